Background: an optimization exercise with open tools, aiming at small area, a short achievable clock period and few clock cycles. Do not read the settings as production practice. At most, simulation tests tie the RTL to the original design; equivalence was not proved. Order is by start time. A run may have started before the one above it ended, and the first run may already hold edits. The series may have gaps, and a smaller design here may also do less where the tests do not look. The RTL of runs 2 to 11, 13, 14, 20, 27 and 28 was laid out without a check of its function.

==> flow/design.v <==
localparam logic [3:0] FMOVA = 4'b0000;
localparam logic [3:0] FINC  = 4'b0001;
localparam logic [3:0] FADD  = 4'b0010;
localparam logic [3:0] FMUL  = 4'b0011;
localparam logic [3:0] FSRA  = 4'b0100;
localparam logic [3:0] FSUB  = 4'b0101;
localparam logic [3:0] FDEC  = 4'b0110;
localparam logic [3:0] FSLA  = 4'b0111;
localparam logic [3:0] FAND  = 4'b1000;
localparam logic [3:0] FOR   = 4'b1001;
localparam logic [3:0] FXOR  = 4'b1010;
localparam logic [3:0] FNOT  = 4'b1011;
localparam logic [3:0] FMOVB = 4'b1100;
localparam logic [3:0] FSHR  = 4'b1101;
localparam logic [3:0] FSHL  = 4'b1110;
localparam logic [3:0] FUSR  = 4'b1111;
localparam logic [6:0] MOVA = 7'b0000000;
localparam logic [6:0] INC  = 7'b0000001;
localparam logic [6:0] ADD  = 7'b0000010;
localparam logic [6:0] MUL  = 7'b0000011;
localparam logic [6:0] SRA  = 7'b0000100;
localparam logic [6:0] SUB  = 7'b0000101;
localparam logic [6:0] DEC  = 7'b0000110;
localparam logic [6:0] SLA  = 7'b0000111;
localparam logic [6:0] AND  = 7'b0001000;
localparam logic [6:0] OR   = 7'b0001001;
localparam logic [6:0] XOR  = 7'b0001010;
localparam logic [6:0] NOT  = 7'b0001011;
localparam logic [6:0] MOVB = 7'b0001100;
localparam logic [6:0] SHR  = 7'b0001101;
localparam logic [6:0] SHL  = 7'b0001110;
localparam logic [6:0] USR  = 7'b0001111;
localparam logic [6:0] LDI  = 7'b1001100;
localparam logic [6:0] ADI  = 7'b1000010;
localparam logic [6:0] LD   = 7'b0010000;
localparam logic [6:0] ST   = 7'b0100000;
localparam logic [6:0] BRZ  = 7'b1100000;
localparam logic [6:0] BRN  = 7'b1100001;
localparam logic [6:0] JMP  = 7'b1110000;
localparam logic [6:0] IOR  = 7'b0010001;
localparam logic [6:0] IOW  = 7'b0100001;
localparam logic [6:0] HAL  = 7'b1111111;
localparam logic [5:0] RST = 6'b000000;
localparam logic [5:0] INF = 6'b000001;
localparam logic [5:0] EX0 = 6'b000010;
localparam logic [5:0] HLT = 6'b000100;
module cu
  (
   input logic 	       clk,
   input logic 	       rst_n,
   input logic [15:0]  ins_in,
   input logic [1:0]   nz_in,
   output logic        il_out,
   output logic [1:0]  ps_out,
   output logic        rw_out,
   output logic [11:0] rs_out,
   output logic [3:0]  mx_out,
   output logic [3:0] fs_out, 
   output logic        wen_out,
   output logic        iom_out   
   );
localparam logic [3:0] FMOVA = 4'b0000;
localparam logic [3:0] FINC  = 4'b0001;
localparam logic [3:0] FADD  = 4'b0010;
localparam logic [3:0] FMUL  = 4'b0011;
localparam logic [3:0] FSRA  = 4'b0100;
localparam logic [3:0] FSUB  = 4'b0101;
localparam logic [3:0] FDEC  = 4'b0110;
localparam logic [3:0] FSLA  = 4'b0111;
localparam logic [3:0] FAND  = 4'b1000;
localparam logic [3:0] FOR   = 4'b1001;
localparam logic [3:0] FXOR  = 4'b1010;
localparam logic [3:0] FNOT  = 4'b1011;
localparam logic [3:0] FMOVB = 4'b1100;
localparam logic [3:0] FSHR  = 4'b1101;
localparam logic [3:0] FSHL  = 4'b1110;
localparam logic [3:0] FUSR  = 4'b1111;
localparam logic [6:0] MOVA = 7'b0000000;
localparam logic [6:0] INC  = 7'b0000001;
localparam logic [6:0] ADD  = 7'b0000010;
localparam logic [6:0] MUL  = 7'b0000011;
localparam logic [6:0] SRA  = 7'b0000100;
localparam logic [6:0] SUB  = 7'b0000101;
localparam logic [6:0] DEC  = 7'b0000110;
localparam logic [6:0] SLA  = 7'b0000111;
localparam logic [6:0] AND  = 7'b0001000;
localparam logic [6:0] OR   = 7'b0001001;
localparam logic [6:0] XOR  = 7'b0001010;
localparam logic [6:0] NOT  = 7'b0001011;
localparam logic [6:0] MOVB = 7'b0001100;
localparam logic [6:0] SHR  = 7'b0001101;
localparam logic [6:0] SHL  = 7'b0001110;
localparam logic [6:0] USR  = 7'b0001111;
localparam logic [6:0] LDI  = 7'b1001100;
localparam logic [6:0] ADI  = 7'b1000010;
localparam logic [6:0] LD   = 7'b0010000;
localparam logic [6:0] ST   = 7'b0100000;
localparam logic [6:0] BRZ  = 7'b1100000;
localparam logic [6:0] BRN  = 7'b1100001;
localparam logic [6:0] JMP  = 7'b1110000;
localparam logic [6:0] IOR  = 7'b0010001;
localparam logic [6:0] IOW  = 7'b0100001;
localparam logic [6:0] HAL  = 7'b1111111;
localparam logic [5:0] RST = 6'b000000;
localparam logic [5:0] INF = 6'b000001;
localparam logic [5:0] EX0 = 6'b000010;
localparam logic [5:0] HLT = 6'b000100;
   logic [5:0]         st_r;		 
   logic [5:0]         ns;   	
   logic [6:0]         opcode;		 
   always_ff @(posedge clk or negedge rst_n)  
    begin : st_regs
    if(rst_n == '0)
     st_r <= RST;
    else 
     st_r <= ns;			 
    end : st_regs 
   always_comb
   begin : idecoder
   case(st_r)
    RST: 	     begin : rst_state	 
     ns = INF;
     ps_out  = '0;
     il_out  = '0;
     rw_out  = '0;
     wen_out = '1;
     rs_out  = '0;                       
     mx_out  = '0;  
     fs_out  = FMOVA; 			 
     iom_out = '0;   end   : rst_state
    INF:	     begin : fetch_state
     ns = EX0;
     ps_out  = '0;
     il_out  = '1;
     rw_out  = '0;
     mx_out  =  1;			 
     rs_out  = '0; 			 
     fs_out  = FMOVA;			 
     wen_out = '1;   
     iom_out = '0;   end   : fetch_state
    EX0: 	     begin : EX0_state
     rs_out  = {'0, ins_in[8:6], '0, ins_in[5:3], '0, ins_in[2:0]};
     if(opcode == MOVA) begin
      ns = INF;
      ps_out  =  1;
      il_out  = '0;
      rw_out  = '1;
      mx_out  = 4'b0100;		 
      fs_out  = FMOVA;
      wen_out = '1;     
      iom_out = '0;     end
     else if(opcode == INC) begin 
      ns = INF;
      ps_out  =  1;
      il_out  = '0;
      rw_out  = '1;
      mx_out  = 4'b0100;		 
      fs_out  =  FINC;
      wen_out = '1;     
      iom_out = '0;         end
     else if(opcode == ADD) begin 
      ns = INF;
      ps_out  =  1;
      il_out  = '0;
      rw_out  = '1;
      mx_out  = 4'b0100;		 
      fs_out  = FADD;	
      wen_out = '1;     
      iom_out = '0;         end  
     else if(opcode == MUL) begin 
      ns = INF;
      ps_out  =  1;
      il_out  = '0;
      rw_out  = '1;
      mx_out  = 4'b0100;		 
      fs_out  = FMUL;
      wen_out = '1;     
      iom_out = '0;         end 
     else if(opcode == SRA) begin 
      ns = INF;
      ps_out  =  1;
      il_out  = '0;
      rw_out  = '1;
      mx_out  = 4'b1100;		 
      fs_out  = FSRA;
      wen_out = '1;     
      iom_out = '0;         end
     else if(opcode == SUB) begin 
      ns = INF;
      ps_out  =  1;
      il_out  = '0;
      rw_out  = '1;
      mx_out  = 4'b0100;		 
      fs_out  = FSUB;
      wen_out = '1;     
      iom_out = '0;         end  
     else if(opcode == DEC) begin 
      ns = INF;
      ps_out  =  1;
      il_out  = '0;
      rw_out  = '1;
      mx_out  = 4'b0100;		 
      fs_out  = FDEC;
      wen_out = '1;     
      iom_out = '0;         end    
     else if(opcode == SLA) begin 
      ns = INF;
      ps_out  =  1;
      il_out  = '0;
      rw_out  = '1;
      mx_out  = 4'b1100;		 
      fs_out  = FSLA;
      wen_out = '1;     
      iom_out = '0;         end 
     else if(opcode == AND) begin 
      ns = INF;
      ps_out  =  1;
      il_out  = '0;
      rw_out  = '1;
      mx_out  = 4'b0100;		 
      fs_out  = FAND;
      wen_out = '1;     
      iom_out = '0;         end    
     else if(opcode == OR) begin 
      ns = INF;
      ps_out  =  1;
      il_out  = '0;
      rw_out  = '1;
      mx_out  = 4'b0100;		 
      fs_out  = FOR;
      wen_out = '1;     
      iom_out = '0;         end   
     else if(opcode == XOR) begin 
      ns = INF;
      ps_out  =  1;
      il_out  = '0;
      rw_out  = '1;
      mx_out  = 4'b0100;		 
      fs_out  = FXOR;
      wen_out = '1;     
      iom_out = '0;         end  
     else if(opcode == NOT) begin 
      ns = INF;
      ps_out  =  1;
      il_out  = '0;
      rw_out  = '1;
      mx_out  = 4'b0100;		 
      fs_out  = FNOT;
      wen_out = '1;     
      iom_out = '0;         end    
     else if(opcode == MOVB) begin 
      ns = INF;
      ps_out  =  1;
      il_out  = '0;
      rw_out  = '1;
      mx_out  = 4'b0100;		 
      fs_out  = FMOVB;
      wen_out = '1;     
      iom_out = '0;         end   
     else if(opcode == SHR) begin 
      ns = INF;
      ps_out  =  1;
      il_out  = '0;
      rw_out  = '1;
      mx_out  = 4'b0100;		 
      fs_out  = FSHR;
      wen_out = '1;     
      iom_out = '0;         end      
     else if(opcode == SHL) begin 
      ns = INF;
      ps_out  =  1;
      il_out  = '0;
      rw_out  = '1;
      mx_out  = 4'b0100;		 
      fs_out  = FSHL;
      wen_out = '1;     
      iom_out = '0;         end  
     else if(opcode == USR) begin 	 
       ns = INF;
       ps_out =  1;
       il_out = '0;
       rw_out =  1;
       mx_out = 4'b0100; 		 
       fs_out = FUSR;
       wen_out =  1;
       iom_out = '0;
     end   
     else if(opcode == LD) begin 
      ns = INF;
      ps_out  =  1;
      il_out  = '0;
      rw_out  = '1;
      mx_out  = 4'b0010;		 
      fs_out  = FMOVA;			 
      wen_out = '1;     
      iom_out = '0;         end  
     else if(opcode == ST) begin 
      ns = INF;
      ps_out  =  1;
      il_out  = '0;
      rw_out  = '0;
      mx_out  = 4'b0000;		 
      fs_out  = FMOVA;			 
      wen_out = '0;     
      iom_out = '0;         end 
     else if(opcode == LDI) begin 
      ns = INF;
      ps_out  =  1;
      il_out  = '0;
      rw_out  = '1;
      mx_out  = 4'b1100;		 
      fs_out  = FMOVB;
      wen_out = '1;     
      iom_out = '0;         end 
     else if(opcode == ADI) begin 
      ns = INF;
      ps_out  =  1;
      il_out  = '0;
      rw_out  = '1;
      mx_out  = 4'b1100;		 
      fs_out  = FADD;
      wen_out = '1;     
      iom_out = '0;         end    
     else if(opcode == BRZ) begin   
      if(nz_in == 2'b01 || nz_in == 2'b11)    begin   
       ns = INF;
       ps_out  = 2'b10;
       il_out  = '0;
       rw_out  = '0;
       mx_out  = 4'b0000;		 
       fs_out  = FMOVA;
       wen_out = '1;     
       iom_out = '0;         end 
      else 		     begin	 
       ns = INF;
       ps_out  = 2'b01;
       il_out  = '0;
       rw_out  = '0;
       mx_out  = 4'b0000;		 
       fs_out  = FMOVA;
       wen_out = '1;     
       iom_out = '0;         end  end
     else if(opcode == BRN) begin      
      if(nz_in == 2'b10 || nz_in == 2'b11)    begin 
       ns = INF;
       ps_out  = 2'b10;
       il_out  = '0;
       rw_out  = '0;
       mx_out  = 4'b0000;		 
       fs_out  = FMOVA;
       wen_out = '1;     
       iom_out = '0;         end 
     else 		     begin
       ns = INF;
       ps_out  = 2'b01;
       il_out  = '0;
       rw_out  = '0;
       mx_out  = 4'b0000;		 
       fs_out  = FMOVA;
       wen_out = '1;     
       iom_out = '0;         end  end
     else if(opcode == JMP) begin 
      ns = INF;
      ps_out  = '1;
      il_out  = '0;
      rw_out  = '0;
      mx_out  = 4'b0000;		 
      fs_out  = FMOVA;
      wen_out = '1;     
      iom_out = '0;         end
     else if(opcode == IOR) begin 
      ns = INF;
      ps_out  = 2'b01;
      il_out  = '0;
      rw_out  = '1;
      mx_out  = 4'b0000;		 
      fs_out  = FMOVA;			 
      wen_out = '1;     
      iom_out = '1;         end
     else if(opcode == IOW) begin 
      ns = INF;
      ps_out  =  1;
      il_out  = '0;
      rw_out  = '0;
      mx_out  = 4'b0000;		 
      fs_out  = FMOVA;		 	 
      wen_out = '0;     
      iom_out = '1;         end
     else if(opcode == HAL) begin 
      ns = HLT;
      ps_out  = '0;
      il_out  = '0;
      rw_out  = '0;
      mx_out  = 4'b0000;		 
      fs_out  = FMOVA;			 
      wen_out = '1;     
      iom_out = '0;         end
     else begin 			 
      ns = HLT;
      ps_out  = '0;
      il_out  = '0;
      rw_out  = '0;
      mx_out  = 4'b0000;		 
      fs_out  = FMOVA;			 
      wen_out = '1;     
      iom_out = '0;         end
    end : EX0_state
    default: begin : dft_case		 
    ns = HLT;
    ps_out  = '0;
    il_out  = '0;
    rw_out  = '0;
    rs_out  = '0;
    mx_out  = 4'b0000;			 
    fs_out  = FMOVA;			 
    wen_out = '1;     
    iom_out = '0;         
    end : dft_case
    endcase;
   end : idecoder 
   assign opcode = ins_in[15:9];    
endmodule
module fu
  (
   input logic [15:0]  a_in,		 
   input logic [15:0]  b_in, 
   input logic [3:0] fs_in, 
   output logic [15:0] f_out,		 
   output logic [1:0]  nz_out
   );
localparam logic [3:0] FMOVA = 4'b0000;
localparam logic [3:0] FINC  = 4'b0001;
localparam logic [3:0] FADD  = 4'b0010;
localparam logic [3:0] FMUL  = 4'b0011;
localparam logic [3:0] FSRA  = 4'b0100;
localparam logic [3:0] FSUB  = 4'b0101;
localparam logic [3:0] FDEC  = 4'b0110;
localparam logic [3:0] FSLA  = 4'b0111;
localparam logic [3:0] FAND  = 4'b1000;
localparam logic [3:0] FOR   = 4'b1001;
localparam logic [3:0] FXOR  = 4'b1010;
localparam logic [3:0] FNOT  = 4'b1011;
localparam logic [3:0] FMOVB = 4'b1100;
localparam logic [3:0] FSHR  = 4'b1101;
localparam logic [3:0] FSHL  = 4'b1110;
localparam logic [3:0] FUSR  = 4'b1111;
localparam logic [6:0] MOVA = 7'b0000000;
localparam logic [6:0] INC  = 7'b0000001;
localparam logic [6:0] ADD  = 7'b0000010;
localparam logic [6:0] MUL  = 7'b0000011;
localparam logic [6:0] SRA  = 7'b0000100;
localparam logic [6:0] SUB  = 7'b0000101;
localparam logic [6:0] DEC  = 7'b0000110;
localparam logic [6:0] SLA  = 7'b0000111;
localparam logic [6:0] AND  = 7'b0001000;
localparam logic [6:0] OR   = 7'b0001001;
localparam logic [6:0] XOR  = 7'b0001010;
localparam logic [6:0] NOT  = 7'b0001011;
localparam logic [6:0] MOVB = 7'b0001100;
localparam logic [6:0] SHR  = 7'b0001101;
localparam logic [6:0] SHL  = 7'b0001110;
localparam logic [6:0] USR  = 7'b0001111;
localparam logic [6:0] LDI  = 7'b1001100;
localparam logic [6:0] ADI  = 7'b1000010;
localparam logic [6:0] LD   = 7'b0010000;
localparam logic [6:0] ST   = 7'b0100000;
localparam logic [6:0] BRZ  = 7'b1100000;
localparam logic [6:0] BRN  = 7'b1100001;
localparam logic [6:0] JMP  = 7'b1110000;
localparam logic [6:0] IOR  = 7'b0010001;
localparam logic [6:0] IOW  = 7'b0100001;
localparam logic [6:0] HAL  = 7'b1111111;
localparam logic [5:0] RST = 6'b000000;
localparam logic [5:0] INF = 6'b000001;
localparam logic [5:0] EX0 = 6'b000010;
localparam logic [5:0] HLT = 6'b000100;
  logic [15:0] alu;    
  logic [15:0] mul;    
  logic [15:0] usr;    
  logic signed [31:0] mab;    
  logic [15:0] DR;      
  always_comb
    begin: ALU_LGC     	 
     case(fs_in)   
      FMOVA   :          
        alu = a_in; 
      FINC    :          
        alu = a_in + 1;
      FADD    :		 
	alu = a_in + b_in;	
      FSRA    :          
        alu = $signed(a_in)>>>(b_in[2:0]+1);
      FSUB    :		 
        alu = a_in - b_in;
      FDEC    :		 
	alu = a_in - 1;
      FSLA    :          
	alu = $signed(a_in)<<<(b_in[2:0]+1);
      FAND    :		 
	alu = a_in & b_in;
      FOR     :		 
	alu = a_in | b_in;
      FXOR    :		 
	alu = a_in ^ b_in;
      FNOT    :		 
	alu = ~a_in;
      FMOVB   :		 
	alu = b_in;
      FSHR    :		 
	alu = b_in >> 1;
      FSHL    :		 
	alu = b_in << 1;
      default :          
        alu = '0;
      endcase
    end: ALU_LGC
  always_comb 		
   begin : MUL_LGC	 
   mab = $signed(a_in) * $signed(b_in);
    if(fs_in == FMUL)
      begin : sgn_mul
      if(mab > $signed(16'h7fff))	   
       mul = 16'h7FFF;
      else if(mab < $signed(16'h8000))     
       mul = $signed(16'h8000); 
      else
       mul = $unsigned(mab);
      end   : sgn_mul
    else
      mul = '0;
   end   : MUL_LGC
  always_comb                                     
   begin : USR_LGC	
   DR = '0;			
   if(fs_in == FUSR) begin
    if($signed(a_in) >= 0)			 
     DR = a_in;
    else					 
     DR = {1'b1, a_in[14:0]};
   usr = DR;
   end
   else 
    usr = '0;
   end   : USR_LGC 
  always_comb				          
   begin : fout
   f_out = alu | mul | usr;
   if(f_out == '0)      
    nz_out[0] = 1;
   else
    nz_out[0] = 0;
   if(f_out[15] == 1)   
    nz_out[1] = 1;
   else
    nz_out[1] = 0;     
   end   : fout
endmodule
module ir
  (
   input logic 	       clk,
   input logic 	       rst_n,
   input logic 	       il_in,
   input logic [15:0]  ins_in,
   output logic [15:0] ins_out
   );
localparam logic [3:0] FMOVA = 4'b0000;
localparam logic [3:0] FINC  = 4'b0001;
localparam logic [3:0] FADD  = 4'b0010;
localparam logic [3:0] FMUL  = 4'b0011;
localparam logic [3:0] FSRA  = 4'b0100;
localparam logic [3:0] FSUB  = 4'b0101;
localparam logic [3:0] FDEC  = 4'b0110;
localparam logic [3:0] FSLA  = 4'b0111;
localparam logic [3:0] FAND  = 4'b1000;
localparam logic [3:0] FOR   = 4'b1001;
localparam logic [3:0] FXOR  = 4'b1010;
localparam logic [3:0] FNOT  = 4'b1011;
localparam logic [3:0] FMOVB = 4'b1100;
localparam logic [3:0] FSHR  = 4'b1101;
localparam logic [3:0] FSHL  = 4'b1110;
localparam logic [3:0] FUSR  = 4'b1111;
localparam logic [6:0] MOVA = 7'b0000000;
localparam logic [6:0] INC  = 7'b0000001;
localparam logic [6:0] ADD  = 7'b0000010;
localparam logic [6:0] MUL  = 7'b0000011;
localparam logic [6:0] SRA  = 7'b0000100;
localparam logic [6:0] SUB  = 7'b0000101;
localparam logic [6:0] DEC  = 7'b0000110;
localparam logic [6:0] SLA  = 7'b0000111;
localparam logic [6:0] AND  = 7'b0001000;
localparam logic [6:0] OR   = 7'b0001001;
localparam logic [6:0] XOR  = 7'b0001010;
localparam logic [6:0] NOT  = 7'b0001011;
localparam logic [6:0] MOVB = 7'b0001100;
localparam logic [6:0] SHR  = 7'b0001101;
localparam logic [6:0] SHL  = 7'b0001110;
localparam logic [6:0] USR  = 7'b0001111;
localparam logic [6:0] LDI  = 7'b1001100;
localparam logic [6:0] ADI  = 7'b1000010;
localparam logic [6:0] LD   = 7'b0010000;
localparam logic [6:0] ST   = 7'b0100000;
localparam logic [6:0] BRZ  = 7'b1100000;
localparam logic [6:0] BRN  = 7'b1100001;
localparam logic [6:0] JMP  = 7'b1110000;
localparam logic [6:0] IOR  = 7'b0010001;
localparam logic [6:0] IOW  = 7'b0100001;
localparam logic [6:0] HAL  = 7'b1111111;
localparam logic [5:0] RST = 6'b000000;
localparam logic [5:0] INF = 6'b000001;
localparam logic [5:0] EX0 = 6'b000010;
localparam logic [5:0] HLT = 6'b000100;
logic [15:0] ir_r;   
  always_ff @(posedge clk or negedge rst_n)   
   begin : ir_regs
   if(rst_n == '0)
    ir_r <= 0;                                
   else if(il_in == '1)
    ir_r <= ins_in;
   end   : ir_regs
  assign ins_out = ir_r;                      
endmodule
module pc
  (
   input logic 	       clk,
   input logic 	       rst_n,
   input logic [1:0]   ps_in,
   input logic [15:0]  ins_in,
   input logic [15:0]  ra_in, 
   output logic [15:0] pc_out      
   );
localparam logic [3:0] FMOVA = 4'b0000;
localparam logic [3:0] FINC  = 4'b0001;
localparam logic [3:0] FADD  = 4'b0010;
localparam logic [3:0] FMUL  = 4'b0011;
localparam logic [3:0] FSRA  = 4'b0100;
localparam logic [3:0] FSUB  = 4'b0101;
localparam logic [3:0] FDEC  = 4'b0110;
localparam logic [3:0] FSLA  = 4'b0111;
localparam logic [3:0] FAND  = 4'b1000;
localparam logic [3:0] FOR   = 4'b1001;
localparam logic [3:0] FXOR  = 4'b1010;
localparam logic [3:0] FNOT  = 4'b1011;
localparam logic [3:0] FMOVB = 4'b1100;
localparam logic [3:0] FSHR  = 4'b1101;
localparam logic [3:0] FSHL  = 4'b1110;
localparam logic [3:0] FUSR  = 4'b1111;
localparam logic [6:0] MOVA = 7'b0000000;
localparam logic [6:0] INC  = 7'b0000001;
localparam logic [6:0] ADD  = 7'b0000010;
localparam logic [6:0] MUL  = 7'b0000011;
localparam logic [6:0] SRA  = 7'b0000100;
localparam logic [6:0] SUB  = 7'b0000101;
localparam logic [6:0] DEC  = 7'b0000110;
localparam logic [6:0] SLA  = 7'b0000111;
localparam logic [6:0] AND  = 7'b0001000;
localparam logic [6:0] OR   = 7'b0001001;
localparam logic [6:0] XOR  = 7'b0001010;
localparam logic [6:0] NOT  = 7'b0001011;
localparam logic [6:0] MOVB = 7'b0001100;
localparam logic [6:0] SHR  = 7'b0001101;
localparam logic [6:0] SHL  = 7'b0001110;
localparam logic [6:0] USR  = 7'b0001111;
localparam logic [6:0] LDI  = 7'b1001100;
localparam logic [6:0] ADI  = 7'b1000010;
localparam logic [6:0] LD   = 7'b0010000;
localparam logic [6:0] ST   = 7'b0100000;
localparam logic [6:0] BRZ  = 7'b1100000;
localparam logic [6:0] BRN  = 7'b1100001;
localparam logic [6:0] JMP  = 7'b1110000;
localparam logic [6:0] IOR  = 7'b0010001;
localparam logic [6:0] IOW  = 7'b0100001;
localparam logic [6:0] HAL  = 7'b1111111;
localparam logic [5:0] RST = 6'b000000;
localparam logic [5:0] INF = 6'b000001;
localparam logic [5:0] EX0 = 6'b000010;
localparam logic [5:0] HLT = 6'b000100;
logic [15:0] pc_r;	 
logic signed [5:0]  ba;         
  always_ff @(posedge clk or negedge rst_n)
   begin : pc_regs
   if(rst_n == '0)
    pc_r <= '0;
   else
    begin : n_reset     
    if(ps_in == '0)
     pc_r <= pc_r;
    else if(ps_in == 2'b01)
     pc_r <= pc_r + 1;
    else if(ps_in == 2'b10)
     pc_r <= $unsigned($signed(pc_r) + ba);
    else 
     pc_r <= ra_in;
    end   : n_reset 
   end   : pc_regs 
assign ba     = {{ins_in[8:6]}, {ins_in[2:0]}};
assign pc_out = pc_r;
endmodule
module rb
  (
   input logic 	       clk,
   input logic 	       rst_n,
   input logic [15:0]  d_in,
   input logic 	       rw_in,
   input logic [11:0]   rs_in,
   output logic [15:0] a_out,
   output logic [15:0] b_out
   );
localparam logic [3:0] FMOVA = 4'b0000;
localparam logic [3:0] FINC  = 4'b0001;
localparam logic [3:0] FADD  = 4'b0010;
localparam logic [3:0] FMUL  = 4'b0011;
localparam logic [3:0] FSRA  = 4'b0100;
localparam logic [3:0] FSUB  = 4'b0101;
localparam logic [3:0] FDEC  = 4'b0110;
localparam logic [3:0] FSLA  = 4'b0111;
localparam logic [3:0] FAND  = 4'b1000;
localparam logic [3:0] FOR   = 4'b1001;
localparam logic [3:0] FXOR  = 4'b1010;
localparam logic [3:0] FNOT  = 4'b1011;
localparam logic [3:0] FMOVB = 4'b1100;
localparam logic [3:0] FSHR  = 4'b1101;
localparam logic [3:0] FSHL  = 4'b1110;
localparam logic [3:0] FUSR  = 4'b1111;
localparam logic [6:0] MOVA = 7'b0000000;
localparam logic [6:0] INC  = 7'b0000001;
localparam logic [6:0] ADD  = 7'b0000010;
localparam logic [6:0] MUL  = 7'b0000011;
localparam logic [6:0] SRA  = 7'b0000100;
localparam logic [6:0] SUB  = 7'b0000101;
localparam logic [6:0] DEC  = 7'b0000110;
localparam logic [6:0] SLA  = 7'b0000111;
localparam logic [6:0] AND  = 7'b0001000;
localparam logic [6:0] OR   = 7'b0001001;
localparam logic [6:0] XOR  = 7'b0001010;
localparam logic [6:0] NOT  = 7'b0001011;
localparam logic [6:0] MOVB = 7'b0001100;
localparam logic [6:0] SHR  = 7'b0001101;
localparam logic [6:0] SHL  = 7'b0001110;
localparam logic [6:0] USR  = 7'b0001111;
localparam logic [6:0] LDI  = 7'b1001100;
localparam logic [6:0] ADI  = 7'b1000010;
localparam logic [6:0] LD   = 7'b0010000;
localparam logic [6:0] ST   = 7'b0100000;
localparam logic [6:0] BRZ  = 7'b1100000;
localparam logic [6:0] BRN  = 7'b1100001;
localparam logic [6:0] JMP  = 7'b1110000;
localparam logic [6:0] IOR  = 7'b0010001;
localparam logic [6:0] IOW  = 7'b0100001;
localparam logic [6:0] HAL  = 7'b1111111;
localparam logic [5:0] RST = 6'b000000;
localparam logic [5:0] INF = 6'b000001;
localparam logic [5:0] EX0 = 6'b000010;
localparam logic [5:0] HLT = 6'b000100;
logic [7:0][15:0] rb_r; 	 
logic [7:0][15:0] hb_r;          
  always_ff @(posedge clk or negedge rst_n)
   begin : reg_bnk
   if(rst_n == 0)
    begin : rst_state
    rb_r <= '0;
    hb_r <= '0;
    end   : rst_state
   else
    begin : reg_asgn			 
    for(int i = 0; i < 8; i++)
     begin : iteration_rb 		 
     if(rs_in[11:8] == i && rw_in == 1)
      rb_r[i] <= d_in;
     end   : iteration_rb
    for(int i = 8; i < 16; i++)
     begin : iteration_hb		 
     if(rs_in[11:8] == i && rw_in == 1)
      hb_r[i-8] <= d_in;
     end : iteration_hb   
    end : reg_asgn		
   end : reg_bnk
  always_comb
   begin : op_asgn 			 
     a_out = '0;
     b_out = '0;
   for(int i = 0; i < 8; i++)
    begin : a_op			 
    if(rs_in[7:4] == i)
     a_out = rb_r[i];
    else if(rs_in[7:4] == i+8)
     a_out = hb_r[i];
    end : a_op
   for(int i = 0; i < 8; i++)
    begin : b_op			 
    if(rs_in[3:0] == i)
     b_out = rb_r[i];
    else if(rs_in[3:0] == i+8)
     b_out = hb_r[i];
    else;				 
    end : b_op
   end : op_asgn
endmodule
module muxb
  (input logic sel_in,
   input logic [15:0] d0_in,
   input logic [15:0] d1_in,
   output logic [15:0] m_out);
localparam logic [3:0] FMOVA = 4'b0000;
localparam logic [3:0] FINC  = 4'b0001;
localparam logic [3:0] FADD  = 4'b0010;
localparam logic [3:0] FMUL  = 4'b0011;
localparam logic [3:0] FSRA  = 4'b0100;
localparam logic [3:0] FSUB  = 4'b0101;
localparam logic [3:0] FDEC  = 4'b0110;
localparam logic [3:0] FSLA  = 4'b0111;
localparam logic [3:0] FAND  = 4'b1000;
localparam logic [3:0] FOR   = 4'b1001;
localparam logic [3:0] FXOR  = 4'b1010;
localparam logic [3:0] FNOT  = 4'b1011;
localparam logic [3:0] FMOVB = 4'b1100;
localparam logic [3:0] FSHR  = 4'b1101;
localparam logic [3:0] FSHL  = 4'b1110;
localparam logic [3:0] FUSR  = 4'b1111;
localparam logic [6:0] MOVA = 7'b0000000;
localparam logic [6:0] INC  = 7'b0000001;
localparam logic [6:0] ADD  = 7'b0000010;
localparam logic [6:0] MUL  = 7'b0000011;
localparam logic [6:0] SRA  = 7'b0000100;
localparam logic [6:0] SUB  = 7'b0000101;
localparam logic [6:0] DEC  = 7'b0000110;
localparam logic [6:0] SLA  = 7'b0000111;
localparam logic [6:0] AND  = 7'b0001000;
localparam logic [6:0] OR   = 7'b0001001;
localparam logic [6:0] XOR  = 7'b0001010;
localparam logic [6:0] NOT  = 7'b0001011;
localparam logic [6:0] MOVB = 7'b0001100;
localparam logic [6:0] SHR  = 7'b0001101;
localparam logic [6:0] SHL  = 7'b0001110;
localparam logic [6:0] USR  = 7'b0001111;
localparam logic [6:0] LDI  = 7'b1001100;
localparam logic [6:0] ADI  = 7'b1000010;
localparam logic [6:0] LD   = 7'b0010000;
localparam logic [6:0] ST   = 7'b0100000;
localparam logic [6:0] BRZ  = 7'b1100000;
localparam logic [6:0] BRN  = 7'b1100001;
localparam logic [6:0] JMP  = 7'b1110000;
localparam logic [6:0] IOR  = 7'b0010001;
localparam logic [6:0] IOW  = 7'b0100001;
localparam logic [6:0] HAL  = 7'b1111111;
localparam logic [5:0] RST = 6'b000000;
localparam logic [5:0] INF = 6'b000001;
localparam logic [5:0] EX0 = 6'b000010;
localparam logic [5:0] HLT = 6'b000100;
   always_comb
   begin : muxb_logic
   if(sel_in)
   m_out = 16'h0000 | d1_in[2:0];
   else
   m_out = d0_in;   
   end   : muxb_logic
endmodule
module muxd
  #(parameter N = 3)
  (input logic [$clog2(N)-1:0] sel_in,
   input logic [N-1:0][15:0]  d_in,
   output logic [15:0] m_out);
localparam logic [3:0] FMOVA = 4'b0000;
localparam logic [3:0] FINC  = 4'b0001;
localparam logic [3:0] FADD  = 4'b0010;
localparam logic [3:0] FMUL  = 4'b0011;
localparam logic [3:0] FSRA  = 4'b0100;
localparam logic [3:0] FSUB  = 4'b0101;
localparam logic [3:0] FDEC  = 4'b0110;
localparam logic [3:0] FSLA  = 4'b0111;
localparam logic [3:0] FAND  = 4'b1000;
localparam logic [3:0] FOR   = 4'b1001;
localparam logic [3:0] FXOR  = 4'b1010;
localparam logic [3:0] FNOT  = 4'b1011;
localparam logic [3:0] FMOVB = 4'b1100;
localparam logic [3:0] FSHR  = 4'b1101;
localparam logic [3:0] FSHL  = 4'b1110;
localparam logic [3:0] FUSR  = 4'b1111;
localparam logic [6:0] MOVA = 7'b0000000;
localparam logic [6:0] INC  = 7'b0000001;
localparam logic [6:0] ADD  = 7'b0000010;
localparam logic [6:0] MUL  = 7'b0000011;
localparam logic [6:0] SRA  = 7'b0000100;
localparam logic [6:0] SUB  = 7'b0000101;
localparam logic [6:0] DEC  = 7'b0000110;
localparam logic [6:0] SLA  = 7'b0000111;
localparam logic [6:0] AND  = 7'b0001000;
localparam logic [6:0] OR   = 7'b0001001;
localparam logic [6:0] XOR  = 7'b0001010;
localparam logic [6:0] NOT  = 7'b0001011;
localparam logic [6:0] MOVB = 7'b0001100;
localparam logic [6:0] SHR  = 7'b0001101;
localparam logic [6:0] SHL  = 7'b0001110;
localparam logic [6:0] USR  = 7'b0001111;
localparam logic [6:0] LDI  = 7'b1001100;
localparam logic [6:0] ADI  = 7'b1000010;
localparam logic [6:0] LD   = 7'b0010000;
localparam logic [6:0] ST   = 7'b0100000;
localparam logic [6:0] BRZ  = 7'b1100000;
localparam logic [6:0] BRN  = 7'b1100001;
localparam logic [6:0] JMP  = 7'b1110000;
localparam logic [6:0] IOR  = 7'b0010001;
localparam logic [6:0] IOW  = 7'b0100001;
localparam logic [6:0] HAL  = 7'b1111111;
localparam logic [5:0] RST = 6'b000000;
localparam logic [5:0] INF = 6'b000001;
localparam logic [5:0] EX0 = 6'b000010;
localparam logic [5:0] HLT = 6'b000100;
   always_comb
   begin  : muxd_logic
     m_out = '0;
     for(int i = 0; i < N; i++)
     begin : for_loop
     if(sel_in == i)
       m_out = d_in[i];
     end   : for_loop
   end    : muxd_logic
endmodule
module muxm
  (input logic sel_in,
   input logic [15:0] d0_in,
   input logic [15:0] d1_in,
   output logic [15:0] m_out);
localparam logic [3:0] FMOVA = 4'b0000;
localparam logic [3:0] FINC  = 4'b0001;
localparam logic [3:0] FADD  = 4'b0010;
localparam logic [3:0] FMUL  = 4'b0011;
localparam logic [3:0] FSRA  = 4'b0100;
localparam logic [3:0] FSUB  = 4'b0101;
localparam logic [3:0] FDEC  = 4'b0110;
localparam logic [3:0] FSLA  = 4'b0111;
localparam logic [3:0] FAND  = 4'b1000;
localparam logic [3:0] FOR   = 4'b1001;
localparam logic [3:0] FXOR  = 4'b1010;
localparam logic [3:0] FNOT  = 4'b1011;
localparam logic [3:0] FMOVB = 4'b1100;
localparam logic [3:0] FSHR  = 4'b1101;
localparam logic [3:0] FSHL  = 4'b1110;
localparam logic [3:0] FUSR  = 4'b1111;
localparam logic [6:0] MOVA = 7'b0000000;
localparam logic [6:0] INC  = 7'b0000001;
localparam logic [6:0] ADD  = 7'b0000010;
localparam logic [6:0] MUL  = 7'b0000011;
localparam logic [6:0] SRA  = 7'b0000100;
localparam logic [6:0] SUB  = 7'b0000101;
localparam logic [6:0] DEC  = 7'b0000110;
localparam logic [6:0] SLA  = 7'b0000111;
localparam logic [6:0] AND  = 7'b0001000;
localparam logic [6:0] OR   = 7'b0001001;
localparam logic [6:0] XOR  = 7'b0001010;
localparam logic [6:0] NOT  = 7'b0001011;
localparam logic [6:0] MOVB = 7'b0001100;
localparam logic [6:0] SHR  = 7'b0001101;
localparam logic [6:0] SHL  = 7'b0001110;
localparam logic [6:0] USR  = 7'b0001111;
localparam logic [6:0] LDI  = 7'b1001100;
localparam logic [6:0] ADI  = 7'b1000010;
localparam logic [6:0] LD   = 7'b0010000;
localparam logic [6:0] ST   = 7'b0100000;
localparam logic [6:0] BRZ  = 7'b1100000;
localparam logic [6:0] BRN  = 7'b1100001;
localparam logic [6:0] JMP  = 7'b1110000;
localparam logic [6:0] IOR  = 7'b0010001;
localparam logic [6:0] IOW  = 7'b0100001;
localparam logic [6:0] HAL  = 7'b1111111;
localparam logic [5:0] RST = 6'b000000;
localparam logic [5:0] INF = 6'b000001;
localparam logic [5:0] EX0 = 6'b000010;
localparam logic [5:0] HLT = 6'b000100;
   always_comb
   begin : muxm_logic
   if(sel_in)
   m_out = d1_in;
   else
   m_out = d0_in;
   end   : muxm_logic
endmodule
module mycpu
  (
   input logic 	       clk,
   input logic 	       rst_n,
   output logic [15:0] a_out, 
   input logic [15:0]  d_in,
   output logic [15:0] d_out,
   input logic [15:0]  io_in,
   output logic        wen_out,
   output logic        iom_out
   );
localparam logic [3:0] FMOVA = 4'b0000;
localparam logic [3:0] FINC  = 4'b0001;
localparam logic [3:0] FADD  = 4'b0010;
localparam logic [3:0] FMUL  = 4'b0011;
localparam logic [3:0] FSRA  = 4'b0100;
localparam logic [3:0] FSUB  = 4'b0101;
localparam logic [3:0] FDEC  = 4'b0110;
localparam logic [3:0] FSLA  = 4'b0111;
localparam logic [3:0] FAND  = 4'b1000;
localparam logic [3:0] FOR   = 4'b1001;
localparam logic [3:0] FXOR  = 4'b1010;
localparam logic [3:0] FNOT  = 4'b1011;
localparam logic [3:0] FMOVB = 4'b1100;
localparam logic [3:0] FSHR  = 4'b1101;
localparam logic [3:0] FSHL  = 4'b1110;
localparam logic [3:0] FUSR  = 4'b1111;
localparam logic [6:0] MOVA = 7'b0000000;
localparam logic [6:0] INC  = 7'b0000001;
localparam logic [6:0] ADD  = 7'b0000010;
localparam logic [6:0] MUL  = 7'b0000011;
localparam logic [6:0] SRA  = 7'b0000100;
localparam logic [6:0] SUB  = 7'b0000101;
localparam logic [6:0] DEC  = 7'b0000110;
localparam logic [6:0] SLA  = 7'b0000111;
localparam logic [6:0] AND  = 7'b0001000;
localparam logic [6:0] OR   = 7'b0001001;
localparam logic [6:0] XOR  = 7'b0001010;
localparam logic [6:0] NOT  = 7'b0001011;
localparam logic [6:0] MOVB = 7'b0001100;
localparam logic [6:0] SHR  = 7'b0001101;
localparam logic [6:0] SHL  = 7'b0001110;
localparam logic [6:0] USR  = 7'b0001111;
localparam logic [6:0] LDI  = 7'b1001100;
localparam logic [6:0] ADI  = 7'b1000010;
localparam logic [6:0] LD   = 7'b0010000;
localparam logic [6:0] ST   = 7'b0100000;
localparam logic [6:0] BRZ  = 7'b1100000;
localparam logic [6:0] BRN  = 7'b1100001;
localparam logic [6:0] JMP  = 7'b1110000;
localparam logic [6:0] IOR  = 7'b0010001;
localparam logic [6:0] IOW  = 7'b0100001;
localparam logic [6:0] HAL  = 7'b1111111;
localparam logic [5:0] RST = 6'b000000;
localparam logic [5:0] INF = 6'b000001;
localparam logic [5:0] EX0 = 6'b000010;
localparam logic [5:0] HLT = 6'b000100;
logic [1:0] ps;
logic il;
logic [3:0] mx;
logic [2:0][15:0] md;
logic rw;
logic [11:0] rs;
logic [3:0] fs;
logic [15:0] pca;
logic [15:0] ins;
logic [15:0] abus;
logic [15:0] bdat;
logic [15:0] bbus;
logic [15:0] dbus;
logic [15:0] fbus;
logic [1:0] nz;
pc   PC(.clk(clk), .rst_n(rst_n), .ps_in(ps), .ins_in(ins), .ra_in(abus), .pc_out(pca));
ir   IR(.clk(clk), .rst_n(rst_n), .il_in(il), .ins_in(d_in), .ins_out(ins));
cu CU(.clk(clk), .rst_n(rst_n), .ins_in(ins), .nz_in(nz), .il_out(il), .ps_out(ps), .rw_out(rw), .rs_out(rs), .mx_out(mx), .fs_out(fs), .wen_out(wen_out), .iom_out(iom_out));
fu   FU(.a_in(abus), .b_in(bbus), .fs_in(fs), .f_out(fbus), .nz_out(nz));
muxb MUXB(.sel_in(mx[3]), .d0_in(bdat), .d1_in(ins), .m_out(bbus));
rb   RB(.clk(clk), .rst_n(rst_n), .d_in(dbus), .rw_in(rw), .rs_in(rs), .a_out(abus), .b_out(bdat));
muxd MUXD(.sel_in(mx[2:1]), .d_in(md), .m_out(dbus));  
muxm MUXM(.sel_in(mx[0]), .d0_in(abus), .d1_in(pca), .m_out(a_out));
assign d_out = bbus;
assign md[0] = io_in;
assign md[1] = d_in;
assign md[2] = fbus;
endmodule 
==> flow/run.sh <==
#!/bin/bash
# synth_recipe.tcl (not shown) runs the flow's synth.tcl, then flattens the netlist and writes it again
# the make line also repeats each setting of config.mk as NAME=value (left out here)
make -C /OpenROAD-flow-scripts/flow DESIGN_CONFIG=/design/flow/config.mk WORK_HOME=/design/flow/orfs CLKGATE_MAP_FILE= SYNTH_SCRIPT=/design/flow/synth_recipe.tcl finish
==> flow/config.mk <==
export PLATFORM = sky130hd
export DESIGN_NAME = mycpu
export DESIGN_NICKNAME = mycpu
export VERILOG_FILES = /design/flow/design.v
export SDC_FILE = /design/flow/constraint.sdc
export NUM_CORES = 4
export LEC_CHECK = 0
export CAP_MARGIN = 20
export CORE_MARGIN = 2
export CORE_UTILIZATION = 40
export SLEW_MARGIN = 20
==> flow/constraint.sdc <==
create_clock -name core_clock -period 12.0 [get_ports {clk}]
set_input_delay 2.4000 -clock core_clock [delete_from_list [all_inputs] [get_ports {clk}]]
set_output_delay 2.4000 -clock core_clock [all_outputs]
set_load 0.01 [all_outputs]
==> metrics.md, run 1 <==
| Metric | Value |
|---|---|
| Crit-path leading delay family | `adder cells` |
| Clock buffer depth | `2` |
| Syn nets | `between 3000 and 4000` |
| Status | `finished clean` |
| 1st-iter DRT viols | `3040` |
| Relative slew slack | `between 10% and 20%` |
| TritonRoute pass-1 iters | `6` |
| Post-synth EDFFs | `0` |
| Synth top area share | `about a fifth` |
| I/O pins | `68` |
| Max_cap viols | `0` |
| Count leader, synth | `nand2_1` |
| Final min period | `11.52 ns` |
| Unrepaired setup endpoints after global routing | `no` |
| Largest net degree at the start of global routing | `84` |
| FF-to-FF End | `PC.pc_r[8]` |
| CTS tree | `yes` |
| Worst slew pin tran | `1.22 ns` |
| TritonCTS Sinks | `163` |
| Syn. warnings | `8` |
| Post-route design area | `28100 sq um` |
| CP Launch Point | `CU.st_r[1]` |
| Die area | `65700 sq um` |
| Top cells by count, synth | `399 x nand2_1, 376 x inv_1, 264 x fa_1` |
| DR DRC count | `0` |
| Area Growth Syn to Fin | `10.4%` |
| Final wirelength | `109000 um` |
| Clock Tree Root | `clkbuf_16` |
| Avg WL per Cell | `26.8 um` |
| CTS H-Tree Depth | `4` |
| Resize count post-CTS | `0` |
| Post-synth top flop | `dfrtp_1` |
| Most common cell on crit path | `fa_1` |
| Vias in the first global route | `24436` |
| Post-CTS Setup Bufs | `0` |
| CP Launch Type | `register` |
| R2R Setup Slk | `0.48 ns` |
| First-pass GRT wire length | `163000 um` |
| Distinct cells, synth | `112` |
| Hold_buf cts | `0` |
| Share of post-route cells with drive strength above 1 | `about a tenth` |
| WS Path Type | `reg2reg` |
| Yosys top cell by area | `fa_1` |
| Gpl congestion | `1.03` |
| FP Rows | `92` |
| Final setup vio count | `0` |
| Max-slew violations | `0` |
| Crit share post-route | `96.0%` |
| Fillers | `6365` |
| Clock latency at the later pin of the worst-skew pair | `0.47 ns` |
| Seq cells post-synth | `163` |
| Mean area per synthesized cell | `8.09 sq um` |
| Sequential fraction of the synthesis area | `16.0%` |
| Hold Crit Class | `reg2reg` |
| Core area | `roughly 63000 sq um` |
| Via/cell ratio | `about 6.1` |
| Clk_skew | `0.0120 ns` |
| Clk pin slew, worst setup/hold paths | `0.08 ns` |
| Initial antenna violation count | `3` |
| Post-placement cell area | `27500 sq um` |
| Total grt overflow | `0` |
| Critical Path AT | `11.88 ns` |
| Worst path depth | `35` |
| R2r startpoint | `CU.st_r[1]` |
| Initial Utilization | `40.4%` |
| Crit path buf inv count | `7` |
| TritonCTS buffer count | `17` |
| Die X | `256 um` |
| Critical path required time | `approximately 12 ns` |
| Number of routed nets with antenna violations | `0` |
| Final hold violation count | `0` |
| Cells after synthesis | `3146` |
| Number of I/O port buffers | `67` |
| Final net count | `3646` |
| Max Freq | `0.0868 GHz` |
| Crit path largest cell delay | `0.73 ns` |
| Crit. End Element | `register` |
| R2R depth | `35` |
| Die extent in y | `256 um` |
| Synthesized area | `25500 sq um` |
| TNS Setup | `0 ns` |
| Gr usage total | `33.2%` |
| CP max FO | `38` |
| Crit path to | `PC.pc_r[8]` |
| Via total after detailed routing | `24965` |
| Crit-path slowest cell | `or3b_4` |
| Area contributors post-synth | `fa_1 21%, dfrtp_1 16%, ha_1 7.3%` |
| Synth async-reset ratio | `100%` |
| DP HPWL | `roughly 85000 um` |
[state kept, by name (all words and copies together) (netlist names)]
signal,flops
RB.rb_r,128
IR.ir_r,16
PC.pc_r,16
CU.st_r,3
[metrics by stage]
stage,worst slack (ns),util (%),instances,hold slack [ns]
4_1_cts,0.376,44.6,4058,0.496
3_3_place_gp,0.393,43.6,4026,0.466
5_1_grt,0.00502,44.6,4059,0.535
2_1_floorplan,2.34,-,3146,0.450
6_report,0.481,44.6,4060,0.492
3_5_place_dp,0.435,43.6,4026,0.480
[placed cells by master, fill, tap and decap left out, drive strengths merged, types with 54 or more instances in the layout]
cell,count
a21oi,116
buf,169
clkdlybuf4s50,66
dfrtp,163
fa,264
ha,148
inv,397
nand2,401
nand3,54
nor2,265
nor3,70
o21ai,285
xnor2,58
[cell families after synthesis]
logic type | Yosys count | share of synthesized area, %
DFF | 163 | 16.0
muxes | 56 | 2.49
adders and majority gates | 413 | 28.1
buffers and inverters | 590 | 9.68
and+or+nand+nor | 1027 | 19.0
AOI/OAI and AO/OA | 820 | 21.9
xor gates and xnor gates | 77 | 2.85
[how the worst min path moves through the flow]
| stage | start | end | slack (ns) | cells after the start |
|---|---|---|---|---|
| after floorplan | RB.rb_r[90] | RB.rb_r[90] | 0.45 | 2 |
| after global placement | RB.rb_r[90] | RB.rb_r[90] | 0.47 | 2 |
| after detailed placement | RB.rb_r[90] | RB.rb_r[90] | 0.48 | 2 |
| after CTS | RB.rb_r[90] | RB.rb_r[90] | 0.50 | 2 |
| after global routing | RB.rb_r[91] | RB.rb_r[91] | 0.54 | 2 |
| final | RB.rb_r[90] | RB.rb_r[90] | 0.49 | 2 |
[area by class of cell]
cell class | count | area (sq um) | share of cell area (%)
flip-flops and latches | 163 | 4080 | 14.5
inverters | 390 | 1470 | 5.23
clock inverters | 14 | 153 | 0.543
repair buffers | 235 | 1940 | 6.91
clock buffers | 18 | 439 | 1.56
multi-input cells | 2393 | 19000 | 67.5
well taps | 846 | 1060 | 3.77
diodes | 1 | 2.50 | 0.00891
[routing by layer]
layer	global-route usage (%)	vias to the layer above	wire length [um]	part of all wire [%]
met1	44.5	12091	44300	41
li1	-	10931	-	-
met2	50.6	1544	47000	43
met3	7.73	395	11100	10
met4	15.5	4	6280	5.8
met5	0	-	19	0.017
[worst register-to-register path, delay by kind of cell, from the launching register on]
kind,cells,cell delay (ns)
muxes,1,0.10
AOI/OAI and AO/OA,8,2.40
adders and majority gates,7,3.54
buffers and inverters,7,1.27
DFF,1,0.61
and+or+nand+nor,12,3.50
Testbench counts, summed over its fixed seeds: cycles 354,144.
Power of run 1 is not shown: default switching activity piles up to over one toggle a cycle in this logic, so the estimate is an artifact.
==> inputs of run 2 (changes only) <==
==> flow/design.v (replaced) <==
module mycpu
  (
   input  logic        clk,
   input  logic        rst_n,
   output logic [15:0] a_out,
   input  logic [15:0] d_in,
   output logic [15:0] d_out,
   input  logic [15:0] io_in,
   output logic        wen_out,
   output logic        iom_out
   );
   logic [15:0] pc;                  
   logic        started;             
   logic        halted;
   logic        d_valid;
   logic [15:0] d_ir;
   logic        e_valid;
   logic [15:0] e_ir;
   logic        e_bus;               
   logic        e_wr;                
   logic        e_io;                
   logic [15:0] oa, ob;              
   logic [16:0] ms;                  
   logic        mp;                  
   logic [2:0]  mk;                  
   logic [7:0][15:0] rf;
   function automatic logic writes_reg(input logic [6:0] op);
      writes_reg = (op[6:4] == 3'b000) || op == 7'b1001100 || op == 7'b1000010 ||
                   op == 7'b0010000 || op == 7'b0010001;
   endfunction
   function automatic logic legal(input logic [6:0] op);
      legal = writes_reg(op) || op == 7'b0100000 || op == 7'b0100001 ||
              op == 7'b1100000 || op == 7'b1100001 || op == 7'b1110000;
   endfunction
   wire [6:0] d_op = d_ir[15:9];
   wire [2:0] d_sa = d_ir[5:3];
   wire [2:0] d_sb = d_ir[2:0];
   wire d_imm = d_op == 7'b0000100 || d_op == 7'b0000111 ||
                d_op == 7'b1001100 || d_op == 7'b1000010;
   wire d_bus = d_op == 7'b0010000 || d_op == 7'b0100000 ||
                d_op == 7'b0010001 || d_op == 7'b0100001;
   wire d_wr  = d_op == 7'b0100000 || d_op == 7'b0100001;
   wire d_io  = d_op == 7'b0010001 || d_op == 7'b0100001;
   wire [6:0] e_op = e_ir[15:9];
   wire [2:0] e_dr = e_ir[8:6];
   wire e_mul   = e_op == 7'b0000011;
   wire e_ld    = e_op == 7'b0010000;
   wire e_ior   = e_op == 7'b0010001;
   wire e_brz   = e_op == 7'b1100000;
   wire e_brn   = e_op == 7'b1100001;
   wire e_jmp   = e_op == 7'b1110000;
   wire e_legal = legal(e_op);
   wire e_wreg  = writes_reg(e_op);
   wire mul_busy = e_valid && e_mul && mk != 3'd4;
   wire e_taken  = e_valid && ((e_brz && oa == 16'h0) || (e_brn && oa[15]) || e_jmp);
   wire e_halt   = e_valid && !e_legal;
   logic [15:0] alu;
   logic [15:0] bsel;
   logic        cin;
   logic [15:0] sum;
   logic [4:0]  sh;
   always_comb begin
      case (e_op)
        7'b0000001: begin bsel = 16'h0000; cin = 1'b1; end
        7'b0000101: begin bsel = ~ob;      cin = 1'b1; end
        7'b0000110: begin bsel = 16'hffff; cin = 1'b0; end
        default:    begin bsel = ob;       cin = 1'b0; end
      endcase
      sum = oa + bsel + {15'b0, cin};
      sh  = {2'b0, ob[2:0]} + 5'd1;
      case (e_op)
        7'b0000001, 7'b0000010, 7'b0000101, 7'b0000110, 7'b1000010:
          alu = sum;
        7'b0000100: alu = $unsigned($signed(oa) >>> sh);
        7'b0000111: alu = oa << sh;
        7'b0001000: alu = oa & ob;
        7'b0001001: alu = oa | ob;
        7'b0001010: alu = oa ^ ob;
        7'b0001011: alu = ~oa;
        7'b0001100, 7'b1001100: alu = ob;
        7'b0001101: alu = {1'b0, ob[15:1]};
        7'b0001110: alu = {ob[14:0], 1'b0};
        7'b0000011: alu = (ms[15:0] == {16{ob[15]}}) ? ob : (ms[16] ? 16'h8000 : 16'h7fff);
        default:    alu = oa;       
      endcase
   end
   function automatic logic [16:0] brow(input logic [2:0] b, input logic [15:0] a);
      logic [16:0] m;
      case (b)
        3'b001, 3'b010: m = {a[15], a};
        3'b101, 3'b110: m = ~{a[15], a};
        3'b011:         m = {a, 1'b0};
        3'b100:         m = ~{a, 1'b0};
        3'b111:         m = 17'h1ffff;
        default:        m = 17'h0;
      endcase
      brow = m;
   endfunction
   wire [2:0]  bd0 = {ob[1:0], mp && mk != 3'd0};
   wire [2:0]  bd1 = ob[3:1];
   wire [16:0] r0  = brow(bd0, oa);
   wire [16:0] r1  = brow(bd1, oa);
   wire [16:0] sin = (mk == 3'd0) ? 17'h0 : ms;
   wire [20:0] mt  = {{4{sin[16]}}, sin} + {{4{r0[16]}}, r0} + {{2{r1[16]}}, r1, 2'b00}
                     + {20'b0, bd0[2]} + {18'b0, bd1[2], 2'b00};
   wire [15:0] wdata = e_ld ? d_in : e_ior ? io_in : alu;
   wire        we    = e_valid && e_wreg && !mul_busy;
   wire fwd_ok = e_valid && e_wreg && !e_ld && !e_ior && !mul_busy;
   wire [15:0] rd_a = rf[d_sa];
   wire [15:0] rd_b = rf[d_sb];
   wire [15:0] op_a = (fwd_ok && e_dr == d_sa) ? alu : rd_a;
   wire [15:0] op_b = d_imm ? {13'b0, d_sb} : (fwd_ok && e_dr == d_sb) ? alu : rd_b;
   wire e_stop = e_taken || e_halt || halted;
   wire adv    = d_valid && !mul_busy && !(e_valid && e_bus) && !e_stop;
   wire fetch  = !mul_busy && !(e_valid && e_bus) && !e_stop && (adv || !d_valid);
   wire [15:0] target = e_jmp ? oa : pc + {{10{e_ir[8]}}, e_ir[8:6], e_ir[2:0]} - 16'd2;
   assign a_out   = e_bus ? oa : pc;
   assign d_out   = ob;
   assign wen_out = !(e_bus && e_wr);
   assign iom_out = e_bus && e_io;
   always_ff @(posedge clk or negedge rst_n)
     if (!rst_n) begin
        pc      <= 16'h0;
        started <= 1'b0;
        halted  <= 1'b0;
        d_valid <= 1'b0;
        e_valid <= 1'b0;
        e_bus   <= 1'b0;
        e_wr    <= 1'b0;
        e_io    <= 1'b0;
        mk      <= 3'd0;
     end else begin
        started <= 1'b1;
        if (e_halt) halted <= 1'b1;
        if (e_taken) pc <= target;
        else if (fetch) pc <= pc + 16'd1;
        if (e_stop) d_valid <= 1'b0;
        else if (fetch) d_valid <= 1'b1;
        else if (adv) d_valid <= 1'b0;
        if (!mul_busy) e_valid <= adv;
        e_bus <= adv && d_bus;
        e_wr  <= adv && d_wr;
        e_io  <= adv && d_io;
        if (mul_busy) mk <= mk + 3'd1;
        else mk <= 3'd0;
     end
   always_ff @(posedge clk) begin
      if (fetch) d_ir <= d_in;
      if (!mul_busy) begin
         e_ir <= d_ir;
         oa   <= op_a;
         ob   <= op_b;
      end else begin
         ob <= {mt[3:0], ob[15:4]};
         ms <= mt[20:4];
         mp <= ob[3];
      end
      for (int i = 0; i < 8; i++)
        if (!started) rf[i] <= 16'h0;
        else if (we && e_dr == i) rf[i] <= wdata;
   end
endmodule
==> metrics.md, run 2 <==
| Metric | Value |
|---|---|
| Status | `finished clean` |
| Mean area per synthesized cell | `8.58 sq um (+6.0%)` |
| Total grt overflow | `0 (unchanged)` |
| Die area | `50900 sq um (-22%)` |
| Post-synth EDFFs | `63 (+63)` |
| Relative slew slack | `25.6% (+7.7 points)` |
| Clock Tree Root | `clkbuf_16` |
| Worst slew pin tran | `1.11 ns (-0.109 ns)` |
| Core area | `48700 sq um (-23%)` |
| Gpl congestion | `0.974 (-5.6%)` |
| Clk pin slew, worst setup/hold paths | `0.06 ns (-0.02 ns)` |
| Avg WL per Cell | `23.9 um (-11%)` |
| First-pass GRT wire length | `107000 um (-35%)` |
| Syn. warnings | `1 (-7)` |
| WS Path Type | `reg2reg` |
| Max_cap viols | `0 (unchanged)` |
| Max Freq | `0.150 GHz (+73%)` |
| I/O pins | `68 (unchanged)` |
| N_diodes | `0 (-1)` |
| Initial Utilization | `40.3% (-0.088 points)` |
| CP Launch Type | `register` |
| Top cells by count, synth | `194 x a21oi_1, 190 x nand2_1, 184 x o21ai_0` |
| Count leader, synth | `a21oi_1` |
| Hold_buf cts | `0 (unchanged)` |
| Most frequent cells in the layout | `194 x a21oi_1, 189 x nand2_1, 183 x o21ai_0, 165 x nor2_1, 141 x dfxtp_1` |
| 1st-iter DRT viols | `1957 (-36%)` |
| DP HPWL | `49900 um (-41%)` |
| Unrepaired setup endpoints after global routing | `no` |
| Largest register FFs | `128 (unchanged)` |
| Vias in the first global route | `17414 (-29%)` |
| TNS Setup | `0 ns (unchanged)` |
| Largest reg by FF count | `rf` |
| Gr usage total | `27.1% (-6.1 points)` |
| Post-CTS Setup Bufs | `0 (unchanged)` |
| Biggest registers after layout | `rf: 128 flops, ms: 17 flops` |
| Clock latency at the later pin of the worst-skew pair | `0.60 ns (+0.13 ns)` |
| Critical path required time | `12.29 ns (-0.08 ns)` |
| FP Rows | `81 (-12%)` |
| Initial antenna violation count | `1 (-2)` |
| Syn nets | `2465 (-31%)` |
| Most common cell after layout, fill and taps aside | `a21oi_1` |
| Number of routed nets with antenna violations | `0 (unchanged)` |
| TritonCTS Sinks | `233 (+43%)` |
| Synth async-reset ratio | `11.2% (-89 points)` |
| Cells after synthesis | `2292 (-27%)` |
| Die X | `226 um (-12%)` |
| Core Util, Final | `44.5% (-0.14 points)` |
| Number of I/O port buffers | `67 (unchanged)` |
| Critical Path AT | `6.96 ns (-4.92 ns)` |
| Area Growth Syn to Fin | `10.3%` |
| Final wirelength | `69900 um (-36%)` |
| Crit. End Element | `register` |
| Via/cell ratio | `6.27 (+2.0%)` |
| Final setup vio count | `0 (unchanged)` |
| Synth top area share | `14.7% (-6.1 points)` |
| R2R Setup Slk | `5.33 ns (+4.85 ns)` |
| Distinct cells, synth | `93 (-17%)` |
| Crit share post-route | `55.5% (-40 points)` |
| Share of post-route cells with drive strength above 1 | `11.0% (+1.5 points)` |
| Seq cells post-synth | `233 (+43%)` |
| Final hold violation count | `0 (unchanged)` |
| Post-synth top flop | `dfxtp_1` |
| Clk_skew | `0.0436 ns (+0.0316 ns)` |
| DR DRC count | `0 (unchanged)` |
| CTS H-Tree Depth | `1 (-3)` |
| Resize count post-CTS | `0 (unchanged)` |
| CP max FO | `33 (-13%)` |
| Final min period | `6.67 ns (-4.85 ns)` |
| Met2 Use GR | `43.7% (-6.9 points)` |
| Synthesized area | `19700 sq um (-23%)` |
| Grt met3 use | `4.74% (-3.0 points)` |
| Via total after detailed routing | `18348 (-27%)` |
| Clock buffer depth | `3 (+1)` |
| TritonRoute pass-1 iters | `5 (-1)` |
| TritonCTS buffer count | `28 (+11)` |
| Die extent in y | `226 um (-12%)` |
| Largest net degree at the start of global routing | `73 (-13%)` |
| Most used routing layer | `met2` |
| Yosys top cell by area | `dfxtp_1` |
| Hold Crit Class | `reg2reg` |
| Max-slew violations | `0 (unchanged)` |
| CTS tree | `yes` |
| Area contributors post-synth | `dfxtp_1 15%, mux4_2 11%, edfxtp_1 9.6%` |
| Final net count | `2412 (-34%)` |
| Sequential fraction of the synthesis area | `27.6% (+12 points)` |
| GR Layer Usage met1 | `36.1% (-8.5 points)` |
[run 2: changes by cell type in the layout (fill, tap and decap cells not counted), sizes merged, moves of 32 or more]
cell	delta
a21oi	+78
buf	-119
dfrtp	-137
dfxtp	+144
edfxtp	+63
fa	-241
ha	-32
inv	-292
mux4	+89
nand2	-211
nand3	+75
nor2	-99
o21ai	-87
[run 2: kinds of logic (layout without fill, tap and decap cells)]
family | Yosys count | after routing | synth area share [%]
buf+inv | 307 | 276 | 6.34
compound gates | 704 | 704 | 23.0
xor+xnor | 62 | 62 | 2.76
other cells | 1 | 1 | 0.0191
mux | 154 | 154 | 13.8
simple gates | 692 | 692 | 16.7
fa+ha+maj | 139 | 139 | 9.72
flops | 233 | 233 | 27.6
[run 2: layout make-up]
class	count	area, sq um
Sequential cell	233	5430
Inverter	107	402
Tap cell	664	831
Clock buffer	42	793
Timing Repair Buffer	117	1070
Multi-Input combinational cell	1752	13000
Fill cell	4786	27100
Clock inverter	10	135
[run 2: final timing paths]
check | end | cells after the start | startpoint
worst max-delay path | ms[16] | 21 | mk[0]
worst min-delay path | e_ir[6] | 0 | d_ir[6]
worst max register to register | ms[16] | 21 | mk[0]
worst min register to register | e_ir[6] | 0 | d_ir[6]
max in group asynchronous | started | 2 | rst_n
min in group asynchronous | pc[11] | 2 | rst_n
[run 2: critical path: stages (launching register included)]
cell and delay, ns:
dfrtp_1 0.37, inv_1 0.05, ha_1 0.20, nand2b_1 0.45
and2_1 0.89, nand2_1 0.57, o22ai_1 0.26, nor2_1 0.08
nor2_1 0.10, a221oi_1 0.08, fa_1 0.55, fa_1 0.42
ha_1 0.24, fa_1 0.48, a211oi_1 0.26, o21a_1 0.27
a211oi_1 0.12, nor2_1 0.18, a21oi_1 0.11, a41o_1 0.27
o41ai_1 0.32, xor2_1 0.11
[run 2: metal layers]
metal / share of wire (%) / routed length (um) / vias up
met5: 0 / 0 / -
li1: - / - / 8410
met3: 7.8 / 5460 / 182
met1: 42 / 29500 / 8949
met4: 4.5 / 3120 / 0
met2: 46 / 31800 / 807
[run 2: through the flow]
step / setup WS (ns) / area (sq um) / std cells / hold WS, ns
finish: 5.33 / 21700 / 2925 / 0.426
global route: 4.80 / 21700 / 2925 / 0.427
CTS: 5.40 / 21700 / 2924 / 0.423
detailed placement: 5.42 / 20700 / 2872 / 0.407
global placement: 5.62 / 20700 / 2872 / 0.402
floorplan: 6.62 / 19700 / 2292 / 0.400
Power of run 2 is not shown: the default activity estimate is doubtful for this run.
==> inputs of run 3 (changes only) <==
==> flow/design.v (replaced) <==
module mycpu
  (
   input  logic        clk,
   input  logic        rst_n,
   output logic [15:0] a_out,
   input  logic [15:0] d_in,
   output logic [15:0] d_out,
   input  logic [15:0] io_in,
   output logic        wen_out,
   output logic        iom_out
   );
   function automatic logic [15:0] add16(input logic [15:0] a, input logic [15:0] b,
                                         input logic ci);
      logic [15:0] g, p, gg, pp, gn, pn;
      g = a & b;
      p = a ^ b;
      gg = g; pp = p;
      for (int d = 1; d < 16; d = d * 2) begin
         gn = gg; pn = pp;
         for (int i = d; i < 16; i++) begin
            gn[i] = gg[i] | (pp[i] & gg[i-d]);
            pn[i] = pp[i] & pp[i-d];
         end
         gg = gn; pp = pn;
      end
      add16[0] = p[0] ^ ci;
      for (int i = 1; i < 16; i++)
        add16[i] = p[i] ^ (gg[i-1] | (pp[i-1] & ci));
   endfunction
   function automatic logic [19:0] add20(input logic [19:0] a, input logic [19:0] b,
                                         input logic ci);
      logic [19:0] g, p, gg, pp, gn, pn;
      g = a & b;
      p = a ^ b;
      gg = g; pp = p;
      for (int d = 1; d < 20; d = d * 2) begin
         gn = gg; pn = pp;
         for (int i = d; i < 20; i++) begin
            gn[i] = gg[i] | (pp[i] & gg[i-d]);
            pn[i] = pp[i] & pp[i-d];
         end
         gg = gn; pp = pn;
      end
      add20[0] = p[0] ^ ci;
      for (int i = 1; i < 20; i++)
        add20[i] = p[i] ^ (gg[i-1] | (pp[i-1] & ci));
   endfunction
   function automatic logic [16:0] brow(input logic [2:0] b, input logic [15:0] a);
      logic one, two, neg;
      one = b[1] ^ b[0];
      two = (b[2] & ~b[1] & ~b[0]) | (~b[2] & b[1] & b[0]);
      neg = b[2];
      brow = ({17{one}} & {a[15], a} | {17{two}} & {a, 1'b0}) ^ {17{neg}};
   endfunction
   logic [15:0] pc;                  
   logic        started;             
   logic        halted;
   logic        d_valid;
   logic [15:0] d_ir;
   logic        e_valid;
   logic        e_bus;               
   logic        e_wr;                
   logic        e_io;                
   logic        e_add, e_log, e_shr, e_shl, e_mul, e_cin, e_binv, e_fill;
   logic [3:0]  e_lt;                
   logic        e_we, e_ld, e_ior, e_brz, e_brn, e_jmp, e_hal;
   logic [2:0]  e_dr;
   logic [6:0]  e_off;               
   logic [15:0] oa, ob;              
   logic [15:0] ms;                  
   logic        mp;                  
   logic [2:0]  mk;                  
   logic [7:0][15:0] rf;
   wire [6:0] op = d_ir[15:9];
   wire [2:0] f_dr = d_ir[8:6];
   wire [2:0] f_sa = d_ir[5:3];
   wire [2:0] f_sb = d_ir[2:0];
   wire o_mova = op == 7'b0000000, o_inc = op == 7'b0000001, o_add = op == 7'b0000010,
        o_mul  = op == 7'b0000011, o_sra = op == 7'b0000100, o_sub = op == 7'b0000101,
        o_dec  = op == 7'b0000110, o_sla = op == 7'b0000111, o_and = op == 7'b0001000,
        o_or   = op == 7'b0001001, o_xor = op == 7'b0001010, o_not = op == 7'b0001011,
        o_movb = op == 7'b0001100, o_shr = op == 7'b0001101, o_shl = op == 7'b0001110,
        o_usr  = op == 7'b0001111, o_ldi = op == 7'b1001100, o_adi = op == 7'b1000010,
        o_ld   = op == 7'b0010000, o_st  = op == 7'b0100000, o_ior = op == 7'b0010001,
        o_iow  = op == 7'b0100001, o_brz = op == 7'b1100000, o_brn = op == 7'b1100001,
        o_jmp  = op == 7'b1110000;
   wire c_add = o_inc | o_add | o_sub | o_dec | o_adi;
   wire c_log = o_mova | o_usr | o_and | o_or | o_xor | o_not | o_movb | o_ldi;
   wire c_shr = o_sra | o_shr;
   wire c_shl = o_sla | o_shl;
   wire c_we  = c_add | c_log | c_shr | c_shl | o_mul | o_ld | o_ior;
   wire c_bus = o_ld | o_st | o_ior | o_iow;
   wire c_hal = !(c_we | o_st | o_iow | o_brz | o_brn | o_jmp);
   wire       swap  = o_movb | o_shr | o_shl;
   wire [2:0] ra    = swap ? f_sb : f_sa;
   wire b_reg  = o_add | o_sub | o_and | o_or | o_xor | o_mul | o_st | o_iow;
   wire b_imm  = o_adi | o_sra | o_sla;
   wire b_ones = o_dec;
   wire [3:0] lt = o_and ? 4'b1000 : o_or ? 4'b1110 : o_xor ? 4'b0110 :
                   o_not ? 4'b0011 : 4'b1100;
   wire mul_busy = e_valid && e_mul && mk != 3'd4;
   wire e_taken  = e_valid && ((e_brz && oa == 16'h0) || (e_brn && oa[15]) || e_jmp);
   wire e_halt   = e_valid && e_hal;
   wire [15:0] sum = add16(oa, ob ^ {16{e_binv}}, e_cin);
   wire [15:0] lgc = ({16{e_lt[3]}} & oa & ob) | ({16{e_lt[2]}} & oa & ~ob) |
                     ({16{e_lt[1]}} & ~oa & ob) | ({16{e_lt[0]}} & ~oa & ~ob);
   wire [15:0] shr1 = {e_fill & oa[15], oa[15:1]};
   wire [15:0] shr2 = ob[0] ? {e_fill & oa[15], shr1[15:1]} : shr1;
   wire [15:0] shr3 = ob[1] ? {{2{e_fill & oa[15]}}, shr2[15:2]} : shr2;
   wire [15:0] shr  = ob[2] ? {{4{e_fill & oa[15]}}, shr3[15:4]} : shr3;
   wire [15:0] shl1 = {oa[14:0], 1'b0};
   wire [15:0] shl2 = ob[0] ? {shl1[14:0], 1'b0} : shl1;
   wire [15:0] shl3 = ob[1] ? {shl2[13:0], 2'b0} : shl2;
   wire [15:0] shl  = ob[2] ? {shl3[11:0], 4'b0} : shl3;
   wire [15:0] mres = (ms == {16{ob[15]}}) ? ob : (ms[15] ? 16'h8000 : 16'h7fff);
   wire [15:0] alu  = ({16{e_add}} & sum) | ({16{e_log}} & lgc) | ({16{e_shr}} & shr) |
                      ({16{e_shl}} & shl) | ({16{e_mul}} & mres);
   wire [2:0]  bd0 = {ob[1:0], mp && mk != 3'd0};
   wire [2:0]  bd1 = ob[3:1];
   wire [16:0] r0  = brow(bd0, oa);
   wire [16:0] r1  = brow(bd1, oa);
   wire [15:0] sin = (mk == 3'd0) ? 16'h0 : ms;
   wire [19:0] x0  = {{4{sin[15]}}, sin};
   wire [19:0] x1  = {{3{r0[16]}}, r0};
   wire [19:0] x2  = {{1{r1[16]}}, r1, {2{bd1[2]}}};
   wire [19:0] cs_s = x0 ^ x1 ^ x2;
   wire [19:0] cs_c = (x0 & x1) | (x0 & x2) | (x1 & x2);
   wire [19:0] mt  = add20(cs_s, {cs_c[18:0], bd1[2]}, bd0[2]);
   wire [15:0] wdata = alu | ({16{e_ld}} & d_in) | ({16{e_ior}} & io_in);
   wire        we    = e_valid && e_we && !mul_busy;
   logic [15:0] rd_a, rd_b;
   always_comb begin
      rd_a = 16'h0;
      rd_b = 16'h0;
      for (int i = 0; i < 8; i++) begin
         rd_a = rd_a | ({16{ra == i}} & rf[i]);
         rd_b = rd_b | ({16{f_sb == i}} & rf[i]);
      end
   end
   wire fwd   = e_valid && e_we && !mul_busy;
   wire [15:0] op_a = o_ldi ? {13'b0, f_sb} : (fwd && e_dr == ra) ? alu : rd_a;
   wire [15:0] op_b = b_reg ? ((fwd && e_dr == f_sb) ? alu : rd_b) :
                      b_imm ? {13'b0, f_sb} : {16{b_ones}};
   wire e_stop = e_taken || e_halt || halted;
   wire adv    = d_valid && !mul_busy && !(e_valid && e_bus) && !e_stop;
   wire fetch  = !mul_busy && !(e_valid && e_bus) && !e_stop && (adv || !d_valid);
   wire [15:0] target = e_jmp ? oa : pc + {{9{e_off[6]}}, e_off};
   assign a_out   = e_bus ? oa : pc;
   assign d_out   = ob;
   assign wen_out = !(e_bus && e_wr);
   assign iom_out = e_bus && e_io;
   always_ff @(posedge clk or negedge rst_n)
     if (!rst_n) begin
        pc      <= 16'h0;
        started <= 1'b0;
        halted  <= 1'b0;
        d_valid <= 1'b0;
        e_valid <= 1'b0;
        e_bus   <= 1'b0;
        e_wr    <= 1'b0;
        e_io    <= 1'b0;
        mk      <= 3'd0;
     end else begin
        started <= 1'b1;
        if (e_halt) halted <= 1'b1;
        if (e_taken) pc <= target;
        else if (fetch) pc <= pc + 16'd1;
        if (e_stop) d_valid <= 1'b0;
        else if (fetch) d_valid <= 1'b1;
        else if (adv) d_valid <= 1'b0;
        if (!mul_busy) e_valid <= adv;
        e_bus <= adv && c_bus;
        e_wr  <= adv && (o_st || o_iow);
        e_io  <= adv && (o_ior || o_iow);
        if (mul_busy) mk <= mk + 3'd1;
        else mk <= 3'd0;
     end
   always_ff @(posedge clk) begin
      if (fetch) d_ir <= d_in;
      if (!mul_busy) begin
         e_add  <= c_add;
         e_log  <= c_log;
         e_shr  <= c_shr;
         e_shl  <= c_shl;
         e_mul  <= o_mul;
         e_cin  <= o_inc | o_sub;
         e_binv <= o_sub;
         e_fill <= o_sra;
         e_lt   <= lt;
         e_we   <= c_we;
         e_ld   <= o_ld;
         e_ior  <= o_ior;
         e_brz  <= o_brz;
         e_brn  <= o_brn;
         e_jmp  <= o_jmp;
         e_hal  <= c_hal;
         e_dr   <= f_dr;
         e_off  <= {f_dr[2], f_dr, f_sb} - 7'd2;
         oa     <= op_a;
         ob     <= op_b;
      end else begin
         ob <= {mt[3:0], ob[15:4]};
         ms <= mt[19:4];
         mp <= ob[3];
      end
      for (int i = 0; i < 8; i++)
        if (!started) rf[i] <= 16'h0;
        else if (we && e_dr == i) rf[i] <= wdata;
   end
endmodule
==> flow/flow/run.sh (new file) <==
#!/bin/bash
# Standard layout, with repair_timing aiming for extra setup slack.
set -euo pipefail
bash standard.sh SETUP_SLACK_MARGIN=8 finish > standard.log 2>&1
==> flow/standard.sh (new file) <==
#!/bin/bash
# synth_recipe.tcl (not shown) runs the flow's synth.tcl, then flattens the netlist and writes it again
# the make line also repeats each setting of config.mk as NAME=value (left out here)
make -C /OpenROAD-flow-scripts/flow DESIGN_CONFIG=/design/flow/config.mk WORK_HOME=/design/flow/orfs CLKGATE_MAP_FILE= SYNTH_SCRIPT=/design/flow/synth_recipe.tcl "${@:-finish}"
removed: flow/run.sh
==> metrics.md, run 3 <==
| Metric | Value |
|---|---|
| Status | `finished clean` |
| Clock buffer depth | `3 (unchanged)` |
| Critical Path AT | `1.88 ns (-5.08 ns)` |
| Gr usage total | `26.9% (-0.24 points)` |
| Initial antenna violation count | `0 (-1)` |
| Share of post-route cells with drive strength above 1 | `16.7% (+5.7 points)` |
| Clk_skew | `0.0173 ns (-0.0263 ns)` |
| CTS H-Tree Depth | `1 (unchanged)` |
| Most common cell after layout, fill and taps aside | `nor2_1` |
| CTS tree | `yes` |
| Gpl congestion | `0.927 (-4.9%)` |
| Clock Tree Root | `clkbuf_16` |
| Vias in the first global route | `15944 (-8.4%)` |
| Syn. warnings | `1 (unchanged)` |
| Post-synth top flop | `dfxtp_1` |
| Crit path largest cell delay | `0.50 ns (-0.39 ns)` |
| Number of routed nets with antenna violations | `0 (unchanged)` |
| Crit. End Element | `output pin` |
| TritonRoute pass-1 iters | `6 (+1)` |
| Synth top area share | `16.2% (+1.5 points)` |
| CP Launch Type | `register` |
| Total grt overflow | `0 (unchanged)` |
| Top cells by count, synth | `225 x nor2_1, 144 x dfxtp_1, 142 x a21oi_1, 142 x clkbuf_1, 127 x nand2_1` |
| DP HPWL | `42000 um (-16%)` |
| Via total after detailed routing | `16708 (-8.9%)` |
| PnR worst setup slack | `7.72 ns (+2.39 ns)` |
| Hold_buf cts | `0 (unchanged)` |
| Max-slew violations | `0 (unchanged)` |
| Final net count | `2130 (-12%)` |
| Crit path buf inv count | `4 (+3)` |
| Critical path cell sequence | `buf_12, buf_6, buf_6, mux2_4, buf_6` |
| 1st-iter DRT viols | `1918 (-2.0%)` |
| Worst slew pin tran | `1.09 ns (-0.0250 ns)` |
| Synthesized area | `17800 sq um (-9.5%)` |
| Cells after synthesis | `2002 (-13%)` |
| Crit-path slowest cell | `dfrtp_4` |
| FP Rows | `77 (-4.9%)` |
| Distinct cells, synth | `86 (-7.5%)` |
| WS Path Type | `reg2out` |
| Post-synth EDFFs | `78 (+24%)` |
| Area contributors post-synth | `dfxtp_1 16%, edfxtp_1 13%, mux4_2 5.3%` |
| DR DRC count | `0 (unchanged)` |
| Crit share post-route | `35.7% (-20 points)` |
| CP max FO | `4 (-88%)` |
| Number of I/O port buffers | `67 (unchanged)` |
| Most common cell on crit path | `buf_6` |
| Syn nets | `2111 (-14%)` |
| Largest reg by FF count | `rf` |
| Mean area per synthesized cell | `8.89 sq um (+3.7%)` |
| Clk pin slew, worst setup/hold paths | `0.06 ns (about the same)` |
| Core area | `44000 sq um (-9.7%)` |
| Count leader, synth | `nor2_1` |
| Post-place setup slack | `6.97 ns (+1.55 ns)` |
| Largest net degree at the start of global routing | `57 (-22%)` |
| Clock latency at the later pin of the worst-skew pair | `0.59 ns (about the same)` |
| Max Freq | `0.234 GHz (+56%)` |
| TNS Setup | `0 ns (unchanged)` |
| Hold slack final | `0.503 ns (+0.0776 ns)` |
| Die extent in y | `215 um (-4.8%)` |
| Avg WL per Cell | `24.5 um (+2.7%)` |
| Final setup vio count | `0 (unchanged)` |
| Most frequent cells in the layout | `218 x nor2_1, 137 x a21oi_1, 128 x dfxtp_1, 124 x nand2_1` |
| Yosys top cell by area | `dfxtp_1` |
| TritonCTS Sinks | `248 (+6.4%)` |
| Largest register FFs | `128 (unchanged)` |
| Hold Crit Class | `reg2reg` |
| Seq cells post-synth | `248 (+6.4%)` |
| TritonCTS buffer count | `29 (+3.6%)` |
| Die X | `215 um (-4.8%)` |
| Final wirelength | `64700 um (-7.5%)` |
| First-pass GRT wire length | `97600 um (-8.6%)` |
| Relative slew slack | `27.5% (+1.9 points)` |
| Final hold violation count | `0 (unchanged)` |
| Max_cap viols | `0 (unchanged)` |
| Via/cell ratio | `6.34 (+1.0%)` |
| Synth async-reset ratio | `10.5% (-0.67 points)` |
| Sequential fraction of the synthesis area | `33.0% (+5.4 points)` |
| Unrepaired setup endpoints after global routing | `yes` |
| Final min period | `4.28 ns (-2.39 ns)` |
| N_diodes | `0 (unchanged)` |
| Die area | `46200 sq um (-9.3%)` |
| Critical path required time | `9.60 ns (-2.69 ns)` |
| Initial Utilization | `40.4% (+0.10 points)` |
| Crit-path leading delay family | `flip-flops` |
| Area Growth Syn to Fin | `17.2%` |
| I/O pins | `68 (unchanged)` |
[run 3: cell count changes after synthesis, moves of 52 or more]
cell	before	now
nand2_1	190	127
inv_1	102	35
nor2_1	165	225
nand3_1	127	36
a211oi_1	57	116
o21ai_0	184	119
ha_1	116	54
a21oi_1	194	142
[run 3: worst paths after layout]
| kind | startpoint | to | slack, ns | cells past startpoint |
|---|---|---|---|---|
| max reg2reg | mk[0] | ms[14] | 8.13 | 19 |
| max in group asynchronous | rst_n | e_bus | 9.48 | 2 |
| min reg2reg | halted | halted | 0.50 | 2 |
| min in group asynchronous | rst_n | pc[4] | 2.20 | 2 |
| max | e_bus | a_out[15] | 7.72 | 5 |
| min | halted | halted | 0.50 | 2 |
[run 3: kinds of logic after synthesis]
family / count (synthesis) / synth area share (%)
compound gates: 622 / 23.4
xor+xnor: 100 / 4.92
fa+ha+maj: 88 / 6.89
buf+inv: 213 / 4.76
flops: 248 / 33.0
mux: 144 / 11.4
other cells: 1 / 0.0211
simple gates: 586 / 15.6
[run 3: timing repair]
action	in CTS	in global routing
gates cloned	1	3
pin swaps	7	23
resized for setup	144	54
setup endpoints to repair	134	106
setup buffers	32	20
[run 3: through the flow]
stage	instances	area [sq um]	utilization, %
after floorplan	2002	17900	-
after global placement	2526	18900	43.0
after detailed placement	2526	18900	43.0
after CTS	2613	20400	46.4
after global routing	2636	20900	47.4
final	2636	20900	47.4
[run 3: layout make-up]
class | count | area (sq um)
clock inverters | 15 | 170
well taps | 592 | 741
multi-input cells | 1542 | 11500
repair buffers | 161 | 1590
clock buffers | 39 | 805
inverters | 39 | 155
flip-flops and latches | 248 | 5940
fillers | 4183 | 23200
[run 3: worst min-delay path, cell delays in order, from the launching register on]
cell and delay, ns:
dfrtp_1 0.33, a21oi_1 0.07, inv_1 0.07
[run 3: per-layer routing]
metal	global-route usage [%]	vias up	routed length [um]	part of all wire, %
met5	0	-	0	0
met4	9.98	0	2520	3.9
met3	4.18	164	5220	8.1
met2	44.4	805	30100	47
met1	35.6	8171	26800	41
li1	-	7568	-	-
Power of run 3 is not shown: the default activity estimate is doubtful for this run.
==> inputs of run 4 (changes only) <==
==> flow/run.sh (new file) <==
#!/bin/bash
# synth_recipe.tcl (not shown) runs the flow's synth.tcl, then flattens the netlist and writes it again
# the make line also repeats each setting of config.mk as NAME=value (left out here)
make -C /OpenROAD-flow-scripts/flow DESIGN_CONFIG=/design/flow/config.mk WORK_HOME=/design/flow/orfs CLKGATE_MAP_FILE= SYNTH_SCRIPT=/design/flow/synth_recipe.tcl finish
removed: flow/flow/run.sh
removed: flow/standard.sh
==> metrics.md, run 4 <==
| Metric | Value |
|---|---|
| Mean area per synthesized cell | `8.89 sq um (unchanged)` |
| Largest reg by FF count | `rf` |
| Sequential fraction of the synthesis area | `33.0% (unchanged)` |
| Vias in the first global route | `15624 (-2.0%)` |
| Final hold violation count | `0 (unchanged)` |
| I/O pins | `68 (unchanged)` |
| Critical Path AT | `5.59 ns (+3.71 ns)` |
| Largest register FFs | `128 (unchanged)` |
| Yosys top cell by area | `dfxtp_1` |
| Crit path buf inv count | `1 (-3)` |
| R2r startpoint | `mk[0]` |
| Gr usage total | `26.0% (-0.86 points)` |
| Seq cells post-synth | `248 (unchanged)` |
| Cells after synthesis | `2002 (unchanged)` |
| R2R Setup Slk | `6.75 ns (-1.38 ns)` |
| Final setup vio count | `0 (unchanged)` |
| Die extent in y | `215 um (unchanged)` |
| DR DRC count | `0 (unchanged)` |
| Crit-path slowest cell | `o21ai_1` |
| Max Freq | `0.191 GHz (-18%)` |
| Clock Tree Root | `clkbuf_16` |
| Relative slew slack | `24.9% (-2.7 points)` |
| Die X | `215 um (unchanged)` |
| 1st-iter DRT viols | `1721 (-10%)` |
| Crit-path leading delay family | `compound AO/OA/AOI/OAI gates` |
| Hold slack final | `0.460 ns (-0.0431 ns)` |
| Number of I/O port buffers | `67 (unchanged)` |
| Top cells by count, synth | `225 x nor2_1, 144 x dfxtp_1, 142 x a21oi_1, 142 x clkbuf_1, 127 x nand2_1` |
| Syn. warnings | `1 (unchanged)` |
| Core area | `44000 sq um (unchanged)` |
| Crit share post-route | `43.7% (+8.1 points)` |
| Crit path largest cell delay | `0.84 ns (+0.34 ns)` |
| Final min period | `5.25 ns (+0.968 ns)` |
| TritonRoute pass-1 iters | `6 (unchanged)` |
| Crit. End Element | `register` |
| N_diodes | `0 (unchanged)` |
| Initial Utilization | `40.4% (unchanged)` |
| Worst path depth | `16 (+11)` |
| Share of post-route cells with drive strength above 1 | `11.2% (-5.5 points)` |
| Area contributors post-synth | `dfxtp_1 16%, edfxtp_1 13%, mux4_2 5.3%` |
| First-pass GRT wire length | `94600 um (-3.1%)` |
| Largest net degree at the start of global routing | `74 (+30%)` |
| Gpl congestion | `0.956 (+3.2%)` |
| Via total after detailed routing | `16310 (-2.4%)` |
| CP Launch Type | `register` |
| Final wirelength | `61600 um (-4.8%)` |
| TNS Setup | `0 ns (unchanged)` |
| Hold_buf cts | `0 (unchanged)` |
| TritonCTS Sinks | `248 (unchanged)` |
| FF-to-FF End | `ms[11]` |
| Clk_skew | `0.0184 ns (+0.00107 ns)` |
| Die area | `46200 sq um (unchanged)` |
| Initial antenna violation count | `0 (unchanged)` |
| Hold Crit Class | `reg2reg` |
| R2R depth | `16 (-3)` |
| WS Path Type | `reg2reg` |
| Distinct cells, synth | `86 (unchanged)` |
| Post-CTS Setup Bufs | `0 (-100%)` |
| Critical path required time | `12.34 ns (+2.74 ns)` |
| Hold Path Depth | `1 (-1)` |
| Via/cell ratio | `6.29 (-0.72%)` |
| Synth async-reset ratio | `10.5% (unchanged)` |
| Count leader, synth | `nor2_1` |
| CTS H-Tree Depth | `1 (unchanged)` |
| TritonCTS buffer count | `29 (unchanged)` |
| Synthesized area | `17800 sq um (unchanged)` |
| Clk pin slew, worst setup/hold paths | `0.06 ns (about the same)` |
| Max_cap viols | `0 (unchanged)` |
| Crit path to | `ms[11]` |
| Post-synth top flop | `dfxtp_1` |
| CP max FO | `19 (+15)` |
| Resize count post-CTS | `0 (-100%)` |
| Clock buffer depth | `3 (unchanged)` |
| FP Rows | `77 (unchanged)` |
| Critical path cell sequence | `inv_1, ha_1, nand2b_1, nand3_1, o21ai_1, a22oi_1, xnor2_1, fa_1, ha_1, o21a_1, a21oi_1, a211oi_1, or2_2, a41o_1, a21oi_1, xnor2_1` |
| Number of routed nets with antenna violations | `0 (unchanged)` |
| Area Growth Syn to Fin | `11.7%` |
| Most frequent cells in the layout | `219 x nor2_1, 142 x a21oi_1, 140 x dfxtp_1, 127 x nand2_1, 119 x o21ai_0` |
| Clock latency at the later pin of the worst-skew pair | `0.60 ns (about the same)` |
| DP HPWL | `41900 um (-0.12%)` |
| Total grt overflow | `0 (unchanged)` |
| Status | `finished clean` |
| Syn nets | `2111 (unchanged)` |
| Worst slew pin tran | `1.12 ns (+0.0315 ns)` |
| Final net count | `2086 (-2.1%)` |
| Unrepaired setup endpoints after global routing | `no` |
| Synth top area share | `16.2% (unchanged)` |
| Max-slew violations | `0 (unchanged)` |
| CP Launch Point | `mk[0]` |
| Post-synth EDFFs | `78 (unchanged)` |
| CTS tree | `yes` |
| Most common cell after layout, fill and taps aside | `nor2_1` |
| Avg WL per Cell | `23.8 um (-3.1%)` |
[run 4: cell counts after synthesis]
No cell type changed its count.
[run 4: layout make-up]
class / instances / area, sq um
clock buffer: 40 / 797
clock inverter: 14 / 135
fill: 4365 / 24100
inverter: 39 / 146
multi-input combinational: 1541 / 11100
sequential: 248 / 5880
tap: 592 / 741
timing repair buffer: 118 / 1040
[run 4: per-stage QoR]
step | setup slack [ns] | utilization, % | instances | area [sq um]
3_3_place_gp | 6.88 | 43.0 | 2531 | 18900
4_1_cts | 6.78 | 45.1 | 2587 | 19900
5_1_grt | 6.34 | 45.2 | 2592 | 19900
2_1_floorplan | 7.09 | - | 2002 | 17800
3_5_place_dp | 6.80 | 43.0 | 2533 | 18900
6_report | 6.75 | 45.2 | 2592 | 19900
[run 4: how the worst min path moves through the flow]
stage,start,endpoint,slack (ns)
floorplan,d_ir[0],e_off[0],0.42
global placement,mk[0],mk[0],0.45
detailed placement,mk[0],mk[0],0.45
CTS,mk[0],mk[0],0.47
global route,mk[0],mk[0],0.49
finish,mk[0],mk[0],0.46
[run 4: worst register-to-register path: stages, from the launching register on]
cell and delay (ns):
dfrtp_1 0.37, inv_1 0.05, ha_1 0.20, nand2b_1 0.47
nand3_1 0.19, o21ai_1 0.84, a22oi_1 0.24, xnor2_1 0.24
fa_1 0.44, ha_1 0.33, o21a_1 0.19, a21oi_1 0.33
a211oi_1 0.20, or2_2 0.37, a41o_1 0.27, a21oi_1 0.18
xnor2_1 0.08
[run 4: cell families (layout without fill, tap and decap cells)]
kind of cell / after synthesis / count (layout) / share of synthesized area, %
flip-flops: 248 / 248 / 33.0
AO/OA/AOI/OAI: 622 / 622 / 23.4
multiplexers: 144 / 144 / 11.4
AND/OR/NAND/NOR: 586 / 586 / 15.6
XOR/XNOR: 100 / 100 / 4.92
buffers and inverters: 213 / 211 / 4.76
adder cells (fa/ha/maj): 88 / 88 / 6.89
other: 1 / 1 / 0.0211
[run 4: per-layer routing]
| layer | global-route usage (%) | vias up | routed length (um) |
|---|---|---|---|
| li1 | - | 7477 | - |
| met1 | 34.1 | 7912 | 25500 |
| met2 | 42.2 | 748 | 28300 |
| met3 | 4.46 | 173 | 4990 |
| met4 | 11.5 | 0 | 2900 |
| met5 | 0 | - | 0 |
Power of run 4 is not shown: the default activity estimate is doubtful for this run.
==> inputs of run 5 (changes only) <==
--- a/flow/design.v
+++ b/flow/design.v
@@ -54,4 +54,5 @@
    endfunction
    logic [15:0] pc;                  
+   logic [15:0] ar;                  
    logic        started;             
    logic        halted;
@@ -116,10 +117,9 @@
    wire [15:0] alu  = ({16{e_add}} & sum) | ({16{e_log}} & lgc) | ({16{e_shr}} & shr) |
                       ({16{e_shl}} & shl) | ({16{e_mul}} & mres);
-   wire [2:0]  bd0 = {ob[1:0], mp && mk != 3'd0};
+   wire [2:0]  bd0 = {ob[1:0], mp};
    wire [2:0]  bd1 = ob[3:1];
    wire [16:0] r0  = brow(bd0, oa);
    wire [16:0] r1  = brow(bd1, oa);
-   wire [15:0] sin = (mk == 3'd0) ? 16'h0 : ms;
-   wire [19:0] x0  = {{4{sin[15]}}, sin};
+   wire [19:0] x0  = {{4{ms[15]}}, ms};
    wire [19:0] x1  = {{3{r0[16]}}, r0};
    wire [19:0] x2  = {{1{r1[16]}}, r1, {2{bd1[2]}}};
@@ -145,6 +145,7 @@
    wire adv    = d_valid && !mul_busy && !(e_valid && e_bus) && !e_stop;
    wire fetch  = !mul_busy && !(e_valid && e_bus) && !e_stop && (adv || !d_valid);
-   wire [15:0] target = e_jmp ? oa : pc + {{9{e_off[6]}}, e_off};
-   assign a_out   = e_bus ? oa : pc;
+   wire [15:0] target  = e_jmp ? oa : pc + {{9{e_off[6]}}, e_off};
+   wire [15:0] pc_next = e_taken ? target : fetch ? pc + 16'd1 : pc;
+   assign a_out   = ar;
    assign d_out   = ob;
    assign wen_out = !(e_bus && e_wr);
@@ -153,4 +154,5 @@
      if (!rst_n) begin
         pc      <= 16'h0;
+        ar      <= 16'h0;
         started <= 1'b0;
         halted  <= 1'b0;
@@ -164,6 +166,6 @@
         started <= 1'b1;
         if (e_halt) halted <= 1'b1;
-        if (e_taken) pc <= target;
-        else if (fetch) pc <= pc + 16'd1;
+        pc <= pc_next;
+        ar <= (adv && c_bus) ? op_a : pc_next;
         if (e_stop) d_valid <= 1'b0;
         else if (fetch) d_valid <= 1'b1;
@@ -199,4 +201,6 @@
          oa     <= op_a;
          ob     <= op_b;
+         ms     <= 16'h0;
+         mp     <= 1'b0;
       end else begin
          ob <= {mt[3:0], ob[15:4]};
==> flow/flow/run.sh (new file) <==
#!/bin/bash
# Standard layout, with repair_timing aiming for extra setup slack.
set -euo pipefail
bash standard.sh SETUP_SLACK_MARGIN=8 finish > standard.log 2>&1
==> flow/standard.sh (new file) <==
#!/bin/bash
# synth_recipe.tcl (not shown) runs the flow's synth.tcl, then flattens the netlist and writes it again
# the make line also repeats each setting of config.mk as NAME=value (left out here)
make -C /OpenROAD-flow-scripts/flow DESIGN_CONFIG=/design/flow/config.mk WORK_HOME=/design/flow/orfs CLKGATE_MAP_FILE= SYNTH_SCRIPT=/design/flow/synth_recipe.tcl "${@:-finish}"
removed: flow/run.sh
==> metrics.md, run 5 <==
| Metric | Value |
|---|---|
| TritonCTS Sinks | `264 (+6.5%)` |
| Vias in the first global route | `15905 (+1.8%)` |
| Final net count | `2194 (+5.2%)` |
| Final min period | `3.97 ns (-1.28 ns)` |
| Critical Path AT | `4.39 ns (-1.20 ns)` |
| Die area | `48800 sq um (+5.6%)` |
| Die X | `221 um (+2.8%)` |
| Most common cell after layout, fill and taps aside | `nor2_1` |
| Gr usage total | `26.1% (+0.047 points)` |
| Hold Crit Class | `reg2reg` |
| Clock latency at the later pin of the worst-skew pair | `0.57 ns (-0.03 ns)` |
| CTS H-Tree Depth | `2 (+1)` |
| Relative slew slack | `34.4% (+9.5 points)` |
| Critical path required time | `12.43 ns (+0.09 ns)` |
| I/O pins | `68 (unchanged)` |
| DP HPWL | `43300 um (+3.1%)` |
| Synth top area share | `17.1% (+0.93 points)` |
| Hold Path Depth | `2 (+1)` |
| Area contributors post-synth | `dfxtp_1 17%, edfxtp_1 9.7%, mux4_2 5.6%` |
| Status | `finished clean` |
| 1st-iter DRT viols | `2025 (+18%)` |
| Final setup vio count | `0 (unchanged)` |
| R2R depth | `18 (+2)` |
| Yosys top cell by area | `dfxtp_1` |
| Clk_skew | `0.0255 ns (+0.00706 ns)` |
| N_diodes | `0 (unchanged)` |
| Syn. warnings | `1 (unchanged)` |
| Crit-path slowest cell | `dfxtp_4` |
| Unrepaired setup endpoints after global routing | `yes` |
| Largest net degree at the start of global routing | `60 (-19%)` |
| Cells after synthesis | `2093 (+4.5%)` |
| CTS tree | `yes` |
| Max-slew violations | `0 (unchanged)` |
| Clock buffer depth | `3 (unchanged)` |
| Max Freq | `0.252 GHz (+32%)` |
| DR DRC count | `0 (unchanged)` |
| Crit path largest cell delay | `0.39 ns (-0.45 ns)` |
| Inst Count DP | `2607 (+2.9%)` |
| First-pass GRT wire length | `99800 um (+5.5%)` |
| Post-place setup slack | `7.56 ns (+0.764 ns)` |
| Sequential fraction of the synthesis area | `32.4% (-0.56 points)` |
| Max_cap viols | `0 (unchanged)` |
| Top cells by count, synth | `216 x nor2_1, 161 x dfxtp_1, 147 x clkbuf_1` |
| TritonRoute pass-1 iters | `7 (+1)` |
| CP max FO | `7 (-12)` |
| Largest reg by FF count | `rf` |
| Most frequent cells in the layout | `210 x nor2_1, 144 x dfxtp_1, 140 x nand2_1, 135 x a21oi_1, 114 x o21ai_0` |
| Clock Tree Root | `clkbuf_16` |
| Count leader, synth | `nor2_1` |
| Worst slew pin tran | `0.984 ns (-0.135 ns)` |
| Crit. End Element | `register` |
| Core Util, Final | `46.8% (+1.7 points)` |
| Post-synth EDFFs | `61 (-22%)` |
| Gpl congestion | `0.925 (-3.2%)` |
| Synthesized area | `18800 sq um (+5.7%)` |
| Largest register FFs | `128 (unchanged)` |
| Distinct cells, synth | `86 (unchanged)` |
| Mean area per synthesized cell | `8.99 sq um (+1.1%)` |
| TNS Setup | `0 ns (unchanged)` |
| Share of post-route cells with drive strength above 1 | `14.7% (+3.5 points)` |
| Final hold violation count | `0 (unchanged)` |
| Core area | `46500 sq um (+5.5%)` |
| Synth async-reset ratio | `15.9% (+5.4 points)` |
| Syn nets | `2202 (+4.3%)` |
| Critical path cell sequence | `buf_12, clkinvlp_4, buf_8, clkbuf_2, buf_4, o311a_1, o22a_1, fa_1, ha_1, and4_4, and3_1, a22o_1, o41ai_4, buf_4, nor2b_2, a21oi_2, xor2_1, nor2_1` |
| Area Growth Syn to Fin | `15.6%` |
| WS Path Type | `reg2reg` |
| Fin cells | `2714 (+4.7%)` |
| Total grt overflow | `0 (unchanged)` |
| Number of routed nets with antenna violations | `0 (unchanged)` |
| Avg WL per Cell | `24.4 um (+2.6%)` |
| CP Launch Type | `register` |
| PnR worst setup slack | `8.03 ns (+1.28 ns)` |
| Most common cell on crit path | `buf_4` |
| Final wirelength | `66200 um (+7.5%)` |
| Clk pin slew, worst setup/hold paths | `0.06 ns (about the same)` |
| Initial antenna violation count | `0 (unchanged)` |
| Initial Utilization | `40.5% (+0.078 points)` |
| Seq cells post-synth | `264 (+6.5%)` |
| Die extent in y | `221 um (+2.8%)` |
| Post-synth top flop | `dfxtp_1` |
| FP Rows | `79 (+2.6%)` |
| Via total after detailed routing | `17213 (+5.5%)` |
| Number of I/O port buffers | `67 (unchanged)` |
| Crit share post-route | `33.1% (-11 points)` |
| TritonCTS buffer count | `34 (+17%)` |
| Via/cell ratio | `6.34 (+0.79%)` |
| Hold_buf cts | `0 (unchanged)` |
[run 5: cell count changes after synthesis, moves of 15 or more]
cell,delta
dfxtp_1,+17
edfxtp_1,-17
nor2b_1,+32
maj3_1,+15
a22o_1,+16
and2_1,-17
xnor2_1,-18
dfrtp_1,+16
[run 5: area by class of cell]
type	count	area, sq um
fill	4460	24700
multi-input combinational	1581	11900
tap	607	759
sequential	264	6150
clock inverter	15	203
timing repair buffer	154	1610
clock buffer	43	915
inverter	50	195
[run 5: metrics by stage]
step / instance area [sq um] / hold slack [ns]
after floorplan: 19000 / 0.426
after global placement: 19800 / 0.446
after detailed placement: 19800 / 0.454
after CTS: 21300 / 0.469
after global routing: 21800 / 0.499
final: 21800 / 0.478
[run 5: final timing paths]
check                      slack (ns)  startpoint     end
max in group asynchronous        9.77       rst_n   ar[4]
min in group asynchronous        1.84       rst_n  ar[14]
max reg2reg                      8.03          mp  ms[11]
min reg2reg                      0.48      halted  halted
min                              0.48      halted  halted
max                              8.03          mp  ms[11]
[run 5: repair_timing]
action / in CTS / in global routing
resized for setup: 36 / 43
buffers inserted: 14 / 29
endpoints found under the setup margin: 108 / 88
cloned: 4 / 2
pin swaps: 0 / 16
endpoints found under the hold margin: 0 / 0
[run 5: critical path, delay by kind of cell (launching register included)]
family / cells / cell delay (ns)
compound gates: 5 / 1.21
xor+xnor: 1 / 0.17
fa+ha+maj: 2 / 0.75
buf+inv: 6 / 0.83
flops: 1 / 0.39
simple gates: 4 / 0.49
[run 5: cell families after synthesis]
| logic type | synth area share, % |
|---|---|
| other | 0.0199 |
| buffers and inverters | 5.32 |
| xor gates and xnor gates | 3.77 |
| adders and majority gates | 7.31 |
| muxes | 10.9 |
| AOI/OAI and AO/OA | 25.8 |
| and+or+nand+nor | 14.4 |
| DFF | 32.4 |
[run 5: per-layer routing]
layer	GRT usage, %	wire length (um)	part of all wire [%]
met5	0	0	0
met1	34.7	27300	41
met3	4.40	5460	8.3
met2	41.2	30300	46
met4	12.4	3100	4.7
Power of run 5 is not shown: the default activity estimate is doubtful for this run.
==> inputs of run 6 (changes only) <==
==> flow/flow/run.sh (replaced) <==
#!/bin/bash
# Standard layout, with repair_timing aiming for extra setup slack.
set -euo pipefail
bash standard.sh SETUP_SLACK_MARGIN=9 finish > standard.log 2>&1
==> metrics.md, run 6 <==
| Metric | Value |
|---|---|
| Status | `finished clean` |
| Synth Area in XOR/XNOR | `3.77% (unchanged)` |
| CP Launch Type | `register` |
| TritonRoute pass-1 iters | `6 (-1)` |
| Hold slack final | `0.471 ns (-0.00693 ns)` |
| Largest net degree at the start of global routing | `56 (-6.7%)` |
| Main combinational cell family by area after synthesis | `compound AO/OA/AOI/OAI gates` |
| Crit path largest cell delay | `0.52 ns (+0.13 ns)` |
| Post-synthesis mux area share | `10.9% (unchanged)` |
| Avg WL per Cell | `25.7 um (+5.2%)` |
| Distinct cells, synth | `86 (unchanged)` |
| Gpl congestion | `0.917 (-0.82%)` |
| CTS tree | `yes` |
| Vias in the first global route | `17571 (+10%)` |
| Die X | `221 um (unchanged)` |
| Crit share post-route | `32.4% (-0.65 points)` |
| Yosys top cell by area | `dfxtp_1` |
| Critical path required time | `12.48 ns (+0.05 ns)` |
| Initial Utilization | `40.5% (unchanged)` |
| Fillers | `4133 (-7.3%)` |
| DR DRC count | `0 (unchanged)` |
| Max-slew violations | `0 (unchanged)` |
| Clock buffer depth | `3 (unchanged)` |
| Final min period | `3.89 ns (-0.0775 ns)` |
| Count leader, synth | `nor2_1` |
| Largest reg by FF count | `rf` |
| Post-synth top flop | `dfxtp_1` |
| WS Path Type | `reg2reg` |
| Via total after detailed routing | `18542 (+7.7%)` |
| Number of routed nets with antenna violations | `0 (unchanged)` |
| Worst slew pin tran | `1.10 ns (+0.113 ns)` |
| Seq cells post-synth | `264 (unchanged)` |
| Max Freq | `0.257 GHz (+2.0%)` |
| Post-route design area | `24500 sq um (+13%)` |
| Hold Crit Class | `reg2reg` |
| Top cells by count, synth | `216 x nor2_1, 161 x dfxtp_1, 147 x clkbuf_1` |
| Inst Count DP | `2608 (+0.038%)` |
| Max_cap viols | `0 (unchanged)` |
| TNS Setup | `0 ns (unchanged)` |
| Crit. End Element | `register` |
| Complex-gate fraction of the synthesized area | `25.8% (unchanged)` |
| Synth async-reset ratio | `15.9% (unchanged)` |
| Synth top area share | `17.1% (unchanged)` |
| Number of I/O port buffers | `67 (unchanged)` |
| Cells after synthesis | `2093 (unchanged)` |
| Die extent in y | `221 um (unchanged)` |
| Syn nets | `2202 (unchanged)` |
| Mean area per synthesized cell | `8.99 sq um (unchanged)` |
| DP HPWL | `42900 um (-0.90%)` |
| Most frequent cells in the layout | `204 x nor2_1, 159 x buf_4, 143 x dfxtp_1, 136 x nand2_1, 105 x o21ai_0` |
| Fin cells | `2867 (+5.6%)` |
| Synthesized area | `18800 sq um (unchanged)` |
| Hold_buf cts | `0 (unchanged)` |
| N_diodes | `0 (unchanged)` |
| Syn. warnings | `1 (unchanged)` |
| Most common cell after layout, fill and taps aside | `nor2_1` |
| Unrepaired setup endpoints after global routing | `yes` |
| Simple-Gate Fraction of Synth Area | `14.4% (unchanged)` |
| First-pass GRT wire length | `107000 um (+7.2%)` |
| FP Rows | `79 (unchanged)` |
| Crit-path slowest cell | `fa_1` |
| Post-placement cell area | `19900 sq um (+0.40%)` |
| Most common cell on crit path | `buf_6` |
| I/O pins | `68 (unchanged)` |
| Adder-cell share of the synthesized area | `7.31% (unchanged)` |
| Final wirelength | `73600 um (+11%)` |
| Largest register FFs | `128 (unchanged)` |
| Clock latency at the later pin of the worst-skew pair | `0.62 ns (+0.05 ns)` |
| Post-synth EDFFs | `61 (unchanged)` |
| Core area | `46500 sq um (unchanged)` |
| Clock Tree Root | `clkbuf_16` |
| Critical path cell sequence | `buf_12, buf_6, and2_4, buf_6, a221oi_2, o22ai_2, fa_1, inv_2, ha_4, and3_4, a221o_1, a22o_4, o41ai_4, buf_4, nor2b_2, a21oi_2, xor2_1, nor2_1` |
| CTS H-Tree Depth | `1 (-1)` |
| Relative slew slack | `26.9% (-7.5 points)` |
| Final hold violation count | `0 (unchanged)` |
| Share of post-route cells with drive strength above 1 | `29.6% (+15 points)` |
| Initial antenna violation count | `0 (unchanged)` |
| TritonCTS Sinks | `264 (unchanged)` |
| Clk_skew | `0.0312 ns (+0.00578 ns)` |
| Gr usage total | `27.9% (+1.8 points)` |
| TritonCTS buffer count | `31 (-8.8%)` |
| 1st-iter DRT viols | `2159 (+6.6%)` |
| Critical Path AT | `4.37 ns (-0.02 ns)` |
| Area Growth Syn to Fin | `30.3%` |
| Die area | `48800 sq um (unchanged)` |
| CP max FO | `8 (+1)` |
| Via/cell ratio | `6.47 (+2.0%)` |
| Clk pin slew, worst setup/hold paths | `0.07 ns (about the same)` |
| Final net count | `2345 (+6.9%)` |
| Total grt overflow | `0 (unchanged)` |
| Area contributors post-synth | `dfxtp_1 17%, edfxtp_1 9.7%, mux4_2 5.6%` |
| Sequential fraction of the synthesis area | `32.4% (unchanged)` |
| Final setup vio count | `0 (unchanged)` |
[run 6: cell counts after synthesis]
No cell type changed its count.
[run 6: area by class of cell]
type / instances / area [sq um] / area share [%]
timing repair buffer: 301 / 3250 / 13.3
tap: 607 / 759 / 3.10
clock buffer: 46 / 902 / 3.68
multi-input combinational: 1588 / 13100 / 53.4
inverter: 50 / 216 / 0.883
clock inverter: 11 / 129 / 0.525
sequential: 264 / 6170 / 25.2
[run 6: per-layer routing]
metal / vias to the layer above / share of wire, % / GRT usage (%)
li1: 8157 / - / -
met1: 8953 / 39 / 36.1
met2: 1122 / 45 / 43.8
met3: 310 / 9.4 / 4.73
met4: 0 / 7.0 / 16.3
met5: - / 0 / 0
[run 6: cells by family after synthesis]
group / Yosys count
other: 1
AOI/OAI and AO/OA: 678
muxes: 139
and+or+nand+nor: 579
adders and majority gates: 103
xor gates and xnor gates: 81
DFF: 264
buffers and inverters: 248
[run 6: timing repair]
item	4_1_cts	5_1_grt
setup endpoints to repair	236	221
cloned	14	8
buffers inserted	140	40
resized for setup	416	105
pin swaps	70	56
[run 6: per-stage QoR]
stage | worst slack (ns) | util, %
floorplan | 8.11 | -
global placement | 6.83 | 42.9
detailed placement | 6.72 | 42.9
CTS | 8.22 | 50.8
global route | 8.02 | 52.8
finish | 8.11 | 52.8
[run 6: worst paths after layout]
check | startpoint | endpoint | slack (ns) | cells after the start
setup / recovery | mp | ms[11] | 8.11 | 18
hold / removal | mk[0] | mk[0] | 0.47 | 1
setup reg to reg | mp | ms[11] | 8.11 | 18
hold reg to reg | mk[0] | mk[0] | 0.47 | 1
max in group asynchronous | rst_n | pc[0] | 9.82 | 1
min in group asynchronous | rst_n | pc[7] | 1.77 | 1
[run 6: critical path: cells and delay by family (launching register included)]
| family | cells | cell delay (ns) |
|---|---|---|
| xor+xnor | 1 | 0.17 |
| fa+ha+maj | 2 | 0.73 |
| simple gates | 4 | 0.44 |
| buf+inv | 5 | 0.59 |
| flops | 1 | 0.36 |
| compound gates | 6 | 1.45 |
Power of run 6 is not shown: the default activity estimate is doubtful for this run.
==> inputs of run 7 (changes only) <==
==> flow/design.v (replaced) <==
module mycpu
  (
   input  logic        clk,
   input  logic        rst_n,
   output logic [15:0] a_out,
   input  logic [15:0] d_in,
   output logic [15:0] d_out,
   input  logic [15:0] io_in,
   output logic        wen_out,
   output logic        iom_out
   );
   function automatic logic [15:0] add16(input logic [15:0] a, input logic [15:0] b,
                                         input logic ci);
      logic [15:0] g, p, gg, pp, gn, pn;
      g = a & b;
      p = a ^ b;
      gg = g; pp = p;
      for (int d = 1; d < 16; d = d * 2) begin
         gn = gg; pn = pp;
         for (int i = d; i < 16; i++) begin
            gn[i] = gg[i] | (pp[i] & gg[i-d]);
            pn[i] = pp[i] & pp[i-d];
         end
         gg = gn; pp = pn;
      end
      add16[0] = p[0] ^ ci;
      for (int i = 1; i < 16; i++)
        add16[i] = p[i] ^ (gg[i-1] | (pp[i-1] & ci));
   endfunction
   function automatic logic [19:0] add20(input logic [19:0] a, input logic [19:0] b,
                                         input logic ci);
      logic [19:0] g, p, gg, pp, gn, pn;
      g = a & b;
      p = a ^ b;
      gg = g; pp = p;
      for (int d = 1; d < 20; d = d * 2) begin
         gn = gg; pn = pp;
         for (int i = d; i < 20; i++) begin
            gn[i] = gg[i] | (pp[i] & gg[i-d]);
            pn[i] = pp[i] & pp[i-d];
         end
         gg = gn; pp = pn;
      end
      add20[0] = p[0] ^ ci;
      for (int i = 1; i < 20; i++)
        add20[i] = p[i] ^ (gg[i-1] | (pp[i-1] & ci));
   endfunction
   function automatic logic [2:0] benc(input logic [2:0] b);
      benc[2] = b[1] ^ b[0];
      benc[1] = (b[2] & ~b[1] & ~b[0]) | (~b[2] & b[1] & b[0]);
      benc[0] = b[2];
   endfunction
   function automatic logic [16:0] brow(input logic [2:0] c, input logic [15:0] a);
      brow = ({17{c[2]}} & {a[15], a} | {17{c[1]}} & {a, 1'b0}) ^ {17{c[0]}};
   endfunction
   logic [15:0] pc;                  
   logic [15:0] ar;                  
   logic        started;             
   logic        halted;
   logic        d_valid;
   logic [15:0] d_ir;
   logic [2:0]  d_ra;                
   logic        d_ldi, d_breg, d_bimm, d_bones;
   logic        e_valid;
   logic        e_bus;               
   logic        e_wr;                
   logic        e_io;                
   logic        e_add, e_log, e_shr, e_shl, e_mul, e_cin, e_binv, e_fill;
   logic [3:0]  e_lt;                
   logic        e_we, e_ld, e_ior, e_brz, e_brn, e_jmp, e_hal;
   logic [2:0]  e_dr;
   logic [2:0]  e_sh;                
   logic [6:0]  e_off;               
   logic [15:0] oa, ob;              
   logic [15:0] dout;                
   logic [15:0] ms;                  
   logic [5:0]  bc;                  
   logic [2:0]  mk;                  
   logic [7:0][15:0] rf;
   wire [6:0] op = d_ir[15:9];
   wire [2:0] f_dr = d_ir[8:6];
   wire [2:0] f_sb = d_ir[2:0];
   wire o_inc = op == 7'b0000001, o_add = op == 7'b0000010,
        o_mul  = op == 7'b0000011, o_sra = op == 7'b0000100, o_sub = op == 7'b0000101,
        o_dec  = op == 7'b0000110, o_sla = op == 7'b0000111, o_and = op == 7'b0001000,
        o_or   = op == 7'b0001001, o_xor = op == 7'b0001010, o_not = op == 7'b0001011,
        o_shr  = op == 7'b0001101, o_shl = op == 7'b0001110,
        o_ldi  = op == 7'b1001100, o_adi = op == 7'b1000010,
        o_ld   = op == 7'b0010000, o_st  = op == 7'b0100000, o_ior = op == 7'b0010001,
        o_iow  = op == 7'b0100001, o_brz = op == 7'b1100000, o_brn = op == 7'b1100001,
        o_jmp  = op == 7'b1110000;
   wire c_log = (op[6:4] == 3'b000 && (op[3] || op[2:0] == 3'b000) &&
                 !o_shr && !o_shl) || o_ldi;
   wire c_add = o_inc | o_add | o_sub | o_dec | o_adi;
   wire c_shr = o_sra | o_shr;
   wire c_shl = o_sla | o_shl;
   wire c_we  = c_add | c_log | c_shr | c_shl | o_mul | o_ld | o_ior;
   wire c_bus = o_ld | o_st | o_ior | o_iow;
   wire c_hal = !(c_we | o_st | o_iow | o_brz | o_brn | o_jmp);
   wire [3:0] lt = o_and ? 4'b1000 : o_or ? 4'b1110 : o_xor ? 4'b0110 :
                   o_not ? 4'b0011 : 4'b1100;
   wire [6:0] n_op   = d_in[15:9];
   wire       n_swap = n_op == 7'b0001100 || n_op == 7'b0001101 || n_op == 7'b0001110;
   wire       n_breg = n_op == 7'b0000010 || n_op == 7'b0000101 || n_op == 7'b0001000 ||
                       n_op == 7'b0001001 || n_op == 7'b0001010 || n_op == 7'b0000011 ||
                       n_op == 7'b0100000 || n_op == 7'b0100001;
   wire       n_bimm = n_op == 7'b1000010 || n_op == 7'b0000100 || n_op == 7'b0000111;
   wire mul_busy = e_valid && e_mul && mk != 3'd4;
   wire e_taken  = e_valid && ((e_brz && oa == 16'h0) || (e_brn && oa[15]) || e_jmp);
   wire e_halt   = e_valid && e_hal;
   wire e_inb    = e_valid && (e_ld || e_ior);    
   wire [15:0] sum = add16(oa, ob ^ {16{e_binv}}, e_cin);
   wire [15:0] lgc = ({16{e_lt[3]}} & oa & ob) | ({16{e_lt[2]}} & oa & ~ob) |
                     ({16{e_lt[1]}} & ~oa & ob) | ({16{e_lt[0]}} & ~oa & ~ob);
   wire        fill = e_fill & oa[15];
   wire [15:0] shr1 = {fill, oa[15:1]};
   wire [15:0] shr2 = e_sh[0] ? {fill, shr1[15:1]} : shr1;
   wire [15:0] shr3 = e_sh[1] ? {{2{fill}}, shr2[15:2]} : shr2;
   wire [15:0] shr  = e_sh[2] ? {{4{fill}}, shr3[15:4]} : shr3;
   wire [15:0] shl1 = {oa[14:0], 1'b0};
   wire [15:0] shl2 = e_sh[0] ? {shl1[14:0], 1'b0} : shl1;
   wire [15:0] shl3 = e_sh[1] ? {shl2[13:0], 2'b0} : shl2;
   wire [15:0] shl  = e_sh[2] ? {shl3[11:0], 4'b0} : shl3;
   wire [15:0] mres = (ms == {16{ob[15]}}) ? ob : (ms[15] ? 16'h8000 : 16'h7fff);
   wire [15:0] alu  = ({16{e_add}} & sum) | ({16{e_log}} & lgc) | ({16{e_shr}} & shr) |
                      ({16{e_shl}} & shl) | ({16{e_mul}} & mres);
   wire [16:0] r0  = brow(bc[2:0], oa);
   wire [16:0] r1  = brow(bc[5:3], oa);
   wire [19:0] x0  = {{4{ms[15]}}, ms};
   wire [19:0] x1  = {{3{r0[16]}}, r0};
   wire [19:0] x2  = {{1{r1[16]}}, r1, {2{bc[3]}}};
   wire [19:0] cs_s = x0 ^ x1 ^ x2;
   wire [19:0] cs_c = (x0 & x1) | (x0 & x2) | (x1 & x2);
   wire [19:0] mt  = add20(cs_s, {cs_c[18:0], bc[3]}, bc[0]);
   wire we = e_valid && e_we && !mul_busy && !e_inb;
   wire [15:0] rd_a = rf[d_ra];
   wire [15:0] rd_b = rf[f_sb];
   wire fwd   = e_valid && e_we && !mul_busy && !e_inb;
   wire fwd_a = fwd && e_dr == d_ra;
   wire fwd_b = fwd && e_dr == f_sb;
   wire [15:0] op_a = d_ldi ? {13'b0, f_sb} : fwd_a ? alu : rd_a;
   wire [15:0] op_b = d_breg ? (fwd_b ? alu : rd_b) :
                      d_bimm ? {13'b0, f_sb} : {16{d_bones}};
   wire mul_wait = o_mul && fwd_b;
   wire e_stop = e_taken || e_halt || halted;
   wire adv    = d_valid && !mul_busy && !(e_valid && e_bus) && !e_stop && !mul_wait;
   wire fetch  = !mul_busy && !(e_valid && e_bus) && !e_stop && (adv || !d_valid);
   wire [15:0] target  = e_jmp ? oa : pc + {{9{e_off[6]}}, e_off};
   wire [15:0] pc_next = e_taken ? target : fetch ? pc + 16'd1 : pc;
   assign a_out   = ar;
   assign d_out   = dout;
   assign wen_out = !(e_bus && e_wr);
   assign iom_out = e_bus && e_io;
   always_ff @(posedge clk or negedge rst_n)
     if (!rst_n) begin
        pc      <= 16'h0;
        ar      <= 16'h0;
        started <= 1'b0;
        halted  <= 1'b0;
        d_valid <= 1'b0;
        e_valid <= 1'b0;
        e_bus   <= 1'b0;
        e_wr    <= 1'b0;
        e_io    <= 1'b0;
        mk      <= 3'd0;
     end else begin
        started <= 1'b1;
        if (e_halt) halted <= 1'b1;
        pc <= pc_next;
        ar <= (adv && c_bus) ? op_a : pc_next;
        if (e_stop) d_valid <= 1'b0;
        else if (fetch) d_valid <= 1'b1;
        else if (adv) d_valid <= 1'b0;
        if (!mul_busy) e_valid <= adv || e_inb;
        e_bus <= adv && c_bus;
        e_wr  <= adv && (o_st || o_iow);
        e_io  <= adv && (o_ior || o_iow);
        if (mul_busy) mk <= mk + 3'd1;
        else mk <= 3'd0;
     end
   always_ff @(posedge clk) begin
      if (fetch) begin
         d_ir    <= d_in;
         d_ra    <= n_swap ? d_in[2:0] : d_in[5:3];
         d_ldi   <= n_op == 7'b1001100;
         d_breg  <= n_breg;
         d_bimm  <= n_bimm;
         d_bones <= n_op == 7'b0000110;
      end
      dout <= op_b;
      if (e_inb) begin
         e_add  <= 1'b0;
         e_log  <= 1'b1;
         e_shr  <= 1'b0;
         e_shl  <= 1'b0;
         e_mul  <= 1'b0;
         e_lt   <= 4'b1100;
         e_ld   <= 1'b0;
         e_ior  <= 1'b0;
         e_brz  <= 1'b0;
         e_brn  <= 1'b0;
         e_jmp  <= 1'b0;
         e_hal  <= 1'b0;
         oa     <= e_ior ? io_in : d_in;
      end else if (!mul_busy) begin
         e_add  <= c_add;
         e_log  <= c_log;
         e_shr  <= c_shr;
         e_shl  <= c_shl;
         e_mul  <= o_mul;
         e_cin  <= o_inc | o_sub;
         e_binv <= o_sub;
         e_fill <= o_sra;
         e_lt   <= lt;
         e_we   <= c_we;
         e_ld   <= o_ld;
         e_ior  <= o_ior;
         e_brz  <= o_brz;
         e_brn  <= o_brn;
         e_jmp  <= o_jmp;
         e_hal  <= c_hal;
         e_dr   <= f_dr;
         e_sh   <= (o_sra || o_sla) ? f_sb : 3'd0;
         e_off  <= {f_dr[2], f_dr, f_sb} - 7'd2;
         oa     <= op_a;
         ob     <= op_b;
         ms     <= 16'h0;
         bc     <= {benc(rd_b[3:1]), benc({rd_b[1:0], 1'b0})};
      end else begin
         ob <= {mt[3:0], ob[15:4]};
         ms <= mt[19:4];
         bc <= {benc(ob[7:5]), benc(ob[5:3])};
      end
      for (int i = 0; i < 8; i++)
        if (!started) rf[i] <= 16'h0;
        else if (we && e_dr == i) rf[i] <= alu;
   end
endmodule
==> flow/flow/run.sh (replaced) <==
#!/bin/bash
# Standard layout, with repair_timing aiming for extra setup slack.
set -euo pipefail
bash standard.sh SETUP_SLACK_MARGIN=8 finish > standard.log 2>&1
==> metrics.md, run 7 <==
| Metric | Value |
|---|---|
| Sequential fraction of the synthesis area | `35.9% (+3.4 points)` |
| Distinct cells, synth | `91 (+5.8%)` |
| Critical Path AT | `1.54 ns (-2.83 ns)` |
| Initial Utilization | `40.6% (+0.069 points)` |
| Status | `finished clean` |
| Via/cell ratio | `6.28 (-2.8%)` |
| FF-to-FF End | `oa[12]` |
| CTS H-Tree Depth | `2 (+1)` |
| Core area | `47800 sq um (+3.0%)` |
| CTS tree | `yes` |
| Initial antenna violation count | `2 (+2)` |
| Fillers | `4542 (+9.9%)` |
| DR DRC count | `0 (unchanged)` |
| R2R Setup Slk | `8.12 ns (about the same)` |
| Top cells by count, synth | `202 x nor2_1, 159 x dfxtp_1, 144 x a211oi_1` |
| Syn. warnings | `1 (unchanged)` |
| WS Path Type | `reg2out` |
| Clk_skew | `0.0318 ns (+0.000585 ns)` |
| Clock latency at the later pin of the worst-skew pair | `0.58 ns (-0.04 ns)` |
| Critical path required time | `9.60 ns (-2.88 ns)` |
| Clock Tree Root | `clkbuf_16` |
| Yosys top cell by area | `dfxtp_1` |
| Worst slew pin tran | `0.961 ns (-0.136 ns)` |
| Die extent in y | `224 um (+1.5%)` |
| Hold path endpoint | `e_hal` |
| Max Freq | `0.254 GHz (-1.3%)` |
| Clk pin slew, worst setup/hold paths | `0.06 ns (about the same)` |
| Relative slew slack | `35.8% (+9.0 points)` |
| Avg WL per Cell | `24.5 um (-4.5%)` |
| Largest register FFs | `128 (unchanged)` |
| Max_cap viols | `0 (unchanged)` |
| TritonRoute pass-1 iters | `5 (-1)` |
| R2r startpoint | `oa[11]` |
| Mean area per synthesized cell | `9.73 sq um (+8.2%)` |
| Share of post-route cells with drive strength above 1 | `14.8% (-15 points)` |
| Gpl congestion | `0.932 (+1.6%)` |
| First-pass GRT wire length | `98800 um (-7.7%)` |
| Vias in the first global route | `15935 (-9.3%)` |
| TritonCTS Sinks | `292 (+11%)` |
| Final hold violation count | `0 (unchanged)` |
| 1st-iter DRT viols | `1643 (-24%)` |
| Crit share post-route | `32.8% (+0.43 points)` |
| Crit path buf inv count | `1 (-4)` |
| Seq cells post-synth | `292 (+11%)` |
| Number of I/O port buffers | `67 (unchanged)` |
| TNS Setup | `0 ns (unchanged)` |
| Crit. End Element | `output pin` |
| Max-slew violations | `0 (unchanged)` |
| Via total after detailed routing | `16613 (-10%)` |
| Cells after synthesis | `1996 (-4.6%)` |
| TritonCTS buffer count | `35 (+13%)` |
| HP Start | `e_hal` |
| Final wirelength | `64800 um (-12%)` |
| Most common cell after layout, fill and taps aside | `nor2_1` |
| Largest net degree at the start of global routing | `78 (+39%)` |
| Die area | `50300 sq um (+3.1%)` |
| Area Growth Syn to Fin | `13.6%` |
| Final min period | `3.94 ns (+0.0512 ns)` |
| Hold Path Depth | `2 (+1)` |
| Count leader, synth | `nor2_1` |
| Die X | `224 um (+1.5%)` |
| Syn nets | `2110 (-4.2%)` |
| Synth top area share | `16.4% (-0.73 points)` |
| Clock buffer depth | `3 (unchanged)` |
| Largest reg by FF count | `rf` |
| Number of routed nets with antenna violations | `0 (unchanged)` |
| I/O pins | `68 (unchanged)` |
| Hold_buf cts | `0 (unchanged)` |
| Final setup vio count | `0 (unchanged)` |
| CP max FO | `1 (-7)` |
| Synthesized area | `19400 sq um (+3.2%)` |
| Final net count | `2115 (-9.8%)` |
| DP HPWL | `43800 um (+2.2%)` |
| Crit path largest cell delay | `0.57 ns (+0.05 ns)` |
| Post-synth EDFFs | `91 (+49%)` |
| Unrepaired setup endpoints after global routing | `yes` |
| Synth async-reset ratio | `14.4% (-1.5 points)` |
| FP Rows | `80 (+1.3%)` |
| Area contributors post-synth | `dfxtp_1 16%, edfxtp_1 14%, mux4_2 11%` |
| Crit-path leading delay family | `buffers and inverters` |
| Gr usage total | `25.6% (-2.2 points)` |
| Most frequent cells in the layout | `199 x nor2_1, 159 x dfxtp_1, 144 x a211oi_1, 138 x nand2_1, 105 x a21oi_1` |
| Critical path cell sequence | `clkdlybuf4s50_1` |
| Post-synth top flop | `dfxtp_1` |
| Hold Crit Class | `reg2reg` |
| Crit-path slowest cell | `clkdlybuf4s50_1` |
| R2R depth | `7 (-11)` |
| Total grt overflow | `0 (unchanged)` |
| CP Launch Type | `register` |
-- run 7: cell types whose count changed in the layout (fill, tap and decap cells not counted), sizes merged, moves of 20 or more --
cell	previous run	this run
buf	257	74
xnor2	31	70
maj3	28	0
a221oi	51	9
a21oi	139	108
a31oi	31	11
edfxtp	61	91
mux4	47	98
clkdlybuf4s50	20	63
a22o	25	4
a211oi	108	146
-- run 7: per-layer routing --
metal	vias to the layer above	routed length, um	GRT usage, %
met5	-	0	0
met2	659	29700	40.2
met3	131	4190	4.19
met1	8295	28500	35.5
met4	0	2390	9.78
li1	7528	-	-
-- run 7: logic make-up after synthesis --
kind of cell,count (synthesis),synth area share (%)
AND/OR/NAND/NOR,584,14.3
AO/OA/AOI/OAI,549,19.6
flip-flops,292,35.9
buffers and inverters,220,4.56
multiplexers,160,14.7
XOR/XNOR,110,4.96
adder cells (fa/ha/maj),80,5.97
other,1,0.0193
-- run 7: worst min-delay path, cell delays in order (launching register included) --
cell and delay (ns):
dfxtp_1 0.33, nand2_1 0.05, o21ai_0 0.05
-- run 7: timing repair --
item                                    in CTS  in global routing
setup buffers                                7                 28
endpoints found under the setup margin      16                 14
pin swaps                                    0                  1
gates resized for setup                      3                  4
-- run 7: final cells by class --
class	instances	area (sq um)	area share, %
sequential	292	6970	31.6
inverter	47	176	0.800
multi-input combinational	1484	11700	52.9
antenna	1	2.50	0.0113
timing repair buffer	141	1260	5.73
tap	615	769	3.49
clock inverter	15	196	0.891
clock buffer	49	1010	4.58
-- run 7: worst max-delay path by stage --
stage,end,start,slack [ns],cells past startpoint
floorplan,ms[9],bc[3],8.10,13
global placement,d_ra[0],d_in[11],7.94,4
detailed placement,oa[12],e_binv,7.90,10
CTS,ms[9],oa[4],8.01,12
global route,ms[10],oa[9],7.97,13
finish,d_out[8],dout[8],8.06,1
-- run 7: metrics by stage --
stage                     instance area (sq um)  hold WS, ns  std cells  setup WS, ns  utilization (%)
after floorplan                           19400        0.421       1996          8.10                -
after global routing                      22100        0.488       2643          7.97             46.1
final                                     22100        0.465       2644          8.06             46.1
after global placement                    20500        0.445       2543          7.94             42.9
after CTS                                 21800        0.469       2615          8.01             45.6
after detailed placement                  20500        0.455       2544          7.90             42.9
Power of run 7 is not shown: the default activity estimate is doubtful for this run.
==> inputs of run 8 (changes only) <==
--- a/flow/design.v
+++ b/flow/design.v
@@ -74,5 +74,4 @@
    logic [15:0] oa, ob;              
    logic [15:0] dout;                
-   logic [15:0] ms;                  
    logic [5:0]  bc;                  
    logic [2:0]  mk;                  
@@ -122,4 +121,5 @@
    wire [15:0] shl3 = e_sh[1] ? {shl2[13:0], 2'b0} : shl2;
    wire [15:0] shl  = e_sh[2] ? {shl3[11:0], 4'b0} : shl3;
+   wire [15:0] ms   = dout;
    wire [15:0] mres = (ms == {16{ob[15]}}) ? ob : (ms[15] ? 16'h8000 : 16'h7fff);
    wire [15:0] alu  = ({16{e_add}} & sum) | ({16{e_log}} & lgc) | ({16{e_shr}} & shr) |
@@ -134,4 +134,5 @@
    wire [19:0] mt  = add20(cs_s, {cs_c[18:0], bc[3]}, bc[0]);
    wire we = e_valid && e_we && !mul_busy && !e_inb;
+   wire [15:0] wd0 = alu & {16{started}};
    wire [15:0] rd_a = rf[d_ra];
    wire [15:0] rd_b = rf[f_sb];
@@ -188,5 +189,6 @@
          d_bones <= n_op == 7'b0000110;
       end
-      dout <= op_b;
+      if (mul_busy) dout <= mt[19:4];
+      else dout <= op_b & {16{!o_mul}};
       if (e_inb) begin
          e_add  <= 1'b0;
@@ -225,14 +227,11 @@
          oa     <= op_a;
          ob     <= op_b;
-         ms     <= 16'h0;
          bc     <= {benc(rd_b[3:1]), benc({rd_b[1:0], 1'b0})};
       end else begin
          ob <= {mt[3:0], ob[15:4]};
-         ms <= mt[19:4];
          bc <= {benc(ob[7:5]), benc(ob[5:3])};
       end
       for (int i = 0; i < 8; i++)
-        if (!started) rf[i] <= 16'h0;
-        else if (we && e_dr == i) rf[i] <= alu;
+        if (!started || (we && e_dr == i)) rf[i] <= wd0;
    end
 endmodule
==> flow/flow/run.sh (replaced) <==
#!/bin/bash
# Standard layout, with repair_timing aiming for extra setup slack.
set -euo pipefail
bash standard.sh SETUP_SLACK_MARGIN=9 finish > standard.log 2>&1
==> metrics.md, run 8 <==
| Metric | Value |
|---|---|
| Via total after detailed routing | `15744 (-5.2%)` |
| Syn nets | `1810 (-14%)` |
| Share of post-route cells with drive strength above 1 | `33.9% (+19 points)` |
| Post-synth top flop | `edfxtp_1` |
| Clk pin slew, worst setup/hold paths | `0.06 ns (about the same)` |
| Relative slew slack | `14.4% (-21 points)` |
| Most used routing layer | `met2` |
| TNS Setup | `0 ns (unchanged)` |
| Avg WL per Cell | `25.9 um (+5.6%)` |
| GR Layer Usage met1 | `34.5% (-1.0 points)` |
| Crit-path slowest cell | `edfxtp_1` |
| Core Util, Final | `52.0% (+5.9 points)` |
| TritonCTS Sinks | `276 (-5.5%)` |
| Clk_skew | `0.0275 ns (-0.00437 ns)` |
| Cells after synthesis | `1696 (-15%)` |
| Max_cap viols | `0 (unchanged)` |
| Largest register FFs | `128 (unchanged)` |
| Count leader, synth | `edfxtp_1` |
| Mean area per synthesized cell | `11.0 sq um (+13%)` |
| Worst slew pin tran | `1.28 ns (+0.322 ns)` |
| Number of I/O port buffers | `67 (unchanged)` |
| Hold Crit Class | `reg2reg` |
| Die area | `48500 sq um (-3.6%)` |
| Crit. End Element | `register` |
| Seq cells post-synth | `276 (-5.5%)` |
| CTS tree | `yes` |
| Crit path largest cell delay | `0.59 ns (+0.02 ns)` |
| Most common cell after layout, fill and taps aside | `edfxtp_1` |
| Area Growth Syn to Fin | `29.0%` |
| Syn. warnings | `1 (unchanged)` |
| Final net count | `2004 (-5.2%)` |
| I/O pins | `68 (unchanged)` |
| Inst Count DP | `2266 (-11%)` |
| Clock Tree Root | `clkbuf_16` |
| Crit share post-route | `30.8% (-2.1 points)` |
| PnR worst setup slack | `8.31 ns (+0.248 ns)` |
| Final min period | `3.69 ns (-0.248 ns)` |
| Final setup vio count | `0 (unchanged)` |
| Core area | `46400 sq um (-3.1%)` |
| Most frequent cells in the layout | `203 x edfxtp_1, 162 x buf_4, 106 x nand2_1, 97 x nor2_1, 91 x mux4_2` |
| Max-slew violations | `0 (unchanged)` |
| Grt met3 use | `4.71% (+0.52 points)` |
| Crit path buf inv count | `1 (unchanged)` |
| Initial Utilization | `40.3% (-0.25 points)` |
| N_diodes | `0 (-1)` |
| Crit-path leading delay family | `compound AO/OA/AOI/OAI gates` |
| Sequential fraction of the synthesis area | `41.5% (+5.7 points)` |
| DP HPWL | `41200 um (-6.0%)` |
| Synth async-reset ratio | `15.2% (+0.83 points)` |
| WS Path Type | `reg2reg` |
| Status | `finished clean` |
| Post-synth EDFFs | `203 (+120%)` |
| Die X | `220 um (-1.8%)` |
| FP Rows | `79 (-1.3%)` |
| TritonCTS buffer count | `34 (-2.9%)` |
| Fin cells | `2523 (-4.6%)` |
| Clock latency at the later pin of the worst-skew pair | `0.56 ns (-0.02 ns)` |
| CP max FO | `4 (+3)` |
| Max Freq | `0.271 GHz (+6.7%)` |
| Number of routed nets with antenna violations | `0 (unchanged)` |
| Synth top area share | `32.6% (+16 points)` |
| CTS H-Tree Depth | `2 (unchanged)` |
| Total grt overflow | `0 (unchanged)` |
| Via/cell ratio | `6.24 (-0.69%)` |
| Final hold violation count | `0 (unchanged)` |
| DR DRC count | `0 (unchanged)` |
| Initial antenna violation count | `0 (-2)` |
| Vias in the first global route | `15051 (-5.5%)` |
| Met2 Use GR | `40.3% (+0.076 points)` |
| Unrepaired setup endpoints after global routing | `yes` |
| Top cells by count, synth | `203 x edfxtp_1, 112 x nand2_1, 102 x nor2_1` |
| Largest reg by FF count | `rf` |
| Critical path cell sequence | `a22oi_2, xnor2_2, fa_1, ha_4, and3_4, a221o_1, a311oi_4, buf_4, o211ai_1, a31oi_1, nor2b_1, nor3_1, o22ai_1` |
| Final wirelength | `65300 um (+0.76%)` |
| Critical path required time | `12.42 ns (+2.82 ns)` |
| Largest net degree at the start of global routing | `52 (-33%)` |
| Yosys top cell by area | `edfxtp_1` |
| Die extent in y | `220 um (-1.8%)` |
| CP Launch Type | `register` |
| Distinct cells, synth | `89 (-2.2%)` |
| Synthesized area | `18700 sq um (-3.7%)` |
| Hold_buf cts | `0 (unchanged)` |
| Clock buffer depth | `3 (unchanged)` |
| Gr usage total | `26.0% (+0.41 points)` |
| TritonRoute pass-1 iters | `6 (+1)` |
| Post-place setup slack | `7.74 ns (-0.161 ns)` |
| 1st-iter DRT viols | `1644 (+0.061%)` |
| Area contributors post-synth | `edfxtp_1 33%, mux4_2 11%, dfrtp_1 5.6%` |
| Critical Path AT | `4.11 ns (+2.57 ns)` |
| Gpl congestion | `0.910 (-2.4%)` |
| First-pass GRT wire length | `94300 um (-4.6%)` |
[run 8: cell count changes in the layout (fill, tap and decap cells not counted), moves of 31 or more]
cell / before / now
dfxtp_1: 159 / 16
a211oi_1: 144 / 26
edfxtp_1: 91 / 203
nor2_1: 199 / 97
buf_4: 69 / 162
o21ai_0: 104 / 44
buf_6: 1 / 60
a21oi_1: 105 / 49
clkdlybuf4s50_1: 63 / 19
nand2_1: 138 / 106
inv_1: 45 / 76
[run 8: per-stage QoR]
step / hold slack, ns / cell area [sq um]
2_1_floorplan: 0.417 / 19000
3_3_place_gp: 0.444 / 20000
3_5_place_dp: 0.445 / 20000
4_1_cts: 0.457 / 23100
5_1_grt: 0.468 / 24100
6_report: 0.456 / 24100
[run 8: cells by family (layout without fill, tap and decap cells)]
family                   after synthesis  count (layout)  synth area share, %
adder cells (fa/ha/maj)               80              80                 6.20
buffers and inverters                213             433                 4.66
AO/OA/AOI/OAI                        413             413                 15.5
multiplexers                         171             171                 15.5
AND/OR/NAND/NOR                      433             433                 11.5
flip-flops                           276             276                 41.5
other                                  1               1               0.0201
XOR/XNOR                             109             109                 5.11
[run 8: worst register-to-register path, delay by kind of cell, from the launching register on]
kind                     cells  cell delay, ns
AO/OA/AOI/OAI                6            1.49
XOR/XNOR                     1            0.15
adder cells (fa/ha/maj)      2            0.72
AND/OR/NAND/NOR              3            0.43
buffers and inverters        1            0.18
flip-flops                   1            0.59
[run 8: cell type report]
| type | instances | area (sq um) |
|---|---|---|
| fill | 3899 | 22200 |
| multi-input combinational | 1207 | 11500 |
| sequential | 276 | 7800 |
| timing repair buffer | 289 | 2650 |
| clock buffer | 45 | 923 |
| tap | 607 | 759 |
| inverter | 82 | 335 |
| clock inverter | 17 | 151 |
[run 8: worst paths after layout]
kind / from / endpoint / slack (ns) / depth (start not counted)
worst max register to register: oa[2] / dout[9] / 8.31 / 13
worst min-delay path: e_brz / e_brz / 0.46 / 2
min in group asynchronous: rst_n / ar[8] / 1.94 / 2
worst min register to register: e_brz / e_brz / 0.46 / 2
worst max-delay path: oa[2] / dout[9] / 8.31 / 13
max in group asynchronous: rst_n / e_valid / 9.57 / 2
[run 8: repair_timing]
item | in CTS | in global routing
gates cloned | 0 | 3
pin swaps | 94 | 81
setup buffers | 148 | 43
endpoints found under the setup margin | 292 | 201
resized for setup | 410 | 134
[run 8: per-layer routing]
layer  vias up  wire length (um)
li1       6856                 -
met1      7842             25600
met2       835             30000
met3       211              5720
met4         0              3930
met5         -                 0
Power of run 8 is not shown: the default activity estimate is doubtful for this run.
==> inputs of run 9 (changes only) <==
==> flow/flow/run.sh (replaced) <==
#!/bin/bash
# Standard layout, with repair_timing aiming for extra setup slack.
set -euo pipefail
bash standard.sh SETUP_SLACK_MARGIN=8.5 finish > standard.log 2>&1
==> metrics.md, run 9 <==
| Metric | Value |
|---|---|
| Simple-Gate Fraction of Synth Area | `11.5% (unchanged)` |
| Hold Crit Class | `reg2reg` |
| Most common cell after layout, fill and taps aside | `edfxtp_1` |
| FP Rows | `79 (unchanged)` |
| Clock latency at the later pin of the worst-skew pair | `0.55 ns (about the same)` |
| First-pass GRT wire length | `94000 um (-0.26%)` |
| Metal2 WL | `28600 um (-4.7%)` |
| Die area | `48500 sq um (unchanged)` |
| Crit-path slowest cell | `fa_1` |
| TritonCTS buffer count | `35 (+2.9%)` |
| Clk_skew | `0.0218 ns (-0.00567 ns)` |
| Crit-path leading delay family | `compound AO/OA/AOI/OAI gates` |
| Post-route design area | `22000 sq um (-8.8%)` |
| Max-slew violations | `0 (unchanged)` |
| Initial Utilization | `40.3% (unchanged)` |
| Initial antenna violation count | `1 (+1)` |
| Gr usage total | `26.3% (+0.31 points)` |
| Post-synth top flop | `edfxtp_1` |
| CTS H-Tree Depth | `2 (unchanged)` |
| Clk pin slew, worst setup/hold paths | `0.06 ns (about the same)` |
| Final setup vio count | `0 (unchanged)` |
| Worst slew pin tran | `1.09 ns (-0.194 ns)` |
| Core Util, Final | `47.4% (-4.6 points)` |
| Max_cap viols | `0 (unchanged)` |
| Via total after detailed routing | `14970 (-4.9%)` |
| Complex-gate fraction of the synthesized area | `15.5% (unchanged)` |
| Met3 routed WL | `5280 um (-7.7%)` |
| Distinct cells, synth | `89 (unchanged)` |
| Gpl congestion | `0.965 (+6.1%)` |
| Unrepaired setup endpoints after global routing | `yes` |
| WS Path Type | `reg2reg` |
| Crit path buf inv count | `2 (+1)` |
| Hold Path Depth | `1 (-1)` |
| Total grt overflow | `0 (unchanged)` |
| Largest register FFs | `128 (unchanged)` |
| N_diodes | `0 (unchanged)` |
| 1st-iter DRT viols | `1539 (-6.4%)` |
| Adder-cell share of the synthesized area | `6.20% (unchanged)` |
| R2R depth | `14 (+1)` |
| Hold_buf cts | `0 (unchanged)` |
| Relative slew slack | `27.4% (+13 points)` |
| DR DRC count | `0 (unchanged)` |
| Yosys top cell by area | `edfxtp_1` |
| Area Growth Syn to Fin | `17.6%` |
| Synth async-reset ratio | `15.2% (unchanged)` |
| Crit path largest cell delay | `0.48 ns (-0.11 ns)` |
| Critical path cell sequence | `buf_6, buf_6, a22oi_2, xnor2_2, fa_1, ha_4, and3_4, a221o_1, a311oi_4, o2111a_2, o21ai_4, a41oi_4, o21ai_0, a211o_1` |
| Post-synthesis mux area share | `15.5% (unchanged)` |
| Clock buffer depth | `3 (unchanged)` |
| Largest reg by FF count | `rf` |
| Most frequent cells in the layout | `203 x edfxtp_1, 109 x nand2_1, 102 x nor2_1, 95 x buf_4, 91 x mux4_2` |
| Avg WL per Cell | `26.5 um (+2.3%)` |
| Number of I/O port buffers | `67 (unchanged)` |
| Synthesized area | `18700 sq um (unchanged)` |
| Syn. warnings | `1 (unchanged)` |
| Max layer used | `met4` |
| Via/cell ratio | `6.21 (-0.42%)` |
| Mean area per synthesized cell | `11.0 sq um (unchanged)` |
| TritonCTS Sinks | `276 (unchanged)` |
| Critical Path AT | `4.14 ns (+0.03 ns)` |
| Post-placement cell area | `19900 sq um (-0.28%)` |
| Share of post-route cells with drive strength above 1 | `23.8% (-10 points)` |
| DP HPWL | `43400 um (+5.5%)` |
| Max Freq | `0.270 GHz (-0.35%)` |
| Core area | `46400 sq um (unchanged)` |
| Count leader, synth | `edfxtp_1` |
| I/O pins | `68 (unchanged)` |
| Status | `finished clean` |
| Number of routed nets with antenna violations | `0 (unchanged)` |
| Inst Count DP | `2275 (+0.40%)` |
| TNS Setup | `0 ns (unchanged)` |
| Top cells by count, synth | `203 x edfxtp_1, 112 x nand2_1, 102 x nor2_1` |
| Largest net degree at the start of global routing | `52 (unchanged)` |
| Vias in the first global route | `14463 (-3.9%)` |
| FF-to-FF End | `dout[15]` |
| Cells after synthesis | `1696 (unchanged)` |
| Die extent in y | `220 um (unchanged)` |
| Syn nets | `1810 (unchanged)` |
| Final min period | `3.71 ns (+0.0129 ns)` |
| Most common cell on crit path | `buf_6` |
| Critical path required time | `12.44 ns (+0.02 ns)` |
| Sequential fraction of the synthesis area | `41.5% (unchanged)` |
| Seq cells post-synth | `276 (unchanged)` |
| Final net count | `1890 (-5.7%)` |
| Synth top area share | `32.6% (unchanged)` |
| Post-synth EDFFs | `203 (unchanged)` |
| Crit share post-route | `30.9% (+0.11 points)` |
| Final wirelength | `63700 um (-2.4%)` |
| CP max FO | `4 (unchanged)` |
| Synth Area in XOR/XNOR | `5.11% (unchanged)` |
| Area contributors post-synth | `edfxtp_1 33%, mux4_2 11%, dfrtp_1 5.6%` |
| Crit. End Element | `register` |
| Final hold violation count | `0 (unchanged)` |
| R2R Setup Slk | `8.29 ns (about the same)` |
| CP Launch Type | `register` |
| CTS tree | `yes` |
| Hold path endpoint | `mk[0]` |
| R2r startpoint | `oa[1]` |
| HP Start | `mk[0]` |
| TritonRoute pass-1 iters | `6 (unchanged)` |
| Fin cells | `2409 (-4.5%)` |
| WL met1 | `26300 um (+2.5%)` |
| Clock Tree Root | `clkbuf_16` |
| Main combinational cell family by area after synthesis | `multiplexers` |
| Die X | `220 um (unchanged)` |
[run 9: cell counts after synthesis]
Identical to the previous run, type by type.
[run 9: routing by layer]
layer	up-vias	track usage (%)
li1	6614	-
met1	7471	36.2
met2	717	40.1
met3	168	4.89
met4	0	12.9
met5	-	0
[run 9: metrics by stage]
stage / setup slack (ns) / hold WS (ns)
2_1_floorplan: 8.48 / 0.417
3_3_place_gp: 7.14 / 0.445
3_5_place_dp: 7.53 / 0.452
4_1_cts: 8.30 / 0.460
5_1_grt: 8.18 / 0.484
6_report: 8.29 / 0.458
[run 9: kinds of logic after synthesis]
logic type                 count (synthesis)
AOI/OAI and AO/OA                        413
buffers and inverters                    213
muxes                                    171
adders and majority gates                 80
xor gates and xnor gates                 109
other                                      1
DFF                                      276
and+or+nand+nor                          433
[run 9: repair_timing]
item                                   in CTS  in global routing
setup buffers                              58                 13
pin swaps                                  19                 23
endpoints found under the hold margin       0                  0
gates resized for setup                   204                 54
setup endpoints to repair                 172                 97
[run 9: worst reg2reg max path, stage by stage, from the launching register on]
cell and delay, ns:
edfxtp_1 0.41, buf_6 0.16, buf_6 0.12, a22oi_2 0.20
xnor2_2 0.15, fa_1 0.48, ha_4 0.25, and3_4 0.16
a221o_1 0.34, a311oi_4 0.30, o2111a_2 0.32, o21ai_4 0.09
a41oi_4 0.22, o21ai_0 0.12, a211o_1 0.27
[run 9: worst max-delay path by stage]
stage,start,endpoint,slack (ns),depth (start not counted)
floorplan,bc[3],dout[15],8.48,14
global placement,e_binv,ar[13],7.14,10
detailed placement,e_binv,ob[10],7.53,10
CTS,oa[1],dout[15],8.30,14
global route,bc[1],dout[15],8.18,14
finish,oa[1],dout[15],8.29,14
[run 9: layout make-up]
type	instances	area, sq um
clock buffer	40	916
clock inverter	23	248
fill	4199	24400
inverter	82	312
multi-input combinational	1207	10600
sequential	276	7810
tap	607	759
timing repair buffer	174	1390
Power of run 9 is not shown: the default activity estimate is doubtful for this run.
==> inputs of run 10 (changes only) <==
--- a/flow/design.v
+++ b/flow/design.v
@@ -151,6 +151,6 @@
    assign a_out   = ar;
    assign d_out   = dout;
-   assign wen_out = !(e_bus && e_wr);
-   assign iom_out = e_bus && e_io;
+   assign wen_out = !e_wr;
+   assign iom_out = e_io;
    always_ff @(posedge clk or negedge rst_n)
      if (!rst_n) begin
@@ -176,5 +176,5 @@
         e_bus <= adv && c_bus;
         e_wr  <= adv && (o_st || o_iow);
-        e_io  <= adv && (o_ior || o_iow);
+        e_io  <= adv && (o_ior || o_iow);    
         if (mul_busy) mk <= mk + 3'd1;
         else mk <= 3'd0;
==> flow/flow/run.sh (replaced) <==
#!/bin/bash
# Standard layout; port buffers are buf_2 cells and repair_timing aims for extra setup slack.
set -euo pipefail
bash standard.sh "BUFFER_PORTS_ARGS=-buffer_cell sky130_fd_sc_hd__buf_2" SETUP_SLACK_MARGIN=8.5 finish > standard.log 2>&1
==> metrics.md, run 10 <==
| Metric | Value |
|---|---|
| Fillers | `4138 (-1.5%)` |
| Hold Crit Class | `reg2reg` |
| Most frequent cells in the layout | `203 x edfxtp_1, 119 x nand2_1, 109 x nor2_1, 102 x buf_4, 92 x mux4_2` |
| 1st-iter DRT viols | `1534 (-0.32%)` |
| Share of post-route cells with drive strength above 1 | `26.2% (+2.4 points)` |
| Distinct cells, synth | `94 (+5.6%)` |
| Total grt overflow | `0 (unchanged)` |
| PnR worst setup slack | `8.39 ns (+0.0968 ns)` |
| Clock latency at the later pin of the worst-skew pair | `0.55 ns (about the same)` |
| Post-place setup slack | `7.79 ns (+0.259 ns)` |
| Relative slew slack | `27.8% (+0.35 points)` |
| Die X | `219 um (-0.57%)` |
| FP Rows | `78 (-1.3%)` |
| Hold path endpoint | `e_brz` |
| TritonRoute pass-1 iters | `6 (unchanged)` |
| Post-synth top flop | `edfxtp_1` |
| Seq cells post-synth | `276 (unchanged)` |
| Worst path depth | `15 (+1)` |
| Sequential fraction of the synthesis area | `42.0% (+0.49 points)` |
| HP Start | `e_brz` |
| Gpl congestion | `0.916 (-5.1%)` |
| Clk_skew | `0.0272 ns (+0.00543 ns)` |
| Avg WL per Cell | `25.2 um (-4.9%)` |
| R2R Setup Slk | `8.39 ns (+0.10 ns)` |
| Count leader, synth | `edfxtp_1` |
| R2r startpoint | `bc[2]` |
| Number of I/O port buffers | `67 (unchanged)` |
| Largest net degree at the start of global routing | `50 (-3.8%)` |
| WS Path Type | `reg2reg` |
| Crit-path slowest cell | `edfxtp_1` |
| Critical Path AT | `3.99 ns (-0.15 ns)` |
| Worst slew pin tran | `1.08 ns (-0.0125 ns)` |
| Vias in the first global route | `14411 (-0.36%)` |
| Largest reg by FF count | `rf` |
| Most common cell after layout, fill and taps aside | `edfxtp_1` |
| Via/cell ratio | `6.16 (-0.92%)` |
| Synth async-reset ratio | `15.2% (unchanged)` |
| Hold Path Depth | `2 (+1)` |
| CTS H-Tree Depth | `2 (unchanged)` |
| Max Freq | `0.277 GHz (+2.7%)` |
| Core area | `45500 sq um (-1.9%)` |
| Syn nets | `1797 (-0.72%)` |
| Core Util, Final | `47.8% (+0.38 points)` |
| Status | `finished clean` |
| TritonCTS Sinks | `276 (unchanged)` |
| Clock Tree Root | `clkbuf_16` |
| Final hold violation count | `0 (unchanged)` |
| Post-synth EDFFs | `203 (unchanged)` |
| Mean area per synthesized cell | `11.0 sq um (-0.40%)` |
| Crit-path leading delay family | `compound AO/OA/AOI/OAI gates` |
| Final setup vio count | `0 (unchanged)` |
| Final net count | `1891 (+0.053%)` |
| Crit. End Element | `register` |
| Gr usage total | `25.2% (-1.1 points)` |
| Crit path buf inv count | `2 (unchanged)` |
| Max-slew violations | `0 (unchanged)` |
| Critical path cell sequence | `buf_6, a22oi_2, xor2_1, fa_1, inv_2, ha_4, and3_1, o2bb2ai_2, o31a_1, nand2_2, a31oi_4, a41o_1, o41ai_2, xnor2_1, o22ai_1` |
| CP Launch Type | `register` |
| Post-route design area | `21800 sq um (-1.1%)` |
| TritonCTS buffer count | `34 (-2.9%)` |
| Via total after detailed routing | `14789 (-1.2%)` |
| Final wirelength | `60500 um (-5.2%)` |
| Post-placement cell area | `19300 sq um (-2.8%)` |
| Synthesized area | `18500 sq um (-1.2%)` |
| Final min period | `3.61 ns (-0.0968 ns)` |
| R2R depth | `15 (+1)` |
| Initial Utilization | `40.6% (+0.30 points)` |
| Yosys top cell by area | `edfxtp_1` |
| Crit path largest cell delay | `0.47 ns (about the same)` |
| Synth top area share | `33.0% (+0.38 points)` |
| Die area | `47900 sq um (-1.1%)` |
| Clock buffer depth | `3 (unchanged)` |
| Crit share post-route | `30.1% (-0.81 points)` |
| Largest register FFs | `128 (unchanged)` |
| Area Growth Syn to Fin | `17.7% (about the same)` |
| Initial antenna violation count | `1 (unchanged)` |
| Max_cap viols | `0 (unchanged)` |
| First-pass GRT wire length | `90400 um (-3.9%)` |
| FF-to-FF End | `dout[15]` |
| Clk pin slew, worst setup/hold paths | `0.06 ns (about the same)` |
| Die extent in y | `219 um (-0.57%)` |
| Area contributors post-synth | `edfxtp_1 33%, mux4_2 11%, dfrtp_1 5.7%` |
| Top cells by count, synth | `203 x edfxtp_1, 122 x nand2_1, 111 x nor2_1` |
| CP max FO | `6 (+2)` |
| TNS Setup | `0 ns (unchanged)` |
| Unrepaired setup endpoints after global routing | `yes` |
| Syn. warnings | `1 (unchanged)` |
| Number of routed nets with antenna violations | `0 (unchanged)` |
| DR DRC count | `0 (unchanged)` |
| Critical path required time | `12.38 ns (-0.06 ns)` |
| DP HPWL | `39900 um (-8.1%)` |
| I/O pins | `68 (unchanged)` |
| Cells after synthesis | `1683 (-0.77%)` |
| CTS tree | `yes` |
==> run 10: worst max path at each step <==
stage	startpoint	endpoint	slack (ns)
after global routing	bc[4]	dout[7]	8.29
after CTS	oa[0]	ar[15]	8.36
final	bc[2]	dout[15]	8.39
after detailed placement	e_binv	ar[15]	7.79
after floorplan	bc[5]	dout[7]	8.43
after global placement	e_binv	ar[15]	7.85
==> run 10: worst reg2reg max path, stage by stage (launching register included) <==
cell and delay (ns):
edfxtp_1 0.47, buf_6 0.18, a22oi_2 0.21, xor2_1 0.20, fa_1 0.46, inv_2 0.08
ha_4 0.21, and3_1 0.19, o2bb2ai_2 0.18, o31a_1 0.30, nand2_2 0.11, a31oi_4 0.10
a41o_1 0.25, o41ai_2 0.25, xnor2_1 0.17, o22ai_1 0.09
==> run 10: timing repair <==
action	4_1_cts	5_1_grt
endpoints found under the setup margin	186	107
gates resized for setup	64	77
hold buffers	0	0
cloned	1	1
buffers inserted	64	16
pin swaps	40	53
==> run 10: stage by stage <==
step / hold WS (ns) / instances
global placement: 0.445 / 2259
finish: 0.463 / 2402
CTS: 0.467 / 2384
floorplan: 0.417 / 1683
detailed placement: 0.459 / 2259
global route: 0.480 / 2401
==> run 10: logic make-up after synthesis <==
group / after synthesis / share of synthesized area (%)
compound gates: 405 / 14.6
fa+ha+maj: 80 / 6.27
mux: 168 / 15.6
simple gates: 422 / 11.1
flops: 276 / 42.0
xor+xnor: 122 / 5.78
buf+inv: 209 / 4.62
other cells: 1 / 0.0203
==> run 10: layout make-up <==
cell class	count	area, sq um	share of cell area, %
multi-input cells	1198	10500	48.2
repair inverters	1	5.00	0.0230
clock buffers	50	972	4.47
well taps	600	751	3.45
flip-flops and latches	276	7790	35.8
clock inverters	10	125	0.575
diodes	1	2.50	0.0115
repair buffers	184	1300	5.99
inverters	82	323	1.48
==> run 10: metal layers <==
metal | wire length, um | track usage, % | share of wire (%) | vias to the layer above
met3 | 5110 | 4.21 | 8.4 | 153
li1 | - | - | - | 6515
met1 | 24500 | 34.2 | 40 | 7376
met5 | 0 | 0 | 0 | -
met2 | 28100 | 40.0 | 47 | 745
met4 | 2740 | 10.7 | 4.5 | 0
Power of run 10 is not shown: the default activity estimate is doubtful for this run.
==> inputs of run 11 (changes only) <==
--- a/flow/config.mk
+++ b/flow/config.mk
@@ -8,4 +8,4 @@
 export CAP_MARGIN = 20
 export CORE_MARGIN = 2
-export CORE_UTILIZATION = 40
+export CORE_UTILIZATION = 60
 export SLEW_MARGIN = 20
==> metrics.md, run 11 <==
| Metric | Value |
|---|---|
| Status | `finished clean` |
| Avg WL per Cell | `26.7 um (+6.3%)` |
| Complex-gate fraction of the synthesized area | `14.6% (unchanged)` |
| Unrepaired setup endpoints after global routing | `yes` |
| Synth async-reset ratio | `15.2% (unchanged)` |
| Syn nets | `1797 (unchanged)` |
| Max Freq | `0.278 GHz (+0.18%)` |
| Largest net degree at the start of global routing | `51 (+2.0%)` |
| Inst Count DP | `2053 (-9.1%)` |
| Number of I/O port buffers | `67 (unchanged)` |
| Fin cells | `2190 (-8.8%)` |
| Total grt overflow | `0 (unchanged)` |
| Number of routed nets with antenna violations | `0 (unchanged)` |
| Register area | `7800 sq um (+0.18%)` |
| CTS H-Tree Depth | `1 (-1)` |
| 1st-iter DRT viols | `1678 (+9.4%)` |
| R2R Setup Slk | `8.40 ns (about the same)` |
| Final net count | `1885 (-0.32%)` |
| Area contributors post-synth | `edfxtp_1 33%, mux4_2 11%, dfrtp_1 5.7%` |
| Top cells by count, synth | `203 x edfxtp_1, 122 x nand2_1, 111 x nor2_1` |
| Hold_buf cts | `0 (unchanged)` |
| Initial Utilization | `60.7% (+20 points)` |
| Gpl congestion | `0.965 (+5.4%)` |
| Initial antenna violation count | `1 (unchanged)` |
| Fillers | `2195 (-47%)` |
| Die area | `32200 sq um (-33%)` |
| Critical path required time | `12.50 ns (+0.12 ns)` |
| Crit share post-route | `30.0% (-0.053 points)` |
| Yosys top cell by area | `edfxtp_1` |
| Gr usage total | `35.5% (+10 points)` |
| Post-synthesis mux area share | `15.6% (unchanged)` |
| TNS Setup | `0 ns (unchanged)` |
| Worst slew pin tran | `1.00 ns (-0.0715 ns)` |
| Final hold violation count | `0 (unchanged)` |
| Synthesized area | `18500 sq um (unchanged)` |
| FP Rows | `64 (-18%)` |
| Area Growth Syn to Fin | `16.1%` |
| Post-synth top flop | `edfxtp_1` |
| Synth Area in XOR/XNOR | `5.78% (unchanged)` |
| TritonCTS Sinks | `276 (unchanged)` |
| Sequential fraction of the synthesis area | `42.0% (unchanged)` |
| CP max FO | `4 (-2)` |
| Multi-input logic area | `10500 sq um (+0.20%)` |
| N_diodes | `0 (-1)` |
| Syn. warnings | `1 (unchanged)` |
| TritonRoute pass-1 iters | `5 (-1)` |
| DP HPWL | `39400 um (-1.2%)` |
| Largest register FFs | `128 (unchanged)` |
| First-pass GRT wire length | `87600 um (-3.1%)` |
| Count leader, synth | `edfxtp_1` |
| Die X | `180 um (-18%)` |
| Cells after synthesis | `1683 (unchanged)` |
| Max_cap viols | `0 (unchanged)` |
| Seq cells post-synth | `276 (unchanged)` |
| Largest reg by FF count | `rf` |
| CP Launch Type | `register` |
| Hold Crit Class | `reg2reg` |
| Max-slew violations | `0 (unchanged)` |
| Via total after detailed routing | `14933 (+0.97%)` |
| TritonCTS buffer count | `30 (-12%)` |
| Share of post-route cells with drive strength above 1 | `26.2% (+0.046 points)` |
| Relative slew slack | `33.0% (+5.2 points)` |
| Via/cell ratio | `6.82 (+11%)` |
| WS Path Type | `reg2reg` |
| I/O pins | `68 (unchanged)` |
| Most common cell after layout, fill and taps aside | `edfxtp_1` |
| Clk pin slew, worst setup/hold paths | `0.06 ns (about the same)` |
| Post-synth EDFFs | `203 (unchanged)` |
| Core area | `30400 sq um (-33%)` |
| Final wirelength | `58600 um (-3.1%)` |
| Main combinational cell family by area after synthesis | `multiplexers` |
| Final setup vio count | `0 (unchanged)` |
| Most frequent cells in the layout | `203 x edfxtp_1, 121 x nand2_1, 110 x nor2_1, 104 x buf_4, 92 x mux4_2` |
| Crit. End Element | `register` |
| Final min period | `3.60 ns (-0.00630 ns)` |
| Adder-cell share of the synthesized area | `6.27% (unchanged)` |
| Die extent in y | `180 um (-18%)` |
| Synth top area share | `33.0% (unchanged)` |
| Simple-Gate Fraction of Synth Area | `11.1% (unchanged)` |
| Clock buffer depth | `3 (unchanged)` |
| DR DRC count | `0 (unchanged)` |
| Vias in the first global route | `14160 (-1.7%)` |
| CTS tree | `yes` |
| Clk_skew | `0.0335 ns (+0.00627 ns)` |
| Critical Path AT | `4.10 ns (+0.11 ns)` |
| Mean area per synthesized cell | `11.0 sq um (unchanged)` |
| Clock Tree Root | `clkbuf_16` |
| Distinct cells, synth | `94 (unchanged)` |
| Clock latency at the later pin of the worst-skew pair | `0.59 ns (+0.04 ns)` |
==> run 11: per-stage QoR <==
step / utilization (%) / worst slack (ns) / cell area, sq um / hold slack, ns
finish: 70.5 / 8.40 / 21500 / 0.469
global route: 70.5 / 8.25 / 21500 / 0.487
CTS: 68.5 / 8.42 / 20800 / 0.469
detailed placement: 62.7 / 7.67 / 19100 / 0.461
global placement: 62.7 / 7.73 / 19100 / 0.454
floorplan: - / 8.43 / 18500 / 0.417
==> run 11: cell families (layout without fill, tap and decap cells) <==
kind of cell	after synthesis	in the layout
and+or+nand+nor	422	422
AOI/OAI and AO/OA	405	405
DFF	276	276
buffers and inverters	209	320
muxes	168	168
xor gates and xnor gates	122	122
adders and majority gates	80	80
other	1	1
==> run 11: timing repair <==
item                       in CTS  in global routing
pin swaps                      25                 32
resized for setup              60                 79
setup endpoints to repair     135                 82
setup buffers                  58                 24
==> run 11: worst max-delay path, stage by stage (launching register included) <==
cell       delay [ns]
edfxtp_1         0.50
buf_6            0.18
a22oi_2          0.22
xnor2_2          0.12
fa_1             0.48
ha_1             0.33
and3_4           0.19
o2bb2ai_4        0.12
o31a_1           0.34
a21o_1           0.20
a21o_1           0.24
a2111oi_2        0.31
a41o_1           0.13
a21oi_1          0.04
o21ai_1          0.11
==> run 11: worst paths after layout <==
check | start | depth (start not counted) | endpoint
worst max register to register | bc[2] | 14 | dout[7]
worst min-delay path | mk[0] | 1 | mk[0]
worst min register to register | mk[0] | 1 | mk[0]
worst max-delay path | bc[2] | 14 | dout[7]
min in group asynchronous | rst_n | 1 | ar[7]
max in group asynchronous | rst_n | 1 | e_wr
==> run 11: final cells by class <==
cell class	instances	share of cell area (%)
multi-input cells	1198	48.9
flip-flops and latches	276	36.4
repair buffers	183	6.07
clock buffers	36	3.85
well taps	396	2.31
inverters	82	1.49
clock inverters	19	0.991
==> run 11: layer usage <==
metal / track usage, % / vias to the layer above / share of wire [%]
met2: 55.7 / 813 / 47
met5: 0 / - / 0.015
li1: - / 6505 / -
met4: 14.5 / 2 / 5.1
met1: 50.0 / 7435 / 39
met3: 5.25 / 178 / 9.1
Power of run 11 is not shown: the default activity estimate is doubtful for this run.
==> inputs of run 12 (changes only) <==
--- a/flow/design.v
+++ b/flow/design.v
@@ -62,4 +62,5 @@
    logic [2:0]  d_ra;                
    logic        d_ldi, d_breg, d_bimm, d_bones;
+   logic        d_brc;               
    logic        e_valid;
    logic        e_bus;               
@@ -68,8 +69,7 @@
    logic        e_add, e_log, e_shr, e_shl, e_mul, e_cin, e_binv, e_fill;
    logic [3:0]  e_lt;                
-   logic        e_we, e_ld, e_ior, e_brz, e_brn, e_jmp, e_hal;
+   logic        e_we, e_ld, e_ior, e_br, e_cond, e_hal;
    logic [2:0]  e_dr;
    logic [2:0]  e_sh;                
-   logic [6:0]  e_off;               
    logic [15:0] oa, ob;              
    logic [15:0] dout;                
@@ -106,5 +106,5 @@
    wire       n_bimm = n_op == 7'b1000010 || n_op == 7'b0000100 || n_op == 7'b0000111;
    wire mul_busy = e_valid && e_mul && mk != 3'd4;
-   wire e_taken  = e_valid && ((e_brz && oa == 16'h0) || (e_brn && oa[15]) || e_jmp);
+   wire e_taken  = e_valid && e_br && e_cond;
    wire e_halt   = e_valid && e_hal;
    wire e_inb    = e_valid && (e_ld || e_ior);    
@@ -140,13 +140,15 @@
    wire fwd_a = fwd && e_dr == d_ra;
    wire fwd_b = fwd && e_dr == f_sb;
-   wire [15:0] op_a = d_ldi ? {13'b0, f_sb} : fwd_a ? alu : rd_a;
+   wire [6:0]  offm = {f_dr[2], f_dr, f_sb} - 7'd1;
+   wire [15:0] op_a = d_ldi ? {13'b0, f_sb} : d_brc ? pc : fwd_a ? alu : rd_a;
    wire [15:0] op_b = d_breg ? (fwd_b ? alu : rd_b) :
-                      d_bimm ? {13'b0, f_sb} : {16{d_bones}};
-   wire mul_wait = o_mul && fwd_b;
+                      d_bimm ? {13'b0, f_sb} : d_brc ? {{9{offm[6]}}, offm} : {16{d_bones}};
+   wire ra_zero = rd_a == 16'h0;
+   wire ra_neg  = fwd_a ? alu[15] : rd_a[15];
+   wire mul_wait = (o_mul && fwd_b) || (o_brz && fwd_a);
    wire e_stop = e_taken || e_halt || halted;
    wire adv    = d_valid && !mul_busy && !(e_valid && e_bus) && !e_stop && !mul_wait;
    wire fetch  = !mul_busy && !(e_valid && e_bus) && !e_stop && (adv || !d_valid);
-   wire [15:0] target  = e_jmp ? oa : pc + {{9{e_off[6]}}, e_off};
-   wire [15:0] pc_next = e_taken ? target : fetch ? pc + 16'd1 : pc;
+   wire [15:0] pc_next = e_taken ? sum : fetch ? pc + 16'd1 : pc;
    assign a_out   = ar;
    assign d_out   = dout;
@@ -188,4 +190,5 @@
          d_bimm  <= n_bimm;
          d_bones <= n_op == 7'b0000110;
+         d_brc   <= n_op == 7'b1100000 || n_op == 7'b1100001;
       end
       if (mul_busy) dout <= mt[19:4];
@@ -200,11 +203,9 @@
          e_ld   <= 1'b0;
          e_ior  <= 1'b0;
-         e_brz  <= 1'b0;
-         e_brn  <= 1'b0;
-         e_jmp  <= 1'b0;
+         e_br   <= 1'b0;
          e_hal  <= 1'b0;
          oa     <= e_ior ? io_in : d_in;
       end else if (!mul_busy) begin
-         e_add  <= c_add;
+         e_add  <= c_add || o_brz || o_brn || o_jmp;
          e_log  <= c_log;
          e_shr  <= c_shr;
@@ -218,11 +219,9 @@
          e_ld   <= o_ld;
          e_ior  <= o_ior;
-         e_brz  <= o_brz;
-         e_brn  <= o_brn;
-         e_jmp  <= o_jmp;
+         e_br   <= o_brz || o_brn || o_jmp;
+         e_cond <= o_jmp || (o_brz && ra_zero) || (o_brn && ra_neg);
          e_hal  <= c_hal;
          e_dr   <= f_dr;
          e_sh   <= (o_sra || o_sla) ? f_sb : 3'd0;
-         e_off  <= {f_dr[2], f_dr, f_sb} - 7'd2;
          oa     <= op_a;
          ob     <= op_b;
--- a/flow/config.mk
+++ b/flow/config.mk
@@ -8,4 +8,4 @@
 export CAP_MARGIN = 20
 export CORE_MARGIN = 2
-export CORE_UTILIZATION = 60
+export CORE_UTILIZATION = 40
 export SLEW_MARGIN = 20
==> metrics.md, run 12 <==
| Metric | Value |
|---|---|
| Inst Count DP | `2166 (+5.5%)` |
| Largest register FFs | `128 (unchanged)` |
| Critical path required time | `12.45 ns (-0.05 ns)` |
| Area contributors post-synth | `edfxtp_1 33%, mux4_2 12%, dfrtp_1 5.9%` |
| Die area | `46400 sq um (+44%)` |
| Max Freq | `0.270 GHz (-2.6%)` |
| Critical path cell sequence | `buf_6, a22oi_2, xor2_2, fa_1, inv_2, ha_4, and4_1, and4_1, a22o_1, o21ai_4, inv_2, a211o_1, xor2_2, a22o_1` |
| Clock buffer depth | `3 (unchanged)` |
| Post-place setup slack | `7.73 ns (+0.0516 ns)` |
| Syn. warnings | `1 (unchanged)` |
| DR DRC count | `0 (unchanged)` |
| Mean area per synthesized cell | `11.1 sq um (+1.5%)` |
| Status | `finished clean` |
| Area Growth Syn to Fin | `17.2%` |
| First-pass GRT wire length | `89200 um (+1.8%)` |
| Avg WL per Cell | `26.6 um (-0.64%)` |
| Fillers | `4087 (+86%)` |
| Post-synth top flop | `edfxtp_1` |
| Die X | `215 um (+20%)` |
| Top cells by count, synth | `198 x edfxtp_1, 125 x nand2_1, 100 x nor2_1` |
| Gr usage total | `25.7% (-9.8 points)` |
| Number of routed nets with antenna violations | `0 (unchanged)` |
| Clock Tree Root | `clkbuf_16` |
| Crit path largest cell delay | `0.56 ns (+0.06 ns)` |
| TritonCTS buffer count | `30 (unchanged)` |
| Final min period | `3.70 ns (+0.0956 ns)` |
| Crit share post-route | `30.8% (+0.80 points)` |
| CTS H-Tree Depth | `1 (unchanged)` |
| Cells after synthesis | `1603 (-4.8%)` |
| Final setup vio count | `0 (unchanged)` |
| Clk_skew | `0.0503 ns (+0.0168 ns)` |
| Syn nets | `1701 (-5.3%)` |
| Synth top area share | `33.3% (+0.29 points)` |
| CTS tree | `yes` |
| PnR worst setup slack | `8.30 ns (-0.0956 ns)` |
| I/O pins | `68 (unchanged)` |
| Total grt overflow | `0 (unchanged)` |
| Crit. End Element | `register` |
| Worst slew pin tran | `1.19 ns (+0.190 ns)` |
| Initial antenna violation count | `1 (unchanged)` |
| TritonCTS Sinks | `269 (-2.5%)` |
| Clock latency at the later pin of the worst-skew pair | `0.61 ns (+0.02 ns)` |
| Clk pin slew, worst setup/hold paths | `0.07 ns (about the same)` |
| TritonRoute pass-1 iters | `5 (unchanged)` |
| Final wirelength | `61100 um (+4.3%)` |
| Vias in the first global route | `13683 (-3.4%)` |
| Crit path buf inv count | `3 (+2)` |
| CP max FO | `4 (unchanged)` |
| Hold_buf cts | `0 (unchanged)` |
| Yosys top cell by area | `edfxtp_1` |
| Largest net degree at the start of global routing | `54 (+5.9%)` |
| Core area | `44100 sq um (+45%)` |
| Initial Utilization | `40.5% (-20 points)` |
| Max_cap viols | `0 (unchanged)` |
| Relative slew slack | `20.3% (-13 points)` |
| Critical Path AT | `4.14 ns (+0.04 ns)` |
| Post-placement cell area | `18700 sq um (-2.0%)` |
| Crit-path leading delay family | `compound AO/OA/AOI/OAI gates` |
| CP Launch Type | `register` |
| Final hold violation count | `0 (unchanged)` |
| Max-slew violations | `0 (unchanged)` |
| Distinct cells, synth | `86 (-8.5%)` |
| Unrepaired setup endpoints after global routing | `yes` |
| Post-synth EDFFs | `198 (-2.5%)` |
| Count leader, synth | `edfxtp_1` |
| Via/cell ratio | `6.19 (-9.3%)` |
| TNS Setup | `0 ns (unchanged)` |
| Sequential fraction of the synthesis area | `42.4% (+0.37 points)` |
| Final net count | `1780 (-5.6%)` |
| Via total after detailed routing | `14222 (-4.8%)` |
| 1st-iter DRT viols | `1681 (+0.18%)` |
| Most frequent cells in the layout | `198 x edfxtp_1, 125 x nand2_1, 98 x nor2_1, 92 x mux4_2, 92 x buf_4` |
| WS Path Type | `reg2reg` |
| Most common cell after layout, fill and taps aside | `edfxtp_1` |
| Hold Crit Class | `reg2reg` |
| FP Rows | `77 (+20%)` |
| DP HPWL | `41800 um (+6.0%)` |
| Gpl congestion | `0.958 (-0.79%)` |
| Synthesized area | `17900 sq um (-3.3%)` |
| Synth async-reset ratio | `15.6% (+0.40 points)` |
| Share of post-route cells with drive strength above 1 | `27.0% (+0.77 points)` |
| Seq cells post-synth | `269 (-2.5%)` |
| Largest reg by FF count | `rf` |
| Number of I/O port buffers | `67 (unchanged)` |
| Die extent in y | `215 um (+20%)` |
| Post-route design area | `20900 sq um (-2.4%)` |
| Crit-path slowest cell | `fa_1` |
| Fin cells | `2299 (+5.0%)` |
==> run 12: cell count changes in the layout (fill, tap and decap cells not counted), moves of 14 or more <==
cell	previous run	this run
a21oi_1	88	60
a211oi_1	34	16
xor2_1	60	45
o21ai_1	40	8
mux2i_1	51	65
ha_1	48	33
==> run 12: final timing paths <==
check / from / to / slack, ns / depth (start not counted)
setup / recovery: oa[9] / dout[10] / 8.30 / 14
hold / removal: mk[0] / mk[0] / 0.46 / 1
setup reg to reg: oa[9] / dout[10] / 8.30 / 14
hold reg to reg: mk[0] / mk[0] / 0.46 / 1
max in group asynchronous: rst_n / e_bus / 9.75 / 1
min in group asynchronous: rst_n / ar[6] / 1.81 / 1
==> run 12: logic make-up after synthesis <==
group	Yosys count	synth area share [%]
simple gates	423	11.6
compound gates	360	14.0
flops	269	42.4
buf+inv	195	4.45
mux	186	17.1
xor+xnor	105	5.15
fa+ha+maj	64	5.32
other cells	1	0.0210
==> run 12: final cells by class <==
type	instances	area, sq um	share of cell area [%]
multi-input cells	1139	10100	48.4
well taps	592	741	3.54
clock inverters	16	133	0.633
flip-flops and latches	269	7610	36.3
clock buffers	40	828	3.95
inverters	77	295	1.41
repair buffers	165	1190	5.70
diodes	1	2.50	0.0119
==> run 12: what timing repair did <==
item,CTS,global route
buffers inserted,60,16
gates resized for setup,54,90
pin swaps,10,35
endpoints found under the setup margin,226,125
==> run 12: metal layers <==
layer | wire [um] | global-route usage [%]
met5 | 0 | 0
met4 | 2760 | 9.31
met3 | 5530 | 4.59
met2 | 27800 | 40.2
met1 | 25000 | 36.0
==> run 12: through the flow <==
stage          hold slack (ns)  util, %
2_1_floorplan            0.426        -
3_3_place_gp             0.446     42.4
3_5_place_dp             0.452     42.4
4_1_cts                  0.466     46.2
5_1_grt                  0.506     47.5
6_report                 0.463     47.5
Testbench counts for the RTL of run 12, summed over its fixed seeds: cycles 273,451.
Power of run 12 is not shown: the default activity estimate is doubtful for this run.
==> inputs of run 13 (changes only) <==
--- a/flow/design.v
+++ b/flow/design.v
@@ -74,4 +74,6 @@
    logic [15:0] oa, ob;              
    logic [15:0] dout;                
+   logic [15:0] ms;                  
+   logic        mfirst;              
    logic [5:0]  bc;                  
    logic [2:0]  mk;                  
@@ -121,5 +123,4 @@
    wire [15:0] shl3 = e_sh[1] ? {shl2[13:0], 2'b0} : shl2;
    wire [15:0] shl  = e_sh[2] ? {shl3[11:0], 4'b0} : shl3;
-   wire [15:0] ms   = dout;
    wire [15:0] mres = (ms == {16{ob[15]}}) ? ob : (ms[15] ? 16'h8000 : 16'h7fff);
    wire [15:0] alu  = ({16{e_add}} & sum) | ({16{e_log}} & lgc) | ({16{e_shr}} & shr) |
@@ -127,5 +128,6 @@
    wire [16:0] r0  = brow(bc[2:0], oa);
    wire [16:0] r1  = brow(bc[5:3], oa);
-   wire [19:0] x0  = {{4{ms[15]}}, ms};
+   wire [15:0] msv = ms & {16{!mfirst}};
+   wire [19:0] x0  = {{4{msv[15]}}, msv};
    wire [19:0] x1  = {{3{r0[16]}}, r0};
    wire [19:0] x2  = {{1{r1[16]}}, r1, {2{bc[3]}}};
@@ -192,6 +194,7 @@
          d_brc   <= n_op == 7'b1100000 || n_op == 7'b1100001;
       end
-      if (mul_busy) dout <= mt[19:4];
-      else dout <= op_b & {16{!o_mul}};
+      dout <= op_b;
+      ms   <= mt[19:4];
+      mfirst <= !mul_busy;
       if (e_inb) begin
          e_add  <= 1'b0;
@@ -206,4 +209,5 @@
          e_hal  <= 1'b0;
          oa     <= e_ior ? io_in : d_in;
+         bc     <= {benc(rd_b[3:1]), benc({rd_b[1:0], 1'b0})};
       end else if (!mul_busy) begin
          e_add  <= c_add || o_brz || o_brn || o_jmp;
==> metrics.md, run 13 <==
| Metric | Value |
|---|---|
| Yosys top cell by area | `edfxtp_1` |
| Most frequent cells in the layout | `192 x edfxtp_1, 129 x nand2_1, 89 x mux4_2, 80 x nor2_1, 73 x a21oi_1` |
| Clock latency at the later pin of the worst-skew pair | `0.62 ns (about the same)` |
| First-pass GRT wire length | `90600 um (+1.5%)` |
| Crit-path slowest cell | `dfrtp_1` |
| Post-synth top flop | `edfxtp_1` |
| Hold Crit Class | `reg2reg` |
| Multi-input logic area | `10200 sq um (+0.54%)` |
| Grt met3 use | `4.57% (-0.025 points)` |
| Most used routing layer | `met2` |
| Crit share post-route | `30.0% (-0.78 points)` |
| Worst slew pin tran | `1.04 ns (-0.154 ns)` |
| N_diodes | `0 (-1)` |
| Area contributors post-synth | `edfxtp_1 32%, mux4_2 11%, dfrtp_1 5.8%` |
| Register area | `7900 sq um (+3.7%)` |
| Critical path required time | `9.60 ns (-2.85 ns)` |
| TritonCTS Sinks | `286 (+6.3%)` |
| Syn nets | `1734 (+1.9%)` |
| 1st-iter DRT viols | `1654 (-1.6%)` |
| Number of I/O port buffers | `67 (unchanged)` |
| Distinct cells, synth | `91 (+5.8%)` |
| CTS H-Tree Depth | `1 (unchanged)` |
| Largest net degree at the start of global routing | `43 (-20%)` |
| Largest reg by FF count | `rf` |
| I/O pins | `68 (unchanged)` |
| Synth async-reset ratio | `14.7% (-0.93 points)` |
| Vias in the first global route | `13916 (+1.7%)` |
| Crit path largest cell delay | `0.43 ns (-0.13 ns)` |
| Avg WL per Cell | `26.4 um (-0.57%)` |
| Gr usage total | `25.7% (-0.056 points)` |
| Unrepaired setup endpoints after global routing | `yes` |
| Critical Path AT | `1.21 ns (-2.93 ns)` |
| Gpl congestion | `1.00 (+4.6%)` |
| Seq cells post-synth | `286 (+6.3%)` |
| Cells after synthesis | `1636 (+2.1%)` |
| Max_cap viols | `0 (unchanged)` |
| Clk pin slew, worst setup/hold paths | `0.07 ns (about the same)` |
| Synthesized area | `18200 sq um (+1.8%)` |
| Status | `finished clean` |
| CP max FO | `1 (-3)` |
| TritonRoute pass-1 iters | `9 (+4)` |
| Post-synth EDFFs | `192 (-3.0%)` |
| Final hold violation count | `0 (unchanged)` |
| Clock buffer depth | `3 (unchanged)` |
| Number of routed nets with antenna violations | `0 (unchanged)` |
| Initial Utilization | `40.3% (-0.22 points)` |
| Clk_skew | `0.0369 ns (-0.0134 ns)` |
| Crit path buf inv count | `1 (-2)` |
| Critical path cell sequence | `buf_6` |
| Total grt overflow | `0 (unchanged)` |
| Via total after detailed routing | `14444 (+1.6%)` |
| Final min period | `3.61 ns (-0.0933 ns)` |
| Share of post-route cells with drive strength above 1 | `25.6% (-1.4 points)` |
| Hold_buf cts | `0 (unchanged)` |
| Max Freq | `0.277 GHz (+2.6%)` |
| Mean area per synthesized cell | `11.1 sq um (-0.21%)` |
| Crit-path leading delay family | `flip-flops` |
| DP HPWL | `43200 um (+3.3%)` |
| Most common cell after layout, fill and taps aside | `edfxtp_1` |
| Final wirelength | `61000 um (-0.18%)` |
| Count leader, synth | `edfxtp_1` |
| Max-slew violations | `0 (unchanged)` |
| TNS Setup | `0 ns (unchanged)` |
| GR Layer Usage met1 | `35.0% (-1.1 points)` |
| Die X | `217 um (+0.90%)` |
| Syn. warnings | `1 (unchanged)` |
| Die extent in y | `217 um (+0.90%)` |
| DR DRC count | `0 (unchanged)` |
| Final net count | `1781 (+0.056%)` |
| Synth top area share | `31.7% (-1.6 points)` |
| TritonCTS buffer count | `31 (+3.3%)` |
| Initial antenna violation count | `0 (-1)` |
| Sequential fraction of the synthesis area | `43.2% (+0.77 points)` |
| Top cells by count, synth | `192 x edfxtp_1, 130 x nand2_1, 101 x clkbuf_1` |
| Final setup vio count | `0 (unchanged)` |
| Met2 Use GR | `40.3% (+0.15 points)` |
| FP Rows | `78 (+1.3%)` |
| Via/cell ratio | `6.26 (+1.2%)` |
| Relative slew slack | `30.7% (+10 points)` |
| CTS tree | `yes` |
| Crit. End Element | `output pin` |
| Die area | `47200 sq um (+1.8%)` |
| Area Growth Syn to Fin | `16.3%` |
| Fillers | `4138 (+1.2%)` |
| CP Launch Type | `register` |
| Core area | `45200 sq um (+2.4%)` |
| Largest register FFs | `128 (unchanged)` |
| WS Path Type | `reg2out` |
| Clock Tree Root | `clkbuf_16` |
## run 13: cell count changes in the layout (fill, tap and decap cells not counted), moves of 14 or more
cell	before	now
buf_4	92	68
dfxtp_1	15	38
inv_1	68	32
nand3_1	28	46
nor2_1	98	80
o22ai_1	20	6
## run 13: layout make-up
type | instances | area share, %
multi-input cells | 1180 | 48.1
flip-flops and latches | 286 | 37.3
repair buffers | 145 | 4.99
clock buffers | 46 | 4.67
well taps | 600 | 3.55
inverters | 39 | 0.709
clock inverters | 12 | 0.650
## run 13: path summary, 6_finish.rpt
kind                                 end  cells after the start  startpoint  slack (ns)
worst min register to register    halted                      1      halted        0.46
min in group asynchronous         ar[10]                      1       rst_n        1.79
worst min-delay path              halted                      1      halted        0.46
worst max-delay path            a_out[9]                      1       ar[9]        8.39
worst max register to register    ob[13]                     11      e_binv        8.51
max in group asynchronous        started                      1       rst_n        9.72
## run 13: per-layer routing
layer	vias to the layer above	share of wire, %
li1	6323	-
met1	7191	40
met2	766	46
met3	164	8.7
met4	0	5.0
met5	-	0
## run 13: logic make-up after synthesis
| kind of cell | after synthesis | synth area share, % |
|---|---|---|
| buffers and inverters | 170 | 3.75 |
| muxes | 177 | 16.1 |
| DFF | 286 | 43.2 |
| and+or+nand+nor | 449 | 12.4 |
| other | 1 | 0.0206 |
| xor gates and xnor gates | 104 | 5.00 |
| adders and majority gates | 64 | 5.22 |
| AOI/OAI and AO/OA | 385 | 14.4 |
## run 13: through the flow
step	worst slack (ns)	hold WS (ns)	instances	instance area, sq um	util [%]
3_5_place_dp	7.05	0.447	2195	19000	41.9
2_1_floorplan	8.50	0.426	1636	18200	-
3_3_place_gp	7.12	0.445	2194	18900	41.9
6_report	8.39	0.461	2308	21200	46.9
5_1_grt	8.39	0.494	2308	21200	46.9
4_1_cts	8.41	0.461	2282	20600	45.6
## run 13: repair_timing
| item | CTS | global route |
|---|---|---|
| setup endpoints to repair | 210 | 164 |
| resized for setup | 65 | 80 |
| buffers inserted | 29 | 26 |
| pin swaps | 9 | 30 |
Power of run 13 is not shown: the default activity estimate is doubtful for this run.
==> inputs of run 14 (changes only) <==
--- a/flow/design.v
+++ b/flow/design.v
@@ -74,8 +74,7 @@
    logic [15:0] oa, ob;              
    logic [15:0] dout;                
-   logic [15:0] ms;                  
-   logic        mfirst;              
    logic [5:0]  bc;                  
    logic [2:0]  mk;                  
+   logic        mshort;              
    logic [7:0][15:0] rf;
    wire [6:0] op = d_ir[15:9];
@@ -107,5 +106,5 @@
                        n_op == 7'b0100000 || n_op == 7'b0100001;
    wire       n_bimm = n_op == 7'b1000010 || n_op == 7'b0000100 || n_op == 7'b0000111;
-   wire mul_busy = e_valid && e_mul && mk != 3'd4;
+   wire mul_busy = e_valid && e_mul && !(mshort ? mk == 3'd1 : mk == 3'd4);
    wire e_taken  = e_valid && e_br && e_cond;
    wire e_halt   = e_valid && e_hal;
@@ -123,11 +122,13 @@
    wire [15:0] shl3 = e_sh[1] ? {shl2[13:0], 2'b0} : shl2;
    wire [15:0] shl  = e_sh[2] ? {shl3[11:0], 4'b0} : shl3;
-   wire [15:0] mres = (ms == {16{ob[15]}}) ? ob : (ms[15] ? 16'h8000 : 16'h7fff);
+   wire [15:0] ms   = dout;
+   wire        mok  = mshort ? (ms[15:11] == {5{ms[11]}}) : (ms == {16{ob[15]}});
+   wire [15:0] mval = mshort ? {ms[11:0], ob[15:12]} : ob;
+   wire [15:0] mres = mok ? mval : (ms[15] ? 16'h8000 : 16'h7fff);
    wire [15:0] alu  = ({16{e_add}} & sum) | ({16{e_log}} & lgc) | ({16{e_shr}} & shr) |
                       ({16{e_shl}} & shl) | ({16{e_mul}} & mres);
    wire [16:0] r0  = brow(bc[2:0], oa);
    wire [16:0] r1  = brow(bc[5:3], oa);
-   wire [15:0] msv = ms & {16{!mfirst}};
-   wire [19:0] x0  = {{4{msv[15]}}, msv};
+   wire [19:0] x0  = {{4{ms[15]}}, ms};
    wire [19:0] x1  = {{3{r0[16]}}, r0};
    wire [19:0] x2  = {{1{r1[16]}}, r1, {2{bc[3]}}};
@@ -194,7 +195,6 @@
          d_brc   <= n_op == 7'b1100000 || n_op == 7'b1100001;
       end
-      dout <= op_b;
-      ms   <= mt[19:4];
-      mfirst <= !mul_busy;
+      if (mul_busy) dout <= mt[19:4];
+      else dout <= op_b & {16{!o_mul}};
       if (e_inb) begin
          e_add  <= 1'b0;
@@ -209,5 +209,4 @@
          e_hal  <= 1'b0;
          oa     <= e_ior ? io_in : d_in;
-         bc     <= {benc(rd_b[3:1]), benc({rd_b[1:0], 1'b0})};
       end else if (!mul_busy) begin
          e_add  <= c_add || o_brz || o_brn || o_jmp;
@@ -231,4 +230,5 @@
          ob     <= op_b;
          bc     <= {benc(rd_b[3:1]), benc({rd_b[1:0], 1'b0})};
+         mshort <= rd_b[15:3] == {13{rd_b[3]}};
       end else begin
          ob <= {mt[3:0], ob[15:4]};
==> metrics.md, run 14 <==
| Metric | Value |
|---|---|
| Via/cell ratio | `6.37 (+1.8%)` |
| Synth top area share | `32.6% (+0.93 points)` |
| Unrepaired setup endpoints after global routing | `yes` |
| Most frequent cells in the layout | `199 x edfxtp_1, 116 x nand2_1, 104 x mux4_2, 103 x buf_4, 101 x nor2_1` |
| Largest reg by FF count | `rf` |
| Largest net degree at the start of global routing | `44 (+2.3%)` |
| Synthesized area | `18300 sq um (+0.68%)` |
| Mean area per synthesized cell | `11.0 sq um (-1.3%)` |
| Post-synth EDFFs | `199 (+3.6%)` |
| CP Launch Point | `e_wr` |
| Worst slew pin tran | `1.01 ns (-0.0289 ns)` |
| Clock Tree Root | `clkbuf_16` |
| Max Freq | `0.275 GHz (-0.77%)` |
| Initial antenna violation count | `0 (unchanged)` |
| Share of post-route cells with drive strength above 1 | `27.5% (+1.9 points)` |
| Relative slew slack | `30.7% (about the same)` |
| Clk_skew | `0.0221 ns (-0.0149 ns)` |
| Gr usage total | `27.2% (+1.5 points)` |
| Synth async-reset ratio | `15.6% (+0.87 points)` |
| Syn. warnings | `1 (unchanged)` |
| 1st-iter DRT viols | `2016 (+22%)` |
| Avg WL per Cell | `27.6 um (+4.5%)` |
| Final setup vio count | `0 (unchanged)` |
| Most common cell after layout, fill and taps aside | `edfxtp_1` |
| Crit-path leading delay family | `flip-flops` |
| CTS H-Tree Depth | `1 (unchanged)` |
| Final hold violation count | `0 (unchanged)` |
| Fillers | `4122 (-0.39%)` |
| Hold Crit Class | `reg2reg` |
| Crit share post-route | `30.3% (+0.23 points)` |
| Sequential fraction of the synthesis area | `41.5% (-1.7 points)` |
| Number of I/O port buffers | `67 (unchanged)` |
| Gpl congestion | `1.02 (+1.6%)` |
| Seq cells post-synth | `270 (-5.6%)` |
| Critical path required time | `9.60 ns (about the same)` |
| First-pass GRT wire length | `95400 um (+5.4%)` |
| Status | `finished clean` |
| Die extent in y | `218 um (+0.33%)` |
| Max_cap viols | `0 (unchanged)` |
| WS Path Type | `reg2out` |
| Count leader, synth | `edfxtp_1` |
| Post-synth top flop | `edfxtp_1` |
| Final net count | `1858 (+4.3%)` |
| Die area | `47500 sq um (+0.67%)` |
| Crit path largest cell delay | `0.45 ns (+0.02 ns)` |
| Area Growth Syn to Fin | `18.8%` |
| Vias in the first global route | `14255 (+2.4%)` |
| Total grt overflow | `0 (unchanged)` |
| TritonRoute pass-1 iters | `8 (-1)` |
| Max-slew violations | `0 (unchanged)` |
| Core area | `45300 sq um (+0.22%)` |
| CP max FO | `1 (unchanged)` |
| Area contributors post-synth | `edfxtp_1 33%, mux4_2 13%, dfrtp_1 5.7%` |
| Largest register FFs | `128 (unchanged)` |
| Crit path buf inv count | `2 (+1)` |
| Number of routed nets with antenna violations | `0 (unchanged)` |
| HP Start | `e_hal` |
| TritonCTS Sinks | `270 (-5.6%)` |
| N_diodes | `0 (unchanged)` |
| Initial Utilization | `40.5% (+0.19 points)` |
| R2r startpoint | `bc[1]` |
| FP Rows | `78 (unchanged)` |
| Critical path cell sequence | `inv_1, buf_2` |
| Yosys top cell by area | `edfxtp_1` |
| DR DRC count | `0 (unchanged)` |
| Clock latency at the later pin of the worst-skew pair | `0.58 ns (-0.04 ns)` |
| Clk pin slew, worst setup/hold paths | `0.06 ns (about the same)` |
| Syn nets | `1766 (+1.8%)` |
| Crit. End Element | `output pin` |
| Final wirelength | `65800 um (+7.9%)` |
| TNS Setup | `0 ns (unchanged)` |
| Die X | `218 um (+0.33%)` |
| Cells after synthesis | `1669 (+2.0%)` |
| Final min period | `3.63 ns (+0.0278 ns)` |
| CTS tree | `yes` |
| DP HPWL | `45200 um (+4.7%)` |
| Critical Path AT | `1.23 ns (+0.02 ns)` |
| Distinct cells, synth | `79 (-13%)` |
| Top cells by count, synth | `199 x edfxtp_1, 118 x nand2_1, 104 x clkbuf_1, 104 x mux4_2, 102 x nor2_1` |
| Crit-path slowest cell | `dfrtp_1` |
| Via total after detailed routing | `15191 (+5.2%)` |
| TritonCTS buffer count | `29 (-6.5%)` |
| CP Launch Type | `register` |
| Clock buffer depth | `3 (unchanged)` |
| I/O pins | `68 (unchanged)` |
[run 14: what timing repair did]
| action | CTS | global route |
|---|---|---|
| resized for setup | 89 | 88 |
| pin swaps | 11 | 32 |
| endpoints found under the setup margin | 287 | 139 |
| buffers inserted | 84 | 13 |
| hold buffers | 0 | 0 |
| cloned | 0 | 1 |
[run 14: per-stage QoR]
stage	hold slack, ns	util [%]	worst slack [ns]	area [sq um]	instances
floorplan	0.420	-	8.46	18300	1669
global placement	0.461	42.3	7.21	19100	2230
detailed placement	0.456	42.4	7.10	19200	2232
CTS	0.471	46.8	8.38	21200	2370
global route	0.489	48.1	8.31	21800	2384
finish	0.474	48.1	8.37	21800	2384
[run 14: tightest hold or removal path, stage by stage, from the launching register on]
cell and delay, ns:
dfxtp_1 0.33, nand2_1 0.05, o41ai_1 0.06
[run 14: cell type report]
class | instances | area, sq um | area share (%)
repair buffers | 189 | 1510 | 6.96
multi-input cells | 1205 | 10700 | 49.0
clock buffers | 46 | 851 | 3.91
inverters | 66 | 258 | 1.18
flip-flops and latches | 270 | 7660 | 35.2
well taps | 600 | 751 | 3.45
clock inverters | 8 | 70.1 | 0.322
[run 14: cells by family after synthesis]
group,after synthesis,synth area share [%]
buf+inv,195,4.12
xor+xnor,106,5.07
flops,270,41.5
mux,177,16.9
compound gates,409,15.2
simple gates,448,12.0
other cells,1,0.0205
fa+ha+maj,63,5.12
[run 14: layer usage]
layer  vias to the layer above  part of all wire (%)  global-route usage [%]
met5                         -                     0                       0
met3                       162                    11                    5.02
met2                       867                    45                    42.1
met1                      7571                    41                    38.6
li1                       6591                     -                       -
met4                         0                   3.9                    8.73
[run 14: final timing paths]
kind	to	slack, ns	cells past startpoint
max in group asynchronous	started	9.74	1
min	e_hal	0.47	2
min in group asynchronous	ar[3]	1.83	1
max reg2reg	dout[12]	8.44	15
min reg2reg	e_hal	0.47	2
max	wen_out	8.37	2
Power of run 14 is not shown: the default activity estimate is doubtful for this run.
==> inputs of run 15 (changes only) <==
--- a/flow/design.v
+++ b/flow/design.v
@@ -74,4 +74,6 @@
    logic [15:0] oa, ob;              
    logic [15:0] dout;                
+   logic [15:0] ms;                  
+   logic        mfirst;              
    logic [5:0]  bc;                  
    logic [2:0]  mk;                  
@@ -122,5 +124,4 @@
    wire [15:0] shl3 = e_sh[1] ? {shl2[13:0], 2'b0} : shl2;
    wire [15:0] shl  = e_sh[2] ? {shl3[11:0], 4'b0} : shl3;
-   wire [15:0] ms   = dout;
    wire        mok  = mshort ? (ms[15:11] == {5{ms[11]}}) : (ms == {16{ob[15]}});
    wire [15:0] mval = mshort ? {ms[11:0], ob[15:12]} : ob;
@@ -130,5 +131,6 @@
    wire [16:0] r0  = brow(bc[2:0], oa);
    wire [16:0] r1  = brow(bc[5:3], oa);
-   wire [19:0] x0  = {{4{ms[15]}}, ms};
+   wire [15:0] msv = ms & {16{!mfirst}};
+   wire [19:0] x0  = {{4{msv[15]}}, msv};
    wire [19:0] x1  = {{3{r0[16]}}, r0};
    wire [19:0] x2  = {{1{r1[16]}}, r1, {2{bc[3]}}};
@@ -195,6 +197,7 @@
          d_brc   <= n_op == 7'b1100000 || n_op == 7'b1100001;
       end
-      if (mul_busy) dout <= mt[19:4];
-      else dout <= op_b & {16{!o_mul}};
+      dout <= op_b;
+      ms   <= mt[19:4];
+      mfirst <= !mul_busy;
       if (e_inb) begin
          e_add  <= 1'b0;
@@ -209,4 +212,5 @@
          e_hal  <= 1'b0;
          oa     <= e_ior ? io_in : d_in;
+         bc     <= {benc(rd_b[3:1]), benc({rd_b[1:0], 1'b0})};
       end else if (!mul_busy) begin
          e_add  <= c_add || o_brz || o_brn || o_jmp;
==> metrics.md, run 15 <==
| Metric | Value |
|---|---|
| Synth async-reset ratio | `14.6% (-0.92 points)` |
| Largest net degree at the start of global routing | `43 (-2.3%)` |
| Clock Tree Root | `clkbuf_16` |
| Crit path largest cell delay | `0.52 ns (+0.07 ns)` |
| Crit share post-route | `29.6% (-0.72 points)` |
| Number of routed nets with antenna violations | `0 (unchanged)` |
| Critical path cell sequence | `buf_6, a22oi_2, xnor2_2, fa_2, ha_2, a21o_1, a21o_1, a21o_1, a221oi_4, o31ai_4, or3_4, a31oi_4, xnor2_1` |
| Clock buffer depth | `3 (unchanged)` |
| Hold path endpoint | `mk[0]` |
| CTS tree | `yes` |
| Seq cells post-synth | `287 (+6.3%)` |
| DP HPWL | `40500 um (-10%)` |
| R2R Setup Slk | `8.45 ns (about the same)` |
| Crit-path slowest cell | `edfxtp_1` |
| Hold Path Depth | `1 (-1)` |
| Mean area per synthesized cell | `11.2 sq um (+2.2%)` |
| Final wirelength | `58800 um (-11%)` |
| CTS H-Tree Depth | `2 (+1)` |
| Final hold violation count | `0 (unchanged)` |
| Clk_skew | `0.0376 ns (+0.0155 ns)` |
| Critical Path AT | `4.01 ns (+2.78 ns)` |
| Max Freq | `0.282 GHz (+2.4%)` |
| Worst slew pin tran | `0.983 ns (-0.0277 ns)` |
| Via total after detailed routing | `14143 (-6.9%)` |
| Share of post-route cells with drive strength above 1 | `26.3% (-1.1 points)` |
| Sequential fraction of the synthesis area | `43.8% (+2.3 points)` |
| Die extent in y | `216 um (-0.86%)` |
| Final min period | `3.55 ns (-0.0867 ns)` |
| Gr usage total | `24.8% (-2.3 points)` |
| Syn. warnings | `1 (unchanged)` |
| CP Launch Type | `register` |
| Total grt overflow | `0 (unchanged)` |
| Cells after synthesis | `1604 (-3.9%)` |
| TritonCTS buffer count | `34 (+17%)` |
| Syn nets | `1701 (-3.7%)` |
| FF-to-FF End | `ms[15]` |
| Synthesized area | `18000 sq um (-1.7%)` |
| Post-synth top flop | `edfxtp_1` |
| Area Growth Syn to Fin | `17.7%` |
| WS Path Type | `reg2reg` |
| Max-slew violations | `0 (unchanged)` |
| Via/cell ratio | `6.16 (-3.3%)` |
| Largest register FFs | `128 (unchanged)` |
| Hold Crit Class | `reg2reg` |
| Vias in the first global route | `13633 (-4.4%)` |
| Area contributors post-synth | `edfxtp_1 32%, mux4_2 11%, dfrtp_1 5.8%` |
| Crit path buf inv count | `1 (-1)` |
| Die area | `46700 sq um (-1.7%)` |
| Status | `finished clean` |
| Die X | `216 um (-0.86%)` |
| Most common cell on crit path | `a21o_1` |
| Final setup vio count | `0 (unchanged)` |
| Clk pin slew, worst setup/hold paths | `0.06 ns (about the same)` |
| Critical path required time | `12.46 ns (+2.86 ns)` |
| Largest reg by FF count | `rf` |
| Post-synth EDFFs | `193 (-3.0%)` |
| Yosys top cell by area | `edfxtp_1` |
| Count leader, synth | `edfxtp_1` |
| Max_cap viols | `0 (unchanged)` |
| Initial antenna violation count | `0 (unchanged)` |
| Most frequent cells in the layout | `193 x edfxtp_1, 130 x nand2_1, 88 x mux4_2, 83 x nor2_1, 81 x buf_4` |
| R2r startpoint | `oa[7]` |
| Synth top area share | `32.2% (-0.42 points)` |
| N_diodes | `0 (unchanged)` |
| I/O pins | `68 (unchanged)` |
| Crit. End Element | `register` |
| R2R depth | `13 (-2)` |
| Most common cell after layout, fill and taps aside | `edfxtp_1` |
| DR DRC count | `0 (unchanged)` |
| FP Rows | `77 (-1.3%)` |
| Avg WL per Cell | `25.6 um (-7.3%)` |
| Clock latency at the later pin of the worst-skew pair | `0.57 ns (about the same)` |
| Distinct cells, synth | `82 (+3.8%)` |
| TNS Setup | `0 ns (unchanged)` |
| Relative slew slack | `34.5% (+3.8 points)` |
| CP Launch Point | `oa[7]` |
| 1st-iter DRT viols | `1795 (-11%)` |
| Gpl congestion | `0.950 (-6.6%)` |
| CP max FO | `3 (+2)` |
| Crit-path leading delay family | `compound AO/OA/AOI/OAI gates` |
| Core area | `44300 sq um (-2.1%)` |
| TritonRoute pass-1 iters | `6 (-2)` |
| TritonCTS Sinks | `287 (+6.3%)` |
| Final net count | `1775 (-4.5%)` |
| First-pass GRT wire length | `87700 um (-8.1%)` |
| Initial Utilization | `40.6% (+0.16 points)` |
| Unrepaired setup endpoints after global routing | `yes` |
| Number of I/O port buffers | `67 (unchanged)` |
| Top cells by count, synth | `193 x edfxtp_1, 134 x nand2_1, 92 x clkbuf_1` |
| HP Start | `mk[0]` |
## run 15: how the worst max path moves through the flow
stage,slack [ns],endpoint,depth (start not counted)
after floorplan,8.47,ms[15],15
after global placement,7.49,oa[13],11
after detailed placement,7.30,oa[15],11
after CTS,8.41,oa[1],9
after global routing,8.34,ms[15],13
final,8.45,ms[15],13
## run 15: logic make-up (layout without fill, tap and decap cells)
family / count (synthesis) / count (layout) / synth area share, %
simple gates: 438 / 438 / 12.0
buf+inv: 162 / 262 / 3.61
xor+xnor: 112 / 112 / 5.45
fa+ha+maj: 63 / 63 / 5.21
other cells: 1 / 1 / 0.0208
compound gates: 353 / 353 / 13.2
mux: 188 / 188 / 16.7
flops: 287 / 287 / 43.8
## run 15: repair_timing
action,in CTS,in global routing
resized for setup,73,80
hold buffers,0,0
gates cloned,0,1
pin swaps,31,46
setup endpoints to repair,226,117
buffers inserted,37,32
## run 15: stage by stage
step | std cells | hold slack [ns] | util (%) | area, sq um | setup WS, ns
floorplan | 1604 | 0.426 | - | 18000 | 8.47
global placement | 2164 | 0.474 | 42.3 | 18800 | 7.49
detailed placement | 2164 | 0.486 | 42.3 | 18800 | 7.30
CTS | 2263 | 0.497 | 46.2 | 20500 | 8.41
global route | 2296 | 0.526 | 47.8 | 21200 | 8.34
finish | 2296 | 0.499 | 47.8 | 21200 | 8.45
## run 15: layout make-up
cell class | count | area [sq um]
Clock buffer | 37 | 862
Clock inverter | 25 | 234
Multi-Input combinational cell | 1155 | 10200
Inverter | 41 | 166
Fill cell | 4015 | 23100
Tap cell | 592 | 741
Timing Repair Buffer | 159 | 1070
Sequential cell | 287 | 7910
## run 15: metal layers
metal  GRT usage [%]  share of wire [%]  vias up  wire [um]
met2            40.1                 48      616      28000
met1            34.3                 42     7158      24400
li1                -                  -     6234          -
met3            3.02                6.9      135       4030
met5               0                  0        -          0
met4            9.77                4.0        0       2360
Testbench counts for the RTL of run 15, summed over its fixed seeds: cycles 261,871.
Power of run 15 is not shown: the default activity estimate is doubtful for this run.
==> inputs of run 16 (changes only) <==
--- a/flow/config.mk
+++ b/flow/config.mk
@@ -8,4 +8,6 @@
 export CAP_MARGIN = 20
 export CORE_MARGIN = 2
-export CORE_UTILIZATION = 40
+export CORE_UTILIZATION = 60
+export CTS_CLUSTER_DIAMETER = 60
+export CTS_CLUSTER_SIZE = 30
 export SLEW_MARGIN = 20
==> metrics.md, run 16 <==
| Metric | Value |
|---|---|
| Status | `finished clean` |
| Worst slew pin tran | `0.984 ns (+0.000800 ns)` |
| Post-synth top flop | `edfxtp_1` |
| CP max FO | `4 (+1)` |
| DR DRC count | `0 (unchanged)` |
| First-pass GRT wire length | `81700 um (-6.9%)` |
| DP HPWL | `38100 um (-5.8%)` |
| WS Path Type | `reg2reg` |
| Initial Utilization | `60.9% (+20 points)` |
| Total grt overflow | `0 (unchanged)` |
| Die extent in y | `177 um (-18%)` |
| Top cells by count, synth | `193 x edfxtp_1, 134 x nand2_1, 92 x clkbuf_1` |
| I/O pins | `68 (unchanged)` |
| Hold_buf cts | `0 (unchanged)` |
| Clk_skew | `0.0365 ns (-0.00110 ns)` |
| Unrepaired setup endpoints after global routing | `yes` |
| Largest register FFs | `128 (unchanged)` |
| Clock buffer depth | `3 (unchanged)` |
| Via total after detailed routing | `14043 (-0.71%)` |
| Crit share post-route | `29.8% (+0.25 points)` |
| Number of routed nets with antenna violations | `0 (unchanged)` |
| Synth top area share | `32.2% (unchanged)` |
| Syn. warnings | `1 (unchanged)` |
| Mean area per synthesized cell | `11.2 sq um (unchanged)` |
| Hold Crit Class | `reg2reg` |
| Sequential fraction of the synthesis area | `43.8% (unchanged)` |
| TritonCTS Sinks | `287 (unchanged)` |
| Final min period | `3.58 ns (+0.0300 ns)` |
| Die X | `177 um (-18%)` |
| N_diodes | `0 (unchanged)` |
| TNS Setup | `0 ns (unchanged)` |
| Distinct cells, synth | `82 (unchanged)` |
| Clock Tree Root | `clkbuf_16` |
| Largest reg by FF count | `rf` |
| Fillers | `2153 (-46%)` |
| Synthesized area | `18000 sq um (unchanged)` |
| Final setup vio count | `0 (unchanged)` |
| Most common cell after layout, fill and taps aside | `edfxtp_1` |
| TritonCTS buffer count | `25 (-26%)` |
| Crit. End Element | `register` |
| Initial antenna violation count | `1 (+1)` |
| Cells after synthesis | `1604 (unchanged)` |
| FP Rows | `63 (-18%)` |
| Max-slew violations | `0 (unchanged)` |
| CTS tree | `yes` |
| CP Launch Type | `register` |
| Clk pin slew, worst setup/hold paths | `0.07 ns (about the same)` |
| CTS H-Tree Depth | `1 (-1)` |
| Count leader, synth | `edfxtp_1` |
| Gpl congestion | `0.964 (+1.4%)` |
| TritonRoute pass-1 iters | `6 (unchanged)` |
| Max_cap viols | `0 (unchanged)` |
| Post-synth EDFFs | `193 (unchanged)` |
| Core area | `29600 sq um (-33%)` |
| Area Growth Syn to Fin | `14.7%` |
| Final wirelength | `55000 um (-6.3%)` |
| Gr usage total | `35.0% (+10 points)` |
| Yosys top cell by area | `edfxtp_1` |
| Max Freq | `0.280 GHz (-0.84%)` |
| Die area | `31400 sq um (-33%)` |
| Final net count | `1764 (-0.62%)` |
| Critical path required time | `12.48 ns (+0.02 ns)` |
| Final hold violation count | `0 (unchanged)` |
| 1st-iter DRT viols | `1514 (-16%)` |
| Number of I/O port buffers | `67 (unchanged)` |
| Share of post-route cells with drive strength above 1 | `25.7% (-0.67 points)` |
| Critical Path AT | `4.06 ns (+0.05 ns)` |
| Largest net degree at the start of global routing | `43 (unchanged)` |
| Seq cells post-synth | `287 (unchanged)` |
| Avg WL per Cell | `26.5 um (+3.6%)` |
| Most frequent cells in the layout | `193 x edfxtp_1, 132 x nand2_1, 88 x mux4_2, 83 x nor2_1` |
| Synth async-reset ratio | `14.6% (unchanged)` |
| Relative slew slack | `34.4% (-0.053 points)` |
| Vias in the first global route | `13465 (-1.2%)` |
| Syn nets | `1701 (unchanged)` |
| Clock latency at the later pin of the worst-skew pair | `0.58 ns (about the same)` |
| Area contributors post-synth | `edfxtp_1 32%, mux4_2 11%, dfrtp_1 5.8%` |
| Via/cell ratio | `6.76 (+9.8%)` |
==> run 16: through the flow <==
stage          setup slack (ns)  hold WS, ns  instances  instance area [sq um]  utilization [%]
2_1_floorplan              8.47        0.426       1604                  18000                -
3_3_place_gp               7.58        0.469       1963                  18600             62.8
3_5_place_dp               7.40        0.491       1964                  18600             62.8
4_1_cts                    8.46        0.504       2049                  20100             67.9
5_1_grt                    8.33        0.507       2076                  20700             69.9
6_report                   8.42        0.497       2076                  20700             69.9
==> run 16: final cells by class <==
cell class	count	area (sq um)	share of cell area, %
Inverter	41	164	0.793
Clock inverter	20	287	1.39
Sequential cell	287	7920	38.3
Tap cell	390	488	2.36
Clock buffer	26	651	3.15
Multi-Input combinational cell	1155	10100	48.8
Timing Repair Buffer	157	1080	5.22
==> run 16: logic make-up after synthesis <==
kind of cell	Yosys count	share of synthesized area, %
XOR/XNOR	112	5.45
flip-flops	287	43.8
adder cells (fa/ha/maj)	63	5.21
buffers and inverters	162	3.61
other	1	0.0208
AND/OR/NAND/NOR	438	12.0
multiplexers	188	16.7
AO/OA/AOI/OAI	353	13.2
==> run 16: final timing paths <==
| path | from | endpoint | slack (ns) | cells after the start |
|---|---|---|---|---|
| max | oa[6] | ms[15] | 8.42 | 13 |
| min | e_hal | e_hal | 0.50 | 2 |
| max reg2reg | oa[6] | ms[15] | 8.42 | 13 |
| min reg2reg | e_hal | e_hal | 0.50 | 2 |
| max in group asynchronous | rst_n | ar[13] | 9.76 | 1 |
| min in group asynchronous | rst_n | pc[1] | 1.81 | 1 |
==> run 16: critical path, cell delays in order, from the launching register on <==
cell and delay, ns:
edfxtp_1 0.55, buf_6 0.19, a22oi_2 0.17, xnor2_1 0.16
fa_1 0.48, ha_4 0.25, a21o_1 0.17, a21o_1 0.19
a21o_1 0.20, a221oi_4 0.35, o31ai_2 0.10, or3_1 0.34
a31oi_1 0.21, xnor2_1 0.14
==> run 16: what timing repair did <==
item	in CTS	in global routing
pin swaps	15	32
buffers inserted	39	27
gates cloned	0	0
setup endpoints to repair	203	125
gates resized for setup	54	77
==> run 16: metal layers <==
layer  vias up  wire length [um]  track usage, %
li1       6209                 -               -
met1      6964             21800            47.5
met2       718             26300            57.2
met3       150              4210            4.38
met4         2              2700            15.1
met5         -                11               0
Power of run 16 is not shown: the default activity estimate is doubtful for this run.
==> inputs of run 17 (changes only) <==
--- a/flow/config.mk
+++ b/flow/config.mk
@@ -8,6 +8,6 @@
 export CAP_MARGIN = 20
 export CORE_MARGIN = 2
-export CORE_UTILIZATION = 60
-export CTS_CLUSTER_DIAMETER = 60
-export CTS_CLUSTER_SIZE = 30
+export CORE_UTILIZATION = 40
+export CTS_CLUSTER_DIAMETER = 100
+export CTS_CLUSTER_SIZE = 25
 export SLEW_MARGIN = 20
==> metrics.md, run 17 <==
| Metric | Value |
|---|---|
| Sequential fraction of the synthesis area | `43.8% (unchanged)` |
| PnR worst setup slack | `8.46 ns (+0.0318 ns)` |
| R2R Setup Slk | `8.46 ns (+0.03 ns)` |
| GR Layer Usage met1 | `33.6% (-14 points)` |
| Crit-path slowest cell | `a2111o_1` |
| Count leader, synth | `edfxtp_1` |
| Share of post-route cells with drive strength above 1 | `24.2% (-1.4 points)` |
| Largest register FFs | `128 (unchanged)` |
| Largest net degree at the start of global routing | `43 (unchanged)` |
| Worst path depth | `12 (-1)` |
| Total grt overflow | `0 (unchanged)` |
| CP max FO | `5 (+1)` |
| Most used routing layer | `met2` |
| Grt met3 use | `2.84% (-1.5 points)` |
| Crit. End Element | `register` |
| I/O pins | `68 (unchanged)` |
| Seq cells post-synth | `287 (unchanged)` |
| Max_cap viols | `0 (unchanged)` |
| TritonRoute pass-1 iters | `6 (unchanged)` |
| Die area | `46700 sq um (+49%)` |
| Die X | `216 um (+22%)` |
| CTS H-Tree Depth | `1 (unchanged)` |
| Vias in the first global route | `13469 (+0.030%)` |
| Number of I/O port buffers | `67 (unchanged)` |
| Gr usage total | `24.3% (-11 points)` |
| DR DRC count | `0 (unchanged)` |
| Critical path cell sequence | `buf_6, xor2_2, ha_1, a21oi_1, a2111o_1, nand3b_1, a21oi_1, xnor2_1, a2111o_1, buf_4, o211ai_1, a31oi_1` |
| Top cells by count, synth | `193 x edfxtp_1, 134 x nand2_1, 92 x clkbuf_1` |
| CP Launch Point | `e_binv` |
| Clk pin slew, worst setup/hold paths | `0.10 ns (+0.03 ns)` |
| Final min period | `3.54 ns (-0.0318 ns)` |
| Final hold violation count | `0 (unchanged)` |
| Clock latency at the later pin of the worst-skew pair | `0.54 ns (-0.04 ns)` |
| Crit-path leading delay family | `compound AO/OA/AOI/OAI gates` |
| Synth async-reset ratio | `14.6% (unchanged)` |
| R2R depth | `12 (-1)` |
| Via/cell ratio | `6.15 (-9.0%)` |
| CP Launch Type | `register` |
| Area Growth Syn to Fin | `13.4%` |
| Final net count | `1749 (-0.85%)` |
| DP HPWL | `40500 um (+6.1%)` |
| Clk_skew | `0.0313 ns (-0.00520 ns)` |
| CTS tree | `yes` |
| Initial antenna violation count | `1 (unchanged)` |
| Mean area per synthesized cell | `11.2 sq um (unchanged)` |
| Max Freq | `0.282 GHz (+0.90%)` |
| Distinct cells, synth | `82 (unchanged)` |
| Avg WL per Cell | `25.6 um (-3.3%)` |
| Clock Tree Root | `clkbuf_16` |
| Hold Crit Class | `reg2reg` |
| Core area | `44300 sq um (+50%)` |
| Crit path to | `ob[8]` |
| Clock buffer depth | `3 (unchanged)` |
| Hold Path Depth | `1 (-1)` |
| Die extent in y | `216 um (+22%)` |
| Relative slew slack | `34.7% (+0.26 points)` |
| Post-synth top flop | `edfxtp_1` |
| Final wirelength | `57800 um (+5.1%)` |
| Syn. warnings | `1 (unchanged)` |
| Via total after detailed routing | `13874 (-1.2%)` |
| Status | `finished clean` |
| Area contributors post-synth | `edfxtp_1 32%, mux4_2 11%, dfrtp_1 5.8%` |
| Gpl congestion | `0.950 (-1.4%)` |
| Initial Utilization | `40.6% (-20 points)` |
| Yosys top cell by area | `edfxtp_1` |
| Most frequent cells in the layout | `193 x edfxtp_1, 132 x nand2_1, 88 x mux4_2, 83 x nor2_1, 78 x mux2i_1` |
| Crit path largest cell delay | `0.54 ns (about the same)` |
| Core Util, Final | `46.1% (-24 points)` |
| Unrepaired setup endpoints after global routing | `yes` |
| Most common cell after layout, fill and taps aside | `edfxtp_1` |
| TritonCTS buffer count | `16 (-36%)` |
| R2r startpoint | `e_binv` |
| Synth top area share | `32.2% (unchanged)` |
| TritonCTS Sinks | `287 (unchanged)` |
| Multi-input logic area | `10100 sq um (about the same)` |
| Largest reg by FF count | `rf` |
| 1st-iter DRT viols | `1562 (+3.2%)` |
| Crit path buf inv count | `2 (+1)` |
| Worst slew pin tran | `0.980 ns (-0.00390 ns)` |
| Critical path required time | `12.29 ns (-0.19 ns)` |
| Final setup vio count | `0 (unchanged)` |
| Crit share post-route | `29.5% (-0.27 points)` |
| FP Rows | `77 (+22%)` |
| Number of routed nets with antenna violations | `0 (unchanged)` |
| Synthesized area | `18000 sq um (unchanged)` |
| Critical Path AT | `3.83 ns (-0.23 ns)` |
| Cells after synthesis | `1604 (unchanged)` |
| Met2 Use GR | `39.7% (-17 points)` |
| Post-place setup slack | `7.30 ns (-0.0954 ns)` |
| Syn nets | `1701 (unchanged)` |
| WS Path Type | `reg2reg` |
| TNS Setup | `0 ns (unchanged)` |
| FF-to-FF End | `ob[8]` |
| Max-slew violations | `0 (unchanged)` |
| First-pass GRT wire length | `86700 um (+6.1%)` |
| Register area | `7910 sq um (about the same)` |
| Post-synth EDFFs | `193 (unchanged)` |
| Fillers | `4112 (+91%)` |
run 17: cell count changes in the layout (fill, tap and decap cells not counted), moves of 5 or more:
cell,delta
o21ai_1,+6
inv_12,-5
inv_6,-5
o21ai_2,-6
clkbuf_1,+5
clkbuf_16,-10
run 17: metal layers:
metal | vias to the layer above | part of all wire [%]
li1 | 6156 | -
met1 | 6934 | 41
met2 | 647 | 47
met3 | 137 | 7.3
met4 | 0 | 4.2
met5 | - | 0
run 17: timing repair:
| action | in CTS | in global routing |
|---|---|---|
| endpoints found under the setup margin | 224 | 140 |
| hold buffers | 0 | 0 |
| pin swaps | 32 | 32 |
| resized for setup | 75 | 56 |
| setup buffers | 37 | 25 |
| hold endpoints to repair | 0 | 0 |
run 17: final cells by class:
class | instances | area share, %
Sequential cell | 287 | 38.8
Inverter | 41 | 0.815
Multi-Input combinational cell | 1155 | 49.4
Antenna cell | 1 | 0.0123
Tap cell | 592 | 3.63
Clock buffer | 22 | 2.12
Timing Repair Buffer | 151 | 4.94
Clock inverter | 6 | 0.313
run 17: per-stage QoR:
step | cell area [sq um] | hold slack (ns) | std cells
finish | 20400 | 0.505 | 2255
CTS | 19900 | 0.506 | 2229
global placement | 18800 | 0.474 | 2164
floorplan | 18000 | 0.426 | 1604
global route | 20400 | 0.531 | 2254
detailed placement | 18800 | 0.486 | 2164
run 17: worst min-delay path by stage:
stage | endpoint | start
6_report | mk[0] | mk[0]
5_1_grt | e_dr[2] | d_ir[8]
4_1_cts | mk[0] | mk[0]
3_5_place_dp | mk[0] | mk[0]
3_3_place_gp | e_hal | e_hal
2_1_floorplan | e_dr[2] | d_ir[8]
run 17: worst register-to-register path: stages (launching register included):
cell and delay (ns):
edfxtp_1 0.46, buf_6 0.18, xor2_2 0.19, ha_1 0.36
a21oi_1 0.11, a2111o_1 0.44, nand3b_1 0.12, a21oi_1 0.10
xnor2_1 0.22, a2111o_1 0.54, buf_4 0.19, o211ai_1 0.28
a31oi_1 0.13
run 17: kinds of logic (layout without fill, tap and decap cells):
kind of cell | after synthesis | after routing | synth area share [%]
AOI/OAI and AO/OA | 353 | 353 | 13.2
adders and majority gates | 63 | 63 | 5.21
and+or+nand+nor | 438 | 438 | 12.0
buffers and inverters | 162 | 220 | 3.61
xor gates and xnor gates | 112 | 112 | 5.45
muxes | 188 | 188 | 16.7
DFF | 287 | 287 | 43.8
other | 1 | 2 | 0.0208
Power of run 17 is not shown: the default activity estimate is doubtful for this run.
==> inputs of run 18 (changes only) <==
--- a/flow/config.mk
+++ b/flow/config.mk
@@ -11,3 +11,4 @@
 export CTS_CLUSTER_DIAMETER = 100
 export CTS_CLUSTER_SIZE = 25
+export GPL_TIMING_DRIVEN = 1
 export SLEW_MARGIN = 20
==> metrics.md, run 18 <==
| Metric | Value |
|---|---|
| Number of routed nets with antenna violations | `0 (unchanged)` |
| Final setup vio count | `0 (unchanged)` |
| Top cells by count, synth | `193 x edfxtp_1, 134 x nand2_1, 92 x clkbuf_1` |
| Status | `finished clean` |
| Clk_skew | `0.0313 ns (unchanged)` |
| Max Freq | `0.282 GHz (unchanged)` |
| Avg WL per Cell | `25.6 um (unchanged)` |
| Crit. End Element | `register` |
| Post-synth EDFFs | `193 (unchanged)` |
| CTS H-Tree Depth | `1 (unchanged)` |
| Total grt overflow | `0 (unchanged)` |
| R2R Setup Slk | `8.46 ns (about the same)` |
| Hold Crit Class | `reg2reg` |
| Crit path largest cell delay | `0.54 ns (about the same)` |
| TritonCTS Sinks | `287 (unchanged)` |
| Clock buffer depth | `3 (unchanged)` |
| CP max FO | `5 (unchanged)` |
| Met3 routed WL | `4240 um (unchanged)` |
| TNS Setup | `0 ns (unchanged)` |
| Final wirelength | `57800 um (unchanged)` |
| Final net count | `1749 (unchanged)` |
| Clock Tree Root | `clkbuf_16` |
| Max-slew violations | `0 (unchanged)` |
| Vias in the first global route | `13469 (unchanged)` |
| Synth top area share | `32.2% (unchanged)` |
| I/O pins | `68 (unchanged)` |
| WS Path Type | `reg2reg` |
| 1st-iter DRT viols | `1562 (unchanged)` |
| TritonCTS buffer count | `16 (unchanged)` |
| DR DRC count | `0 (unchanged)` |
| Most common cell after layout, fill and taps aside | `edfxtp_1` |
| Worst slew pin tran | `0.980 ns (unchanged)` |
| Largest register FFs | `128 (unchanged)` |
| Share of post-route cells with drive strength above 1 | `24.2% (unchanged)` |
| Unrepaired setup endpoints after global routing | `yes` |
| Largest reg by FF count | `rf` |
| Clock latency at the later pin of the worst-skew pair | `0.54 ns (about the same)` |
| Most frequent cells in the layout | `193 x edfxtp_1, 132 x nand2_1, 88 x mux4_2, 83 x nor2_1, 78 x mux2i_1` |
| FP Rows | `77 (unchanged)` |
| WL met1 | `23700 um (unchanged)` |
| Mean area per synthesized cell | `11.2 sq um (unchanged)` |
| Final hold violation count | `0 (unchanged)` |
| Critical path cell sequence | `buf_6, xor2_2, ha_1, a21oi_1, a2111o_1, nand3b_1, a21oi_1, xnor2_1, a2111o_1, buf_4, o211ai_1, a31oi_1` |
| Die extent in y | `216 um (unchanged)` |
| Distinct cells, synth | `82 (unchanged)` |
| Area Growth Syn to Fin | `13.4% (unchanged)` |
| Count leader, synth | `edfxtp_1` |
| Crit-path slowest cell | `a2111o_1` |
| Area contributors post-synth | `edfxtp_1 32%, mux4_2 11%, dfrtp_1 5.8%` |
| Post-synth top flop | `edfxtp_1` |
| Cells after synthesis | `1604 (unchanged)` |
| Via total after detailed routing | `13874 (unchanged)` |
| Critical Path AT | `3.83 ns (about the same)` |
| Sequential fraction of the synthesis area | `43.8% (unchanged)` |
| Relative slew slack | `34.7% (unchanged)` |
| Crit share post-route | `29.5% (unchanged)` |
| Yosys top cell by area | `edfxtp_1` |
| Number of I/O port buffers | `67 (unchanged)` |
| Seq cells post-synth | `287 (unchanged)` |
| Final min period | `3.54 ns (unchanged)` |
| Syn nets | `1701 (unchanged)` |
| Metal2 WL | `27400 um (unchanged)` |
| Syn. warnings | `1 (unchanged)` |
| Synth async-reset ratio | `14.6% (unchanged)` |
| Max_cap viols | `0 (unchanged)` |
| Via/cell ratio | `6.15 (unchanged)` |
| DP HPWL | `40500 um (unchanged)` |
| Die X | `216 um (unchanged)` |
| TritonRoute pass-1 iters | `6 (unchanged)` |
| Synthesized area | `18000 sq um (unchanged)` |
| Die area | `46700 sq um (unchanged)` |
| Core area | `44300 sq um (unchanged)` |
| Max layer used | `met4` |
| Largest net degree at the start of global routing | `43 (unchanged)` |
| Gpl congestion | `0.950 (unchanged)` |
| CP Launch Type | `register` |
| Initial Utilization | `40.6% (unchanged)` |
| Fillers | `4112 (unchanged)` |
| Critical path required time | `12.29 ns (about the same)` |
| Gr usage total | `24.3% (unchanged)` |
| Hold_buf cts | `0 (unchanged)` |
| Clk pin slew, worst setup/hold paths | `0.10 ns (about the same)` |
| First-pass GRT wire length | `86700 um (unchanged)` |
| CTS tree | `yes` |
| Initial antenna violation count | `1 (unchanged)` |
## run 18: layer usage
metal	track usage [%]	vias up
li1	-	6156
met1	33.6	6934
met2	39.7	647
met3	2.84	137
met4	8.47	0
met5	0	-
## run 18: worst paths after layout
kind,startpoint,to,depth (start not counted)
max reg2reg,e_binv,ob[8],12
max,e_binv,ob[8],12
max in group asynchronous,rst_n,ar[11],1
min in group asynchronous,rst_n,ar[3],1
min reg2reg,mk[0],mk[0],1
min,mk[0],mk[0],1
## run 18: layout make-up
cell class / count / area [sq um] / share of cell area [%]
multi-input combinational: 1155 / 10100 / 49.4
antenna: 1 / 2.50 / 0.0123
inverter: 41 / 166 / 0.815
clock inverter: 6 / 63.8 / 0.313
clock buffer: 22 / 433 / 2.12
tap: 592 / 741 / 3.63
sequential: 287 / 7910 / 38.8
timing repair buffer: 151 / 1010 / 4.94
## run 18: critical path, delay by kind of cell, from the launching register on
family	cells	cell delay, ns
AOI/OAI and AO/OA	6	1.59
xor gates and xnor gates	2	0.41
adders and majority gates	1	0.36
buffers and inverters	2	0.37
DFF	1	0.46
and+or+nand+nor	1	0.12
## run 18: cells by family (layout without fill, tap and decap cells)
kind of cell | after synthesis | after routing | synth area share [%]
other cells | 1 | 2 | 0.0208
simple gates | 438 | 438 | 12.0
flops | 287 | 287 | 43.8
fa+ha+maj | 63 | 63 | 5.21
xor+xnor | 112 | 112 | 5.45
buf+inv | 162 | 220 | 3.61
mux | 188 | 188 | 16.7
compound gates | 353 | 353 | 13.2
## run 18: what timing repair did
item,CTS,global route
hold endpoints to repair,0,0
setup buffers,37,25
pin swaps,32,32
resized for setup,75,56
endpoints found under the setup margin,224,140
gates cloned,0,0
## run 18: metrics by stage
| stage | worst slack (ns) | util (%) | hold WS (ns) | std cells | instance area (sq um) |
|---|---|---|---|---|---|
| finish | 8.46 | 46.1 | 0.505 | 2255 | 20400 |
| global route | 8.35 | 46.1 | 0.531 | 2254 | 20400 |
| CTS | 8.39 | 44.9 | 0.506 | 2229 | 19900 |
| detailed placement | 7.30 | 42.3 | 0.486 | 2164 | 18800 |
| global placement | 7.49 | 42.3 | 0.474 | 2164 | 18800 |
| floorplan | 8.47 | - | 0.426 | 1604 | 18000 |
Power of run 18 is not shown: the default activity estimate is doubtful for this run.
==> inputs of run 19 (changes only) <==
--- a/flow/config.mk
+++ b/flow/config.mk
@@ -8,7 +8,7 @@
 export CAP_MARGIN = 20
 export CORE_MARGIN = 2
-export CORE_UTILIZATION = 40
+export CORE_UTILIZATION = 50
 export CTS_CLUSTER_DIAMETER = 100
 export CTS_CLUSTER_SIZE = 25
-export GPL_TIMING_DRIVEN = 1
+export PLACE_DENSITY = 0.75
 export SLEW_MARGIN = 20
==> metrics.md, run 19 <==
| Metric | Value |
|---|---|
| Core area | `35500 sq um (-20%)` |
| Core Util, Final | `57.4% (+11 points)` |
| Post-synth EDFFs | `193 (unchanged)` |
| Hold Crit Class | `reg2reg` |
| Relative slew slack | `20.6% (-14 points)` |
| Number of I/O port buffers | `67 (unchanged)` |
| CTS tree | `yes` |
| Status | `finished clean` |
| Top cells by count, synth | `193 x edfxtp_1, 134 x nand2_1, 92 x clkbuf_1` |
| Hold slack final | `0.505 ns (+0.000648 ns)` |
| Worst slew pin tran | `1.19 ns (+0.209 ns)` |
| Cells after synthesis | `1604 (unchanged)` |
| Clk_skew | `0.0265 ns (-0.00471 ns)` |
| I/O pins | `68 (unchanged)` |
| Final hold violation count | `0 (unchanged)` |
| Max_cap viols | `0 (unchanged)` |
| Gpl congestion | `1.01 (+6.6%)` |
| Via total after detailed routing | `14200 (+2.3%)` |
| Mean area per synthesized cell | `11.2 sq um (unchanged)` |
| Initial Utilization | `50.7% (+10 points)` |
| Crit share post-route | `30.0% (+0.45 points)` |
| Most frequent cells in the layout | `193 x edfxtp_1, 131 x nand2_1, 88 x mux4_2, 82 x nor2_1, 79 x buf_4` |
| Count leader, synth | `edfxtp_1` |
| Crit. End Element | `register` |
| TritonCTS buffer count | `16 (unchanged)` |
| Syn nets | `1701 (unchanged)` |
| Gr usage total | `29.1% (+4.7 points)` |
| Avg WL per Cell | `26.3 um (+2.4%)` |
| CP max FO | `4 (-1)` |
| Max Freq | `0.278 GHz (-1.5%)` |
| Final net count | `1752 (+0.17%)` |
| Vias in the first global route | `13739 (+2.0%)` |
| Largest register FFs | `128 (unchanged)` |
| Critical Path AT | `4.00 ns (+0.17 ns)` |
| TNS Setup | `0 ns (unchanged)` |
| Syn. warnings | `1 (unchanged)` |
| Clock buffer depth | `3 (unchanged)` |
| Clock Tree Root | `clkbuf_16` |
| DR DRC count | `0 (unchanged)` |
| Area Growth Syn to Fin | `13.1%` |
| TritonCTS Sinks | `287 (unchanged)` |
| PnR worst setup slack | `8.40 ns (-0.0537 ns)` |
| Final setup vio count | `0 (unchanged)` |
| Post-synth top flop | `edfxtp_1` |
| Clock latency at the later pin of the worst-skew pair | `0.53 ns (about the same)` |
| Initial antenna violation count | `1 (unchanged)` |
| Distinct cells, synth | `82 (unchanged)` |
| CTS H-Tree Depth | `1 (unchanged)` |
| FP Rows | `69 (-10%)` |
| Die X | `194 um (-10%)` |
| Number of routed nets with antenna violations | `0 (unchanged)` |
| Total grt overflow | `0 (unchanged)` |
| Final wirelength | `55900 um (-3.4%)` |
| Sequential fraction of the synthesis area | `43.8% (unchanged)` |
| Seq cells post-synth | `287 (unchanged)` |
| Via/cell ratio | `6.68 (+8.5%)` |
| Area contributors post-synth | `edfxtp_1 32%, mux4_2 11%, dfrtp_1 5.8%` |
| 1st-iter DRT viols | `1771 (+13%)` |
| DP HPWL | `38800 um (-4.1%)` |
| Die extent in y | `194 um (-10%)` |
| CP Launch Type | `register` |
| Unrepaired setup endpoints after global routing | `yes` |
| Fillers | `2875 (-30%)` |
| WS Path Type | `reg2reg` |
| Synth async-reset ratio | `14.6% (unchanged)` |
| TritonRoute pass-1 iters | `6 (unchanged)` |
| Synthesized area | `18000 sq um (unchanged)` |
| First-pass GRT wire length | `83700 um (-3.5%)` |
| Share of post-route cells with drive strength above 1 | `25.2% (+0.92 points)` |
| Max-slew violations | `0 (unchanged)` |
| Critical path required time | `12.40 ns (+0.11 ns)` |
| Hold_buf cts | `0 (unchanged)` |
| Post-place setup slack | `7.30 ns (-0.00573 ns)` |
| Largest net degree at the start of global routing | `43 (unchanged)` |
| Clk pin slew, worst setup/hold paths | `0.10 ns (about the same)` |
| Largest reg by FF count | `rf` |
| Yosys top cell by area | `edfxtp_1` |
| Die area | `37500 sq um (-20%)` |
| Most common cell after layout, fill and taps aside | `edfxtp_1` |
| Final min period | `3.60 ns (+0.0537 ns)` |
| Synth top area share | `32.2% (unchanged)` |
==> run 19: path summary, 6_finish.rpt <==
check / startpoint / cells past startpoint / end / slack, ns
setup / recovery: oa[3] / 13 / ms[15] / 8.40
hold / removal: halted / 1 / halted / 0.51
setup reg to reg: oa[3] / 13 / ms[15] / 8.40
hold reg to reg: halted / 1 / halted / 0.51
max in group asynchronous: rst_n / 1 / mk[0] / 9.71
min in group asynchronous: rst_n / 1 / ar[7] / 1.87
==> run 19: area by class of cell <==
| cell class | count | area, sq um | area share, % |
|---|---|---|---|
| Clock inverter | 3 | 41.3 | 0.203 |
| Multi-Input combinational cell | 1155 | 10200 | 49.9 |
| Sequential cell | 287 | 7910 | 38.8 |
| Clock buffer | 25 | 475 | 2.34 |
| Tap cell | 461 | 577 | 2.83 |
| Antenna cell | 1 | 2.50 | 0.0123 |
| Inverter | 41 | 166 | 0.817 |
| Timing Repair Buffer | 154 | 1030 | 5.06 |
==> run 19: repair_timing <==
action / in CTS / in global routing
resized for setup: 44 / 108
pin swaps: 11 / 68
cloned: 0 / 0
buffers inserted: 37 / 26
setup endpoints to repair: 184 / 138
==> run 19: per-stage QoR <==
stage | std cells | instance area, sq um
after detailed placement | 2035 | 18600
final | 2127 | 20400
after CTS | 2100 | 19600
after global placement | 2035 | 18600
after floorplan | 1604 | 18000
after global routing | 2126 | 20400
==> run 19: per-layer routing <==
layer,up-vias,share of wire [%],track usage [%]
met1,7044,38,38.4
met4,0,5.2,11.9
met5,-,0,0
li1,6153,-,-
met2,831,48,47.8
met3,172,9.5,4.82
==> run 19: cell families after synthesis <==
kind of cell / share of synthesized area, %
flip-flops: 43.8
buffers and inverters: 3.61
multiplexers: 16.7
AO/OA/AOI/OAI: 13.2
other: 0.0208
AND/OR/NAND/NOR: 12.0
XOR/XNOR: 5.45
adder cells (fa/ha/maj): 5.21
==> run 19: critical path, stage by stage (launching register included) <==
cell and delay (ns):
edfxtp_1 0.53, buf_6 0.18, a22oi_2 0.18, xnor2_2 0.10, fa_1 0.54, ha_4 0.31, and3_4 0.20, nand4_1 0.20
a211oi_4 0.41, a221oi_4 0.13, o31ai_4 0.31, or3_4 0.19, a31oi_4 0.08, xnor2_1 0.13
Power of run 19 is not shown: the default activity estimate is doubtful for this run.
==> inputs of run 20 (changes only) <==
--- a/flow/design.v
+++ b/flow/design.v
@@ -63,4 +63,5 @@
    logic        d_ldi, d_breg, d_bimm, d_bones;
    logic        d_brc;               
+   logic        d_mulop;             
    logic        e_valid;
    logic        e_bus;               
@@ -139,4 +140,5 @@
    wire [19:0] mt  = add20(cs_s, {cs_c[18:0], bc[3]}, bc[0]);
    wire we = e_valid && e_we && !mul_busy && !e_inb;
+   wire ld_e = !mul_busy && !e_inb;      
    wire [15:0] wd0 = alu & {16{started}};
    wire [15:0] rd_a = rf[d_ra];
@@ -196,46 +198,31 @@
          d_bones <= n_op == 7'b0000110;
          d_brc   <= n_op == 7'b1100000 || n_op == 7'b1100001;
-      end
-      dout <= op_b;
+         d_mulop <= n_op == 7'b0000011;
+      end
+      dout <= mul_busy ? oa : d_mulop ? op_a : op_b;
       ms   <= mt[19:4];
       mfirst <= !mul_busy;
-      if (e_inb) begin
-         e_add  <= 1'b0;
-         e_log  <= 1'b1;
-         e_shr  <= 1'b0;
-         e_shl  <= 1'b0;
-         e_mul  <= 1'b0;
-         e_lt   <= 4'b1100;
-         e_ld   <= 1'b0;
-         e_ior  <= 1'b0;
-         e_br   <= 1'b0;
-         e_hal  <= 1'b0;
-         oa     <= e_ior ? io_in : d_in;
-         bc     <= {benc(rd_b[3:1]), benc({rd_b[1:0], 1'b0})};
-      end else if (!mul_busy) begin
-         e_add  <= c_add || o_brz || o_brn || o_jmp;
-         e_log  <= c_log;
-         e_shr  <= c_shr;
-         e_shl  <= c_shl;
-         e_mul  <= o_mul;
-         e_cin  <= o_inc | o_sub;
-         e_binv <= o_sub;
-         e_fill <= o_sra;
-         e_lt   <= lt;
-         e_we   <= c_we;
-         e_ld   <= o_ld;
-         e_ior  <= o_ior;
-         e_br   <= o_brz || o_brn || o_jmp;
-         e_cond <= o_jmp || (o_brz && ra_zero) || (o_brn && ra_neg);
-         e_hal  <= c_hal;
-         e_dr   <= f_dr;
-         e_sh   <= (o_sra || o_sla) ? f_sb : 3'd0;
-         oa     <= op_a;
-         ob     <= op_b;
-         bc     <= {benc(rd_b[3:1]), benc({rd_b[1:0], 1'b0})};
+      e_cin  <= o_inc | o_sub;
+      e_binv <= o_sub;
+      e_fill <= o_sra;
+      e_sh   <= (o_sra || o_sla) ? f_sb : 3'd0;
+      e_lt   <= e_inb ? 4'b1100 : lt;
+      e_add  <= ld_e && (c_add || o_brz || o_brn || o_jmp);
+      e_log  <= e_inb || (ld_e && c_log);
+      e_shr  <= ld_e && c_shr;
+      e_shl  <= ld_e && c_shl;
+      e_br   <= ld_e && (o_brz || o_brn || o_jmp);
+      e_cond <= o_jmp || (o_brz && ra_zero) || (o_brn && ra_neg);
+      e_hal  <= ld_e && c_hal;
+      e_ld   <= ld_e && o_ld;
+      e_ior  <= ld_e && o_ior;
+      bc     <= mul_busy ? {benc(ob[7:5]), benc(ob[5:3])} : {benc(rd_b[3:1]), benc({rd_b[1:0], 1'b0})};
+      ob     <= mul_busy ? {mt[3:0], ob[15:4]} : op_b;
+      oa     <= e_inb ? (e_ior ? io_in : d_in) : mul_busy ? dout : op_a;
+      if (!mul_busy) begin
+         e_mul  <= ld_e && o_mul;
+         e_we   <= e_inb || c_we;
+         if (!e_inb) e_dr <= f_dr;
          mshort <= rd_b[15:3] == {13{rd_b[3]}};
-      end else begin
-         ob <= {mt[3:0], ob[15:4]};
-         bc <= {benc(ob[7:5]), benc(ob[5:3])};
       end
       for (int i = 0; i < 8; i++)
--- a/flow/config.mk
+++ b/flow/config.mk
@@ -8,7 +8,6 @@
 export CAP_MARGIN = 20
 export CORE_MARGIN = 2
-export CORE_UTILIZATION = 50
+export CORE_UTILIZATION = 40
 export CTS_CLUSTER_DIAMETER = 100
 export CTS_CLUSTER_SIZE = 25
-export PLACE_DENSITY = 0.75
 export SLEW_MARGIN = 20
==> metrics.md, run 20 <==
| Metric | Value |
|---|---|
| Max-slew violations | `0 (unchanged)` |
| CP Launch Type | `register` |
| Hold Crit Class | `reg2reg` |
| Crit path to | `dout[13]` |
| Final min period | `3.56 ns (-0.0371 ns)` |
| Most common cell after layout, fill and taps aside | `edfxtp_1` |
| R2R Setup Slk | `8.44 ns (+0.04 ns)` |
| Syn. warnings | `1 (unchanged)` |
| Crit. End Element | `register` |
| CTS tree | `yes` |
| Seq cells post-synth | `288 (+0.35%)` |
| Count leader, synth | `edfxtp_1` |
| Relative slew slack | `15.5% (-5.1 points)` |
| Hold_buf cts | `0 (unchanged)` |
| Cells after synthesis | `1691 (+5.4%)` |
| Initial Utilization | `40.5% (-10 points)` |
| Die area | `47700 sq um (+27%)` |
| Worst slew pin tran | `1.26 ns (+0.0723 ns)` |
| I/O pins | `68 (unchanged)` |
| Largest register FFs | `128 (unchanged)` |
| GR Layer Usage met1 | `35.7% (-2.7 points)` |
| Clk_skew | `0.0581 ns (+0.0315 ns)` |
| Largest reg by FF count | `rf` |
| CP max FO | `4 (unchanged)` |
| Status | `finished clean` |
| Final hold violation count | `0 (unchanged)` |
| FP Rows | `78 (+13%)` |
| Hold Path Depth | `1 (unchanged)` |
| Clk pin slew, worst setup/hold paths | `0.11 ns (about the same)` |
| Max_cap viols | `0 (unchanged)` |
| Syn nets | `1788 (+5.1%)` |
| Most frequent cells in the layout | `156 x edfxtp_1, 130 x nand2_1, 119 x nor2_1, 102 x mux4_2, 83 x a21oi_1` |
| CP Launch Point | `ob[0]` |
| Number of routed nets with antenna violations | `0 (unchanged)` |
| Grt met3 use | `3.60% (-1.2 points)` |
| Top cells by count, synth | `156 x edfxtp_1, 131 x nand2_1, 120 x nor2_1` |
| Synth top area share | `25.5% (-6.7 points)` |
| Final setup vio count | `0 (unchanged)` |
| Crit share post-route | `29.7% (-0.31 points)` |
| Total grt overflow | `0 (unchanged)` |
| Sequential fraction of the synthesis area | `41.0% (-2.8 points)` |
| R2R depth | `12 (-1)` |
| Final wirelength | `62100 um (+11%)` |
| TNS Setup | `0 ns (unchanged)` |
| Critical Path AT | `4.02 ns (+0.02 ns)` |
| Number of I/O port buffers | `67 (unchanged)` |
| Via/cell ratio | `6.31 (-5.6%)` |
| Synth async-reset ratio | `14.6% (-0.051 points)` |
| Post-synth EDFFs | `156 (-19%)` |
| Clock buffer depth | `3 (unchanged)` |
| TritonCTS buffer count | `17 (+1)` |
| Gr usage total | `25.6% (-3.5 points)` |
| Initial antenna violation count | `1 (unchanged)` |
| Most used routing layer | `met2` |
| Die X | `218 um (+13%)` |
| FF-to-FF End | `dout[13]` |
| Mean area per synthesized cell | `10.9 sq um (-3.2%)` |
| Yosys top cell by area | `edfxtp_1` |
| Met2 Use GR | `39.2% (-8.6 points)` |
| Area Growth Syn to Fin | `12.6%` |
| R2r startpoint | `ob[0]` |
| First-pass GRT wire length | `90700 um (+8.5%)` |
| Vias in the first global route | `13938 (+1.4%)` |
| TritonCTS Sinks | `288 (+0.35%)` |
| WS Path Type | `reg2reg` |
| CTS H-Tree Depth | `1 (unchanged)` |
| DR DRC count | `0 (unchanged)` |
| Gpl congestion | `0.985 (-2.7%)` |
| Share of post-route cells with drive strength above 1 | `24.2% (-0.98 points)` |
| Synthesized area | `18400 sq um (+2.1%)` |
| Max Freq | `0.281 GHz (+1.0%)` |
| Die extent in y | `218 um (+13%)` |
| Area contributors post-synth | `edfxtp_1 25%, mux4_2 12%, dfxtp_1 9.8%` |
| Clock Tree Root | `clkbuf_16` |
| Largest net degree at the start of global routing | `63 (+47%)` |
| Clock latency at the later pin of the worst-skew pair | `0.56 ns (+0.03 ns)` |
| Core area | `45400 sq um (+28%)` |
| Via total after detailed routing | `14609 (+2.9%)` |
| Distinct cells, synth | `84 (+2.4%)` |
| Critical path required time | `12.46 ns (+0.06 ns)` |
| Post-synth top flop | `edfxtp_1` |
| Avg WL per Cell | `26.8 um (+2.0%)` |
| DP HPWL | `43900 um (+13%)` |
| 1st-iter DRT viols | `1605 (-9.4%)` |
| Fillers | `4209 (+46%)` |
| Final net count | `1802 (+2.9%)` |
| TritonRoute pass-1 iters | `5 (-1)` |
| Unrepaired setup endpoints after global routing | `yes` |
==> run 20: timing repair <==
| action | in CTS | in global routing |
|---|---|---|
| pin swaps | 18 | 26 |
| endpoints found under the setup margin | 294 | 134 |
| gates cloned | 1 | 1 |
| setup buffers | 19 | 13 |
| gates resized for setup | 83 | 75 |
==> run 20: cells by family after synthesis <==
family,Yosys count,share of synthesized area [%]
xor+xnor,97,4.62
fa+ha+maj,63,5.11
compound gates,404,15.0
flops,288,41.0
buf+inv,166,3.95
mux,192,17.6
simple gates,480,12.7
other cells,1,0.0204
==> run 20: area by class of cell <==
type / count / area (sq um) / share of cell area, %
multi-input cells: 1238 / 10700 / 51.6
flip-flops and latches: 288 / 7620 / 36.8
repair buffers: 126 / 932 / 4.51
well taps: 600 / 751 / 3.63
clock buffers: 23 / 448 / 2.17
clock inverters: 7 / 133 / 0.641
inverters: 34 / 130 / 0.629
diodes: 1 / 2.50 / 0.0121
==> run 20: metrics by stage <==
step	hold slack [ns]	setup WS (ns)	utilization, %	cell area (sq um)	std cells
floorplan	0.416	8.52	-	18400	1691
global route	0.484	8.36	45.6	20700	2316
global placement	0.440	7.28	42.1	19100	2251
CTS	0.475	8.42	44.4	20200	2301
detailed placement	0.447	7.13	42.2	19100	2251
finish	0.465	8.44	45.6	20700	2317
==> run 20: worst min-delay path by stage <==
stage,from,end,slack [ns]
6_report,e_hal,halted,0.47
5_1_grt,e_hal,halted,0.48
4_1_cts,e_hal,halted,0.47
3_3_place_gp,e_hal,halted,0.44
3_5_place_dp,halted,halted,0.45
2_1_floorplan,halted,halted,0.42
==> run 20: worst max-delay path: stages (launching register included) <==
cell	delay (ns)
dfxtp_4	0.41
xor2_2	0.19
ha_1	0.28
a21o_1	0.18
a21o_1	0.18
a2111o_1	0.40
a2111o_1	0.46
a31oi_2	0.21
xnor2_2	0.14
buf_4	0.16
a2111oi_4	0.39
o21ai_2	0.18
o221a_2	0.31
==> run 20: layer usage <==
| layer | share of wire (%) | vias up | routed length, um |
|---|---|---|---|
| li1 | - | 6431 | - |
| met1 | 41 | 7291 | 25600 |
| met2 | 45 | 752 | 28100 |
| met3 | 8.4 | 135 | 5190 |
| met4 | 5.1 | 0 | 3190 |
| met5 | 0 | - | 0 |
Power of run 20 is not shown: the default activity estimate is doubtful for this run.
==> inputs of run 21 (changes only) <==
--- a/flow/design.v
+++ b/flow/design.v
@@ -63,5 +63,4 @@
    logic        d_ldi, d_breg, d_bimm, d_bones;
    logic        d_brc;               
-   logic        d_mulop;             
    logic        e_valid;
    logic        e_bus;               
@@ -198,7 +197,6 @@
          d_bones <= n_op == 7'b0000110;
          d_brc   <= n_op == 7'b1100000 || n_op == 7'b1100001;
-         d_mulop <= n_op == 7'b0000011;
-      end
-      dout <= mul_busy ? oa : d_mulop ? op_a : op_b;
+      end
+      dout <= op_b;
       ms   <= mt[19:4];
       mfirst <= !mul_busy;
@@ -219,5 +217,6 @@
       bc     <= mul_busy ? {benc(ob[7:5]), benc(ob[5:3])} : {benc(rd_b[3:1]), benc({rd_b[1:0], 1'b0})};
       ob     <= mul_busy ? {mt[3:0], ob[15:4]} : op_b;
-      oa     <= e_inb ? (e_ior ? io_in : d_in) : mul_busy ? dout : op_a;
+      if (e_inb) oa <= e_ior ? io_in : d_in;
+      else if (!mul_busy) oa <= op_a;
       if (!mul_busy) begin
          e_mul  <= ld_e && o_mul;
==> flow/flow/run.sh (replaced) <==
#!/bin/bash
# Standard layout; port buffers are buf_2 cells and repair_timing aims for extra setup slack.
set -euo pipefail
bash standard.sh "BUFFER_PORTS_ARGS=-buffer_cell sky130_fd_sc_hd__buf_2" SETUP_SLACK_MARGIN=8.8 finish > standard.log 2>&1
==> metrics.md, run 21 <==
| Metric | Value |
|---|---|
| Largest net degree at the start of global routing | `43 (-32%)` |
| Vias in the first global route | `13641 (-2.1%)` |
| Count leader, synth | `edfxtp_1` |
| Relative slew slack | `31.2% (+16 points)` |
| Crit share post-route | `29.5% (-0.20 points)` |
| R2R depth | `12 (unchanged)` |
| Die area | `47300 sq um (-0.81%)` |
| Final hold violation count | `0 (unchanged)` |
| FP Rows | `78 (unchanged)` |
| Area Growth Syn to Fin | `18.3%` |
| Clock buffer depth | `3 (unchanged)` |
| Distinct cells, synth | `93 (+11%)` |
| Sequential fraction of the synthesis area | `42.1% (+1.1 points)` |
| Area contributors post-synth | `edfxtp_1 28%, mux4_2 11%, dfxtp_1 8.1%` |
| Core area | `45200 sq um (-0.43%)` |
| Crit-path leading delay family | `flip-flops` |
| Top cells by count, synth | `171 x edfxtp_1, 110 x nand2_1, 92 x mux4_2` |
| Seq cells post-synth | `287 (-0.35%)` |
| I/O pins | `68 (unchanged)` |
| Crit path largest cell delay | `0.44 ns (-0.02 ns)` |
| Most common cell after layout, fill and taps aside | `edfxtp_1` |
| First-pass GRT wire length | `89000 um (-1.9%)` |
| Die X | `217 um (-0.41%)` |
| Crit. End Element | `output pin` |
| Max-slew violations | `0 (unchanged)` |
| Critical path cell sequence | `buf_2` |
| Syn nets | `1697 (-5.1%)` |
| Max Freq | `0.283 GHz (+0.69%)` |
| Post-synth EDFFs | `171 (+9.6%)` |
| CP Launch Type | `register` |
| Number of I/O port buffers | `67 (unchanged)` |
| Clock Tree Root | `clkbuf_16` |
| Largest reg by FF count | `rf` |
| Hold Path Depth | `1 (unchanged)` |
| Clk pin slew, worst setup/hold paths | `0.10 ns (about the same)` |
| Clk_skew | `0.0413 ns (-0.0168 ns)` |
| Synth async-reset ratio | `14.6% (+0.051 points)` |
| Synthesized area | `18200 sq um (-0.82%)` |
| Share of post-route cells with drive strength above 1 | `31.6% (+7.4 points)` |
| CP max FO | `1 (-3)` |
| Status | `finished clean` |
| Largest register FFs | `128 (unchanged)` |
| Final net count | `1800 (-0.11%)` |
| WS Path Type | `reg2out` |
| Initial antenna violation count | `1 (unchanged)` |
| Gpl congestion | `0.919 (-6.7%)` |
| Via total after detailed routing | `14306 (-2.1%)` |
| 1st-iter DRT viols | `1649 (+2.7%)` |
| Final setup vio count | `0 (unchanged)` |
| Final wirelength | `60900 um (-1.8%)` |
| Post-synth top flop | `edfxtp_1` |
| Initial Utilization | `40.3% (-0.16 points)` |
| TNS Setup | `0 ns (unchanged)` |
| Cells after synthesis | `1600 (-5.4%)` |
| TritonCTS buffer count | `17 (unchanged)` |
| Via/cell ratio | `6.18 (-2.0%)` |
| Worst slew pin tran | `1.03 ns (-0.231 ns)` |
| DR DRC count | `0 (unchanged)` |
| Crit path buf inv count | `1 (unchanged)` |
| Critical Path AT | `1.14 ns (-2.88 ns)` |
| Total grt overflow | `0 (unchanged)` |
| Mean area per synthesized cell | `11.4 sq um (+4.8%)` |
| Avg WL per Cell | `26.3 um (-1.8%)` |
| Hold Crit Class | `reg2reg` |
| DP HPWL | `42400 um (-3.5%)` |
| Clock latency at the later pin of the worst-skew pair | `0.55 ns (about the same)` |
| CTS tree | `yes` |
| Number of routed nets with antenna violations | `0 (unchanged)` |
| TritonRoute pass-1 iters | `6 (+1)` |
| CTS H-Tree Depth | `1 (unchanged)` |
| Die extent in y | `217 um (-0.41%)` |
| Max_cap viols | `0 (unchanged)` |
| Final min period | `3.54 ns (-0.0244 ns)` |
| Synth top area share | `28.2% (+2.7 points)` |
| Crit-path slowest cell | `dfrtp_1` |
| Yosys top cell by area | `edfxtp_1` |
| Most frequent cells in the layout | `171 x edfxtp_1, 116 x buf_4, 109 x nand2_1, 92 x mux4_2, 82 x mux2i_1` |
| Gr usage total | `25.2% (-0.41 points)` |
| Worst path depth | `1 (-11)` |
| Syn. warnings | `1 (unchanged)` |
| Critical path required time | `9.60 ns (-2.86 ns)` |
| TritonCTS Sinks | `287 (-0.35%)` |
| Unrepaired setup endpoints after global routing | `yes` |
run 21: changes by cell type after synthesis, sizes merged, moves of 15 or more:
| cell | delta |
|---|---|
| clkbuf | -21 |
| edfxtp | +15 |
| nand2 | -21 |
| dfxtp | -16 |
| mux2i | +21 |
| nor2 | -38 |
| a21oi | -16 |
run 21: layout make-up:
type	instances	area (sq um)
repair buffers	204	1550
clock buffers	25	477
inverters	35	134
fillers	4071	23600
diodes	2	5.00
clock inverters	5	72.6
flip-flops and latches	287	7720
multi-input cells	1158	10800
well taps	600	751
run 21: through the flow:
| step | hold slack (ns) | instance area, sq um | worst slack (ns) | utilization (%) | std cells |
|---|---|---|---|---|---|
| after floorplan | 0.445 | 18300 | 8.54 | - | 1600 |
| after global placement | 0.466 | 19100 | 7.80 | 42.2 | 2174 |
| after detailed placement | 0.472 | 19100 | 7.68 | 42.2 | 2174 |
| after CTS | 0.495 | 20800 | 8.44 | 46.0 | 2276 |
| after global routing | 0.543 | 21600 | 8.43 | 47.7 | 2314 |
| final | 0.512 | 21600 | 8.46 | 47.7 | 2316 |
run 21: worst paths after layout:
check / slack (ns) / startpoint / to
max in group asynchronous: 9.39 / rst_n / ar[15]
max: 8.46 / ar[15] / a_out[15]
max reg2reg: 8.67 / oa[10] / ms[15]
min in group asynchronous: 2.00 / rst_n / ar[11]
min reg2reg: 0.51 / halted / halted
min: 0.51 / halted / halted
run 21: what timing repair did:
| action | in CTS | in global routing |
|---|---|---|
| gates resized for setup | 139 | 90 |
| endpoints found under the setup margin | 313 | 181 |
| buffers inserted | 72 | 38 |
| hold buffers | 0 | 0 |
| pin swaps | 29 | 58 |
run 21: kinds of logic after synthesis:
group           Yosys count  share of synthesized area, %
other cells               1                        0.0206
mux                     211                          18.2
compound gates          352                          13.6
flops                   287                          42.1
fa+ha+maj                63                          5.15
buf+inv                 155                          3.60
xor+xnor                114                          5.52
simple gates            417                          11.8
run 21: routing by layer:
layer	vias to the layer above	GRT usage [%]	share of wire, %
met5	-	0	0
met4	0	7.56	3.7
met3	115	3.92	8.0
met2	688	40.5	46
met1	7208	35.2	42
li1	6295	-	-
Testbench counts for the RTL of run 21, summed over its fixed seeds: cycles 261,871.
Power of run 21 is not shown: the default activity estimate is doubtful for this run.
==> inputs of run 22 (changes only) <==
==> flow/flow/run.sh (replaced) <==
#!/bin/bash
# Standard layout; port buffers are buf_2 cells and repair_timing aims for extra setup slack.
set -euo pipefail
bash standard.sh "BUFFER_PORTS_ARGS=-buffer_cell sky130_fd_sc_hd__buf_2" SETUP_SLACK_MARGIN=8.5 finish > standard.log 2>&1
==> metrics.md, run 22 <==
| Metric | Value |
|---|---|
| Status | `finished clean` |
| Count leader, synth | `edfxtp_1` |
| WS Path Type | `reg2out` |
| Post-synth EDFFs | `171 (unchanged)` |
| Final hold violation count | `0 (unchanged)` |
| Hold path endpoint | `halted` |
| Mean area per synthesized cell | `11.4 sq um (unchanged)` |
| Area Growth Syn to Fin | `10.9%` |
| Synth top area share | `28.2% (unchanged)` |
| TritonCTS Sinks | `287 (unchanged)` |
| R2r startpoint | `oa[9]` |
| Share of post-route cells with drive strength above 1 | `22.8% (-8.7 points)` |
| Core area | `45200 sq um (unchanged)` |
| Post-route design area | `20200 sq um (-6.3%)` |
| Number of I/O port buffers | `67 (unchanged)` |
| Largest net degree at the start of global routing | `43 (unchanged)` |
| Fin cells | `2251 (-2.8%)` |
| Number of routed nets with antenna violations | `0 (unchanged)` |
| 1st-iter DRT viols | `1578 (-4.3%)` |
| Critical path required time | `9.60 ns (about the same)` |
| Synth async-reset ratio | `14.6% (unchanged)` |
| Crit. End Element | `output pin` |
| Initial Utilization | `40.3% (unchanged)` |
| Area contributors post-synth | `edfxtp_1 28%, mux4_2 11%, dfxtp_1 8.1%` |
| Seq cells post-synth | `287 (unchanged)` |
| Crit-path leading delay family | `flip-flops` |
| Die area | `47300 sq um (unchanged)` |
| Final min period | `3.53 ns (-0.00265 ns)` |
| Hold_buf cts | `0 (unchanged)` |
| Post-synthesis mux area share | `18.2% (unchanged)` |
| Most common cell after layout, fill and taps aside | `edfxtp_1` |
| Crit-path slowest cell | `dfrtp_1` |
| Clk pin slew, worst setup/hold paths | `0.11 ns (about the same)` |
| Vias in the first global route | `13391 (-1.8%)` |
| Clock Tree Root | `clkbuf_16` |
| CP Launch Type | `register` |
| Post-synth top flop | `edfxtp_1` |
| Worst slew pin tran | `1.08 ns (+0.0534 ns)` |
| Critical path cell sequence | `buf_2` |
| TritonRoute pass-1 iters | `6 (unchanged)` |
| Hold Path Depth | `1 (unchanged)` |
| First-pass GRT wire length | `86700 um (-2.6%)` |
| Register area | `7700 sq um (-0.36%)` |
| TritonCTS buffer count | `17 (unchanged)` |
| Via/cell ratio | `6.21 (+0.48%)` |
| Hold Crit Class | `reg2reg` |
| DR DRC count | `0 (unchanged)` |
| Gr usage total | `24.5% (-0.73 points)` |
| CP max FO | `1 (unchanged)` |
| Most frequent cells in the layout | `171 x edfxtp_1, 110 x nand2_1, 92 x mux4_2, 83 x mux2i_1, 81 x nor2_1` |
| Clock latency at the later pin of the worst-skew pair | `0.55 ns (about the same)` |
| Final net count | `1737 (-3.5%)` |
| Sequential fraction of the synthesis area | `42.1% (unchanged)` |
| Post-placement cell area | `19100 sq um (+0.18%)` |
| Final setup vio count | `0 (unchanged)` |
| Yosys top cell by area | `edfxtp_1` |
| Avg WL per Cell | `26.1 um (-0.96%)` |
| Syn. warnings | `1 (unchanged)` |
| Max Freq | `0.283 GHz (about the same)` |
| Simple-Gate Fraction of Synth Area | `11.8% (unchanged)` |
| N_diodes | `0 (-2)` |
| HP Start | `halted` |
| Largest register FFs | `128 (unchanged)` |
| Crit share post-route | `29.5% (about the same)` |
| Clk_skew | `0.0336 ns (-0.00770 ns)` |
| Clock buffer depth | `3 (unchanged)` |
| Critical Path AT | `1.13 ns (about the same)` |
| Relative slew slack | `27.6% (-3.6 points)` |
| Unrepaired setup endpoints after global routing | `yes` |
| R2R Setup Slk | `8.47 ns (-0.20 ns)` |
| Crit path buf inv count | `1 (unchanged)` |
| Synthesized area | `18200 sq um (unchanged)` |
| Syn nets | `1697 (unchanged)` |
| Main combinational cell family by area after synthesis | `multiplexers` |
| Adder-cell share of the synthesized area | `5.15% (unchanged)` |
| Multi-input logic area | `10100 sq um (-6.7%)` |
| Gpl congestion | `0.923 (+0.45%)` |
| Crit path largest cell delay | `0.43 ns (about the same)` |
| Max_cap viols | `0 (unchanged)` |
| Complex-gate fraction of the synthesized area | `13.6% (unchanged)` |
| FF-to-FF End | `ob[2]` |
| Cells after synthesis | `1600 (unchanged)` |
| DP HPWL | `42200 um (-0.42%)` |
| Final wirelength | `58700 um (-3.7%)` |
| Via total after detailed routing | `13971 (-2.3%)` |
| Inst Count DP | `2175 (+0.046%)` |
| Largest reg by FF count | `rf` |
| I/O pins | `68 (unchanged)` |
| FP Rows | `78 (unchanged)` |
| Top cells by count, synth | `171 x edfxtp_1, 110 x nand2_1, 92 x mux4_2` |
| CTS H-Tree Depth | `1 (unchanged)` |
| Synth Area in XOR/XNOR | `5.52% (unchanged)` |
| CTS tree | `yes` |
| Fillers | `4218 (+3.6%)` |
| Total grt overflow | `0 (unchanged)` |
| Die extent in y | `217 um (unchanged)` |
| TNS Setup | `0 ns (unchanged)` |
| Initial antenna violation count | `0 (-1)` |
| Die X | `217 um (unchanged)` |
| Distinct cells, synth | `93 (unchanged)` |
| R2R depth | `11 (-1)` |
| Max-slew violations | `0 (unchanged)` |
## run 22: cell counts after synthesis
Identical to the previous run, type by type.
## run 22: cells by family after synthesis
kind of cell / Yosys count
AO/OA/AOI/OAI: 352
XOR/XNOR: 114
adder cells (fa/ha/maj): 63
buffers and inverters: 155
flip-flops: 287
multiplexers: 211
other: 1
AND/OR/NAND/NOR: 417
## run 22: per-stage QoR
stage               hold WS, ns  setup slack, ns  utilization (%)
global placement          0.477             7.85             42.2
detailed placement        0.485             7.68             42.2
CTS                       0.509             8.42             44.1
global route              0.529             8.45             44.7
floorplan                 0.445             8.51                -
finish                    0.497             8.47             44.7
## run 22: per-layer routing
layer	track usage, %	part of all wire (%)
met3	3.70	8.1
met1	34.2	42
met5	0	0
met4	8.20	3.8
met2	38.9	46
## run 22: final cells by class
type / instances / area share, %
multi-input combinational: 1158 / 50.1
sequential: 287 / 38.1
timing repair buffer: 141 / 4.80
tap: 600 / 3.71
clock buffer: 25 / 2.25
inverter: 35 / 0.650
clock inverter: 5 / 0.427
## run 22: worst max-delay path by stage
| stage | startpoint | to | slack [ns] | cells past startpoint |
|---|---|---|---|---|
| 2_1_floorplan | d_in[10] | d_ra[0] | 8.51 | 3 |
| 3_3_place_gp | e_binv | dout[14] | 7.85 | 10 |
| 3_5_place_dp | e_binv | dout[14] | 7.68 | 10 |
| 4_1_cts | e_binv | dout[14] | 8.42 | 10 |
| 5_1_grt | e_binv | dout[14] | 8.45 | 12 |
| 6_report | ar[12] | a_out[12] | 8.47 | 1 |
## run 22: repair_timing
| item | 4_1_cts | 5_1_grt |
|---|---|---|
| setup buffers | 29 | 17 |
| endpoints found under the setup margin | 265 | 102 |
| pin swaps | 1 | 5 |
| gates resized for setup | 20 | 32 |
Power of run 22 is not shown: the default activity estimate is doubtful for this run.
==> inputs of run 23 (changes only) <==
==> flow/flow/run.sh (replaced) <==
#!/bin/bash
# Standard layout; port buffers are buf_2 cells and repair_timing aims for extra setup slack.
set -euo pipefail
bash standard.sh "BUFFER_PORTS_ARGS=-buffer_cell sky130_fd_sc_hd__buf_2" SETUP_SLACK_MARGIN=8.3 finish > standard.log 2>&1
==> metrics.md, run 23 <==
| Metric | Value |
|---|---|
| Die extent in y | `217 um (unchanged)` |
| CTS H-Tree Depth | `1 (unchanged)` |
| Number of I/O port buffers | `67 (unchanged)` |
| CP max FO | `16 (+15)` |
| Final hold violation count | `0 (unchanged)` |
| Total grt overflow | `0 (unchanged)` |
| Seq cells post-synth | `287 (unchanged)` |
| CP Launch Type | `register` |
| Crit path largest cell delay | `0.63 ns (+0.20 ns)` |
| Die area | `47300 sq um (unchanged)` |
| Post-synth top flop | `edfxtp_1` |
| Most frequent cells in the layout | `171 x edfxtp_1, 110 x nand2_1, 92 x mux4_2, 83 x mux2i_1, 82 x nor2_1` |
| R2r startpoint | `e_binv` |
| Status | `finished clean` |
| Hold slack final | `0.500 ns (+0.00360 ns)` |
| TritonRoute pass-1 iters | `6 (unchanged)` |
| Final setup vio count | `0 (unchanged)` |
| Hold Path Depth | `1 (unchanged)` |
| Crit-path slowest cell | `a21oi_1` |
| Worst slew pin tran | `1.17 ns (+0.0892 ns)` |
| Largest net degree at the start of global routing | `43 (unchanged)` |
| Worst path depth | `10 (+9)` |
| Mean area per synthesized cell | `11.4 sq um (unchanged)` |
| Vias in the first global route | `13106 (-2.1%)` |
| Hold Crit Class | `reg2reg` |
| N_diodes | `0 (unchanged)` |
| Syn nets | `1697 (unchanged)` |
| Relative slew slack | `21.0% (-6.6 points)` |
| Crit share post-route | `30.4% (+0.96 points)` |
| I/O pins | `68 (unchanged)` |
| CTS tree | `yes` |
| Sequential fraction of the synthesis area | `42.1% (unchanged)` |
| Clk_skew | `0.0393 ns (+0.00568 ns)` |
| Area contributors post-synth | `edfxtp_1 28%, mux4_2 11%, dfxtp_1 8.1%` |
| Core area | `45200 sq um (unchanged)` |
| Area Growth Syn to Fin | `9.22%` |
| Largest register FFs | `128 (unchanged)` |
| Crit-path leading delay family | `compound AO/OA/AOI/OAI gates` |
| Gr usage total | `24.0% (-0.43 points)` |
| DR DRC count | `0 (unchanged)` |
| Final net count | `1726 (-0.63%)` |
| Avg WL per Cell | `25.8 um (-1.1%)` |
| Clock Tree Root | `clkbuf_16` |
| TritonCTS Sinks | `287 (unchanged)` |
| TritonCTS buffer count | `17 (unchanged)` |
| TNS Setup | `0 ns (unchanged)` |
| Synth top area share | `28.2% (unchanged)` |
| Distinct cells, synth | `93 (unchanged)` |
| FF-to-FF End | `oa[0]` |
| Clock latency at the later pin of the worst-skew pair | `0.55 ns (about the same)` |
| Most common cell after layout, fill and taps aside | `edfxtp_1` |
| Final wirelength | `57700 um (-1.6%)` |
| Unrepaired setup endpoints after global routing | `yes` |
| Most common cell on crit path | `a21oi_1` |
| Top cells by count, synth | `171 x edfxtp_1, 110 x nand2_1, 92 x mux4_2` |
| Die X | `217 um (unchanged)` |
| Max Freq | `0.274 GHz (-3.2%)` |
| Hold_buf cts | `0 (unchanged)` |
| FP Rows | `78 (unchanged)` |
| Clock buffer depth | `3 (unchanged)` |
| Clk pin slew, worst setup/hold paths | `0.10 ns (about the same)` |
| 1st-iter DRT viols | `1376 (-13%)` |
| Crit. End Element | `register` |
| Critical Path AT | `3.90 ns (+2.77 ns)` |
| Synthesized area | `18200 sq um (unchanged)` |
| Post-synth EDFFs | `171 (unchanged)` |
| Gpl congestion | `0.873 (-5.4%)` |
| Max-slew violations | `0 (unchanged)` |
| Share of post-route cells with drive strength above 1 | `20.5% (-2.3 points)` |
| Synth async-reset ratio | `14.6% (unchanged)` |
| CP Launch Point | `e_binv` |
| WS Path Type | `reg2reg` |
| Crit path buf inv count | `1 (unchanged)` |
| Max_cap viols | `0 (unchanged)` |
| R2R depth | `10 (-1)` |
| Number of routed nets with antenna violations | `0 (unchanged)` |
| HP Start | `halted` |
| Largest reg by FF count | `rf` |
| Count leader, synth | `edfxtp_1` |
| Yosys top cell by area | `edfxtp_1` |
| Critical path cell sequence | `xor2_1, inv_1, fa_1, nor2b_1, a21oi_1, o21ai_0, a21oi_1, a211oi_1, o22ai_1, a21oi_1` |
| Initial Utilization | `40.3% (unchanged)` |
| Critical path required time | `12.25 ns (+2.65 ns)` |
| Final min period | `3.65 ns (+0.115 ns)` |
| Cells after synthesis | `1600 (unchanged)` |
| Syn. warnings | `1 (unchanged)` |
| DP HPWL | `42300 um (+0.25%)` |
| R2R Setup Slk | `8.35 ns (-0.12 ns)` |
| Hold path endpoint | `halted` |
| Initial antenna violation count | `1 (+1)` |
| Via/cell ratio | `6.17 (-0.63%)` |
| Via total after detailed routing | `13815 (-1.1%)` |
| First-pass GRT wire length | `84700 um (-2.3%)` |
[run 23: cell count changes in the layout (fill, tap and decap cells not counted), sizes merged]
cell	delta
inv	-2
buf	-11
clkinv	+2
[run 23: routing by layer]
metal | vias to the layer above | GRT usage, % | share of wire (%) | wire (um)
met5 | - | 0 | 0.031 | 18
met4 | 2 | 7.88 | 3.9 | 2250
met3 | 116 | 3.44 | 7.6 | 4370
met2 | 635 | 38.3 | 46 | 26500
met1 | 6910 | 33.8 | 43 | 24600
li1 | 6152 | - | - | -
[run 23: timing repair]
item	4_1_cts	5_1_grt
endpoints found under the hold margin	0	0
gates resized for setup	7	9
endpoints found under the setup margin	112	38
buffers inserted	4	30
pin swaps	1	1
[run 23: cell type report]
cell class | count | area, sq um
tap | 600 | 751
inverter | 35 | 131
clock buffer | 25 | 455
multi-input combinational | 1158 | 9970
timing repair buffer | 130 | 832
clock inverter | 5 | 91.3
sequential | 287 | 7680
fill | 4287 | 25300
[run 23: kinds of logic (layout without fill, tap and decap cells)]
group                      Yosys count  in the layout  share of synthesized area, %
adders and majority gates           63             63                          5.15
buffers and inverters              155            195                          3.60
xor gates and xnor gates           114            114                          5.52
and+or+nand+nor                    417            417                          11.8
muxes                              211            211                          18.2
DFF                                287            287                          42.1
AOI/OAI and AO/OA                  352            352                          13.6
other                                1              1                        0.0206
[run 23: per-stage QoR]
stage	setup slack (ns)	std cells	instance area, sq um	util (%)
final	8.35	2240	19900	44.1
after global routing	8.28	2240	19900	44.1
after CTS	8.31	2210	19600	43.5
after detailed placement	7.82	2176	19000	42.1
after global placement	7.61	2173	19000	42.1
after floorplan	8.35	1600	18200	-
[run 23: worst max path at each step]
| stage | end | slack (ns) |
|---|---|---|
| 6_report | oa[0] | 8.35 |
| 3_3_place_gp | dout[14] | 7.61 |
| 3_5_place_dp | rf[92] | 7.82 |
| 2_1_floorplan | ms[15] | 8.35 |
| 5_1_grt | ms[15] | 8.28 |
| 4_1_cts | ms[15] | 8.31 |
Power of run 23 is not shown: the default activity estimate is doubtful for this run.
==> inputs of run 24 (changes only) <==
==> flow/flow/run.sh (replaced) <==
#!/bin/bash
# Standard layout; port buffers are buf_2 cells and repair_timing aims for extra setup slack.
set -euo pipefail
bash standard.sh "BUFFER_PORTS_ARGS=-buffer_cell sky130_fd_sc_hd__buf_2" SETUP_SLACK_MARGIN=8.5 finish > standard.log 2>&1
--- a/flow/config.mk
+++ b/flow/config.mk
@@ -9,5 +9,5 @@
 export CORE_MARGIN = 2
 export CORE_UTILIZATION = 40
-export CTS_CLUSTER_DIAMETER = 100
-export CTS_CLUSTER_SIZE = 25
+export CTS_CLUSTER_DIAMETER = 90
+export CTS_CLUSTER_SIZE = 30
 export SLEW_MARGIN = 20
==> metrics.md, run 24 <==
| Metric | Value |
|---|---|
| N_diodes | `0 (unchanged)` |
| Initial Utilization | `40.3% (unchanged)` |
| Fin cells | `2253 (+0.58%)` |
| Vias in the first global route | `13369 (+2.0%)` |
| TritonRoute pass-1 iters | `6 (unchanged)` |
| Final min period | `3.56 ns (-0.0879 ns)` |
| Crit. End Element | `output pin` |
| Number of I/O port buffers | `67 (unchanged)` |
| Most frequent cells in the layout | `171 x edfxtp_1, 110 x nand2_1, 92 x mux4_2, 83 x mux2i_1, 81 x nor2_1` |
| First-pass GRT wire length | `86700 um (+2.4%)` |
| Max Freq | `0.281 GHz (+2.5%)` |
| Yosys top cell by area | `edfxtp_1` |
| CP max FO | `1 (-15)` |
| Worst slew pin tran | `1.03 ns (-0.148 ns)` |
| Largest net degree at the start of global routing | `43 (unchanged)` |
| Die extent in y | `217 um (unchanged)` |
| Crit share post-route | `29.7% (-0.73 points)` |
| TritonCTS Sinks | `287 (unchanged)` |
| Mean area per synthesized cell | `11.4 sq um (unchanged)` |
| Crit path buf inv count | `1 (unchanged)` |
| Share of post-route cells with drive strength above 1 | `23.6% (+3.0 points)` |
| DP HPWL | `42200 um (-0.25%)` |
| Inst Count DP | `2175 (-0.046%)` |
| Clock buffer depth | `3 (unchanged)` |
| Initial antenna violation count | `0 (-1)` |
| Hold Crit Class | `reg2reg` |
| Post-synth EDFFs | `171 (unchanged)` |
| Syn nets | `1697 (unchanged)` |
| Post-place setup slack | `7.68 ns (-0.133 ns)` |
| Relative slew slack | `31.7% (+11 points)` |
| WS Path Type | `reg2out` |
| Total grt overflow | `0 (unchanged)` |
| Critical Path AT | `1.16 ns (-2.74 ns)` |
| CTS tree | `yes` |
| Synthesized area | `18200 sq um (unchanged)` |
| Status | `finished clean` |
| CP Launch Type | `register` |
| HP Start | `halted` |
| Die X | `217 um (unchanged)` |
| Final net count | `1738 (+0.70%)` |
| 1st-iter DRT viols | `1450 (+5.4%)` |
| Via/cell ratio | `6.19 (+0.44%)` |
| Syn. warnings | `1 (unchanged)` |
| Final wirelength | `58900 um (+2.0%)` |
| Top cells by count, synth | `171 x edfxtp_1, 110 x nand2_1, 92 x mux4_2` |
| Clk_skew | `0.0694 ns (+0.0301 ns)` |
| FP Rows | `78 (unchanged)` |
| Via total after detailed routing | `13957 (+1.0%)` |
| TNS Setup | `0 ns (unchanged)` |
| Final setup vio count | `0 (unchanged)` |
| Gr usage total | `24.5% (+0.43 points)` |
| Unrepaired setup endpoints after global routing | `yes` |
| Critical path cell sequence | `buf_6` |
| Core area | `45200 sq um (unchanged)` |
| Critical path required time | `9.60 ns (-2.65 ns)` |
| CTS H-Tree Depth | `1 (unchanged)` |
| Avg WL per Cell | `26.1 um (+1.4%)` |
| CP Launch Point | `ar[6]` |
| Seq cells post-synth | `287 (unchanged)` |
| Fillers | `4190 (-2.3%)` |
| Sequential fraction of the synthesis area | `42.1% (unchanged)` |
| Largest reg by FF count | `rf` |
| Crit-path leading delay family | `flip-flops` |
| Clock latency at the later pin of the worst-skew pair | `0.59 ns (+0.04 ns)` |
| Post-synth top flop | `edfxtp_1` |
| Die area | `47300 sq um (unchanged)` |
| Most common cell after layout, fill and taps aside | `edfxtp_1` |
| Gpl congestion | `0.923 (+5.7%)` |
| PnR worst setup slack | `8.44 ns (+0.0879 ns)` |
| Cells after synthesis | `1600 (unchanged)` |
| I/O pins | `68 (unchanged)` |
| R2r startpoint | `oa[5]` |
| DR DRC count | `0 (unchanged)` |
| Clk pin slew, worst setup/hold paths | `0.11 ns (about the same)` |
| Count leader, synth | `edfxtp_1` |
| Largest register FFs | `128 (unchanged)` |
| Crit-path slowest cell | `dfrtp_1` |
| Number of routed nets with antenna violations | `0 (unchanged)` |
| TritonCTS buffer count | `18 (+1)` |
| Max-slew violations | `0 (unchanged)` |
| Crit path largest cell delay | `0.43 ns (-0.20 ns)` |
| Distinct cells, synth | `93 (unchanged)` |
| Hold slack final | `0.497 ns (-0.00299 ns)` |
| Synth async-reset ratio | `14.6% (unchanged)` |
| Area contributors post-synth | `edfxtp_1 28%, mux4_2 11%, dfxtp_1 8.1%` |
| Area Growth Syn to Fin | `11.7%` |
| Max_cap viols | `0 (unchanged)` |
| Synth top area share | `28.2% (unchanged)` |
| Clock Tree Root | `clkbuf_16` |
| Hold_buf cts | `0 (unchanged)` |
| Final hold violation count | `0 (unchanged)` |
==> run 24: worst reg2reg max path: cells and delay by family, from the launching register on <==
family                   cells  cell delay (ns)
XOR/XNOR                     2             0.28
adder cells (fa/ha/maj)      2             0.81
AO/OA/AOI/OAI                6             1.63
flip-flops                   1             0.43
buffers and inverters        1             0.17
==> run 24: kinds of logic after synthesis <==
kind of cell             count (synthesis)  synth area share [%]
AO/OA/AOI/OAI                          352                  13.6
adder cells (fa/ha/maj)                 63                  5.15
other                                    1                0.0206
buffers and inverters                  155                  3.60
multiplexers                           211                  18.2
flip-flops                             287                  42.1
AND/OR/NAND/NOR                        417                  11.8
XOR/XNOR                               114                  5.52
==> run 24: layout make-up <==
| type | instances | area [sq um] | share of cell area [%] |
|---|---|---|---|
| repair buffers | 141 | 961 | 4.72 |
| clock inverters | 11 | 166 | 0.818 |
| inverters | 35 | 131 | 0.645 |
| multi-input cells | 1158 | 10200 | 49.9 |
| well taps | 600 | 751 | 3.69 |
| flip-flops and latches | 287 | 7700 | 37.8 |
| clock buffers | 21 | 493 | 2.42 |
==> run 24: final timing paths <==
kind	to	slack, ns	cells past startpoint
worst min-delay path	halted	0.50	1
worst min register to register	halted	0.50	1
max in group asynchronous	ar[12]	9.42	1
min in group asynchronous	ar[7]	1.97	1
worst max register to register	ms[15]	8.54	11
worst max-delay path	a_out[6]	8.44	1
==> run 24: through the flow <==
stage / area (sq um) / util (%)
5_1_grt: 20400 / 45.0
3_3_place_gp: 19100 / 42.2
3_5_place_dp: 19100 / 42.2
4_1_cts: 20100 / 44.4
6_report: 20400 / 45.0
2_1_floorplan: 18200 / -
==> run 24: repair_timing <==
action,in CTS,in global routing
pin swaps,2,5
gates resized for setup,26,33
endpoints found under the setup margin,269,122
buffers inserted,30,16
==> run 24: routing by layer <==
layer	vias to the layer above	track usage, %	share of wire [%]	wire length (um)
li1	6171	-	-	-
met1	7027	33.9	42	24600
met2	642	38.8	46	27000
met5	-	0	0	0
met4	0	8.65	4.1	2440
met3	117	4.03	8.3	4860
Power of run 24 is not shown: the default activity estimate is doubtful for this run.
==> inputs of run 25 (changes only) <==
--- a/flow/design.v
+++ b/flow/design.v
@@ -73,5 +73,4 @@
    logic [2:0]  e_sh;                
    logic [15:0] oa, ob;              
-   logic [15:0] dout;                
    logic [15:0] ms;                  
    logic        mfirst;              
@@ -158,5 +157,5 @@
    wire [15:0] pc_next = e_taken ? sum : fetch ? pc + 16'd1 : pc;
    assign a_out   = ar;
-   assign d_out   = dout;
+   assign d_out   = ob;
    assign wen_out = !e_wr;
    assign iom_out = e_io;
@@ -198,5 +197,4 @@
          d_brc   <= n_op == 7'b1100000 || n_op == 7'b1100001;
       end
-      dout <= op_b;
       ms   <= mt[19:4];
       mfirst <= !mul_busy;
--- a/flow/config.mk
+++ b/flow/config.mk
@@ -9,5 +9,5 @@
 export CORE_MARGIN = 2
 export CORE_UTILIZATION = 40
-export CTS_CLUSTER_DIAMETER = 90
-export CTS_CLUSTER_SIZE = 30
+export CTS_CLUSTER_DIAMETER = 100
+export CTS_CLUSTER_SIZE = 25
 export SLEW_MARGIN = 20
==> metrics.md, run 25 <==
| Metric | Value |
|---|---|
| Adder-cell share of the synthesized area | `5.33% (+0.19 points)` |
| Distinct cells, synth | `84 (-9.7%)` |
| TritonCTS Sinks | `271 (-5.6%)` |
| Largest reg by FF count | `rf` |
| Number of I/O port buffers | `67 (unchanged)` |
| Gpl congestion | `0.926 (+0.23%)` |
| Post-synth top flop | `edfxtp_1` |
| Area Growth Syn to Fin | `12.9%` |
| Max Freq | `0.280 GHz (-0.33%)` |
| Synth top area share | `29.2% (+1.0 points)` |
| Gr usage total | `26.0% (+1.6 points)` |
| Seq cells post-synth | `271 (-5.6%)` |
| Avg WL per Cell | `26.8 um (+2.7%)` |
| Mean area per synthesized cell | `11.3 sq um (-0.88%)` |
| FP Rows | `76 (-2.6%)` |
| Die X | `214 um (-1.7%)` |
| Top cells by count, synth | `171 x edfxtp_1, 104 x mux4_2, 102 x nor2_1` |
| Crit. End Element | `register` |
| Final wirelength | `59200 um (+0.46%)` |
| Unrepaired setup endpoints after global routing | `yes` |
| CTS H-Tree Depth | `1 (unchanged)` |
| Die extent in y | `214 um (-1.7%)` |
| Final setup vio count | `0 (unchanged)` |
| Clock Tree Root | `clkbuf_16` |
| 1st-iter DRT viols | `1773 (+22%)` |
| CTS tree | `yes` |
| Hold slack final | `0.500 ns (+0.00261 ns)` |
| Sequential fraction of the synthesis area | `41.8% (-0.30 points)` |
| Via total after detailed routing | `13884 (-0.52%)` |
| Main combinational cell family by area after synthesis | `multiplexers` |
| Post-synth EDFFs | `171 (unchanged)` |
| Largest net degree at the start of global routing | `43 (unchanged)` |
| Initial Utilization | `40.7% (+0.32 points)` |
| Crit-path slowest cell | `edfxtp_1` |
| Initial antenna violation count | `0 (unchanged)` |
| Crit path largest cell delay | `0.52 ns (+0.09 ns)` |
| Most common cell after layout, fill and taps aside | `edfxtp_1` |
| Status | `finished clean` |
| Max-slew violations | `0 (unchanged)` |
| Syn nets | `1655 (-2.5%)` |
| Synth Area in XOR/XNOR | `5.53% (+0.0073 points)` |
| Hold Crit Class | `reg2reg` |
| DP HPWL | `41200 um (-2.4%)` |
| Fin cells | `2204 (-2.2%)` |
| Critical path required time | `12.42 ns (+2.82 ns)` |
| Final min period | `3.57 ns (+0.0117 ns)` |
| Post-placement cell area | `18500 sq um (-3.2%)` |
| TNS Setup | `0 ns (unchanged)` |
| CP Launch Type | `register` |
| Die area | `45700 sq um (-3.4%)` |
| Core area | `43300 sq um (-4.2%)` |
| Worst slew pin tran | `1.05 ns (+0.0266 ns)` |
| Simple-Gate Fraction of Synth Area | `11.9% (+0.14 points)` |
| Crit share post-route | `29.8% (+0.098 points)` |
| Via/cell ratio | `6.30 (+1.7%)` |
| Final net count | `1705 (-1.9%)` |
| Most frequent cells in the layout | `171 x edfxtp_1, 104 x mux4_2, 98 x nor2_1, 91 x nand2_1, 88 x a21oi_1` |
| Critical Path AT | `4.00 ns (+2.84 ns)` |
| WS Path Type | `reg2reg` |
| Total grt overflow | `0 (unchanged)` |
| Share of post-route cells with drive strength above 1 | `23.9% (+0.26 points)` |
| Count leader, synth | `edfxtp_1` |
| Yosys top cell by area | `edfxtp_1` |
| Synthesized area | `17600 sq um (-3.5%)` |
| Number of routed nets with antenna violations | `0 (unchanged)` |
| Final hold violation count | `0 (unchanged)` |
| Fillers | `3973 (-5.2%)` |
| Clk pin slew, worst setup/hold paths | `0.10 ns (about the same)` |
| Syn. warnings | `1 (unchanged)` |
| TritonRoute pass-1 iters | `5 (-1)` |
| Post-synthesis mux area share | `17.9% (-0.30 points)` |
| I/O pins | `68 (unchanged)` |
| Clk_skew | `0.0361 ns (-0.0333 ns)` |
| Synth async-reset ratio | `15.5% (+0.86 points)` |
| Inst Count DP | `2116 (-2.7%)` |
| Cells after synthesis | `1558 (-2.6%)` |
| Max_cap viols | `0 (unchanged)` |
| First-pass GRT wire length | `87000 um (+0.42%)` |
| Relative slew slack | `29.9% (-1.8 points)` |
| Complex-gate fraction of the synthesized area | `13.9% (+0.31 points)` |
| Critical path cell sequence | `a22oi_2, xor2_1, fa_1, inv_2, ha_4, and3_4, a221oi_4, buf_4, a2111oi_4, o21a_2, o211ai_1, a31oi_2, buf_4, xor2_1` |
| CP max FO | `4 (+3)` |
| Area contributors post-synth | `edfxtp_1 29%, mux4_2 13%, dfxtp_1 6.6%` |
| Register area | `7420 sq um (-3.5%)` |
| DR DRC count | `0 (unchanged)` |
| TritonCTS buffer count | `16 (-2)` |
| Clock latency at the later pin of the worst-skew pair | `0.55 ns (-0.04 ns)` |
| Multi-input logic area | `9970 sq um (-1.8%)` |
| Post-route design area | `19900 sq um (-2.4%)` |
| Largest register FFs | `128 (unchanged)` |
| Clock buffer depth | `3 (unchanged)` |
| Vias in the first global route | `13371 (+0.015%)` |
run 25: cell types whose count changed in the layout (fill, tap and decap cells not counted), sizes merged, moves of 10 or more:
cell	previous run	this run
mux4	93	104
mux2	35	25
nand2	110	91
mux2i	83	53
a21oi	79	95
nor2	83	103
a31o	11	1
dfxtp	74	58
run 25: per-stage QoR:
stage / utilization [%] / setup WS, ns
floorplan: - / 8.50
global placement: 42.6 / 7.82
detailed placement: 42.7 / 7.71
CTS: 45.5 / 8.42
global route: 45.9 / 8.25
finish: 45.9 / 8.43
run 25: path summary, 6_finish.rpt:
check	start	to	slack, ns	depth (start not counted)
max reg2reg	oa[2]	ms[14]	8.43	14
max	oa[2]	ms[14]	8.43	14
max in group asynchronous	rst_n	mk[0]	9.63	2
min in group asynchronous	rst_n	e_wr	1.94	2
min	halted	halted	0.50	1
min reg2reg	halted	halted	0.50	1
run 25: what timing repair did:
action                                  in CTS  in global routing
endpoints found under the setup margin     253                 96
pin swaps                                   20                 17
buffers inserted                            49                  9
gates resized for setup                     75                 32
gates cloned                                 1                  0
hold buffers                                 0                  0
run 25: area by class of cell:
cell class | count | area share, %
clock buffer | 23 | 2.26
timing repair buffer | 150 | 5.34
clock inverter | 5 | 0.365
antenna | 1 | 0.0126
multi-input combinational | 1130 | 50.2
sequential | 271 | 37.4
inverter | 39 | 0.743
tap | 585 | 3.69
run 25: logic make-up after synthesis:
logic type,Yosys count
AND/OR/NAND/NOR,415
XOR/XNOR,111
adder cells (fa/ha/maj),63
flip-flops,271
buffers and inverters,158
multiplexers,182
AO/OA/AOI/OAI,357
other,1
run 25: critical path: cells and delay by family (launching register included):
family / cells / cell delay (ns)
AO/OA/AOI/OAI: 6 / 1.35
adder cells (fa/ha/maj): 2 / 0.65
flip-flops: 1 / 0.52
buffers and inverters: 3 / 0.44
XOR/XNOR: 2 / 0.34
AND/OR/NAND/NOR: 1 / 0.17
run 25: layer usage:
metal	vias to the layer above	part of all wire (%)	GRT usage (%)
met5	-	0	0
met4	0	4.0	9.75
met3	124	9.5	3.90
met2	747	44	39.4
met1	6978	42	37.9
li1	6035	-	-
Testbench counts for the RTL of run 25, summed over its fixed seeds: cycles 261,871.
Power of run 25 is not shown: the default activity estimate is doubtful for this run.
==> inputs of run 26 (changes only) <==
==> flow/flow/run.sh (replaced) <==
#!/bin/bash
# Standard layout; port buffers are buf_2 cells and repair_timing aims for extra setup slack.
set -euo pipefail
bash standard.sh "BUFFER_PORTS_ARGS=-buffer_cell sky130_fd_sc_hd__buf_2" SETUP_SLACK_MARGIN=8.65 finish > standard.log 2>&1
==> metrics.md, run 26 <==
| Metric | Value |
|---|---|
| Status | `finished clean` |
| Number of I/O port buffers | `67 (unchanged)` |
| Hold Path Depth | `1 (unchanged)` |
| FP Rows | `76 (unchanged)` |
| Largest register FFs | `128 (unchanged)` |
| Synthesized area | `17600 sq um (unchanged)` |
| WS Path Type | `reg2out` |
| Clk pin slew, worst setup/hold paths | `0.12 ns (+0.02 ns)` |
| Avg WL per Cell | `26.3 um (-2.0%)` |
| Clock buffer depth | `3 (unchanged)` |
| Syn. warnings | `1 (unchanged)` |
| Worst slew pin tran | `0.960 ns (-0.0920 ns)` |
| TritonCTS Sinks | `271 (unchanged)` |
| Via/cell ratio | `6.28 (-0.39%)` |
| Final setup vio count | `0 (unchanged)` |
| TritonCTS buffer count | `16 (unchanged)` |
| Post-route design area | `20300 sq um (+2.2%)` |
| Sequential fraction of the synthesis area | `41.8% (unchanged)` |
| Number of routed nets with antenna violations | `0 (unchanged)` |
| Post-placement cell area | `18500 sq um (about the same)` |
| Critical Path AT | `1.13 ns (-2.87 ns)` |
| Seq cells post-synth | `271 (unchanged)` |
| TNS Setup | `0 ns (unchanged)` |
| Crit path buf inv count | `1 (-2)` |
| Vias in the first global route | `13119 (-1.9%)` |
| Critical path required time | `9.60 ns (-2.82 ns)` |
| Max-slew violations | `0 (unchanged)` |
| Die extent in y | `214 um (unchanged)` |
| Die area | `45700 sq um (unchanged)` |
| Area contributors post-synth | `edfxtp_1 29%, mux4_2 13%, dfxtp_1 6.6%` |
| Clk_skew | `0.0571 ns (+0.0210 ns)` |
| Mean area per synthesized cell | `11.3 sq um (unchanged)` |
| Crit path largest cell delay | `0.42 ns (-0.10 ns)` |
| Post-synth top flop | `edfxtp_1` |
| Area Growth Syn to Fin | `15.4%` |
| Final min period | `3.53 ns (-0.0453 ns)` |
| Fin cells | `2229 (+1.1%)` |
| R2R Setup Slk | `8.48 ns (+0.05 ns)` |
| Crit share post-route | `29.4% (-0.38 points)` |
| FF-to-FF End | `ms[15]` |
| CP Launch Point | `ar[12]` |
| Crit-path leading delay family | `flip-flops` |
| Count leader, synth | `edfxtp_1` |
| Relative slew slack | `36.0% (+6.1 points)` |
| Core Util, Final | `46.9% (+1.0 points)` |
| 1st-iter DRT viols | `1716 (-3.2%)` |
| CP max FO | `1 (-3)` |
| Most common cell after layout, fill and taps aside | `edfxtp_1` |
| Core area | `43300 sq um (unchanged)` |
| Hold Crit Class | `reg2reg` |
| Crit. End Element | `output pin` |
| Unrepaired setup endpoints after global routing | `yes` |
| Initial antenna violation count | `1 (+1)` |
| Distinct cells, synth | `84 (unchanged)` |
| First-pass GRT wire length | `85500 um (-1.8%)` |
| Final hold violation count | `0 (unchanged)` |
| Syn nets | `1655 (unchanged)` |
| Largest net degree at the start of global routing | `43 (unchanged)` |
| Critical path cell sequence | `buf_2` |
| Most frequent cells in the layout | `171 x edfxtp_1, 104 x mux4_2, 98 x nor2_1, 95 x buf_4, 91 x nand2_1` |
| R2R depth | `13 (-1)` |
| Die X | `214 um (unchanged)` |
| Crit path to | `a_out[12]` |
| Yosys top cell by area | `edfxtp_1` |
| Final wirelength | `58600 um (-0.88%)` |
| Largest reg by FF count | `rf` |
| DR DRC count | `0 (unchanged)` |
| Cells after synthesis | `1558 (unchanged)` |
| Share of post-route cells with drive strength above 1 | `26.0% (+2.2 points)` |
| Max_cap viols | `0 (unchanged)` |
| Synth top area share | `29.2% (unchanged)` |
| Synth async-reset ratio | `15.5% (unchanged)` |
| Crit-path slowest cell | `dfrtp_1` |
| R2r startpoint | `oa[9]` |
| CP Launch Type | `register` |
| Top cells by count, synth | `171 x edfxtp_1, 104 x mux4_2, 102 x nor2_1` |
| Gr usage total | `25.4% (-0.63 points)` |
| DP HPWL | `40500 um (-1.6%)` |
| Final net count | `1730 (+1.5%)` |
| CTS H-Tree Depth | `1 (unchanged)` |
| Via total after detailed routing | `13987 (+0.74%)` |
| CTS tree | `yes` |
| Inst Count DP | `2115 (-0.047%)` |
| Clock latency at the later pin of the worst-skew pair | `0.56 ns (about the same)` |
| Total grt overflow | `0 (unchanged)` |
| Max Freq | `0.283 GHz (+1.3%)` |
| Initial Utilization | `40.7% (unchanged)` |
| Worst path depth | `1 (-13)` |
| Gpl congestion | `0.927 (+0.12%)` |
| Post-synth EDFFs | `171 (unchanged)` |
| Hold_buf cts | `0 (unchanged)` |
| Clock Tree Root | `clkbuf_16` |
| TritonRoute pass-1 iters | `6 (+1)` |
| I/O pins | `68 (unchanged)` |
==> run 26: cell counts after synthesis <==
No cell type changed its count.
==> run 26: cells by family (layout without fill, tap and decap cells) <==
| family | count (synthesis) | in the layout | synth area share [%] |
|---|---|---|---|
| AND/OR/NAND/NOR | 415 | 416 | 11.9 |
| AO/OA/AOI/OAI | 357 | 357 | 13.9 |
| flip-flops | 271 | 271 | 41.8 |
| multiplexers | 182 | 182 | 17.9 |
| buffers and inverters | 158 | 242 | 3.55 |
| XOR/XNOR | 111 | 111 | 5.53 |
| adder cells (fa/ha/maj) | 63 | 63 | 5.33 |
| other | 1 | 2 | 0.0213 |
==> run 26: worst min path at each step <==
stage	startpoint	endpoint	slack (ns)
detailed placement	halted	halted	0.48
CTS	halted	halted	0.50
finish	halted	halted	0.50
global route	mk[0]	mk[0]	0.53
global placement	halted	halted	0.47
floorplan	halted	halted	0.44
==> run 26: stage by stage <==
stage	setup slack, ns	hold slack, ns
floorplan	8.55	0.443
global placement	7.89	0.471
detailed placement	7.85	0.480
CTS	8.47	0.502
global route	8.31	0.527
finish	8.47	0.504
==> run 26: layout make-up <==
| class | count | area (sq um) |
|---|---|---|
| Fill cell | 3936 | 23000 |
| Multi-Input combinational cell | 1130 | 10100 |
| Sequential cell | 271 | 7430 |
| Timing Repair Buffer | 175 | 1380 |
| Tap cell | 585 | 732 |
| Clock buffer | 22 | 423 |
| Inverter | 39 | 148 |
| Clock inverter | 6 | 91.3 |
| Antenna cell | 1 | 2.50 |
==> run 26: layer usage <==
| metal | global-route usage, % | routed length (um) | vias up |
|---|---|---|---|
| met3 | 4.22 | 4980 | 118 |
| li1 | - | - | 6089 |
| met2 | 38.5 | 26300 | 713 |
| met5 | 0 | 13 | - |
| met1 | 36.9 | 25200 | 7065 |
| met4 | 8.84 | 2160 | 2 |
==> run 26: timing repair <==
action,CTS,global route
pin swaps,27,19
resized for setup,105,48
setup buffers,56,28
cloned,1,0
endpoints found under the setup margin,286,124
endpoints found under the hold margin,0,0
Power of run 26 is not shown: the default activity estimate is doubtful for this run.
==> inputs of run 27 (changes only) <==
--- a/flow/design.v
+++ b/flow/design.v
@@ -70,4 +70,5 @@
    logic [3:0]  e_lt;                
    logic        e_we, e_ld, e_ior, e_br, e_cond, e_hal;
+   logic        e_inc;               
    logic [2:0]  e_dr;
    logic [2:0]  e_sh;                
@@ -151,9 +152,15 @@
    wire ra_zero = rd_a == 16'h0;
    wire ra_neg  = fwd_a ? alu[15] : rd_a[15];
-   wire mul_wait = (o_mul && fwd_b) || (o_brz && fwd_a);
+   wire inc_neg  = oa[15] ^ (&oa[14:0]);
+   wire inc_zero = &oa;
+   wire known_d  = !fwd_a || e_inc;
+   wire cond_d   = o_brn ? (fwd_a ? inc_neg : rd_a[15]) : (fwd_a ? inc_zero : ra_zero);
+   wire [15:0] tgt_d = pc + {{9{offm[6]}}, offm};
+   wire mul_wait = (o_mul && fwd_b) || (o_brz && fwd_a && !e_inc);
    wire e_stop = e_taken || e_halt || halted;
    wire adv    = d_valid && !mul_busy && !(e_valid && e_bus) && !e_stop && !mul_wait;
    wire fetch  = !mul_busy && !(e_valid && e_bus) && !e_stop && (adv || !d_valid);
-   wire [15:0] pc_next = e_taken ? sum : fetch ? pc + 16'd1 : pc;
+   wire d_redirect = adv && d_brc && known_d && cond_d;
+   wire [15:0] pc_next = e_taken ? sum : d_redirect ? tgt_d : fetch ? pc + 16'd1 : pc;
    assign a_out   = ar;
    assign d_out   = ob;
@@ -177,5 +184,5 @@
         pc <= pc_next;
         ar <= (adv && c_bus) ? op_a : pc_next;
-        if (e_stop) d_valid <= 1'b0;
+        if (e_stop || d_redirect) d_valid <= 1'b0;
         else if (fetch) d_valid <= 1'b1;
         else if (adv) d_valid <= 1'b0;
@@ -208,5 +215,6 @@
       e_shr  <= ld_e && c_shr;
       e_shl  <= ld_e && c_shl;
-      e_br   <= ld_e && (o_brz || o_brn || o_jmp);
+      e_br   <= ld_e && (o_jmp || ((o_brz || o_brn) && !known_d));
+      e_inc  <= ld_e && o_inc;
       e_cond <= o_jmp || (o_brz && ra_zero) || (o_brn && ra_neg);
       e_hal  <= ld_e && c_hal;
==> flow/flow/run.sh (replaced) <==
#!/bin/bash
# Standard layout; port buffers are buf_2 cells and repair_timing aims for extra setup slack.
set -euo pipefail
bash standard.sh "BUFFER_PORTS_ARGS=-buffer_cell sky130_fd_sc_hd__buf_2" SETUP_SLACK_MARGIN=8.5 finish > standard.log 2>&1
==> metrics.md, run 27 <==
| Metric | Value |
|---|---|
| Gpl congestion | `0.987 (+6.5%)` |
| Seq cells post-synth | `272 (+0.37%)` |
| DP HPWL | `49000 um (+21%)` |
| Most common cell after layout, fill and taps aside | `edfxtp_1` |
| HP Start | `halted` |
| Critical Path AT | `3.86 ns (+2.73 ns)` |
| First-pass GRT wire length | `106000 um (+24%)` |
| Number of I/O port buffers | `67 (unchanged)` |
| Register area | `7450 sq um (+0.27%)` |
| Count leader, synth | `edfxtp_1` |
| CTS H-Tree Depth | `1 (unchanged)` |
| Top cells by count, synth | `171 x edfxtp_1, 169 x nand2_1, 130 x nor2_1` |
| Most frequent cells in the layout | `171 x edfxtp_1, 166 x nand2_1, 139 x buf_4, 124 x nor2_1, 105 x a21oi_1` |
| Unrepaired setup endpoints after global routing | `yes` |
| Area Growth Syn to Fin | `19.2%` |
| N_diodes | `0 (-1)` |
| Vias in the first global route | `16074 (+23%)` |
| FP Rows | `80 (+5.3%)` |
| Final setup vio count | `0 (unchanged)` |
| Post-synth top flop | `edfxtp_1` |
| Multi-input logic area | `12100 sq um (+20%)` |
| Via/cell ratio | `6.62 (+5.4%)` |
| TritonCTS Sinks | `272 (+0.37%)` |
| FF-to-FF End | `oa[14]` |
| Max Freq | `0.281 GHz (-1.0%)` |
| Worst slew pin tran | `1.26 ns (+0.297 ns)` |
| R2R Setup Slk | `8.44 ns (-0.04 ns)` |
| Sequential fraction of the synthesis area | `38.3% (-3.4 points)` |
| CTS tree | `yes` |
| Synth async-reset ratio | `15.4% (-0.057 points)` |
| Hold Crit Class | `reg2reg` |
| Distinct cells, synth | `96 (+14%)` |
| Crit path buf inv count | `2 (+1)` |
| Gr usage total | `28.4% (+3.0 points)` |
| DR DRC count | `0 (unchanged)` |
| Largest reg by FF count | `rf` |
| Number of routed nets with antenna violations | `0 (unchanged)` |
| TNS Setup | `0 ns (unchanged)` |
| Relative slew slack | `15.2% (-21 points)` |
| Die X | `223 um (+4.4%)` |
| Clk_skew | `0.0326 ns (-0.0245 ns)` |
| TritonRoute pass-1 iters | `9 (+3)` |
| Hold path endpoint | `halted` |
| Syn nets | `1961 (+18%)` |
| Max-slew violations | `0 (unchanged)` |
| Avg WL per Cell | `28.1 um (+6.8%)` |
| Hold Path Depth | `1 (unchanged)` |
| Yosys top cell by area | `edfxtp_1` |
| Core area | `47500 sq um (+9.9%)` |
| Critical path cell sequence | `buf_8, buf_4, xor2_1, ha_1, nand2_2, a2111oi_4, or4b_4, a311oi_4, xnor2_4, a211oi_4, a211oi_2, o21ai_2, mux2i_1` |
| Crit path largest cell delay | `0.60 ns (+0.18 ns)` |
| Synth top area share | `26.7% (-2.5 points)` |
| Initial Utilization | `40.4% (-0.25 points)` |
| Final min period | `3.56 ns (+0.0370 ns)` |
| Clk pin slew, worst setup/hold paths | `0.11 ns (about the same)` |
| Crit. End Element | `register` |
| Crit-path slowest cell | `or4b_4` |
| Clock latency at the later pin of the worst-skew pair | `0.55 ns (about the same)` |
| Die area | `49800 sq um (+9.0%)` |
| Syn. warnings | `1 (unchanged)` |
| Share of post-route cells with drive strength above 1 | `28.9% (+2.9 points)` |
| Final net count | `2075 (+20%)` |
| R2R depth | `13 (unchanged)` |
| Mean area per synthesized cell | `10.4 sq um (-7.9%)` |
| TritonCTS buffer count | `17 (+1)` |
| Fillers | `4273 (+8.6%)` |
| I/O pins | `68 (unchanged)` |
| Largest net degree at the start of global routing | `43 (unchanged)` |
| Die extent in y | `223 um (+4.4%)` |
| Max_cap viols | `0 (unchanged)` |
| Crit-path leading delay family | `compound AO/OA/AOI/OAI gates` |
| Final wirelength | `72700 um (+24%)` |
| Clock buffer depth | `3 (unchanged)` |
| Clock Tree Root | `clkbuf_16` |
| Critical path required time | `12.30 ns (+2.70 ns)` |
| Initial antenna violation count | `1 (unchanged)` |
| Status | `finished clean` |
| WS Path Type | `reg2reg` |
| Cells after synthesis | `1848 (+19%)` |
| Hold_buf cts | `0 (unchanged)` |
| CP Launch Type | `register` |
| CP max FO | `5 (+4)` |
| Area contributors post-synth | `edfxtp_1 27%, mux4_2 12%, dfxtp_1 6.1%` |
| Final hold violation count | `0 (unchanged)` |
| Crit share post-route | `29.7% (+0.31 points)` |
| 1st-iter DRT viols | `2535 (+48%)` |
| Post-synth EDFFs | `171 (unchanged)` |
| Synthesized area | `19200 sq um (+9.2%)` |
| Total grt overflow | `0 (unchanged)` |
| R2r startpoint | `e_binv` |
| Largest register FFs | `128 (unchanged)` |
| Via total after detailed routing | `17121 (+22%)` |
==> run 27: changes by cell type after synthesis, moves of 8 or more <==
cell / before / now
o21ai_0: 51 / 70
ha_1: 43 / 58
nor3_1: 33 / 50
mux2_2: 22 / 14
a211oi_1: 13 / 25
o211ai_1: 9 / 17
nor2_1: 102 / 130
nand4_1: 11 / 23
clkbuf_1: 87 / 96
or4_1: 4 / 17
a21oi_1: 94 / 122
nand2_1: 91 / 169
==> run 27: what timing repair did <==
action,CTS,global route
pin swaps,28,48
gates resized for setup,171,100
setup buffers,86,41
endpoints found under the hold margin,0,0
cloned,3,2
endpoints found under the setup margin,218,92
==> run 27: through the flow <==
stage | instances | cell area, sq um | util (%) | worst slack, ns | hold WS (ns)
3_5_place_dp | 2426 | 20000 | 42.1 | 6.99 | 0.467
4_1_cts | 2545 | 22100 | 46.4 | 8.39 | 0.491
6_report | 2588 | 22900 | 48.2 | 8.44 | 0.496
5_1_grt | 2588 | 22900 | 48.2 | 8.26 | 0.530
2_1_floorplan | 1848 | 19300 | - | 8.41 | 0.448
3_3_place_gp | 2426 | 20000 | 42.1 | 6.77 | 0.471
==> run 27: worst register-to-register path, delay by kind of cell (launching register included) <==
| family | cells | cell delay (ns) |
|---|---|---|
| AO/OA/AOI/OAI | 5 | 1.19 |
| AND/OR/NAND/NOR | 2 | 0.74 |
| XOR/XNOR | 2 | 0.31 |
| adder cells (fa/ha/maj) | 1 | 0.37 |
| buffers and inverters | 2 | 0.27 |
| multiplexers | 1 | 0.09 |
| flip-flops | 1 | 0.36 |
==> run 27: final cells by class <==
cell class	count	area share (%)
Tap cell	615	3.36
Timing Repair inverter	1	0.0218
Multi-Input combinational cell	1400	53.0
Clock inverter	8	0.448
Inverter	43	0.847
Clock buffer	22	1.94
Sequential cell	272	32.5
Timing Repair Buffer	227	7.91
==> run 27: worst max path at each step <==
| stage | start | end | slack [ns] | cells after the start |
|---|---|---|---|---|
| after floorplan | oa[2] | ms[8] | 8.41 | 15 |
| after global placement | e_binv | oa[13] | 6.77 | 11 |
| after detailed placement | e_binv | oa[13] | 6.99 | 11 |
| after CTS | oa[2] | ms[8] | 8.39 | 14 |
| after global routing | oa[0] | ms[7] | 8.26 | 15 |
| final | e_binv | oa[14] | 8.44 | 13 |
==> run 27: cell families after synthesis <==
group	count (synthesis)	synth area share (%)
AO/OA/AOI/OAI	439	15.4
buffers and inverters	177	3.72
flip-flops	272	38.3
adder cells (fa/ha/maj)	79	5.97
other	1	0.0195
multiplexers	166	15.3
XOR/XNOR	118	5.38
AND/OR/NAND/NOR	596	15.9
==> run 27: layer usage <==
metal	vias to the layer above	share of wire, %	GRT usage (%)
li1	7263	-	-
met1	8568	39	38.3
met2	1069	45	44.3
met3	221	10	5.27
met4	0	5.5	13.4
met5	-	0	0
Power of run 27 is not shown: the default activity estimate is doubtful for this run.
==> inputs of run 28 (changes only) <==
--- a/flow/design.v
+++ b/flow/design.v
@@ -154,6 +154,6 @@
    wire inc_neg  = oa[15] ^ (&oa[14:0]);
    wire inc_zero = &oa;
-   wire known_d  = !fwd_a || e_inc;
-   wire cond_d   = o_brn ? (fwd_a ? inc_neg : rd_a[15]) : (fwd_a ? inc_zero : ra_zero);
+   wire known_d  = fwd_a && e_inc;
+   wire cond_d   = o_brn ? inc_neg : inc_zero;
    wire [15:0] tgt_d = pc + {{9{offm[6]}}, offm};
    wire mul_wait = (o_mul && fwd_b) || (o_brz && fwd_a && !e_inc);
==> metrics.md, run 28 <==
| Metric | Value |
|---|---|
| Share of post-route cells with drive strength above 1 | `24.4% (-4.6 points)` |
| Initial antenna violation count | `3 (+2)` |
| Most common cell after layout, fill and taps aside | `edfxtp_1` |
| Initial Utilization | `40.6% (+0.20 points)` |
| Max Freq | `0.282 GHz (+0.58%)` |
| Core area | `45500 sq um (-4.3%)` |
| HP Start | `halted` |
| Avg WL per Cell | `26.5 um (-5.6%)` |
| 1st-iter DRT viols | `1914 (-24%)` |
| Post-place setup slack | `7.42 ns (+0.422 ns)` |
| CTS tree | `yes` |
| Unrepaired setup endpoints after global routing | `yes` |
| FP Rows | `78 (-2.5%)` |
| Post-synth top flop | `edfxtp_1` |
| Area contributors post-synth | `edfxtp_1 28%, mux4_2 11%, dfxtp_1 6.4%` |
| PnR worst setup slack | `8.46 ns (+0.0204 ns)` |
| WS Path Type | `reg2out` |
| Count leader, synth | `edfxtp_1` |
| R2r startpoint | `oa[1]` |
| CP max FO | `1 (-4)` |
| Top cells by count, synth | `171 x edfxtp_1, 141 x nand2_1, 110 x nor2_1` |
| Number of routed nets with antenna violations | `0 (unchanged)` |
| Critical path required time | `9.60 ns (-2.70 ns)` |
| Crit-path leading delay family | `flip-flops` |
| Worst slew pin tran | `1.05 ns (-0.203 ns)` |
| Crit share post-route | `29.5% (-0.17 points)` |
| Fin cells | `2414 (-6.7%)` |
| Hold Crit Class | `reg2reg` |
| Via/cell ratio | `6.28 (-5.1%)` |
| Max_cap viols | `0 (unchanged)` |
| Max-slew violations | `0 (unchanged)` |
| Clk_skew | `0.0325 ns (-0.000130 ns)` |
| Largest net degree at the start of global routing | `43 (unchanged)` |
| Die X | `219 um (-1.9%)` |
| Final setup vio count | `0 (unchanged)` |
| Crit path buf inv count | `1 (-1)` |
| N_diodes | `0 (unchanged)` |
| Crit. End Element | `output pin` |
| Syn. warnings | `1 (unchanged)` |
| Total grt overflow | `0 (unchanged)` |
| Via total after detailed routing | `15158 (-11%)` |
| Hold_buf cts | `0 (unchanged)` |
| TritonRoute pass-1 iters | `6 (-3)` |
| Number of I/O port buffers | `67 (unchanged)` |
| Gpl congestion | `0.987 (unchanged)` |
| TritonCTS Sinks | `272 (unchanged)` |
| Largest reg by FF count | `rf` |
| Worst path depth | `1 (-12)` |
| Die extent in y | `219 um (-1.9%)` |
| Clock latency at the later pin of the worst-skew pair | `0.56 ns (about the same)` |
| Clk pin slew, worst setup/hold paths | `0.10 ns (about the same)` |
| Clock buffer depth | `3 (unchanged)` |
| Inst Count DP | `2286 (-5.8%)` |
| CP Launch Point | `ar[10]` |
| Most frequent cells in the layout | `171 x edfxtp_1, 140 x nand2_1, 110 x nor2_1, 102 x buf_4, 94 x mux4_2` |
| Post-synth EDFFs | `171 (unchanged)` |
| Die area | `47900 sq um (-3.8%)` |
| Synthesized area | `18500 sq um (-3.9%)` |
| Final hold violation count | `0 (unchanged)` |
| DR DRC count | `0 (unchanged)` |
| Yosys top cell by area | `edfxtp_1` |
| Gr usage total | `26.3% (-2.1 points)` |
| TNS Setup | `0 ns (unchanged)` |
| Synth top area share | `27.8% (+1.1 points)` |
| Fillers | `4197 (-1.8%)` |
| Sequential fraction of the synthesis area | `39.9% (+1.5 points)` |
| Critical path cell sequence | `buf_6` |
| Final net count | `1916 (-7.7%)` |
| CP Launch Type | `register` |
| Clock Tree Root | `clkbuf_16` |
| CTS H-Tree Depth | `1 (unchanged)` |
| Cells after synthesis | `1727 (-6.5%)` |
| Seq cells post-synth | `272 (unchanged)` |
| DP HPWL | `44800 um (-8.5%)` |
| Crit path largest cell delay | `0.46 ns (-0.14 ns)` |
| Synth async-reset ratio | `15.4% (unchanged)` |
| TritonCTS buffer count | `17 (unchanged)` |
| Final min period | `3.54 ns (-0.0204 ns)` |
| R2R depth | `14 (+1)` |
| Relative slew slack | `29.7% (+15 points)` |
| Mean area per synthesized cell | `10.7 sq um (+2.9%)` |
| Final wirelength | `64000 um (-12%)` |
| Area Growth Syn to Fin | `16.0%` |
| Crit-path slowest cell | `dfrtp_2` |
| Vias in the first global route | `14488 (-9.9%)` |
| Largest register FFs | `128 (unchanged)` |
| Critical Path AT | `1.14 ns (-2.72 ns)` |
| I/O pins | `68 (unchanged)` |
| Hold Path Depth | `1 (unchanged)` |
| Distinct cells, synth | `84 (-13%)` |
| Syn nets | `1840 (-6.2%)` |
| First-pass GRT wire length | `93900 um (-11%)` |
| Status | `finished clean` |
| Core Util, Final | `47.1% (-1.1 points)` |
## run 28: cell count changes in the layout (fill, tap and decap cells not counted), moves of 7 or more
cell and delta:
a211oi_1 +8, a21oi_1 -12, a21oi_2 -11, buf_4 -37
ha_1 +9, mux2i_1 +31, nand2_1 -26, nor2_1 -14
nor3_1 -10, o21ai_0 -7, o21ai_1 -8, or4_1 -10
xor2_1 +17, xor2_2 -7
## run 28: worst paths after layout
check	endpoint	slack, ns
max in group asynchronous	ar[10]	9.73
worst max register to register	ms[9]	8.51
worst min register to register	halted	0.53
worst min-delay path	halted	0.53
worst max-delay path	a_out[10]	8.46
min in group asynchronous	d_valid	1.84
## run 28: per-layer routing
layer | wire, um | vias to the layer above | global-route usage (%)
met5 | 14 | - | 0
met4 | 2660 | 2 | 8.49
met3 | 6000 | 163 | 5.00
met2 | 28700 | 797 | 40.8
met1 | 26700 | 7512 | 37.1
li1 | - | 6684 | -
## run 28: per-stage QoR
stage                     hold WS [ns]  instance area, sq um
after floorplan                  0.443                 18500
after global placement           0.471                 19300
after detailed placement         0.486                 19300
after CTS                        0.509                 20900
after global routing             0.545                 21400
final                            0.533                 21400
## run 28: cell type report
| type | instances | area, sq um | area share (%) |
|---|---|---|---|
| sequential | 272 | 7440 | 34.8 |
| clock buffer | 22 | 444 | 2.07 |
| clock inverter | 8 | 109 | 0.508 |
| timing repair buffer | 189 | 1510 | 7.07 |
| inverter | 37 | 159 | 0.742 |
| tap | 600 | 751 | 3.51 |
| multi-input combinational | 1286 | 11000 | 51.3 |
## run 28: cell families after synthesis
family                   synth area share, %
AO/OA/AOI/OAI                           13.8
XOR/XNOR                                6.12
adder cells (fa/ha/maj)                 6.21
buffers and inverters                   3.60
flip-flops                              39.9
multiplexers                            16.6
other                                 0.0203
AND/OR/NAND/NOR                         13.8
## run 28: timing repair
action / CTS / global route
resized for setup: 85 / 65
pin swaps: 6 / 15
setup buffers: 69 / 24
setup endpoints to repair: 220 / 110
gates cloned: 2 / 1
Power of run 28 is not shown: the default activity estimate is doubtful for this run.

re-timing with driven ports:
In the flow no input, the clock included, has a driving cell. The finished layouts below were timed again as built, in two steps. Step 1: set_driving_cell puts a clkbuf_16 on clk and a buf_2 on each other input, an assumption about the parent block. Step 2 times the ports against the registers' clock, not the clock port: input delays grow and output delays shrink by t, the midpoint of the rising clock arrivals with the driver on. a / b / c = ideal / step 1 / step 2; a / b = the first two.
run | shift t [ns] | slack for setup (ns) | hold slack, ns | worst slew at a driven data input, ns
run 1 | 0.519 | 0.481 / 0.481 / 0.481 | 0.492 / 0.492 / 0.492 | 0.04
run 2 | 0.639 | 5.334 / 5.334 / 5.334 | 0.426 / 0.426 / 0.426 | 0.05
run 3 | 0.635 | 7.722 / 7.667 / 7.897 | 0.503 / 0.503 / 0.503 | 0.05
run 4 | 0.641 | 6.754 / 6.754 / 6.754 | 0.460 / 0.460 / 0.460 | 0.05
run 5 | 0.609 | 8.033 / 7.982 / 7.828 | 0.478 / 0.478 / 0.478 | 0.04
run 6 | 0.656 | 8.110 / 8.110 / 8.110 | 0.471 / 0.471 / 0.471 | 0.05
run 7 | 0.616 | 8.059 / 8.003 / 7.793 | 0.465 / 0.465 / 0.465 | 0.09
run 8 | 0.589 | 8.307 / 8.307 / 8.307 | 0.456 / 0.456 / 0.456 | 0.09
run 9 | 0.595 | 8.294 / 8.294 / 7.983 | 0.458 / 0.458 / 0.458 | 0.07
run 10 | 0.587 | 8.391 / 8.391 / 8.318 | 0.463 / 0.463 / 0.463 | 0.03
run 11 | 0.629 | 8.397 / 8.397 / 8.248 | 0.469 / 0.469 / 0.469 | 0.05
run 12 | 0.631 | 8.301 / 8.301 / 8.301 | 0.463 / 0.463 / 0.463 | 0.05
run 13 | 0.661 | 8.395 / 8.340 / 8.236 | 0.461 / 0.461 / 0.461 | 0.04
run 14 | 0.625 | 8.367 / 8.315 / 8.303 | 0.474 / 0.474 / 0.474 | 0.06
run 15 | 0.603 | 8.454 / 8.417 / 8.275 | 0.499 / 0.499 / 0.499 | 0.03
run 16 | 0.619 | 8.424 / 8.424 / 8.259 | 0.497 / 0.497 / 0.497 | 0.03
run 17 | 0.579 | 8.455 / 8.421 / 8.257 | 0.505 / 0.505 / 0.505 | 0.04
run 18 | 0.579 | 8.455 / 8.421 / 8.257 | 0.505 / 0.505 / 0.505 | 0.04
run 19 | 0.564 | 8.402 / 8.402 / 8.298 | 0.505 / 0.505 / 0.505 | 0.03
run 20 | 0.586 | 8.439 / 8.439 / 8.322 | 0.465 / 0.465 / 0.465 | 0.04
run 21 | 0.591 | 8.463 / 8.406 / 8.310 | 0.512 / 0.512 / 0.512 | 0.03
run 22 | 0.593 | 8.466 / 8.407 / 8.246 | 0.497 / 0.497 / 0.497 | 0.04
run 23 | 0.593 | 8.351 / 8.351 / 8.297 | 0.500 / 0.500 / 0.500 | 0.03
run 24 | 0.611 | 8.438 / 8.381 / 8.333 | 0.497 / 0.497 / 0.497 | 0.04
run 25 | 0.592 | 8.427 / 8.424 / 8.384 | 0.500 / 0.500 / 0.500 | 0.04
run 26 | 0.587 | 8.472 / 8.414 / 8.398 | 0.504 / 0.504 / 0.504 | 0.03
run 27 | 0.597 | 8.435 / 8.392 / 8.277 | 0.496 / 0.496 / 0.496 | 0.04
run 28 | 0.596 | 8.455 / 8.399 / 8.328 | 0.533 / 0.533 / 0.533 | 0.03
After both steps every run listed still meets setup and hold. For run 9, which loses most, drivers alone change the setup slack by 0.000 ns; drivers and shift together by -0.311 ns.
